What follows belongs to an exercise in optimizing a design on an open flow for small area and a short achievable clock period; a production flow would make more cautious choices.
RTL that was checked went through simulation tests only; none was proved equivalent to the original.
Runs are listed by start time; runs that overlapped did not see each other's results, and the first one shown may already differ from the original design.
Some runs may be left out. An edit can pass the tests and still lose a function that they never use.
Function not checked in runs 2 to 5, 7, 8, 10 to 12, 17, 19, 20, 22 and 25: the RTL went through the layout flow alone.
Power figures rest on the tool's default switching activity, not on a simulated workload.

--- run.sh ---
#!/bin/bash
# synth_recipe.tcl (not shown) runs the flow's synth.tcl, then flattens the netlist and writes it again
# the make line also repeats each setting of config.mk as NAME=value (left out here)
make -C /OpenROAD-flow-scripts/flow DESIGN_CONFIG=/design/flow/config.mk WORK_HOME=/design/flow/orfs CLKGATE_MAP_FILE= SYNTH_SCRIPT=/design/flow/synth_recipe.tcl finish
--- constraint.sdc ---
create_clock -name core_clock -period 9.0 [get_ports {clk}]
set_input_delay 1.8000 -clock core_clock [delete_from_list [all_inputs] [get_ports {clk}]]
set_output_delay 1.8000 -clock core_clock [all_outputs]
set_load 0.01 [all_outputs]
--- config.mk ---
export PLATFORM = sky130hd
export DESIGN_NAME = pwl
export DESIGN_NICKNAME = pwl
export VERILOG_FILES = /design/flow/design.v
export SDC_FILE = /design/flow/constraint.sdc
export NUM_CORES = 4
export LEC_CHECK = 0
export CAP_MARGIN = 20
export CORE_MARGIN = 2
export CORE_UTILIZATION = 40
export SLEW_MARGIN = 20
--- design.v ---
module pwl(
  input signed [13:0] x,   
  input signed [13:0] x0,  
  input signed [13:0] x1,
  input signed [13:0] x2,
  input signed [13:0] x3,
  input signed [13:0] x4,
  input signed [13:0] x5,
  input signed [13:0] x6,
  input signed [13:0] x7,
  input signed [13:0] x8,
  input signed [13:0] k0,   
  input signed [13:0] k1,
  input signed [13:0] k2,
  input signed [13:0] k3,
  input signed [13:0] k4,
  input signed [13:0] k5,
  input signed [13:0] k6,
  input signed [13:0] k7,
  input signed [13:0] k8,
  input signed [13:0] k9,
  input signed [13:0] b0,   
  input signed [13:0] b1,
  input signed [13:0] b2,
  input signed [13:0] b3,
  input signed [13:0] b4,
  input signed [13:0] b5,
  input signed [13:0] b6,
  input signed [13:0] b7,
  input signed [13:0] b8,
  input signed [13:0] b9,
  input clk,
  output reg signed [27:0] out
);
wire [8:0] z;
assign z[0] = ((x-x0) < 0);
assign z[1] = ((x-x1) < 0);
assign z[2] = ((x-x2) < 0);
assign z[3] = ((x-x3) < 0);
assign z[4] = ((x-x4) < 0);
assign z[5] = ((x-x5) < 0);
assign z[6] = ((x-x6) < 0);
assign z[7] = ((x-x7) < 0);
assign z[8] = ((x-x8) < 0);
reg [13:0] kx, bx;
always @(*) begin
    case(z)
        9'b111111111: begin
            kx = k0; 
            bx = b0;
        end
        9'b011111111: begin
            kx = k1; 
            bx = b1;
        end
        9'b001111111: begin
            kx = k2; 
            bx = b2;
        end
        9'b000111111: begin
            kx = k3; 
            bx = b3;
        end
        9'b000011111: begin
            kx = k4; 
            bx = b4;
        end
        9'b000001111: begin
            kx = k5; 
            bx = b5;
        end
        9'b000000111: begin
            kx = k6; 
            bx = b6;
        end
        9'b000000011: begin
            kx = k7; 
            bx = b7;
        end
        9'b000000001: begin
            kx = k8; 
            bx = b8;
        end
        9'b000000000: begin
            kx = k9; 
            bx = b9;
        end
        default: begin
            kx = 14'd0;
            bx = 14'd0;
        end
    endcase
end
  reg signed [27:0] mul_out;
  reg signed [13:0] P_reg1_high, P_reg2_high;
  reg signed [13:0] P_reg2_low;
  reg [13:0] P_reg1_low;
  always @(posedge clk) begin
    P_reg1_high <= $signed(kx[13:7]) * $signed(x[13:7]);
    P_reg1_low <= kx[6:0] * x[6:0];
    P_reg2_high <= $signed(kx[13:7]) * $signed({1'b0, x[6:0]});
    P_reg2_low <= $signed({1'b0, kx[6:0]}) * $signed(x[13:7]);
  end
  always @(posedge clk) begin
    mul_out <= $signed({14'd0, P_reg1_low}) + (P_reg1_high <<< 14) + (P_reg2_high <<< 7) + (P_reg2_low <<< 7);
  end
reg signed [13:0] bx1,bx2;
always @(posedge clk) begin
    bx1 <= bx;
    bx2 <= bx1;
end
always @(posedge clk) begin
    out <= (mul_out+bx2);
end
endmodule
==> impl_metrics.env, run 1 <==
export IMPL_hold_ws_ps=324.7
export IMPL_cp_endpoint="P_reg1_low[13]"
export IMPL_power_leakage_nw=12.44
export IMPL_antenna_found_initial=1
export IMPL_crit_path_start_kind="primary input"
export IMPL_skew_ps=6.809
export IMPL_core_area_mm2=0.04289
export IMPL_nNetsFinal=3428
export IMPL_grt_usage_pct=27.22
export IMPL_wl_um=60750
export IMPL_async_reset_ff_share_pct=0
export IMPL_clk_pin_slew_ps=60
export IMPL_clockRootBuffer="clkbuf_16"
export IMPL_chipWidth_um=212.0
export IMPL_ios=449
export IMPL_ys_ff_latch=140
export IMPL_place_congestion=0.9786
export IMPL_final_layout_size_suffix_gt1_share_pct=14.32
export IMPL_use_met2_pct=48.72
export IMPL_area_delta_synth_final_pct=44.99
export IMPL_seq_area_mm2=0.002803
export IMPL_synth_edf_count=0
export IMPL_synth_avg_cell_area_um2=8.922
export IMPL_reg2reg_depth=13
export IMPL_hp_start="P_reg1_low[1]"
export IMPL_cap_violations=0
export IMPL_crit_fanout=7
export IMPL_vias=16090
export IMPL_synth_cell_type_count=70
export IMPL_first_iter_violations=930
export IMPL_grt_overflow=0
export IMPL_p_per_area_mw_per_mm2=112.5
export IMPL_hold_buffers=0
export IMPL_grt_pass1_vias=16720
export IMPL_die_h_um=212.0
export IMPL_tightestPinTransition_ps=728.2
export IMPL_hold_violations=0
export IMPL_clkLatencyLatePin_ps=430
export IMPL_h_tree_depth=4
export IMPL_ys_flop_type="dfxtp_1"
export IMPL_grt_busiest_layer="met2"
export IMPL_drcViolationCount=0
export IMPL_globalRouteMet3Util_pct=3.456
export IMPL_vias_per_cell=5.067
export IMPL_n_antenna_cell=0
export IMPL_io_buffer_count=448
export IMPL_outcome="timing/DRC/antenna clean"
export IMPL_crit_required_ps=9310
export IMPL_reg2reg_slack_ps=5600
export IMPL_crit_path_end_kind="flop"
export IMPL_yosysWarnings=1
export IMPL_hpwl_um=53590
export IMPL_preCtsSetupSlack_ps=-504.9
export IMPL_drt_pass1_iterations=6
export IMPL_use_met1_pct=34.06
export IMPL_grt_setup_unrepaired="false"
export IMPL_syn_cell_area_mm2=0.01730
export IMPL_finalSetupViolCount=0
export IMPL_ir_drop_v=0.0001373
export IMPL_fin_crit_ps=8765
export IMPL_rr_startpoint="P_reg2_high[1]"
export IMPL_cts_tree="yes"
export IMPL_fin_ws_ps=234.6
export IMPL_multi_input_area_mm2=0.01333
export IMPL_cts_buffers_inserted=17
export IMPL_maxSlewHeadroom_pct=51.05
export IMPL_crit_type="primary input to flop"
export IMPL_nFillCells=3872
export IMPL_r2r_end="mul_out[26]"
export IMPL_fp_row_count=76
export IMPL_drv_slew=0
export IMPL_grt_max_degree=29
export IMPL_syn_inst=1939
export IMPL_min_path_type="flop to flop"
export IMPL_grt_pass1_wl_um=92850
export IMPL_antenna_left=0
export IMPL_start_util_pct=40.34
export IMPL_fmax_ghz=0.1141
export IMPL_post_route_util_pct=58.49
export IMPL_synth_seq_area_share_pct=16.20
export IMPL_clock_sinks=140
export IMPL_die_area_mm2=0.04493
export IMPL_fin_crit_sh_pct=97.39
export IMPL_avgRoutedWirePerCell_um=19.13
export IMPL_cts_buffer_depth=2
export IMPL_critical_path_arrival_ps=9070
export IMPL_startpoint="x[1]"
[worst max-delay path, cell delays in order]
cell and delay (ps):
clkdlybuf4s50_1 470, buf_4 180, buf_4 210, ha_4 220, a2111oi_4 320, nor4_2 90
o41ai_2 430, nand2_1 160, buf_6 170, buf_4 140, mux2_2 280, a222oi_1 640
nand3_2 260, nand2_2 140, fa_1 440, fa_1 540, inv_1 50, fa_1 520
inv_1 50, fa_1 550, inv_2 50, ha_4 240, a21oi_2 140, nor2b_1 60
o21a_1 170, o31a_1 300, o41ai_2 320, xnor2_1 110
[sequential cells by signal, indices dropped and copies added, names as in the netlist]
| register | count |
|---|---|
| P_reg1_high | 14 |
| P_reg2_low | 14 |
| mul_out | 28 |
| bx1 | 14 |
| P_reg2_high | 14 |
| out | 28 |
| P_reg1_low | 14 |
| bx2 | 14 |
[kinds of logic (layout without fill, tap and decap cells)]
family	count (synthesis)	after routing	share of synthesized area, %
and+or+nand+nor	448	448	13.79
muxes	76	76	4.701
AOI/OAI and AO/OA	375	375	15.22
adders and majority gates	430	430	36.96
buffers and inverters	382	1033	8.672
DFF	140	140	16.20
xor gates and xnor gates	88	88	4.455
[per-layer routing]
metal,up-vias,share of wire (%)
li1,7898,-
met1,7644,43
met2,473,49
met3,72,4.6
met4,2,2.7
met5,-,0.015
[through the flow]
step / TNS (ps) / std cells / instance area, µm² / total power, mW
6_report: 0 / 3175 / 25080 / 2.822
5_1_grt: 0 / 3175 / 25080 / 3.006
4_1_cts: -0.6519 / 3161 / 24630 / 2.817
3_5_place_dp: -5931 / 3129 / 24000 / 2.069
3_3_place_gp: -4353 / 3129 / 24000 / 2.057
2_1_floorplan: 0 / 1939 / 17300 / 1.482
[placed cells by master, fill, tap and decap left out, drive strengths merged, types with 10 or more instances in the layout]
cell type and n:
clkdlybuf4s50 443, o21bai 25, o21a 19, mux2i 34, xor2 13, ha 295
fa 135, a222oi 25, buf 228, dfxtp 140, nand3 43, a211oi 10
nor2b 22, nand4 10, clkbuf 19, inv 332, nor2 58, a22oi 38
nor3 22, a2111oi 12, o21ai 56, mux2 42, and2 135, nand2b 10
a21oi 84, xnor2 75, nand2 111, o2bb2ai 14, a21o 26
[repair_timing]
item / in CTS / in global routing
setup endpoints to repair: 5 / 18
pin swaps: 1 / 54
setup buffers: 0 / 15
gates resized for setup: 2 / 77
[Yosys cell counts (all sizes together) (10+ instances only)]
cell type	number	share of area (%)
fa	135	16
a2111oi	12	0.64
clkbuf	27	0.59
nand2	111	2.4
mux2	42	2.7
xnor2	75	3.8
o21a	19	0.82
a21oi	84	2.4
mux2i	34	2.0
a22oi	38	1.6
nand3	43	1.4
nor2	58	1.3
o21bai	25	1.1
a21o	26	1.1
nor2b	22	0.80
ha	295	21
inv	325	7.1
and2	135	4.9
nand2b	10	0.40
buf	30	1.0
nor3	22	0.67
a211oi	10	0.43
dfxtp	140	16
o21ai	56	1.6
nand4	10	0.36
a222oi	25	1.4
xor2	13	0.66
o2bb2ai	14	0.71
[where the power goes]
part | switching, mW | internal (mW)
clock | 0.280 | 0.450
sequential | 0.0434 | 0.741
combinational | 0.609 | 0.699
[worst min path at each step]
stage	cells past startpoint	to
2_1_floorplan	0	bx2[0]
3_3_place_gp	0	mul_out[3]
3_5_place_dp	0	mul_out[4]
4_1_cts	0	mul_out[1]
5_1_grt	0	mul_out[2]
6_report	0	mul_out[1]
[final cells by class]
class	count	share of cell area [%]
clock buffer	19	1.766
inverter	325	4.864
timing repair buffer	676	25.43
sequential	140	11.17
multi-input combinational	1417	53.14
tap	585	2.918
clock inverter	13	0.7083
==> inputs of run 2 (changes only) <==
==> design.v (replaced) <==
module pwl(
  input signed [13:0] x,
  input signed [13:0] x0,
  input signed [13:0] x1,
  input signed [13:0] x2,
  input signed [13:0] x3,
  input signed [13:0] x4,
  input signed [13:0] x5,
  input signed [13:0] x6,
  input signed [13:0] x7,
  input signed [13:0] x8,
  input signed [13:0] k0,
  input signed [13:0] k1,
  input signed [13:0] k2,
  input signed [13:0] k3,
  input signed [13:0] k4,
  input signed [13:0] k5,
  input signed [13:0] k6,
  input signed [13:0] k7,
  input signed [13:0] k8,
  input signed [13:0] k9,
  input signed [13:0] b0,
  input signed [13:0] b1,
  input signed [13:0] b2,
  input signed [13:0] b3,
  input signed [13:0] b4,
  input signed [13:0] b5,
  input signed [13:0] b6,
  input signed [13:0] b7,
  input signed [13:0] b8,
  input signed [13:0] b9,
  input clk,
  output reg signed [27:0] out
);
wire [8:0] ge;
assign ge[0] = (x >= x0);
assign ge[1] = (x >= x1);
assign ge[2] = (x >= x2);
assign ge[3] = (x >= x3);
assign ge[4] = (x >= x4);
assign ge[5] = (x >= x5);
assign ge[6] = (x >= x6);
assign ge[7] = (x >= x7);
assign ge[8] = (x >= x8);
wire [9:0] sel;
assign sel[0] = ~ge[8];
assign sel[1] = ge[8] & ~ge[7];
assign sel[2] = ge[7] & ~ge[6];
assign sel[3] = ge[6] & ~ge[5];
assign sel[4] = ge[5] & ~ge[4];
assign sel[5] = ge[4] & ~ge[3];
assign sel[6] = ge[3] & ~ge[2];
assign sel[7] = ge[2] & ~ge[1];
assign sel[8] = ge[1] & ~ge[0];
assign sel[9] = ge[0];
wire [13:0] k_sel = ({14{sel[0]}} & k0) | ({14{sel[1]}} & k1) | ({14{sel[2]}} & k2) | ({14{sel[3]}} & k3) | ({14{sel[4]}} & k4) | ({14{sel[5]}} & k5) | ({14{sel[6]}} & k6) | ({14{sel[7]}} & k7) | ({14{sel[8]}} & k8) | ({14{sel[9]}} & k9);
wire [13:0] b_sel = ({14{sel[0]}} & b0) | ({14{sel[1]}} & b1) | ({14{sel[2]}} & b2) | ({14{sel[3]}} & b3) | ({14{sel[4]}} & b4) | ({14{sel[5]}} & b5) | ({14{sel[6]}} & b6) | ({14{sel[7]}} & b7) | ({14{sel[8]}} & b8) | ({14{sel[9]}} & b9);
reg [13:0] k_r, b_r;
reg [13:0] x_r;
always @(posedge clk) begin
  k_r <= k_sel; b_r <= b_sel; x_r <= x;
end
wire [14:0] xe = {x_r, 1'b0};
wire [6:0] one, two, neg;
genvar g;
generate for (g = 0; g < 7; g = g + 1) begin : enc
  assign one[g] = xe[2*g+1] ^ xe[2*g];
  assign two[g] = (xe[2*g+2] & ~xe[2*g+1] & ~xe[2*g]) | (~xe[2*g+2] & xe[2*g+1] & xe[2*g]);
  assign neg[g] = xe[2*g+2];
end endgenerate
wire [14:0] ks1 = {k_r[13], k_r};
wire [14:0] ks2 = {k_r, 1'b0};
wire [14:0] pp0 = (({15{one[0]}} & ks1) | ({15{two[0]}} & ks2)) ^ {15{neg[0]}};
wire [14:0] pp1 = (({15{one[1]}} & ks1) | ({15{two[1]}} & ks2)) ^ {15{neg[1]}};
wire [14:0] pp2 = (({15{one[2]}} & ks1) | ({15{two[2]}} & ks2)) ^ {15{neg[2]}};
wire [14:0] pp3 = (({15{one[3]}} & ks1) | ({15{two[3]}} & ks2)) ^ {15{neg[3]}};
wire [14:0] pp4 = (({15{one[4]}} & ks1) | ({15{two[4]}} & ks2)) ^ {15{neg[4]}};
wire [14:0] pp5 = (({15{one[5]}} & ks1) | ({15{two[5]}} & ks2)) ^ {15{neg[5]}};
wire [14:0] pp6 = (({15{one[6]}} & ks1) | ({15{two[6]}} & ks2)) ^ {15{neg[6]}};
wire s1;
wire c2;
wire s3;
wire c4;
wire s5;
wire c6;
wire s7;
wire c8;
wire s9;
wire c10;
wire s11;
wire c12;
wire s13;
wire c14;
wire s15;
wire c16;
wire s17;
wire c18;
wire s19;
wire c20;
wire s21;
wire c22;
wire s23;
wire c24;
wire s25;
wire c26;
wire s27;
wire c28;
wire s29;
wire c30;
wire s31;
wire c32;
wire s33;
wire c34;
wire s35;
wire c36;
wire s37;
wire c38;
wire s39;
wire c40;
wire s41;
wire c42;
wire s43;
wire c44;
wire s45;
wire c46;
wire s47;
wire c48;
wire s49;
wire c50;
wire s51;
wire c52;
wire s53;
wire c54;
wire s55;
wire c56;
wire s57;
wire c58;
wire s59;
wire c60;
wire s61;
wire c62;
wire s63;
wire c64;
wire s65;
wire c66;
wire s67;
wire c68;
wire s69;
wire c70;
wire s71;
wire c72;
wire s73;
wire c74;
wire s75;
wire c76;
wire s77;
wire c78;
wire s79;
wire c80;
wire s81;
wire c82;
wire s83;
wire c84;
wire s85;
wire c86;
wire s87;
wire c88;
wire s89;
wire c90;
wire s91;
wire c92;
wire s93;
wire c94;
wire s95;
wire c96;
wire s97;
wire c98;
wire s99;
wire c100;
wire s101;
wire c102;
wire s103;
wire c104;
wire s105;
wire c106;
wire s107;
wire c108;
wire s109;
wire c110;
wire s111;
wire c112;
wire s113;
wire c114;
wire s115;
wire c116;
wire s117;
wire c118;
wire s119;
wire c120;
wire s121;
wire c122;
wire s123;
wire c124;
wire s125;
wire c126;
wire s127;
wire c128;
wire s129;
wire c130;
wire s131;
wire c132;
wire s133;
wire c134;
wire s135;
wire c136;
wire s137;
wire c138;
wire s139;
wire c140;
wire s141;
wire c142;
wire s143;
wire c144;
wire s145;
wire c146;
wire s147;
wire c148;
wire s149;
wire c150;
wire s151;
wire c152;
wire s153;
wire c154;
wire s155;
wire c156;
wire s157;
wire c158;
wire s159;
wire c160;
wire s161;
wire c162;
wire s163;
wire c164;
wire s165;
wire c166;
wire s167;
wire c168;
wire s169;
wire c170;
wire s171;
wire c172;
wire s173;
wire c174;
wire s175;
wire c176;
wire s177;
wire c178;
wire s179;
wire c180;
wire s181;
wire c182;
wire s183;
wire c184;
wire s185;
wire c186;
wire s187;
wire c188;
wire s189;
wire c190;
wire s191;
wire c192;
wire s193;
wire c194;
wire s195;
wire c196;
assign s1 = pp0[8] ^ pp1[6];
assign c2 = pp0[8] & pp1[6];
assign s3 = pp0[9] ^ pp1[7];
assign c4 = pp0[9] & pp1[7];
assign s5 = pp0[10] ^ pp1[8] ^ pp2[6];
assign c6 = (pp0[10] & pp1[8]) | (pp0[10] & pp2[6]) | (pp1[8] & pp2[6]);
assign s7 = pp3[4] ^ pp4[2];
assign c8 = pp3[4] & pp4[2];
assign s9 = pp0[11] ^ pp1[9] ^ pp2[7];
assign c10 = (pp0[11] & pp1[9]) | (pp0[11] & pp2[7]) | (pp1[9] & pp2[7]);
assign s11 = pp3[5] ^ pp4[3];
assign c12 = pp3[5] & pp4[3];
assign s13 = pp0[12] ^ pp1[10] ^ pp2[8];
assign c14 = (pp0[12] & pp1[10]) | (pp0[12] & pp2[8]) | (pp1[10] & pp2[8]);
assign s15 = pp3[6] ^ pp4[4] ^ pp5[2];
assign c16 = (pp3[6] & pp4[4]) | (pp3[6] & pp5[2]) | (pp4[4] & pp5[2]);
assign s17 = pp6[0] ^ neg[6];
assign c18 = pp6[0] & neg[6];
assign s19 = pp0[13] ^ pp1[11] ^ pp2[9];
assign c20 = (pp0[13] & pp1[11]) | (pp0[13] & pp2[9]) | (pp1[11] & pp2[9]);
assign s21 = pp3[7] ^ pp4[5] ^ pp5[3];
assign c22 = (pp3[7] & pp4[5]) | (pp3[7] & pp5[3]) | (pp4[5] & pp5[3]);
assign s23 = pp6[1] ^ ~b_r[13] ^ 1'b1;
assign c24 = (pp6[1] & ~b_r[13]) | (pp6[1] & 1'b1) | (~b_r[13] & 1'b1);
assign s25 = ~pp0[14] ^ pp1[12] ^ pp2[10];
assign c26 = (~pp0[14] & pp1[12]) | (~pp0[14] & pp2[10]) | (pp1[12] & pp2[10]);
assign s27 = pp3[8] ^ pp4[6] ^ pp5[4];
assign c28 = (pp3[8] & pp4[6]) | (pp3[8] & pp5[4]) | (pp4[6] & pp5[4]);
assign s29 = pp1[13] ^ pp2[11] ^ pp3[9];
assign c30 = (pp1[13] & pp2[11]) | (pp1[13] & pp3[9]) | (pp2[11] & pp3[9]);
assign s31 = pp4[7] ^ pp5[5];
assign c32 = pp4[7] & pp5[5];
assign s33 = ~pp1[14] ^ pp2[12] ^ pp3[10];
assign c34 = (~pp1[14] & pp2[12]) | (~pp1[14] & pp3[10]) | (pp2[12] & pp3[10]);
assign s35 = pp2[13] ^ pp3[11];
assign c36 = pp2[13] & pp3[11];
assign s37 = pp0[4] ^ pp1[2];
assign c38 = pp0[4] & pp1[2];
assign s39 = pp0[5] ^ pp1[3];
assign c40 = pp0[5] & pp1[3];
assign s41 = pp0[6] ^ pp1[4] ^ pp2[2];
assign c42 = (pp0[6] & pp1[4]) | (pp0[6] & pp2[2]) | (pp1[4] & pp2[2]);
assign s43 = pp3[0] ^ neg[3];
assign c44 = pp3[0] & neg[3];
assign s45 = pp0[7] ^ pp1[5] ^ pp2[3];
assign c46 = (pp0[7] & pp1[5]) | (pp0[7] & pp2[3]) | (pp1[5] & pp2[3]);
assign s47 = pp3[1] ^ b_r[7];
assign c48 = pp3[1] & b_r[7];
assign s49 = s1 ^ pp2[4] ^ pp3[2];
assign c50 = (s1 & pp2[4]) | (s1 & pp3[2]) | (pp2[4] & pp3[2]);
assign s51 = pp4[0] ^ neg[4] ^ b_r[8];
assign c52 = (pp4[0] & neg[4]) | (pp4[0] & b_r[8]) | (neg[4] & b_r[8]);
assign s53 = c2 ^ s3 ^ pp2[5];
assign c54 = (c2 & s3) | (c2 & pp2[5]) | (s3 & pp2[5]);
assign s55 = pp3[3] ^ pp4[1] ^ b_r[9];
assign c56 = (pp3[3] & pp4[1]) | (pp3[3] & b_r[9]) | (pp4[1] & b_r[9]);
assign s57 = c4 ^ s5 ^ s7;
assign c58 = (c4 & s5) | (c4 & s7) | (s5 & s7);
assign s59 = pp5[0] ^ neg[5] ^ b_r[10];
assign c60 = (pp5[0] & neg[5]) | (pp5[0] & b_r[10]) | (neg[5] & b_r[10]);
assign s61 = c6 ^ c8 ^ s9;
assign c62 = (c6 & c8) | (c6 & s9) | (c8 & s9);
assign s63 = s11 ^ pp5[1] ^ b_r[11];
assign c64 = (s11 & pp5[1]) | (s11 & b_r[11]) | (pp5[1] & b_r[11]);
assign s65 = c10 ^ c12 ^ s13;
assign c66 = (c10 & c12) | (c10 & s13) | (c12 & s13);
assign s67 = s15 ^ s17 ^ b_r[12];
assign c68 = (s15 & s17) | (s15 & b_r[12]) | (s17 & b_r[12]);
assign s69 = c14 ^ c16 ^ c18;
assign c70 = (c14 & c16) | (c14 & c18) | (c16 & c18);
assign s71 = s19 ^ s21 ^ s23;
assign c72 = (s19 & s21) | (s19 & s23) | (s21 & s23);
assign s73 = c20 ^ c22 ^ c24;
assign c74 = (c20 & c22) | (c20 & c24) | (c22 & c24);
assign s75 = s25 ^ s27 ^ pp6[2];
assign c76 = (s25 & s27) | (s25 & pp6[2]) | (s27 & pp6[2]);
assign s77 = c26 ^ c28 ^ s29;
assign c78 = (c26 & c28) | (c26 & s29) | (c28 & s29);
assign s79 = s31 ^ pp6[3] ^ 1'b1;
assign c80 = (s31 & pp6[3]) | (s31 & 1'b1) | (pp6[3] & 1'b1);
assign s81 = c30 ^ c32 ^ s33;
assign c82 = (c30 & c32) | (c30 & s33) | (c32 & s33);
assign s83 = pp4[8] ^ pp5[6] ^ pp6[4];
assign c84 = (pp4[8] & pp5[6]) | (pp4[8] & pp6[4]) | (pp5[6] & pp6[4]);
assign s85 = c34 ^ s35 ^ pp4[9];
assign c86 = (c34 & s35) | (c34 & pp4[9]) | (s35 & pp4[9]);
assign s87 = pp5[7] ^ pp6[5] ^ 1'b1;
assign c88 = (pp5[7] & pp6[5]) | (pp5[7] & 1'b1) | (pp6[5] & 1'b1);
assign s89 = c36 ^ ~pp2[14] ^ pp3[12];
assign c90 = (c36 & ~pp2[14]) | (c36 & pp3[12]) | (~pp2[14] & pp3[12]);
assign s91 = pp4[10] ^ pp5[8] ^ pp6[6];
assign c92 = (pp4[10] & pp5[8]) | (pp4[10] & pp6[6]) | (pp5[8] & pp6[6]);
assign s93 = pp3[13] ^ pp4[11] ^ pp5[9];
assign c94 = (pp3[13] & pp4[11]) | (pp3[13] & pp5[9]) | (pp4[11] & pp5[9]);
assign s95 = pp6[7] ^ 1'b1;
assign c96 = pp6[7] & 1'b1;
assign s97 = ~pp3[14] ^ pp4[12] ^ pp5[10];
assign c98 = (~pp3[14] & pp4[12]) | (~pp3[14] & pp5[10]) | (pp4[12] & pp5[10]);
assign s99 = pp4[13] ^ pp5[11];
assign c100 = pp4[13] & pp5[11];
assign s101 = pp0[2] ^ pp1[0];
assign c102 = pp0[2] & pp1[0];
assign s103 = pp0[3] ^ pp1[1];
assign c104 = pp0[3] & pp1[1];
assign s105 = s37 ^ pp2[0] ^ neg[2];
assign c106 = (s37 & pp2[0]) | (s37 & neg[2]) | (pp2[0] & neg[2]);
assign s107 = c38 ^ s39 ^ pp2[1];
assign c108 = (c38 & s39) | (c38 & pp2[1]) | (s39 & pp2[1]);
assign s109 = c40 ^ s41 ^ s43;
assign c110 = (c40 & s41) | (c40 & s43) | (s41 & s43);
assign s111 = c42 ^ c44 ^ s45;
assign c112 = (c42 & c44) | (c42 & s45) | (c44 & s45);
assign s113 = c46 ^ c48 ^ s49;
assign c114 = (c46 & c48) | (c46 & s49) | (c48 & s49);
assign s115 = c50 ^ c52 ^ s53;
assign c116 = (c50 & c52) | (c50 & s53) | (c52 & s53);
assign s117 = c54 ^ c56 ^ s57;
assign c118 = (c54 & c56) | (c54 & s57) | (c56 & s57);
assign s119 = c58 ^ c60 ^ s61;
assign c120 = (c58 & c60) | (c58 & s61) | (c60 & s61);
assign s121 = c62 ^ c64 ^ s65;
assign c122 = (c62 & c64) | (c62 & s65) | (c64 & s65);
assign s123 = c66 ^ c68 ^ s69;
assign c124 = (c66 & c68) | (c66 & s69) | (c68 & s69);
assign s125 = c70 ^ c72 ^ s73;
assign c126 = (c70 & c72) | (c70 & s73) | (c72 & s73);
assign s127 = c74 ^ c76 ^ s77;
assign c128 = (c74 & c76) | (c74 & s77) | (c76 & s77);
assign s129 = c78 ^ c80 ^ s81;
assign c130 = (c78 & c80) | (c78 & s81) | (c80 & s81);
assign s131 = c82 ^ c84 ^ s85;
assign c132 = (c82 & c84) | (c82 & s85) | (c84 & s85);
assign s133 = c86 ^ c88 ^ s89;
assign c134 = (c86 & c88) | (c86 & s89) | (c88 & s89);
assign s135 = c90 ^ c92 ^ s93;
assign c136 = (c90 & c92) | (c90 & s93) | (c92 & s93);
assign s137 = c94 ^ c96 ^ s97;
assign c138 = (c94 & c96) | (c94 & s97) | (c96 & s97);
assign s139 = c98 ^ s99 ^ pp6[9];
assign c140 = (c98 & s99) | (c98 & pp6[9]) | (s99 & pp6[9]);
assign s141 = c100 ^ ~pp4[14] ^ pp5[12];
assign c142 = (c100 & ~pp4[14]) | (c100 & pp5[12]) | (~pp4[14] & pp5[12]);
assign s143 = pp5[13] ^ pp6[11];
assign c144 = pp5[13] & pp6[11];
assign s145 = pp0[0] ^ neg[0];
assign c146 = pp0[0] & neg[0];
assign s147 = pp0[1] ^ b_r[1];
assign c148 = pp0[1] & b_r[1];
assign s149 = s101 ^ neg[1] ^ b_r[2];
assign c150 = (s101 & neg[1]) | (s101 & b_r[2]) | (neg[1] & b_r[2]);
assign s151 = c102 ^ s103 ^ b_r[3];
assign c152 = (c102 & s103) | (c102 & b_r[3]) | (s103 & b_r[3]);
assign s153 = c104 ^ s105 ^ b_r[4];
assign c154 = (c104 & s105) | (c104 & b_r[4]) | (s105 & b_r[4]);
assign s155 = c106 ^ s107 ^ b_r[5];
assign c156 = (c106 & s107) | (c106 & b_r[5]) | (s107 & b_r[5]);
assign s157 = c108 ^ s109 ^ b_r[6];
assign c158 = (c108 & s109) | (c108 & b_r[6]) | (s109 & b_r[6]);
assign s159 = c110 ^ s111 ^ s47;
assign c160 = (c110 & s111) | (c110 & s47) | (s111 & s47);
assign s161 = c112 ^ s113 ^ s51;
assign c162 = (c112 & s113) | (c112 & s51) | (s113 & s51);
assign s163 = c114 ^ s115 ^ s55;
assign c164 = (c114 & s115) | (c114 & s55) | (s115 & s55);
assign s165 = c116 ^ s117 ^ s59;
assign c166 = (c116 & s117) | (c116 & s59) | (s117 & s59);
assign s167 = c118 ^ s119 ^ s63;
assign c168 = (c118 & s119) | (c118 & s63) | (s119 & s63);
assign s169 = c120 ^ s121 ^ s67;
assign c170 = (c120 & s121) | (c120 & s67) | (s121 & s67);
assign s171 = c122 ^ s123 ^ s71;
assign c172 = (c122 & s123) | (c122 & s71) | (s123 & s71);
assign s173 = c124 ^ s125 ^ s75;
assign c174 = (c124 & s125) | (c124 & s75) | (s125 & s75);
assign s175 = c126 ^ s127 ^ s79;
assign c176 = (c126 & s127) | (c126 & s79) | (s127 & s79);
assign s177 = c128 ^ s129 ^ s83;
assign c178 = (c128 & s129) | (c128 & s83) | (s129 & s83);
assign s179 = c130 ^ s131 ^ s87;
assign c180 = (c130 & s131) | (c130 & s87) | (s131 & s87);
assign s181 = c132 ^ s133 ^ s91;
assign c182 = (c132 & s133) | (c132 & s91) | (s133 & s91);
assign s183 = c134 ^ s135 ^ s95;
assign c184 = (c134 & s135) | (c134 & s95) | (s135 & s95);
assign s185 = c136 ^ s137 ^ pp6[8];
assign c186 = (c136 & s137) | (c136 & pp6[8]) | (s137 & pp6[8]);
assign s187 = c138 ^ s139 ^ 1'b1;
assign c188 = (c138 & s139) | (c138 & 1'b1) | (s139 & 1'b1);
assign s189 = c140 ^ s141 ^ pp6[10];
assign c190 = (c140 & s141) | (c140 & pp6[10]) | (s141 & pp6[10]);
assign s191 = c142 ^ s143 ^ 1'b1;
assign c192 = (c142 & s143) | (c142 & 1'b1) | (s143 & 1'b1);
assign s193 = c144 ^ ~pp5[14] ^ pp6[12];
assign c194 = (c144 & ~pp5[14]) | (c144 & pp6[12]) | (~pp5[14] & pp6[12]);
assign s195 = pp6[13] ^ 1'b1;
assign c196 = pp6[13] & 1'b1;
wire [27:0] ra = {1'b1, c196, c194, c192, c190, c188, c186, c184, c182, c180, c178, c176, c174, c172, c170, c168, c166, c164, c162, c160, c158, c156, c154, c152, c150, c148, c146, s145};
wire [27:0] rb = {1'b0, ~pp6[14], s195, s193, s191, s189, s187, s185, s183, s181, s179, s177, s175, s173, s171, s169, s167, s165, s163, s161, s159, s157, s155, s153, s151, s149, s147, b_r[0]};
reg [27:0] sa_r, sb_r;
always @(posedge clk) begin sa_r <= ra; sb_r <= rb; end
always @(posedge clk) out <= sa_r + sb_r;
endmodule
==> run 2 against run 1 <==
Still clean on timing, DRC and antenna; worst setup slack gained 3700 ps; core utilization shrank 3.4 points; fmax grew 74%; final cell count shrank 8.0%; synthesized area shrank 12%; sequential cell count shrank 16; sequential power grew 15%; die area shrank 11%; register-to-register slack lost 1500 ps; routed wire length grew 16%; sequential share of layout area grew 0.80 points; critical path type unchanged; highest routed layer unchanged.
==> impl_metrics.env, run 2 <==
export IMPL_ys_flop_type="dfxtp_1"
export IMPL_crit_type="primary input to flop"
export IMPL_synth_avg_cell_area_um2=7.495
export IMPL_path_cells="clkdlybuf4s50_1 > inv_1 > buf_4 > ha_1 > nand2b_1 > a2111oi_0 > o21ai_1 > a22o_1 > buf_4 > and4bb_2 > a222oi_1 > nand4_1"
export IMPL_preCtsSetupSlack_ps=3641
export IMPL_avgRoutedWirePerCell_um=24.12
export IMPL_cts_setup_buffers=0
export IMPL_final_common_cell="clkdlybuf4s50_1"
export IMPL_critical_path_top_delay_family="simple AND/OR/NAND/NOR gates"
export IMPL_synth_most_common_cell="inv_1"
export IMPL_io_buffer_count=448
export IMPL_finalSetupTns_ps=0
export IMPL_wl_um=70440
export IMPL_outcome="timing/DRC/antenna clean"
export IMPL_drv_slew=0
export IMPL_clockRootBuffer="clkbuf_16"
export IMPL_hpwl_um=56200
export IMPL_final_cell_mix="clkdlybuf4s50_1, inv_1, nand2_1"
export IMPL_min_path_type="flop to flop"
export IMPL_cp_slowest_stage_delay_ps=880
export IMPL_chipWidth_um=199.6
export IMPL_synth_seq_area_share_pct=16.22
export IMPL_grt_overflow=0
export IMPL_ir_drop_v=0.0001394
export IMPL_final_cells=2921
export IMPL_fin_crit_sh_pct=55.94
export IMPL_grt_pass1_vias=16390
export IMPL_cts_tree="yes"
export IMPL_drcViolationCount=0
export IMPL_fmax_ghz=0.1986
export IMPL_first_iter_violations=1619
export IMPL_tightestPinTransition_ps=1088
export IMPL_grt_pass1_wl_um=103100
export IMPL_p_total_mw=4.867
export IMPL_multi_input_area_mm2=0.01117
export IMPL_crit_required_ps=9360
export IMPL_clkLatencyLatePin_ps=440
export IMPL_post_cts_resize_count=0
export IMPL_grt_setup_unrepaired="false"
export IMPL_crit_fanout=29
export IMPL_antenna_found_initial=5
export IMPL_yosysWarnings=1
export IMPL_finalSetupViolCount=0
export IMPL_nFillCells=3604
export IMPL_p_per_area_mw_per_mm2=234.6
export IMPL_crit_path_end_kind="flop"
export IMPL_cts_buffer_depth=2
export IMPL_seq_area_mm2=0.002484
export IMPL_slowest_stage="and4bb_2"
export IMPL_hold_buffers=0
export IMPL_cap_violations=0
export IMPL_fin_crit_ps=5035
export IMPL_place_congestion=1.025
export IMPL_yosysTopAreaCellShare_pct=16.22
export IMPL_grt_usage_pct=35.06
export IMPL_vias=17090
export IMPL_largest_reg_flops=28
export IMPL_reg_top3="out: 28 flops, sa_r: 27 flops, sb_r: 27 flops"
export IMPL_crit_path_start_kind="primary input"
export IMPL_fin_ws_ps=3965
export IMPL_largest_register="out"
export IMPL_nNetsFinal=3062
export IMPL_synthTopCellsByCount="inv_1, nand2_1, ha_1, a21oi_1, nor2_1"
export IMPL_crit_buf_inv=4
export IMPL_synth_cell_type_count=81
export IMPL_async_reset_ff_share_pct=0
export IMPL_syn_cell_area_mm2=0.01530
export IMPL_syn_inst=2042
export IMPL_maxSlewHeadroom_pct=27.19
export IMPL_start_util_pct=40.63
export IMPL_vias_per_cell=5.850
export IMPL_die_h_um=199.6
export IMPL_post_route_util_pct=55.07
export IMPL_final_layout_size_suffix_gt1_share_pct=5.650
export IMPL_antenna_left=0
export IMPL_core_area_mm2=0.03767
export IMPL_ios=449
export IMPL_fp_row_count=71
export IMPL_area_delta_synth_final_pct=35.54
export IMPL_cts_buffers_inserted=17
export IMPL_skew_ps=17.11
export IMPL_synth_edf_count=0
export IMPL_grt_max_degree=83
export IMPL_crit_top_cell="buf_4"
export IMPL_h_tree_depth=4
export IMPL_clock_sinks=124
export IMPL_synth_area_top_cells="dfxtp_1, ha_1, fa_1, inv_1, a21oi_1"
export IMPL_ys_ff_latch=124
export IMPL_critical_path_arrival_ps=5400
export IMPL_reg2reg_slack_ps=4130
export IMPL_yosysTopAreaCell="dfxtp_1"
export IMPL_dpl_cell_count=2886
export IMPL_hold_violations=0
export IMPL_drt_pass1_iterations=6
export IMPL_clk_pin_slew_ps=70
export IMPL_power_leakage_nw=8.939
export IMPL_die_area_mm2=0.03984
==> run 2: cell count changes after synthesis, sizes merged, moves of 75 or more <==
cell    change
ha        -120
and2      -129
nand2      +75
a21oi      +89
nor2      +109
clkbuf     +84
==> run 2: power by group <==
group          leakage, nW  internal, mW  switching, mW
Combinational         7.61          1.41           1.85
Sequential            1.04         0.818         0.0859
Clock                0.290         0.420          0.289
Total                 8.94          2.65           2.22
==> run 2: worst paths after layout <==
path	start	end	cells after the start
setup reg to reg	x_r[4]	sb_r[16]	9
setup / recovery	x[0]	b_r[9]	12
hold reg to reg	b_r[0]	sb_r[0]	0
hold / removal	b_r[0]	sb_r[0]	0
==> run 2: layer usage <==
metal  global-route usage, %  share of wire [%]  wire length (µm)
met1                   47.09                 42             29670
met2                   56.15                 45             31500
met3                   5.924                9.2              6462
met4                   13.28                4.0              2790
met5                       0              0.018                13
==> run 2: worst reg2reg max path: stages (launching register included) <==
cell and delay [ps]:
dfxtp_1 990, inv_2 450, nor2_1 760, a21oi_1 160
o221ai_1 380, fa_1 500, fa_1 430, fa_1 580
inv_1 60, fa_1 440
==> run 2: cells by family (layout without fill, tap and decap cells) <==
logic type / Yosys count / after routing / synth area share (%)
XOR/XNOR: 45 / 45 / 2.575
AO/OA/AOI/OAI: 613 / 613 / 27.18
multiplexers: 38 / 38 / 2.829
adder cells (fa/ha/maj): 260 / 260 / 24.57
other: 0 / 3 / 0
AND/OR/NAND/NOR: 531 / 531 / 15.52
buffers and inverters: 431 / 796 / 11.09
flip-flops: 124 / 124 / 16.22
==> run 2: metrics by stage <==
stage	hold slack, ps	cell area (µm²)
after CTS	436.0	20730
after floorplan	309.6	15300
after global routing	427.9	20740
final	444.7	20740
after global placement	407.3	20140
after detailed placement	409.8	20140
==> run 2: area by class of cell <==
type / instances / share of cell area (%)
inverters: 270 / 4.886
clock inverters: 14 / 0.7600
diodes: 3 / 0.03619
flip-flops and latches: 124 / 11.97
repair buffers: 494 / 23.28
well taps: 511 / 3.082
multi-input cells: 1487 / 53.86
clock buffers: 18 / 2.117
==> inputs of run 3 (changes only) <==
--- a/design.v
+++ b/design.v
@@ -34,13 +34,13 @@
 );
 wire [8:0] ge;
-assign ge[0] = (x >= x0);
-assign ge[1] = (x >= x1);
-assign ge[2] = (x >= x2);
-assign ge[3] = (x >= x3);
-assign ge[4] = (x >= x4);
-assign ge[5] = (x >= x5);
-assign ge[6] = (x >= x6);
-assign ge[7] = (x >= x7);
-assign ge[8] = (x >= x8);
+ge14 u_ge0(.a(x), .b(x0), .y(ge[0]));
+ge14 u_ge1(.a(x), .b(x1), .y(ge[1]));
+ge14 u_ge2(.a(x), .b(x2), .y(ge[2]));
+ge14 u_ge3(.a(x), .b(x3), .y(ge[3]));
+ge14 u_ge4(.a(x), .b(x4), .y(ge[4]));
+ge14 u_ge5(.a(x), .b(x5), .y(ge[5]));
+ge14 u_ge6(.a(x), .b(x6), .y(ge[6]));
+ge14 u_ge7(.a(x), .b(x7), .y(ge[7]));
+ge14 u_ge8(.a(x), .b(x8), .y(ge[8]));
 wire [9:0] sel;
 assign sel[0] = ~ge[8];
@@ -474,4 +474,124 @@
 reg [27:0] sa_r, sb_r;
 always @(posedge clk) begin sa_r <= ra; sb_r <= rb; end
-always @(posedge clk) out <= sa_r + sb_r;
+wire [27:0] bsum;
+wire [3:0] bco;
+wire [7:0] rc0;
+assign rc0[0] = 1'b0;
+assign bsum[0] = sa_r[0] ^ sb_r[0] ^ rc0[0];
+assign rc0[1] = (sa_r[0] & sb_r[0]) | (sa_r[0] & rc0[0]) | (sb_r[0] & rc0[0]);
+assign bsum[1] = sa_r[1] ^ sb_r[1] ^ rc0[1];
+assign rc0[2] = (sa_r[1] & sb_r[1]) | (sa_r[1] & rc0[1]) | (sb_r[1] & rc0[1]);
+assign bsum[2] = sa_r[2] ^ sb_r[2] ^ rc0[2];
+assign rc0[3] = (sa_r[2] & sb_r[2]) | (sa_r[2] & rc0[2]) | (sb_r[2] & rc0[2]);
+assign bsum[3] = sa_r[3] ^ sb_r[3] ^ rc0[3];
+assign rc0[4] = (sa_r[3] & sb_r[3]) | (sa_r[3] & rc0[3]) | (sb_r[3] & rc0[3]);
+assign bsum[4] = sa_r[4] ^ sb_r[4] ^ rc0[4];
+assign rc0[5] = (sa_r[4] & sb_r[4]) | (sa_r[4] & rc0[4]) | (sb_r[4] & rc0[4]);
+assign bsum[5] = sa_r[5] ^ sb_r[5] ^ rc0[5];
+assign rc0[6] = (sa_r[5] & sb_r[5]) | (sa_r[5] & rc0[5]) | (sb_r[5] & rc0[5]);
+assign bsum[6] = sa_r[6] ^ sb_r[6] ^ rc0[6];
+assign rc0[7] = (sa_r[6] & sb_r[6]) | (sa_r[6] & rc0[6]) | (sb_r[6] & rc0[6]);
+assign bco[0] = rc0[7];
+wire [7:0] rc1;
+assign rc1[0] = 1'b0;
+assign bsum[7] = sa_r[7] ^ sb_r[7] ^ rc1[0];
+assign rc1[1] = (sa_r[7] & sb_r[7]) | (sa_r[7] & rc1[0]) | (sb_r[7] & rc1[0]);
+assign bsum[8] = sa_r[8] ^ sb_r[8] ^ rc1[1];
+assign rc1[2] = (sa_r[8] & sb_r[8]) | (sa_r[8] & rc1[1]) | (sb_r[8] & rc1[1]);
+assign bsum[9] = sa_r[9] ^ sb_r[9] ^ rc1[2];
+assign rc1[3] = (sa_r[9] & sb_r[9]) | (sa_r[9] & rc1[2]) | (sb_r[9] & rc1[2]);
+assign bsum[10] = sa_r[10] ^ sb_r[10] ^ rc1[3];
+assign rc1[4] = (sa_r[10] & sb_r[10]) | (sa_r[10] & rc1[3]) | (sb_r[10] & rc1[3]);
+assign bsum[11] = sa_r[11] ^ sb_r[11] ^ rc1[4];
+assign rc1[5] = (sa_r[11] & sb_r[11]) | (sa_r[11] & rc1[4]) | (sb_r[11] & rc1[4]);
+assign bsum[12] = sa_r[12] ^ sb_r[12] ^ rc1[5];
+assign rc1[6] = (sa_r[12] & sb_r[12]) | (sa_r[12] & rc1[5]) | (sb_r[12] & rc1[5]);
+assign bsum[13] = sa_r[13] ^ sb_r[13] ^ rc1[6];
+assign rc1[7] = (sa_r[13] & sb_r[13]) | (sa_r[13] & rc1[6]) | (sb_r[13] & rc1[6]);
+assign bco[1] = rc1[7];
+wire [7:0] rc2;
+assign rc2[0] = 1'b0;
+assign bsum[14] = sa_r[14] ^ sb_r[14] ^ rc2[0];
+assign rc2[1] = (sa_r[14] & sb_r[14]) | (sa_r[14] & rc2[0]) | (sb_r[14] & rc2[0]);
+assign bsum[15] = sa_r[15] ^ sb_r[15] ^ rc2[1];
+assign rc2[2] = (sa_r[15] & sb_r[15]) | (sa_r[15] & rc2[1]) | (sb_r[15] & rc2[1]);
+assign bsum[16] = sa_r[16] ^ sb_r[16] ^ rc2[2];
+assign rc2[3] = (sa_r[16] & sb_r[16]) | (sa_r[16] & rc2[2]) | (sb_r[16] & rc2[2]);
+assign bsum[17] = sa_r[17] ^ sb_r[17] ^ rc2[3];
+assign rc2[4] = (sa_r[17] & sb_r[17]) | (sa_r[17] & rc2[3]) | (sb_r[17] & rc2[3]);
+assign bsum[18] = sa_r[18] ^ sb_r[18] ^ rc2[4];
+assign rc2[5] = (sa_r[18] & sb_r[18]) | (sa_r[18] & rc2[4]) | (sb_r[18] & rc2[4]);
+assign bsum[19] = sa_r[19] ^ sb_r[19] ^ rc2[5];
+assign rc2[6] = (sa_r[19] & sb_r[19]) | (sa_r[19] & rc2[5]) | (sb_r[19] & rc2[5]);
+assign bsum[20] = sa_r[20] ^ sb_r[20] ^ rc2[6];
+assign rc2[7] = (sa_r[20] & sb_r[20]) | (sa_r[20] & rc2[6]) | (sb_r[20] & rc2[6]);
+assign bco[2] = rc2[7];
+wire [7:0] rc3;
+assign rc3[0] = 1'b0;
+assign bsum[21] = sa_r[21] ^ sb_r[21] ^ rc3[0];
+assign rc3[1] = (sa_r[21] & sb_r[21]) | (sa_r[21] & rc3[0]) | (sb_r[21] & rc3[0]);
+assign bsum[22] = sa_r[22] ^ sb_r[22] ^ rc3[1];
+assign rc3[2] = (sa_r[22] & sb_r[22]) | (sa_r[22] & rc3[1]) | (sb_r[22] & rc3[1]);
+assign bsum[23] = sa_r[23] ^ sb_r[23] ^ rc3[2];
+assign rc3[3] = (sa_r[23] & sb_r[23]) | (sa_r[23] & rc3[2]) | (sb_r[23] & rc3[2]);
+assign bsum[24] = sa_r[24] ^ sb_r[24] ^ rc3[3];
+assign rc3[4] = (sa_r[24] & sb_r[24]) | (sa_r[24] & rc3[3]) | (sb_r[24] & rc3[3]);
+assign bsum[25] = sa_r[25] ^ sb_r[25] ^ rc3[4];
+assign rc3[5] = (sa_r[25] & sb_r[25]) | (sa_r[25] & rc3[4]) | (sb_r[25] & rc3[4]);
+assign bsum[26] = sa_r[26] ^ sb_r[26] ^ rc3[5];
+assign rc3[6] = (sa_r[26] & sb_r[26]) | (sa_r[26] & rc3[5]) | (sb_r[26] & rc3[5]);
+assign bsum[27] = sa_r[27] ^ sb_r[27] ^ rc3[6];
+assign rc3[7] = (sa_r[27] & sb_r[27]) | (sa_r[27] & rc3[6]) | (sb_r[27] & rc3[6]);
+assign bco[3] = rc3[7];
+reg [27:0] s_r;
+reg [2:0] co_r;
+always @(posedge clk) begin s_r <= bsum; co_r <= bco[2:0]; end
+wire [3:0] cin;
+assign cin[0] = 1'b0;
+assign cin[1] = co_r[0];
+assign cin[2] = co_r[1] | ((&s_r[13:7]) & cin[1]);
+assign cin[3] = co_r[2] | ((&s_r[20:14]) & cin[2]);
+wire [27:0] res;
+assign res[6:0] = s_r[6:0];
+assign res[7] = s_r[7] ^ cin[1];
+assign res[8] = s_r[8] ^ (cin[1] & (&s_r[7:7]));
+assign res[9] = s_r[9] ^ (cin[1] & (&s_r[8:7]));
+assign res[10] = s_r[10] ^ (cin[1] & (&s_r[9:7]));
+assign res[11] = s_r[11] ^ (cin[1] & (&s_r[10:7]));
+assign res[12] = s_r[12] ^ (cin[1] & (&s_r[11:7]));
+assign res[13] = s_r[13] ^ (cin[1] & (&s_r[12:7]));
+assign res[14] = s_r[14] ^ cin[2];
+assign res[15] = s_r[15] ^ (cin[2] & (&s_r[14:14]));
+assign res[16] = s_r[16] ^ (cin[2] & (&s_r[15:14]));
+assign res[17] = s_r[17] ^ (cin[2] & (&s_r[16:14]));
+assign res[18] = s_r[18] ^ (cin[2] & (&s_r[17:14]));
+assign res[19] = s_r[19] ^ (cin[2] & (&s_r[18:14]));
+assign res[20] = s_r[20] ^ (cin[2] & (&s_r[19:14]));
+assign res[21] = s_r[21] ^ cin[3];
+assign res[22] = s_r[22] ^ (cin[3] & (&s_r[21:21]));
+assign res[23] = s_r[23] ^ (cin[3] & (&s_r[22:21]));
+assign res[24] = s_r[24] ^ (cin[3] & (&s_r[23:21]));
+assign res[25] = s_r[25] ^ (cin[3] & (&s_r[24:21]));
+assign res[26] = s_r[26] ^ (cin[3] & (&s_r[25:21]));
+assign res[27] = s_r[27] ^ (cin[3] & (&s_r[26:21]));
+always @(*) out = res;
+endmodule
+module ge14(input [13:0] a, input [13:0] b, output y);
+  wire [13:0] ua = {~a[13], a[12:0]};
+  wire [13:0] ub = {~b[13], b[12:0]};
+  wire [13:0] g = ua & ~ub;
+  wire [13:0] p = ua | ~ub;
+  wire g10 = g[1] | (p[1] & p[0]);
+  wire g32 = g[3] | (p[3] & g[2]);  wire p32 = p[3] & p[2];
+  wire g54 = g[5] | (p[5] & g[4]);  wire p54 = p[5] & p[4];
+  wire g76 = g[7] | (p[7] & g[6]);  wire p76 = p[7] & p[6];
+  wire g98 = g[9] | (p[9] & g[8]);  wire p98 = p[9] & p[8];
+  wire gba = g[11] | (p[11] & g[10]); wire pba = p[11] & p[10];
+  wire gdc = g[13] | (p[13] & g[12]); wire pdc = p[13] & p[12];
+  wire g3_0 = g32 | (p32 & g10);
+  wire g7_4 = g76 | (p76 & g54); wire p7_4 = p76 & p54;
+  wire gb_8 = gba | (pba & g98); wire pb_8 = pba & p98;
+  wire g7_0 = g7_4 | (p7_4 & g3_0);
+  wire gd_8 = gdc | (pdc & gb_8); wire pd_8 = pdc & pb_8;
+  assign y = gd_8 | (pd_8 & g7_0);
 endmodule
==> flow/run.sh (new file) <==
#!/bin/bash
# Standard ORFS layout, but the port buffers use the smallest buffer cell
# (sky130_fd_sc_hd__buf_1) instead of the resizer's default choice.
set -euo pipefail
echo 'export BUFFER_PORTS_ARGS = -buffer_cell sky130_fd_sc_hd__buf_1' >> config.mk
bash standard.sh > standard_flow.log 2>&1
==> standard.sh (new file) <==
#!/bin/bash
# synth_recipe.tcl (not shown) runs the flow's synth.tcl, then flattens the netlist and writes it again
# the make line also repeats each setting of config.mk as NAME=value (left out here)
make -C /OpenROAD-flow-scripts/flow DESIGN_CONFIG=/design/flow/config.mk WORK_HOME=/design/flow/orfs CLKGATE_MAP_FILE= SYNTH_SCRIPT=/design/flow/synth_recipe.tcl "${@:-finish}"
--- a/config.mk
+++ b/config.mk
@@ -8,4 +8,7 @@
 export CAP_MARGIN = 20
 export CORE_MARGIN = 2
-export CORE_UTILIZATION = 40
+export CORE_UTILIZATION = 50
+export PLACE_DENSITY = 0.65
+export SETUP_SLACK_MARGIN = 5
 export SLEW_MARGIN = 20
+export BUFFER_PORTS_ARGS = -buffer_cell sky130_fd_sc_hd__buf_1
removed: run.sh
==> run 3 against run 2 <==
Fmax rose by 12%; power decreased by 13%; combinational power is 23% lower; sequential share of layout area increased by 2.4 points; register-to-register slack better by 910 ps; critical path type is now flop to output pin; still clean.
==> impl_metrics.env, run 3 <==
export IMPL_ios=449
export IMPL_final_common_cell="buf_1"
export IMPL_final_cells=2496
export IMPL_first_iter_violations=2541
export IMPL_synthTopCellsByCount="inv_1, dfxtp_1, nor2_1, nand2_1, a21oi_1"
export IMPL_ir_drop_v=0.0002745
export IMPL_crit_buf_inv=13
export IMPL_min_path_type="flop to flop"
export IMPL_critical_path_top_delay_family="buffers and inverters"
export IMPL_tightestPinTransition_ps=1171
export IMPL_crit_type="flop to output pin"
export IMPL_core_area_mm2=0.02606
export IMPL_die_h_um=166.9
export IMPL_clkLatencyLatePin_ps=440
export IMPL_startpoint="s_r[7]"
export IMPL_antenna_found_initial=22
export IMPL_fin_crit_ps=4513
export IMPL_maxSlewHeadroom_pct=21.82
export IMPL_synth_area_top_cells="dfxtp_1, fa_1, inv_1, a21oi_1, maj3_1"
export IMPL_hold_violations=0
export IMPL_drcViolationCount=0
export IMPL_grt_pass1_vias=15330
export IMPL_power_leakage_nw=7.069
export IMPL_h_tree_depth=4
export IMPL_yosysTopAreaCellShare_pct=19.17
export IMPL_hold_ws_ps=364.1
export IMPL_finalSetupTns_ps=0
export IMPL_cts_buffer_depth=2
export IMPL_synth_seq_area_share_pct=19.17
export IMPL_clk_pin_slew_ps=80
export IMPL_hold_buffers=0
export IMPL_crit_path_end_kind="output pin"
export IMPL_grt_usage_pct=46.92
export IMPL_rr_startpoint="x_r[3]"
export IMPL_reg_top3="s_r: 28 flops, sa_r: 27 flops, sb_r: 27 flops"
export IMPL_clockRootBuffer="clkbuf_16"
export IMPL_fmax_ghz=0.2216
export IMPL_drt_pass1_iterations=6
export IMPL_slowest_stage="dfxtp_2"
export IMPL_syn_cell_area_mm2=0.01326
export IMPL_chipWidth_um=166.9
export IMPL_syn_inst=1665
export IMPL_hold_end="sb_r[0]"
export IMPL_yosysWarnings=1
export IMPL_crit_path_start_kind="flop"
export IMPL_dpl_cell_count=2321
export IMPL_finalSetupViolCount=0
export IMPL_synth_avg_cell_area_um2=7.966
export IMPL_nNetsFinal=2670
export IMPL_fp_row_count=59
export IMPL_synth_most_common_cell="inv_1"
export IMPL_clock_sinks=127
export IMPL_critical_path_arrival_ps=2710
export IMPL_crit_top_cell="buf_4"
export IMPL_hold_depth=0
export IMPL_crit_fanout=2
export IMPL_ys_flop_type="dfxtp_1"
export IMPL_hp_start="b_r[0]"
export IMPL_largest_register="s_r"
export IMPL_die_area_mm2=0.02785
export IMPL_reg2reg_depth=12
export IMPL_grt_pass1_wl_um=97640
export IMPL_fin_crit_sh_pct=50.15
export IMPL_vias_per_cell=6.675
export IMPL_final_cell_mix="buf_1, inv_1, dfxtp_1"
export IMPL_ys_ff_latch=127
export IMPL_cts_tree="yes"
export IMPL_drv_slew=0
export IMPL_grt_setup_unrepaired="true"
export IMPL_cp_slowest_stage_delay_ps=340
export IMPL_post_route_util_pct=68.27
export IMPL_r2r_end="sb_r[16]"
export IMPL_io_buffer_count=448
export IMPL_final_layout_size_suffix_gt1_share_pct=16.78
export IMPL_outcome="timing/DRC/antenna clean"
export IMPL_skew_ps=13.34
export IMPL_start_util_pct=50.90
export IMPL_reg2reg_slack_ps=5040
export IMPL_async_reset_ff_share_pct=0
export IMPL_synth_cell_type_count=79
export IMPL_largest_reg_flops=28
export IMPL_path_cells="nand4_1 > buf_4 > buf_4 > buf_4 > buf_4 > buf_4 > buf_4 > buf_4 > buf_4 > buf_6 > buf_6 > buf_6 > buf_6 > xnor2_2 > buf_2"
export IMPL_crit_required_ps=7200
export IMPL_place_congestion=1.178
export IMPL_yosysTopAreaCell="dfxtp_1"
export IMPL_grt_max_degree=76
export IMPL_synth_edf_count=0
export IMPL_cts_buffers_inserted=17
export IMPL_avgRoutedWirePerCell_um=28.55
export IMPL_antenna_left=0
export IMPL_hpwl_um=49730
export IMPL_vias=16660
export IMPL_wl_um=71270
export IMPL_p_per_area_mw_per_mm2=237.3
export IMPL_area_delta_synth_final_pct=34.13
export IMPL_grt_overflow=0
export IMPL_cap_violations=0
run 3: cell count changes after synthesis, sizes merged, moves of 29 or more:
| cell | change |
|---|---|
| a21oi | -60 |
| a22o | +32 |
| ha | -146 |
| inv | -107 |
| maj3 | +55 |
| nand2 | -67 |
| nand3 | -33 |
| nor2 | -46 |
| nor2b | +29 |
| o21ai | -29 |
run 3: kinds of logic after synthesis:
kind of cell    count (synthesis)  share of synthesized area, %
flops                         127                         19.17
simple gates                  411                         15.14
xor+xnor                       44                         2.905
fa+ha+maj                     191                         22.17
mux                            11                        0.8678
buf+inv                       324                         9.933
compound gates                557                         29.82
run 3: area by class of cell:
type                       instances  area (µm²)
multi-input combinational       1221       10080
fill                            2048        8268
timing repair buffer             593        3411
sequential                       127        2555
inverter                         166       675.6
clock buffer                      17       425.4
tap                              335       419.2
clock inverter                    15       172.7
antenna                           22       55.05
run 3: how the worst max path moves through the flow:
stage               endpoint  slack, ps  cells past startpoint
CTS                  out[10]       4630                     15
global route         out[27]       4410                     10
finish               out[10]       4490                     15
detailed placement    k_r[7]       3560                     11
floorplan             b_r[1]       4970                     11
global placement      k_r[7]       3630                     11
run 3: timing repair:
item | CTS | global route
cloned | 8 | 10
pin swaps | 40 | 75
resized for setup | 124 | 129
endpoints found under the setup margin | 41 | 53
setup buffers | 73 | 30
hold endpoints to repair | 0 | 0
run 3: power breakdown:
group | switching (mW) | internal (mW) | total, mW
sequential | 0.175 | 0.827 | 1.00
clock | 0.349 | 0.372 | 0.721
combinational | 1.42 | 1.08 | 2.50
run 3: routing by layer:
| metal | up-vias | track usage, % | part of all wire [%] |
|---|---|---|---|
| li1 | 6940 | - | - |
| met1 | 7902 | 57.36 | 35 |
| met2 | 1437 | 74.83 | 45 |
| met3 | 378 | 12.48 | 13 |
| met4 | 4 | 26.76 | 8.1 |
| met5 | - | 0.5217 | 0.091 |
run 3: metrics by stage:
stage                     instance area (µm²)  total power [mW]  setup WS, ps
after detailed placement                14980             2.982          3555
after global placement                  14980             2.879          3629
after global routing                    17780             4.455          4407
final                                   17790             4.222          4487
after floorplan                         13330             2.327          4973
after CTS                               16740             3.870          4632
==> inputs of run 4 (changes only) <==
==> design.v (replaced) <==
module pwl(
  input signed [13:0] x,
  input signed [13:0] x0,
  input signed [13:0] x1,
  input signed [13:0] x2,
  input signed [13:0] x3,
  input signed [13:0] x4,
  input signed [13:0] x5,
  input signed [13:0] x6,
  input signed [13:0] x7,
  input signed [13:0] x8,
  input signed [13:0] k0,
  input signed [13:0] k1,
  input signed [13:0] k2,
  input signed [13:0] k3,
  input signed [13:0] k4,
  input signed [13:0] k5,
  input signed [13:0] k6,
  input signed [13:0] k7,
  input signed [13:0] k8,
  input signed [13:0] k9,
  input signed [13:0] b0,
  input signed [13:0] b1,
  input signed [13:0] b2,
  input signed [13:0] b3,
  input signed [13:0] b4,
  input signed [13:0] b5,
  input signed [13:0] b6,
  input signed [13:0] b7,
  input signed [13:0] b8,
  input signed [13:0] b9,
  input clk,
  output reg signed [27:0] out
);
wire [8:0] ge;
pwl_ge14 u_ge0(.a(x), .b(x0), .y(ge[0]));
pwl_ge14 u_ge1(.a(x), .b(x1), .y(ge[1]));
pwl_ge14 u_ge2(.a(x), .b(x2), .y(ge[2]));
pwl_ge14 u_ge3(.a(x), .b(x3), .y(ge[3]));
pwl_ge14 u_ge4(.a(x), .b(x4), .y(ge[4]));
pwl_ge14 u_ge5(.a(x), .b(x5), .y(ge[5]));
pwl_ge14 u_ge6(.a(x), .b(x6), .y(ge[6]));
pwl_ge14 u_ge7(.a(x), .b(x7), .y(ge[7]));
pwl_ge14 u_ge8(.a(x), .b(x8), .y(ge[8]));
wire [9:0] sel;
assign sel[0] = ~ge[8];
assign sel[1] = ge[8] & ~ge[7];
assign sel[2] = ge[7] & ~ge[6];
assign sel[3] = ge[6] & ~ge[5];
assign sel[4] = ge[5] & ~ge[4];
assign sel[5] = ge[4] & ~ge[3];
assign sel[6] = ge[3] & ~ge[2];
assign sel[7] = ge[2] & ~ge[1];
assign sel[8] = ge[1] & ~ge[0];
assign sel[9] = ge[0];
wire [27:0] kb_sel;
genvar g;
generate for (g = 0; g < 28; g = g + 1) begin : selb
  wire [9:0] d;
  if (g < 14) begin : kk
    assign d = {k9[g], k8[g], k7[g], k6[g], k5[g], k4[g], k3[g], k2[g], k1[g], k0[g]};
  end else begin : bb
    assign d = {b9[g-14], b8[g-14], b7[g-14], b6[g-14], b5[g-14], b4[g-14], b3[g-14], b2[g-14], b1[g-14], b0[g-14]};
  end
  pwl_sel10 u_sel(.s(sel), .d(d), .y(kb_sel[g]));
end endgenerate
wire [14:0] xe = {x, 1'b0};
wire [6:0] one_d, two_d, neg_d;
generate for (g = 0; g < 7; g = g + 1) begin : enc
  assign one_d[g] = xe[2*g+1] ^ xe[2*g];
  assign two_d[g] = (xe[2*g+2] & ~xe[2*g+1] & ~xe[2*g]) | (~xe[2*g+2] & xe[2*g+1] & xe[2*g]);
  assign neg_d[g] = xe[2*g+2];
end endgenerate
reg [13:0] k_r, b_r;
reg [6:0] one_r, two_r, neg_r;
always @(posedge clk) begin
  k_r <= kb_sel[13:0]; b_r <= kb_sel[27:14];
  one_r <= one_d; two_r <= two_d; neg_r <= neg_d;
end
wire pp0_0;
wire pp0_1;
wire pp0_2;
wire pp0_3;
wire pp0_4;
wire pp0_5;
wire pp0_6;
wire pp0_7;
wire pp0_8;
wire pp0_9;
wire pp0_10;
wire pp0_11;
wire pp0_12;
wire pp0_13;
wire pp0_14;
wire pp1_0;
wire pp1_1;
wire pp1_2;
wire pp1_3;
wire pp1_4;
wire pp1_5;
wire pp1_6;
wire pp1_7;
wire pp1_8;
wire pp1_9;
wire pp1_10;
wire pp1_11;
wire pp1_12;
wire pp1_13;
wire pp1_14;
wire pp2_0;
wire pp2_1;
wire pp2_2;
wire pp2_3;
wire pp2_4;
wire pp2_5;
wire pp2_6;
wire pp2_7;
wire pp2_8;
wire pp2_9;
wire pp2_10;
wire pp2_11;
wire pp2_12;
wire pp2_13;
wire pp2_14;
wire pp3_0;
wire pp3_1;
wire pp3_2;
wire pp3_3;
wire pp3_4;
wire pp3_5;
wire pp3_6;
wire pp3_7;
wire pp3_8;
wire pp3_9;
wire pp3_10;
wire pp3_11;
wire pp3_12;
wire pp3_13;
wire pp3_14;
wire pp4_0;
wire pp4_1;
wire pp4_2;
wire pp4_3;
wire pp4_4;
wire pp4_5;
wire pp4_6;
wire pp4_7;
wire pp4_8;
wire pp4_9;
wire pp4_10;
wire pp4_11;
wire pp4_12;
wire pp4_13;
wire pp4_14;
wire pp5_0;
wire pp5_1;
wire pp5_2;
wire pp5_3;
wire pp5_4;
wire pp5_5;
wire pp5_6;
wire pp5_7;
wire pp5_8;
wire pp5_9;
wire pp5_10;
wire pp5_11;
wire pp5_12;
wire pp5_13;
wire pp5_14;
wire pp6_0;
wire pp6_1;
wire pp6_2;
wire pp6_3;
wire pp6_4;
wire pp6_5;
wire pp6_6;
wire pp6_7;
wire pp6_8;
wire pp6_9;
wire pp6_10;
wire pp6_11;
wire pp6_12;
wire pp6_13;
wire pp6_14;
wire b13n;
wire n1;
wire n2;
wire n3;
wire n4;
wire n5;
wire n6;
wire n7;
wire s8, c9;
wire s10, c11;
wire s12, c13;
wire s14, c15;
wire s16, c17;
wire s18, c19;
wire s20, c21;
wire s22, c23;
wire s24, c25;
wire s26, c27;
wire s28, c29;
wire s30, c31;
wire s32, c33;
wire s34, c35;
wire s36, c37;
wire s38, c39;
wire s40, c41;
wire s42, c43;
wire s44, c45;
wire s46, c47;
wire s48, c49;
wire s50, c51;
wire s52, c53;
wire s54, c55;
wire s56, c57;
wire s58, c59;
wire s60, c61;
wire s62, c63;
wire s64, c65;
wire s66, c67;
wire s68, c69;
wire s70, c71;
wire s72, c73;
wire s74, c75;
wire s76, c77;
wire s78, c79;
wire s80, c81;
wire s82, c83;
wire s84, c85;
wire s86, c87;
wire s88, c89;
wire s90, c91;
wire s92, c93;
wire s94, c95;
wire s96, c97;
wire s98, c99;
wire s100, c101;
wire s102, c103;
wire s104, c105;
wire s106, c107;
wire s108, c109;
wire s110, c111;
wire s112, c113;
wire s114, c115;
wire s116, c117;
wire s118, c119;
wire s120, c121;
wire s122, c123;
wire s124, c125;
wire s126, c127;
wire s128, c129;
wire s130, c131;
wire s132, c133;
wire s134, c135;
wire s136, c137;
wire s138, c139;
wire s140, c141;
wire s142, c143;
wire s144, c145;
wire s146, c147;
wire s148, c149;
wire s150, c151;
wire s152, c153;
wire s154, c155;
wire s156, c157;
wire s158, c159;
wire s160, c161;
wire s162, c163;
wire s164, c165;
wire s166, c167;
wire s168, c169;
wire s170, c171;
wire s172, c173;
wire s174, c175;
wire s176, c177;
wire s178, c179;
wire s180, c181;
wire s182, c183;
wire s184, c185;
wire s186, c187;
wire s188, c189;
wire s190, c191;
wire s192, c193;
wire s194, c195;
wire s196, c197;
wire s198, c199;
wire s200, c201;
wire s202, c203;
wire s204, c205;
wire s206, c207;
wire s208, c209;
wire s210, c211;
wire s212, c213;
wire s214, c215;
wire s216, c217;
pwl_bpp0 u_pp0_0(.k1(k_r[0]), .one(one_r[0]), .neg(neg_r[0]), .y(pp0_0));
pwl_bpp u_pp0_1(.k1(k_r[1]), .k0(k_r[0]), .one(one_r[0]), .two(two_r[0]), .neg(neg_r[0]), .y(pp0_1));
pwl_bpp u_pp0_2(.k1(k_r[2]), .k0(k_r[1]), .one(one_r[0]), .two(two_r[0]), .neg(neg_r[0]), .y(pp0_2));
pwl_bpp u_pp0_3(.k1(k_r[3]), .k0(k_r[2]), .one(one_r[0]), .two(two_r[0]), .neg(neg_r[0]), .y(pp0_3));
pwl_bpp u_pp0_4(.k1(k_r[4]), .k0(k_r[3]), .one(one_r[0]), .two(two_r[0]), .neg(neg_r[0]), .y(pp0_4));
pwl_bpp u_pp0_5(.k1(k_r[5]), .k0(k_r[4]), .one(one_r[0]), .two(two_r[0]), .neg(neg_r[0]), .y(pp0_5));
pwl_bpp u_pp0_6(.k1(k_r[6]), .k0(k_r[5]), .one(one_r[0]), .two(two_r[0]), .neg(neg_r[0]), .y(pp0_6));
pwl_bpp u_pp0_7(.k1(k_r[7]), .k0(k_r[6]), .one(one_r[0]), .two(two_r[0]), .neg(neg_r[0]), .y(pp0_7));
pwl_bpp u_pp0_8(.k1(k_r[8]), .k0(k_r[7]), .one(one_r[0]), .two(two_r[0]), .neg(neg_r[0]), .y(pp0_8));
pwl_bpp u_pp0_9(.k1(k_r[9]), .k0(k_r[8]), .one(one_r[0]), .two(two_r[0]), .neg(neg_r[0]), .y(pp0_9));
pwl_bpp u_pp0_10(.k1(k_r[10]), .k0(k_r[9]), .one(one_r[0]), .two(two_r[0]), .neg(neg_r[0]), .y(pp0_10));
pwl_bpp u_pp0_11(.k1(k_r[11]), .k0(k_r[10]), .one(one_r[0]), .two(two_r[0]), .neg(neg_r[0]), .y(pp0_11));
pwl_bpp u_pp0_12(.k1(k_r[12]), .k0(k_r[11]), .one(one_r[0]), .two(two_r[0]), .neg(neg_r[0]), .y(pp0_12));
pwl_bpp u_pp0_13(.k1(k_r[13]), .k0(k_r[12]), .one(one_r[0]), .two(two_r[0]), .neg(neg_r[0]), .y(pp0_13));
pwl_bppn u_pp0_14(.k1(k_r[13]), .k0(k_r[13]), .one(one_r[0]), .two(two_r[0]), .neg(neg_r[0]), .y(pp0_14));
pwl_bpp0 u_pp1_0(.k1(k_r[0]), .one(one_r[1]), .neg(neg_r[1]), .y(pp1_0));
pwl_bpp u_pp1_1(.k1(k_r[1]), .k0(k_r[0]), .one(one_r[1]), .two(two_r[1]), .neg(neg_r[1]), .y(pp1_1));
pwl_bpp u_pp1_2(.k1(k_r[2]), .k0(k_r[1]), .one(one_r[1]), .two(two_r[1]), .neg(neg_r[1]), .y(pp1_2));
pwl_bpp u_pp1_3(.k1(k_r[3]), .k0(k_r[2]), .one(one_r[1]), .two(two_r[1]), .neg(neg_r[1]), .y(pp1_3));
pwl_bpp u_pp1_4(.k1(k_r[4]), .k0(k_r[3]), .one(one_r[1]), .two(two_r[1]), .neg(neg_r[1]), .y(pp1_4));
pwl_bpp u_pp1_5(.k1(k_r[5]), .k0(k_r[4]), .one(one_r[1]), .two(two_r[1]), .neg(neg_r[1]), .y(pp1_5));
pwl_bpp u_pp1_6(.k1(k_r[6]), .k0(k_r[5]), .one(one_r[1]), .two(two_r[1]), .neg(neg_r[1]), .y(pp1_6));
pwl_bpp u_pp1_7(.k1(k_r[7]), .k0(k_r[6]), .one(one_r[1]), .two(two_r[1]), .neg(neg_r[1]), .y(pp1_7));
pwl_bpp u_pp1_8(.k1(k_r[8]), .k0(k_r[7]), .one(one_r[1]), .two(two_r[1]), .neg(neg_r[1]), .y(pp1_8));
pwl_bpp u_pp1_9(.k1(k_r[9]), .k0(k_r[8]), .one(one_r[1]), .two(two_r[1]), .neg(neg_r[1]), .y(pp1_9));
pwl_bpp u_pp1_10(.k1(k_r[10]), .k0(k_r[9]), .one(one_r[1]), .two(two_r[1]), .neg(neg_r[1]), .y(pp1_10));
pwl_bpp u_pp1_11(.k1(k_r[11]), .k0(k_r[10]), .one(one_r[1]), .two(two_r[1]), .neg(neg_r[1]), .y(pp1_11));
pwl_bpp u_pp1_12(.k1(k_r[12]), .k0(k_r[11]), .one(one_r[1]), .two(two_r[1]), .neg(neg_r[1]), .y(pp1_12));
pwl_bpp u_pp1_13(.k1(k_r[13]), .k0(k_r[12]), .one(one_r[1]), .two(two_r[1]), .neg(neg_r[1]), .y(pp1_13));
pwl_bppn u_pp1_14(.k1(k_r[13]), .k0(k_r[13]), .one(one_r[1]), .two(two_r[1]), .neg(neg_r[1]), .y(pp1_14));
pwl_bpp0 u_pp2_0(.k1(k_r[0]), .one(one_r[2]), .neg(neg_r[2]), .y(pp2_0));
pwl_bpp u_pp2_1(.k1(k_r[1]), .k0(k_r[0]), .one(one_r[2]), .two(two_r[2]), .neg(neg_r[2]), .y(pp2_1));
pwl_bpp u_pp2_2(.k1(k_r[2]), .k0(k_r[1]), .one(one_r[2]), .two(two_r[2]), .neg(neg_r[2]), .y(pp2_2));
pwl_bpp u_pp2_3(.k1(k_r[3]), .k0(k_r[2]), .one(one_r[2]), .two(two_r[2]), .neg(neg_r[2]), .y(pp2_3));
pwl_bpp u_pp2_4(.k1(k_r[4]), .k0(k_r[3]), .one(one_r[2]), .two(two_r[2]), .neg(neg_r[2]), .y(pp2_4));
pwl_bpp u_pp2_5(.k1(k_r[5]), .k0(k_r[4]), .one(one_r[2]), .two(two_r[2]), .neg(neg_r[2]), .y(pp2_5));
pwl_bpp u_pp2_6(.k1(k_r[6]), .k0(k_r[5]), .one(one_r[2]), .two(two_r[2]), .neg(neg_r[2]), .y(pp2_6));
pwl_bpp u_pp2_7(.k1(k_r[7]), .k0(k_r[6]), .one(one_r[2]), .two(two_r[2]), .neg(neg_r[2]), .y(pp2_7));
pwl_bpp u_pp2_8(.k1(k_r[8]), .k0(k_r[7]), .one(one_r[2]), .two(two_r[2]), .neg(neg_r[2]), .y(pp2_8));
pwl_bpp u_pp2_9(.k1(k_r[9]), .k0(k_r[8]), .one(one_r[2]), .two(two_r[2]), .neg(neg_r[2]), .y(pp2_9));
pwl_bpp u_pp2_10(.k1(k_r[10]), .k0(k_r[9]), .one(one_r[2]), .two(two_r[2]), .neg(neg_r[2]), .y(pp2_10));
pwl_bpp u_pp2_11(.k1(k_r[11]), .k0(k_r[10]), .one(one_r[2]), .two(two_r[2]), .neg(neg_r[2]), .y(pp2_11));
pwl_bpp u_pp2_12(.k1(k_r[12]), .k0(k_r[11]), .one(one_r[2]), .two(two_r[2]), .neg(neg_r[2]), .y(pp2_12));
pwl_bpp u_pp2_13(.k1(k_r[13]), .k0(k_r[12]), .one(one_r[2]), .two(two_r[2]), .neg(neg_r[2]), .y(pp2_13));
pwl_bppn u_pp2_14(.k1(k_r[13]), .k0(k_r[13]), .one(one_r[2]), .two(two_r[2]), .neg(neg_r[2]), .y(pp2_14));
pwl_bpp0 u_pp3_0(.k1(k_r[0]), .one(one_r[3]), .neg(neg_r[3]), .y(pp3_0));
pwl_bpp u_pp3_1(.k1(k_r[1]), .k0(k_r[0]), .one(one_r[3]), .two(two_r[3]), .neg(neg_r[3]), .y(pp3_1));
pwl_bpp u_pp3_2(.k1(k_r[2]), .k0(k_r[1]), .one(one_r[3]), .two(two_r[3]), .neg(neg_r[3]), .y(pp3_2));
pwl_bpp u_pp3_3(.k1(k_r[3]), .k0(k_r[2]), .one(one_r[3]), .two(two_r[3]), .neg(neg_r[3]), .y(pp3_3));
pwl_bpp u_pp3_4(.k1(k_r[4]), .k0(k_r[3]), .one(one_r[3]), .two(two_r[3]), .neg(neg_r[3]), .y(pp3_4));
pwl_bpp u_pp3_5(.k1(k_r[5]), .k0(k_r[4]), .one(one_r[3]), .two(two_r[3]), .neg(neg_r[3]), .y(pp3_5));
pwl_bpp u_pp3_6(.k1(k_r[6]), .k0(k_r[5]), .one(one_r[3]), .two(two_r[3]), .neg(neg_r[3]), .y(pp3_6));
pwl_bpp u_pp3_7(.k1(k_r[7]), .k0(k_r[6]), .one(one_r[3]), .two(two_r[3]), .neg(neg_r[3]), .y(pp3_7));
pwl_bpp u_pp3_8(.k1(k_r[8]), .k0(k_r[7]), .one(one_r[3]), .two(two_r[3]), .neg(neg_r[3]), .y(pp3_8));
pwl_bpp u_pp3_9(.k1(k_r[9]), .k0(k_r[8]), .one(one_r[3]), .two(two_r[3]), .neg(neg_r[3]), .y(pp3_9));
pwl_bpp u_pp3_10(.k1(k_r[10]), .k0(k_r[9]), .one(one_r[3]), .two(two_r[3]), .neg(neg_r[3]), .y(pp3_10));
pwl_bpp u_pp3_11(.k1(k_r[11]), .k0(k_r[10]), .one(one_r[3]), .two(two_r[3]), .neg(neg_r[3]), .y(pp3_11));
pwl_bpp u_pp3_12(.k1(k_r[12]), .k0(k_r[11]), .one(one_r[3]), .two(two_r[3]), .neg(neg_r[3]), .y(pp3_12));
pwl_bpp u_pp3_13(.k1(k_r[13]), .k0(k_r[12]), .one(one_r[3]), .two(two_r[3]), .neg(neg_r[3]), .y(pp3_13));
pwl_bppn u_pp3_14(.k1(k_r[13]), .k0(k_r[13]), .one(one_r[3]), .two(two_r[3]), .neg(neg_r[3]), .y(pp3_14));
pwl_bpp0 u_pp4_0(.k1(k_r[0]), .one(one_r[4]), .neg(neg_r[4]), .y(pp4_0));
pwl_bpp u_pp4_1(.k1(k_r[1]), .k0(k_r[0]), .one(one_r[4]), .two(two_r[4]), .neg(neg_r[4]), .y(pp4_1));
pwl_bpp u_pp4_2(.k1(k_r[2]), .k0(k_r[1]), .one(one_r[4]), .two(two_r[4]), .neg(neg_r[4]), .y(pp4_2));
pwl_bpp u_pp4_3(.k1(k_r[3]), .k0(k_r[2]), .one(one_r[4]), .two(two_r[4]), .neg(neg_r[4]), .y(pp4_3));
pwl_bpp u_pp4_4(.k1(k_r[4]), .k0(k_r[3]), .one(one_r[4]), .two(two_r[4]), .neg(neg_r[4]), .y(pp4_4));
pwl_bpp u_pp4_5(.k1(k_r[5]), .k0(k_r[4]), .one(one_r[4]), .two(two_r[4]), .neg(neg_r[4]), .y(pp4_5));
pwl_bpp u_pp4_6(.k1(k_r[6]), .k0(k_r[5]), .one(one_r[4]), .two(two_r[4]), .neg(neg_r[4]), .y(pp4_6));
pwl_bpp u_pp4_7(.k1(k_r[7]), .k0(k_r[6]), .one(one_r[4]), .two(two_r[4]), .neg(neg_r[4]), .y(pp4_7));
pwl_bpp u_pp4_8(.k1(k_r[8]), .k0(k_r[7]), .one(one_r[4]), .two(two_r[4]), .neg(neg_r[4]), .y(pp4_8));
pwl_bpp u_pp4_9(.k1(k_r[9]), .k0(k_r[8]), .one(one_r[4]), .two(two_r[4]), .neg(neg_r[4]), .y(pp4_9));
pwl_bpp u_pp4_10(.k1(k_r[10]), .k0(k_r[9]), .one(one_r[4]), .two(two_r[4]), .neg(neg_r[4]), .y(pp4_10));
pwl_bpp u_pp4_11(.k1(k_r[11]), .k0(k_r[10]), .one(one_r[4]), .two(two_r[4]), .neg(neg_r[4]), .y(pp4_11));
pwl_bpp u_pp4_12(.k1(k_r[12]), .k0(k_r[11]), .one(one_r[4]), .two(two_r[4]), .neg(neg_r[4]), .y(pp4_12));
pwl_bpp u_pp4_13(.k1(k_r[13]), .k0(k_r[12]), .one(one_r[4]), .two(two_r[4]), .neg(neg_r[4]), .y(pp4_13));
pwl_bppn u_pp4_14(.k1(k_r[13]), .k0(k_r[13]), .one(one_r[4]), .two(two_r[4]), .neg(neg_r[4]), .y(pp4_14));
pwl_bpp0 u_pp5_0(.k1(k_r[0]), .one(one_r[5]), .neg(neg_r[5]), .y(pp5_0));
pwl_bpp u_pp5_1(.k1(k_r[1]), .k0(k_r[0]), .one(one_r[5]), .two(two_r[5]), .neg(neg_r[5]), .y(pp5_1));
pwl_bpp u_pp5_2(.k1(k_r[2]), .k0(k_r[1]), .one(one_r[5]), .two(two_r[5]), .neg(neg_r[5]), .y(pp5_2));
pwl_bpp u_pp5_3(.k1(k_r[3]), .k0(k_r[2]), .one(one_r[5]), .two(two_r[5]), .neg(neg_r[5]), .y(pp5_3));
pwl_bpp u_pp5_4(.k1(k_r[4]), .k0(k_r[3]), .one(one_r[5]), .two(two_r[5]), .neg(neg_r[5]), .y(pp5_4));
pwl_bpp u_pp5_5(.k1(k_r[5]), .k0(k_r[4]), .one(one_r[5]), .two(two_r[5]), .neg(neg_r[5]), .y(pp5_5));
pwl_bpp u_pp5_6(.k1(k_r[6]), .k0(k_r[5]), .one(one_r[5]), .two(two_r[5]), .neg(neg_r[5]), .y(pp5_6));
pwl_bpp u_pp5_7(.k1(k_r[7]), .k0(k_r[6]), .one(one_r[5]), .two(two_r[5]), .neg(neg_r[5]), .y(pp5_7));
pwl_bpp u_pp5_8(.k1(k_r[8]), .k0(k_r[7]), .one(one_r[5]), .two(two_r[5]), .neg(neg_r[5]), .y(pp5_8));
pwl_bpp u_pp5_9(.k1(k_r[9]), .k0(k_r[8]), .one(one_r[5]), .two(two_r[5]), .neg(neg_r[5]), .y(pp5_9));
pwl_bpp u_pp5_10(.k1(k_r[10]), .k0(k_r[9]), .one(one_r[5]), .two(two_r[5]), .neg(neg_r[5]), .y(pp5_10));
pwl_bpp u_pp5_11(.k1(k_r[11]), .k0(k_r[10]), .one(one_r[5]), .two(two_r[5]), .neg(neg_r[5]), .y(pp5_11));
pwl_bpp u_pp5_12(.k1(k_r[12]), .k0(k_r[11]), .one(one_r[5]), .two(two_r[5]), .neg(neg_r[5]), .y(pp5_12));
pwl_bpp u_pp5_13(.k1(k_r[13]), .k0(k_r[12]), .one(one_r[5]), .two(two_r[5]), .neg(neg_r[5]), .y(pp5_13));
pwl_bppn u_pp5_14(.k1(k_r[13]), .k0(k_r[13]), .one(one_r[5]), .two(two_r[5]), .neg(neg_r[5]), .y(pp5_14));
pwl_bpp0 u_pp6_0(.k1(k_r[0]), .one(one_r[6]), .neg(neg_r[6]), .y(pp6_0));
pwl_bpp u_pp6_1(.k1(k_r[1]), .k0(k_r[0]), .one(one_r[6]), .two(two_r[6]), .neg(neg_r[6]), .y(pp6_1));
pwl_bpp u_pp6_2(.k1(k_r[2]), .k0(k_r[1]), .one(one_r[6]), .two(two_r[6]), .neg(neg_r[6]), .y(pp6_2));
pwl_bpp u_pp6_3(.k1(k_r[3]), .k0(k_r[2]), .one(one_r[6]), .two(two_r[6]), .neg(neg_r[6]), .y(pp6_3));
pwl_bpp u_pp6_4(.k1(k_r[4]), .k0(k_r[3]), .one(one_r[6]), .two(two_r[6]), .neg(neg_r[6]), .y(pp6_4));
pwl_bpp u_pp6_5(.k1(k_r[5]), .k0(k_r[4]), .one(one_r[6]), .two(two_r[6]), .neg(neg_r[6]), .y(pp6_5));
pwl_bpp u_pp6_6(.k1(k_r[6]), .k0(k_r[5]), .one(one_r[6]), .two(two_r[6]), .neg(neg_r[6]), .y(pp6_6));
pwl_bpp u_pp6_7(.k1(k_r[7]), .k0(k_r[6]), .one(one_r[6]), .two(two_r[6]), .neg(neg_r[6]), .y(pp6_7));
pwl_bpp u_pp6_8(.k1(k_r[8]), .k0(k_r[7]), .one(one_r[6]), .two(two_r[6]), .neg(neg_r[6]), .y(pp6_8));
pwl_bpp u_pp6_9(.k1(k_r[9]), .k0(k_r[8]), .one(one_r[6]), .two(two_r[6]), .neg(neg_r[6]), .y(pp6_9));
pwl_bpp u_pp6_10(.k1(k_r[10]), .k0(k_r[9]), .one(one_r[6]), .two(two_r[6]), .neg(neg_r[6]), .y(pp6_10));
pwl_bpp u_pp6_11(.k1(k_r[11]), .k0(k_r[10]), .one(one_r[6]), .two(two_r[6]), .neg(neg_r[6]), .y(pp6_11));
pwl_bpp u_pp6_12(.k1(k_r[12]), .k0(k_r[11]), .one(one_r[6]), .two(two_r[6]), .neg(neg_r[6]), .y(pp6_12));
pwl_bpp u_pp6_13(.k1(k_r[13]), .k0(k_r[12]), .one(one_r[6]), .two(two_r[6]), .neg(neg_r[6]), .y(pp6_13));
pwl_bppn u_pp6_14(.k1(k_r[13]), .k0(k_r[13]), .one(one_r[6]), .two(two_r[6]), .neg(neg_r[6]), .y(pp6_14));
assign b13n = ~b_r[13];
assign n1 = ~b13n;
assign n2 = ~pp6_3;
assign n3 = ~pp6_5;
assign n4 = ~pp6_7;
assign n5 = ~pp6_9;
assign n6 = ~pp6_11;
assign n7 = ~pp6_13;
pwl_ha u_s8(.a(pp0_8), .b(pp1_6), .s(s8), .co(c9));
pwl_ha u_s10(.a(pp0_9), .b(pp1_7), .s(s10), .co(c11));
pwl_fa u_s12(.a(pp0_10), .b(pp1_8), .c(pp2_6), .s(s12), .co(c13));
pwl_ha u_s14(.a(pp3_4), .b(pp4_2), .s(s14), .co(c15));
pwl_fa u_s16(.a(pp0_11), .b(pp1_9), .c(pp2_7), .s(s16), .co(c17));
pwl_ha u_s18(.a(pp3_5), .b(pp4_3), .s(s18), .co(c19));
pwl_fa u_s20(.a(pp0_12), .b(pp1_10), .c(pp2_8), .s(s20), .co(c21));
pwl_fa u_s22(.a(pp3_6), .b(pp4_4), .c(pp5_2), .s(s22), .co(c23));
pwl_ha u_s24(.a(pp6_0), .b(neg_r[6]), .s(s24), .co(c25));
pwl_fa u_s26(.a(pp0_13), .b(pp1_11), .c(pp2_9), .s(s26), .co(c27));
pwl_fa u_s28(.a(pp3_7), .b(pp4_5), .c(pp5_3), .s(s28), .co(c29));
pwl_ha u_s30(.a(pp6_1), .b(n1), .s(s30), .co(c31));
pwl_fa u_s32(.a(pp0_14), .b(pp1_12), .c(pp2_10), .s(s32), .co(c33));
pwl_fa u_s34(.a(pp3_8), .b(pp4_6), .c(pp5_4), .s(s34), .co(c35));
pwl_ha u_s36(.a(pp6_2), .b(b13n), .s(s36), .co(c37));
pwl_fa u_s38(.a(pp1_13), .b(pp2_11), .c(pp3_9), .s(s38), .co(c39));
pwl_ha u_s40(.a(pp4_7), .b(pp5_5), .s(s40), .co(c41));
pwl_fa u_s42(.a(pp1_14), .b(pp2_12), .c(pp3_10), .s(s42), .co(c43));
pwl_ha u_s44(.a(pp4_8), .b(pp5_6), .s(s44), .co(c45));
pwl_ha u_s46(.a(pp2_13), .b(pp3_11), .s(s46), .co(c47));
pwl_ha u_s48(.a(pp2_14), .b(pp3_12), .s(s48), .co(c49));
pwl_ha u_s50(.a(pp0_4), .b(pp1_2), .s(s50), .co(c51));
pwl_ha u_s52(.a(pp0_5), .b(pp1_3), .s(s52), .co(c53));
pwl_fa u_s54(.a(pp0_6), .b(pp1_4), .c(pp2_2), .s(s54), .co(c55));
pwl_ha u_s56(.a(pp3_0), .b(neg_r[3]), .s(s56), .co(c57));
pwl_fa u_s58(.a(pp0_7), .b(pp1_5), .c(pp2_3), .s(s58), .co(c59));
pwl_ha u_s60(.a(pp3_1), .b(b_r[7]), .s(s60), .co(c61));
pwl_fa u_s62(.a(s8), .b(pp2_4), .c(pp3_2), .s(s62), .co(c63));
pwl_fa u_s64(.a(pp4_0), .b(neg_r[4]), .c(b_r[8]), .s(s64), .co(c65));
pwl_fa u_s66(.a(c9), .b(s10), .c(pp2_5), .s(s66), .co(c67));
pwl_fa u_s68(.a(pp3_3), .b(pp4_1), .c(b_r[9]), .s(s68), .co(c69));
pwl_fa u_s70(.a(c11), .b(s12), .c(s14), .s(s70), .co(c71));
pwl_fa u_s72(.a(pp5_0), .b(neg_r[5]), .c(b_r[10]), .s(s72), .co(c73));
pwl_fa u_s74(.a(c13), .b(c15), .c(s16), .s(s74), .co(c75));
pwl_fa u_s76(.a(s18), .b(pp5_1), .c(b_r[11]), .s(s76), .co(c77));
pwl_fa u_s78(.a(c17), .b(c19), .c(s20), .s(s78), .co(c79));
pwl_fa u_s80(.a(s22), .b(s24), .c(b_r[12]), .s(s80), .co(c81));
pwl_fa u_s82(.a(c21), .b(c23), .c(c25), .s(s82), .co(c83));
pwl_fa u_s84(.a(s26), .b(s28), .c(s30), .s(s84), .co(c85));
pwl_fa u_s86(.a(c27), .b(c29), .c(c31), .s(s86), .co(c87));
pwl_fa u_s88(.a(s32), .b(s34), .c(s36), .s(s88), .co(c89));
pwl_fa u_s90(.a(c33), .b(c35), .c(c37), .s(s90), .co(c91));
pwl_fa u_s92(.a(s38), .b(s40), .c(n2), .s(s92), .co(c93));
pwl_fa u_s94(.a(c39), .b(c41), .c(s42), .s(s94), .co(c95));
pwl_fa u_s96(.a(s44), .b(pp6_4), .c(pp6_3), .s(s96), .co(c97));
pwl_fa u_s98(.a(c43), .b(c45), .c(s46), .s(s98), .co(c99));
pwl_fa u_s100(.a(pp4_9), .b(pp5_7), .c(n3), .s(s100), .co(c101));
pwl_fa u_s102(.a(c47), .b(s48), .c(pp4_10), .s(s102), .co(c103));
pwl_fa u_s104(.a(pp5_8), .b(pp6_6), .c(pp6_5), .s(s104), .co(c105));
pwl_fa u_s106(.a(c49), .b(pp3_13), .c(pp4_11), .s(s106), .co(c107));
pwl_ha u_s108(.a(pp5_9), .b(n4), .s(s108), .co(c109));
pwl_fa u_s110(.a(pp3_14), .b(pp4_12), .c(pp5_10), .s(s110), .co(c111));
pwl_ha u_s112(.a(pp6_8), .b(pp6_7), .s(s112), .co(c113));
pwl_ha u_s114(.a(pp4_13), .b(pp5_11), .s(s114), .co(c115));
pwl_ha u_s116(.a(pp4_14), .b(pp5_12), .s(s116), .co(c117));
pwl_ha u_s118(.a(pp0_2), .b(pp1_0), .s(s118), .co(c119));
pwl_ha u_s120(.a(pp0_3), .b(pp1_1), .s(s120), .co(c121));
pwl_fa u_s122(.a(s50), .b(pp2_0), .c(neg_r[2]), .s(s122), .co(c123));
pwl_fa u_s124(.a(c51), .b(s52), .c(pp2_1), .s(s124), .co(c125));
pwl_fa u_s126(.a(c53), .b(s54), .c(s56), .s(s126), .co(c127));
pwl_fa u_s128(.a(c55), .b(c57), .c(s58), .s(s128), .co(c129));
pwl_fa u_s130(.a(c59), .b(c61), .c(s62), .s(s130), .co(c131));
pwl_fa u_s132(.a(c63), .b(c65), .c(s66), .s(s132), .co(c133));
pwl_fa u_s134(.a(c67), .b(c69), .c(s70), .s(s134), .co(c135));
pwl_fa u_s136(.a(c71), .b(c73), .c(s74), .s(s136), .co(c137));
pwl_fa u_s138(.a(c75), .b(c77), .c(s78), .s(s138), .co(c139));
pwl_fa u_s140(.a(c79), .b(c81), .c(s82), .s(s140), .co(c141));
pwl_fa u_s142(.a(c83), .b(c85), .c(s86), .s(s142), .co(c143));
pwl_fa u_s144(.a(c87), .b(c89), .c(s90), .s(s144), .co(c145));
pwl_fa u_s146(.a(c91), .b(c93), .c(s94), .s(s146), .co(c147));
pwl_fa u_s148(.a(c95), .b(c97), .c(s98), .s(s148), .co(c149));
pwl_fa u_s150(.a(c99), .b(c101), .c(s102), .s(s150), .co(c151));
pwl_fa u_s152(.a(c103), .b(c105), .c(s106), .s(s152), .co(c153));
pwl_fa u_s154(.a(c107), .b(c109), .c(s110), .s(s154), .co(c155));
pwl_fa u_s156(.a(c111), .b(c113), .c(s114), .s(s156), .co(c157));
pwl_fa u_s158(.a(c115), .b(s116), .c(pp6_10), .s(s158), .co(c159));
pwl_ha u_s160(.a(c117), .b(pp5_13), .s(s160), .co(c161));
pwl_ha u_s162(.a(pp5_14), .b(pp6_12), .s(s162), .co(c163));
pwl_ha u_s164(.a(pp0_0), .b(neg_r[0]), .s(s164), .co(c165));
pwl_ha u_s166(.a(pp0_1), .b(b_r[1]), .s(s166), .co(c167));
pwl_fa u_s168(.a(s118), .b(neg_r[1]), .c(b_r[2]), .s(s168), .co(c169));
pwl_fa u_s170(.a(c119), .b(s120), .c(b_r[3]), .s(s170), .co(c171));
pwl_fa u_s172(.a(c121), .b(s122), .c(b_r[4]), .s(s172), .co(c173));
pwl_fa u_s174(.a(c123), .b(s124), .c(b_r[5]), .s(s174), .co(c175));
pwl_fa u_s176(.a(c125), .b(s126), .c(b_r[6]), .s(s176), .co(c177));
pwl_fa u_s178(.a(c127), .b(s128), .c(s60), .s(s178), .co(c179));
pwl_fa u_s180(.a(c129), .b(s130), .c(s64), .s(s180), .co(c181));
pwl_fa u_s182(.a(c131), .b(s132), .c(s68), .s(s182), .co(c183));
pwl_fa u_s184(.a(c133), .b(s134), .c(s72), .s(s184), .co(c185));
pwl_fa u_s186(.a(c135), .b(s136), .c(s76), .s(s186), .co(c187));
pwl_fa u_s188(.a(c137), .b(s138), .c(s80), .s(s188), .co(c189));
pwl_fa u_s190(.a(c139), .b(s140), .c(s84), .s(s190), .co(c191));
pwl_fa u_s192(.a(c141), .b(s142), .c(s88), .s(s192), .co(c193));
pwl_fa u_s194(.a(c143), .b(s144), .c(s92), .s(s194), .co(c195));
pwl_fa u_s196(.a(c145), .b(s146), .c(s96), .s(s196), .co(c197));
pwl_fa u_s198(.a(c147), .b(s148), .c(s100), .s(s198), .co(c199));
pwl_fa u_s200(.a(c149), .b(s150), .c(s104), .s(s200), .co(c201));
pwl_fa u_s202(.a(c151), .b(s152), .c(s108), .s(s202), .co(c203));
pwl_fa u_s204(.a(c153), .b(s154), .c(s112), .s(s204), .co(c205));
pwl_fa u_s206(.a(c155), .b(s156), .c(n5), .s(s206), .co(c207));
pwl_fa u_s208(.a(c157), .b(s158), .c(pp6_9), .s(s208), .co(c209));
pwl_fa u_s210(.a(c159), .b(s160), .c(n6), .s(s210), .co(c211));
pwl_fa u_s212(.a(c161), .b(s162), .c(pp6_11), .s(s212), .co(c213));
pwl_ha u_s214(.a(c163), .b(n7), .s(s214), .co(c215));
pwl_ha u_s216(.a(pp6_14), .b(pp6_13), .s(s216), .co(c217));
reg [54:0] r2;
always @(posedge clk) r2 <= {c217, s216, c215, s214, c213, s212, c211, s210, c209, s208, c207, s206, c205, s204, c203, s202, c201, s200, c199, s198, c197, s196, c195, s194, c193, s192, c191, s190, c189, s188, c187, s186, c185, s184, c183, s182, c181, s180, c179, s178, c177, s176, c175, s174, c173, s172, c171, s170, c169, s168, c167, s166, c165, b_r[0], s164};
wire cs218, cc219;
pwl_ha u_cs218(.a(r2[0]), .b(r2[1]), .s(cs218), .co(cc219));
wire cs220, cc221;
pwl_fa u_cs220(.a(r2[2]), .b(r2[3]), .c(cc219), .s(cs220), .co(cc221));
wire cs222, cc223;
pwl_fa u_cs222(.a(r2[4]), .b(r2[5]), .c(cc221), .s(cs222), .co(cc223));
wire cs224, cc225;
pwl_fa u_cs224(.a(r2[6]), .b(r2[7]), .c(cc223), .s(cs224), .co(cc225));
wire cs226, cc227;
pwl_fa u_cs226(.a(r2[8]), .b(r2[9]), .c(cc225), .s(cs226), .co(cc227));
wire cs228, cc229;
pwl_fa u_cs228(.a(r2[10]), .b(r2[11]), .c(cc227), .s(cs228), .co(cc229));
wire cs230, cc231;
pwl_fa u_cs230(.a(r2[12]), .b(r2[13]), .c(cc229), .s(cs230), .co(cc231));
wire cs232, cc233;
pwl_ha u_cs232(.a(r2[14]), .b(r2[15]), .s(cs232), .co(cc233));
wire cs234, cc235;
pwl_fa u_cs234(.a(r2[16]), .b(r2[17]), .c(cc233), .s(cs234), .co(cc235));
wire cs236, cc237;
pwl_fa u_cs236(.a(r2[18]), .b(r2[19]), .c(cc235), .s(cs236), .co(cc237));
wire cs238, cc239;
pwl_fa u_cs238(.a(r2[20]), .b(r2[21]), .c(cc237), .s(cs238), .co(cc239));
wire cs240, cc241;
pwl_fa u_cs240(.a(r2[22]), .b(r2[23]), .c(cc239), .s(cs240), .co(cc241));
wire cs242, cc243;
pwl_fa u_cs242(.a(r2[24]), .b(r2[25]), .c(cc241), .s(cs242), .co(cc243));
wire cs244, cc245;
pwl_fa u_cs244(.a(r2[26]), .b(r2[27]), .c(cc243), .s(cs244), .co(cc245));
wire cin246 = cc231;
wire cin247 = cc245 | ((cs232 & cs234 & cs236 & cs238 & cs240 & cs242 & cs244) & cin246);
wire cs248, cc249;
pwl_ha u_cs248(.a(r2[28]), .b(r2[29]), .s(cs248), .co(cc249));
wire cs250, cc251;
pwl_fa u_cs250(.a(r2[30]), .b(r2[31]), .c(cc249), .s(cs250), .co(cc251));
wire cs252, cc253;
pwl_fa u_cs252(.a(r2[32]), .b(r2[33]), .c(cc251), .s(cs252), .co(cc253));
wire cs254, cc255;
pwl_fa u_cs254(.a(r2[34]), .b(r2[35]), .c(cc253), .s(cs254), .co(cc255));
wire cs256, cc257;
pwl_fa u_cs256(.a(r2[36]), .b(r2[37]), .c(cc255), .s(cs256), .co(cc257));
wire cs258, cc259;
pwl_fa u_cs258(.a(r2[38]), .b(r2[39]), .c(cc257), .s(cs258), .co(cc259));
wire cs260, cc261;
pwl_fa u_cs260(.a(r2[40]), .b(r2[41]), .c(cc259), .s(cs260), .co(cc261));
wire cin262 = cin247;
wire cin263 = cc261 | ((cs248 & cs250 & cs252 & cs254 & cs256 & cs258 & cs260) & cin262);
wire cs264, cc265;
pwl_ha u_cs264(.a(r2[42]), .b(r2[43]), .s(cs264), .co(cc265));
wire cs266, cc267;
pwl_fa u_cs266(.a(r2[44]), .b(r2[45]), .c(cc265), .s(cs266), .co(cc267));
wire cs268, cc269;
pwl_fa u_cs268(.a(r2[46]), .b(r2[47]), .c(cc267), .s(cs268), .co(cc269));
wire cs270, cc271;
pwl_fa u_cs270(.a(r2[48]), .b(r2[49]), .c(cc269), .s(cs270), .co(cc271));
wire cs272, cc273;
pwl_fa u_cs272(.a(r2[50]), .b(r2[51]), .c(cc271), .s(cs272), .co(cc273));
wire cs274, cc275;
pwl_fa u_cs274(.a(r2[52]), .b(r2[53]), .c(cc273), .s(cs274), .co(cc275));
wire cs276;
assign cs276 = ~(r2[54] ^ cc275);
wire cin278 = cin263;
wire cin279 = 1'b0 | ((cs264 & cs266 & cs268 & cs270 & cs272 & cs274 & cs276) & cin278);
wire [27:0] res = {(cs276 ^ (cin278 & cs264 & cs266 & cs268 & cs270 & cs272 & cs274)), (cs274 ^ (cin278 & cs264 & cs266 & cs268 & cs270 & cs272)), (cs272 ^ (cin278 & cs264 & cs266 & cs268 & cs270)), (cs270 ^ (cin278 & cs264 & cs266 & cs268)), (cs268 ^ (cin278 & cs264 & cs266)), (cs266 ^ (cin278 & cs264)), (cs264 ^ (cin278)), (cs260 ^ (cin262 & cs248 & cs250 & cs252 & cs254 & cs256 & cs258)), (cs258 ^ (cin262 & cs248 & cs250 & cs252 & cs254 & cs256)), (cs256 ^ (cin262 & cs248 & cs250 & cs252 & cs254)), (cs254 ^ (cin262 & cs248 & cs250 & cs252)), (cs252 ^ (cin262 & cs248 & cs250)), (cs250 ^ (cin262 & cs248)), (cs248 ^ (cin262)), (cs244 ^ (cin246 & cs232 & cs234 & cs236 & cs238 & cs240 & cs242)), (cs242 ^ (cin246 & cs232 & cs234 & cs236 & cs238 & cs240)), (cs240 ^ (cin246 & cs232 & cs234 & cs236 & cs238)), (cs238 ^ (cin246 & cs232 & cs234 & cs236)), (cs236 ^ (cin246 & cs232 & cs234)), (cs234 ^ (cin246 & cs232)), (cs232 ^ (cin246)), cs230, cs228, cs226, cs224, cs222, cs220, cs218};
always @(posedge clk) out <= res;
endmodule
module pwl_ge14(input [13:0] a, input [13:0] b, output y);
  wire [13:0] ua = {~a[13], a[12:0]};
  wire [13:0] ub = {~b[13], b[12:0]};
  wire [13:0] g = ua & ~ub;
  wire [13:0] p = ua | ~ub;
  wire g10 = g[1] | (p[1] & p[0]);
  wire g32 = g[3] | (p[3] & g[2]);  wire p32 = p[3] & p[2];
  wire g54 = g[5] | (p[5] & g[4]);  wire p54 = p[5] & p[4];
  wire g76 = g[7] | (p[7] & g[6]);  wire p76 = p[7] & p[6];
  wire g98 = g[9] | (p[9] & g[8]);  wire p98 = p[9] & p[8];
  wire gba = g[11] | (p[11] & g[10]); wire pba = p[11] & p[10];
  wire gdc = g[13] | (p[13] & g[12]); wire pdc = p[13] & p[12];
  wire g3_0 = g32 | (p32 & g10);
  wire g7_4 = g76 | (p76 & g54); wire p7_4 = p76 & p54;
  wire gb_8 = gba | (pba & g98); wire pb_8 = pba & p98;
  wire g7_0 = g7_4 | (p7_4 & g3_0);
  wire gd_8 = gdc | (pdc & gb_8); wire pd_8 = pdc & pb_8;
  assign y = gd_8 | (pd_8 & g7_0);
endmodule
module pwl_sel10(input [9:0] s, input [9:0] d, output y);
  assign y = |(s & d);
endmodule
module pwl_bpp(input k1, input k0, input one, input two, input neg, output y);
  assign y = ((one & k1) | (two & k0)) ^ neg;
endmodule
module pwl_bpp0(input k1, input one, input neg, output y);
  assign y = (one & k1) ^ neg;
endmodule
module pwl_bppn(input k1, input k0, input one, input two, input neg, output y);
  assign y = ~(((one & k1) | (two & k0)) ^ neg);
endmodule
module pwl_fa(input a, input b, input c, output s, output co);
  assign s = a ^ b ^ c;
  assign co = (a & b) | (a & c) | (b & c);
endmodule
module pwl_ha(input a, input b, output s, output co);
  assign s = a ^ b;
  assign co = a & b;
endmodule
module pwl_ha1(input a, input b, output s, output co);
  assign s = ~(a ^ b);
  assign co = a | b;
endmodule
module pwl_ha_nn(input a, input b, output s, output co);
  assign s = a ^ b;
  assign co = ~(a | b);
endmodule
module pwl_ha_pn(input a, input b, output s, output co);
  assign s = a ^ b;
  assign co = a & ~b;
endmodule
--- a/config.mk
+++ b/config.mk
@@ -8,7 +8,7 @@
 export CAP_MARGIN = 20
 export CORE_MARGIN = 2
-export CORE_UTILIZATION = 50
-export PLACE_DENSITY = 0.65
-export SETUP_SLACK_MARGIN = 5
+export CORE_UTILIZATION = 40
+export CTS_BUF_LIST = sky130_fd_sc_hd__clkbuf_4 sky130_fd_sc_hd__clkbuf_8
 export SLEW_MARGIN = 20
+export SYNTH_HIERARCHICAL = 1
 export BUFFER_PORTS_ARGS = -buffer_cell sky130_fd_sc_hd__buf_1
==> run 4 against run 3 <==
Routed wire length shrank 33%; worst setup slack got worse by 460 ps; non-clock buffer count shrank 124; die area rose by 9.5%.
==> impl_metrics.env, run 4 <==
export IMPL_outcome="timing/DRC/antenna clean"
export IMPL_clockRootBuffer="clkbuf_8"
export IMPL_clock_sinks=132
export IMPL_core_area_mm2=0.02870
export IMPL_cts_buffers_inserted=17
export IMPL_synth_avg_cell_area_um2=11.11
export IMPL_h_tree_depth=4
export IMPL_reg2reg_depth=18
export IMPL_fin_crit_sh_pct=55.23
export IMPL_synth_seq_area_share_pct=22.70
export IMPL_power_leakage_nw=5.312
export IMPL_largest_register="r2"
export IMPL_hp_start="b_r[0]"
export IMPL_final_common_cell="buf_1"
export IMPL_synth_edf_count=0
export IMPL_fp_row_count=62
export IMPL_cts_tree="yes"
export IMPL_avgRoutedWirePerCell_um=24.70
export IMPL_final_cell_mix="buf_1, dfxtp_1, a22oi_1"
export IMPL_cts_setup_buffers=0
export IMPL_hold_depth=0
export IMPL_grt_usage_pct=30.93
export IMPL_synth_most_common_cell="dfxtp_1"
export IMPL_nFillCells=2799
export IMPL_grt_overflow=0
export IMPL_p_total_mw=3.824
export IMPL_min_path_type="flop to flop"
export IMPL_io_buffer_count=448
export IMPL_antenna_left=0
export IMPL_largest_reg_flops=55
export IMPL_fin_crit_ps=4971
export IMPL_crit_required_ps=9370
export IMPL_crit_path_end_kind="flop"
export IMPL_clkLatencyLatePin_ps=470
export IMPL_reg_top3="r2: 55 flops, out: 28 flops"
export IMPL_post_cts_resize_count=0
export IMPL_crit_fanout=2
export IMPL_r2r_end="out[27]"
export IMPL_vias=11140
export IMPL_critical_path_arrival_ps=5340
export IMPL_crit_type="flop to flop"
export IMPL_final_layout_size_suffix_gt1_share_pct=15.82
export IMPL_ios=449
export IMPL_skew_ps=18.70
export IMPL_area_delta_synth_final_pct=24.08
export IMPL_rr_startpoint="r2[0]"
export IMPL_tightestPinTransition_ps=1063
export IMPL_place_congestion=1.009
export IMPL_synth_cell_type_count=33
export IMPL_hpwl_um=38860
export IMPL_antenna_found_initial=10
export IMPL_finalSetupTns_ps=0
export IMPL_start_util_pct=40.56
export IMPL_finalSetupViolCount=0
export IMPL_hold_violations=0
export IMPL_ys_flop_type="dfxtp_1"
export IMPL_drv_slew=0
export IMPL_synthTopCellsByCount="dfxtp_1, a22oi_1, fa_1, xnor2_1"
export IMPL_yosysTopAreaCellShare_pct=22.70
export IMPL_grt_max_degree=30
export IMPL_cap_violations=0
export IMPL_yosysWarnings=7
export IMPL_drt_pass1_iterations=5
export IMPL_vias_per_cell=5.728
export IMPL_die_area_mm2=0.03049
export IMPL_hold_buffers=0
export IMPL_grt_pass1_vias=11210
export IMPL_nNetsFinal=2107
export IMPL_wl_um=48010
export IMPL_first_iter_violations=841
export IMPL_p_per_area_mw_per_mm2=264.7
export IMPL_ir_drop_v=0.0001302
export IMPL_hold_end="r2[1]"
export IMPL_reg2reg_slack_ps=4030
export IMPL_grt_pass1_wl_um=70370
export IMPL_grt_setup_unrepaired="false"
export IMPL_crit_path_start_kind="flop"
export IMPL_async_reset_ff_share_pct=0
export IMPL_maxSlewHeadroom_pct=29.16
export IMPL_syn_cell_area_mm2=0.01164
export IMPL_syn_inst=1048
export IMPL_die_h_um=174.6
export IMPL_synth_area_top_cells="dfxtp_1, fa_1, a22oi_2, xnor2_1, a22oi_1"
export IMPL_drcViolationCount=0
export IMPL_clk_pin_slew_ps=110
export IMPL_cts_buffer_depth=2
export IMPL_ys_ff_latch=132
export IMPL_fmax_ghz=0.2012
export IMPL_chipWidth_um=174.6
export IMPL_yosysTopAreaCell="dfxtp_1"
==> run 4: report_power, final <==
group	switching, mW	internal [mW]	leakage, nW
Sequential	0.231	0.872	1.11
Clock	0.307	0.238	0.210
Combinational	1.15	1.03	3.99
==> run 4: worst max-delay path by stage <==
stage / start / end / slack [ps] / depth (start not counted)
final: r2[0] / out[27] / 4030 / 18
after global routing: r2[0] / out[27] / 3820 / 18
after CTS: r2[0] / out[27] / 4000 / 18
after detailed placement: x[13] / b_r[12] / 4020 / 11
after global placement: r2[0] / out[27] / 4030 / 18
after floorplan: x8[8] / b_r[0] / 3980 / 9
==> run 4: kinds of logic (layout without fill, tap and decap cells) <==
logic type | count (synthesis) | after routing | share of synthesized area [%]
AOI/OAI and AO/OA | 363 | 363 | 31.08
xor gates and xnor gates | 115 | 115 | 8.651
adders and majority gates | 177 | 177 | 25.05
buffers and inverters | 98 | 599 | 3.160
DFF | 132 | 132 | 22.70
other | 0 | 11 | 0
and+or+nand+nor | 163 | 163 | 9.361
==> run 4: routing by layer <==
metal,part of all wire [%],track usage (%)
met1,43,41.69
met2,48,50.99
met3,5.7,3.721
met4,2.9,11.70
met5,0,0
==> run 4: critical path, stage by stage, from the launching register on <==
cell and delay, ps:
dfxtp_1 330, ha_1 200, fa_1 390, fa_1 410, fa_1 400, fa_1 430
fa_1 400, fa_1 480, nand4_1 160, o21bai_2 110, a21o_1 180, ha_1 180
ha_1 180, ha_1 190, ha_1 190, ha_1 180, ha_1 190, xor2_1 150
xnor2_1 130
==> run 4: area by class of cell <==
class	count	area [µm²]	area share, %
tap	384	480.5	3.326
sequential	132	2643	18.29
clock buffer	17	234.0	1.620
antenna	11	27.53	0.1905
timing repair buffer	469	1846	12.77
clock inverter	15	183.9	1.273
multi-input combinational	818	8665	59.98
inverter	98	367.9	2.546
==> run 4: per-module statistics from Yosys (local to each module, per instance), a selection <==
| module | copies in the design | cells | flip-flops and latches |
|---|---|---|---|
| pwl_sel10 | 28 | 6 | 0 |
| pwl_fa | 101 | 1 | 0 |
| pwl_bpp | 91 | 2 | 0 |
| pwl_bpp0 | 7 | 2 | 0 |
| pwl | 1 | 205 | 132 |
| pwl_ha | 31 | 1 | 0 |
==> run 4: per-stage QoR <==
stage | cell area, µm² | setup WS [ps] | utilization, % | hold WS (ps) | std cells
floorplan | 11640 | 3977 | - | 309.6 | 1048
finish | 14450 | 4029 | 50.33 | 353.3 | 1944
global placement | 13990 | 4033 | 48.74 | 332.7 | 1900
global route | 14440 | 3815 | 50.32 | 360.3 | 1943
detailed placement | 14000 | 4017 | 48.78 | 333.1 | 1901
CTS | 14420 | 3999 | 50.23 | 355.9 | 1933
==> inputs of run 5 (changes only) <==
--- a/config.mk
+++ b/config.mk
@@ -10,4 +10,5 @@
 export CORE_UTILIZATION = 40
 export CTS_BUF_LIST = sky130_fd_sc_hd__clkbuf_4 sky130_fd_sc_hd__clkbuf_8
+export SETUP_SLACK_MARGIN = 5
 export SLEW_MARGIN = 20
 export SYNTH_HIERARCHICAL = 1
==> run 5 against run 4 <==
Worst setup slack improved by 540 ps; routed wire length down 7.2%; via count down 0.98%; final area is 1.9% higher; hold slack worse by 11 ps; largest cell class unchanged; largest power group unchanged; highest routed layer is now met5.
==> impl_metrics.env, run 5 <==
export IMPL_outcome="timing/DRC/antenna clean"
export IMPL_h_tree_depth=4
export IMPL_area_delta_synth_final_pct=26.42
export IMPL_reg_top3="r2: 55 flops, out: 28 flops"
export IMPL_core_area_mm2=0.02870
export IMPL_clock_sinks=132
export IMPL_grt_max_degree=30
export IMPL_fin_area_mm2=0.01472
export IMPL_synth_cell_type_count=33
export IMPL_antenna_found_initial=13
export IMPL_final_layout_size_suffix_gt1_share_pct=18.92
export IMPL_drt_pass1_iterations=6
export IMPL_start_util_pct=40.56
export IMPL_syn_cell_area_mm2=0.01164
export IMPL_critical_path_arrival_ps=4780
export IMPL_die_h_um=174.6
export IMPL_grt_pass1_wl_um=66450
export IMPL_cts_tree="yes"
export IMPL_maxSlewHeadroom_pct=29.92
export IMPL_largest_register="r2"
export IMPL_path_cells="ha_2 > fa_2 > fa_2 > fa_2 > fa_2 > fa_2 > fa_2 > nand4_1 > o21bai_2 > a21o_1 > ha_2 > ha_4 > ha_4 > ha_4 > ha_4 > ha_4 > xor2_2 > xnor2_1"
export IMPL_crit_fanout=2
export IMPL_grt_usage_pct=28.81
export IMPL_die_area_mm2=0.03049
export IMPL_dpl_cell_area_mm2=0.01408
export IMPL_skew_ps=14.45
export IMPL_clockRootBuffer="clkbuf_8"
export IMPL_crit_path_end_kind="flop"
export IMPL_hold_buffers=0
export IMPL_synth_most_common_cell="dfxtp_1"
export IMPL_yosysTopAreaCellShare_pct=22.70
export IMPL_finalSetupTns_ps=0
export IMPL_drv_slew=0
export IMPL_first_iter_violations=755
export IMPL_dpl_cell_count=1897
export IMPL_synth_edf_count=0
export IMPL_crit_type="flop to flop"
export IMPL_fin_crit_ps=4428
export IMPL_tightestPinTransition_ps=1050
export IMPL_yosysWarnings=7
export IMPL_async_reset_ff_share_pct=0
export IMPL_ir_drop_v=0.0001369
export IMPL_ys_ff_latch=132
export IMPL_nNetsFinal=2107
export IMPL_crit_buf_inv=0
export IMPL_syn_inst=1048
export IMPL_fin_crit_sh_pct=49.20
export IMPL_largest_reg_flops=55
export IMPL_final_cell_mix="buf_1, dfxtp_1, a22oi_1"
export IMPL_avgRoutedWirePerCell_um=22.89
export IMPL_drcViolationCount=0
export IMPL_p_total_mw=4.097
export IMPL_yosysTopAreaCell="dfxtp_1"
export IMPL_post_route_util_pct=51.28
export IMPL_nFillCells=2763
export IMPL_grt_overflow=0
export IMPL_fmax_ghz=0.2259
export IMPL_chipWidth_um=174.6
export IMPL_cts_buffers_inserted=17
export IMPL_ios=449
export IMPL_critical_path_top_delay_family="adder cells"
export IMPL_final_common_cell="buf_1"
export IMPL_final_cells=1947
export IMPL_crit_required_ps=9350
export IMPL_synthTopCellsByCount="dfxtp_1, a22oi_1, fa_1, xnor2_1"
export IMPL_wl_um=44570
export IMPL_reg2reg_slack_ps=4570
export IMPL_antenna_left=0
export IMPL_synth_avg_cell_area_um2=11.11
export IMPL_min_path_type="flop to flop"
export IMPL_io_buffer_count=448
export IMPL_p_per_area_mw_per_mm2=278.3
export IMPL_finalSetupViolCount=0
export IMPL_hold_violations=0
export IMPL_clkLatencyLatePin_ps=460
export IMPL_cp_slowest_stage_delay_ps=390
export IMPL_vias_per_cell=5.663
export IMPL_crit_top_cell="fa_2"
export IMPL_slowest_stage="fa_2"
export IMPL_vias=11030
export IMPL_cap_violations=0
export IMPL_ys_flop_type="dfxtp_1"
export IMPL_grt_pass1_vias=11170
export IMPL_clk_pin_slew_ps=90
export IMPL_power_leakage_nw=5.283
export IMPL_grt_setup_unrepaired="true"
export IMPL_synth_area_top_cells="dfxtp_1, fa_1, a22oi_2, xnor2_1, a22oi_1"
export IMPL_crit_path_start_kind="flop"
export IMPL_fp_row_count=62
export IMPL_hpwl_um=36060
export IMPL_synth_seq_area_share_pct=22.70
export IMPL_cts_buffer_depth=2
export IMPL_place_congestion=1.013
run 5: stage by stage:
step | setup slack, ps | hold WS [ps]
after floorplan | 4755 | 309.6
after global placement | 3960 | 337.5
after detailed placement | 4280 | 330.6
after CTS | 4559 | 351.9
after global routing | 4454 | 357.3
final | 4572 | 341.8
run 5: layer usage:
metal / wire, µm / vias to the layer above / global-route usage (%)
met5: 13 / - / 0
met4: 1735 / 2 / 12.92
met3: 3607 / 99 / 7.746
met2: 20110 / 511 / 43.98
met1: 19100 / 5438 / 38.27
li1: - / 4976 / -
run 5: layout make-up:
class / count / area [µm²] / area share (%)
antenna: 14 / 35.03 / 0.2380
clock buffer: 20 / 256.5 / 1.743
clock inverter: 12 / 122.6 / 0.8331
inverter: 98 / 367.9 / 2.499
multi-input combinational: 818 / 8920 / 60.61
sequential: 132 / 2649 / 18.00
tap: 384 / 480.5 / 3.264
timing repair buffer: 469 / 1887 / 12.82
run 5: worst paths after layout:
| path | end | startpoint | cells past startpoint |
|---|---|---|---|
| setup / recovery | out[27] | r2[0] | 18 |
| hold / removal | r2[1] | b_r[0] | 0 |
| setup reg to reg | out[27] | r2[0] | 18 |
| hold reg to reg | r2[1] | b_r[0] | 0 |
run 5: repair_timing:
item / 4_1_cts / 5_1_grt
setup buffers: 3 / 1
pin swaps: 3 / 6
gates cloned: 0 / 0
resized for setup: 29 / 18
setup endpoints to repair: 37 / 37
run 5: worst reg2reg max path, delay by kind of cell, from the launching register on:
kind / cells / cell delay, ps
DFF: 1 / 320
and+or+nand+nor: 1 / 130
adders and majority gates: 13 / 3320
xor gates and xnor gates: 2 / 270
AOI/OAI and AO/OA: 2 / 280
run 5: modules after synthesis, one instance, submodules excluded:
module     cells inside  copies in the design
pwl_ha                1                    31
pwl_fa                1                   101
pwl_sel10             6                    28
pwl                 205                     1
pwl_bpp0              2                     7
pwl_ge14             37                     9
pwl_bppn              2                     7
pwl_bpp               2                    91
run 5: cells by family (layout without fill, tap and decap cells):
group | Yosys count | in the layout | share of synthesized area, %
compound gates | 363 | 363 | 31.08
xor+xnor | 115 | 115 | 8.651
fa+ha+maj | 177 | 177 | 25.05
buf+inv | 98 | 599 | 3.160
flops | 132 | 132 | 22.70
other cells | 0 | 14 | 0
simple gates | 163 | 163 | 9.361
run 5: report_power, final:
group          total [mW]  internal [mW]  switching (mW)
clock network       0.492          0.233           0.260
logic                2.48           1.23            1.26
registers            1.12          0.875           0.248
total                4.10           2.33            1.76
==> inputs of run 6 (changes only) <==
--- a/design.v
+++ b/design.v
@@ -34,13 +34,14 @@
 );
 wire [8:0] ge;
-pwl_ge14 u_ge0(.a(x), .b(x0), .y(ge[0]));
-pwl_ge14 u_ge1(.a(x), .b(x1), .y(ge[1]));
-pwl_ge14 u_ge2(.a(x), .b(x2), .y(ge[2]));
-pwl_ge14 u_ge3(.a(x), .b(x3), .y(ge[3]));
-pwl_ge14 u_ge4(.a(x), .b(x4), .y(ge[4]));
-pwl_ge14 u_ge5(.a(x), .b(x5), .y(ge[5]));
-pwl_ge14 u_ge6(.a(x), .b(x6), .y(ge[6]));
-pwl_ge14 u_ge7(.a(x), .b(x7), .y(ge[7]));
-pwl_ge14 u_ge8(.a(x), .b(x8), .y(ge[8]));
+wire [13:0] nx = ~x;
+pwl_ge14 u_ge0(.nx(nx), .b(x0), .y(ge[0]));
+pwl_ge14 u_ge1(.nx(nx), .b(x1), .y(ge[1]));
+pwl_ge14 u_ge2(.nx(nx), .b(x2), .y(ge[2]));
+pwl_ge14 u_ge3(.nx(nx), .b(x3), .y(ge[3]));
+pwl_ge14 u_ge4(.nx(nx), .b(x4), .y(ge[4]));
+pwl_ge14 u_ge5(.nx(nx), .b(x5), .y(ge[5]));
+pwl_ge14 u_ge6(.nx(nx), .b(x6), .y(ge[6]));
+pwl_ge14 u_ge7(.nx(nx), .b(x7), .y(ge[7]));
+pwl_ge14 u_ge8(.nx(nx), .b(x8), .y(ge[8]));
 wire [9:0] sel;
 assign sel[0] = ~ge[8];
@@ -527,9 +528,9 @@
 pwl_fa u_cs226(.a(r2[8]), .b(r2[9]), .c(cc225), .s(cs226), .co(cc227));
 wire cs228, cc229;
-pwl_fa u_cs228(.a(r2[10]), .b(r2[11]), .c(cc227), .s(cs228), .co(cc229));
+pwl_ha u_cs228(.a(r2[10]), .b(r2[11]), .s(cs228), .co(cc229));
 wire cs230, cc231;
 pwl_fa u_cs230(.a(r2[12]), .b(r2[13]), .c(cc229), .s(cs230), .co(cc231));
 wire cs232, cc233;
-pwl_ha u_cs232(.a(r2[14]), .b(r2[15]), .s(cs232), .co(cc233));
+pwl_fa u_cs232(.a(r2[14]), .b(r2[15]), .c(cc231), .s(cs232), .co(cc233));
 wire cs234, cc235;
 pwl_fa u_cs234(.a(r2[16]), .b(r2[17]), .c(cc233), .s(cs234), .co(cc235));
@@ -538,52 +539,55 @@
 wire cs238, cc239;
 pwl_fa u_cs238(.a(r2[20]), .b(r2[21]), .c(cc237), .s(cs238), .co(cc239));
-wire cs240, cc241;
-pwl_fa u_cs240(.a(r2[22]), .b(r2[23]), .c(cc239), .s(cs240), .co(cc241));
+wire cin240 = cc227;
+wire cin241 = cc239 | ((cs228 & cs230 & cs232 & cs234 & cs236 & cs238) & cin240);
 wire cs242, cc243;
-pwl_fa u_cs242(.a(r2[24]), .b(r2[25]), .c(cc241), .s(cs242), .co(cc243));
+pwl_ha u_cs242(.a(r2[22]), .b(r2[23]), .s(cs242), .co(cc243));
 wire cs244, cc245;
-pwl_fa u_cs244(.a(r2[26]), .b(r2[27]), .c(cc243), .s(cs244), .co(cc245));
-wire cin246 = cc231;
-wire cin247 = cc245 | ((cs232 & cs234 & cs236 & cs238 & cs240 & cs242 & cs244) & cin246);
+pwl_fa u_cs244(.a(r2[24]), .b(r2[25]), .c(cc243), .s(cs244), .co(cc245));
+wire cs246, cc247;
+pwl_fa u_cs246(.a(r2[26]), .b(r2[27]), .c(cc245), .s(cs246), .co(cc247));
 wire cs248, cc249;
-pwl_ha u_cs248(.a(r2[28]), .b(r2[29]), .s(cs248), .co(cc249));
+pwl_fa u_cs248(.a(r2[28]), .b(r2[29]), .c(cc247), .s(cs248), .co(cc249));
 wire cs250, cc251;
 pwl_fa u_cs250(.a(r2[30]), .b(r2[31]), .c(cc249), .s(cs250), .co(cc251));
 wire cs252, cc253;
 pwl_fa u_cs252(.a(r2[32]), .b(r2[33]), .c(cc251), .s(cs252), .co(cc253));
-wire cs254, cc255;
-pwl_fa u_cs254(.a(r2[34]), .b(r2[35]), .c(cc253), .s(cs254), .co(cc255));
+wire cin254 = cin241;
+wire cin255 = cc253 | ((cs242 & cs244 & cs246 & cs248 & cs250 & cs252) & cin254);
 wire cs256, cc257;
-pwl_fa u_cs256(.a(r2[36]), .b(r2[37]), .c(cc255), .s(cs256), .co(cc257));
+pwl_ha u_cs256(.a(r2[34]), .b(r2[35]), .s(cs256), .co(cc257));
 wire cs258, cc259;
-pwl_fa u_cs258(.a(r2[38]), .b(r2[39]), .c(cc257), .s(cs258), .co(cc259));
+pwl_fa u_cs258(.a(r2[36]), .b(r2[37]), .c(cc257), .s(cs258), .co(cc259));
 wire cs260, cc261;
-pwl_fa u_cs260(.a(r2[40]), .b(r2[41]), .c(cc259), .s(cs260), .co(cc261));
-wire cin262 = cin247;
-wire cin263 = cc261 | ((cs248 & cs250 & cs252 & cs254 & cs256 & cs258 & cs260) & cin262);
+pwl_fa u_cs260(.a(r2[38]), .b(r2[39]), .c(cc259), .s(cs260), .co(cc261));
+wire cs262, cc263;
+pwl_fa u_cs262(.a(r2[40]), .b(r2[41]), .c(cc261), .s(cs262), .co(cc263));
 wire cs264, cc265;
-pwl_ha u_cs264(.a(r2[42]), .b(r2[43]), .s(cs264), .co(cc265));
+pwl_fa u_cs264(.a(r2[42]), .b(r2[43]), .c(cc263), .s(cs264), .co(cc265));
 wire cs266, cc267;
 pwl_fa u_cs266(.a(r2[44]), .b(r2[45]), .c(cc265), .s(cs266), .co(cc267));
-wire cs268, cc269;
-pwl_fa u_cs268(.a(r2[46]), .b(r2[47]), .c(cc267), .s(cs268), .co(cc269));
+wire cin268 = cin255;
+wire cin269 = cc267 | ((cs256 & cs258 & cs260 & cs262 & cs264 & cs266) & cin268);
 wire cs270, cc271;
-pwl_fa u_cs270(.a(r2[48]), .b(r2[49]), .c(cc269), .s(cs270), .co(cc271));
+pwl_ha u_cs270(.a(r2[46]), .b(r2[47]), .s(cs270), .co(cc271));
 wire cs272, cc273;
-pwl_fa u_cs272(.a(r2[50]), .b(r2[51]), .c(cc271), .s(cs272), .co(cc273));
+pwl_fa u_cs272(.a(r2[48]), .b(r2[49]), .c(cc271), .s(cs272), .co(cc273));
 wire cs274, cc275;
-pwl_fa u_cs274(.a(r2[52]), .b(r2[53]), .c(cc273), .s(cs274), .co(cc275));
-wire cs276;
-assign cs276 = ~(r2[54] ^ cc275);
-wire cin278 = cin263;
-wire cin279 = 1'b0 | ((cs264 & cs266 & cs268 & cs270 & cs272 & cs274 & cs276) & cin278);
-wire [27:0] res = {(cs276 ^ (cin278 & cs264 & cs266 & cs268 & cs270 & cs272 & cs274)), (cs274 ^ (cin278 & cs264 & cs266 & cs268 & cs270 & cs272)), (cs272 ^ (cin278 & cs264 & cs266 & cs268 & cs270)), (cs270 ^ (cin278 & cs264 & cs266 & cs268)), (cs268 ^ (cin278 & cs264 & cs266)), (cs266 ^ (cin278 & cs264)), (cs264 ^ (cin278)), (cs260 ^ (cin262 & cs248 & cs250 & cs252 & cs254 & cs256 & cs258)), (cs258 ^ (cin262 & cs248 & cs250 & cs252 & cs254 & cs256)), (cs256 ^ (cin262 & cs248 & cs250 & cs252 & cs254)), (cs254 ^ (cin262 & cs248 & cs250 & cs252)), (cs252 ^ (cin262 & cs248 & cs250)), (cs250 ^ (cin262 & cs248)), (cs248 ^ (cin262)), (cs244 ^ (cin246 & cs232 & cs234 & cs236 & cs238 & cs240 & cs242)), (cs242 ^ (cin246 & cs232 & cs234 & cs236 & cs238 & cs240)), (cs240 ^ (cin246 & cs232 & cs234 & cs236 & cs238)), (cs238 ^ (cin246 & cs232 & cs234 & cs236)), (cs236 ^ (cin246 & cs232 & cs234)), (cs234 ^ (cin246 & cs232)), (cs232 ^ (cin246)), cs230, cs228, cs226, cs224, cs222, cs220, cs218};
+pwl_fa u_cs274(.a(r2[50]), .b(r2[51]), .c(cc273), .s(cs274), .co(cc275));
+wire cs276, cc277;
+pwl_fa u_cs276(.a(r2[52]), .b(r2[53]), .c(cc275), .s(cs276), .co(cc277));
+wire cs278;
+assign cs278 = ~(r2[54] ^ cc277);
+wire cin280 = cin269;
+wire cin281 = 1'b0 | ((cs270 & cs272 & cs274 & cs276 & cs278) & cin280);
+wire [27:0] res = {(cs278 ^ (cin280 & cs270 & cs272 & cs274 & cs276)), (cs276 ^ (cin280 & cs270 & cs272 & cs274)), (cs274 ^ (cin280 & cs270 & cs272)), (cs272 ^ (cin280 & cs270)), (cs270 ^ (cin280)), (cs266 ^ (cin268 & cs256 & cs258 & cs260 & cs262 & cs264)), (cs264 ^ (cin268 & cs256 & cs258 & cs260 & cs262)), (cs262 ^ (cin268 & cs256 & cs258 & cs260)), (cs260 ^ (cin268 & cs256 & cs258)), (cs258 ^ (cin268 & cs256)), (cs256 ^ (cin268)), (cs252 ^ (cin254 & cs242 & cs244 & cs246 & cs248 & cs250)), (cs250 ^ (cin254 & cs242 & cs244 & cs246 & cs248)), (cs248 ^ (cin254 & cs242 & cs244 & cs246)), (cs246 ^ (cin254 & cs242 & cs244)), (cs244 ^ (cin254 & cs242)), (cs242 ^ (cin254)), (cs238 ^ (cin240 & cs228 & cs230 & cs232 & cs234 & cs236)), (cs236 ^ (cin240 & cs228 & cs230 & cs232 & cs234)), (cs234 ^ (cin240 & cs228 & cs230 & cs232)), (cs232 ^ (cin240 & cs228 & cs230)), (cs230 ^ (cin240 & cs228)), (cs228 ^ (cin240)), cs226, cs224, cs222, cs220, cs218};
 always @(posedge clk) out <= res;
 endmodule
-module pwl_ge14(input [13:0] a, input [13:0] b, output y);
-  wire [13:0] ua = {~a[13], a[12:0]};
-  wire [13:0] ub = {~b[13], b[12:0]};
-  wire [13:0] g = ua & ~ub;
-  wire [13:0] p = ua | ~ub;
+module pwl_ge14(input [13:0] nx, input [13:0] b, output y);
+  wire [13:0] g, p;
+  assign g[12:0] = ~(nx[12:0] | b[12:0]);
+  assign p[12:0] = ~(nx[12:0] & b[12:0]);
+  assign g[13] = nx[13] & b[13];
+  assign p[13] = nx[13] | b[13];
   wire g10 = g[1] | (p[1] & p[0]);
   wire g32 = g[3] | (p[3] & g[2]);  wire p32 = p[3] & p[2];
==> flow/run.sh (replaced) <==
#!/bin/bash
# Standard ORFS layout (standard.sh) with three changes:
#  - port buffers use sky130_fd_sc_hd__buf_1 instead of the resizer's default choice;
#  - buffers left by synthesis are removed at floorplan (repair_design re-buffers as needed);
#  - before floorplan every combinational cell is swapped for the smallest-area cell of the
#    same function (flow/downsize.tcl); later timing/design repair upsizes where needed.
set -euo pipefail
here=$(pwd)
cat >> config.mk <<EOC
export BUFFER_PORTS_ARGS = -buffer_cell sky130_fd_sc_hd__buf_1
export REMOVE_ABC_BUFFERS = 1
export PRE_FLOORPLAN_TCL = $here/flow/downsize.tcl
EOC
bash standard.sh > standard_flow.log 2>&1
==> flow/downsize.tcl (new file) <==
# Replace each combinational cell with the smallest-area cell of the same function
# (same name stem, other drive strength). Registers, adders and tie cells are kept.
set n 0
set saved 0.0
foreach inst [get_cells *] {
  set cell [get_lib_cells -of_objects $inst]
  set ref [get_name $cell]
  if {![regexp {^(sky130_fd_sc_hd__[a-z0-9]+)_([0-9]+)$} $ref -> stem drive]} { continue }
  if {[regexp {__(df|dl|sdf|edf|fa|ha|conb|tap|clk|fill|decap|diode)} $stem]} { continue }
  set best $ref
  set best_area [get_property $cell area]
  foreach cand [get_lib_cells ${stem}_*] {
    set cname [get_name $cand]
    if {![regexp "^${stem}_\[0-9\]+\$" $cname]} { continue }
    set a [get_property $cand area]
    if {$a < $best_area - 1e-6} { set best $cname; set best_area $a }
  }
  if {$best ne $ref} {
    set saved [expr {$saved + [get_property $cell area] - $best_area}]
    replace_cell $inst $best
    incr n
  }
}
puts "downsize: replaced $n cells, saved [format %.1f $saved] um2"
--- a/config.mk
+++ b/config.mk
@@ -14,2 +14,4 @@
 export SYNTH_HIERARCHICAL = 1
 export BUFFER_PORTS_ARGS = -buffer_cell sky130_fd_sc_hd__buf_1
+export REMOVE_ABC_BUFFERS = 1
+export PRE_FLOORPLAN_TCL = /design/flow/flow/downsize.tcl
==> run 6 against run 5 <==
Worst setup slack better by 460 ps; sequential power is 4% lower; fmax is 12% higher; combinational power is 2% higher; power is 0.80% higher; largest power group unchanged; core utilization is 2.6 points higher; count of clock-buffer cells in the layout is 3 lower; global-route usage is 6.7 points higher; routed wire length is 12% higher; critical path depth is 6 lower; first-iteration DRC count is 130% higher; synthesized cell count is 3.2% lower.
==> impl_metrics.env, run 6 <==
export IMPL_fmax_ghz=0.2521
export IMPL_die_h_um=164.8
export IMPL_power_net_switching_mw=1.827
export IMPL_p_int_mw=2.303
export IMPL_multi_input_area_mm2=0.007796
export IMPL_crit_path_end_kind="flop"
export IMPL_fp_row_count=58
export IMPL_avgRoutedWirePerCell_um=26.27
export IMPL_cts_tree="yes"
export IMPL_largest_register="r2"
export IMPL_grt_pass1_vias=10930
export IMPL_antenna_found_initial=4
export IMPL_finalSetupTns_ps=0
export IMPL_maxSlewHeadroom_pct=26.48
export IMPL_core_area_mm2=0.02525
export IMPL_skew_ps=19.89
export IMPL_drcViolationCount=0
export IMPL_first_iter_violations=1699
export IMPL_final_common_cell="buf_1"
export IMPL_die_area_mm2=0.02715
export IMPL_cts_buffer_depth=2
export IMPL_h_tree_depth=4
export IMPL_reg_top3="r2: 55 flops, out: 28 flops"
export IMPL_yosysWarnings=7
export IMPL_p_clk_share_pct=12.5
export IMPL_outcome="timing/DRC/antenna clean"
export IMPL_final_cell_mix="buf_1, a22oi_1, dfxtp_1"
export IMPL_place_congestion=1.097
export IMPL_ios=449
export IMPL_io_buffer_count=448
export IMPL_crit_type="primary input to flop"
export IMPL_critical_path_arrival_ps=4300
export IMPL_chipWidth_um=164.8
export IMPL_hpwl_um=39260
export IMPL_crit_top_cell="buf_4"
export IMPL_vias_per_cell=6.275
export IMPL_drt_pass1_iterations=7
export IMPL_power_leakage_nw=4.818
export IMPL_final_layout_size_suffix_gt1_share_pct=9.942
export IMPL_nFillCells=2401
export IMPL_fin_crit_sh_pct=44.08
export IMPL_crit_path_start_kind="primary input"
export IMPL_slowest_stage="a22oi_1"
export IMPL_cap_violations=0
export IMPL_clk_pin_slew_ps=90
export IMPL_path_cells="buf_1 > clkinvlp_4 > buf_4 > buf_4 > a22oi_1 > a211oi_1 > nor2_1 > o21a_1 > nor2b_4 > buf_4 > a22oi_1 > nand4_1"
export IMPL_cp_slowest_stage_delay_ps=420
export IMPL_grt_usage_pct=35.46
export IMPL_hold_violations=0
export IMPL_p_per_area_mw_per_mm2=303.7
export IMPL_clkLatencyLatePin_ps=470
export IMPL_pwr_share_comb_pct=61.3
export IMPL_fin_crit_ps=3967
export IMPL_seq_area_mm2=0.002644
export IMPL_crit_required_ps=9340
export IMPL_grt_overflow=0
export IMPL_p_sw_share_pct=44.24
export IMPL_hold_buffers=0
export IMPL_clock_sinks=132
export IMPL_drv_slew=0
export IMPL_crit_fanout=20
export IMPL_p_seq_share_pct=26.1
export IMPL_grt_setup_unrepaired="true"
export IMPL_cts_buffers_inserted=17
export IMPL_finalSetupViolCount=0
export IMPL_ir_drop_v=0.0002281
export IMPL_wl_um=49730
export IMPL_clockRootBuffer="clkbuf_8"
export IMPL_vias=11880
export IMPL_largest_reg_flops=55
export IMPL_hold_ws_ps=336.8
export IMPL_grt_max_degree=30
export IMPL_syn_inst=1014
export IMPL_antenna_left=0
export IMPL_start_util_pct=40.94
export IMPL_min_path_type="flop to flop"
export IMPL_nNetsFinal=2118
export IMPL_tightestPinTransition_ps=1101
export IMPL_grt_pass1_wl_um=69930
[run 6: layout make-up]
class                   instances  area share, %
flip-flops and latches        132          19.45
inverters                      24          1.022
multi-input cells             858          57.35
diodes                          4        0.07363
clock buffers                  17          1.721
well taps                     330          3.037
clock inverters                15          1.215
repair inverters                8         0.4050
repair buffers                505          15.73
[run 6: critical path: cells and delay by family]
family                 cells  cell delay (ps)
AO/OA/AOI/OAI              4              990
AND/OR/NAND/NOR            3              460
buffers and inverters      5             1020
[run 6: worst paths after layout]
check                             from      end  slack [ps]  cells after the start
worst max-delay path              x[2]   b_r[1]        5030                     12
worst min register to register  b_r[0]    r2[1]         340                      0
worst max register to register  r2[10]  out[27]        5090                     15
worst min-delay path            b_r[0]    r2[1]         340                      0
[run 6: power by group through the flow]
stage	Sequential [mW]	Clock (mW)	Combinational, mW
2_1_floorplan	1.06	0	1.43
3_3_place_gp	1.08	0	2.25
3_5_place_dp	1.09	0	2.31
4_1_cts	1.08	0.531	2.39
5_1_grt	1.11	0.559	2.84
6_report	1.08	0.518	2.53
[run 6: metrics by stage]
step	worst slack [ps]	area (µm²)	total power, mW	instances	utilization, %
final	5033	13590	4.129	1893	53.83
after global routing	4936	13590	4.506	1892	53.82
after CTS	4943	13290	3.999	1869	52.61
after detailed placement	4121	12550	3.397	1805	49.70
after global placement	4207	12550	3.338	1805	49.70
after floorplan	4427	10340	2.492	1014	-
[run 6: routing by layer]
metal,wire length [µm],track usage [%]
met1,20950,50.32
met2,21640,52.30
met3,5533,10.22
met4,1538,10.12
met5,72,1.705
[run 6: what timing repair did]
action                                 in CTS  in global routing
setup buffers                              27                 17
cloned                                      5                  3
pin swaps                                   8                 14
setup endpoints to repair                  33                 32
resized for setup                          35                 38
endpoints found under the hold margin       0                  0
==> inputs of run 7 (changes only) <==
--- a/design.v
+++ b/design.v
@@ -66,17 +66,15 @@
   pwl_sel10 u_sel(.s(sel), .d(d), .y(kb_sel[g]));
 end endgenerate
-wire [14:0] xe = {x, 1'b0};
-wire [6:0] one_d, two_d, neg_d;
-generate for (g = 0; g < 7; g = g + 1) begin : enc
-  assign one_d[g] = xe[2*g+1] ^ xe[2*g];
-  assign two_d[g] = (xe[2*g+2] & ~xe[2*g+1] & ~xe[2*g]) | (~xe[2*g+2] & xe[2*g+1] & xe[2*g]);
-  assign neg_d[g] = xe[2*g+2];
-end endgenerate
-reg [13:0] k_r, b_r;
-reg [6:0] one_r, two_r, neg_r;
+reg [13:0] k_r, b_r, x_r;
 always @(posedge clk) begin
-  k_r <= kb_sel[13:0]; b_r <= kb_sel[27:14];
-  one_r <= one_d; two_r <= two_d; neg_r <= neg_d;
+  k_r <= kb_sel[13:0]; b_r <= kb_sel[27:14]; x_r <= x;
 end
+wire [14:0] xe = {x_r, 1'b0};
+wire [6:0] one_r, two_r, neg_r;
+generate for (g = 0; g < 7; g = g + 1) begin : enc
+  assign one_r[g] = xe[2*g+1] ^ xe[2*g];
+  assign two_r[g] = (xe[2*g+2] & ~xe[2*g+1] & ~xe[2*g]) | (~xe[2*g+2] & xe[2*g+1] & xe[2*g]);
+  assign neg_r[g] = xe[2*g+2];
+end endgenerate
 wire pp0_0;
 wire pp0_1;
@@ -605,5 +603,13 @@
 endmodule
 module pwl_sel10(input [9:0] s, input [9:0] d, output y);
-  assign y = |(s & d);
+  wire n0, n1, n2, n3;
+  pwl_aoi222 u0(.s(s[2:0]), .d(d[2:0]), .yn(n0));
+  pwl_aoi222 u1(.s(s[5:3]), .d(d[5:3]), .yn(n1));
+  pwl_aoi222 u2(.s(s[8:6]), .d(d[8:6]), .yn(n2));
+  assign n3 = ~(s[9] & d[9]);
+  assign y = ~(n0 & n1 & n2 & n3);
+endmodule
+module pwl_aoi222(input [2:0] s, input [2:0] d, output yn);
+  assign yn = ~((s[0] & d[0]) | (s[1] & d[1]) | (s[2] & d[2]));
 endmodule
 module pwl_bpp(input k1, input k0, input one, input two, input neg, output y);
==> flow/run.sh (replaced) <==
#!/bin/bash
# Standard ORFS layout (standard.sh) with these changes:
#  - port buffers use sky130_fd_sc_hd__buf_1 instead of the resizer's default choice;
#  - buffers left by synthesis are removed at floorplan (repair_design re-buffers as needed);
#  - before floorplan every combinational cell is swapped for the smallest-area cell of the
#    same function (flow/downsize.tcl); later timing/design repair upsizes where needed;
#  - clock tree synthesis adds no dummy loads.
set -euo pipefail
here=$(pwd)
cat >> config.mk <<EOC
export BUFFER_PORTS_ARGS = -buffer_cell sky130_fd_sc_hd__buf_1
export REMOVE_ABC_BUFFERS = 1
export CTS_ARGS = -sink_clustering_enable -repair_clock_nets -dont_use_dummy_load -buf_list "sky130_fd_sc_hd__clkbuf_4 sky130_fd_sc_hd__clkbuf_8"
export PRE_FLOORPLAN_TCL = $here/flow/downsize.tcl
EOC
bash standard.sh > standard_flow.log 2>&1
--- a/config.mk
+++ b/config.mk
@@ -15,3 +15,4 @@
 export BUFFER_PORTS_ARGS = -buffer_cell sky130_fd_sc_hd__buf_1
 export REMOVE_ABC_BUFFERS = 1
+export CTS_ARGS = -sink_clustering_enable -repair_clock_nets -dont_use_dummy_load -buf_list "sky130_fd_sc_hd__clkbuf_4 sky130_fd_sc_hd__clkbuf_8"
 export PRE_FLOORPLAN_TCL = /design/flow/flow/downsize.tcl
==> run 7 against run 6 <==
Die area is 2.7% lower; sequential cell count is 7 lower; first-iteration DRC count is 26% higher; largest cell class unchanged; still clean; via count is 2.5% higher; final cell count is 0.21% higher; hold slack worse by 19 ps; synthesized cell count is 3.4% lower; fmax is 5.7% lower; final area is 2.0% higher; global-route usage is 2.8 points higher; sequential share of layout area is 1.4 points lower; core utilization is 1.7 points higher.
==> impl_metrics.env, run 7 <==
export IMPL_fmax_ghz=0.2377
export IMPL_nNetsFinal=2130
export IMPL_crit_type="primary input to flop"
export IMPL_min_path_type="flop to flop"
export IMPL_core_area_mm2=0.02496
export IMPL_crit_top_cell="a222oi_1"
export IMPL_antenna_left=0
export IMPL_grt_setup_unrepaired="true"
export IMPL_finalSetupTns_ps=0
export IMPL_finalSetupViolCount=0
export IMPL_nFillCells=2376
export IMPL_grt_max_degree=29
export IMPL_critical_path_arrival_ps=4470
export IMPL_vias_per_cell=6.419
export IMPL_grt_pass1_wl_um=73950
export IMPL_hpwl_um=38670
export IMPL_place_congestion=1.019
export IMPL_crit_buf_inv=3
export IMPL_yosysWarnings=7
export IMPL_largest_register="r2"
export IMPL_grt_overflow=0
export IMPL_cts_tree="yes"
export IMPL_skew_ps=31.66
export IMPL_tightestPinTransition_ps=947.0
export IMPL_crit_required_ps=9270
export IMPL_cp_slowest_stage_delay_ps=730
export IMPL_cts_buffer_depth=2
export IMPL_clockRootBuffer="clkbuf_8"
export IMPL_cts_buffers_inserted=17
export IMPL_largest_reg_flops=55
export IMPL_crit_path_start_kind="primary input"
export IMPL_syn_inst=980
export IMPL_final_common_cell="buf_1"
export IMPL_critical_path_top_delay_family="compound AO/OA/AOI/OAI gates"
export IMPL_drv_slew=0
export IMPL_drt_pass1_iterations=10
export IMPL_h_tree_depth=4
export IMPL_chipWidth_um=162.5
export IMPL_clock_sinks=125
export IMPL_reg_top3="r2: 55 flops, out: 28 flops"
export IMPL_path_cells="buf_8 > clkinvlp_4 > a222oi_1 > o21ai_1 > nor2_2 > o21a_2 > nor2_4 > buf_12 > a222oi_1 > nand4_1"
export IMPL_ir_drop_v=0.0001532
export IMPL_io_buffer_count=448
export IMPL_clkLatencyLatePin_ps=460
export IMPL_crit_fanout=5
export IMPL_first_iter_violations=2141
export IMPL_p_per_area_mw_per_mm2=293.5
export IMPL_final_cell_mix="buf_1, a22oi_1, dfxtp_1"
export IMPL_final_layout_size_suffix_gt1_share_pct=13.50
export IMPL_grt_usage_pct=38.29
export IMPL_maxSlewHeadroom_pct=36.87
export IMPL_fp_row_count=58
export IMPL_die_area_mm2=0.02642
export IMPL_die_h_um=162.5
export IMPL_outcome="timing/DRC/antenna clean"
export IMPL_drcViolationCount=0
export IMPL_start_util_pct=40.28
export IMPL_hold_violations=0
export IMPL_antenna_found_initial=15
export IMPL_avgRoutedWirePerCell_um=28.09
export IMPL_fin_crit_sh_pct=46.75
export IMPL_hold_buffers=0
export IMPL_clk_pin_slew_ps=80
export IMPL_grt_pass1_vias=11560
export IMPL_wl_um=53290
export IMPL_crit_path_end_kind="flop"
export IMPL_cap_violations=0
export IMPL_vias=12180
export IMPL_slowest_stage="a222oi_1"
export IMPL_power_leakage_nw=4.948
export IMPL_p_total_mw=4.070
export IMPL_fin_crit_ps=4207
export IMPL_ios=449
-- run 7: path summary, 6_finish.rpt --
path / startpoint / cells after the start / end / slack (ps)
max: x[5] / 10 / k_r[8] / 4790
max reg2reg: r2[34] / 15 / out[27] / 5120
min reg2reg: b_r[0] / 0 / r2[1] / 320
min: b_r[0] / 0 / r2[1] / 320
-- run 7: power breakdown --
group          total (mW)  internal, mW  leakage [nW]  switching (mW)
clock network       0.376         0.166         0.122           0.210
logic                2.67          1.25          3.78            1.42
registers            1.02         0.843          1.05           0.181
-- run 7: timing repair --
item | CTS | global route
setup buffers | 34 | 31
gates cloned | 12 | 6
endpoints found under the setup margin | 43 | 39
resized for setup | 67 | 74
pin swaps | 22 | 39
-- run 7: final cells by class --
| type | count | area (µm²) | share of cell area [%] |
|---|---|---|---|
| multi-input cells | 833 | 7792 | 56.19 |
| well taps | 330 | 412.9 | 2.977 |
| flip-flops and latches | 125 | 2505 | 18.06 |
| clock buffers | 17 | 234.0 | 1.687 |
| repair buffers | 547 | 2685 | 19.36 |
| diodes | 11 | 27.53 | 0.1985 |
| repair inverters | 10 | 70.07 | 0.5052 |
| inverters | 24 | 141.4 | 1.019 |
-- run 7: stage by stage --
stage	hold slack (ps)	setup WS, ps	area [µm²]	util (%)	cells
4_1_cts	340.6	4883	13200	52.86	1849
5_1_grt	333.7	4861	13850	55.48	1890
2_1_floorplan	309.6	4366	10050	-	980
6_report	318.1	4793	13870	55.55	1897
3_3_place_gp	328.4	3846	12390	49.63	1786
3_5_place_dp	338.1	3747	12390	49.63	1786
-- run 7: metal layers --
| layer | global-route usage (%) | vias up | wire, µm |
|---|---|---|---|
| met1 | 51.95 | 5838 | 21200 |
| li1 | - | 5138 | - |
| met3 | 14.13 | 171 | 7462 |
| met4 | 13.76 | 16 | 2577 |
| met5 | 0 | - | 102 |
| met2 | 55.98 | 1013 | 21950 |
==> inputs of run 8 (changes only) <==
--- a/design.v
+++ b/design.v
@@ -515,69 +515,137 @@
 reg [54:0] r2;
 always @(posedge clk) r2 <= {c217, s216, c215, s214, c213, s212, c211, s210, c209, s208, c207, s206, c205, s204, c203, s202, c201, s200, c199, s198, c197, s196, c195, s194, c193, s192, c191, s190, c189, s188, c187, s186, c185, s184, c183, s182, c181, s180, c179, s178, c177, s176, c175, s174, c173, s172, c171, s170, c169, s168, c167, s166, c165, b_r[0], s164};
-wire cs218, cc219;
-pwl_ha u_cs218(.a(r2[0]), .b(r2[1]), .s(cs218), .co(cc219));
-wire cs220, cc221;
-pwl_fa u_cs220(.a(r2[2]), .b(r2[3]), .c(cc219), .s(cs220), .co(cc221));
-wire cs222, cc223;
-pwl_fa u_cs222(.a(r2[4]), .b(r2[5]), .c(cc221), .s(cs222), .co(cc223));
-wire cs224, cc225;
-pwl_fa u_cs224(.a(r2[6]), .b(r2[7]), .c(cc223), .s(cs224), .co(cc225));
-wire cs226, cc227;
-pwl_fa u_cs226(.a(r2[8]), .b(r2[9]), .c(cc225), .s(cs226), .co(cc227));
-wire cs228, cc229;
-pwl_ha u_cs228(.a(r2[10]), .b(r2[11]), .s(cs228), .co(cc229));
-wire cs230, cc231;
-pwl_fa u_cs230(.a(r2[12]), .b(r2[13]), .c(cc229), .s(cs230), .co(cc231));
-wire cs232, cc233;
-pwl_fa u_cs232(.a(r2[14]), .b(r2[15]), .c(cc231), .s(cs232), .co(cc233));
-wire cs234, cc235;
-pwl_fa u_cs234(.a(r2[16]), .b(r2[17]), .c(cc233), .s(cs234), .co(cc235));
-wire cs236, cc237;
-pwl_fa u_cs236(.a(r2[18]), .b(r2[19]), .c(cc235), .s(cs236), .co(cc237));
-wire cs238, cc239;
-pwl_fa u_cs238(.a(r2[20]), .b(r2[21]), .c(cc237), .s(cs238), .co(cc239));
-wire cin240 = cc227;
-wire cin241 = cc239 | ((cs228 & cs230 & cs232 & cs234 & cs236 & cs238) & cin240);
-wire cs242, cc243;
-pwl_ha u_cs242(.a(r2[22]), .b(r2[23]), .s(cs242), .co(cc243));
-wire cs244, cc245;
-pwl_fa u_cs244(.a(r2[24]), .b(r2[25]), .c(cc243), .s(cs244), .co(cc245));
-wire cs246, cc247;
-pwl_fa u_cs246(.a(r2[26]), .b(r2[27]), .c(cc245), .s(cs246), .co(cc247));
-wire cs248, cc249;
-pwl_fa u_cs248(.a(r2[28]), .b(r2[29]), .c(cc247), .s(cs248), .co(cc249));
-wire cs250, cc251;
-pwl_fa u_cs250(.a(r2[30]), .b(r2[31]), .c(cc249), .s(cs250), .co(cc251));
-wire cs252, cc253;
-pwl_fa u_cs252(.a(r2[32]), .b(r2[33]), .c(cc251), .s(cs252), .co(cc253));
-wire cin254 = cin241;
-wire cin255 = cc253 | ((cs242 & cs244 & cs246 & cs248 & cs250 & cs252) & cin254);
-wire cs256, cc257;
-pwl_ha u_cs256(.a(r2[34]), .b(r2[35]), .s(cs256), .co(cc257));
-wire cs258, cc259;
-pwl_fa u_cs258(.a(r2[36]), .b(r2[37]), .c(cc257), .s(cs258), .co(cc259));
-wire cs260, cc261;
-pwl_fa u_cs260(.a(r2[38]), .b(r2[39]), .c(cc259), .s(cs260), .co(cc261));
-wire cs262, cc263;
-pwl_fa u_cs262(.a(r2[40]), .b(r2[41]), .c(cc261), .s(cs262), .co(cc263));
-wire cs264, cc265;
-pwl_fa u_cs264(.a(r2[42]), .b(r2[43]), .c(cc263), .s(cs264), .co(cc265));
-wire cs266, cc267;
-pwl_fa u_cs266(.a(r2[44]), .b(r2[45]), .c(cc265), .s(cs266), .co(cc267));
-wire cin268 = cin255;
-wire cin269 = cc267 | ((cs256 & cs258 & cs260 & cs262 & cs264 & cs266) & cin268);
-wire cs270, cc271;
-pwl_ha u_cs270(.a(r2[46]), .b(r2[47]), .s(cs270), .co(cc271));
-wire cs272, cc273;
-pwl_fa u_cs272(.a(r2[48]), .b(r2[49]), .c(cc271), .s(cs272), .co(cc273));
-wire cs274, cc275;
-pwl_fa u_cs274(.a(r2[50]), .b(r2[51]), .c(cc273), .s(cs274), .co(cc275));
-wire cs276, cc277;
-pwl_fa u_cs276(.a(r2[52]), .b(r2[53]), .c(cc275), .s(cs276), .co(cc277));
-wire cs278;
-assign cs278 = ~(r2[54] ^ cc277);
-wire cin280 = cin269;
-wire cin281 = 1'b0 | ((cs270 & cs272 & cs274 & cs276 & cs278) & cin280);
-wire [27:0] res = {(cs278 ^ (cin280 & cs270 & cs272 & cs274 & cs276)), (cs276 ^ (cin280 & cs270 & cs272 & cs274)), (cs274 ^ (cin280 & cs270 & cs272)), (cs272 ^ (cin280 & cs270)), (cs270 ^ (cin280)), (cs266 ^ (cin268 & cs256 & cs258 & cs260 & cs262 & cs264)), (cs264 ^ (cin268 & cs256 & cs258 & cs260 & cs262)), (cs262 ^ (cin268 & cs256 & cs258 & cs260)), (cs260 ^ (cin268 & cs256 & cs258)), (cs258 ^ (cin268 & cs256)), (cs256 ^ (cin268)), (cs252 ^ (cin254 & cs242 & cs244 & cs246 & cs248 & cs250)), (cs250 ^ (cin254 & cs242 & cs244 & cs246 & cs248)), (cs248 ^ (cin254 & cs242 & cs244 & cs246)), (cs246 ^ (cin254 & cs242 & cs244)), (cs244 ^ (cin254 & cs242)), (cs242 ^ (cin254)), (cs238 ^ (cin240 & cs228 & cs230 & cs232 & cs234 & cs236)), (cs236 ^ (cin240 & cs228 & cs230 & cs232 & cs234)), (cs234 ^ (cin240 & cs228 & cs230 & cs232)), (cs232 ^ (cin240 & cs228 & cs230)), (cs230 ^ (cin240 & cs228)), (cs228 ^ (cin240)), cs226, cs224, cs222, cs220, cs218};
+wire [27:0] ca = {r2[54], r2[52], r2[50], r2[48], r2[46], r2[44], r2[42], r2[40], r2[38], r2[36], r2[34], r2[32], r2[30], r2[28], r2[26], r2[24], r2[22], r2[20], r2[18], r2[16], r2[14], r2[12], r2[10], r2[8], r2[6], r2[4], r2[2], r2[0]};
+wire [27:0] cb = {1'b1, r2[53], r2[51], r2[49], r2[47], r2[45], r2[43], r2[41], r2[39], r2[37], r2[35], r2[33], r2[31], r2[29], r2[27], r2[25], r2[23], r2[21], r2[19], r2[17], r2[15], r2[13], r2[11], r2[9], r2[7], r2[5], r2[3], r2[1]};
+wire [27:0] pg_g = ca & cb;
+wire [27:0] pg_p = ca ^ cb;
+wire G218 = pg_g[1] | (pg_p[1] & pg_g[0]);
+wire P219 = pg_p[1] & pg_p[0];
+wire G220 = pg_g[3] | (pg_p[3] & pg_g[2]);
+wire P221 = pg_p[3] & pg_p[2];
+wire G222 = pg_g[5] | (pg_p[5] & pg_g[4]);
+wire P223 = pg_p[5] & pg_p[4];
+wire G224 = pg_g[7] | (pg_p[7] & pg_g[6]);
+wire P225 = pg_p[7] & pg_p[6];
+wire G226 = pg_g[9] | (pg_p[9] & pg_g[8]);
+wire P227 = pg_p[9] & pg_p[8];
+wire G228 = pg_g[11] | (pg_p[11] & pg_g[10]);
+wire P229 = pg_p[11] & pg_p[10];
+wire G230 = pg_g[13] | (pg_p[13] & pg_g[12]);
+wire P231 = pg_p[13] & pg_p[12];
+wire G232 = pg_g[15] | (pg_p[15] & pg_g[14]);
+wire P233 = pg_p[15] & pg_p[14];
+wire G234 = pg_g[17] | (pg_p[17] & pg_g[16]);
+wire P235 = pg_p[17] & pg_p[16];
+wire G236 = pg_g[19] | (pg_p[19] & pg_g[18]);
+wire P237 = pg_p[19] & pg_p[18];
+wire G238 = pg_g[21] | (pg_p[21] & pg_g[20]);
+wire P239 = pg_p[21] & pg_p[20];
+wire G240 = pg_g[23] | (pg_p[23] & pg_g[22]);
+wire P241 = pg_p[23] & pg_p[22];
+wire G242 = pg_g[25] | (pg_p[25] & pg_g[24]);
+wire P243 = pg_p[25] & pg_p[24];
+wire G244 = pg_g[27] | (pg_p[27] & pg_g[26]);
+wire P245 = pg_p[27] & pg_p[26];
+wire G246 = pg_g[2] | (pg_p[2] & G218);
+wire P247 = pg_p[2] & P219;
+wire G248 = G220 | (P221 & G218);
+wire P249 = P221 & P219;
+wire G250 = pg_g[6] | (pg_p[6] & G222);
+wire P251 = pg_p[6] & P223;
+wire G252 = G224 | (P225 & G222);
+wire P253 = P225 & P223;
+wire G254 = pg_g[10] | (pg_p[10] & G226);
+wire P255 = pg_p[10] & P227;
+wire G256 = G228 | (P229 & G226);
+wire P257 = P229 & P227;
+wire G258 = pg_g[14] | (pg_p[14] & G230);
+wire P259 = pg_p[14] & P231;
+wire G260 = G232 | (P233 & G230);
+wire P261 = P233 & P231;
+wire G262 = pg_g[18] | (pg_p[18] & G234);
+wire P263 = pg_p[18] & P235;
+wire G264 = G236 | (P237 & G234);
+wire P265 = P237 & P235;
+wire G266 = pg_g[22] | (pg_p[22] & G238);
+wire P267 = pg_p[22] & P239;
+wire G268 = G240 | (P241 & G238);
+wire P269 = P241 & P239;
+wire G270 = pg_g[26] | (pg_p[26] & G242);
+wire P271 = pg_p[26] & P243;
+wire G272 = G244 | (P245 & G242);
+wire P273 = P245 & P243;
+wire G274 = pg_g[4] | (pg_p[4] & G248);
+wire P275 = pg_p[4] & P249;
+wire G276 = G222 | (P223 & G248);
+wire P277 = P223 & P249;
+wire G278 = G250 | (P251 & G248);
+wire P279 = P251 & P249;
+wire G280 = G252 | (P253 & G248);
+wire P281 = P253 & P249;
+wire G282 = pg_g[12] | (pg_p[12] & G256);
+wire P283 = pg_p[12] & P257;
+wire G284 = G230 | (P231 & G256);
+wire P285 = P231 & P257;
+wire G286 = G258 | (P259 & G256);
+wire P287 = P259 & P257;
+wire G288 = G260 | (P261 & G256);
+wire P289 = P261 & P257;
+wire G290 = pg_g[20] | (pg_p[20] & G264);
+wire P291 = pg_p[20] & P265;
+wire G292 = G238 | (P239 & G264);
+wire P293 = P239 & P265;
+wire G294 = G266 | (P267 & G264);
+wire P295 = P267 & P265;
+wire G296 = G268 | (P269 & G264);
+wire P297 = P269 & P265;
+wire G298 = pg_g[8] | (pg_p[8] & G280);
+wire P299 = pg_p[8] & P281;
+wire G300 = G226 | (P227 & G280);
+wire P301 = P227 & P281;
+wire G302 = G254 | (P255 & G280);
+wire P303 = P255 & P281;
+wire G304 = G256 | (P257 & G280);
+wire P305 = P257 & P281;
+wire G306 = G282 | (P283 & G280);
+wire P307 = P283 & P281;
+wire G308 = G284 | (P285 & G280);
+wire P309 = P285 & P281;
+wire G310 = G286 | (P287 & G280);
+wire P311 = P287 & P281;
+wire G312 = G288 | (P289 & G280);
+wire P313 = P289 & P281;
+wire G314 = pg_g[24] | (pg_p[24] & G296);
+wire P315 = pg_p[24] & P297;
+wire G316 = G242 | (P243 & G296);
+wire P317 = P243 & P297;
+wire G318 = G270 | (P271 & G296);
+wire P319 = P271 & P297;
+wire G320 = G272 | (P273 & G296);
+wire P321 = P273 & P297;
+wire G322 = pg_g[16] | (pg_p[16] & G312);
+wire P323 = pg_p[16] & P313;
+wire G324 = G234 | (P235 & G312);
+wire P325 = P235 & P313;
+wire G326 = G262 | (P263 & G312);
+wire P327 = P263 & P313;
+wire G328 = G264 | (P265 & G312);
+wire P329 = P265 & P313;
+wire G330 = G290 | (P291 & G312);
+wire P331 = P291 & P313;
+wire G332 = G292 | (P293 & G312);
+wire P333 = P293 & P313;
+wire G334 = G294 | (P295 & G312);
+wire P335 = P295 & P313;
+wire G336 = G296 | (P297 & G312);
+wire P337 = P297 & P313;
+wire G338 = G314 | (P315 & G312);
+wire P339 = P315 & P313;
+wire G340 = G316 | (P317 & G312);
+wire P341 = P317 & P313;
+wire G342 = G318 | (P319 & G312);
+wire P343 = P319 & P313;
+wire G344 = G320 | (P321 & G312);
+wire P345 = P321 & P313;
+wire [27:0] res = {(pg_p[27] ^ G342), (pg_p[26] ^ G340), (pg_p[25] ^ G338), (pg_p[24] ^ G336), (pg_p[23] ^ G334), (pg_p[22] ^ G332), (pg_p[21] ^ G330), (pg_p[20] ^ G328), (pg_p[19] ^ G326), (pg_p[18] ^ G324), (pg_p[17] ^ G322), (pg_p[16] ^ G312), (pg_p[15] ^ G310), (pg_p[14] ^ G308), (pg_p[13] ^ G306), (pg_p[12] ^ G304), (pg_p[11] ^ G302), (pg_p[10] ^ G300), (pg_p[9] ^ G298), (pg_p[8] ^ G280), (pg_p[7] ^ G278), (pg_p[6] ^ G276), (pg_p[5] ^ G274), (pg_p[4] ^ G248), (pg_p[3] ^ G246), (pg_p[2] ^ G218), (pg_p[1] ^ pg_g[0]), pg_p[0]};
 always @(posedge clk) out <= res;
 endmodule
--- a/flow/run.sh
+++ b/flow/run.sh
@@ -5,5 +5,6 @@
 #  - before floorplan every combinational cell is swapped for the smallest-area cell of the
 #    same function (flow/downsize.tcl); later timing/design repair upsizes where needed;
-#  - clock tree synthesis adds no dummy loads.
+#  - clock tree synthesis adds no dummy loads;
+#  - timing repair aims at a setup slack of 5.5 ns against the 9 ns clock.
 set -euo pipefail
 here=$(pwd)
@@ -12,4 +13,5 @@
 export REMOVE_ABC_BUFFERS = 1
 export CTS_ARGS = -sink_clustering_enable -repair_clock_nets -dont_use_dummy_load -buf_list "sky130_fd_sc_hd__clkbuf_4 sky130_fd_sc_hd__clkbuf_8"
+export SETUP_SLACK_MARGIN = 5.5
 export PRE_FLOORPLAN_TCL = $here/flow/downsize.tcl
 EOC
--- a/config.mk
+++ b/config.mk
@@ -10,5 +10,4 @@
 export CORE_UTILIZATION = 40
 export CTS_BUF_LIST = sky130_fd_sc_hd__clkbuf_4 sky130_fd_sc_hd__clkbuf_8
-export SETUP_SLACK_MARGIN = 5
 export SLEW_MARGIN = 20
 export SYNTH_HIERARCHICAL = 1
@@ -16,3 +15,4 @@
 export REMOVE_ABC_BUFFERS = 1
 export CTS_ARGS = -sink_clustering_enable -repair_clock_nets -dont_use_dummy_load -buf_list "sky130_fd_sc_hd__clkbuf_4 sky130_fd_sc_hd__clkbuf_8"
+export SETUP_SLACK_MARGIN = 5.5
 export PRE_FLOORPLAN_TCL = /design/flow/flow/downsize.tcl
==> run 8 against run 7 <==
Via count grew 4.4%; combinational power grew 4%; largest cell class unchanged; final cell count grew 6.6%; sequential power is essentially flat; highest routed layer unchanged; still clean on timing, DRC and antenna.
==> impl_metrics.env, run 8 <==
export IMPL_critical_path_arrival_ps=3970
export IMPL_crit_required_ps=9280
export IMPL_finalSetupViolCount=0
export IMPL_grt_pass1_vias=11750
export IMPL_fmax_ghz=0.2715
export IMPL_hold_buffers=0
export IMPL_tightestPinTransition_ps=756.8
export IMPL_core_area_mm2=0.02584
export IMPL_final_cell_mix="buf_1, a22oi_1, dfxtp_1"
export IMPL_crit_path_start_kind="primary input"
export IMPL_ios=449
export IMPL_path_cells="buf_8 > clkinvlp_4 > a222oi_1 > o21ai_1 > nor2_4 > o21a_4 > nor2b_4 > clkbuf_16 > a222oi_1 > nand4_1"
export IMPL_cts_buffer_depth=2
export IMPL_avgRoutedWirePerCell_um=25.14
export IMPL_clkLatencyLatePin_ps=460
export IMPL_drt_pass1_iterations=12
export IMPL_cp_slowest_stage_delay_ps=450
export IMPL_hold_end="r2[1]"
export IMPL_place_congestion=0.9903
export IMPL_r2r_end="r2[23]"
export IMPL_grt_busiest_layer="met2"
export IMPL_h_tree_depth=4
export IMPL_slowest_stage="a222oi_1"
export IMPL_start_util_pct=40.33
export IMPL_rr_startpoint="x_r[1]"
export IMPL_io_buffer_count=448
export IMPL_die_area_mm2=0.02736
export IMPL_hpwl_um=36160
export IMPL_reg_top3="r2: 55 flops, out: 28 flops"
export IMPL_grt_usage_pct=34.55
export IMPL_nFillCells=2370
export IMPL_reg2reg_slack_ps=5560
export IMPL_cap_violations=0
export IMPL_clock_sinks=125
export IMPL_grt_setup_unrepaired="true"
export IMPL_vias_per_cell=6.285
export IMPL_fp_row_count=59
export IMPL_use_met2_pct=50.64
export IMPL_p_per_area_mw_per_mm2=281.9
export IMPL_vias=12720
export IMPL_clk_pin_slew_ps=60
export IMPL_crit_fanout=7
export IMPL_hold_depth=0
export IMPL_largest_register="r2"
export IMPL_syn_inst=1083
export IMPL_preCtsSetupSlack_ps=4105
export IMPL_reg2reg_depth=9
export IMPL_cts_tree="yes"
export IMPL_antenna_found_initial=10
export IMPL_final_common_cell="buf_1"
export IMPL_nNetsFinal=2238
export IMPL_die_h_um=165.4
export IMPL_cts_buffers_inserted=17
export IMPL_maxSlewHeadroom_pct=49.48
export IMPL_crit_path_end_kind="flop"
export IMPL_drv_slew=0
export IMPL_largest_reg_flops=55
export IMPL_yosysWarnings=7
export IMPL_globalRouteMet3Util_pct=9.391
export IMPL_crit_top_cell="a222oi_1"
export IMPL_ir_drop_v=0.0002173
export IMPL_power_leakage_nw=5.369
export IMPL_hp_start="b_r[0]"
export IMPL_final_layout_size_suffix_gt1_share_pct=14.35
export IMPL_grt_max_degree=37
export IMPL_clockRootBuffer="clkbuf_8"
export IMPL_skew_ps=42.18
export IMPL_drcViolationCount=0
export IMPL_chipWidth_um=165.4
export IMPL_fin_crit_sh_pct=40.93
export IMPL_use_met1_pct=48.48
export IMPL_antenna_left=0
export IMPL_hold_violations=0
export IMPL_min_path_type="flop to flop"
export IMPL_hold_ws_ps=328.9
export IMPL_fin_ws_ps=5316
export IMPL_grt_overflow=0
export IMPL_fin_crit_ps=3684
export IMPL_crit_type="primary input to flop"
export IMPL_first_iter_violations=2057
export IMPL_wl_um=50870
export IMPL_outcome="timing/DRC/antenna clean"
export IMPL_grt_pass1_wl_um=69770
export IMPL_finalSetupTns_ps=0
-- run 8: report_power, final --
part           switching (mW)  internal, mW  leakage [nW]
Combinational            1.51          1.28          4.20
Clock                   0.215         0.166         0.122
Sequential              0.155         0.837          1.05
-- run 8: metrics by stage --
step           std cells  utilization (%)  instance area [µm²]  total power [mW]
5_1_grt             2020            57.09                14750             4.517
3_3_place_gp        1891            49.27                12730             3.509
4_1_cts             1969            54.06                13970             4.057
2_1_floorplan       1083                -                10420             2.691
6_report            2023            57.12                14760             4.160
3_5_place_dp        1891            49.30                12740             3.569
-- run 8: final cells by class --
class,count,area [µm²],share of cell area (%)
Inverter,45,214.0,1.450
Multi-Input combinational cell,913,8155,55.26
Clock buffer,17,234.0,1.585
Timing Repair inverter,11,77.57,0.5256
Timing Repair Buffer,568,3114,21.10
Tap cell,335,419.2,2.840
Sequential cell,125,2522,17.09
Antenna cell,9,22.52,0.1526
-- run 8: layer usage --
metal / share of wire (%) / up-vias
met3: 12 / 186
met1: 40 / 6067
met5: 0.098 / -
li1: - / 5551
met4: 4.2 / 8
met2: 44 / 903
-- run 8: repair_timing --
item / CTS / global route
setup buffers: 50 / 32
resized for setup: 113 / 82
pin swaps: 83 / 89
hold endpoints to repair: 0 / 0
setup endpoints to repair: 65 / 45
gates cloned: 11 / 13
-- run 8: how the worst max path moves through the flow --
stage,startpoint,endpoint,slack [ps]
finish,x[6],k_r[4],5320
global route,x[7],b_r[12],5280
CTS,x[13],k_r[12],5420
global placement,x[13],b_r[3],4220
detailed placement,x[12],k_r[7],4110
floorplan,x[10],b_r[0],4370
-- run 8: critical path, delay by kind of cell --
kind            cells  cell delay [ps]
simple gates        3              460
compound gates      4             1230
buf+inv             3              460
==> inputs of run 9 (changes only) <==
--- a/design.v
+++ b/design.v
@@ -66,15 +66,17 @@
   pwl_sel10 u_sel(.s(sel), .d(d), .y(kb_sel[g]));
 end endgenerate
-reg [13:0] k_r, b_r, x_r;
-always @(posedge clk) begin
-  k_r <= kb_sel[13:0]; b_r <= kb_sel[27:14]; x_r <= x;
-end
-wire [14:0] xe = {x_r, 1'b0};
-wire [6:0] one_r, two_r, neg_r;
+wire [14:0] xe = {x, 1'b0};
+wire [6:0] one_d, two_d, neg_d;
 generate for (g = 0; g < 7; g = g + 1) begin : enc
-  assign one_r[g] = xe[2*g+1] ^ xe[2*g];
-  assign two_r[g] = (xe[2*g+2] & ~xe[2*g+1] & ~xe[2*g]) | (~xe[2*g+2] & xe[2*g+1] & xe[2*g]);
-  assign neg_r[g] = xe[2*g+2];
+  assign one_d[g] = xe[2*g+1] ^ xe[2*g];
+  assign two_d[g] = (xe[2*g+2] & ~xe[2*g+1] & ~xe[2*g]) | (~xe[2*g+2] & xe[2*g+1] & xe[2*g]);
+  assign neg_d[g] = xe[2*g+2];
 end endgenerate
+reg [13:0] k_r, b_r;
+reg [6:0] one_r, two_r, neg_r;
+always @(posedge clk) begin
+  k_r <= kb_sel[13:0]; b_r <= kb_sel[27:14];
+  one_r <= one_d; two_r <= two_d; neg_r <= neg_d;
+end
 wire pp0_0;
 wire pp0_1;
@@ -515,137 +517,69 @@
 reg [54:0] r2;
 always @(posedge clk) r2 <= {c217, s216, c215, s214, c213, s212, c211, s210, c209, s208, c207, s206, c205, s204, c203, s202, c201, s200, c199, s198, c197, s196, c195, s194, c193, s192, c191, s190, c189, s188, c187, s186, c185, s184, c183, s182, c181, s180, c179, s178, c177, s176, c175, s174, c173, s172, c171, s170, c169, s168, c167, s166, c165, b_r[0], s164};
-wire [27:0] ca = {r2[54], r2[52], r2[50], r2[48], r2[46], r2[44], r2[42], r2[40], r2[38], r2[36], r2[34], r2[32], r2[30], r2[28], r2[26], r2[24], r2[22], r2[20], r2[18], r2[16], r2[14], r2[12], r2[10], r2[8], r2[6], r2[4], r2[2], r2[0]};
-wire [27:0] cb = {1'b1, r2[53], r2[51], r2[49], r2[47], r2[45], r2[43], r2[41], r2[39], r2[37], r2[35], r2[33], r2[31], r2[29], r2[27], r2[25], r2[23], r2[21], r2[19], r2[17], r2[15], r2[13], r2[11], r2[9], r2[7], r2[5], r2[3], r2[1]};
-wire [27:0] pg_g = ca & cb;
-wire [27:0] pg_p = ca ^ cb;
-wire G218 = pg_g[1] | (pg_p[1] & pg_g[0]);
-wire P219 = pg_p[1] & pg_p[0];
-wire G220 = pg_g[3] | (pg_p[3] & pg_g[2]);
-wire P221 = pg_p[3] & pg_p[2];
-wire G222 = pg_g[5] | (pg_p[5] & pg_g[4]);
-wire P223 = pg_p[5] & pg_p[4];
-wire G224 = pg_g[7] | (pg_p[7] & pg_g[6]);
-wire P225 = pg_p[7] & pg_p[6];
-wire G226 = pg_g[9] | (pg_p[9] & pg_g[8]);
-wire P227 = pg_p[9] & pg_p[8];
-wire G228 = pg_g[11] | (pg_p[11] & pg_g[10]);
-wire P229 = pg_p[11] & pg_p[10];
-wire G230 = pg_g[13] | (pg_p[13] & pg_g[12]);
-wire P231 = pg_p[13] & pg_p[12];
-wire G232 = pg_g[15] | (pg_p[15] & pg_g[14]);
-wire P233 = pg_p[15] & pg_p[14];
-wire G234 = pg_g[17] | (pg_p[17] & pg_g[16]);
-wire P235 = pg_p[17] & pg_p[16];
-wire G236 = pg_g[19] | (pg_p[19] & pg_g[18]);
-wire P237 = pg_p[19] & pg_p[18];
-wire G238 = pg_g[21] | (pg_p[21] & pg_g[20]);
-wire P239 = pg_p[21] & pg_p[20];
-wire G240 = pg_g[23] | (pg_p[23] & pg_g[22]);
-wire P241 = pg_p[23] & pg_p[22];
-wire G242 = pg_g[25] | (pg_p[25] & pg_g[24]);
-wire P243 = pg_p[25] & pg_p[24];
-wire G244 = pg_g[27] | (pg_p[27] & pg_g[26]);
-wire P245 = pg_p[27] & pg_p[26];
-wire G246 = pg_g[2] | (pg_p[2] & G218);
-wire P247 = pg_p[2] & P219;
-wire G248 = G220 | (P221 & G218);
-wire P249 = P221 & P219;
-wire G250 = pg_g[6] | (pg_p[6] & G222);
-wire P251 = pg_p[6] & P223;
-wire G252 = G224 | (P225 & G222);
-wire P253 = P225 & P223;
-wire G254 = pg_g[10] | (pg_p[10] & G226);
-wire P255 = pg_p[10] & P227;
-wire G256 = G228 | (P229 & G226);
-wire P257 = P229 & P227;
-wire G258 = pg_g[14] | (pg_p[14] & G230);
-wire P259 = pg_p[14] & P231;
-wire G260 = G232 | (P233 & G230);
-wire P261 = P233 & P231;
-wire G262 = pg_g[18] | (pg_p[18] & G234);
-wire P263 = pg_p[18] & P235;
-wire G264 = G236 | (P237 & G234);
-wire P265 = P237 & P235;
-wire G266 = pg_g[22] | (pg_p[22] & G238);
-wire P267 = pg_p[22] & P239;
-wire G268 = G240 | (P241 & G238);
-wire P269 = P241 & P239;
-wire G270 = pg_g[26] | (pg_p[26] & G242);
-wire P271 = pg_p[26] & P243;
-wire G272 = G244 | (P245 & G242);
-wire P273 = P245 & P243;
-wire G274 = pg_g[4] | (pg_p[4] & G248);
-wire P275 = pg_p[4] & P249;
-wire G276 = G222 | (P223 & G248);
-wire P277 = P223 & P249;
-wire G278 = G250 | (P251 & G248);
-wire P279 = P251 & P249;
-wire G280 = G252 | (P253 & G248);
-wire P281 = P253 & P249;
-wire G282 = pg_g[12] | (pg_p[12] & G256);
-wire P283 = pg_p[12] & P257;
-wire G284 = G230 | (P231 & G256);
-wire P285 = P231 & P257;
-wire G286 = G258 | (P259 & G256);
-wire P287 = P259 & P257;
-wire G288 = G260 | (P261 & G256);
-wire P289 = P261 & P257;
-wire G290 = pg_g[20] | (pg_p[20] & G264);
-wire P291 = pg_p[20] & P265;
-wire G292 = G238 | (P239 & G264);
-wire P293 = P239 & P265;
-wire G294 = G266 | (P267 & G264);
-wire P295 = P267 & P265;
-wire G296 = G268 | (P269 & G264);
-wire P297 = P269 & P265;
-wire G298 = pg_g[8] | (pg_p[8] & G280);
-wire P299 = pg_p[8] & P281;
-wire G300 = G226 | (P227 & G280);
-wire P301 = P227 & P281;
-wire G302 = G254 | (P255 & G280);
-wire P303 = P255 & P281;
-wire G304 = G256 | (P257 & G280);
-wire P305 = P257 & P281;
-wire G306 = G282 | (P283 & G280);
-wire P307 = P283 & P281;
-wire G308 = G284 | (P285 & G280);
-wire P309 = P285 & P281;
-wire G310 = G286 | (P287 & G280);
-wire P311 = P287 & P281;
-wire G312 = G288 | (P289 & G280);
-wire P313 = P289 & P281;
-wire G314 = pg_g[24] | (pg_p[24] & G296);
-wire P315 = pg_p[24] & P297;
-wire G316 = G242 | (P243 & G296);
-wire P317 = P243 & P297;
-wire G318 = G270 | (P271 & G296);
-wire P319 = P271 & P297;
-wire G320 = G272 | (P273 & G296);
-wire P321 = P273 & P297;
-wire G322 = pg_g[16] | (pg_p[16] & G312);
-wire P323 = pg_p[16] & P313;
-wire G324 = G234 | (P235 & G312);
-wire P325 = P235 & P313;
-wire G326 = G262 | (P263 & G312);
-wire P327 = P263 & P313;
-wire G328 = G264 | (P265 & G312);
-wire P329 = P265 & P313;
-wire G330 = G290 | (P291 & G312);
-wire P331 = P291 & P313;
-wire G332 = G292 | (P293 & G312);
-wire P333 = P293 & P313;
-wire G334 = G294 | (P295 & G312);
-wire P335 = P295 & P313;
-wire G336 = G296 | (P297 & G312);
-wire P337 = P297 & P313;
-wire G338 = G314 | (P315 & G312);
-wire P339 = P315 & P313;
-wire G340 = G316 | (P317 & G312);
-wire P341 = P317 & P313;
-wire G342 = G318 | (P319 & G312);
-wire P343 = P319 & P313;
-wire G344 = G320 | (P321 & G312);
-wire P345 = P321 & P313;
-wire [27:0] res = {(pg_p[27] ^ G342), (pg_p[26] ^ G340), (pg_p[25] ^ G338), (pg_p[24] ^ G336), (pg_p[23] ^ G334), (pg_p[22] ^ G332), (pg_p[21] ^ G330), (pg_p[20] ^ G328), (pg_p[19] ^ G326), (pg_p[18] ^ G324), (pg_p[17] ^ G322), (pg_p[16] ^ G312), (pg_p[15] ^ G310), (pg_p[14] ^ G308), (pg_p[13] ^ G306), (pg_p[12] ^ G304), (pg_p[11] ^ G302), (pg_p[10] ^ G300), (pg_p[9] ^ G298), (pg_p[8] ^ G280), (pg_p[7] ^ G278), (pg_p[6] ^ G276), (pg_p[5] ^ G274), (pg_p[4] ^ G248), (pg_p[3] ^ G246), (pg_p[2] ^ G218), (pg_p[1] ^ pg_g[0]), pg_p[0]};
+wire cs218, cc219;
+pwl_ha u_cs218(.a(r2[0]), .b(r2[1]), .s(cs218), .co(cc219));
+wire cs220, cc221;
+pwl_fa u_cs220(.a(r2[2]), .b(r2[3]), .c(cc219), .s(cs220), .co(cc221));
+wire cs222, cc223;
+pwl_fa u_cs222(.a(r2[4]), .b(r2[5]), .c(cc221), .s(cs222), .co(cc223));
+wire cs224, cc225;
+pwl_fa u_cs224(.a(r2[6]), .b(r2[7]), .c(cc223), .s(cs224), .co(cc225));
+wire cs226, cc227;
+pwl_fa u_cs226(.a(r2[8]), .b(r2[9]), .c(cc225), .s(cs226), .co(cc227));
+wire cs228, cc229;
+pwl_ha u_cs228(.a(r2[10]), .b(r2[11]), .s(cs228), .co(cc229));
+wire cs230, cc231;
+pwl_fa u_cs230(.a(r2[12]), .b(r2[13]), .c(cc229), .s(cs230), .co(cc231));
+wire cs232, cc233;
+pwl_fa u_cs232(.a(r2[14]), .b(r2[15]), .c(cc231), .s(cs232), .co(cc233));
+wire cs234, cc235;
+pwl_fa u_cs234(.a(r2[16]), .b(r2[17]), .c(cc233), .s(cs234), .co(cc235));
+wire cs236, cc237;
+pwl_fa u_cs236(.a(r2[18]), .b(r2[19]), .c(cc235), .s(cs236), .co(cc237));
+wire cs238, cc239;
+pwl_fa u_cs238(.a(r2[20]), .b(r2[21]), .c(cc237), .s(cs238), .co(cc239));
+wire cin240 = cc227;
+wire cin241 = cc239 | ((cs228 & cs230 & cs232 & cs234 & cs236 & cs238) & cin240);
+wire cs242, cc243;
+pwl_ha u_cs242(.a(r2[22]), .b(r2[23]), .s(cs242), .co(cc243));
+wire cs244, cc245;
+pwl_fa u_cs244(.a(r2[24]), .b(r2[25]), .c(cc243), .s(cs244), .co(cc245));
+wire cs246, cc247;
+pwl_fa u_cs246(.a(r2[26]), .b(r2[27]), .c(cc245), .s(cs246), .co(cc247));
+wire cs248, cc249;
+pwl_fa u_cs248(.a(r2[28]), .b(r2[29]), .c(cc247), .s(cs248), .co(cc249));
+wire cs250, cc251;
+pwl_fa u_cs250(.a(r2[30]), .b(r2[31]), .c(cc249), .s(cs250), .co(cc251));
+wire cs252, cc253;
+pwl_fa u_cs252(.a(r2[32]), .b(r2[33]), .c(cc251), .s(cs252), .co(cc253));
+wire cin254 = cin241;
+wire cin255 = cc253 | ((cs242 & cs244 & cs246 & cs248 & cs250 & cs252) & cin254);
+wire cs256, cc257;
+pwl_ha u_cs256(.a(r2[34]), .b(r2[35]), .s(cs256), .co(cc257));
+wire cs258, cc259;
+pwl_fa u_cs258(.a(r2[36]), .b(r2[37]), .c(cc257), .s(cs258), .co(cc259));
+wire cs260, cc261;
+pwl_fa u_cs260(.a(r2[38]), .b(r2[39]), .c(cc259), .s(cs260), .co(cc261));
+wire cs262, cc263;
+pwl_fa u_cs262(.a(r2[40]), .b(r2[41]), .c(cc261), .s(cs262), .co(cc263));
+wire cs264, cc265;
+pwl_fa u_cs264(.a(r2[42]), .b(r2[43]), .c(cc263), .s(cs264), .co(cc265));
+wire cs266, cc267;
+pwl_fa u_cs266(.a(r2[44]), .b(r2[45]), .c(cc265), .s(cs266), .co(cc267));
+wire cin268 = cin255;
+wire cin269 = cc267 | ((cs256 & cs258 & cs260 & cs262 & cs264 & cs266) & cin268);
+wire cs270, cc271;
+pwl_ha u_cs270(.a(r2[46]), .b(r2[47]), .s(cs270), .co(cc271));
+wire cs272, cc273;
+pwl_fa u_cs272(.a(r2[48]), .b(r2[49]), .c(cc271), .s(cs272), .co(cc273));
+wire cs274, cc275;
+pwl_fa u_cs274(.a(r2[50]), .b(r2[51]), .c(cc273), .s(cs274), .co(cc275));
+wire cs276, cc277;
+pwl_fa u_cs276(.a(r2[52]), .b(r2[53]), .c(cc275), .s(cs276), .co(cc277));
+wire cs278;
+assign cs278 = ~(r2[54] ^ cc277);
+wire cin280 = cin269;
+wire cin281 = 1'b0 | ((cs270 & cs272 & cs274 & cs276 & cs278) & cin280);
+wire [27:0] res = {(cs278 ^ (cin280 & cs270 & cs272 & cs274 & cs276)), (cs276 ^ (cin280 & cs270 & cs272 & cs274)), (cs274 ^ (cin280 & cs270 & cs272)), (cs272 ^ (cin280 & cs270)), (cs270 ^ (cin280)), (cs266 ^ (cin268 & cs256 & cs258 & cs260 & cs262 & cs264)), (cs264 ^ (cin268 & cs256 & cs258 & cs260 & cs262)), (cs262 ^ (cin268 & cs256 & cs258 & cs260)), (cs260 ^ (cin268 & cs256 & cs258)), (cs258 ^ (cin268 & cs256)), (cs256 ^ (cin268)), (cs252 ^ (cin254 & cs242 & cs244 & cs246 & cs248 & cs250)), (cs250 ^ (cin254 & cs242 & cs244 & cs246 & cs248)), (cs248 ^ (cin254 & cs242 & cs244 & cs246)), (cs246 ^ (cin254 & cs242 & cs244)), (cs244 ^ (cin254 & cs242)), (cs242 ^ (cin254)), (cs238 ^ (cin240 & cs228 & cs230 & cs232 & cs234 & cs236)), (cs236 ^ (cin240 & cs228 & cs230 & cs232 & cs234)), (cs234 ^ (cin240 & cs228 & cs230 & cs232)), (cs232 ^ (cin240 & cs228 & cs230)), (cs230 ^ (cin240 & cs228)), (cs228 ^ (cin240)), cs226, cs224, cs222, cs220, cs218};
 always @(posedge clk) out <= res;
 endmodule
==> flow/run.sh (replaced) <==
#!/bin/bash
# Standard ORFS layout (standard.sh) with three changes:
#  - port buffers use sky130_fd_sc_hd__buf_1 instead of the resizer's default choice;
#  - buffers left by synthesis are removed at floorplan (repair_design re-buffers as needed);
#  - before floorplan every combinational cell is swapped for the smallest-area cell of the
#    same function (flow/downsize.tcl); later timing/design repair upsizes where needed.
set -euo pipefail
here=$(pwd)
cat >> config.mk <<EOC
export BUFFER_PORTS_ARGS = -buffer_cell sky130_fd_sc_hd__buf_1
export REMOVE_ABC_BUFFERS = 1
export PRE_FLOORPLAN_TCL = $here/flow/downsize.tcl
EOC
bash standard.sh > standard_flow.log 2>&1
--- a/config.mk
+++ b/config.mk
@@ -10,9 +10,8 @@
 export CORE_UTILIZATION = 40
 export CTS_BUF_LIST = sky130_fd_sc_hd__clkbuf_4 sky130_fd_sc_hd__clkbuf_8
+export SETUP_SLACK_MARGIN = 5
 export SLEW_MARGIN = 20
 export SYNTH_HIERARCHICAL = 1
 export BUFFER_PORTS_ARGS = -buffer_cell sky130_fd_sc_hd__buf_1
 export REMOVE_ABC_BUFFERS = 1
-export CTS_ARGS = -sink_clustering_enable -repair_clock_nets -dont_use_dummy_load -buf_list "sky130_fd_sc_hd__clkbuf_4 sky130_fd_sc_hd__clkbuf_8"
-export SETUP_SLACK_MARGIN = 5.5
 export PRE_FLOORPLAN_TCL = /design/flow/flow/downsize.tcl
==> run 9 against run 8 <==
Clock power increased by 26%; sequential cell count up 7; critical path depth rose by 6; critical endpoint is now out[27].
==> impl_metrics.env, run 9 <==
export IMPL_hp_start="b_r[0]"
export IMPL_die_area_mm2=0.02670
export IMPL_crit_fanout=2
export IMPL_clockRootBuffer="clkbuf_8"
export IMPL_clk_pin_slew_ps=90
export IMPL_reg2reg_depth=16
export IMPL_largest_reg_flops=55
export IMPL_crit_path_start_kind="flop"
export IMPL_antenna_left=0
export IMPL_grt_busiest_layer="met2"
export IMPL_use_met2_pct=50.96
export IMPL_cts_buffers_inserted=17
export IMPL_power_leakage_nw=4.737
export IMPL_grt_pass1_wl_um=66950
export IMPL_critical_path_arrival_ps=4390
export IMPL_die_h_um=163.4
export IMPL_drcViolationCount=0
export IMPL_clkLatencyLatePin_ps=450
export IMPL_globalRouteMet3Util_pct=8.888
export IMPL_use_met1_pct=47.09
export IMPL_syn_inst=986
export IMPL_r2r_end="out[27]"
export IMPL_rr_startpoint="r2[34]"
export IMPL_tightestPinTransition_ps=1051
export IMPL_vias_per_cell=6.203
export IMPL_cts_buffer_depth=2
export IMPL_io_buffer_count=448
export IMPL_ir_drop_v=0.0001983
export IMPL_final_layout_size_suffix_gt1_share_pct=10.33
export IMPL_avgRoutedWirePerCell_um=25.16
export IMPL_skew_ps=16.57
export IMPL_largest_register="r2"
export IMPL_finalSetupTns_ps=0
export IMPL_grt_max_degree=38
export IMPL_core_area_mm2=0.02504
export IMPL_final_common_cell="buf_1"
export IMPL_fin_crit_sh_pct=44.93
export IMPL_yosysWarnings=7
export IMPL_crit_required_ps=9340
export IMPL_fin_ws_ps=4957
export IMPL_reg_top3="r2: 55 flops, out: 28 flops"
export IMPL_cts_tree="yes"
export IMPL_drt_pass1_iterations=10
export IMPL_hold_violations=0
export IMPL_reg2reg_slack_ps=4960
export IMPL_fp_row_count=58
export IMPL_min_path_type="flop to flop"
export IMPL_crit_path_end_kind="flop"
export IMPL_vias=11580
export IMPL_grt_usage_pct=34.06
export IMPL_place_congestion=1.011
export IMPL_hpwl_um=36580
export IMPL_h_tree_depth=4
export IMPL_wl_um=46980
export IMPL_cap_violations=0
export IMPL_clock_sinks=132
export IMPL_grt_pass1_vias=10850
export IMPL_nNetsFinal=2088
export IMPL_first_iter_violations=1823
export IMPL_outcome="timing/DRC/antenna clean"
export IMPL_startpoint="r2[34]"
export IMPL_fin_crit_ps=4044
export IMPL_p_per_area_mw_per_mm2=297.5
export IMPL_antenna_found_initial=5
export IMPL_preCtsSetupSlack_ps=4251
export IMPL_maxSlewHeadroom_pct=29.84
export IMPL_chipWidth_um=163.4
export IMPL_fmax_ghz=0.2473
export IMPL_hold_depth=0
export IMPL_grt_overflow=0
export IMPL_start_util_pct=40.60
export IMPL_ios=449
export IMPL_grt_setup_unrepaired="true"
export IMPL_hold_end="r2[1]"
export IMPL_crit_type="flop to flop"
export IMPL_drv_slew=0
export IMPL_finalSetupViolCount=0
export IMPL_final_cell_mix="buf_1, dfxtp_1, a22oi_1"
export IMPL_post_route_util_pct=53.48
## run 9: through the flow
stage	power, mW	std cells	hold WS (ps)	cell area, µm²
final	3.983	1867	337.9	13390
after global routing	4.356	1863	359.2	13380
after global placement	3.299	1778	320.2	12380
after detailed placement	3.339	1778	319.2	12380
after CTS	3.897	1830	340.8	12980
after floorplan	2.481	986	309.6	10160
## run 9: worst max-delay path by stage
stage | end | slack, ps | cells after the start
after floorplan | b_r[0] | 4350 | 8
after global placement | k_r[9] | 4220 | 12
after detailed placement | k_r[9] | 4250 | 12
after CTS | out[27] | 4960 | 15
after global routing | out[27] | 4830 | 16
final | out[27] | 4960 | 16
## run 9: power by group
group          internal, mW  switching (mW)
clock                 0.223           0.259
sequential            0.877           0.208
combinational          1.13            1.28
total                  2.23            1.75
## run 9: layout make-up
class / count / area, µm²
fill: 2431 / 11650
multi-input combinational: 830 / 7601
sequential: 132 / 2646
timing repair buffer: 504 / 2162
tap: 330 / 412.9
clock buffer: 18 / 241.5
inverter: 24 / 133.9
clock inverter: 14 / 130.1
timing repair inverter: 7 / 42.54
antenna: 8 / 20.02
## run 9: what timing repair did
item / in CTS / in global routing
pin swaps: 9 / 19
resized for setup: 30 / 45
buffers inserted: 16 / 25
endpoints found under the setup margin: 33 / 31
gates cloned: 4 / 4
hold buffers: 0 / 0
## run 9: worst max-delay path, stage by stage, from the launching register on
cell and delay, ps:
dfxtp_2 340, ha_4 160, fa_2 360, fa_2 370
fa_2 380, fa_2 370, fa_1 490, nand4_1 150
buf_4 120, nor2_2 20, a31o_1 240, ha_2 210
ha_4 160, ha_4 150, ha_4 160, xor2_2 140
xnor2_1 120
## run 9: metal layers
layer  wire length (µm)  vias to the layer above
li1                   -                     5060
met3               5125                      152
met1              19330                     5602
met5                  0                        -
met2              20610                      767
met4               1917                        0
==> inputs of run 10 (changes only) <==
--- a/design.v
+++ b/design.v
@@ -44,15 +44,7 @@
 pwl_ge14 u_ge7(.nx(nx), .b(x7), .y(ge[7]));
 pwl_ge14 u_ge8(.nx(nx), .b(x8), .y(ge[8]));
-wire [9:0] sel;
-assign sel[0] = ~ge[8];
-assign sel[1] = ge[8] & ~ge[7];
-assign sel[2] = ge[7] & ~ge[6];
-assign sel[3] = ge[6] & ~ge[5];
-assign sel[4] = ge[5] & ~ge[4];
-assign sel[5] = ge[4] & ~ge[3];
-assign sel[6] = ge[3] & ~ge[2];
-assign sel[7] = ge[2] & ~ge[1];
-assign sel[8] = ge[1] & ~ge[0];
-assign sel[9] = ge[0];
+wire [9:0] sel_k, sel_b;
+pwl_dec u_dec_k(.ge(ge), .sel(sel_k));
+pwl_dec u_dec_b(.ge(ge), .sel(sel_b));
 wire [27:0] kb_sel;
 genvar g;
@@ -64,5 +56,5 @@
     assign d = {b9[g-14], b8[g-14], b7[g-14], b6[g-14], b5[g-14], b4[g-14], b3[g-14], b2[g-14], b1[g-14], b0[g-14]};
   end
-  pwl_sel10 u_sel(.s(sel), .d(d), .y(kb_sel[g]));
+  pwl_sel10 u_sel(.s(g < 14 ? sel_k : sel_b), .d(d), .y(kb_sel[g]));
 end endgenerate
 wire [14:0] xe = {x, 1'b0};
@@ -517,69 +509,137 @@
 reg [54:0] r2;
 always @(posedge clk) r2 <= {c217, s216, c215, s214, c213, s212, c211, s210, c209, s208, c207, s206, c205, s204, c203, s202, c201, s200, c199, s198, c197, s196, c195, s194, c193, s192, c191, s190, c189, s188, c187, s186, c185, s184, c183, s182, c181, s180, c179, s178, c177, s176, c175, s174, c173, s172, c171, s170, c169, s168, c167, s166, c165, b_r[0], s164};
-wire cs218, cc219;
-pwl_ha u_cs218(.a(r2[0]), .b(r2[1]), .s(cs218), .co(cc219));
-wire cs220, cc221;
-pwl_fa u_cs220(.a(r2[2]), .b(r2[3]), .c(cc219), .s(cs220), .co(cc221));
-wire cs222, cc223;
-pwl_fa u_cs222(.a(r2[4]), .b(r2[5]), .c(cc221), .s(cs222), .co(cc223));
-wire cs224, cc225;
-pwl_fa u_cs224(.a(r2[6]), .b(r2[7]), .c(cc223), .s(cs224), .co(cc225));
-wire cs226, cc227;
-pwl_fa u_cs226(.a(r2[8]), .b(r2[9]), .c(cc225), .s(cs226), .co(cc227));
-wire cs228, cc229;
-pwl_ha u_cs228(.a(r2[10]), .b(r2[11]), .s(cs228), .co(cc229));
-wire cs230, cc231;
-pwl_fa u_cs230(.a(r2[12]), .b(r2[13]), .c(cc229), .s(cs230), .co(cc231));
-wire cs232, cc233;
-pwl_fa u_cs232(.a(r2[14]), .b(r2[15]), .c(cc231), .s(cs232), .co(cc233));
-wire cs234, cc235;
-pwl_fa u_cs234(.a(r2[16]), .b(r2[17]), .c(cc233), .s(cs234), .co(cc235));
-wire cs236, cc237;
-pwl_fa u_cs236(.a(r2[18]), .b(r2[19]), .c(cc235), .s(cs236), .co(cc237));
-wire cs238, cc239;
-pwl_fa u_cs238(.a(r2[20]), .b(r2[21]), .c(cc237), .s(cs238), .co(cc239));
-wire cin240 = cc227;
-wire cin241 = cc239 | ((cs228 & cs230 & cs232 & cs234 & cs236 & cs238) & cin240);
-wire cs242, cc243;
-pwl_ha u_cs242(.a(r2[22]), .b(r2[23]), .s(cs242), .co(cc243));
-wire cs244, cc245;
-pwl_fa u_cs244(.a(r2[24]), .b(r2[25]), .c(cc243), .s(cs244), .co(cc245));
-wire cs246, cc247;
-pwl_fa u_cs246(.a(r2[26]), .b(r2[27]), .c(cc245), .s(cs246), .co(cc247));
-wire cs248, cc249;
-pwl_fa u_cs248(.a(r2[28]), .b(r2[29]), .c(cc247), .s(cs248), .co(cc249));
-wire cs250, cc251;
-pwl_fa u_cs250(.a(r2[30]), .b(r2[31]), .c(cc249), .s(cs250), .co(cc251));
-wire cs252, cc253;
-pwl_fa u_cs252(.a(r2[32]), .b(r2[33]), .c(cc251), .s(cs252), .co(cc253));
-wire cin254 = cin241;
-wire cin255 = cc253 | ((cs242 & cs244 & cs246 & cs248 & cs250 & cs252) & cin254);
-wire cs256, cc257;
-pwl_ha u_cs256(.a(r2[34]), .b(r2[35]), .s(cs256), .co(cc257));
-wire cs258, cc259;
-pwl_fa u_cs258(.a(r2[36]), .b(r2[37]), .c(cc257), .s(cs258), .co(cc259));
-wire cs260, cc261;
-pwl_fa u_cs260(.a(r2[38]), .b(r2[39]), .c(cc259), .s(cs260), .co(cc261));
-wire cs262, cc263;
-pwl_fa u_cs262(.a(r2[40]), .b(r2[41]), .c(cc261), .s(cs262), .co(cc263));
-wire cs264, cc265;
-pwl_fa u_cs264(.a(r2[42]), .b(r2[43]), .c(cc263), .s(cs264), .co(cc265));
-wire cs266, cc267;
-pwl_fa u_cs266(.a(r2[44]), .b(r2[45]), .c(cc265), .s(cs266), .co(cc267));
-wire cin268 = cin255;
-wire cin269 = cc267 | ((cs256 & cs258 & cs260 & cs262 & cs264 & cs266) & cin268);
-wire cs270, cc271;
-pwl_ha u_cs270(.a(r2[46]), .b(r2[47]), .s(cs270), .co(cc271));
-wire cs272, cc273;
-pwl_fa u_cs272(.a(r2[48]), .b(r2[49]), .c(cc271), .s(cs272), .co(cc273));
-wire cs274, cc275;
-pwl_fa u_cs274(.a(r2[50]), .b(r2[51]), .c(cc273), .s(cs274), .co(cc275));
-wire cs276, cc277;
-pwl_fa u_cs276(.a(r2[52]), .b(r2[53]), .c(cc275), .s(cs276), .co(cc277));
-wire cs278;
-assign cs278 = ~(r2[54] ^ cc277);
-wire cin280 = cin269;
-wire cin281 = 1'b0 | ((cs270 & cs272 & cs274 & cs276 & cs278) & cin280);
-wire [27:0] res = {(cs278 ^ (cin280 & cs270 & cs272 & cs274 & cs276)), (cs276 ^ (cin280 & cs270 & cs272 & cs274)), (cs274 ^ (cin280 & cs270 & cs272)), (cs272 ^ (cin280 & cs270)), (cs270 ^ (cin280)), (cs266 ^ (cin268 & cs256 & cs258 & cs260 & cs262 & cs264)), (cs264 ^ (cin268 & cs256 & cs258 & cs260 & cs262)), (cs262 ^ (cin268 & cs256 & cs258 & cs260)), (cs260 ^ (cin268 & cs256 & cs258)), (cs258 ^ (cin268 & cs256)), (cs256 ^ (cin268)), (cs252 ^ (cin254 & cs242 & cs244 & cs246 & cs248 & cs250)), (cs250 ^ (cin254 & cs242 & cs244 & cs246 & cs248)), (cs248 ^ (cin254 & cs242 & cs244 & cs246)), (cs246 ^ (cin254 & cs242 & cs244)), (cs244 ^ (cin254 & cs242)), (cs242 ^ (cin254)), (cs238 ^ (cin240 & cs228 & cs230 & cs232 & cs234 & cs236)), (cs236 ^ (cin240 & cs228 & cs230 & cs232 & cs234)), (cs234 ^ (cin240 & cs228 & cs230 & cs232)), (cs232 ^ (cin240 & cs228 & cs230)), (cs230 ^ (cin240 & cs228)), (cs228 ^ (cin240)), cs226, cs224, cs222, cs220, cs218};
+wire [27:0] ca = {r2[54], r2[52], r2[50], r2[48], r2[46], r2[44], r2[42], r2[40], r2[38], r2[36], r2[34], r2[32], r2[30], r2[28], r2[26], r2[24], r2[22], r2[20], r2[18], r2[16], r2[14], r2[12], r2[10], r2[8], r2[6], r2[4], r2[2], r2[0]};
+wire [27:0] cb = {1'b1, r2[53], r2[51], r2[49], r2[47], r2[45], r2[43], r2[41], r2[39], r2[37], r2[35], r2[33], r2[31], r2[29], r2[27], r2[25], r2[23], r2[21], r2[19], r2[17], r2[15], r2[13], r2[11], r2[9], r2[7], r2[5], r2[3], r2[1]};
+wire [27:0] pg_g = ca & cb;
+wire [27:0] pg_p = ca ^ cb;
+wire G218 = pg_g[1] | (pg_p[1] & pg_g[0]);
+wire P219 = pg_p[1] & pg_p[0];
+wire G220 = pg_g[3] | (pg_p[3] & pg_g[2]);
+wire P221 = pg_p[3] & pg_p[2];
+wire G222 = pg_g[5] | (pg_p[5] & pg_g[4]);
+wire P223 = pg_p[5] & pg_p[4];
+wire G224 = pg_g[7] | (pg_p[7] & pg_g[6]);
+wire P225 = pg_p[7] & pg_p[6];
+wire G226 = pg_g[9] | (pg_p[9] & pg_g[8]);
+wire P227 = pg_p[9] & pg_p[8];
+wire G228 = pg_g[11] | (pg_p[11] & pg_g[10]);
+wire P229 = pg_p[11] & pg_p[10];
+wire G230 = pg_g[13] | (pg_p[13] & pg_g[12]);
+wire P231 = pg_p[13] & pg_p[12];
+wire G232 = pg_g[15] | (pg_p[15] & pg_g[14]);
+wire P233 = pg_p[15] & pg_p[14];
+wire G234 = pg_g[17] | (pg_p[17] & pg_g[16]);
+wire P235 = pg_p[17] & pg_p[16];
+wire G236 = pg_g[19] | (pg_p[19] & pg_g[18]);
+wire P237 = pg_p[19] & pg_p[18];
+wire G238 = pg_g[21] | (pg_p[21] & pg_g[20]);
+wire P239 = pg_p[21] & pg_p[20];
+wire G240 = pg_g[23] | (pg_p[23] & pg_g[22]);
+wire P241 = pg_p[23] & pg_p[22];
+wire G242 = pg_g[25] | (pg_p[25] & pg_g[24]);
+wire P243 = pg_p[25] & pg_p[24];
+wire G244 = pg_g[27] | (pg_p[27] & pg_g[26]);
+wire P245 = pg_p[27] & pg_p[26];
+wire G246 = pg_g[2] | (pg_p[2] & G218);
+wire P247 = pg_p[2] & P219;
+wire G248 = G220 | (P221 & G218);
+wire P249 = P221 & P219;
+wire G250 = pg_g[6] | (pg_p[6] & G222);
+wire P251 = pg_p[6] & P223;
+wire G252 = G224 | (P225 & G222);
+wire P253 = P225 & P223;
+wire G254 = pg_g[10] | (pg_p[10] & G226);
+wire P255 = pg_p[10] & P227;
+wire G256 = G228 | (P229 & G226);
+wire P257 = P229 & P227;
+wire G258 = pg_g[14] | (pg_p[14] & G230);
+wire P259 = pg_p[14] & P231;
+wire G260 = G232 | (P233 & G230);
+wire P261 = P233 & P231;
+wire G262 = pg_g[18] | (pg_p[18] & G234);
+wire P263 = pg_p[18] & P235;
+wire G264 = G236 | (P237 & G234);
+wire P265 = P237 & P235;
+wire G266 = pg_g[22] | (pg_p[22] & G238);
+wire P267 = pg_p[22] & P239;
+wire G268 = G240 | (P241 & G238);
+wire P269 = P241 & P239;
+wire G270 = pg_g[26] | (pg_p[26] & G242);
+wire P271 = pg_p[26] & P243;
+wire G272 = G244 | (P245 & G242);
+wire P273 = P245 & P243;
+wire G274 = pg_g[4] | (pg_p[4] & G248);
+wire P275 = pg_p[4] & P249;
+wire G276 = G222 | (P223 & G248);
+wire P277 = P223 & P249;
+wire G278 = G250 | (P251 & G248);
+wire P279 = P251 & P249;
+wire G280 = G252 | (P253 & G248);
+wire P281 = P253 & P249;
+wire G282 = pg_g[12] | (pg_p[12] & G256);
+wire P283 = pg_p[12] & P257;
+wire G284 = G230 | (P231 & G256);
+wire P285 = P231 & P257;
+wire G286 = G258 | (P259 & G256);
+wire P287 = P259 & P257;
+wire G288 = G260 | (P261 & G256);
+wire P289 = P261 & P257;
+wire G290 = pg_g[20] | (pg_p[20] & G264);
+wire P291 = pg_p[20] & P265;
+wire G292 = G238 | (P239 & G264);
+wire P293 = P239 & P265;
+wire G294 = G266 | (P267 & G264);
+wire P295 = P267 & P265;
+wire G296 = G268 | (P269 & G264);
+wire P297 = P269 & P265;
+wire G298 = pg_g[8] | (pg_p[8] & G280);
+wire P299 = pg_p[8] & P281;
+wire G300 = G226 | (P227 & G280);
+wire P301 = P227 & P281;
+wire G302 = G254 | (P255 & G280);
+wire P303 = P255 & P281;
+wire G304 = G256 | (P257 & G280);
+wire P305 = P257 & P281;
+wire G306 = G282 | (P283 & G280);
+wire P307 = P283 & P281;
+wire G308 = G284 | (P285 & G280);
+wire P309 = P285 & P281;
+wire G310 = G286 | (P287 & G280);
+wire P311 = P287 & P281;
+wire G312 = G288 | (P289 & G280);
+wire P313 = P289 & P281;
+wire G314 = pg_g[24] | (pg_p[24] & G296);
+wire P315 = pg_p[24] & P297;
+wire G316 = G242 | (P243 & G296);
+wire P317 = P243 & P297;
+wire G318 = G270 | (P271 & G296);
+wire P319 = P271 & P297;
+wire G320 = G272 | (P273 & G296);
+wire P321 = P273 & P297;
+wire G322 = pg_g[16] | (pg_p[16] & G312);
+wire P323 = pg_p[16] & P313;
+wire G324 = G234 | (P235 & G312);
+wire P325 = P235 & P313;
+wire G326 = G262 | (P263 & G312);
+wire P327 = P263 & P313;
+wire G328 = G264 | (P265 & G312);
+wire P329 = P265 & P313;
+wire G330 = G290 | (P291 & G312);
+wire P331 = P291 & P313;
+wire G332 = G292 | (P293 & G312);
+wire P333 = P293 & P313;
+wire G334 = G294 | (P295 & G312);
+wire P335 = P295 & P313;
+wire G336 = G296 | (P297 & G312);
+wire P337 = P297 & P313;
+wire G338 = G314 | (P315 & G312);
+wire P339 = P315 & P313;
+wire G340 = G316 | (P317 & G312);
+wire P341 = P317 & P313;
+wire G342 = G318 | (P319 & G312);
+wire P343 = P319 & P313;
+wire G344 = G320 | (P321 & G312);
+wire P345 = P321 & P313;
+wire [27:0] res = {(pg_p[27] ^ G342), (pg_p[26] ^ G340), (pg_p[25] ^ G338), (pg_p[24] ^ G336), (pg_p[23] ^ G334), (pg_p[22] ^ G332), (pg_p[21] ^ G330), (pg_p[20] ^ G328), (pg_p[19] ^ G326), (pg_p[18] ^ G324), (pg_p[17] ^ G322), (pg_p[16] ^ G312), (pg_p[15] ^ G310), (pg_p[14] ^ G308), (pg_p[13] ^ G306), (pg_p[12] ^ G304), (pg_p[11] ^ G302), (pg_p[10] ^ G300), (pg_p[9] ^ G298), (pg_p[8] ^ G280), (pg_p[7] ^ G278), (pg_p[6] ^ G276), (pg_p[5] ^ G274), (pg_p[4] ^ G248), (pg_p[3] ^ G246), (pg_p[2] ^ G218), (pg_p[1] ^ pg_g[0]), pg_p[0]};
 always @(posedge clk) out <= res;
 endmodule
@@ -604,4 +664,12 @@
   assign y = gd_8 | (pd_8 & g7_0);
 endmodule
+module pwl_dec(input [8:0] ge, output [9:0] sel);
+  assign sel[0] = ~ge[8];
+  genvar j;
+  generate for (j = 1; j < 9; j = j + 1) begin : d
+    assign sel[j] = ge[9-j] & ~ge[8-j];
+  end endgenerate
+  assign sel[9] = ge[0];
+endmodule
 module pwl_sel10(input [9:0] s, input [9:0] d, output y);
   wire n0, n1, n2, n3;
==> flow/run.sh (replaced) <==
#!/bin/bash
# Standard ORFS layout (standard.sh) with these changes:
#  - port buffers use sky130_fd_sc_hd__buf_1 instead of the resizer's default choice;
#  - buffers left by synthesis are removed at floorplan (repair_design re-buffers as needed);
#  - before floorplan every combinational cell is swapped for the smallest-area cell of the
#    same function (flow/downsize.tcl); later timing/design repair upsizes where needed;
#  - clock tree synthesis adds no dummy loads;
#  - timing repair aims at a setup slack of 5.3 ns against the 9 ns clock.
set -euo pipefail
here=$(pwd)
cat >> config.mk <<EOC
export BUFFER_PORTS_ARGS = -buffer_cell sky130_fd_sc_hd__buf_1
export REMOVE_ABC_BUFFERS = 1
export CTS_ARGS = -sink_clustering_enable -repair_clock_nets -dont_use_dummy_load -buf_list "sky130_fd_sc_hd__clkbuf_4 sky130_fd_sc_hd__clkbuf_8"
export SETUP_SLACK_MARGIN = 5.3
export PRE_FLOORPLAN_TCL = $here/flow/downsize.tcl
EOC
bash standard.sh > standard_flow.log 2>&1
--- a/config.mk
+++ b/config.mk
@@ -10,8 +10,9 @@
 export CORE_UTILIZATION = 40
 export CTS_BUF_LIST = sky130_fd_sc_hd__clkbuf_4 sky130_fd_sc_hd__clkbuf_8
-export SETUP_SLACK_MARGIN = 5
 export SLEW_MARGIN = 20
 export SYNTH_HIERARCHICAL = 1
 export BUFFER_PORTS_ARGS = -buffer_cell sky130_fd_sc_hd__buf_1
 export REMOVE_ABC_BUFFERS = 1
+export CTS_ARGS = -sink_clustering_enable -repair_clock_nets -dont_use_dummy_load -buf_list "sky130_fd_sc_hd__clkbuf_4 sky130_fd_sc_hd__clkbuf_8"
+export SETUP_SLACK_MARGIN = 5.3
 export PRE_FLOORPLAN_TCL = /design/flow/flow/downsize.tcl
==> run 10 against run 9 <==
Combinational power up 8.7%; non-clock buffer count up 45; synthesized cell count up 12%; global-route usage down 0.60 points; critical path type is now primary input to flop; die area up 4.2%; first-iteration DRC count up 1.9%; critical endpoint is now k_r[2]; clock power down 22%; sequential share of layout area down 1.5 points; sequential cell count unchanged; largest power group unchanged; critical path depth down 5; power up 2.2%; largest cell class unchanged; routed wire length up 6.5%.
==> impl_metrics.env, run 10 <==
export IMPL_core_area_mm2=0.02606
export IMPL_largest_register="r2"
export IMPL_skew_ps=33.60
export IMPL_place_congestion=0.9425
export IMPL_crit_fanout=9
export IMPL_fin_crit_sh_pct=42.33
export IMPL_hpwl_um=35800
export IMPL_cts_buffer_depth=2
export IMPL_wl_um=50020
export IMPL_nFillCells=2480
export IMPL_grt_setup_unrepaired="true"
export IMPL_final_cells=2016
export IMPL_min_path_type="flop to flop"
export IMPL_p_per_area_mw_per_mm2=281.7
export IMPL_power_leakage_nw=5.285
export IMPL_crit_required_ps=9280
export IMPL_hold_end="r2[1]"
export IMPL_fin_crit_ps=3809
export IMPL_yosysWarnings=7
export IMPL_final_layout_size_suffix_gt1_share_pct=12.17
export IMPL_final_common_cell="buf_1"
export IMPL_reg2reg_slack_ps=5530
export IMPL_syn_inst=1102
export IMPL_hold_depth=0
export IMPL_clock_sinks=132
export IMPL_drt_pass1_iterations=12
export IMPL_grt_max_degree=31
export IMPL_route_met2_wl_um=22400
export IMPL_clkLatencyLatePin_ps=450
export IMPL_p_int_mw=2.254
export IMPL_pwr_share_comb_pct=64.6
export IMPL_maxSlewHeadroom_pct=28.62
export IMPL_largest_reg_flops=55
export IMPL_vias_per_cell=6.254
export IMPL_antenna_left=0
export IMPL_wirelength_met1_um=20060
export IMPL_crit_type="primary input to flop"
export IMPL_grt_pass1_wl_um=71590
export IMPL_drcViolationCount=0
export IMPL_wl_met3_um=5293
export IMPL_drv_slew=0
export IMPL_start_util_pct=40.67
export IMPL_outcome="timing/DRC/antenna clean"
export IMPL_fp_row_count=59
export IMPL_antenna_found_initial=5
export IMPL_crit_path_end_kind="flop"
export IMPL_chipWidth_um=166.8
export IMPL_cap_violations=0
export IMPL_finalSetupTns_ps=0
export IMPL_hp_start="b_r[0]"
export IMPL_cts_buffers_inserted=17
export IMPL_top_layer="met4"
export IMPL_p_clk_share_pct=9.3
export IMPL_vias=12610
export IMPL_h_tree_depth=4
export IMPL_grt_overflow=0
export IMPL_clockRootBuffer="clkbuf_8"
export IMPL_p_sw_share_pct=44.61
export IMPL_final_cell_mix="buf_1, dfxtp_1, a22oi_1"
export IMPL_io_buffer_count=448
export IMPL_grt_usage_pct=33.45
export IMPL_r2r_end="r2[29]"
export IMPL_critical_path_arrival_ps=4090
export IMPL_rr_startpoint="neg_r[3]"
export IMPL_p_seq_share_pct=26.1
export IMPL_ios=449
export IMPL_tightestPinTransition_ps=1069
export IMPL_hold_violations=0
export IMPL_grt_pass1_vias=11980
export IMPL_dpl_cell_count=1894
export IMPL_avgRoutedWirePerCell_um=24.81
export IMPL_die_h_um=166.8
export IMPL_power_net_switching_mw=1.815
export IMPL_clk_pin_slew_ps=70
export IMPL_p_total_mw=4.069
export IMPL_crit_path_start_kind="primary input"
export IMPL_cts_tree="yes"
export IMPL_nNetsFinal=2235
export IMPL_die_area_mm2=0.02781
export IMPL_first_iter_violations=1858
export IMPL_hold_buffers=0
export IMPL_finalSetupViolCount=0
export IMPL_reg2reg_depth=5
export IMPL_reg_top3="r2: 55 flops, out: 28 flops"
export IMPL_fmax_ghz=0.2625
export IMPL_ir_drop_v=0.0001944
[run 10: cell type report]
type | instances | area [µm²] | share of cell area (%)
multi-input cells | 926 | 8077 | 55.92
repair buffers | 549 | 2783 | 19.27
flip-flops and latches | 132 | 2643 | 18.30
well taps | 335 | 419.2 | 2.902
clock buffers | 17 | 234.0 | 1.620
inverters | 45 | 222.7 | 1.542
repair inverters | 7 | 52.55 | 0.3639
diodes | 5 | 12.51 | 0.08663
[run 10: per-stage QoR]
stage / worst slack, ps / cell area, µm² / hold slack [ps] / util, %
after floorplan: 4687 / 10590 / 309.6 / -
after global placement: 4035 / 12770 / 318.6 / 49.02
after detailed placement: 3887 / 12780 / 319.9 / 49.05
after CTS: 5299 / 13990 / 332.0 / 53.68
after global routing: 5124 / 14440 / 337.8 / 55.42
final: 5191 / 14440 / 334.1 / 55.42
[run 10: worst max-delay path, stage by stage]
cell and delay (ps):
buf_4 150, clkinvlp_4 70, buf_4 160, buf_4 140, nor2_1 40, a211oi_2 290
nand3_1 110, o21a_2 250, and2b_4 210, a222oi_1 720, nand4_1 140
[run 10: worst max path at each step]
| stage | from | cells past startpoint | to |
|---|---|---|---|
| 6_report | x[12] | 11 | k_r[2] |
| 5_1_grt | x[5] | 11 | k_r[2] |
| 4_1_cts | x[7] | 10 | k_r[2] |
| 3_5_place_dp | x[7] | 9 | k_r[2] |
| 3_3_place_gp | x[11] | 10 | k_r[7] |
| 2_1_floorplan | x[10] | 8 | b_r[0] |
[run 10: power groups by stage]
stage | clock network [mW] | logic [mW] | registers, mW
floorplan | 0 | 1.70 | 1.03
global placement | 0 | 2.43 | 1.07
detailed placement | 0 | 2.49 | 1.07
CTS | 0.386 | 2.57 | 1.06
global route | 0.409 | 2.96 | 1.09
finish | 0.377 | 2.63 | 1.06
[run 10: timing repair]
item                                    in CTS  in global routing
setup buffers                               59                 26
pin swaps                                   26                 57
resized for setup                          122                 56
endpoints found under the setup margin      28                 28
cloned                                      11                  4
[run 10: per-layer routing]
layer	vias up	global-route usage, %
met4	0	14.09
met2	853	52.53
met1	6049	45.15
met3	142	6.488
li1	5565	-
met5	-	0
==> inputs of run 11 (changes only) <==
--- a/design.v
+++ b/design.v
@@ -646,22 +646,38 @@
 module pwl_ge14(input [13:0] nx, input [13:0] b, output y);
   wire [13:0] g, p;
-  assign g[12:0] = ~(nx[12:0] | b[12:0]);
-  assign p[12:0] = ~(nx[12:0] & b[12:0]);
-  assign g[13] = nx[13] & b[13];
-  assign p[13] = nx[13] | b[13];
-  wire g10 = g[1] | (p[1] & p[0]);
-  wire g32 = g[3] | (p[3] & g[2]);  wire p32 = p[3] & p[2];
-  wire g54 = g[5] | (p[5] & g[4]);  wire p54 = p[5] & p[4];
-  wire g76 = g[7] | (p[7] & g[6]);  wire p76 = p[7] & p[6];
-  wire g98 = g[9] | (p[9] & g[8]);  wire p98 = p[9] & p[8];
-  wire gba = g[11] | (p[11] & g[10]); wire pba = p[11] & p[10];
-  wire gdc = g[13] | (p[13] & g[12]); wire pdc = p[13] & p[12];
-  wire g3_0 = g32 | (p32 & g10);
-  wire g7_4 = g76 | (p76 & g54); wire p7_4 = p76 & p54;
-  wire gb_8 = gba | (pba & g98); wire pb_8 = pba & p98;
-  wire g7_0 = g7_4 | (p7_4 & g3_0);
-  wire gd_8 = gdc | (pdc & gb_8); wire pd_8 = pdc & pb_8;
-  assign y = gd_8 | (pd_8 & g7_0);
+  genvar i;
+  generate for (i = 0; i < 13; i = i + 1) begin : bl
+    pwl_nor2 ug(.a(nx[i]), .b(b[i]), .y(g[i]));
+    pwl_nand2 up(.a(nx[i]), .b(b[i]), .y(p[i]));
+  end endgenerate
+  pwl_and2 ug13(.a(nx[13]), .b(b[13]), .y(g[13]));
+  pwl_or2 up13(.a(nx[13]), .b(b[13]), .y(p[13]));
+  wire [6:0] gn1, pn1;
+  pwl_a21oi l1g0(.a1(p[1]), .a2(p[0]), .b1(g[1]), .y(gn1[0]));
+  generate for (i = 1; i < 7; i = i + 1) begin : l1
+    pwl_a21oi ug(.a1(p[2*i+1]), .a2(g[2*i]), .b1(g[2*i+1]), .y(gn1[i]));
+    pwl_nand2 up(.a(p[2*i+1]), .b(p[2*i]), .y(pn1[i]));
+  end endgenerate
+  wire [3:0] g2, p2;
+  pwl_o21ai l2g0(.a1(pn1[1]), .a2(gn1[0]), .b1(gn1[1]), .y(g2[0]));
+  pwl_o21ai l2g1(.a1(pn1[3]), .a2(gn1[2]), .b1(gn1[3]), .y(g2[1]));
+  pwl_nor2  l2p1(.a(pn1[3]), .b(pn1[2]), .y(p2[1]));
+  pwl_o21ai l2g2(.a1(pn1[5]), .a2(gn1[4]), .b1(gn1[5]), .y(g2[2]));
+  pwl_nor2  l2p2(.a(pn1[5]), .b(pn1[4]), .y(p2[2]));
+  pwl_inv   l2g3(.a(gn1[6]), .y(g2[3]));
+  pwl_inv   l2p3(.a(pn1[6]), .y(p2[3]));
+  wire gn3_0, gn3_1, pn3_1;
+  pwl_a21oi l3g0(.a1(p2[1]), .a2(g2[0]), .b1(g2[1]), .y(gn3_0));
+  pwl_a21oi l3g1(.a1(p2[3]), .a2(g2[2]), .b1(g2[3]), .y(gn3_1));
+  pwl_nand2 l3p1(.a(p2[3]), .b(p2[2]), .y(pn3_1));
+  pwl_o21ai l4(.a1(pn3_1), .a2(gn3_0), .b1(gn3_1), .y(y));
 endmodule
+module pwl_nor2(input a, input b, output y); assign y = ~(a | b); endmodule
+module pwl_nand2(input a, input b, output y); assign y = ~(a & b); endmodule
+module pwl_and2(input a, input b, output y); assign y = a & b; endmodule
+module pwl_or2(input a, input b, output y); assign y = a | b; endmodule
+module pwl_inv(input a, output y); assign y = ~a; endmodule
+module pwl_a21oi(input a1, input a2, input b1, output y); assign y = ~((a1 & a2) | b1); endmodule
+module pwl_o21ai(input a1, input a2, input b1, output y); assign y = ~((a1 | a2) & b1); endmodule
 module pwl_dec(input [8:0] ge, output [9:0] sel);
   assign sel[0] = ~ge[8];
--- a/flow/run.sh
+++ b/flow/run.sh
@@ -6,5 +6,5 @@
 #    same function (flow/downsize.tcl); later timing/design repair upsizes where needed;
 #  - clock tree synthesis adds no dummy loads;
-#  - timing repair aims at a setup slack of 5.3 ns against the 9 ns clock.
+#  - timing repair aims at a setup slack of 5.0 ns against the 9 ns clock.
 set -euo pipefail
 here=$(pwd)
@@ -13,5 +13,5 @@
 export REMOVE_ABC_BUFFERS = 1
 export CTS_ARGS = -sink_clustering_enable -repair_clock_nets -dont_use_dummy_load -buf_list "sky130_fd_sc_hd__clkbuf_4 sky130_fd_sc_hd__clkbuf_8"
-export SETUP_SLACK_MARGIN = 5.3
+export SETUP_SLACK_MARGIN = 5.0
 export PRE_FLOORPLAN_TCL = $here/flow/downsize.tcl
 EOC
--- a/config.mk
+++ b/config.mk
@@ -15,4 +15,4 @@
 export REMOVE_ABC_BUFFERS = 1
 export CTS_ARGS = -sink_clustering_enable -repair_clock_nets -dont_use_dummy_load -buf_list "sky130_fd_sc_hd__clkbuf_4 sky130_fd_sc_hd__clkbuf_8"
-export SETUP_SLACK_MARGIN = 5.3
+export SETUP_SLACK_MARGIN = 5.0
 export PRE_FLOORPLAN_TCL = /design/flow/flow/downsize.tcl
==> run 11 against run 10 <==
Hold slack better by 16 ps; count of clock-buffer cells in the layout unchanged; die area up 2.1%; sequential cell count unchanged; core utilization down 4.3 points; via count down 1.3%; synthesized cell count up 16%; final area down 5.3%; sequential power about the same; power down 5.1%; register-to-register slack about the same; critical path type unchanged.
==> impl_metrics.env, run 11 <==
export IMPL_cp_slowest_stage_delay_ps=430
export IMPL_grt_setup_unrepaired="true"
export IMPL_hold_buffers=0
export IMPL_finalSetupTns_ps=0
export IMPL_crit_path_end_kind="flop"
export IMPL_power_leakage_nw=5.426
export IMPL_clockRootBuffer="clkbuf_8"
export IMPL_final_common_cell="buf_1"
export IMPL_post_route_util_pct=51.15
export IMPL_fmax_ghz=0.2503
export IMPL_grt_pass1_wl_um=65430
export IMPL_final_cells=2140
export IMPL_grt_max_degree=31
export IMPL_avgRoutedWirePerCell_um=21.11
export IMPL_reg_top3="r2: 55 flops, out: 28 flops"
export IMPL_yosysWarnings=7
export IMPL_die_area_mm2=0.02839
export IMPL_crit_required_ps=9230
export IMPL_drt_pass1_iterations=8
export IMPL_crit_path_start_kind="primary input"
export IMPL_wl_um=45180
export IMPL_top_layer="met5"
export IMPL_maxSlewHeadroom_pct=26.85
export IMPL_largest_reg_flops=55
export IMPL_fin_crit_sh_pct=44.39
export IMPL_antenna_left=0
export IMPL_clkLatencyLatePin_ps=450
export IMPL_clock_sinks=132
export IMPL_grt_pass1_vias=11390
export IMPL_crit_type="primary input to flop"
export IMPL_io_buffer_count=448
export IMPL_path_cells="buf_2 > clkinvlp_4 > buf_4 > nand2_1 > nand2_1 > o21ai_1 > a21oi_1 > o21ai_1 > nor2b_1 > buf_4 > a222oi_1 > nand4_1"
export IMPL_slowest_stage="a222oi_1"
export IMPL_clk_pin_slew_ps=70
export IMPL_largest_register="r2"
export IMPL_route_met2_wl_um=19980
export IMPL_wirelength_met1_um=19020
export IMPL_drcViolationCount=0
export IMPL_fin_crit_ps=3995
export IMPL_grt_usage_pct=30.19
export IMPL_nNetsFinal=2353
export IMPL_outcome="timing/DRC/antenna clean"
export IMPL_final_cell_mix="buf_1, nand2_1, nor2_1"
export IMPL_hold_violations=0
export IMPL_core_area_mm2=0.02673
export IMPL_syn_inst=1282
export IMPL_crit_fanout=14
export IMPL_cts_tree="yes"
export IMPL_cts_buffers_inserted=17
export IMPL_skew_ps=52.39
export IMPL_p_per_area_mw_per_mm2=282.4
export IMPL_fin_ws_ps=5005
export IMPL_wl_met3_um=5013
export IMPL_vias=12450
export IMPL_vias_per_cell=5.817
export IMPL_h_tree_depth=4
export IMPL_p_total_mw=3.861
export IMPL_preCtsSetupSlack_ps=4269
export IMPL_chipWidth_um=168.5
export IMPL_tightestPinTransition_ps=1096
export IMPL_die_h_um=168.5
export IMPL_critical_path_arrival_ps=4230
export IMPL_cts_buffer_depth=2
export IMPL_ios=449
export IMPL_hpwl_um=34940
export IMPL_grt_overflow=0
export IMPL_ir_drop_v=0.0001013
export IMPL_place_congestion=0.9828
export IMPL_cap_violations=0
export IMPL_fp_row_count=60
export IMPL_drv_slew=0
export IMPL_finalSetupViolCount=0
export IMPL_dpl_cell_count=2078
export IMPL_start_util_pct=40.50
export IMPL_final_layout_size_suffix_gt1_share_pct=5.518
export IMPL_min_path_type="flop to flop"
export IMPL_first_iter_violations=1898
export IMPL_antenna_found_initial=6
[run 11: repair_timing]
item                                    CTS  global route
buffers inserted                         16            18
gates resized for setup                  18            25
pin swaps                                 0             5
endpoints found under the setup margin   25            28
gates cloned                              3             3
[run 11: stage by stage]
| stage | hold WS, ps | instance area, µm² |
|---|---|---|
| 2_1_floorplan | 309.6 | 10820 |
| 3_3_place_gp | 319.5 | 13000 |
| 3_5_place_dp | 317.8 | 13000 |
| 4_1_cts | 334.3 | 13430 |
| 5_1_grt | 354.3 | 13660 |
| 6_report | 350.0 | 13670 |
[run 11: final timing paths]
kind                              start      to  slack (ps)  cells past startpoint
worst min register to register   b_r[0]   r2[1]         350                      0
worst min-delay path             b_r[0]   r2[1]         350                      0
worst max-delay path               x[3]  b_r[2]        5000                     12
worst max register to register  k_r[13]  r2[37]        5530                      6
[run 11: critical path, delay by kind of cell]
kind | cells | cell delay [ps]
AOI/OAI and AO/OA | 4 | 1040
buffers and inverters | 4 | 840
and+or+nand+nor | 4 | 520
[run 11: final cells by class]
type,instances,area (µm²)
Antenna cell,5,12.51
Clock buffer,17,234.0
Fill cell,2683,13060
Inverter,63,277.8
Multi-Input combinational cell,1085,7983
Sequential cell,132,2643
Tap cell,341,426.7
Timing Repair Buffer,491,2049
Timing Repair inverter,6,45.04
[run 11: per-layer routing]
metal	vias up	GRT usage, %
met1	5877	41.83
met2	789	45.54
met3	78	8.768
met4	4	9.070
met5	-	1.043
li1	5700	-
[run 11: power by group]
part / leakage [nW] / total, mW / internal [mW] / switching, mW
sequential: 1.11 / 1.05 / 0.868 / 0.180
clock: 0.122 / 0.369 / 0.166 / 0.203
combinational: 4.19 / 2.44 / 1.11 / 1.33
total: 5.43 / 3.86 / 2.14 / 1.72
==> inputs of run 12 (changes only) <==
--- a/design.v
+++ b/design.v
@@ -509,137 +509,69 @@
 reg [54:0] r2;
 always @(posedge clk) r2 <= {c217, s216, c215, s214, c213, s212, c211, s210, c209, s208, c207, s206, c205, s204, c203, s202, c201, s200, c199, s198, c197, s196, c195, s194, c193, s192, c191, s190, c189, s188, c187, s186, c185, s184, c183, s182, c181, s180, c179, s178, c177, s176, c175, s174, c173, s172, c171, s170, c169, s168, c167, s166, c165, b_r[0], s164};
-wire [27:0] ca = {r2[54], r2[52], r2[50], r2[48], r2[46], r2[44], r2[42], r2[40], r2[38], r2[36], r2[34], r2[32], r2[30], r2[28], r2[26], r2[24], r2[22], r2[20], r2[18], r2[16], r2[14], r2[12], r2[10], r2[8], r2[6], r2[4], r2[2], r2[0]};
-wire [27:0] cb = {1'b1, r2[53], r2[51], r2[49], r2[47], r2[45], r2[43], r2[41], r2[39], r2[37], r2[35], r2[33], r2[31], r2[29], r2[27], r2[25], r2[23], r2[21], r2[19], r2[17], r2[15], r2[13], r2[11], r2[9], r2[7], r2[5], r2[3], r2[1]};
-wire [27:0] pg_g = ca & cb;
-wire [27:0] pg_p = ca ^ cb;
-wire G218 = pg_g[1] | (pg_p[1] & pg_g[0]);
-wire P219 = pg_p[1] & pg_p[0];
-wire G220 = pg_g[3] | (pg_p[3] & pg_g[2]);
-wire P221 = pg_p[3] & pg_p[2];
-wire G222 = pg_g[5] | (pg_p[5] & pg_g[4]);
-wire P223 = pg_p[5] & pg_p[4];
-wire G224 = pg_g[7] | (pg_p[7] & pg_g[6]);
-wire P225 = pg_p[7] & pg_p[6];
-wire G226 = pg_g[9] | (pg_p[9] & pg_g[8]);
-wire P227 = pg_p[9] & pg_p[8];
-wire G228 = pg_g[11] | (pg_p[11] & pg_g[10]);
-wire P229 = pg_p[11] & pg_p[10];
-wire G230 = pg_g[13] | (pg_p[13] & pg_g[12]);
-wire P231 = pg_p[13] & pg_p[12];
-wire G232 = pg_g[15] | (pg_p[15] & pg_g[14]);
-wire P233 = pg_p[15] & pg_p[14];
-wire G234 = pg_g[17] | (pg_p[17] & pg_g[16]);
-wire P235 = pg_p[17] & pg_p[16];
-wire G236 = pg_g[19] | (pg_p[19] & pg_g[18]);
-wire P237 = pg_p[19] & pg_p[18];
-wire G238 = pg_g[21] | (pg_p[21] & pg_g[20]);
-wire P239 = pg_p[21] & pg_p[20];
-wire G240 = pg_g[23] | (pg_p[23] & pg_g[22]);
-wire P241 = pg_p[23] & pg_p[22];
-wire G242 = pg_g[25] | (pg_p[25] & pg_g[24]);
-wire P243 = pg_p[25] & pg_p[24];
-wire G244 = pg_g[27] | (pg_p[27] & pg_g[26]);
-wire P245 = pg_p[27] & pg_p[26];
-wire G246 = pg_g[2] | (pg_p[2] & G218);
-wire P247 = pg_p[2] & P219;
-wire G248 = G220 | (P221 & G218);
-wire P249 = P221 & P219;
-wire G250 = pg_g[6] | (pg_p[6] & G222);
-wire P251 = pg_p[6] & P223;
-wire G252 = G224 | (P225 & G222);
-wire P253 = P225 & P223;
-wire G254 = pg_g[10] | (pg_p[10] & G226);
-wire P255 = pg_p[10] & P227;
-wire G256 = G228 | (P229 & G226);
-wire P257 = P229 & P227;
-wire G258 = pg_g[14] | (pg_p[14] & G230);
-wire P259 = pg_p[14] & P231;
-wire G260 = G232 | (P233 & G230);
-wire P261 = P233 & P231;
-wire G262 = pg_g[18] | (pg_p[18] & G234);
-wire P263 = pg_p[18] & P235;
-wire G264 = G236 | (P237 & G234);
-wire P265 = P237 & P235;
-wire G266 = pg_g[22] | (pg_p[22] & G238);
-wire P267 = pg_p[22] & P239;
-wire G268 = G240 | (P241 & G238);
-wire P269 = P241 & P239;
-wire G270 = pg_g[26] | (pg_p[26] & G242);
-wire P271 = pg_p[26] & P243;
-wire G272 = G244 | (P245 & G242);
-wire P273 = P245 & P243;
-wire G274 = pg_g[4] | (pg_p[4] & G248);
-wire P275 = pg_p[4] & P249;
-wire G276 = G222 | (P223 & G248);
-wire P277 = P223 & P249;
-wire G278 = G250 | (P251 & G248);
-wire P279 = P251 & P249;
-wire G280 = G252 | (P253 & G248);
-wire P281 = P253 & P249;
-wire G282 = pg_g[12] | (pg_p[12] & G256);
-wire P283 = pg_p[12] & P257;
-wire G284 = G230 | (P231 & G256);
-wire P285 = P231 & P257;
-wire G286 = G258 | (P259 & G256);
-wire P287 = P259 & P257;
-wire G288 = G260 | (P261 & G256);
-wire P289 = P261 & P257;
-wire G290 = pg_g[20] | (pg_p[20] & G264);
-wire P291 = pg_p[20] & P265;
-wire G292 = G238 | (P239 & G264);
-wire P293 = P239 & P265;
-wire G294 = G266 | (P267 & G264);
-wire P295 = P267 & P265;
-wire G296 = G268 | (P269 & G264);
-wire P297 = P269 & P265;
-wire G298 = pg_g[8] | (pg_p[8] & G280);
-wire P299 = pg_p[8] & P281;
-wire G300 = G226 | (P227 & G280);
-wire P301 = P227 & P281;
-wire G302 = G254 | (P255 & G280);
-wire P303 = P255 & P281;
-wire G304 = G256 | (P257 & G280);
-wire P305 = P257 & P281;
-wire G306 = G282 | (P283 & G280);
-wire P307 = P283 & P281;
-wire G308 = G284 | (P285 & G280);
-wire P309 = P285 & P281;
-wire G310 = G286 | (P287 & G280);
-wire P311 = P287 & P281;
-wire G312 = G288 | (P289 & G280);
-wire P313 = P289 & P281;
-wire G314 = pg_g[24] | (pg_p[24] & G296);
-wire P315 = pg_p[24] & P297;
-wire G316 = G242 | (P243 & G296);
-wire P317 = P243 & P297;
-wire G318 = G270 | (P271 & G296);
-wire P319 = P271 & P297;
-wire G320 = G272 | (P273 & G296);
-wire P321 = P273 & P297;
-wire G322 = pg_g[16] | (pg_p[16] & G312);
-wire P323 = pg_p[16] & P313;
-wire G324 = G234 | (P235 & G312);
-wire P325 = P235 & P313;
-wire G326 = G262 | (P263 & G312);
-wire P327 = P263 & P313;
-wire G328 = G264 | (P265 & G312);
-wire P329 = P265 & P313;
-wire G330 = G290 | (P291 & G312);
-wire P331 = P291 & P313;
-wire G332 = G292 | (P293 & G312);
-wire P333 = P293 & P313;
-wire G334 = G294 | (P295 & G312);
-wire P335 = P295 & P313;
-wire G336 = G296 | (P297 & G312);
-wire P337 = P297 & P313;
-wire G338 = G314 | (P315 & G312);
-wire P339 = P315 & P313;
-wire G340 = G316 | (P317 & G312);
-wire P341 = P317 & P313;
-wire G342 = G318 | (P319 & G312);
-wire P343 = P319 & P313;
-wire G344 = G320 | (P321 & G312);
-wire P345 = P321 & P313;
-wire [27:0] res = {(pg_p[27] ^ G342), (pg_p[26] ^ G340), (pg_p[25] ^ G338), (pg_p[24] ^ G336), (pg_p[23] ^ G334), (pg_p[22] ^ G332), (pg_p[21] ^ G330), (pg_p[20] ^ G328), (pg_p[19] ^ G326), (pg_p[18] ^ G324), (pg_p[17] ^ G322), (pg_p[16] ^ G312), (pg_p[15] ^ G310), (pg_p[14] ^ G308), (pg_p[13] ^ G306), (pg_p[12] ^ G304), (pg_p[11] ^ G302), (pg_p[10] ^ G300), (pg_p[9] ^ G298), (pg_p[8] ^ G280), (pg_p[7] ^ G278), (pg_p[6] ^ G276), (pg_p[5] ^ G274), (pg_p[4] ^ G248), (pg_p[3] ^ G246), (pg_p[2] ^ G218), (pg_p[1] ^ pg_g[0]), pg_p[0]};
+wire cs218, cc219;
+pwl_ha u_cs218(.a(r2[0]), .b(r2[1]), .s(cs218), .co(cc219));
+wire cs220, cc221;
+pwl_fa u_cs220(.a(r2[2]), .b(r2[3]), .c(cc219), .s(cs220), .co(cc221));
+wire cs222, cc223;
+pwl_fa u_cs222(.a(r2[4]), .b(r2[5]), .c(cc221), .s(cs222), .co(cc223));
+wire cs224, cc225;
+pwl_fa u_cs224(.a(r2[6]), .b(r2[7]), .c(cc223), .s(cs224), .co(cc225));
+wire cs226, cc227;
+pwl_fa u_cs226(.a(r2[8]), .b(r2[9]), .c(cc225), .s(cs226), .co(cc227));
+wire cs228, cc229;
+pwl_ha u_cs228(.a(r2[10]), .b(r2[11]), .s(cs228), .co(cc229));
+wire cs230, cc231;
+pwl_fa u_cs230(.a(r2[12]), .b(r2[13]), .c(cc229), .s(cs230), .co(cc231));
+wire cs232, cc233;
+pwl_fa u_cs232(.a(r2[14]), .b(r2[15]), .c(cc231), .s(cs232), .co(cc233));
+wire cs234, cc235;
+pwl_fa u_cs234(.a(r2[16]), .b(r2[17]), .c(cc233), .s(cs234), .co(cc235));
+wire cs236, cc237;
+pwl_fa u_cs236(.a(r2[18]), .b(r2[19]), .c(cc235), .s(cs236), .co(cc237));
+wire cs238, cc239;
+pwl_fa u_cs238(.a(r2[20]), .b(r2[21]), .c(cc237), .s(cs238), .co(cc239));
+wire cin240 = cc227;
+wire cin241 = cc239 | ((cs228 & cs230 & cs232 & cs234 & cs236 & cs238) & cin240);
+wire cs242, cc243;
+pwl_ha u_cs242(.a(r2[22]), .b(r2[23]), .s(cs242), .co(cc243));
+wire cs244, cc245;
+pwl_fa u_cs244(.a(r2[24]), .b(r2[25]), .c(cc243), .s(cs244), .co(cc245));
+wire cs246, cc247;
+pwl_fa u_cs246(.a(r2[26]), .b(r2[27]), .c(cc245), .s(cs246), .co(cc247));
+wire cs248, cc249;
+pwl_fa u_cs248(.a(r2[28]), .b(r2[29]), .c(cc247), .s(cs248), .co(cc249));
+wire cs250, cc251;
+pwl_fa u_cs250(.a(r2[30]), .b(r2[31]), .c(cc249), .s(cs250), .co(cc251));
+wire cs252, cc253;
+pwl_fa u_cs252(.a(r2[32]), .b(r2[33]), .c(cc251), .s(cs252), .co(cc253));
+wire cin254 = cin241;
+wire cin255 = cc253 | ((cs242 & cs244 & cs246 & cs248 & cs250 & cs252) & cin254);
+wire cs256, cc257;
+pwl_ha u_cs256(.a(r2[34]), .b(r2[35]), .s(cs256), .co(cc257));
+wire cs258, cc259;
+pwl_fa u_cs258(.a(r2[36]), .b(r2[37]), .c(cc257), .s(cs258), .co(cc259));
+wire cs260, cc261;
+pwl_fa u_cs260(.a(r2[38]), .b(r2[39]), .c(cc259), .s(cs260), .co(cc261));
+wire cs262, cc263;
+pwl_fa u_cs262(.a(r2[40]), .b(r2[41]), .c(cc261), .s(cs262), .co(cc263));
+wire cs264, cc265;
+pwl_fa u_cs264(.a(r2[42]), .b(r2[43]), .c(cc263), .s(cs264), .co(cc265));
+wire cs266, cc267;
+pwl_fa u_cs266(.a(r2[44]), .b(r2[45]), .c(cc265), .s(cs266), .co(cc267));
+wire cin268 = cin255;
+wire cin269 = cc267 | ((cs256 & cs258 & cs260 & cs262 & cs264 & cs266) & cin268);
+wire cs270, cc271;
+pwl_ha u_cs270(.a(r2[46]), .b(r2[47]), .s(cs270), .co(cc271));
+wire cs272, cc273;
+pwl_fa u_cs272(.a(r2[48]), .b(r2[49]), .c(cc271), .s(cs272), .co(cc273));
+wire cs274, cc275;
+pwl_fa u_cs274(.a(r2[50]), .b(r2[51]), .c(cc273), .s(cs274), .co(cc275));
+wire cs276, cc277;
+pwl_fa u_cs276(.a(r2[52]), .b(r2[53]), .c(cc275), .s(cs276), .co(cc277));
+wire cs278;
+assign cs278 = ~(r2[54] ^ cc277);
+wire cin280 = cin269;
+wire cin281 = 1'b0 | ((cs270 & cs272 & cs274 & cs276 & cs278) & cin280);
+wire [27:0] res = {(cs278 ^ (cin280 & cs270 & cs272 & cs274 & cs276)), (cs276 ^ (cin280 & cs270 & cs272 & cs274)), (cs274 ^ (cin280 & cs270 & cs272)), (cs272 ^ (cin280 & cs270)), (cs270 ^ (cin280)), (cs266 ^ (cin268 & cs256 & cs258 & cs260 & cs262 & cs264)), (cs264 ^ (cin268 & cs256 & cs258 & cs260 & cs262)), (cs262 ^ (cin268 & cs256 & cs258 & cs260)), (cs260 ^ (cin268 & cs256 & cs258)), (cs258 ^ (cin268 & cs256)), (cs256 ^ (cin268)), (cs252 ^ (cin254 & cs242 & cs244 & cs246 & cs248 & cs250)), (cs250 ^ (cin254 & cs242 & cs244 & cs246 & cs248)), (cs248 ^ (cin254 & cs242 & cs244 & cs246)), (cs246 ^ (cin254 & cs242 & cs244)), (cs244 ^ (cin254 & cs242)), (cs242 ^ (cin254)), (cs238 ^ (cin240 & cs228 & cs230 & cs232 & cs234 & cs236)), (cs236 ^ (cin240 & cs228 & cs230 & cs232 & cs234)), (cs234 ^ (cin240 & cs228 & cs230 & cs232)), (cs232 ^ (cin240 & cs228 & cs230)), (cs230 ^ (cin240 & cs228)), (cs228 ^ (cin240)), cs226, cs224, cs222, cs220, cs218};
 always @(posedge clk) out <= res;
 endmodule
==> run 12 against run 11 <==
Global-route usage rose by 5.3 points; final area is 2.1% higher; die area fell by 3.3%; critical path type unchanged; still clean; clock skew is 20 ps lower; sequential power rose by 4%.
==> impl_metrics.env, run 12 <==
export IMPL_outcome="timing/DRC/antenna clean"
export IMPL_core_area_mm2=0.02584
export IMPL_pwr_share_comb_pct=62.2
export IMPL_crit_required_ps=9280
export IMPL_grt_max_degree=22
export IMPL_p_int_mw=2.184
export IMPL_cap_violations=0
export IMPL_p_seq_share_pct=28.0
export IMPL_drt_pass1_iterations=10
export IMPL_antenna_found_initial=10
export IMPL_hpwl_um=39050
export IMPL_wl_um=50790
export IMPL_finalSetupTns_ps=0
export IMPL_start_util_pct=40.48
export IMPL_multi_input_area_mm2=0.007996
export IMPL_hold_violations=0
export IMPL_nNetsFinal=2290
export IMPL_grt_pass1_wl_um=72620
export IMPL_final_layout_size_suffix_gt1_share_pct=11.42
export IMPL_vias_per_cell=5.894
export IMPL_place_congestion=1.016
export IMPL_skew_ps=32.64
export IMPL_clock_sinks=132
export IMPL_grt_overflow=0
export IMPL_ios=449
export IMPL_fin_crit_ps=4061
export IMPL_crit_path_end_kind="flop"
export IMPL_seq_area_mm2=0.002646
export IMPL_largest_reg_flops=55
export IMPL_drv_slew=0
export IMPL_h_tree_depth=4
export IMPL_grt_usage_pct=35.48
export IMPL_p_sw_share_pct=43.76
export IMPL_crit_type="primary input to flop"
export IMPL_critical_path_arrival_ps=4350
export IMPL_p_clk_share_pct=9.9
export IMPL_p_per_area_mw_per_mm2=278.3
export IMPL_syn_inst=1177
export IMPL_min_path_type="flop to flop"
export IMPL_final_cell_mix="buf_1, nand2_1, dfxtp_1"
export IMPL_clk_pin_slew_ps=80
export IMPL_cts_buffer_depth=2
export IMPL_first_iter_violations=1803
export IMPL_cts_tree="yes"
export IMPL_chipWidth_um=165.7
export IMPL_largest_register="r2"
export IMPL_preCtsSetupSlack_ps=3595
export IMPL_crit_fanout=6
export IMPL_die_h_um=165.7
export IMPL_finalSetupViolCount=0
export IMPL_antenna_left=0
export IMPL_grt_pass1_vias=11600
export IMPL_io_buffer_count=448
export IMPL_power_net_switching_mw=1.700
export IMPL_die_area_mm2=0.02746
export IMPL_avgRoutedWirePerCell_um=24.68
export IMPL_yosysWarnings=7
export IMPL_clkLatencyLatePin_ps=470
export IMPL_tightestPinTransition_ps=1099
export IMPL_drcViolationCount=0
export IMPL_fmax_ghz=0.2462
export IMPL_power_leakage_nw=5.482
export IMPL_vias=12130
export IMPL_maxSlewHeadroom_pct=26.76
export IMPL_clockRootBuffer="clkbuf_8"
export IMPL_grt_setup_unrepaired="true"
export IMPL_crit_path_start_kind="primary input"
export IMPL_fp_row_count=59
export IMPL_reg_top3="r2: 55 flops, out: 28 flops"
export IMPL_fin_crit_sh_pct=45.13
export IMPL_ir_drop_v=0.0001959
export IMPL_fin_ws_ps=4939
export IMPL_cts_buffers_inserted=17
export IMPL_final_common_cell="buf_1"
export IMPL_nFillCells=2513
[run 12: power by group through the flow]
stage	registers (mW)	clock network (mW)	logic (mW)
floorplan	1.05	0	1.40
global placement	1.08	0	2.10
detailed placement	1.09	0	2.15
CTS	1.08	0.390	2.32
global route	1.11	0.411	2.72
finish	1.09	0.383	2.41
[run 12: critical path, cell delays in order]
cell        delay, ps
buf_4             160
clkinvlp_4        160
buf_4             130
nand2_1            40
a21oi_1           170
o21ai_1           110
a21oi_2           270
o21ai_2           130
and2b_4           220
a222oi_1          950
nand4_1           190
[run 12: per-stage QoR]
stage | power, mW | area (µm²) | utilization [%] | instances | hold WS [ps]
2_1_floorplan | 2.454 | 10450 | - | 1175 | 309.6
3_3_place_gp | 3.183 | 12690 | 49.12 | 1973 | 310.1
3_5_place_dp | 3.233 | 12690 | 49.12 | 1973 | 313.2
4_1_cts | 3.786 | 13480 | 52.19 | 2028 | 331.6
5_1_grt | 4.243 | 13940 | 53.97 | 2052 | 338.1
6_report | 3.884 | 13960 | 54.02 | 2058 | 330.9
[run 12: area by class of cell]
type	count	area share [%]
repair buffers	523	17.36
clock buffers	17	1.676
inverters	43	1.533
multi-input cells	1000	57.29
repair inverters	1	0.05378
flip-flops and latches	132	18.96
diodes	7	0.1255
well taps	335	3.003
[run 12: per-layer routing]
metal | vias up | global-route usage [%] | wire (µm)
met3 | 82 | 11.09 | 6360
met5 | - | 0 | 31
li1 | 5368 | - | -
met2 | 875 | 54.81 | 22260
met4 | 4 | 8.582 | 1105
met1 | 5801 | 48.64 | 21040
[run 12: worst paths after layout]
check / startpoint / endpoint / slack (ps) / depth (start not counted)
worst min-delay path: b_r[0] / r2[1] / 330 / 0
worst max register to register: r2[35] / out[27] / 5100 / 15
worst min register to register: b_r[0] / r2[1] / 330 / 0
worst max-delay path: x[1] / k_r[4] / 4940 / 11
[run 12: what timing repair did]
item                                   in CTS  in global routing
gates resized for setup                    57                 76
pin swaps                                  19                 31
setup endpoints to repair                  37                 32
buffers inserted                           37                 22
endpoints found under the hold margin       0                  0
cloned                                      1                  1
hold buffers                                0                  0
==> inputs of run 13 (changes only) <==
==> design.v: back to that of run 9 <==
--- a/flow/run.sh
+++ b/flow/run.sh
@@ -5,6 +5,5 @@
 #  - before floorplan every combinational cell is swapped for the smallest-area cell of the
 #    same function (flow/downsize.tcl); later timing/design repair upsizes where needed;
-#  - clock tree synthesis adds no dummy loads;
-#  - timing repair aims at a setup slack of 5.0 ns against the 9 ns clock.
+#  - clock tree synthesis adds no dummy loads.
 set -euo pipefail
 here=$(pwd)
@@ -13,5 +12,4 @@
 export REMOVE_ABC_BUFFERS = 1
 export CTS_ARGS = -sink_clustering_enable -repair_clock_nets -dont_use_dummy_load -buf_list "sky130_fd_sc_hd__clkbuf_4 sky130_fd_sc_hd__clkbuf_8"
-export SETUP_SLACK_MARGIN = 5.0
 export PRE_FLOORPLAN_TCL = $here/flow/downsize.tcl
 EOC
--- a/config.mk
+++ b/config.mk
@@ -10,4 +10,5 @@
 export CORE_UTILIZATION = 40
 export CTS_BUF_LIST = sky130_fd_sc_hd__clkbuf_4 sky130_fd_sc_hd__clkbuf_8
+export SETUP_SLACK_MARGIN = 5
 export SLEW_MARGIN = 20
 export SYNTH_HIERARCHICAL = 1
@@ -15,4 +16,3 @@
 export REMOVE_ABC_BUFFERS = 1
 export CTS_ARGS = -sink_clustering_enable -repair_clock_nets -dont_use_dummy_load -buf_list "sky130_fd_sc_hd__clkbuf_4 sky130_fd_sc_hd__clkbuf_8"
-export SETUP_SLACK_MARGIN = 5.0
 export PRE_FLOORPLAN_TCL = /design/flow/flow/downsize.tcl
==> run 13 against run 12 <==
Worst setup slack better by 21 ps; fmax rose by 0.53%; first-iteration DRC count decreased by 1.8%; routed wire length down 8.1%; final area shrank 5.2%; critical endpoint is now k_r[9]; largest cell class unchanged.
==> impl_metrics.env, run 13 <==
export IMPL_yosysWarnings=7
export IMPL_reg2reg_slack_ps=4970
export IMPL_core_area_mm2=0.02504
export IMPL_cap_violations=0
export IMPL_syn_inst=986
export IMPL_chipWidth_um=163.4
export IMPL_power_leakage_nw=4.634
export IMPL_drt_pass1_iterations=8
export IMPL_first_iter_violations=1770
export IMPL_rr_startpoint="r2[34]"
export IMPL_preCtsSetupSlack_ps=4251
export IMPL_hold_violations=0
export IMPL_post_route_util_pct=52.83
export IMPL_drcViolationCount=0
export IMPL_grt_usage_pct=33.99
export IMPL_skew_ps=25.01
export IMPL_slowest_stage="a222oi_1"
export IMPL_crit_type="primary input to flop"
export IMPL_reg_top3="r2: 55 flops, out: 28 flops"
export IMPL_io_buffer_count=448
export IMPL_p_per_area_mw_per_mm2=295.9
export IMPL_fin_crit_sh_pct=44.89
export IMPL_start_util_pct=40.60
export IMPL_clock_sinks=132
export IMPL_antenna_found_initial=4
export IMPL_crit_required_ps=9290
export IMPL_final_cell_mix="buf_1, dfxtp_1, a22oi_1"
export IMPL_finalSetupTns_ps=0
export IMPL_min_path_type="flop to flop"
export IMPL_hold_buffers=0
export IMPL_hpwl_um=36580
export IMPL_clockRootBuffer="clkbuf_8"
export IMPL_final_layout_size_suffix_gt1_share_pct=9.344
export IMPL_crit_path_start_kind="primary input"
export IMPL_ir_drop_v=0.0002063
export IMPL_crit_path_end_kind="flop"
export IMPL_final_cells=1847
export IMPL_wl_um=46650
export IMPL_clkLatencyLatePin_ps=450
export IMPL_tightestPinTransition_ps=1055
export IMPL_fmax_ghz=0.2475
export IMPL_dpl_cell_area_mm2=0.01238
export IMPL_final_common_cell="buf_1"
export IMPL_cp_slowest_stage_delay_ps=580
export IMPL_nNetsFinal=2083
export IMPL_fin_ws_ps=4960
export IMPL_h_tree_depth=4
export IMPL_grt_overflow=0
export IMPL_fin_area_mm2=0.01323
export IMPL_die_h_um=163.4
export IMPL_grt_setup_unrepaired="true"
export IMPL_critical_path_arrival_ps=4330
export IMPL_reg2reg_depth=16
export IMPL_hp_start="b_r[0]"
export IMPL_place_congestion=1.011
export IMPL_drv_slew=0
export IMPL_ios=449
export IMPL_cts_tree="yes"
export IMPL_cts_buffer_depth=2
export IMPL_startpoint="x[2]"
export IMPL_largest_reg_flops=55
export IMPL_grt_pass1_vias=10800
export IMPL_cts_buffers_inserted=17
export IMPL_maxSlewHeadroom_pct=29.59
export IMPL_die_area_mm2=0.02670
export IMPL_clk_pin_slew_ps=90
export IMPL_crit_fanout=28
export IMPL_dpl_cell_count=1778
export IMPL_fp_row_count=58
export IMPL_finalSetupViolCount=0
export IMPL_grt_pass1_wl_um=66740
export IMPL_path_cells="buf_1 > clkinvlp_4 > a22oi_1 > a211oi_1 > nor2_1 > o21a_1 > nor2b_2 > buf_4 > a222oi_1 > nand4_1"
export IMPL_antenna_left=0
export IMPL_cp_endpoint="k_r[9]"
export IMPL_largest_register="r2"
export IMPL_outcome="timing/DRC/antenna clean"
export IMPL_vias=11510
export IMPL_fin_crit_ps=4040
export IMPL_vias_per_cell=6.230
export IMPL_avgRoutedWirePerCell_um=25.26
export IMPL_grt_max_degree=38
export IMPL_r2r_end="out[27]"
run 13: metrics by stage:
stage	hold slack (ps)	power [mW]
after global routing	359.2	4.287
final	337.7	3.914
after floorplan	309.6	2.481
after global placement	320.2	3.299
after detailed placement	319.2	3.339
after CTS	340.8	3.782
run 13: timing repair:
action                                  4_1_cts  5_1_grt
endpoints found under the setup margin       33       31
cloned                                        5        4
gates resized for setup                      29       54
buffers inserted                             17       18
pin swaps                                     8       34
run 13: cell type report:
cell class                      count  area (µm²)
Antenna cell                        8       20.02
Clock buffer                       17       234.0
Fill cell                        2434       11810
Inverter                           24       131.4
Multi-Input combinational cell    830        7631
Sequential cell                   132        2646
Tap cell                          330       412.9
Timing Repair Buffer              497        2090
Timing Repair inverter              9       62.56
run 13: worst min-delay path by stage:
| stage | to | cells after the start |
|---|---|---|
| final | r2[1] | 0 |
| after floorplan | r2[1] | 0 |
| after detailed placement | r2[1] | 0 |
| after global routing | r2[1] | 0 |
| after global placement | r2[1] | 0 |
| after CTS | r2[1] | 0 |
run 13: power breakdown:
part	switching, mW	internal [mW]
Clock	0.206	0.166
Combinational	1.30	1.16
Sequential	0.207	0.878
run 13: worst max-delay path: cells and delay by family:
kind | cells | cell delay (ps)
AOI/OAI and AO/OA | 4 | 1190
buffers and inverters | 3 | 910
and+or+nand+nor | 3 | 420
run 13: per-layer routing:
metal	vias to the layer above	routed length, µm	track usage, %
met5	-	0	0
met4	0	1737	12.31
met3	124	5121	8.964
met2	764	20660	51.07
met1	5583	19130	47.03
li1	5035	-	-
==> inputs of run 14 (changes only) <==
--- a/design.v
+++ b/design.v
@@ -410,176 +410,166 @@
 assign n6 = ~pp6_11;
 assign n7 = ~pp6_13;
-pwl_ha u_s8(.a(pp0_8), .b(pp1_6), .s(s8), .co(c9));
-pwl_ha u_s10(.a(pp0_9), .b(pp1_7), .s(s10), .co(c11));
-pwl_fa u_s12(.a(pp0_10), .b(pp1_8), .c(pp2_6), .s(s12), .co(c13));
-pwl_ha u_s14(.a(pp3_4), .b(pp4_2), .s(s14), .co(c15));
-pwl_fa u_s16(.a(pp0_11), .b(pp1_9), .c(pp2_7), .s(s16), .co(c17));
-pwl_ha u_s18(.a(pp3_5), .b(pp4_3), .s(s18), .co(c19));
-pwl_fa u_s20(.a(pp0_12), .b(pp1_10), .c(pp2_8), .s(s20), .co(c21));
-pwl_fa u_s22(.a(pp3_6), .b(pp4_4), .c(pp5_2), .s(s22), .co(c23));
-pwl_ha u_s24(.a(pp6_0), .b(neg_r[6]), .s(s24), .co(c25));
-pwl_fa u_s26(.a(pp0_13), .b(pp1_11), .c(pp2_9), .s(s26), .co(c27));
-pwl_fa u_s28(.a(pp3_7), .b(pp4_5), .c(pp5_3), .s(s28), .co(c29));
-pwl_ha u_s30(.a(pp6_1), .b(n1), .s(s30), .co(c31));
-pwl_fa u_s32(.a(pp0_14), .b(pp1_12), .c(pp2_10), .s(s32), .co(c33));
-pwl_fa u_s34(.a(pp3_8), .b(pp4_6), .c(pp5_4), .s(s34), .co(c35));
-pwl_ha u_s36(.a(pp6_2), .b(b13n), .s(s36), .co(c37));
-pwl_fa u_s38(.a(pp1_13), .b(pp2_11), .c(pp3_9), .s(s38), .co(c39));
-pwl_ha u_s40(.a(pp4_7), .b(pp5_5), .s(s40), .co(c41));
-pwl_fa u_s42(.a(pp1_14), .b(pp2_12), .c(pp3_10), .s(s42), .co(c43));
-pwl_ha u_s44(.a(pp4_8), .b(pp5_6), .s(s44), .co(c45));
-pwl_ha u_s46(.a(pp2_13), .b(pp3_11), .s(s46), .co(c47));
-pwl_ha u_s48(.a(pp2_14), .b(pp3_12), .s(s48), .co(c49));
-pwl_ha u_s50(.a(pp0_4), .b(pp1_2), .s(s50), .co(c51));
-pwl_ha u_s52(.a(pp0_5), .b(pp1_3), .s(s52), .co(c53));
-pwl_fa u_s54(.a(pp0_6), .b(pp1_4), .c(pp2_2), .s(s54), .co(c55));
-pwl_ha u_s56(.a(pp3_0), .b(neg_r[3]), .s(s56), .co(c57));
-pwl_fa u_s58(.a(pp0_7), .b(pp1_5), .c(pp2_3), .s(s58), .co(c59));
-pwl_ha u_s60(.a(pp3_1), .b(b_r[7]), .s(s60), .co(c61));
-pwl_fa u_s62(.a(s8), .b(pp2_4), .c(pp3_2), .s(s62), .co(c63));
-pwl_fa u_s64(.a(pp4_0), .b(neg_r[4]), .c(b_r[8]), .s(s64), .co(c65));
-pwl_fa u_s66(.a(c9), .b(s10), .c(pp2_5), .s(s66), .co(c67));
-pwl_fa u_s68(.a(pp3_3), .b(pp4_1), .c(b_r[9]), .s(s68), .co(c69));
-pwl_fa u_s70(.a(c11), .b(s12), .c(s14), .s(s70), .co(c71));
-pwl_fa u_s72(.a(pp5_0), .b(neg_r[5]), .c(b_r[10]), .s(s72), .co(c73));
-pwl_fa u_s74(.a(c13), .b(c15), .c(s16), .s(s74), .co(c75));
-pwl_fa u_s76(.a(s18), .b(pp5_1), .c(b_r[11]), .s(s76), .co(c77));
-pwl_fa u_s78(.a(c17), .b(c19), .c(s20), .s(s78), .co(c79));
-pwl_fa u_s80(.a(s22), .b(s24), .c(b_r[12]), .s(s80), .co(c81));
-pwl_fa u_s82(.a(c21), .b(c23), .c(c25), .s(s82), .co(c83));
-pwl_fa u_s84(.a(s26), .b(s28), .c(s30), .s(s84), .co(c85));
-pwl_fa u_s86(.a(c27), .b(c29), .c(c31), .s(s86), .co(c87));
-pwl_fa u_s88(.a(s32), .b(s34), .c(s36), .s(s88), .co(c89));
-pwl_fa u_s90(.a(c33), .b(c35), .c(c37), .s(s90), .co(c91));
-pwl_fa u_s92(.a(s38), .b(s40), .c(n2), .s(s92), .co(c93));
-pwl_fa u_s94(.a(c39), .b(c41), .c(s42), .s(s94), .co(c95));
-pwl_fa u_s96(.a(s44), .b(pp6_4), .c(pp6_3), .s(s96), .co(c97));
-pwl_fa u_s98(.a(c43), .b(c45), .c(s46), .s(s98), .co(c99));
-pwl_fa u_s100(.a(pp4_9), .b(pp5_7), .c(n3), .s(s100), .co(c101));
-pwl_fa u_s102(.a(c47), .b(s48), .c(pp4_10), .s(s102), .co(c103));
-pwl_fa u_s104(.a(pp5_8), .b(pp6_6), .c(pp6_5), .s(s104), .co(c105));
-pwl_fa u_s106(.a(c49), .b(pp3_13), .c(pp4_11), .s(s106), .co(c107));
-pwl_ha u_s108(.a(pp5_9), .b(n4), .s(s108), .co(c109));
-pwl_fa u_s110(.a(pp3_14), .b(pp4_12), .c(pp5_10), .s(s110), .co(c111));
-pwl_ha u_s112(.a(pp6_8), .b(pp6_7), .s(s112), .co(c113));
-pwl_ha u_s114(.a(pp4_13), .b(pp5_11), .s(s114), .co(c115));
-pwl_ha u_s116(.a(pp4_14), .b(pp5_12), .s(s116), .co(c117));
-pwl_ha u_s118(.a(pp0_2), .b(pp1_0), .s(s118), .co(c119));
-pwl_ha u_s120(.a(pp0_3), .b(pp1_1), .s(s120), .co(c121));
-pwl_fa u_s122(.a(s50), .b(pp2_0), .c(neg_r[2]), .s(s122), .co(c123));
-pwl_fa u_s124(.a(c51), .b(s52), .c(pp2_1), .s(s124), .co(c125));
-pwl_fa u_s126(.a(c53), .b(s54), .c(s56), .s(s126), .co(c127));
-pwl_fa u_s128(.a(c55), .b(c57), .c(s58), .s(s128), .co(c129));
-pwl_fa u_s130(.a(c59), .b(c61), .c(s62), .s(s130), .co(c131));
-pwl_fa u_s132(.a(c63), .b(c65), .c(s66), .s(s132), .co(c133));
-pwl_fa u_s134(.a(c67), .b(c69), .c(s70), .s(s134), .co(c135));
-pwl_fa u_s136(.a(c71), .b(c73), .c(s74), .s(s136), .co(c137));
-pwl_fa u_s138(.a(c75), .b(c77), .c(s78), .s(s138), .co(c139));
-pwl_fa u_s140(.a(c79), .b(c81), .c(s82), .s(s140), .co(c141));
-pwl_fa u_s142(.a(c83), .b(c85), .c(s86), .s(s142), .co(c143));
-pwl_fa u_s144(.a(c87), .b(c89), .c(s90), .s(s144), .co(c145));
-pwl_fa u_s146(.a(c91), .b(c93), .c(s94), .s(s146), .co(c147));
-pwl_fa u_s148(.a(c95), .b(c97), .c(s98), .s(s148), .co(c149));
-pwl_fa u_s150(.a(c99), .b(c101), .c(s102), .s(s150), .co(c151));
-pwl_fa u_s152(.a(c103), .b(c105), .c(s106), .s(s152), .co(c153));
-pwl_fa u_s154(.a(c107), .b(c109), .c(s110), .s(s154), .co(c155));
-pwl_fa u_s156(.a(c111), .b(c113), .c(s114), .s(s156), .co(c157));
-pwl_fa u_s158(.a(c115), .b(s116), .c(pp6_10), .s(s158), .co(c159));
-pwl_ha u_s160(.a(c117), .b(pp5_13), .s(s160), .co(c161));
-pwl_ha u_s162(.a(pp5_14), .b(pp6_12), .s(s162), .co(c163));
-pwl_ha u_s164(.a(pp0_0), .b(neg_r[0]), .s(s164), .co(c165));
-pwl_ha u_s166(.a(pp0_1), .b(b_r[1]), .s(s166), .co(c167));
-pwl_fa u_s168(.a(s118), .b(neg_r[1]), .c(b_r[2]), .s(s168), .co(c169));
-pwl_fa u_s170(.a(c119), .b(s120), .c(b_r[3]), .s(s170), .co(c171));
-pwl_fa u_s172(.a(c121), .b(s122), .c(b_r[4]), .s(s172), .co(c173));
-pwl_fa u_s174(.a(c123), .b(s124), .c(b_r[5]), .s(s174), .co(c175));
-pwl_fa u_s176(.a(c125), .b(s126), .c(b_r[6]), .s(s176), .co(c177));
-pwl_fa u_s178(.a(c127), .b(s128), .c(s60), .s(s178), .co(c179));
-pwl_fa u_s180(.a(c129), .b(s130), .c(s64), .s(s180), .co(c181));
-pwl_fa u_s182(.a(c131), .b(s132), .c(s68), .s(s182), .co(c183));
-pwl_fa u_s184(.a(c133), .b(s134), .c(s72), .s(s184), .co(c185));
-pwl_fa u_s186(.a(c135), .b(s136), .c(s76), .s(s186), .co(c187));
-pwl_fa u_s188(.a(c137), .b(s138), .c(s80), .s(s188), .co(c189));
-pwl_fa u_s190(.a(c139), .b(s140), .c(s84), .s(s190), .co(c191));
-pwl_fa u_s192(.a(c141), .b(s142), .c(s88), .s(s192), .co(c193));
-pwl_fa u_s194(.a(c143), .b(s144), .c(s92), .s(s194), .co(c195));
-pwl_fa u_s196(.a(c145), .b(s146), .c(s96), .s(s196), .co(c197));
-pwl_fa u_s198(.a(c147), .b(s148), .c(s100), .s(s198), .co(c199));
-pwl_fa u_s200(.a(c149), .b(s150), .c(s104), .s(s200), .co(c201));
-pwl_fa u_s202(.a(c151), .b(s152), .c(s108), .s(s202), .co(c203));
-pwl_fa u_s204(.a(c153), .b(s154), .c(s112), .s(s204), .co(c205));
-pwl_fa u_s206(.a(c155), .b(s156), .c(n5), .s(s206), .co(c207));
-pwl_fa u_s208(.a(c157), .b(s158), .c(pp6_9), .s(s208), .co(c209));
-pwl_fa u_s210(.a(c159), .b(s160), .c(n6), .s(s210), .co(c211));
-pwl_fa u_s212(.a(c161), .b(s162), .c(pp6_11), .s(s212), .co(c213));
-pwl_ha u_s214(.a(c163), .b(n7), .s(s214), .co(c215));
-pwl_ha u_s216(.a(pp6_14), .b(pp6_13), .s(s216), .co(c217));
-reg [54:0] r2;
-always @(posedge clk) r2 <= {c217, s216, c215, s214, c213, s212, c211, s210, c209, s208, c207, s206, c205, s204, c203, s202, c201, s200, c199, s198, c197, s196, c195, s194, c193, s192, c191, s190, c189, s188, c187, s186, c185, s184, c183, s182, c181, s180, c179, s178, c177, s176, c175, s174, c173, s172, c171, s170, c169, s168, c167, s166, c165, b_r[0], s164};
-wire cs218, cc219;
-pwl_ha u_cs218(.a(r2[0]), .b(r2[1]), .s(cs218), .co(cc219));
-wire cs220, cc221;
-pwl_fa u_cs220(.a(r2[2]), .b(r2[3]), .c(cc219), .s(cs220), .co(cc221));
-wire cs222, cc223;
-pwl_fa u_cs222(.a(r2[4]), .b(r2[5]), .c(cc221), .s(cs222), .co(cc223));
-wire cs224, cc225;
-pwl_fa u_cs224(.a(r2[6]), .b(r2[7]), .c(cc223), .s(cs224), .co(cc225));
+pwl_fa u_s8(.a(neg_r[0]), .b(b_r[0]), .c(pp0_0), .s(s8), .co(c9));
+pwl_fa u_s10(.a(b_r[1]), .b(pp0_1), .c(c9), .s(s10), .co(c11));
+pwl_fa u_s12(.a(neg_r[1]), .b(b_r[2]), .c(pp0_2), .s(s12), .co(c13));
+pwl_fa u_s14(.a(pp1_0), .b(s12), .c(c11), .s(s14), .co(c15));
+pwl_fa u_s16(.a(b_r[3]), .b(pp0_3), .c(pp1_1), .s(s16), .co(c17));
+pwl_fa u_s18(.a(c13), .b(s16), .c(c15), .s(s18), .co(c19));
+pwl_fa u_s20(.a(neg_r[2]), .b(b_r[4]), .c(pp0_4), .s(s20), .co(c21));
+pwl_fa u_s22(.a(pp1_2), .b(pp2_0), .c(c17), .s(s22), .co(c23));
+pwl_ha u_s24(.a(s20), .b(s22), .s(s24), .co(c25));
+pwl_fa u_s26(.a(b_r[5]), .b(pp0_5), .c(pp1_3), .s(s26), .co(c27));
+pwl_fa u_s28(.a(pp2_1), .b(c21), .c(s26), .s(s28), .co(c29));
+pwl_fa u_s30(.a(c23), .b(s28), .c(c25), .s(s30), .co(c31));
+pwl_fa u_s32(.a(neg_r[3]), .b(b_r[6]), .c(pp0_6), .s(s32), .co(c33));
+pwl_fa u_s34(.a(pp1_4), .b(pp2_2), .c(pp3_0), .s(s34), .co(c35));
+pwl_fa u_s36(.a(c27), .b(s32), .c(s34), .s(s36), .co(c37));
+pwl_ha u_s38(.a(c29), .b(s36), .s(s38), .co(c39));
+pwl_fa u_s40(.a(b_r[7]), .b(pp0_7), .c(pp1_5), .s(s40), .co(c41));
+pwl_fa u_s42(.a(pp2_3), .b(pp3_1), .c(c33), .s(s42), .co(c43));
+pwl_fa u_s44(.a(c35), .b(s40), .c(c37), .s(s44), .co(c45));
+pwl_fa u_s46(.a(s42), .b(c39), .c(s44), .s(s46), .co(c47));
+pwl_fa u_s48(.a(neg_r[4]), .b(b_r[8]), .c(pp0_8), .s(s48), .co(c49));
+pwl_fa u_s50(.a(pp1_6), .b(pp2_4), .c(pp3_2), .s(s50), .co(c51));
+pwl_fa u_s52(.a(pp4_0), .b(c41), .c(s48), .s(s52), .co(c53));
+pwl_fa u_s54(.a(s50), .b(c43), .c(s52), .s(s54), .co(c55));
+pwl_ha u_s56(.a(c45), .b(s54), .s(s56), .co(c57));
+pwl_fa u_s58(.a(b_r[9]), .b(pp0_9), .c(pp1_7), .s(s58), .co(c59));
+pwl_fa u_s60(.a(pp2_5), .b(pp3_3), .c(pp4_1), .s(s60), .co(c61));
+pwl_fa u_s62(.a(c49), .b(c51), .c(s58), .s(s62), .co(c63));
+pwl_fa u_s64(.a(s60), .b(c53), .c(s62), .s(s64), .co(c65));
+pwl_ha u_s66(.a(c55), .b(s64), .s(s66), .co(c67));
+pwl_fa u_s68(.a(neg_r[5]), .b(b_r[10]), .c(pp0_10), .s(s68), .co(c69));
+pwl_fa u_s70(.a(pp1_8), .b(pp2_6), .c(pp3_4), .s(s70), .co(c71));
+pwl_fa u_s72(.a(pp4_2), .b(pp5_0), .c(c59), .s(s72), .co(c73));
+pwl_fa u_s74(.a(c61), .b(s68), .c(s70), .s(s74), .co(c75));
+pwl_fa u_s76(.a(c63), .b(s72), .c(s74), .s(s76), .co(c77));
+pwl_ha u_s78(.a(c65), .b(s76), .s(s78), .co(c79));
+pwl_fa u_s80(.a(b_r[11]), .b(pp0_11), .c(pp1_9), .s(s80), .co(c81));
+pwl_fa u_s82(.a(pp2_7), .b(pp3_5), .c(pp4_3), .s(s82), .co(c83));
+pwl_fa u_s84(.a(pp5_1), .b(c69), .c(c71), .s(s84), .co(c85));
+pwl_fa u_s86(.a(s80), .b(s82), .c(c73), .s(s86), .co(c87));
+pwl_fa u_s88(.a(c75), .b(s84), .c(s86), .s(s88), .co(c89));
+pwl_ha u_s90(.a(c77), .b(c79), .s(s90), .co(c91));
+pwl_fa u_s92(.a(neg_r[6]), .b(b_r[12]), .c(pp0_12), .s(s92), .co(c93));
+pwl_fa u_s94(.a(pp1_10), .b(pp2_8), .c(pp3_6), .s(s94), .co(c95));
+pwl_fa u_s96(.a(pp4_4), .b(pp5_2), .c(pp6_0), .s(s96), .co(c97));
+pwl_fa u_s98(.a(c81), .b(c83), .c(s92), .s(s98), .co(c99));
+pwl_fa u_s100(.a(s94), .b(s96), .c(c85), .s(s100), .co(c101));
+pwl_fa u_s102(.a(s98), .b(c87), .c(s100), .s(s102), .co(c103));
+pwl_ha u_s104(.a(c89), .b(s102), .s(s104), .co(c105));
+pwl_fa u_s106(.a(n1), .b(pp0_13), .c(pp1_11), .s(s106), .co(c107));
+pwl_fa u_s108(.a(pp2_9), .b(pp3_7), .c(pp4_5), .s(s108), .co(c109));
+pwl_fa u_s110(.a(pp5_3), .b(pp6_1), .c(c93), .s(s110), .co(c111));
+pwl_fa u_s112(.a(c95), .b(c97), .c(s106), .s(s112), .co(c113));
+pwl_fa u_s114(.a(s108), .b(c99), .c(s110), .s(s114), .co(c115));
+pwl_fa u_s116(.a(s112), .b(c101), .c(s114), .s(s116), .co(c117));
+pwl_ha u_s118(.a(c103), .b(s116), .s(s118), .co(c119));
+pwl_fa u_s120(.a(b13n), .b(pp0_14), .c(pp1_12), .s(s120), .co(c121));
+pwl_fa u_s122(.a(pp2_10), .b(pp3_8), .c(pp4_6), .s(s122), .co(c123));
+pwl_fa u_s124(.a(pp5_4), .b(pp6_2), .c(c107), .s(s124), .co(c125));
+pwl_fa u_s126(.a(c109), .b(s120), .c(s122), .s(s126), .co(c127));
+pwl_fa u_s128(.a(c111), .b(c113), .c(s124), .s(s128), .co(c129));
+pwl_fa u_s130(.a(s126), .b(c115), .c(s128), .s(s130), .co(c131));
+pwl_ha u_s132(.a(c117), .b(s130), .s(s132), .co(c133));
+pwl_fa u_s134(.a(pp1_13), .b(pp2_11), .c(pp3_9), .s(s134), .co(c135));
+pwl_fa u_s136(.a(pp4_7), .b(pp5_5), .c(n2), .s(s136), .co(c137));
+pwl_fa u_s138(.a(c121), .b(c123), .c(s134), .s(s138), .co(c139));
+pwl_fa u_s140(.a(s136), .b(c125), .c(c127), .s(s140), .co(c141));
+pwl_fa u_s142(.a(s138), .b(c129), .c(s140), .s(s142), .co(c143));
+pwl_ha u_s144(.a(c131), .b(s142), .s(s144), .co(c145));
+pwl_fa u_s146(.a(pp1_14), .b(pp2_12), .c(pp3_10), .s(s146), .co(c147));
+pwl_fa u_s148(.a(pp4_8), .b(pp5_6), .c(pp6_4), .s(s148), .co(c149));
+pwl_fa u_s150(.a(pp6_3), .b(c135), .c(s146), .s(s150), .co(c151));
+pwl_fa u_s152(.a(s148), .b(c137), .c(c139), .s(s152), .co(c153));
+pwl_fa u_s154(.a(s150), .b(c141), .c(s152), .s(s154), .co(c155));
+pwl_ha u_s156(.a(c143), .b(s154), .s(s156), .co(c157));
+pwl_fa u_s158(.a(pp2_13), .b(pp3_11), .c(pp4_9), .s(s158), .co(c159));
+pwl_fa u_s160(.a(pp5_7), .b(n3), .c(c147), .s(s160), .co(c161));
+pwl_fa u_s162(.a(c149), .b(s158), .c(c151), .s(s162), .co(c163));
+pwl_fa u_s164(.a(s160), .b(c153), .c(s162), .s(s164), .co(c165));
+pwl_ha u_s166(.a(c155), .b(s164), .s(s166), .co(c167));
+pwl_fa u_s168(.a(pp2_14), .b(pp3_12), .c(pp4_10), .s(s168), .co(c169));
+pwl_fa u_s170(.a(pp5_8), .b(pp6_6), .c(pp6_5), .s(s170), .co(c171));
+pwl_fa u_s172(.a(c159), .b(s168), .c(s170), .s(s172), .co(c173));
+pwl_fa u_s174(.a(c161), .b(s172), .c(c163), .s(s174), .co(c175));
+pwl_ha u_s176(.a(c165), .b(s174), .s(s176), .co(c177));
+pwl_fa u_s178(.a(pp3_13), .b(pp4_11), .c(pp5_9), .s(s178), .co(c179));
+pwl_fa u_s180(.a(n4), .b(c169), .c(c171), .s(s180), .co(c181));
+pwl_fa u_s182(.a(s178), .b(c173), .c(s180), .s(s182), .co(c183));
+pwl_ha u_s184(.a(s182), .b(c175), .s(s184), .co(c185));
+pwl_fa u_s186(.a(pp3_14), .b(pp4_12), .c(pp5_10), .s(s186), .co(c187));
+pwl_fa u_s188(.a(pp6_8), .b(pp6_7), .c(c179), .s(s188), .co(c189));
+pwl_fa u_s190(.a(s186), .b(c181), .c(s188), .s(s190), .co(c191));
+pwl_ha u_s192(.a(c183), .b(s190), .s(s192), .co(c193));
+pwl_fa u_s194(.a(pp4_13), .b(pp5_11), .c(n5), .s(s194), .co(c195));
+pwl_fa u_s196(.a(c187), .b(s194), .c(c189), .s(s196), .co(c197));
+pwl_ha u_s198(.a(c191), .b(s196), .s(s198), .co(c199));
+pwl_fa u_s200(.a(pp4_14), .b(pp5_12), .c(pp6_10), .s(s200), .co(c201));
+pwl_fa u_s202(.a(pp6_9), .b(s200), .c(c195), .s(s202), .co(c203));
+pwl_ha u_s204(.a(s202), .b(c197), .s(s204), .co(c205));
+pwl_fa u_s206(.a(pp5_13), .b(n6), .c(c201), .s(s206), .co(c207));
+pwl_ha u_s208(.a(s206), .b(c203), .s(s208), .co(c209));
+pwl_fa u_s210(.a(pp5_14), .b(pp6_12), .c(pp6_11), .s(s210), .co(c211));
+pwl_fa u_s212(.a(s210), .b(c207), .c(c209), .s(s212), .co(c213));
+pwl_ha u_s214(.a(n7), .b(c211), .s(s214), .co(c215));
+pwl_fa u_s216(.a(pp6_14), .b(pp6_13), .c(c215), .s(s216), .co(c217));
+reg [46:0] r2;
+always @(posedge clk) r2 <= {c217, s216, s214, c213, s212, s208, c205, s204, c199, s198, c193, s192, c185, s184, c177, s176, c167, s166, c157, s156, c145, s144, c133, s132, c119, s118, c105, s104, c91, s90, s88, s78, c67, s66, c57, s56, c47, s46, s38, c31, s30, s24, c19, s18, s14, s10, s8};
 wire cs226, cc227;
-pwl_fa u_cs226(.a(r2[8]), .b(r2[9]), .c(cc225), .s(cs226), .co(cc227));
-wire cs228, cc229;
-pwl_ha u_cs228(.a(r2[10]), .b(r2[11]), .s(cs228), .co(cc229));
+pwl_ha u_cs226(.a(r2[4]), .b(r2[5]), .s(cs226), .co(cc227));
 wire cs230, cc231;
-pwl_fa u_cs230(.a(r2[12]), .b(r2[13]), .c(cc229), .s(cs230), .co(cc231));
+pwl_ha u_cs230(.a(r2[7]), .b(r2[8]), .s(cs230), .co(cc231));
 wire cs232, cc233;
-pwl_fa u_cs232(.a(r2[14]), .b(r2[15]), .c(cc231), .s(cs232), .co(cc233));
+pwl_ha u_cs232(.a(r2[9]), .b(cc231), .s(cs232), .co(cc233));
 wire cs234, cc235;
-pwl_fa u_cs234(.a(r2[16]), .b(r2[17]), .c(cc233), .s(cs234), .co(cc235));
+pwl_fa u_cs234(.a(r2[10]), .b(r2[11]), .c(cc233), .s(cs234), .co(cc235));
 wire cs236, cc237;
-pwl_fa u_cs236(.a(r2[18]), .b(r2[19]), .c(cc235), .s(cs236), .co(cc237));
+pwl_fa u_cs236(.a(r2[12]), .b(r2[13]), .c(cc235), .s(cs236), .co(cc237));
 wire cs238, cc239;
-pwl_fa u_cs238(.a(r2[20]), .b(r2[21]), .c(cc237), .s(cs238), .co(cc239));
+pwl_fa u_cs238(.a(r2[14]), .b(r2[15]), .c(cc237), .s(cs238), .co(cc239));
 wire cin240 = cc227;
-wire cin241 = cc239 | ((cs228 & cs230 & cs232 & cs234 & cs236 & cs238) & cin240);
+wire cin241 = cc239 | ((r2[6] & cs230 & cs232 & cs234 & cs236 & cs238) & cin240);
 wire cs242, cc243;
-pwl_ha u_cs242(.a(r2[22]), .b(r2[23]), .s(cs242), .co(cc243));
+pwl_ha u_cs242(.a(r2[16]), .b(r2[17]), .s(cs242), .co(cc243));
 wire cs244, cc245;
-pwl_fa u_cs244(.a(r2[24]), .b(r2[25]), .c(cc243), .s(cs244), .co(cc245));
+pwl_fa u_cs244(.a(r2[18]), .b(r2[19]), .c(cc243), .s(cs244), .co(cc245));
 wire cs246, cc247;
-pwl_fa u_cs246(.a(r2[26]), .b(r2[27]), .c(cc245), .s(cs246), .co(cc247));
+pwl_fa u_cs246(.a(r2[20]), .b(r2[21]), .c(cc245), .s(cs246), .co(cc247));
 wire cs248, cc249;
-pwl_fa u_cs248(.a(r2[28]), .b(r2[29]), .c(cc247), .s(cs248), .co(cc249));
+pwl_fa u_cs248(.a(r2[22]), .b(r2[23]), .c(cc247), .s(cs248), .co(cc249));
 wire cs250, cc251;
-pwl_fa u_cs250(.a(r2[30]), .b(r2[31]), .c(cc249), .s(cs250), .co(cc251));
+pwl_fa u_cs250(.a(r2[24]), .b(r2[25]), .c(cc249), .s(cs250), .co(cc251));
 wire cs252, cc253;
-pwl_fa u_cs252(.a(r2[32]), .b(r2[33]), .c(cc251), .s(cs252), .co(cc253));
+pwl_fa u_cs252(.a(r2[26]), .b(r2[27]), .c(cc251), .s(cs252), .co(cc253));
 wire cin254 = cin241;
 wire cin255 = cc253 | ((cs242 & cs244 & cs246 & cs248 & cs250 & cs252) & cin254);
 wire cs256, cc257;
-pwl_ha u_cs256(.a(r2[34]), .b(r2[35]), .s(cs256), .co(cc257));
+pwl_ha u_cs256(.a(r2[28]), .b(r2[29]), .s(cs256), .co(cc257));
 wire cs258, cc259;
-pwl_fa u_cs258(.a(r2[36]), .b(r2[37]), .c(cc257), .s(cs258), .co(cc259));
+pwl_fa u_cs258(.a(r2[30]), .b(r2[31]), .c(cc257), .s(cs258), .co(cc259));
 wire cs260, cc261;
-pwl_fa u_cs260(.a(r2[38]), .b(r2[39]), .c(cc259), .s(cs260), .co(cc261));
+pwl_fa u_cs260(.a(r2[32]), .b(r2[33]), .c(cc259), .s(cs260), .co(cc261));
 wire cs262, cc263;
-pwl_fa u_cs262(.a(r2[40]), .b(r2[41]), .c(cc261), .s(cs262), .co(cc263));
+pwl_fa u_cs262(.a(r2[34]), .b(r2[35]), .c(cc261), .s(cs262), .co(cc263));
 wire cs264, cc265;
-pwl_fa u_cs264(.a(r2[42]), .b(r2[43]), .c(cc263), .s(cs264), .co(cc265));
+pwl_fa u_cs264(.a(r2[36]), .b(r2[37]), .c(cc263), .s(cs264), .co(cc265));
 wire cs266, cc267;
-pwl_fa u_cs266(.a(r2[44]), .b(r2[45]), .c(cc265), .s(cs266), .co(cc267));
+pwl_fa u_cs266(.a(r2[38]), .b(r2[39]), .c(cc265), .s(cs266), .co(cc267));
 wire cin268 = cin255;
 wire cin269 = cc267 | ((cs256 & cs258 & cs260 & cs262 & cs264 & cs266) & cin268);
 wire cs270, cc271;
-pwl_ha u_cs270(.a(r2[46]), .b(r2[47]), .s(cs270), .co(cc271));
+pwl_ha u_cs270(.a(r2[40]), .b(r2[41]), .s(cs270), .co(cc271));
 wire cs272, cc273;
-pwl_fa u_cs272(.a(r2[48]), .b(r2[49]), .c(cc271), .s(cs272), .co(cc273));
+pwl_ha u_cs272(.a(r2[42]), .b(cc271), .s(cs272), .co(cc273));
 wire cs274, cc275;
-pwl_fa u_cs274(.a(r2[50]), .b(r2[51]), .c(cc273), .s(cs274), .co(cc275));
+pwl_fa u_cs274(.a(r2[43]), .b(r2[44]), .c(cc273), .s(cs274), .co(cc275));
 wire cs276, cc277;
-pwl_fa u_cs276(.a(r2[52]), .b(r2[53]), .c(cc275), .s(cs276), .co(cc277));
+pwl_ha u_cs276(.a(r2[45]), .b(cc275), .s(cs276), .co(cc277));
 wire cs278;
-assign cs278 = ~(r2[54] ^ cc277);
+assign cs278 = ~(r2[46] ^ cc277);
 wire cin280 = cin269;
 wire cin281 = 1'b0 | ((cs270 & cs272 & cs274 & cs276 & cs278) & cin280);
-wire [27:0] res = {(cs278 ^ (cin280 & cs270 & cs272 & cs274 & cs276)), (cs276 ^ (cin280 & cs270 & cs272 & cs274)), (cs274 ^ (cin280 & cs270 & cs272)), (cs272 ^ (cin280 & cs270)), (cs270 ^ (cin280)), (cs266 ^ (cin268 & cs256 & cs258 & cs260 & cs262 & cs264)), (cs264 ^ (cin268 & cs256 & cs258 & cs260 & cs262)), (cs262 ^ (cin268 & cs256 & cs258 & cs260)), (cs260 ^ (cin268 & cs256 & cs258)), (cs258 ^ (cin268 & cs256)), (cs256 ^ (cin268)), (cs252 ^ (cin254 & cs242 & cs244 & cs246 & cs248 & cs250)), (cs250 ^ (cin254 & cs242 & cs244 & cs246 & cs248)), (cs248 ^ (cin254 & cs242 & cs244 & cs246)), (cs246 ^ (cin254 & cs242 & cs244)), (cs244 ^ (cin254 & cs242)), (cs242 ^ (cin254)), (cs238 ^ (cin240 & cs228 & cs230 & cs232 & cs234 & cs236)), (cs236 ^ (cin240 & cs228 & cs230 & cs232 & cs234)), (cs234 ^ (cin240 & cs228 & cs230 & cs232)), (cs232 ^ (cin240 & cs228 & cs230)), (cs230 ^ (cin240 & cs228)), (cs228 ^ (cin240)), cs226, cs224, cs222, cs220, cs218};
+wire [27:0] res = {(cs278 ^ (cin280 & cs270 & cs272 & cs274 & cs276)), (cs276 ^ (cin280 & cs270 & cs272 & cs274)), (cs274 ^ (cin280 & cs270 & cs272)), (cs272 ^ (cin280 & cs270)), (cs270 ^ (cin280)), (cs266 ^ (cin268 & cs256 & cs258 & cs260 & cs262 & cs264)), (cs264 ^ (cin268 & cs256 & cs258 & cs260 & cs262)), (cs262 ^ (cin268 & cs256 & cs258 & cs260)), (cs260 ^ (cin268 & cs256 & cs258)), (cs258 ^ (cin268 & cs256)), (cs256 ^ (cin268)), (cs252 ^ (cin254 & cs242 & cs244 & cs246 & cs248 & cs250)), (cs250 ^ (cin254 & cs242 & cs244 & cs246 & cs248)), (cs248 ^ (cin254 & cs242 & cs244 & cs246)), (cs246 ^ (cin254 & cs242 & cs244)), (cs244 ^ (cin254 & cs242)), (cs242 ^ (cin254)), (cs238 ^ (cin240 & r2[6] & cs230 & cs232 & cs234 & cs236)), (cs236 ^ (cin240 & r2[6] & cs230 & cs232 & cs234)), (cs234 ^ (cin240 & r2[6] & cs230 & cs232)), (cs232 ^ (cin240 & r2[6] & cs230)), (cs230 ^ (cin240 & r2[6])), (r2[6] ^ (cin240)), cs226, r2[3], r2[2], r2[1], r2[0]};
 always @(posedge clk) out <= res;
 endmodule
--- a/config.mk
+++ b/config.mk
@@ -8,6 +8,7 @@
 export CAP_MARGIN = 20
 export CORE_MARGIN = 2
-export CORE_UTILIZATION = 40
+export CORE_UTILIZATION = 55
 export CTS_BUF_LIST = sky130_fd_sc_hd__clkbuf_4 sky130_fd_sc_hd__clkbuf_8
+export PLACE_DENSITY = 0.7
 export SETUP_SLACK_MARGIN = 5
 export SLEW_MARGIN = 20
==> run 14 against run 13 <==
Still clean; sequential share of layout area down 1.8 points; register-to-register slack worse by 130 ps; global-route usage up 22 points; clock skew up 17 ps; via count up 17%.
==> impl_metrics.env, run 14 <==
export IMPL_outcome="timing/DRC/antenna clean"
export IMPL_fmax_ghz=0.2333
export IMPL_use_met2_pct=77.54
export IMPL_largest_register="r2"
export IMPL_final_common_cell="buf_1"
export IMPL_hold_end="out[0]"
export IMPL_path_cells="buf_12 > clkinvlp_4 > buf_6 > a222oi_1 > o21ai_1 > nor2_2 > o21a_1 > nor2b_4 > a222oi_1 > nand4_1"
export IMPL_skew_ps=41.71
export IMPL_clk_pin_slew_ps=80
export IMPL_clockRootBuffer="clkbuf_8"
export IMPL_grt_pass1_vias=12660
export IMPL_grt_max_degree=27
export IMPL_antenna_left=0
export IMPL_start_util_pct=55.73
export IMPL_power_leakage_nw=4.882
export IMPL_finalSetupViolCount=0
export IMPL_grt_overflow=0
export IMPL_cts_buffer_depth=2
export IMPL_use_met1_pct=69.31
export IMPL_r2r_end="out[27]"
export IMPL_grt_setup_unrepaired="true"
export IMPL_fin_area_mm2=0.01366
export IMPL_tightestPinTransition_ps=1188
export IMPL_crit_top_cell="a222oi_1"
export IMPL_finalSetupTns_ps=0
export IMPL_critical_path_arrival_ps=4570
export IMPL_die_h_um=138.5
export IMPL_fin_crit_sh_pct=47.64
export IMPL_rr_startpoint="r2[28]"
export IMPL_grt_pass1_wl_um=79680
export IMPL_io_buffer_count=448
export IMPL_syn_inst=973
export IMPL_hold_violations=0
export IMPL_grt_busiest_layer="met2"
export IMPL_crit_path_end_kind="flop"
export IMPL_crit_fanout=7
export IMPL_chipWidth_um=138.5
export IMPL_die_area_mm2=0.01917
export IMPL_maxSlewHeadroom_pct=20.68
export IMPL_hpwl_um=41050
export IMPL_wl_um=58200
export IMPL_reg2reg_slack_ps=4840
export IMPL_h_tree_depth=4
export IMPL_grt_usage_pct=56.31
export IMPL_drcViolationCount=0
export IMPL_cts_buffers_inserted=17
export IMPL_place_congestion=1.111
export IMPL_crit_buf_inv=3
export IMPL_dpl_cell_area_mm2=0.01205
export IMPL_yosysWarnings=7
export IMPL_vias=13420
export IMPL_fin_ws_ps=4713
export IMPL_globalRouteMet3Util_pct=34.67
export IMPL_ios=449
export IMPL_nNetsFinal=2116
export IMPL_crit_type="primary input to flop"
export IMPL_vias_per_cell=7.513
export IMPL_crit_path_start_kind="primary input"
export IMPL_preCtsSetupSlack_ps=3768
export IMPL_largest_reg_flops=47
export IMPL_ir_drop_v=0.0003168
export IMPL_clkLatencyLatePin_ps=460
export IMPL_cp_slowest_stage_delay_ps=850
export IMPL_final_cell_mix="buf_1, a22oi_1, dfxtp_1"
export IMPL_core_area_mm2=0.01784
export IMPL_final_layout_size_suffix_gt1_share_pct=13.70
export IMPL_cts_tree="yes"
export IMPL_antenna_found_initial=11
export IMPL_drv_slew=0
export IMPL_drt_pass1_iterations=12
export IMPL_fin_crit_ps=4287
export IMPL_reg_top3="r2: 47 flops, out: 28 flops"
export IMPL_min_path_type="flop to flop"
export IMPL_first_iter_violations=3412
export IMPL_crit_required_ps=9290
export IMPL_hp_start="r2[0]"
export IMPL_hold_depth=0
export IMPL_slowest_stage="a222oi_1"
export IMPL_hold_buffers=0
export IMPL_p_per_area_mw_per_mm2=322.8
export IMPL_cap_violations=0
export IMPL_critical_path_top_delay_family="compound AO/OA/AOI/OAI gates"
export IMPL_reg2reg_depth=15
export IMPL_fp_row_count=49
export IMPL_clock_sinks=124
export IMPL_avgRoutedWirePerCell_um=32.59
## run 14: area by class of cell
cell class              instances  area, µm²
multi-input cells             827       7701
clock buffers                  17      234.0
fillers                      1246       4182
diodes                         10      25.02
repair inverters               12      85.08
well taps                     229      286.5
repair buffers                543       2700
flip-flops and latches        124       2485
inverters                      24      142.6
## run 14: layer usage
layer  up-vias  routed length (µm)  share of wire, %
met5         -                 182              0.31
met4        10                4263               7.3
met3       457               11890                20
met2      1628               22950                39
met1      6217               18910                32
li1       5107                   -                 -
## run 14: report_power, final
part	internal [mW]	switching [mW]	leakage, nW	total (mW)
logic	1.33	1.67	3.72	3.00
clock network	0.166	0.206	0.122	0.371
registers	0.829	0.213	1.04	1.04
## run 14: timing repair
action / CTS / global route
setup endpoints to repair: 33 / 31
pin swaps: 19 / 34
cloned: 15 / 2
gates resized for setup: 81 / 75
buffers inserted: 46 / 32
## run 14: metrics by stage
stage	hold slack, ps	util, %	total power [mW]	instances
floorplan	309.6	-	2.402	973
global placement	315.0	67.46	3.241	1664
global route	340.0	76.48	4.520	1780
detailed placement	313.2	67.52	3.486	1664
finish	334.7	76.56	4.409	1786
CTS	317.6	73.13	4.006	1742
## run 14: worst max-delay path by stage
stage | from | to | slack (ps) | cells past startpoint
global placement | x[7] | b_r[7] | 3510 | 10
detailed placement | x[10] | k_r[4] | 3770 | 10
global route | r2[29] | out[27] | 4810 | 15
CTS | x[10] | k_r[2] | 5000 | 10
floorplan | x[10] | b_r[0] | 4350 | 8
finish | x[7] | k_r[11] | 4710 | 10
==> inputs of run 15 (changes only) <==
--- a/config.mk
+++ b/config.mk
@@ -8,7 +8,6 @@
 export CAP_MARGIN = 20
 export CORE_MARGIN = 2
-export CORE_UTILIZATION = 55
+export CORE_UTILIZATION = 40
 export CTS_BUF_LIST = sky130_fd_sc_hd__clkbuf_4 sky130_fd_sc_hd__clkbuf_8
-export PLACE_DENSITY = 0.7
 export SETUP_SLACK_MARGIN = 5
 export SLEW_MARGIN = 20
==> run 15 against run 14 <==
Non-clock buffer count decreased by 46; critical path type unchanged; first-iteration DRC count decreased by 41%; synthesized cell count unchanged; routed wire length decreased by 14%; worst setup slack improved by 230 ps; final cell count increased by 2.5%; critical path depth increased by 2; sequential power about the same; fmax increased by 5.6%.
==> impl_metrics.env, run 15 <==
export IMPL_outcome="timing/DRC/antenna clean"
export IMPL_p_seq_share_pct=25.8
export IMPL_grt_pass1_vias=11170
export IMPL_vias_per_cell=6.406
export IMPL_power_leakage_nw=4.542
export IMPL_p_int_mw=2.154
export IMPL_grt_max_degree=30
export IMPL_fmax_ghz=0.2464
export IMPL_crit_type="primary input to flop"
export IMPL_p_sw_share_pct=45.16
export IMPL_finalSetupViolCount=0
export IMPL_cts_buffer_depth=2
export IMPL_min_path_type="flop to flop"
export IMPL_fin_crit_ps=4059
export IMPL_p_clk_share_pct=9.3
export IMPL_vias=11720
export IMPL_largest_reg_flops=47
export IMPL_hpwl_um=38860
export IMPL_clk_pin_slew_ps=80
export IMPL_final_common_cell="buf_1"
export IMPL_antenna_left=0
export IMPL_p_per_area_mw_per_mm2=302.0
export IMPL_nNetsFinal=2065
export IMPL_crit_required_ps=9270
export IMPL_first_iter_violations=2015
export IMPL_antenna_found_initial=10
export IMPL_grt_overflow=0
export IMPL_power_net_switching_mw=1.774
export IMPL_core_area_mm2=0.02439
export IMPL_wl_um=50000
export IMPL_place_congestion=1.024
export IMPL_pwr_share_comb_pct=64.9
export IMPL_maxSlewHeadroom_pct=25.16
export IMPL_final_layout_size_suffix_gt1_share_pct=8.957
export IMPL_drt_pass1_iterations=10
export IMPL_hold_violations=0
export IMPL_crit_fanout=28
export IMPL_drcViolationCount=0
export IMPL_final_cell_mix="buf_1, a22oi_1, dfxtp_1"
export IMPL_seq_area_mm2=0.002484
export IMPL_finalSetupTns_ps=0
export IMPL_crit_path_start_kind="primary input"
export IMPL_drv_slew=0
export IMPL_syn_inst=973
export IMPL_die_area_mm2=0.02613
export IMPL_avgRoutedWirePerCell_um=27.32
export IMPL_yosysWarnings=7
export IMPL_cap_violations=0
export IMPL_chipWidth_um=161.7
export IMPL_start_util_pct=40.76
export IMPL_cts_buffers_inserted=17
export IMPL_cts_tree="yes"
export IMPL_multi_input_area_mm2=0.007530
export IMPL_grt_usage_pct=36.80
export IMPL_reg_top3="r2: 47 flops, out: 28 flops"
export IMPL_grt_pass1_wl_um=70790
export IMPL_fp_row_count=57
export IMPL_io_buffer_count=448
export IMPL_clockRootBuffer="clkbuf_8"
export IMPL_grt_setup_unrepaired="true"
export IMPL_largest_register="r2"
export IMPL_h_tree_depth=4
export IMPL_die_h_um=161.7
export IMPL_skew_ps=43.88
export IMPL_crit_path_end_kind="flop"
export IMPL_clkLatencyLatePin_ps=460
export IMPL_critical_path_arrival_ps=4330
export IMPL_nFillCells=2364
export IMPL_fin_crit_sh_pct=45.10
export IMPL_ios=449
export IMPL_tightestPinTransition_ps=1121
export IMPL_p_total_mw=3.928
export IMPL_ir_drop_v=0.0001741
export IMPL_clock_sinks=124
[run 15: power groups by stage]
stage	logic, mW	registers, mW	clock network [mW]
floorplan	1.40	0.999	0
global placement	2.37	1.02	0
detailed placement	2.40	1.02	0
CTS	2.46	1.01	0.376
global route	2.83	1.04	0.397
finish	2.55	1.01	0.364
[run 15: final cells by class]
cell class	count	area share, %
Inverter	24	1.068
Timing Repair Buffer	497	16.32
Timing Repair inverter	9	0.5003
Antenna cell	10	0.1924
Tap cell	324	3.117
Clock buffer	17	1.799
Sequential cell	124	19.10
Multi-Input combinational cell	825	57.90
[run 15: worst max-delay path, cell delays in order]
cell and delay (ps):
buf_1 270, clkinvlp_4 140, buf_4 200, buf_4 160
a21oi_1 120, a21oi_1 120, a32oi_1 210, o21a_1 240
nor2b_2 70, buf_6 190, a222oi_1 610, nand4_1 170
[run 15: stage by stage]
step | hold slack (ps) | setup slack [ps] | area (µm²) | util, % | instances
after global placement | 313.0 | 4178 | 12150 | 49.80 | 1758
after floorplan | 309.6 | 4350 | 9942 | - | 973
after CTS | 328.5 | 4993 | 12670 | 51.94 | 1801
after detailed placement | 314.6 | 4055 | 12150 | 49.80 | 1758
final | 332.1 | 4941 | 13000 | 53.31 | 1830
after global routing | 334.6 | 4851 | 13000 | 53.28 | 1827
[run 15: path summary, 6_finish.rpt]
path                            slack [ps]  endpoint  depth (start not counted)   start
worst max-delay path                  4940    k_r[0]                         12    x[9]
worst min register to register         330    out[1]                          0   r2[1]
worst min-delay path                   330    out[1]                          0   r2[1]
worst max register to register        4970   out[27]                         16  r2[28]
[run 15: repair_timing]
item | CTS | global route
buffers inserted | 19 | 17
hold buffers | 0 | 0
endpoints found under the setup margin | 31 | 30
resized for setup | 30 | 52
gates cloned | 7 | 2
pin swaps | 3 | 14
[run 15: metal layers]
layer,share of wire (%),GRT usage (%),vias to the layer above
li1,-,-,5005
met1,41,50.80,5661
met2,43,54.84,901
met3,12,10.93,154
met4,3.6,13.35,2
met5,0.022,0,-
==> inputs of run 16 (changes only) <==
--- a/flow/run.sh
+++ b/flow/run.sh
@@ -5,5 +5,5 @@
 #  - before floorplan every combinational cell is swapped for the smallest-area cell of the
 #    same function (flow/downsize.tcl); later timing/design repair upsizes where needed;
-#  - clock tree synthesis adds no dummy loads.
+#  - clock tree synthesis adds no dummy loads and clusters up to 30 sinks per buffer.
 set -euo pipefail
 here=$(pwd)
@@ -11,5 +11,5 @@
 export BUFFER_PORTS_ARGS = -buffer_cell sky130_fd_sc_hd__buf_1
 export REMOVE_ABC_BUFFERS = 1
-export CTS_ARGS = -sink_clustering_enable -repair_clock_nets -dont_use_dummy_load -buf_list "sky130_fd_sc_hd__clkbuf_4 sky130_fd_sc_hd__clkbuf_8"
+export CTS_ARGS = -sink_clustering_enable -repair_clock_nets -dont_use_dummy_load -sink_clustering_size 30 -buf_list "sky130_fd_sc_hd__clkbuf_4 sky130_fd_sc_hd__clkbuf_8"
 export PRE_FLOORPLAN_TCL = $here/flow/downsize.tcl
 EOC
--- a/config.mk
+++ b/config.mk
@@ -15,4 +15,4 @@
 export BUFFER_PORTS_ARGS = -buffer_cell sky130_fd_sc_hd__buf_1
 export REMOVE_ABC_BUFFERS = 1
-export CTS_ARGS = -sink_clustering_enable -repair_clock_nets -dont_use_dummy_load -buf_list "sky130_fd_sc_hd__clkbuf_4 sky130_fd_sc_hd__clkbuf_8"
+export CTS_ARGS = -sink_clustering_enable -repair_clock_nets -dont_use_dummy_load -sink_clustering_size 30 -buf_list "sky130_fd_sc_hd__clkbuf_4 sky130_fd_sc_hd__clkbuf_8"
 export PRE_FLOORPLAN_TCL = /design/flow/flow/downsize.tcl
==> run 16 against run 15 <==
Still clean; sequential cell count unchanged; hold slack stayed put; sequential power is essentially flat; core utilization did not move; power is the same; sequential share of layout area stayed put; first-iteration DRC count unchanged; fmax did not move; count of clock-buffer cells in the layout unchanged; critical path depth unchanged.
==> impl_metrics.env, run 16 <==
export IMPL_final_cell_mix="buf_1, a22oi_1, dfxtp_1"
export IMPL_crit_buf_inv=5
export IMPL_core_area_mm2=0.02439
export IMPL_power_leakage_nw=4.542
export IMPL_tightestPinTransition_ps=1121
export IMPL_cts_buffer_depth=2
export IMPL_die_area_mm2=0.02613
export IMPL_clockRootBuffer="clkbuf_8"
export IMPL_final_layout_size_suffix_gt1_share_pct=8.957
export IMPL_skew_ps=43.88
export IMPL_start_util_pct=40.76
export IMPL_clkLatencyLatePin_ps=460
export IMPL_syn_inst=973
export IMPL_maxSlewHeadroom_pct=25.16
export IMPL_largest_reg_flops=47
export IMPL_ir_drop_v=0.0001741
export IMPL_outcome="timing/DRC/antenna clean"
export IMPL_reg_top3="r2: 47 flops, out: 28 flops"
export IMPL_grt_busiest_layer="met2"
export IMPL_crit_fanout=28
export IMPL_finalSetupViolCount=0
export IMPL_globalRouteMet3Util_pct=10.93
export IMPL_hold_violations=0
export IMPL_crit_path_end_kind="flop"
export IMPL_grt_pass1_vias=11170
export IMPL_slowest_stage="a222oi_1"
export IMPL_fmax_ghz=0.2464
export IMPL_yosysWarnings=7
export IMPL_finalSetupTns_ps=0
export IMPL_vias=11720
export IMPL_place_congestion=1.024
export IMPL_drv_slew=0
export IMPL_fin_area_mm2=0.01300
export IMPL_ios=449
export IMPL_first_iter_violations=2015
export IMPL_avgRoutedWirePerCell_um=27.32
export IMPL_drt_pass1_iterations=10
export IMPL_post_route_util_pct=53.31
export IMPL_critical_path_arrival_ps=4330
export IMPL_use_met2_pct=54.84
export IMPL_fin_crit_ps=4059
export IMPL_wl_um=50000
export IMPL_cts_buffers_inserted=17
export IMPL_grt_setup_unrepaired="true"
export IMPL_chipWidth_um=161.7
export IMPL_h_tree_depth=4
export IMPL_antenna_left=0
export IMPL_cap_violations=0
export IMPL_hpwl_um=38860
export IMPL_fin_crit_sh_pct=45.10
export IMPL_cts_tree="yes"
export IMPL_clk_pin_slew_ps=80
export IMPL_final_common_cell="buf_1"
export IMPL_critical_path_top_delay_family="compound AO/OA/AOI/OAI gates"
export IMPL_p_per_area_mw_per_mm2=302.0
export IMPL_dpl_cell_area_mm2=0.01215
export IMPL_grt_usage_pct=36.80
export IMPL_cp_slowest_stage_delay_ps=610
export IMPL_die_h_um=161.7
export IMPL_min_path_type="flop to flop"
export IMPL_crit_type="primary input to flop"
export IMPL_path_cells="buf_1 > clkinvlp_4 > buf_4 > buf_4 > a21oi_1 > a21oi_1 > a32oi_1 > o21a_1 > nor2b_2 > buf_6 > a222oi_1 > nand4_1"
export IMPL_clock_sinks=124
export IMPL_grt_max_degree=30
export IMPL_grt_pass1_wl_um=70790
export IMPL_grt_overflow=0
export IMPL_drcViolationCount=0
export IMPL_fp_row_count=57
export IMPL_antenna_found_initial=10
export IMPL_use_met1_pct=50.80
export IMPL_largest_register="r2"
export IMPL_crit_required_ps=9270
export IMPL_crit_path_start_kind="primary input"
export IMPL_hold_ws_ps=332.1
export IMPL_vias_per_cell=6.406
export IMPL_io_buffer_count=448
export IMPL_nNetsFinal=2065
[run 16: stage by stage]
| step | total power, mW | setup WS [ps] | instances |
|---|---|---|---|
| after global routing | 4.262 | 4851 | 1827 |
| after floorplan | 2.402 | 4350 | 973 |
| after global placement | 3.383 | 4178 | 1758 |
| after detailed placement | 3.418 | 4055 | 1758 |
| after CTS | 3.849 | 4993 | 1801 |
| final | 3.928 | 4941 | 1830 |
[run 16: worst reg2reg max path, stage by stage (launching register included)]
cell	delay, ps
dfxtp_1	310
ha_2	190
fa_2	340
fa_2	350
fa_2	340
fa_2	350
fa_1	480
nand4_1	170
buf_4	130
nor2_1	30
a31o_1	230
ha_2	170
ha_1	180
ha_2	190
ha_4	160
xor2_2	170
xnor2_1	120
[run 16: routing by layer]
layer	routed length, µm	part of all wire (%)	vias up
li1	-	-	5005
met1	20450	41	5661
met2	21670	43	901
met3	6073	12	154
met4	1799	3.6	2
met5	11	0.022	-
[run 16: what timing repair did]
item | in CTS | in global routing
pin swaps | 3 | 14
gates resized for setup | 30 | 52
buffers inserted | 19 | 17
endpoints found under the setup margin | 31 | 30
hold buffers | 0 | 0
gates cloned | 7 | 2
[run 16: area by class of cell]
class / instances / area, µm²
fill: 2364 / 11390
inverter: 24 / 138.9
timing repair buffer: 497 / 2122
timing repair inverter: 9 / 65.06
tap: 324 / 405.4
antenna: 10 / 25.02
sequential: 124 / 2484
multi-input combinational: 825 / 7530
clock buffer: 17 / 234.0
[run 16: where the power goes]
| group | internal, mW | switching [mW] | leakage [nW] |
|---|---|---|---|
| registers | 0.828 | 0.187 | 1.04 |
| clock network | 0.166 | 0.198 | 0.122 |
| logic | 1.16 | 1.39 | 3.38 |
| total | 2.15 | 1.77 | 4.54 |
[run 16: path summary, 6_finish.rpt]
kind / start / to / slack, ps / depth (start not counted)
max: x[9] / k_r[0] / 4940 / 12
min: r2[1] / out[1] / 330 / 0
max reg2reg: r2[28] / out[27] / 4970 / 16
min reg2reg: r2[1] / out[1] / 330 / 0
==> inputs of run 17 (changes only) <==
--- a/design.v
+++ b/design.v
@@ -418,16 +418,16 @@
 pwl_fa u_s20(.a(neg_r[2]), .b(b_r[4]), .c(pp0_4), .s(s20), .co(c21));
 pwl_fa u_s22(.a(pp1_2), .b(pp2_0), .c(c17), .s(s22), .co(c23));
-pwl_ha u_s24(.a(s20), .b(s22), .s(s24), .co(c25));
+pwl_fa u_s24(.a(s20), .b(s22), .c(c19), .s(s24), .co(c25));
 pwl_fa u_s26(.a(b_r[5]), .b(pp0_5), .c(pp1_3), .s(s26), .co(c27));
 pwl_fa u_s28(.a(pp2_1), .b(c21), .c(s26), .s(s28), .co(c29));
-pwl_fa u_s30(.a(c23), .b(s28), .c(c25), .s(s30), .co(c31));
+pwl_ha u_s30(.a(c23), .b(s28), .s(s30), .co(c31));
 pwl_fa u_s32(.a(neg_r[3]), .b(b_r[6]), .c(pp0_6), .s(s32), .co(c33));
 pwl_fa u_s34(.a(pp1_4), .b(pp2_2), .c(pp3_0), .s(s34), .co(c35));
 pwl_fa u_s36(.a(c27), .b(s32), .c(s34), .s(s36), .co(c37));
-pwl_ha u_s38(.a(c29), .b(s36), .s(s38), .co(c39));
+pwl_fa u_s38(.a(c29), .b(s36), .c(c31), .s(s38), .co(c39));
 pwl_fa u_s40(.a(b_r[7]), .b(pp0_7), .c(pp1_5), .s(s40), .co(c41));
 pwl_fa u_s42(.a(pp2_3), .b(pp3_1), .c(c33), .s(s42), .co(c43));
 pwl_fa u_s44(.a(c35), .b(s40), .c(c37), .s(s44), .co(c45));
-pwl_fa u_s46(.a(s42), .b(c39), .c(s44), .s(s46), .co(c47));
+pwl_fa u_s46(.a(s42), .b(s44), .c(c39), .s(s46), .co(c47));
 pwl_fa u_s48(.a(neg_r[4]), .b(b_r[8]), .c(pp0_8), .s(s48), .co(c49));
 pwl_fa u_s50(.a(pp1_6), .b(pp2_4), .c(pp3_2), .s(s50), .co(c51));
@@ -439,5 +439,5 @@
 pwl_fa u_s62(.a(c49), .b(c51), .c(s58), .s(s62), .co(c63));
 pwl_fa u_s64(.a(s60), .b(c53), .c(s62), .s(s64), .co(c65));
-pwl_ha u_s66(.a(c55), .b(s64), .s(s66), .co(c67));
+pwl_fa u_s66(.a(c55), .b(s64), .c(c57), .s(s66), .co(c67));
 pwl_fa u_s68(.a(neg_r[5]), .b(b_r[10]), .c(pp0_10), .s(s68), .co(c69));
 pwl_fa u_s70(.a(pp1_8), .b(pp2_6), .c(pp3_4), .s(s70), .co(c71));
@@ -505,72 +505,71 @@
 pwl_fa u_s194(.a(pp4_13), .b(pp5_11), .c(n5), .s(s194), .co(c195));
 pwl_fa u_s196(.a(c187), .b(s194), .c(c189), .s(s196), .co(c197));
-pwl_ha u_s198(.a(c191), .b(s196), .s(s198), .co(c199));
+pwl_fa u_s198(.a(c191), .b(s196), .c(c193), .s(s198), .co(c199));
 pwl_fa u_s200(.a(pp4_14), .b(pp5_12), .c(pp6_10), .s(s200), .co(c201));
 pwl_fa u_s202(.a(pp6_9), .b(s200), .c(c195), .s(s202), .co(c203));
 pwl_ha u_s204(.a(s202), .b(c197), .s(s204), .co(c205));
 pwl_fa u_s206(.a(pp5_13), .b(n6), .c(c201), .s(s206), .co(c207));
-pwl_ha u_s208(.a(s206), .b(c203), .s(s208), .co(c209));
+pwl_fa u_s208(.a(s206), .b(c203), .c(c205), .s(s208), .co(c209));
 pwl_fa u_s210(.a(pp5_14), .b(pp6_12), .c(pp6_11), .s(s210), .co(c211));
-pwl_fa u_s212(.a(s210), .b(c207), .c(c209), .s(s212), .co(c213));
-pwl_ha u_s214(.a(n7), .b(c211), .s(s214), .co(c215));
+pwl_ha u_s212(.a(s210), .b(c207), .s(s212), .co(c213));
+pwl_fa u_s214(.a(n7), .b(c211), .c(c213), .s(s214), .co(c215));
 pwl_fa u_s216(.a(pp6_14), .b(pp6_13), .c(c215), .s(s216), .co(c217));
-reg [46:0] r2;
-always @(posedge clk) r2 <= {c217, s216, s214, c213, s212, s208, c205, s204, c199, s198, c193, s192, c185, s184, c177, s176, c167, s166, c157, s156, c145, s144, c133, s132, c119, s118, c105, s104, c91, s90, s88, s78, c67, s66, c57, s56, c47, s46, s38, c31, s30, s24, c19, s18, s14, s10, s8};
-wire cs226, cc227;
-pwl_ha u_cs226(.a(r2[4]), .b(r2[5]), .s(cs226), .co(cc227));
-wire cs230, cc231;
-pwl_ha u_cs230(.a(r2[7]), .b(r2[8]), .s(cs230), .co(cc231));
-wire cs232, cc233;
-pwl_ha u_cs232(.a(r2[9]), .b(cc231), .s(cs232), .co(cc233));
+reg [42:0] r2;
+always @(posedge clk) r2 <= {c217, s216, s214, s212, c209, s208, s204, c199, s198, s192, c185, s184, c177, s176, c167, s166, c157, s156, c145, s144, c133, s132, c119, s118, c105, s104, c91, s90, s88, s78, c67, s66, s56, c47, s46, s38, s30, c25, s24, s18, s14, s10, s8};
+wire cs228, cc229;
+pwl_ha u_cs228(.a(r2[5]), .b(r2[6]), .s(cs228), .co(cc229));
 wire cs234, cc235;
-pwl_fa u_cs234(.a(r2[10]), .b(r2[11]), .c(cc233), .s(cs234), .co(cc235));
+pwl_ha u_cs234(.a(r2[9]), .b(r2[10]), .s(cs234), .co(cc235));
 wire cs236, cc237;
-pwl_fa u_cs236(.a(r2[12]), .b(r2[13]), .c(cc235), .s(cs236), .co(cc237));
+pwl_ha u_cs236(.a(r2[11]), .b(cc235), .s(cs236), .co(cc237));
 wire cs238, cc239;
-pwl_fa u_cs238(.a(r2[14]), .b(r2[15]), .c(cc237), .s(cs238), .co(cc239));
-wire cin240 = cc227;
-wire cin241 = cc239 | ((r2[6] & cs230 & cs232 & cs234 & cs236 & cs238) & cin240);
-wire cs242, cc243;
-pwl_ha u_cs242(.a(r2[16]), .b(r2[17]), .s(cs242), .co(cc243));
+pwl_fa u_cs238(.a(r2[12]), .b(r2[13]), .c(cc237), .s(cs238), .co(cc239));
+wire cs240, cc241;
+pwl_fa u_cs240(.a(r2[14]), .b(r2[15]), .c(cc239), .s(cs240), .co(cc241));
+wire cin242 = cc229;
+wire cin243 = cc241 | ((r2[7] & r2[8] & cs234 & cs236 & cs238 & cs240) & cin242);
 wire cs244, cc245;
-pwl_fa u_cs244(.a(r2[18]), .b(r2[19]), .c(cc243), .s(cs244), .co(cc245));
+pwl_ha u_cs244(.a(r2[16]), .b(r2[17]), .s(cs244), .co(cc245));
 wire cs246, cc247;
-pwl_fa u_cs246(.a(r2[20]), .b(r2[21]), .c(cc245), .s(cs246), .co(cc247));
+pwl_fa u_cs246(.a(r2[18]), .b(r2[19]), .c(cc245), .s(cs246), .co(cc247));
 wire cs248, cc249;
-pwl_fa u_cs248(.a(r2[22]), .b(r2[23]), .c(cc247), .s(cs248), .co(cc249));
+pwl_fa u_cs248(.a(r2[20]), .b(r2[21]), .c(cc247), .s(cs248), .co(cc249));
 wire cs250, cc251;
-pwl_fa u_cs250(.a(r2[24]), .b(r2[25]), .c(cc249), .s(cs250), .co(cc251));
+pwl_fa u_cs250(.a(r2[22]), .b(r2[23]), .c(cc249), .s(cs250), .co(cc251));
 wire cs252, cc253;
-pwl_fa u_cs252(.a(r2[26]), .b(r2[27]), .c(cc251), .s(cs252), .co(cc253));
-wire cin254 = cin241;
-wire cin255 = cc253 | ((cs242 & cs244 & cs246 & cs248 & cs250 & cs252) & cin254);
-wire cs256, cc257;
-pwl_ha u_cs256(.a(r2[28]), .b(r2[29]), .s(cs256), .co(cc257));
+pwl_fa u_cs252(.a(r2[24]), .b(r2[25]), .c(cc251), .s(cs252), .co(cc253));
+wire cs254, cc255;
+pwl_fa u_cs254(.a(r2[26]), .b(r2[27]), .c(cc253), .s(cs254), .co(cc255));
+wire cin256 = cin243;
+wire cin257 = cc255 | ((cs244 & cs246 & cs248 & cs250 & cs252 & cs254) & cin256);
 wire cs258, cc259;
-pwl_fa u_cs258(.a(r2[30]), .b(r2[31]), .c(cc257), .s(cs258), .co(cc259));
+pwl_ha u_cs258(.a(r2[28]), .b(r2[29]), .s(cs258), .co(cc259));
 wire cs260, cc261;
-pwl_fa u_cs260(.a(r2[32]), .b(r2[33]), .c(cc259), .s(cs260), .co(cc261));
+pwl_fa u_cs260(.a(r2[30]), .b(r2[31]), .c(cc259), .s(cs260), .co(cc261));
 wire cs262, cc263;
-pwl_fa u_cs262(.a(r2[34]), .b(r2[35]), .c(cc261), .s(cs262), .co(cc263));
+pwl_fa u_cs262(.a(r2[32]), .b(r2[33]), .c(cc261), .s(cs262), .co(cc263));
 wire cs264, cc265;
-pwl_fa u_cs264(.a(r2[36]), .b(r2[37]), .c(cc263), .s(cs264), .co(cc265));
+pwl_ha u_cs264(.a(r2[34]), .b(cc263), .s(cs264), .co(cc265));
 wire cs266, cc267;
-pwl_fa u_cs266(.a(r2[38]), .b(r2[39]), .c(cc265), .s(cs266), .co(cc267));
-wire cin268 = cin255;
-wire cin269 = cc267 | ((cs256 & cs258 & cs260 & cs262 & cs264 & cs266) & cin268);
-wire cs270, cc271;
-pwl_ha u_cs270(.a(r2[40]), .b(r2[41]), .s(cs270), .co(cc271));
+pwl_fa u_cs266(.a(r2[35]), .b(r2[36]), .c(cc265), .s(cs266), .co(cc267));
+wire cin268 = cin257;
+wire cin269 = cc267 | ((cs258 & cs260 & cs262 & cs264 & cs266) & cin268);
 wire cs272, cc273;
-pwl_ha u_cs272(.a(r2[42]), .b(cc271), .s(cs272), .co(cc273));
+pwl_ha u_cs272(.a(r2[38]), .b(r2[39]), .s(cs272), .co(cc273));
 wire cs274, cc275;
-pwl_fa u_cs274(.a(r2[43]), .b(r2[44]), .c(cc273), .s(cs274), .co(cc275));
+pwl_ha u_cs274(.a(r2[40]), .b(cc273), .s(cs274), .co(cc275));
 wire cs276, cc277;
-pwl_ha u_cs276(.a(r2[45]), .b(cc275), .s(cs276), .co(cc277));
+pwl_ha u_cs276(.a(r2[41]), .b(cc275), .s(cs276), .co(cc277));
 wire cs278;
-assign cs278 = ~(r2[46] ^ cc277);
+assign cs278 = ~(r2[42] ^ cc277);
 wire cin280 = cin269;
-wire cin281 = 1'b0 | ((cs270 & cs272 & cs274 & cs276 & cs278) & cin280);
-wire [27:0] res = {(cs278 ^ (cin280 & cs270 & cs272 & cs274 & cs276)), (cs276 ^ (cin280 & cs270 & cs272 & cs274)), (cs274 ^ (cin280 & cs270 & cs272)), (cs272 ^ (cin280 & cs270)), (cs270 ^ (cin280)), (cs266 ^ (cin268 & cs256 & cs258 & cs260 & cs262 & cs264)), (cs264 ^ (cin268 & cs256 & cs258 & cs260 & cs262)), (cs262 ^ (cin268 & cs256 & cs258 & cs260)), (cs260 ^ (cin268 & cs256 & cs258)), (cs258 ^ (cin268 & cs256)), (cs256 ^ (cin268)), (cs252 ^ (cin254 & cs242 & cs244 & cs246 & cs248 & cs250)), (cs250 ^ (cin254 & cs242 & cs244 & cs246 & cs248)), (cs248 ^ (cin254 & cs242 & cs244 & cs246)), (cs246 ^ (cin254 & cs242 & cs244)), (cs244 ^ (cin254 & cs242)), (cs242 ^ (cin254)), (cs238 ^ (cin240 & r2[6] & cs230 & cs232 & cs234 & cs236)), (cs236 ^ (cin240 & r2[6] & cs230 & cs232 & cs234)), (cs234 ^ (cin240 & r2[6] & cs230 & cs232)), (cs232 ^ (cin240 & r2[6] & cs230)), (cs230 ^ (cin240 & r2[6])), (r2[6] ^ (cin240)), cs226, r2[3], r2[2], r2[1], r2[0]};
-always @(posedge clk) out <= res;
+wire cin281 = 1'b0 | ((r2[37] & cs272 & cs274 & cs276 & cs278) & cin280);
+reg [27:0] s_r;
+reg [3:0] ci_r;
+always @(posedge clk) begin
+  s_r <= {cs278, cs276, cs274, cs272, r2[37], cs266, cs264, cs262, cs260, cs258, cs254, cs252, cs250, cs248, cs246, cs244, cs240, cs238, cs236, cs234, r2[8], r2[7], cs228, r2[4], r2[3], r2[2], r2[1], r2[0]};
+  ci_r <= {cin280, cin268, cin256, cin242};
+end
+always @(*) out = {(s_r[27] ^ (ci_r[3] & s_r[23] & s_r[24] & s_r[25] & s_r[26])), (s_r[26] ^ (ci_r[3] & s_r[23] & s_r[24] & s_r[25])), (s_r[25] ^ (ci_r[3] & s_r[23] & s_r[24])), (s_r[24] ^ (ci_r[3] & s_r[23])), (s_r[23] ^ (ci_r[3])), (s_r[22] ^ (ci_r[2] & s_r[18] & s_r[19] & s_r[20] & s_r[21])), (s_r[21] ^ (ci_r[2] & s_r[18] & s_r[19] & s_r[20])), (s_r[20] ^ (ci_r[2] & s_r[18] & s_r[19])), (s_r[19] ^ (ci_r[2] & s_r[18])), (s_r[18] ^ (ci_r[2])), (s_r[17] ^ (ci_r[1] & s_r[12] & s_r[13] & s_r[14] & s_r[15] & s_r[16])), (s_r[16] ^ (ci_r[1] & s_r[12] & s_r[13] & s_r[14] & s_r[15])), (s_r[15] ^ (ci_r[1] & s_r[12] & s_r[13] & s_r[14])), (s_r[14] ^ (ci_r[1] & s_r[12] & s_r[13])), (s_r[13] ^ (ci_r[1] & s_r[12])), (s_r[12] ^ (ci_r[1])), (s_r[11] ^ (ci_r[0] & s_r[6] & s_r[7] & s_r[8] & s_r[9] & s_r[10])), (s_r[10] ^ (ci_r[0] & s_r[6] & s_r[7] & s_r[8] & s_r[9])), (s_r[9] ^ (ci_r[0] & s_r[6] & s_r[7] & s_r[8])), (s_r[8] ^ (ci_r[0] & s_r[6] & s_r[7])), (s_r[7] ^ (ci_r[0] & s_r[6])), (s_r[6] ^ (ci_r[0])), s_r[5], s_r[4], s_r[3], s_r[2], s_r[1], s_r[0]};
 endmodule
 module pwl_ge14(input [13:0] nx, input [13:0] b, output y);
==> flow/run.sh (replaced) <==
#!/bin/bash
# Standard ORFS layout (standard.sh) with these changes:
#  - port buffers use sky130_fd_sc_hd__buf_1 instead of the resizer's default choice;
#  - buffers left by synthesis are removed at floorplan (repair_design re-buffers as needed);
#  - before floorplan every combinational cell is swapped for the smallest-area cell of the
#    same function (flow/downsize.tcl); later timing/design repair upsizes where needed;
#  - clock tree synthesis adds no dummy loads.
set -euo pipefail
here=$(pwd)
cat >> config.mk <<EOC
export BUFFER_PORTS_ARGS = -buffer_cell sky130_fd_sc_hd__buf_1
export REMOVE_ABC_BUFFERS = 1
export CTS_ARGS = -sink_clustering_enable -repair_clock_nets -dont_use_dummy_load -buf_list "sky130_fd_sc_hd__clkbuf_4 sky130_fd_sc_hd__clkbuf_8"
export PRE_FLOORPLAN_TCL = $here/flow/downsize.tcl
EOC
bash standard.sh > standard_flow.log 2>&1
--- a/config.mk
+++ b/config.mk
@@ -15,4 +15,4 @@
 export BUFFER_PORTS_ARGS = -buffer_cell sky130_fd_sc_hd__buf_1
 export REMOVE_ABC_BUFFERS = 1
-export CTS_ARGS = -sink_clustering_enable -repair_clock_nets -dont_use_dummy_load -sink_clustering_size 30 -buf_list "sky130_fd_sc_hd__clkbuf_4 sky130_fd_sc_hd__clkbuf_8"
+export CTS_ARGS = -sink_clustering_enable -repair_clock_nets -dont_use_dummy_load -buf_list "sky130_fd_sc_hd__clkbuf_4 sky130_fd_sc_hd__clkbuf_8"
 export PRE_FLOORPLAN_TCL = /design/flow/flow/downsize.tcl
==> run 17 against run 16 <==
Worst setup slack gained 18 ps; routed wire length decreased by 3.0%; critical path type unchanged; register-to-register slack improved by 440 ps; non-clock buffer count increased by 6; sequential power about the same; sequential share of layout area increased by 0.077 points; sequential cell count stayed put; still clean; clock power shrank 3%; combinational power down 7.8%; global-route usage down 0.99 points; synthesized cell count increased by 0.21%.
==> impl_metrics.env, run 17 <==
export IMPL_clk_pin_slew_ps=80
export IMPL_largest_reg_flops=43
export IMPL_hold_depth=0
export IMPL_hold_ws_ps=297.1
export IMPL_start_util_pct=40.77
export IMPL_hpwl_um=37720
export IMPL_fmax_ghz=0.2475
export IMPL_die_h_um=161.4
export IMPL_fp_row_count=57
export IMPL_antenna_left=0
export IMPL_die_area_mm2=0.02606
export IMPL_min_path_type="flop to flop"
export IMPL_ir_drop_v=0.0001657
export IMPL_clock_sinks=124
export IMPL_crit_required_ps=9290
export IMPL_clkLatencyLatePin_ps=450
export IMPL_avgRoutedWirePerCell_um=26.50
export IMPL_skew_ps=30.84
export IMPL_cts_tree="yes"
export IMPL_maxSlewHeadroom_pct=27.65
export IMPL_vias_per_cell=6.390
export IMPL_cts_buffers_inserted=17
export IMPL_drcViolationCount=0
export IMPL_final_cells=1830
export IMPL_outcome="timing/DRC/antenna clean"
export IMPL_h_tree_depth=4
export IMPL_cap_violations=0
export IMPL_crit_type="primary input to flop"
export IMPL_hold_violations=0
export IMPL_drv_slew=0
export IMPL_syn_inst=975
export IMPL_grt_pass1_wl_um=68960
export IMPL_cp_slowest_stage_delay_ps=610
export IMPL_first_iter_violations=1870
export IMPL_grt_usage_pct=35.82
export IMPL_ios=449
export IMPL_hold_buffers=0
export IMPL_crit_fanout=28
export IMPL_p_per_area_mw_per_mm2=286.4
export IMPL_crit_path_end_kind="flop"
export IMPL_crit_top_cell="buf_4"
export IMPL_fin_crit_ps=4041
export IMPL_nFillCells=2364
export IMPL_reg2reg_depth=6
export IMPL_slowest_stage="a222oi_1"
export IMPL_largest_register="r2"
export IMPL_reg_top3="r2: 43 flops, s_r: 28 flops"
export IMPL_reg2reg_slack_ps=5410
export IMPL_core_area_mm2=0.02432
export IMPL_tightestPinTransition_ps=1084
export IMPL_wl_um=48500
export IMPL_vias=11690
export IMPL_crit_path_start_kind="primary input"
export IMPL_finalSetupTns_ps=0
export IMPL_chipWidth_um=161.4
export IMPL_seq_area_mm2=0.002482
export IMPL_io_buffer_count=448
export IMPL_grt_overflow=0
export IMPL_path_cells="clkbuf_4 > clkinvlp_4 > buf_4 > a2111oi_0 > a21oi_1 > a32oi_1 > o21a_1 > nor2b_2 > buf_4 > a222oi_1 > nand4_1"
export IMPL_final_common_cell="buf_1"
export IMPL_finalSetupViolCount=0
export IMPL_grt_setup_unrepaired="true"
export IMPL_critical_path_arrival_ps=4330
export IMPL_cts_buffer_depth=2
export IMPL_clockRootBuffer="clkbuf_8"
export IMPL_multi_input_area_mm2=0.007435
export IMPL_yosysWarnings=7
export IMPL_final_cell_mix="buf_1, a22oi_1, dfxtp_1"
export IMPL_dpl_cell_count=1754
export IMPL_nNetsFinal=2061
export IMPL_drt_pass1_iterations=10
export IMPL_grt_pass1_vias=10950
export IMPL_antenna_found_initial=8
export IMPL_final_layout_size_suffix_gt1_share_pct=8.690
export IMPL_power_leakage_nw=4.559
export IMPL_grt_max_degree=30
export IMPL_place_congestion=1.033
export IMPL_fin_crit_sh_pct=44.90
==> run 17: layout make-up <==
class	instances	share of cell area, %
Multi-Input combinational cell	820	57.43
Sequential cell	124	19.18
Timing Repair Buffer	503	16.75
Tap cell	324	3.132
Clock buffer	17	1.807
Inverter	25	1.102
Timing Repair inverter	7	0.4060
Antenna cell	10	0.1933
==> run 17: routing by layer <==
layer / track usage, % / routed length, µm / vias to the layer above / part of all wire [%]
li1: - / - / 4988 / -
met1: 51.40 / 20320 / 5714 / 42
met2: 52.23 / 20900 / 873 / 43
met3: 10.30 / 6002 / 117 / 12
met4: 10.59 / 1259 / 2 / 2.6
met5: 0 / 13 / - / 0.027
==> run 17: metrics by stage <==
step | utilization, % | instance area, µm² | power, mW | setup WS, ps
6_report | 53.23 | 12940 | 3.707 | 4959
5_1_grt | 53.20 | 12940 | 4.026 | 4963
4_1_cts | 52.47 | 12760 | 3.685 | 4986
3_5_place_dp | 49.74 | 12100 | 3.291 | 4040
3_3_place_gp | 49.74 | 12100 | 3.248 | 4063
2_1_floorplan | - | 9892 | 2.392 | 4350
==> run 17: power by group <==
| group | internal, mW | switching (mW) | total (mW) |
|---|---|---|---|
| Clock | 0.165 | 0.188 | 0.353 |
| Combinational | 1.06 | 1.29 | 2.35 |
| Sequential | 0.825 | 0.180 | 1.01 |
==> run 17: path summary, 6_finish.rpt <==
kind	start	to
max	x[10]	k_r[13]
min	r2[37]	s_r[23]
max reg2reg	neg_r[2]	r2[21]
min reg2reg	r2[37]	s_r[23]
==> run 17: critical path: cells and delay by family <==
kind,cells,cell delay (ps)
AOI/OAI and AO/OA,5,1530
buffers and inverters,4,780
and+or+nand+nor,2,210
==> run 17: repair_timing <==
| item | 4_1_cts | 5_1_grt |
|---|---|---|
| pin swaps | 3 | 22 |
| cloned | 7 | 0 |
| buffers inserted | 39 | 3 |
| resized for setup | 36 | 44 |
| setup endpoints to repair | 28 | 28 |
==> inputs of run 18 (changes only) <==
--- a/design.v
+++ b/design.v
@@ -418,16 +418,16 @@
 pwl_fa u_s20(.a(neg_r[2]), .b(b_r[4]), .c(pp0_4), .s(s20), .co(c21));
 pwl_fa u_s22(.a(pp1_2), .b(pp2_0), .c(c17), .s(s22), .co(c23));
-pwl_fa u_s24(.a(s20), .b(s22), .c(c19), .s(s24), .co(c25));
+pwl_ha u_s24(.a(s20), .b(s22), .s(s24), .co(c25));
 pwl_fa u_s26(.a(b_r[5]), .b(pp0_5), .c(pp1_3), .s(s26), .co(c27));
 pwl_fa u_s28(.a(pp2_1), .b(c21), .c(s26), .s(s28), .co(c29));
-pwl_ha u_s30(.a(c23), .b(s28), .s(s30), .co(c31));
+pwl_fa u_s30(.a(c23), .b(s28), .c(c25), .s(s30), .co(c31));
 pwl_fa u_s32(.a(neg_r[3]), .b(b_r[6]), .c(pp0_6), .s(s32), .co(c33));
 pwl_fa u_s34(.a(pp1_4), .b(pp2_2), .c(pp3_0), .s(s34), .co(c35));
 pwl_fa u_s36(.a(c27), .b(s32), .c(s34), .s(s36), .co(c37));
-pwl_fa u_s38(.a(c29), .b(s36), .c(c31), .s(s38), .co(c39));
+pwl_ha u_s38(.a(c29), .b(s36), .s(s38), .co(c39));
 pwl_fa u_s40(.a(b_r[7]), .b(pp0_7), .c(pp1_5), .s(s40), .co(c41));
 pwl_fa u_s42(.a(pp2_3), .b(pp3_1), .c(c33), .s(s42), .co(c43));
 pwl_fa u_s44(.a(c35), .b(s40), .c(c37), .s(s44), .co(c45));
-pwl_fa u_s46(.a(s42), .b(s44), .c(c39), .s(s46), .co(c47));
+pwl_fa u_s46(.a(s42), .b(c39), .c(s44), .s(s46), .co(c47));
 pwl_fa u_s48(.a(neg_r[4]), .b(b_r[8]), .c(pp0_8), .s(s48), .co(c49));
 pwl_fa u_s50(.a(pp1_6), .b(pp2_4), .c(pp3_2), .s(s50), .co(c51));
@@ -439,5 +439,5 @@
 pwl_fa u_s62(.a(c49), .b(c51), .c(s58), .s(s62), .co(c63));
 pwl_fa u_s64(.a(s60), .b(c53), .c(s62), .s(s64), .co(c65));
-pwl_fa u_s66(.a(c55), .b(s64), .c(c57), .s(s66), .co(c67));
+pwl_ha u_s66(.a(c55), .b(s64), .s(s66), .co(c67));
 pwl_fa u_s68(.a(neg_r[5]), .b(b_r[10]), .c(pp0_10), .s(s68), .co(c69));
 pwl_fa u_s70(.a(pp1_8), .b(pp2_6), .c(pp3_4), .s(s70), .co(c71));
@@ -505,68 +505,76 @@
 pwl_fa u_s194(.a(pp4_13), .b(pp5_11), .c(n5), .s(s194), .co(c195));
 pwl_fa u_s196(.a(c187), .b(s194), .c(c189), .s(s196), .co(c197));
-pwl_fa u_s198(.a(c191), .b(s196), .c(c193), .s(s198), .co(c199));
+pwl_ha u_s198(.a(c191), .b(s196), .s(s198), .co(c199));
 pwl_fa u_s200(.a(pp4_14), .b(pp5_12), .c(pp6_10), .s(s200), .co(c201));
 pwl_fa u_s202(.a(pp6_9), .b(s200), .c(c195), .s(s202), .co(c203));
 pwl_ha u_s204(.a(s202), .b(c197), .s(s204), .co(c205));
 pwl_fa u_s206(.a(pp5_13), .b(n6), .c(c201), .s(s206), .co(c207));
-pwl_fa u_s208(.a(s206), .b(c203), .c(c205), .s(s208), .co(c209));
+pwl_ha u_s208(.a(s206), .b(c203), .s(s208), .co(c209));
 pwl_fa u_s210(.a(pp5_14), .b(pp6_12), .c(pp6_11), .s(s210), .co(c211));
-pwl_ha u_s212(.a(s210), .b(c207), .s(s212), .co(c213));
-pwl_fa u_s214(.a(n7), .b(c211), .c(c213), .s(s214), .co(c215));
+pwl_fa u_s212(.a(s210), .b(c207), .c(c209), .s(s212), .co(c213));
+pwl_ha u_s214(.a(n7), .b(c211), .s(s214), .co(c215));
 pwl_fa u_s216(.a(pp6_14), .b(pp6_13), .c(c215), .s(s216), .co(c217));
-reg [42:0] r2;
-always @(posedge clk) r2 <= {c217, s216, s214, s212, c209, s208, s204, c199, s198, s192, c185, s184, c177, s176, c167, s166, c157, s156, c145, s144, c133, s132, c119, s118, c105, s104, c91, s90, s88, s78, c67, s66, s56, c47, s46, s38, s30, c25, s24, s18, s14, s10, s8};
+reg [46:0] r2;
+always @(posedge clk) r2 <= {c217, s216, s214, c213, s212, s208, c205, s204, c199, s198, c193, s192, c185, s184, c177, s176, c167, s166, c157, s156, c145, s144, c133, s132, c119, s118, c105, s104, c91, s90, s88, s78, c67, s66, c57, s56, c47, s46, s38, c31, s30, s24, c19, s18, s14, s10, s8};
+wire cs226, cc227;
+pwl_ha u_cs226(.a(r2[4]), .b(r2[5]), .s(cs226), .co(cc227));
 wire cs228, cc229;
-pwl_ha u_cs228(.a(r2[5]), .b(r2[6]), .s(cs228), .co(cc229));
+pwl_ha u_cs228(.a(r2[6]), .b(cc227), .s(cs228), .co(cc229));
+wire cs230, cc231;
+pwl_ha u_cs230(.a(r2[7]), .b(r2[8]), .s(cs230), .co(cc231));
+wire cs232, cc233;
+pwl_ha u_cs232(.a(r2[9]), .b(cc231), .s(cs232), .co(cc233));
 wire cs234, cc235;
-pwl_ha u_cs234(.a(r2[9]), .b(r2[10]), .s(cs234), .co(cc235));
+pwl_fa u_cs234(.a(r2[10]), .b(r2[11]), .c(cc233), .s(cs234), .co(cc235));
 wire cs236, cc237;
-pwl_ha u_cs236(.a(r2[11]), .b(cc235), .s(cs236), .co(cc237));
+pwl_fa u_cs236(.a(r2[12]), .b(r2[13]), .c(cc235), .s(cs236), .co(cc237));
 wire cs238, cc239;
-pwl_fa u_cs238(.a(r2[12]), .b(r2[13]), .c(cc237), .s(cs238), .co(cc239));
+pwl_fa u_cs238(.a(r2[14]), .b(r2[15]), .c(cc237), .s(cs238), .co(cc239));
 wire cs240, cc241;
-pwl_fa u_cs240(.a(r2[14]), .b(r2[15]), .c(cc239), .s(cs240), .co(cc241));
+pwl_fa u_cs240(.a(r2[16]), .b(r2[17]), .c(cc239), .s(cs240), .co(cc241));
 wire cin242 = cc229;
-wire cin243 = cc241 | ((r2[7] & r2[8] & cs234 & cs236 & cs238 & cs240) & cin242);
+wire cin243 = cc241 | ((cs230 & cs232 & cs234 & cs236 & cs238 & cs240) & cin242);
 wire cs244, cc245;
-pwl_ha u_cs244(.a(r2[16]), .b(r2[17]), .s(cs244), .co(cc245));
+pwl_ha u_cs244(.a(r2[18]), .b(r2[19]), .s(cs244), .co(cc245));
 wire cs246, cc247;
-pwl_fa u_cs246(.a(r2[18]), .b(r2[19]), .c(cc245), .s(cs246), .co(cc247));
+pwl_fa u_cs246(.a(r2[20]), .b(r2[21]), .c(cc245), .s(cs246), .co(cc247));
 wire cs248, cc249;
-pwl_fa u_cs248(.a(r2[20]), .b(r2[21]), .c(cc247), .s(cs248), .co(cc249));
+pwl_fa u_cs248(.a(r2[22]), .b(r2[23]), .c(cc247), .s(cs248), .co(cc249));
 wire cs250, cc251;
-pwl_fa u_cs250(.a(r2[22]), .b(r2[23]), .c(cc249), .s(cs250), .co(cc251));
+pwl_fa u_cs250(.a(r2[24]), .b(r2[25]), .c(cc249), .s(cs250), .co(cc251));
 wire cs252, cc253;
-pwl_fa u_cs252(.a(r2[24]), .b(r2[25]), .c(cc251), .s(cs252), .co(cc253));
+pwl_fa u_cs252(.a(r2[26]), .b(r2[27]), .c(cc251), .s(cs252), .co(cc253));
 wire cs254, cc255;
-pwl_fa u_cs254(.a(r2[26]), .b(r2[27]), .c(cc253), .s(cs254), .co(cc255));
+pwl_fa u_cs254(.a(r2[28]), .b(r2[29]), .c(cc253), .s(cs254), .co(cc255));
 wire cin256 = cin243;
 wire cin257 = cc255 | ((cs244 & cs246 & cs248 & cs250 & cs252 & cs254) & cin256);
 wire cs258, cc259;
-pwl_ha u_cs258(.a(r2[28]), .b(r2[29]), .s(cs258), .co(cc259));
+pwl_ha u_cs258(.a(r2[30]), .b(r2[31]), .s(cs258), .co(cc259));
 wire cs260, cc261;
-pwl_fa u_cs260(.a(r2[30]), .b(r2[31]), .c(cc259), .s(cs260), .co(cc261));
+pwl_fa u_cs260(.a(r2[32]), .b(r2[33]), .c(cc259), .s(cs260), .co(cc261));
 wire cs262, cc263;
-pwl_fa u_cs262(.a(r2[32]), .b(r2[33]), .c(cc261), .s(cs262), .co(cc263));
+pwl_fa u_cs262(.a(r2[34]), .b(r2[35]), .c(cc261), .s(cs262), .co(cc263));
 wire cs264, cc265;
-pwl_ha u_cs264(.a(r2[34]), .b(cc263), .s(cs264), .co(cc265));
+pwl_fa u_cs264(.a(r2[36]), .b(r2[37]), .c(cc263), .s(cs264), .co(cc265));
 wire cs266, cc267;
-pwl_fa u_cs266(.a(r2[35]), .b(r2[36]), .c(cc265), .s(cs266), .co(cc267));
+pwl_fa u_cs266(.a(r2[38]), .b(r2[39]), .c(cc265), .s(cs266), .co(cc267));
 wire cin268 = cin257;
 wire cin269 = cc267 | ((cs258 & cs260 & cs262 & cs264 & cs266) & cin268);
+wire cs270, cc271;
+pwl_ha u_cs270(.a(r2[40]), .b(r2[41]), .s(cs270), .co(cc271));
 wire cs272, cc273;
-pwl_ha u_cs272(.a(r2[38]), .b(r2[39]), .s(cs272), .co(cc273));
+pwl_ha u_cs272(.a(r2[42]), .b(cc271), .s(cs272), .co(cc273));
 wire cs274, cc275;
-pwl_ha u_cs274(.a(r2[40]), .b(cc273), .s(cs274), .co(cc275));
+pwl_fa u_cs274(.a(r2[43]), .b(r2[44]), .c(cc273), .s(cs274), .co(cc275));
 wire cs276, cc277;
-pwl_ha u_cs276(.a(r2[41]), .b(cc275), .s(cs276), .co(cc277));
+pwl_ha u_cs276(.a(r2[45]), .b(cc275), .s(cs276), .co(cc277));
 wire cs278;
-assign cs278 = ~(r2[42] ^ cc277);
+assign cs278 = ~(r2[46] ^ cc277);
 wire cin280 = cin269;
-wire cin281 = 1'b0 | ((r2[37] & cs272 & cs274 & cs276 & cs278) & cin280);
+wire cin281 = 1'b0 | ((cs270 & cs272 & cs274 & cs276 & cs278) & cin280);
 reg [27:0] s_r;
 reg [3:0] ci_r;
 always @(posedge clk) begin
-  s_r <= {cs278, cs276, cs274, cs272, r2[37], cs266, cs264, cs262, cs260, cs258, cs254, cs252, cs250, cs248, cs246, cs244, cs240, cs238, cs236, cs234, r2[8], r2[7], cs228, r2[4], r2[3], r2[2], r2[1], r2[0]};
+  s_r <= {cs278, cs276, cs274, cs272, cs270, cs266, cs264, cs262, cs260, cs258, cs254, cs252, cs250, cs248, cs246, cs244, cs240, cs238, cs236, cs234, cs232, cs230, cs228, cs226, r2[3], r2[2], r2[1], r2[0]};
   ci_r <= {cin280, cin268, cin256, cin242};
 end
==> run 18 against run 17 <==
Via count is essentially flat; core utilization fell by 0.25 points; worst setup slack gained 44 ps; routed wire length increased by 5.7%; clock power is 5% higher; combinational power about the same; global-route usage rose by 2.1 points; fmax rose by 1.1%; synthesized cell count rose by 0.82%; final cell count barely moved.
==> impl_metrics.env, run 18 <==
export IMPL_p_int_mw=2.072
export IMPL_largest_register="r2"
export IMPL_grt_pass1_wl_um=73170
export IMPL_grt_pass1_vias=11350
export IMPL_cts_buffers_inserted=17
export IMPL_startpoint="x[7]"
export IMPL_die_h_um=162.5
export IMPL_h_tree_depth=4
export IMPL_final_layout_size_suffix_gt1_share_pct=7.759
export IMPL_place_congestion=1.142
export IMPL_maxSlewHeadroom_pct=23.72
export IMPL_crit_path_end_kind="flop"
export IMPL_min_path_type="flop to flop"
export IMPL_grt_overflow=0
export IMPL_ir_drop_v=0.0001571
export IMPL_fin_crit_ps=3996
export IMPL_fmax_ghz=0.2502
export IMPL_hp_start="r2[2]"
export IMPL_drt_pass1_iterations=10
export IMPL_cap_violations=0
export IMPL_drcViolationCount=0
export IMPL_tightestPinTransition_ps=1143
export IMPL_reg_top3="r2: 47 flops, s_r: 28 flops"
export IMPL_final_cell_mix="buf_1, dfxtp_1, a22oi_1"
export IMPL_power_net_switching_mw=1.701
export IMPL_skew_ps=32.69
export IMPL_clkLatencyLatePin_ps=440
export IMPL_dpl_cell_count=1762
export IMPL_hold_buffers=0
export IMPL_critical_path_arrival_ps=4280
export IMPL_fp_row_count=57
export IMPL_nNetsFinal=2064
export IMPL_start_util_pct=41.06
export IMPL_p_seq_share_pct=27.5
export IMPL_chipWidth_um=162.5
export IMPL_antenna_found_initial=6
export IMPL_outcome="timing/DRC/antenna clean"
export IMPL_vias=11700
export IMPL_grt_setup_unrepaired="false"
export IMPL_yosysWarnings=7
export IMPL_grt_max_degree=30
export IMPL_clk_pin_slew_ps=60
export IMPL_p_clk_share_pct=9.8
export IMPL_cts_tree="yes"
export IMPL_final_cells=1829
export IMPL_ios=449
export IMPL_first_iter_violations=1971
export IMPL_grt_usage_pct=37.95
export IMPL_p_sw_share_pct=45.09
export IMPL_avgRoutedWirePerCell_um=28.03
export IMPL_p_total_mw=3.773
export IMPL_crit_required_ps=9290
export IMPL_clock_sinks=128
export IMPL_fin_crit_sh_pct=44.40
export IMPL_drv_slew=0
export IMPL_final_common_cell="buf_1"
export IMPL_syn_inst=983
export IMPL_finalSetupViolCount=0
export IMPL_rr_startpoint="neg_r[3]"
export IMPL_post_route_util_pct=52.97
export IMPL_crit_fanout=28
export IMPL_crit_path_start_kind="primary input"
export IMPL_clockRootBuffer="clkbuf_8"
export IMPL_hold_violations=0
export IMPL_cts_buffer_depth=2
export IMPL_power_leakage_nw=4.569
export IMPL_antenna_left=0
export IMPL_hpwl_um=40170
export IMPL_core_area_mm2=0.02446
export IMPL_crit_type="primary input to flop"
export IMPL_pwr_share_comb_pct=62.7
export IMPL_finalSetupTns_ps=0
export IMPL_io_buffer_count=448
export IMPL_wl_um=51270
export IMPL_die_area_mm2=0.02639
export IMPL_p_per_area_mw_per_mm2=291.2
export IMPL_vias_per_cell=6.399
export IMPL_largest_reg_flops=47
run 18: power groups by stage:
stage,combinational [mW],sequential (mW),clock [mW]
5_1_grt,2.64,1.06,0.399
4_1_cts,2.33,1.04,0.382
6_report,2.37,1.04,0.370
3_3_place_gp,2.26,1.04,0
3_5_place_dp,2.30,1.05,0
2_1_floorplan,1.41,0.994,0
run 18: worst paths after layout:
path,end,slack (ps),cells after the start
setup / recovery,b_r[7],5000,11
hold / removal,s_r[2],320,0
setup reg to reg,r2[21],5330,6
hold reg to reg,s_r[2],320,0
run 18: critical path: stages:
cell and delay (ps):
clkbuf_4 180, clkinvlp_4 160, buf_4 200, a222oi_1 310, o21ai_0 150, nor2_2 250, o21a_1 240, nor2b_2 60
buf_6 190, a222oi_1 550, nand4_1 150
run 18: through the flow:
step,setup WS (ps),area (µm²),hold slack [ps]
6_report,5004,12960,321.1
5_1_grt,4973,12940,336.2
4_1_cts,5004,12820,327.7
3_5_place_dp,4047,12230,315.0
3_3_place_gp,4030,12230,311.3
2_1_floorplan,4350,10020,309.6
run 18: layout make-up:
| cell class | count | area, µm² |
|---|---|---|
| diodes | 10 | 25.02 |
| fillers | 2396 | 11500 |
| well taps | 324 | 405.4 |
| multi-input cells | 824 | 7448 |
| repair inverters | 7 | 50.05 |
| repair buffers | 494 | 2091 |
| clock buffers | 17 | 234.0 |
| inverters | 25 | 142.6 |
| flip-flops and latches | 128 | 2562 |
run 18: layer usage:
layer / vias up / global-route usage (%) / routed length [µm]
met2: 839 / 54.55 / 21700
met3: 122 / 10.54 / 6526
met1: 5740 / 54.74 / 21160
li1: 5001 / - / -
met4: 2 / 12.87 / 1878
met5: - / 0 / 11
run 18: repair_timing:
action	CTS	global route
pin swaps	3	13
endpoints found under the setup margin	28	28
setup buffers	32	1
cloned	7	0
resized for setup	31	35
==> inputs of run 19 (changes only) <==
--- a/design.v
+++ b/design.v
@@ -583,22 +583,38 @@
 module pwl_ge14(input [13:0] nx, input [13:0] b, output y);
   wire [13:0] g, p;
-  assign g[12:0] = ~(nx[12:0] | b[12:0]);
-  assign p[12:0] = ~(nx[12:0] & b[12:0]);
-  assign g[13] = nx[13] & b[13];
-  assign p[13] = nx[13] | b[13];
-  wire g10 = g[1] | (p[1] & p[0]);
-  wire g32 = g[3] | (p[3] & g[2]);  wire p32 = p[3] & p[2];
-  wire g54 = g[5] | (p[5] & g[4]);  wire p54 = p[5] & p[4];
-  wire g76 = g[7] | (p[7] & g[6]);  wire p76 = p[7] & p[6];
-  wire g98 = g[9] | (p[9] & g[8]);  wire p98 = p[9] & p[8];
-  wire gba = g[11] | (p[11] & g[10]); wire pba = p[11] & p[10];
-  wire gdc = g[13] | (p[13] & g[12]); wire pdc = p[13] & p[12];
-  wire g3_0 = g32 | (p32 & g10);
-  wire g7_4 = g76 | (p76 & g54); wire p7_4 = p76 & p54;
-  wire gb_8 = gba | (pba & g98); wire pb_8 = pba & p98;
-  wire g7_0 = g7_4 | (p7_4 & g3_0);
-  wire gd_8 = gdc | (pdc & gb_8); wire pd_8 = pdc & pb_8;
-  assign y = gd_8 | (pd_8 & g7_0);
+  genvar i;
+  generate for (i = 0; i < 13; i = i + 1) begin : bl
+    pwl_nor2 ug(.a(nx[i]), .b(b[i]), .y(g[i]));
+    pwl_nand2 up(.a(nx[i]), .b(b[i]), .y(p[i]));
+  end endgenerate
+  pwl_and2 ug13(.a(nx[13]), .b(b[13]), .y(g[13]));
+  pwl_or2 up13(.a(nx[13]), .b(b[13]), .y(p[13]));
+  wire [6:0] gn1, pn1;
+  pwl_a21oi l1g0(.a1(p[1]), .a2(p[0]), .b1(g[1]), .y(gn1[0]));
+  generate for (i = 1; i < 7; i = i + 1) begin : l1
+    pwl_a21oi ug(.a1(p[2*i+1]), .a2(g[2*i]), .b1(g[2*i+1]), .y(gn1[i]));
+    pwl_nand2 up(.a(p[2*i+1]), .b(p[2*i]), .y(pn1[i]));
+  end endgenerate
+  wire [3:0] g2, p2;
+  pwl_o21ai l2g0(.a1(pn1[1]), .a2(gn1[0]), .b1(gn1[1]), .y(g2[0]));
+  pwl_o21ai l2g1(.a1(pn1[3]), .a2(gn1[2]), .b1(gn1[3]), .y(g2[1]));
+  pwl_nor2  l2p1(.a(pn1[3]), .b(pn1[2]), .y(p2[1]));
+  pwl_o21ai l2g2(.a1(pn1[5]), .a2(gn1[4]), .b1(gn1[5]), .y(g2[2]));
+  pwl_nor2  l2p2(.a(pn1[5]), .b(pn1[4]), .y(p2[2]));
+  pwl_inv   l2g3(.a(gn1[6]), .y(g2[3]));
+  pwl_inv   l2p3(.a(pn1[6]), .y(p2[3]));
+  wire gn3_0, gn3_1, pn3_1;
+  pwl_a21oi l3g0(.a1(p2[1]), .a2(g2[0]), .b1(g2[1]), .y(gn3_0));
+  pwl_a21oi l3g1(.a1(p2[3]), .a2(g2[2]), .b1(g2[3]), .y(gn3_1));
+  pwl_nand2 l3p1(.a(p2[3]), .b(p2[2]), .y(pn3_1));
+  pwl_o21ai l4(.a1(pn3_1), .a2(gn3_0), .b1(gn3_1), .y(y));
 endmodule
+module pwl_nor2(input a, input b, output y); assign y = ~(a | b); endmodule
+module pwl_nand2(input a, input b, output y); assign y = ~(a & b); endmodule
+module pwl_and2(input a, input b, output y); assign y = a & b; endmodule
+module pwl_or2(input a, input b, output y); assign y = a | b; endmodule
+module pwl_inv(input a, output y); assign y = ~a; endmodule
+module pwl_a21oi(input a1, input a2, input b1, output y); assign y = ~((a1 & a2) | b1); endmodule
+module pwl_o21ai(input a1, input a2, input b1, output y); assign y = ~((a1 | a2) & b1); endmodule
 module pwl_sel10(input [9:0] s, input [9:0] d, output y);
   wire n0, n1, n2, n3;
--- a/flow/run.sh
+++ b/flow/run.sh
@@ -5,5 +5,6 @@
 #  - before floorplan every combinational cell is swapped for the smallest-area cell of the
 #    same function (flow/downsize.tcl); later timing/design repair upsizes where needed;
-#  - clock tree synthesis adds no dummy loads.
+#  - clock tree synthesis adds no dummy loads;
+#  - timing repair aims at a setup slack of 5.3 ns against the 9 ns clock.
 set -euo pipefail
 here=$(pwd)
@@ -12,4 +13,5 @@
 export REMOVE_ABC_BUFFERS = 1
 export CTS_ARGS = -sink_clustering_enable -repair_clock_nets -dont_use_dummy_load -buf_list "sky130_fd_sc_hd__clkbuf_4 sky130_fd_sc_hd__clkbuf_8"
+export SETUP_SLACK_MARGIN = 5.3
 export PRE_FLOORPLAN_TCL = $here/flow/downsize.tcl
 EOC
--- a/config.mk
+++ b/config.mk
@@ -10,5 +10,4 @@
 export CORE_UTILIZATION = 40
 export CTS_BUF_LIST = sky130_fd_sc_hd__clkbuf_4 sky130_fd_sc_hd__clkbuf_8
-export SETUP_SLACK_MARGIN = 5
 export SLEW_MARGIN = 20
 export SYNTH_HIERARCHICAL = 1
@@ -16,3 +15,4 @@
 export REMOVE_ABC_BUFFERS = 1
 export CTS_ARGS = -sink_clustering_enable -repair_clock_nets -dont_use_dummy_load -buf_list "sky130_fd_sc_hd__clkbuf_4 sky130_fd_sc_hd__clkbuf_8"
+export SETUP_SLACK_MARGIN = 5.3
 export PRE_FLOORPLAN_TCL = /design/flow/flow/downsize.tcl
==> run 19 against run 18 <==
Still clean; count of clock-buffer cells in the layout unchanged; sequential cell count unchanged; sequential power about the same; register-to-register slack improved by 40 ps; final area is 10% higher; worst setup slack better by 240 ps; critical endpoint is now b_r[11]; largest power group unchanged.
==> impl_metrics.env, run 19 <==
export IMPL_h_tree_depth=4
export IMPL_antenna_found_initial=17
export IMPL_chipWidth_um=164.2
export IMPL_fmax_ghz=0.2665
export IMPL_reg_top3="r2: 47 flops, s_r: 28 flops"
export IMPL_crit_top_cell="o21ai_2"
export IMPL_hold_buffers=0
export IMPL_first_iter_violations=1758
export IMPL_crit_fanout=8
export IMPL_min_path_type="flop to flop"
export IMPL_cp_slowest_stage_delay_ps=670
export IMPL_final_cells=2064
export IMPL_clock_sinks=128
export IMPL_use_met1_pct=47.35
export IMPL_finalSetupTns_ps=0
export IMPL_cap_violations=0
export IMPL_grt_setup_unrepaired="true"
export IMPL_ios=449
export IMPL_final_cell_mix="buf_1, nand2_1, nor2_1"
export IMPL_grt_pass1_wl_um=71820
export IMPL_skew_ps=32.52
export IMPL_clkLatencyLatePin_ps=470
export IMPL_path_cells="buf_8 > clkinvlp_4 > buf_6 > nor2_1 > a21oi_1 > o21ai_2 > a21oi_4 > o21ai_2 > nor2b_4 > buf_12 > a222oi_1 > nand4_1"
export IMPL_ir_drop_v=0.0001594
export IMPL_fin_crit_ps=3752
export IMPL_p_total_mw=3.799
export IMPL_crit_path_end_kind="flop"
export IMPL_globalRouteMet3Util_pct=19.17
export IMPL_largest_reg_flops=47
export IMPL_reg2reg_depth=7
export IMPL_grt_max_degree=29
export IMPL_core_area_mm2=0.02518
export IMPL_hold_ws_ps=335.2
export IMPL_slowest_stage="a222oi_1"
export IMPL_power_leakage_nw=5.597
export IMPL_preCtsSetupSlack_ps=3950
export IMPL_syn_inst=1163
export IMPL_grt_usage_pct=37.00
export IMPL_p_per_area_mw_per_mm2=265.8
export IMPL_hold_violations=0
export IMPL_crit_path_start_kind="primary input"
export IMPL_final_common_cell="buf_1"
export IMPL_io_buffer_count=448
export IMPL_largest_register="r2"
export IMPL_dpl_cell_count=1950
export IMPL_grt_busiest_layer="met2"
export IMPL_final_layout_size_suffix_gt1_share_pct=14.00
export IMPL_crit_required_ps=9290
export IMPL_tightestPinTransition_ps=1090
export IMPL_cts_buffer_depth=2
export IMPL_drv_slew=0
export IMPL_grt_overflow=0
export IMPL_yosysWarnings=7
export IMPL_crit_type="primary input to flop"
export IMPL_hold_depth=0
export IMPL_drcViolationCount=0
export IMPL_hpwl_um=38020
export IMPL_vias_per_cell=5.859
export IMPL_wl_um=51500
export IMPL_fin_area_mm2=0.01429
export IMPL_nNetsFinal=2290
export IMPL_fin_ws_ps=5248
export IMPL_fp_row_count=58
export IMPL_outcome="timing/DRC/antenna clean"
export IMPL_clockRootBuffer="clkbuf_8"
export IMPL_vias=12090
export IMPL_place_congestion=1.011
export IMPL_clk_pin_slew_ps=90
export IMPL_drt_pass1_iterations=10
export IMPL_grt_pass1_vias=11570
export IMPL_use_met2_pct=52.76
export IMPL_cts_buffers_inserted=17
export IMPL_maxSlewHeadroom_pct=27.27
export IMPL_start_util_pct=40.78
export IMPL_cts_tree="yes"
export IMPL_avgRoutedWirePerCell_um=24.95
export IMPL_finalSetupViolCount=0
export IMPL_die_area_mm2=0.02697
export IMPL_post_route_util_pct=56.76
export IMPL_dpl_cell_area_mm2=0.01249
export IMPL_die_h_um=164.2
export IMPL_critical_path_arrival_ps=4040
export IMPL_antenna_left=0
export IMPL_fin_crit_sh_pct=41.69
==> run 19: final timing paths <==
check | start | endpoint | slack (ps)
worst max-delay path | x[3] | b_r[11] | 5250
worst max register to register | one_r[2] | r2[23] | 5370
worst min-delay path | r2[1] | s_r[1] | 340
worst min register to register | r2[1] | s_r[1] | 340
==> run 19: timing repair <==
item / CTS / global route
buffers inserted: 44 / 30
setup endpoints to repair: 32 / 39
pin swaps: 18 / 45
cloned: 9 / 1
resized for setup: 96 / 107
==> run 19: cell type report <==
cell class | instances | area (µm²)
fill | 2447 | 10890
multi-input combinational | 986 | 8025
timing repair buffer | 542 | 2774
sequential | 128 | 2575
tap | 330 | 412.9
clock buffer | 17 | 234.0
inverter | 43 | 202.7
timing repair inverter | 5 | 37.54
antenna | 13 | 32.53
==> run 19: power breakdown <==
group          internal, mW  leakage (nW)  total [mW]  switching (mW)
combinational          1.09          4.40        2.35            1.26
clock                 0.166         0.122       0.376           0.209
sequential            0.849          1.07        1.07           0.221
==> run 19: per-layer routing <==
layer  share of wire [%]  up-vias
li1                    -     5368
met3                  15      119
met4                 3.1        8
met1                  40     5752
met5               0.099        -
met2                  42      846
==> run 19: critical path: cells and delay by family <==
family                 cells  cell delay [ps]
and+or+nand+nor            3              360
buffers and inverters      4              550
AOI/OAI and AO/OA          5             1330
==> inputs of run 20 (changes only) <==
--- a/design.v
+++ b/design.v
@@ -418,5 +418,5 @@
 pwl_fa u_s20(.a(neg_r[2]), .b(b_r[4]), .c(pp0_4), .s(s20), .co(c21));
 pwl_fa u_s22(.a(pp1_2), .b(pp2_0), .c(c17), .s(s22), .co(c23));
-pwl_ha u_s24(.a(s20), .b(s22), .s(s24), .co(c25));
+pwl_fa u_s24(.a(s20), .b(s22), .c(c19), .s(s24), .co(c25));
 pwl_fa u_s26(.a(b_r[5]), .b(pp0_5), .c(pp1_3), .s(s26), .co(c27));
 pwl_fa u_s28(.a(pp2_1), .b(c21), .c(s26), .s(s28), .co(c29));
@@ -434,5 +434,5 @@
 pwl_fa u_s52(.a(pp4_0), .b(c41), .c(s48), .s(s52), .co(c53));
 pwl_fa u_s54(.a(s50), .b(c43), .c(s52), .s(s54), .co(c55));
-pwl_ha u_s56(.a(c45), .b(s54), .s(s56), .co(c57));
+pwl_fa u_s56(.a(c45), .b(s54), .c(c47), .s(s56), .co(c57));
 pwl_fa u_s58(.a(b_r[9]), .b(pp0_9), .c(pp1_7), .s(s58), .co(c59));
 pwl_fa u_s60(.a(pp2_5), .b(pp3_3), .c(pp4_1), .s(s60), .co(c61));
@@ -445,5 +445,5 @@
 pwl_fa u_s74(.a(c61), .b(s68), .c(s70), .s(s74), .co(c75));
 pwl_fa u_s76(.a(c63), .b(s72), .c(s74), .s(s76), .co(c77));
-pwl_ha u_s78(.a(c65), .b(s76), .s(s78), .co(c79));
+pwl_fa u_s78(.a(c65), .b(s76), .c(c67), .s(s78), .co(c79));
 pwl_fa u_s80(.a(b_r[11]), .b(pp0_11), .c(pp1_9), .s(s80), .co(c81));
 pwl_fa u_s82(.a(pp2_7), .b(pp3_5), .c(pp4_3), .s(s82), .co(c83));
@@ -451,5 +451,5 @@
 pwl_fa u_s86(.a(s80), .b(s82), .c(c73), .s(s86), .co(c87));
 pwl_fa u_s88(.a(c75), .b(s84), .c(s86), .s(s88), .co(c89));
-pwl_ha u_s90(.a(c77), .b(c79), .s(s90), .co(c91));
+pwl_fa u_s90(.a(c77), .b(s88), .c(c79), .s(s90), .co(c91));
 pwl_fa u_s92(.a(neg_r[6]), .b(b_r[12]), .c(pp0_12), .s(s92), .co(c93));
 pwl_fa u_s94(.a(pp1_10), .b(pp2_8), .c(pp3_6), .s(s94), .co(c95));
@@ -465,5 +465,5 @@
 pwl_fa u_s114(.a(s108), .b(c99), .c(s110), .s(s114), .co(c115));
 pwl_fa u_s116(.a(s112), .b(c101), .c(s114), .s(s116), .co(c117));
-pwl_ha u_s118(.a(c103), .b(s116), .s(s118), .co(c119));
+pwl_fa u_s118(.a(c103), .b(s116), .c(c105), .s(s118), .co(c119));
 pwl_fa u_s120(.a(b13n), .b(pp0_14), .c(pp1_12), .s(s120), .co(c121));
 pwl_fa u_s122(.a(pp2_10), .b(pp3_8), .c(pp4_6), .s(s122), .co(c123));
@@ -478,5 +478,5 @@
 pwl_fa u_s140(.a(s136), .b(c125), .c(c127), .s(s140), .co(c141));
 pwl_fa u_s142(.a(s138), .b(c129), .c(s140), .s(s142), .co(c143));
-pwl_ha u_s144(.a(c131), .b(s142), .s(s144), .co(c145));
+pwl_fa u_s144(.a(c131), .b(s142), .c(c133), .s(s144), .co(c145));
 pwl_fa u_s146(.a(pp1_14), .b(pp2_12), .c(pp3_10), .s(s146), .co(c147));
 pwl_fa u_s148(.a(pp4_8), .b(pp5_6), .c(pp6_4), .s(s148), .co(c149));
@@ -489,5 +489,5 @@
 pwl_fa u_s162(.a(c149), .b(s158), .c(c151), .s(s162), .co(c163));
 pwl_fa u_s164(.a(s160), .b(c153), .c(s162), .s(s164), .co(c165));
-pwl_ha u_s166(.a(c155), .b(s164), .s(s166), .co(c167));
+pwl_fa u_s166(.a(c155), .b(s164), .c(c157), .s(s166), .co(c167));
 pwl_fa u_s168(.a(pp2_14), .b(pp3_12), .c(pp4_10), .s(s168), .co(c169));
 pwl_fa u_s170(.a(pp5_8), .b(pp6_6), .c(pp6_5), .s(s170), .co(c171));
@@ -498,5 +498,5 @@
 pwl_fa u_s180(.a(n4), .b(c169), .c(c171), .s(s180), .co(c181));
 pwl_fa u_s182(.a(s178), .b(c173), .c(s180), .s(s182), .co(c183));
-pwl_ha u_s184(.a(s182), .b(c175), .s(s184), .co(c185));
+pwl_fa u_s184(.a(s182), .b(c175), .c(c177), .s(s184), .co(c185));
 pwl_fa u_s186(.a(pp3_14), .b(pp4_12), .c(pp5_10), .s(s186), .co(c187));
 pwl_fa u_s188(.a(pp6_8), .b(pp6_7), .c(c179), .s(s188), .co(c189));
@@ -505,70 +505,66 @@
 pwl_fa u_s194(.a(pp4_13), .b(pp5_11), .c(n5), .s(s194), .co(c195));
 pwl_fa u_s196(.a(c187), .b(s194), .c(c189), .s(s196), .co(c197));
-pwl_ha u_s198(.a(c191), .b(s196), .s(s198), .co(c199));
+pwl_fa u_s198(.a(c191), .b(s196), .c(c193), .s(s198), .co(c199));
 pwl_fa u_s200(.a(pp4_14), .b(pp5_12), .c(pp6_10), .s(s200), .co(c201));
 pwl_fa u_s202(.a(pp6_9), .b(s200), .c(c195), .s(s202), .co(c203));
-pwl_ha u_s204(.a(s202), .b(c197), .s(s204), .co(c205));
+pwl_fa u_s204(.a(s202), .b(c197), .c(c199), .s(s204), .co(c205));
 pwl_fa u_s206(.a(pp5_13), .b(n6), .c(c201), .s(s206), .co(c207));
 pwl_ha u_s208(.a(s206), .b(c203), .s(s208), .co(c209));
 pwl_fa u_s210(.a(pp5_14), .b(pp6_12), .c(pp6_11), .s(s210), .co(c211));
 pwl_fa u_s212(.a(s210), .b(c207), .c(c209), .s(s212), .co(c213));
-pwl_ha u_s214(.a(n7), .b(c211), .s(s214), .co(c215));
+pwl_fa u_s214(.a(n7), .b(c211), .c(c213), .s(s214), .co(c215));
 pwl_fa u_s216(.a(pp6_14), .b(pp6_13), .c(c215), .s(s216), .co(c217));
-reg [46:0] r2;
-always @(posedge clk) r2 <= {c217, s216, s214, c213, s212, s208, c205, s204, c199, s198, c193, s192, c185, s184, c177, s176, c167, s166, c157, s156, c145, s144, c133, s132, c119, s118, c105, s104, c91, s90, s88, s78, c67, s66, c57, s56, c47, s46, s38, c31, s30, s24, c19, s18, s14, s10, s8};
-wire cs226, cc227;
-pwl_ha u_cs226(.a(r2[4]), .b(r2[5]), .s(cs226), .co(cc227));
-wire cs228, cc229;
-pwl_ha u_cs228(.a(r2[6]), .b(cc227), .s(cs228), .co(cc229));
+reg [35:0] r2;
+always @(posedge clk) r2 <= {c217, s216, s214, s212, s208, c205, s204, s198, s192, c185, s184, s176, c167, s166, s156, c145, s144, s132, c119, s118, s104, c91, s90, s78, s66, c57, s56, s46, s38, c31, s30, s24, s18, s14, s10, s8};
 wire cs230, cc231;
-pwl_ha u_cs230(.a(r2[7]), .b(r2[8]), .s(cs230), .co(cc231));
+pwl_ha u_cs230(.a(r2[6]), .b(r2[7]), .s(cs230), .co(cc231));
 wire cs232, cc233;
-pwl_ha u_cs232(.a(r2[9]), .b(cc231), .s(cs232), .co(cc233));
+pwl_ha u_cs232(.a(r2[8]), .b(cc231), .s(cs232), .co(cc233));
 wire cs234, cc235;
-pwl_fa u_cs234(.a(r2[10]), .b(r2[11]), .c(cc233), .s(cs234), .co(cc235));
+pwl_ha u_cs234(.a(r2[9]), .b(cc233), .s(cs234), .co(cc235));
 wire cs236, cc237;
-pwl_fa u_cs236(.a(r2[12]), .b(r2[13]), .c(cc235), .s(cs236), .co(cc237));
+pwl_fa u_cs236(.a(r2[10]), .b(r2[11]), .c(cc235), .s(cs236), .co(cc237));
 wire cs238, cc239;
-pwl_fa u_cs238(.a(r2[14]), .b(r2[15]), .c(cc237), .s(cs238), .co(cc239));
+pwl_ha u_cs238(.a(r2[12]), .b(cc237), .s(cs238), .co(cc239));
 wire cs240, cc241;
-pwl_fa u_cs240(.a(r2[16]), .b(r2[17]), .c(cc239), .s(cs240), .co(cc241));
-wire cin242 = cc229;
+pwl_ha u_cs240(.a(r2[13]), .b(cc239), .s(cs240), .co(cc241));
+wire cin242 = 1'b0;
 wire cin243 = cc241 | ((cs230 & cs232 & cs234 & cs236 & cs238 & cs240) & cin242);
 wire cs244, cc245;
-pwl_ha u_cs244(.a(r2[18]), .b(r2[19]), .s(cs244), .co(cc245));
+pwl_ha u_cs244(.a(r2[14]), .b(r2[15]), .s(cs244), .co(cc245));
 wire cs246, cc247;
-pwl_fa u_cs246(.a(r2[20]), .b(r2[21]), .c(cc245), .s(cs246), .co(cc247));
+pwl_ha u_cs246(.a(r2[16]), .b(cc245), .s(cs246), .co(cc247));
 wire cs248, cc249;
-pwl_fa u_cs248(.a(r2[22]), .b(r2[23]), .c(cc247), .s(cs248), .co(cc249));
+pwl_fa u_cs248(.a(r2[17]), .b(r2[18]), .c(cc247), .s(cs248), .co(cc249));
 wire cs250, cc251;
-pwl_fa u_cs250(.a(r2[24]), .b(r2[25]), .c(cc249), .s(cs250), .co(cc251));
+pwl_ha u_cs250(.a(r2[19]), .b(cc249), .s(cs250), .co(cc251));
 wire cs252, cc253;
-pwl_fa u_cs252(.a(r2[26]), .b(r2[27]), .c(cc251), .s(cs252), .co(cc253));
+pwl_fa u_cs252(.a(r2[20]), .b(r2[21]), .c(cc251), .s(cs252), .co(cc253));
 wire cs254, cc255;
-pwl_fa u_cs254(.a(r2[28]), .b(r2[29]), .c(cc253), .s(cs254), .co(cc255));
+pwl_ha u_cs254(.a(r2[22]), .b(cc253), .s(cs254), .co(cc255));
 wire cin256 = cin243;
 wire cin257 = cc255 | ((cs244 & cs246 & cs248 & cs250 & cs252 & cs254) & cin256);
 wire cs258, cc259;
-pwl_ha u_cs258(.a(r2[30]), .b(r2[31]), .s(cs258), .co(cc259));
+pwl_ha u_cs258(.a(r2[23]), .b(r2[24]), .s(cs258), .co(cc259));
 wire cs260, cc261;
-pwl_fa u_cs260(.a(r2[32]), .b(r2[33]), .c(cc259), .s(cs260), .co(cc261));
+pwl_ha u_cs260(.a(r2[25]), .b(cc259), .s(cs260), .co(cc261));
 wire cs262, cc263;
-pwl_fa u_cs262(.a(r2[34]), .b(r2[35]), .c(cc261), .s(cs262), .co(cc263));
+pwl_fa u_cs262(.a(r2[26]), .b(r2[27]), .c(cc261), .s(cs262), .co(cc263));
 wire cs264, cc265;
-pwl_fa u_cs264(.a(r2[36]), .b(r2[37]), .c(cc263), .s(cs264), .co(cc265));
+pwl_ha u_cs264(.a(r2[28]), .b(cc263), .s(cs264), .co(cc265));
 wire cs266, cc267;
-pwl_fa u_cs266(.a(r2[38]), .b(r2[39]), .c(cc265), .s(cs266), .co(cc267));
+pwl_ha u_cs266(.a(r2[29]), .b(cc265), .s(cs266), .co(cc267));
 wire cin268 = cin257;
 wire cin269 = cc267 | ((cs258 & cs260 & cs262 & cs264 & cs266) & cin268);
 wire cs270, cc271;
-pwl_ha u_cs270(.a(r2[40]), .b(r2[41]), .s(cs270), .co(cc271));
+pwl_ha u_cs270(.a(r2[30]), .b(r2[31]), .s(cs270), .co(cc271));
 wire cs272, cc273;
-pwl_ha u_cs272(.a(r2[42]), .b(cc271), .s(cs272), .co(cc273));
+pwl_ha u_cs272(.a(r2[32]), .b(cc271), .s(cs272), .co(cc273));
 wire cs274, cc275;
-pwl_fa u_cs274(.a(r2[43]), .b(r2[44]), .c(cc273), .s(cs274), .co(cc275));
+pwl_ha u_cs274(.a(r2[33]), .b(cc273), .s(cs274), .co(cc275));
 wire cs276, cc277;
-pwl_ha u_cs276(.a(r2[45]), .b(cc275), .s(cs276), .co(cc277));
+pwl_ha u_cs276(.a(r2[34]), .b(cc275), .s(cs276), .co(cc277));
 wire cs278;
-assign cs278 = ~(r2[46] ^ cc277);
+assign cs278 = ~(r2[35] ^ cc277);
 wire cin280 = cin269;
 wire cin281 = 1'b0 | ((cs270 & cs272 & cs274 & cs276 & cs278) & cin280);
@@ -576,5 +572,5 @@
 reg [3:0] ci_r;
 always @(posedge clk) begin
-  s_r <= {cs278, cs276, cs274, cs272, cs270, cs266, cs264, cs262, cs260, cs258, cs254, cs252, cs250, cs248, cs246, cs244, cs240, cs238, cs236, cs234, cs232, cs230, cs228, cs226, r2[3], r2[2], r2[1], r2[0]};
+  s_r <= {cs278, cs276, cs274, cs272, cs270, cs266, cs264, cs262, cs260, cs258, cs254, cs252, cs250, cs248, cs246, cs244, cs240, cs238, cs236, cs234, cs232, cs230, r2[5], r2[4], r2[3], r2[2], r2[1], r2[0]};
   ci_r <= {cin280, cin268, cin256, cin242};
 end
@@ -583,38 +579,22 @@
 module pwl_ge14(input [13:0] nx, input [13:0] b, output y);
   wire [13:0] g, p;
-  genvar i;
-  generate for (i = 0; i < 13; i = i + 1) begin : bl
-    pwl_nor2 ug(.a(nx[i]), .b(b[i]), .y(g[i]));
-    pwl_nand2 up(.a(nx[i]), .b(b[i]), .y(p[i]));
-  end endgenerate
-  pwl_and2 ug13(.a(nx[13]), .b(b[13]), .y(g[13]));
-  pwl_or2 up13(.a(nx[13]), .b(b[13]), .y(p[13]));
-  wire [6:0] gn1, pn1;
-  pwl_a21oi l1g0(.a1(p[1]), .a2(p[0]), .b1(g[1]), .y(gn1[0]));
-  generate for (i = 1; i < 7; i = i + 1) begin : l1
-    pwl_a21oi ug(.a1(p[2*i+1]), .a2(g[2*i]), .b1(g[2*i+1]), .y(gn1[i]));
-    pwl_nand2 up(.a(p[2*i+1]), .b(p[2*i]), .y(pn1[i]));
-  end endgenerate
-  wire [3:0] g2, p2;
-  pwl_o21ai l2g0(.a1(pn1[1]), .a2(gn1[0]), .b1(gn1[1]), .y(g2[0]));
-  pwl_o21ai l2g1(.a1(pn1[3]), .a2(gn1[2]), .b1(gn1[3]), .y(g2[1]));
-  pwl_nor2  l2p1(.a(pn1[3]), .b(pn1[2]), .y(p2[1]));
-  pwl_o21ai l2g2(.a1(pn1[5]), .a2(gn1[4]), .b1(gn1[5]), .y(g2[2]));
-  pwl_nor2  l2p2(.a(pn1[5]), .b(pn1[4]), .y(p2[2]));
-  pwl_inv   l2g3(.a(gn1[6]), .y(g2[3]));
-  pwl_inv   l2p3(.a(pn1[6]), .y(p2[3]));
-  wire gn3_0, gn3_1, pn3_1;
-  pwl_a21oi l3g0(.a1(p2[1]), .a2(g2[0]), .b1(g2[1]), .y(gn3_0));
-  pwl_a21oi l3g1(.a1(p2[3]), .a2(g2[2]), .b1(g2[3]), .y(gn3_1));
-  pwl_nand2 l3p1(.a(p2[3]), .b(p2[2]), .y(pn3_1));
-  pwl_o21ai l4(.a1(pn3_1), .a2(gn3_0), .b1(gn3_1), .y(y));
+  assign g[12:0] = ~(nx[12:0] | b[12:0]);
+  assign p[12:0] = ~(nx[12:0] & b[12:0]);
+  assign g[13] = nx[13] & b[13];
+  assign p[13] = nx[13] | b[13];
+  wire g10 = g[1] | (p[1] & p[0]);
+  wire g32 = g[3] | (p[3] & g[2]);  wire p32 = p[3] & p[2];
+  wire g54 = g[5] | (p[5] & g[4]);  wire p54 = p[5] & p[4];
+  wire g76 = g[7] | (p[7] & g[6]);  wire p76 = p[7] & p[6];
+  wire g98 = g[9] | (p[9] & g[8]);  wire p98 = p[9] & p[8];
+  wire gba = g[11] | (p[11] & g[10]); wire pba = p[11] & p[10];
+  wire gdc = g[13] | (p[13] & g[12]); wire pdc = p[13] & p[12];
+  wire g3_0 = g32 | (p32 & g10);
+  wire g7_4 = g76 | (p76 & g54); wire p7_4 = p76 & p54;
+  wire gb_8 = gba | (pba & g98); wire pb_8 = pba & p98;
+  wire g7_0 = g7_4 | (p7_4 & g3_0);
+  wire gd_8 = gdc | (pdc & gb_8); wire pd_8 = pdc & pb_8;
+  assign y = gd_8 | (pd_8 & g7_0);
 endmodule
-module pwl_nor2(input a, input b, output y); assign y = ~(a | b); endmodule
-module pwl_nand2(input a, input b, output y); assign y = ~(a & b); endmodule
-module pwl_and2(input a, input b, output y); assign y = a & b; endmodule
-module pwl_or2(input a, input b, output y); assign y = a | b; endmodule
-module pwl_inv(input a, output y); assign y = ~a; endmodule
-module pwl_a21oi(input a1, input a2, input b1, output y); assign y = ~((a1 & a2) | b1); endmodule
-module pwl_o21ai(input a1, input a2, input b1, output y); assign y = ~((a1 | a2) & b1); endmodule
 module pwl_sel10(input [9:0] s, input [9:0] d, output y);
   wire n0, n1, n2, n3;
--- a/flow/run.sh
+++ b/flow/run.sh
@@ -5,6 +5,5 @@
 #  - before floorplan every combinational cell is swapped for the smallest-area cell of the
 #    same function (flow/downsize.tcl); later timing/design repair upsizes where needed;
-#  - clock tree synthesis adds no dummy loads;
-#  - timing repair aims at a setup slack of 5.3 ns against the 9 ns clock.
+#  - clock tree synthesis adds no dummy loads.
 set -euo pipefail
 here=$(pwd)
@@ -13,5 +12,4 @@
 export REMOVE_ABC_BUFFERS = 1
 export CTS_ARGS = -sink_clustering_enable -repair_clock_nets -dont_use_dummy_load -buf_list "sky130_fd_sc_hd__clkbuf_4 sky130_fd_sc_hd__clkbuf_8"
-export SETUP_SLACK_MARGIN = 5.3
 export PRE_FLOORPLAN_TCL = $here/flow/downsize.tcl
 EOC
--- a/config.mk
+++ b/config.mk
@@ -10,4 +10,5 @@
 export CORE_UTILIZATION = 40
 export CTS_BUF_LIST = sky130_fd_sc_hd__clkbuf_4 sky130_fd_sc_hd__clkbuf_8
+export SETUP_SLACK_MARGIN = 5
 export SLEW_MARGIN = 20
 export SYNTH_HIERARCHICAL = 1
@@ -15,4 +16,3 @@
 export REMOVE_ABC_BUFFERS = 1
 export CTS_ARGS = -sink_clustering_enable -repair_clock_nets -dont_use_dummy_load -buf_list "sky130_fd_sc_hd__clkbuf_4 sky130_fd_sc_hd__clkbuf_8"
-export SETUP_SLACK_MARGIN = 5.3
 export PRE_FLOORPLAN_TCL = /design/flow/flow/downsize.tcl
==> run 20 against run 19 <==
Still clean on timing, DRC and antenna; register-to-register slack got worse by 250 ps; critical path depth fell by 1; synthesized cell count down 17%; via count is 4.0% lower; global-route usage is 0.40 points higher; count of clock-buffer cells in the layout did not move; hold slack worse by 14 ps; largest cell class unchanged.
==> impl_metrics.env, run 20 <==
export IMPL_nNetsFinal=2043
export IMPL_crit_path_end_kind="flop"
export IMPL_reg2reg_depth=8
export IMPL_avgRoutedWirePerCell_um=27.19
export IMPL_reg_top3="r2: 36 flops, s_r: 28 flops"
export IMPL_cts_buffers_inserted=17
export IMPL_hold_violations=0
export IMPL_wl_um=49290
export IMPL_hpwl_um=38920
export IMPL_clkLatencyLatePin_ps=440
export IMPL_crit_type="primary input to flop"
export IMPL_place_congestion=1.118
export IMPL_yosysWarnings=7
export IMPL_clock_sinks=116
export IMPL_final_cell_mix="buf_1, a22oi_1, dfxtp_1"
export IMPL_critical_path_arrival_ps=4340
export IMPL_grt_pass1_vias=10960
export IMPL_vias=11610
export IMPL_cp_depth=11
export IMPL_vias_per_cell=6.403
export IMPL_fp_row_count=56
export IMPL_final_layout_size_suffix_gt1_share_pct=8.710
export IMPL_cts_tree="yes"
export IMPL_largest_register="r2"
export IMPL_first_iter_violations=1774
export IMPL_antenna_found_initial=10
export IMPL_cp_slowest_stage_delay_ps=420
export IMPL_drcViolationCount=0
export IMPL_dpl_cell_area_mm2=0.01184
export IMPL_final_common_cell="buf_1"
export IMPL_p_per_area_mw_per_mm2=304.2
export IMPL_ir_drop_v=0.0002303
export IMPL_crit_buf_inv=4
export IMPL_ios=449
export IMPL_crit_top_cell="buf_4"
export IMPL_cts_buffer_depth=2
export IMPL_die_area_mm2=0.02550
export IMPL_grt_pass1_wl_um=70790
export IMPL_hold_ws_ps=321.1
export IMPL_crit_required_ps=9280
export IMPL_tightestPinTransition_ps=866.1
export IMPL_fin_crit_sh_pct=45.15
export IMPL_critical_path_top_delay_family="compound AO/OA/AOI/OAI gates"
export IMPL_maxSlewHeadroom_pct=42.18
export IMPL_syn_inst=960
export IMPL_finalSetupViolCount=0
export IMPL_grt_setup_unrepaired="true"
export IMPL_grt_max_degree=30
export IMPL_slowest_stage="a2111oi_0"
export IMPL_preCtsSetupSlack_ps=4010
export IMPL_p_total_mw=3.862
export IMPL_fmax_ghz=0.2461
export IMPL_h_tree_depth=4
export IMPL_path_cells="buf_2 > clkinvlp_4 > buf_4 > a2111oi_0 > a21oi_1 > a32oi_1 > o21a_1 > nor2b_4 > buf_4 > a222oi_1 > nand4_1"
export IMPL_crit_fanout=24
export IMPL_largest_reg_flops=36
export IMPL_hold_depth=0
export IMPL_clk_pin_slew_ps=60
export IMPL_clockRootBuffer="clkbuf_8"
export IMPL_chipWidth_um=159.7
export IMPL_fin_crit_ps=4063
export IMPL_drv_slew=0
export IMPL_start_util_pct=41.06
export IMPL_skew_ps=32.62
export IMPL_fin_area_mm2=0.01269
export IMPL_crit_path_start_kind="primary input"
export IMPL_cap_violations=0
export IMPL_outcome="timing/DRC/antenna clean"
export IMPL_antenna_left=0
export IMPL_power_leakage_nw=4.458
export IMPL_die_h_um=159.7
export IMPL_finalSetupTns_ps=0
export IMPL_io_buffer_count=448
export IMPL_min_path_type="flop to flop"
export IMPL_drt_pass1_iterations=7
export IMPL_grt_usage_pct=37.40
export IMPL_core_area_mm2=0.02361
export IMPL_fin_ws_ps=4937
export IMPL_grt_overflow=0
## run 20: power breakdown
part / total [mW] / switching (mW) / internal [mW]
sequential: 0.956 / 0.174 / 0.782
combinational: 2.56 / 1.40 / 1.16
clock: 0.346 / 0.181 / 0.165
total: 3.86 / 1.76 / 2.10
## run 20: worst paths after layout
check	from	end	slack (ps)
max	x[10]	b_r[5]	4940
min	r2[5]	s_r[5]	320
max reg2reg	k_r[9]	r2[13]	5120
min reg2reg	r2[5]	s_r[5]	320
## run 20: final cells by class
| class | count | area (µm²) |
|---|---|---|
| diodes | 13 | 32.53 |
| repair buffers | 507 | 2197 |
| flip-flops and latches | 116 | 2327 |
| inverters | 22 | 131.4 |
| fillers | 2303 | 10920 |
| well taps | 319 | 399.1 |
| multi-input cells | 810 | 7311 |
| clock buffers | 17 | 234.0 |
| repair inverters | 9 | 62.56 |
## run 20: what timing repair did
| action | CTS | global route |
|---|---|---|
| setup endpoints to repair | 28 | 36 |
| gates resized for setup | 27 | 32 |
| pin swaps | 1 | 19 |
| setup buffers | 26 | 21 |
| gates cloned | 7 | 2 |
| hold endpoints to repair | 0 | 0 |
| hold buffers | 0 | 0 |
## run 20: layer usage
layer / vias up / share of wire, % / GRT usage [%]
li1: 4935 / - / -
met1: 5666 / 41 / 52.44
met2: 882 / 42 / 54.31
met3: 125 / 13 / 12.31
met4: 0 / 3.3 / 12.02
met5: - / 0 / 0
## run 20: metrics by stage
step	util (%)	std cells
5_1_grt	53.71	1808
2_1_floorplan	-	948
3_5_place_dp	50.15	1727
4_1_cts	52.56	1777
3_3_place_gp	50.15	1727
6_report	53.76	1813
==> inputs of run 21 (changes only) <==
--- a/design.v
+++ b/design.v
@@ -421,23 +421,23 @@
 pwl_fa u_s26(.a(b_r[5]), .b(pp0_5), .c(pp1_3), .s(s26), .co(c27));
 pwl_fa u_s28(.a(pp2_1), .b(c21), .c(s26), .s(s28), .co(c29));
-pwl_fa u_s30(.a(c23), .b(s28), .c(c25), .s(s30), .co(c31));
+pwl_ha u_s30(.a(c23), .b(s28), .s(s30), .co(c31));
 pwl_fa u_s32(.a(neg_r[3]), .b(b_r[6]), .c(pp0_6), .s(s32), .co(c33));
 pwl_fa u_s34(.a(pp1_4), .b(pp2_2), .c(pp3_0), .s(s34), .co(c35));
 pwl_fa u_s36(.a(c27), .b(s32), .c(s34), .s(s36), .co(c37));
-pwl_ha u_s38(.a(c29), .b(s36), .s(s38), .co(c39));
+pwl_fa u_s38(.a(c29), .b(s36), .c(c31), .s(s38), .co(c39));
 pwl_fa u_s40(.a(b_r[7]), .b(pp0_7), .c(pp1_5), .s(s40), .co(c41));
 pwl_fa u_s42(.a(pp2_3), .b(pp3_1), .c(c33), .s(s42), .co(c43));
 pwl_fa u_s44(.a(c35), .b(s40), .c(c37), .s(s44), .co(c45));
-pwl_fa u_s46(.a(s42), .b(c39), .c(s44), .s(s46), .co(c47));
+pwl_fa u_s46(.a(s42), .b(s44), .c(c39), .s(s46), .co(c47));
 pwl_fa u_s48(.a(neg_r[4]), .b(b_r[8]), .c(pp0_8), .s(s48), .co(c49));
 pwl_fa u_s50(.a(pp1_6), .b(pp2_4), .c(pp3_2), .s(s50), .co(c51));
 pwl_fa u_s52(.a(pp4_0), .b(c41), .c(s48), .s(s52), .co(c53));
 pwl_fa u_s54(.a(s50), .b(c43), .c(s52), .s(s54), .co(c55));
-pwl_fa u_s56(.a(c45), .b(s54), .c(c47), .s(s56), .co(c57));
+pwl_ha u_s56(.a(c45), .b(s54), .s(s56), .co(c57));
 pwl_fa u_s58(.a(b_r[9]), .b(pp0_9), .c(pp1_7), .s(s58), .co(c59));
 pwl_fa u_s60(.a(pp2_5), .b(pp3_3), .c(pp4_1), .s(s60), .co(c61));
 pwl_fa u_s62(.a(c49), .b(c51), .c(s58), .s(s62), .co(c63));
 pwl_fa u_s64(.a(s60), .b(c53), .c(s62), .s(s64), .co(c65));
-pwl_ha u_s66(.a(c55), .b(s64), .s(s66), .co(c67));
+pwl_fa u_s66(.a(c55), .b(s64), .c(c57), .s(s66), .co(c67));
 pwl_fa u_s68(.a(neg_r[5]), .b(b_r[10]), .c(pp0_10), .s(s68), .co(c69));
 pwl_fa u_s70(.a(pp1_8), .b(pp2_6), .c(pp3_4), .s(s70), .co(c71));
@@ -445,5 +445,5 @@
 pwl_fa u_s74(.a(c61), .b(s68), .c(s70), .s(s74), .co(c75));
 pwl_fa u_s76(.a(c63), .b(s72), .c(s74), .s(s76), .co(c77));
-pwl_fa u_s78(.a(c65), .b(s76), .c(c67), .s(s78), .co(c79));
+pwl_ha u_s78(.a(c65), .b(s76), .s(s78), .co(c79));
 pwl_fa u_s80(.a(b_r[11]), .b(pp0_11), .c(pp1_9), .s(s80), .co(c81));
 pwl_fa u_s82(.a(pp2_7), .b(pp3_5), .c(pp4_3), .s(s82), .co(c83));
@@ -451,5 +451,5 @@
 pwl_fa u_s86(.a(s80), .b(s82), .c(c73), .s(s86), .co(c87));
 pwl_fa u_s88(.a(c75), .b(s84), .c(s86), .s(s88), .co(c89));
-pwl_fa u_s90(.a(c77), .b(s88), .c(c79), .s(s90), .co(c91));
+pwl_fa u_s90(.a(c77), .b(c79), .c(s88), .s(s90), .co(c91));
 pwl_fa u_s92(.a(neg_r[6]), .b(b_r[12]), .c(pp0_12), .s(s92), .co(c93));
 pwl_fa u_s94(.a(pp1_10), .b(pp2_8), .c(pp3_6), .s(s94), .co(c95));
@@ -465,5 +465,5 @@
 pwl_fa u_s114(.a(s108), .b(c99), .c(s110), .s(s114), .co(c115));
 pwl_fa u_s116(.a(s112), .b(c101), .c(s114), .s(s116), .co(c117));
-pwl_fa u_s118(.a(c103), .b(s116), .c(c105), .s(s118), .co(c119));
+pwl_ha u_s118(.a(c103), .b(s116), .s(s118), .co(c119));
 pwl_fa u_s120(.a(b13n), .b(pp0_14), .c(pp1_12), .s(s120), .co(c121));
 pwl_fa u_s122(.a(pp2_10), .b(pp3_8), .c(pp4_6), .s(s122), .co(c123));
@@ -478,5 +478,5 @@
 pwl_fa u_s140(.a(s136), .b(c125), .c(c127), .s(s140), .co(c141));
 pwl_fa u_s142(.a(s138), .b(c129), .c(s140), .s(s142), .co(c143));
-pwl_fa u_s144(.a(c131), .b(s142), .c(c133), .s(s144), .co(c145));
+pwl_ha u_s144(.a(c131), .b(s142), .s(s144), .co(c145));
 pwl_fa u_s146(.a(pp1_14), .b(pp2_12), .c(pp3_10), .s(s146), .co(c147));
 pwl_fa u_s148(.a(pp4_8), .b(pp5_6), .c(pp6_4), .s(s148), .co(c149));
@@ -489,5 +489,5 @@
 pwl_fa u_s162(.a(c149), .b(s158), .c(c151), .s(s162), .co(c163));
 pwl_fa u_s164(.a(s160), .b(c153), .c(s162), .s(s164), .co(c165));
-pwl_fa u_s166(.a(c155), .b(s164), .c(c157), .s(s166), .co(c167));
+pwl_ha u_s166(.a(c155), .b(s164), .s(s166), .co(c167));
 pwl_fa u_s168(.a(pp2_14), .b(pp3_12), .c(pp4_10), .s(s168), .co(c169));
 pwl_fa u_s170(.a(pp5_8), .b(pp6_6), .c(pp6_5), .s(s170), .co(c171));
@@ -498,5 +498,5 @@
 pwl_fa u_s180(.a(n4), .b(c169), .c(c171), .s(s180), .co(c181));
 pwl_fa u_s182(.a(s178), .b(c173), .c(s180), .s(s182), .co(c183));
-pwl_fa u_s184(.a(s182), .b(c175), .c(c177), .s(s184), .co(c185));
+pwl_ha u_s184(.a(s182), .b(c175), .s(s184), .co(c185));
 pwl_fa u_s186(.a(pp3_14), .b(pp4_12), .c(pp5_10), .s(s186), .co(c187));
 pwl_fa u_s188(.a(pp6_8), .b(pp6_7), .c(c179), .s(s188), .co(c189));
@@ -508,69 +508,63 @@
 pwl_fa u_s200(.a(pp4_14), .b(pp5_12), .c(pp6_10), .s(s200), .co(c201));
 pwl_fa u_s202(.a(pp6_9), .b(s200), .c(c195), .s(s202), .co(c203));
-pwl_fa u_s204(.a(s202), .b(c197), .c(c199), .s(s204), .co(c205));
+pwl_ha u_s204(.a(s202), .b(c197), .s(s204), .co(c205));
 pwl_fa u_s206(.a(pp5_13), .b(n6), .c(c201), .s(s206), .co(c207));
-pwl_ha u_s208(.a(s206), .b(c203), .s(s208), .co(c209));
+pwl_fa u_s208(.a(s206), .b(c203), .c(c205), .s(s208), .co(c209));
 pwl_fa u_s210(.a(pp5_14), .b(pp6_12), .c(pp6_11), .s(s210), .co(c211));
 pwl_fa u_s212(.a(s210), .b(c207), .c(c209), .s(s212), .co(c213));
-pwl_fa u_s214(.a(n7), .b(c211), .c(c213), .s(s214), .co(c215));
+pwl_ha u_s214(.a(n7), .b(c211), .s(s214), .co(c215));
 pwl_fa u_s216(.a(pp6_14), .b(pp6_13), .c(c215), .s(s216), .co(c217));
-reg [35:0] r2;
-always @(posedge clk) r2 <= {c217, s216, s214, s212, s208, c205, s204, s198, s192, c185, s184, s176, c167, s166, s156, c145, s144, s132, c119, s118, s104, c91, s90, s78, s66, c57, s56, s46, s38, c31, s30, s24, s18, s14, s10, s8};
-wire cs230, cc231;
-pwl_ha u_cs230(.a(r2[6]), .b(r2[7]), .s(cs230), .co(cc231));
-wire cs232, cc233;
-pwl_ha u_cs232(.a(r2[8]), .b(cc231), .s(cs232), .co(cc233));
+reg [41:0] r2;
+always @(posedge clk) r2 <= {c217, s216, s214, c213, s212, s208, s204, c199, s198, s192, c185, s184, c177, s176, c167, s166, c157, s156, c145, s144, c133, s132, c119, s118, c105, s104, c91, s90, s78, c67, s66, s56, c47, s46, s38, s30, c25, s24, s18, s14, s10, s8};
+wire cs228, cc229;
+pwl_ha u_cs228(.a(r2[5]), .b(r2[6]), .s(cs228), .co(cc229));
 wire cs234, cc235;
-pwl_ha u_cs234(.a(r2[9]), .b(cc233), .s(cs234), .co(cc235));
+pwl_ha u_cs234(.a(r2[9]), .b(r2[10]), .s(cs234), .co(cc235));
 wire cs236, cc237;
-pwl_fa u_cs236(.a(r2[10]), .b(r2[11]), .c(cc235), .s(cs236), .co(cc237));
+pwl_ha u_cs236(.a(r2[11]), .b(cc235), .s(cs236), .co(cc237));
 wire cs238, cc239;
-pwl_ha u_cs238(.a(r2[12]), .b(cc237), .s(cs238), .co(cc239));
+pwl_fa u_cs238(.a(r2[12]), .b(r2[13]), .c(cc237), .s(cs238), .co(cc239));
 wire cs240, cc241;
-pwl_ha u_cs240(.a(r2[13]), .b(cc239), .s(cs240), .co(cc241));
-wire cin242 = 1'b0;
-wire cin243 = cc241 | ((cs230 & cs232 & cs234 & cs236 & cs238 & cs240) & cin242);
+pwl_ha u_cs240(.a(r2[14]), .b(cc239), .s(cs240), .co(cc241));
+wire cin242 = cc229;
+wire cin243 = cc241 | ((r2[7] & r2[8] & cs234 & cs236 & cs238 & cs240) & cin242);
 wire cs244, cc245;
-pwl_ha u_cs244(.a(r2[14]), .b(r2[15]), .s(cs244), .co(cc245));
+pwl_ha u_cs244(.a(r2[15]), .b(r2[16]), .s(cs244), .co(cc245));
 wire cs246, cc247;
-pwl_ha u_cs246(.a(r2[16]), .b(cc245), .s(cs246), .co(cc247));
+pwl_fa u_cs246(.a(r2[17]), .b(r2[18]), .c(cc245), .s(cs246), .co(cc247));
 wire cs248, cc249;
-pwl_fa u_cs248(.a(r2[17]), .b(r2[18]), .c(cc247), .s(cs248), .co(cc249));
+pwl_fa u_cs248(.a(r2[19]), .b(r2[20]), .c(cc247), .s(cs248), .co(cc249));
 wire cs250, cc251;
-pwl_ha u_cs250(.a(r2[19]), .b(cc249), .s(cs250), .co(cc251));
+pwl_fa u_cs250(.a(r2[21]), .b(r2[22]), .c(cc249), .s(cs250), .co(cc251));
 wire cs252, cc253;
-pwl_fa u_cs252(.a(r2[20]), .b(r2[21]), .c(cc251), .s(cs252), .co(cc253));
+pwl_fa u_cs252(.a(r2[23]), .b(r2[24]), .c(cc251), .s(cs252), .co(cc253));
 wire cs254, cc255;
-pwl_ha u_cs254(.a(r2[22]), .b(cc253), .s(cs254), .co(cc255));
+pwl_fa u_cs254(.a(r2[25]), .b(r2[26]), .c(cc253), .s(cs254), .co(cc255));
 wire cin256 = cin243;
 wire cin257 = cc255 | ((cs244 & cs246 & cs248 & cs250 & cs252 & cs254) & cin256);
 wire cs258, cc259;
-pwl_ha u_cs258(.a(r2[23]), .b(r2[24]), .s(cs258), .co(cc259));
+pwl_ha u_cs258(.a(r2[27]), .b(r2[28]), .s(cs258), .co(cc259));
 wire cs260, cc261;
-pwl_ha u_cs260(.a(r2[25]), .b(cc259), .s(cs260), .co(cc261));
+pwl_fa u_cs260(.a(r2[29]), .b(r2[30]), .c(cc259), .s(cs260), .co(cc261));
 wire cs262, cc263;
-pwl_fa u_cs262(.a(r2[26]), .b(r2[27]), .c(cc261), .s(cs262), .co(cc263));
+pwl_fa u_cs262(.a(r2[31]), .b(r2[32]), .c(cc261), .s(cs262), .co(cc263));
 wire cs264, cc265;
-pwl_ha u_cs264(.a(r2[28]), .b(cc263), .s(cs264), .co(cc265));
+pwl_ha u_cs264(.a(r2[33]), .b(cc263), .s(cs264), .co(cc265));
 wire cs266, cc267;
-pwl_ha u_cs266(.a(r2[29]), .b(cc265), .s(cs266), .co(cc267));
+pwl_fa u_cs266(.a(r2[34]), .b(r2[35]), .c(cc265), .s(cs266), .co(cc267));
 wire cin268 = cin257;
 wire cin269 = cc267 | ((cs258 & cs260 & cs262 & cs264 & cs266) & cin268);
-wire cs270, cc271;
-pwl_ha u_cs270(.a(r2[30]), .b(r2[31]), .s(cs270), .co(cc271));
-wire cs272, cc273;
-pwl_ha u_cs272(.a(r2[32]), .b(cc271), .s(cs272), .co(cc273));
 wire cs274, cc275;
-pwl_ha u_cs274(.a(r2[33]), .b(cc273), .s(cs274), .co(cc275));
+pwl_ha u_cs274(.a(r2[38]), .b(r2[39]), .s(cs274), .co(cc275));
 wire cs276, cc277;
-pwl_ha u_cs276(.a(r2[34]), .b(cc275), .s(cs276), .co(cc277));
+pwl_ha u_cs276(.a(r2[40]), .b(cc275), .s(cs276), .co(cc277));
 wire cs278;
-assign cs278 = ~(r2[35] ^ cc277);
+assign cs278 = ~(r2[41] ^ cc277);
 wire cin280 = cin269;
-wire cin281 = 1'b0 | ((cs270 & cs272 & cs274 & cs276 & cs278) & cin280);
+wire cin281 = 1'b0 | ((r2[36] & r2[37] & cs274 & cs276 & cs278) & cin280);
 reg [27:0] s_r;
 reg [3:0] ci_r;
 always @(posedge clk) begin
-  s_r <= {cs278, cs276, cs274, cs272, cs270, cs266, cs264, cs262, cs260, cs258, cs254, cs252, cs250, cs248, cs246, cs244, cs240, cs238, cs236, cs234, cs232, cs230, r2[5], r2[4], r2[3], r2[2], r2[1], r2[0]};
+  s_r <= {cs278, cs276, cs274, r2[37], r2[36], cs266, cs264, cs262, cs260, cs258, cs254, cs252, cs250, cs248, cs246, cs244, cs240, cs238, cs236, cs234, r2[8], r2[7], cs228, r2[4], r2[3], r2[2], r2[1], r2[0]};
   ci_r <= {cin280, cin268, cin256, cin242};
 end
==> run 21 against run 20 <==
Still clean on timing, DRC and antenna; final area grew 0.59%; final cell count is 0.17% lower; routed wire length down 1.5%; clock power is 7.2% higher; count of clock-buffer cells in the layout stayed put; non-clock buffer count decreased by 20; via count decreased by 0.84%.
==> impl_metrics.env, run 21 <==
export IMPL_outcome="timing/DRC/antenna clean"
export IMPL_p_per_area_mw_per_mm2=292.6
export IMPL_crit_type="primary input to flop"
export IMPL_fin_crit_ps=3997
export IMPL_final_common_cell="buf_1"
export IMPL_finalSetupViolCount=0
export IMPL_vias=11510
export IMPL_avgRoutedWirePerCell_um=26.82
export IMPL_largest_register="r2"
export IMPL_place_congestion=1.097
export IMPL_dpl_cell_count=1751
export IMPL_tightestPinTransition_ps=1180
export IMPL_power_net_switching_mw=1.682
export IMPL_yosysWarnings=7
export IMPL_grt_max_degree=30
export IMPL_hp_start="r2[2]"
export IMPL_crit_fanout=28
export IMPL_fin_area_mm2=0.01277
export IMPL_antenna_found_initial=7
export IMPL_dpl_cell_area_mm2=0.01206
export IMPL_critical_path_arrival_ps=4260
export IMPL_clk_pin_slew_ps=100
export IMPL_grt_usage_pct=35.91
export IMPL_maxSlewHeadroom_pct=21.20
export IMPL_critical_path_top_delay_family="compound AO/OA/AOI/OAI gates"
export IMPL_core_area_mm2=0.02432
export IMPL_finalSetupTns_ps=0
export IMPL_reg_top3="r2: 42 flops, s_r: 28 flops"
export IMPL_fin_crit_sh_pct=44.41
export IMPL_skew_ps=39.41
export IMPL_path_cells="clkbuf_4 > clkinvlp_4 > buf_4 > or2_0 > a211oi_2 > nand3_1 > o21a_1 > nor2b_2 > buf_6 > a222oi_1 > nand4_1"
export IMPL_final_cells=1810
export IMPL_p_clk_share_pct=9.9
export IMPL_start_util_pct=40.63
export IMPL_vias_per_cell=6.359
export IMPL_cts_buffer_depth=2
export IMPL_slowest_stage="a222oi_1"
export IMPL_syn_inst=973
export IMPL_ios=449
export IMPL_pwr_share_comb_pct=63.3
export IMPL_die_h_um=161.2
export IMPL_crit_path_start_kind="primary input"
export IMPL_post_route_util_pct=52.51
export IMPL_drcViolationCount=0
export IMPL_p_int_mw=2.054
export IMPL_largest_reg_flops=42
export IMPL_antenna_left=0
export IMPL_drv_slew=0
export IMPL_h_tree_depth=4
export IMPL_clockRootBuffer="clkbuf_8"
export IMPL_clkLatencyLatePin_ps=460
export IMPL_rr_startpoint="neg_r[1]"
export IMPL_hold_buffers=0
export IMPL_p_seq_share_pct=26.8
export IMPL_drt_pass1_iterations=7
export IMPL_fp_row_count=57
export IMPL_chipWidth_um=161.2
export IMPL_first_iter_violations=2000
export IMPL_crit_path_end_kind="flop"
export IMPL_fmax_ghz=0.2502
export IMPL_hpwl_um=38170
export IMPL_cts_buffers_inserted=17
export IMPL_clock_sinks=123
export IMPL_p_sw_share_pct=45.02
export IMPL_min_path_type="flop to flop"
export IMPL_power_leakage_nw=4.463
export IMPL_grt_overflow=0
export IMPL_final_cell_mix="buf_1, a22oi_1, dfxtp_1"
export IMPL_cp_slowest_stage_delay_ps=550
export IMPL_startpoint="x[13]"
export IMPL_hold_violations=0
export IMPL_grt_pass1_vias=11060
export IMPL_nNetsFinal=2042
export IMPL_grt_pass1_wl_um=69200
export IMPL_wl_um=48540
export IMPL_die_area_mm2=0.02598
export IMPL_io_buffer_count=448
export IMPL_cap_violations=0
export IMPL_grt_setup_unrepaired="true"
export IMPL_ir_drop_v=0.0001537
export IMPL_crit_required_ps=9260
export IMPL_crit_buf_inv=4
export IMPL_cts_tree="yes"
export IMPL_final_layout_size_suffix_gt1_share_pct=7.037
-- run 21: repair_timing --
item,4_1_cts,5_1_grt
gates resized for setup,25,36
setup buffers,19,8
pin swaps,3,7
cloned,7,0
setup endpoints to repair,28,28
-- run 21: area by class of cell --
type / count / area (µm²)
timing repair inverter: 7 / 47.55
timing repair buffer: 487 / 2079
inverter: 25 / 142.6
multi-input combinational: 819 / 7378
clock buffer: 17 / 234.0
sequential: 123 / 2462
antenna: 8 / 20.02
fill: 2383 / 11550
tap: 324 / 405.4
-- run 21: metal layers --
layer / global-route usage (%) / share of wire [%] / wire length [µm] / vias to the layer above
li1: - / - / - / 4947
met2: 53.34 / 44 / 21130 / 817
met4: 11.73 / 3.1 / 1516 / 0
met1: 49.63 / 41 / 19820 / 5633
met3: 11.53 / 13 / 6068 / 113
met5: 0 / 0 / 0 / -
-- run 21: power groups by stage --
stage	clock, mW	combinational, mW	sequential, mW
after floorplan	0	1.45	0.957
after global placement	0	2.28	1.01
after detailed placement	0	2.30	1.01
after CTS	0.379	2.34	0.999
after global routing	0.401	2.66	1.02
final	0.371	2.37	1.00
-- run 21: worst paths after layout --
kind / cells past startpoint / end / slack, ps
max: 11 / b_r[12] / 5000
min: 0 / s_r[2] / 330
max reg2reg: 6 / r2[14] / 5240
min reg2reg: 0 / s_r[2] / 330
-- run 21: per-stage QoR --
| step | setup slack [ps] | hold WS, ps | power (mW) |
|---|---|---|---|
| 2_1_floorplan | 4350 | 309.6 | 2.409 |
| 3_3_place_gp | 4133 | 311.0 | 3.290 |
| 3_5_place_dp | 4050 | 314.3 | 3.315 |
| 4_1_cts | 5000 | 327.9 | 3.722 |
| 5_1_grt | 4957 | 339.0 | 4.089 |
| 6_report | 5003 | 329.9 | 3.737 |
==> inputs of run 22 (changes only) <==
--- a/design.v
+++ b/design.v
@@ -451,5 +451,5 @@
 pwl_fa u_s86(.a(s80), .b(s82), .c(c73), .s(s86), .co(c87));
 pwl_fa u_s88(.a(c75), .b(s84), .c(s86), .s(s88), .co(c89));
-pwl_fa u_s90(.a(c77), .b(c79), .c(s88), .s(s90), .co(c91));
+pwl_ha u_s90(.a(c77), .b(c79), .s(s90), .co(c91));
 pwl_fa u_s92(.a(neg_r[6]), .b(b_r[12]), .c(pp0_12), .s(s92), .co(c93));
 pwl_fa u_s94(.a(pp1_10), .b(pp2_8), .c(pp3_6), .s(s94), .co(c95));
@@ -512,9 +512,9 @@
 pwl_fa u_s208(.a(s206), .b(c203), .c(c205), .s(s208), .co(c209));
 pwl_fa u_s210(.a(pp5_14), .b(pp6_12), .c(pp6_11), .s(s210), .co(c211));
-pwl_fa u_s212(.a(s210), .b(c207), .c(c209), .s(s212), .co(c213));
-pwl_ha u_s214(.a(n7), .b(c211), .s(s214), .co(c215));
+pwl_ha u_s212(.a(s210), .b(c207), .s(s212), .co(c213));
+pwl_fa u_s214(.a(n7), .b(c211), .c(c213), .s(s214), .co(c215));
 pwl_fa u_s216(.a(pp6_14), .b(pp6_13), .c(c215), .s(s216), .co(c217));
-reg [41:0] r2;
-always @(posedge clk) r2 <= {c217, s216, s214, c213, s212, s208, s204, c199, s198, s192, c185, s184, c177, s176, c167, s166, c157, s156, c145, s144, c133, s132, c119, s118, c105, s104, c91, s90, s78, c67, s66, s56, c47, s46, s38, s30, c25, s24, s18, s14, s10, s8};
+reg [42:0] r2;
+always @(posedge clk) r2 <= {c217, s216, s214, s212, c209, s208, s204, c199, s198, s192, c185, s184, c177, s176, c167, s166, c157, s156, c145, s144, c133, s132, c119, s118, c105, s104, c91, s90, s88, s78, c67, s66, s56, c47, s46, s38, s30, c25, s24, s18, s14, s10, s8};
 wire cs228, cc229;
 pwl_ha u_cs228(.a(r2[5]), .b(r2[6]), .s(cs228), .co(cc229));
@@ -526,45 +526,47 @@
 pwl_fa u_cs238(.a(r2[12]), .b(r2[13]), .c(cc237), .s(cs238), .co(cc239));
 wire cs240, cc241;
-pwl_ha u_cs240(.a(r2[14]), .b(cc239), .s(cs240), .co(cc241));
+pwl_fa u_cs240(.a(r2[14]), .b(r2[15]), .c(cc239), .s(cs240), .co(cc241));
 wire cin242 = cc229;
 wire cin243 = cc241 | ((r2[7] & r2[8] & cs234 & cs236 & cs238 & cs240) & cin242);
 wire cs244, cc245;
-pwl_ha u_cs244(.a(r2[15]), .b(r2[16]), .s(cs244), .co(cc245));
+pwl_ha u_cs244(.a(r2[16]), .b(r2[17]), .s(cs244), .co(cc245));
 wire cs246, cc247;
-pwl_fa u_cs246(.a(r2[17]), .b(r2[18]), .c(cc245), .s(cs246), .co(cc247));
+pwl_fa u_cs246(.a(r2[18]), .b(r2[19]), .c(cc245), .s(cs246), .co(cc247));
 wire cs248, cc249;
-pwl_fa u_cs248(.a(r2[19]), .b(r2[20]), .c(cc247), .s(cs248), .co(cc249));
+pwl_fa u_cs248(.a(r2[20]), .b(r2[21]), .c(cc247), .s(cs248), .co(cc249));
 wire cs250, cc251;
-pwl_fa u_cs250(.a(r2[21]), .b(r2[22]), .c(cc249), .s(cs250), .co(cc251));
+pwl_fa u_cs250(.a(r2[22]), .b(r2[23]), .c(cc249), .s(cs250), .co(cc251));
 wire cs252, cc253;
-pwl_fa u_cs252(.a(r2[23]), .b(r2[24]), .c(cc251), .s(cs252), .co(cc253));
+pwl_fa u_cs252(.a(r2[24]), .b(r2[25]), .c(cc251), .s(cs252), .co(cc253));
 wire cs254, cc255;
-pwl_fa u_cs254(.a(r2[25]), .b(r2[26]), .c(cc253), .s(cs254), .co(cc255));
+pwl_fa u_cs254(.a(r2[26]), .b(r2[27]), .c(cc253), .s(cs254), .co(cc255));
 wire cin256 = cin243;
 wire cin257 = cc255 | ((cs244 & cs246 & cs248 & cs250 & cs252 & cs254) & cin256);
 wire cs258, cc259;
-pwl_ha u_cs258(.a(r2[27]), .b(r2[28]), .s(cs258), .co(cc259));
+pwl_ha u_cs258(.a(r2[28]), .b(r2[29]), .s(cs258), .co(cc259));
 wire cs260, cc261;
-pwl_fa u_cs260(.a(r2[29]), .b(r2[30]), .c(cc259), .s(cs260), .co(cc261));
+pwl_fa u_cs260(.a(r2[30]), .b(r2[31]), .c(cc259), .s(cs260), .co(cc261));
 wire cs262, cc263;
-pwl_fa u_cs262(.a(r2[31]), .b(r2[32]), .c(cc261), .s(cs262), .co(cc263));
+pwl_fa u_cs262(.a(r2[32]), .b(r2[33]), .c(cc261), .s(cs262), .co(cc263));
 wire cs264, cc265;
-pwl_ha u_cs264(.a(r2[33]), .b(cc263), .s(cs264), .co(cc265));
+pwl_ha u_cs264(.a(r2[34]), .b(cc263), .s(cs264), .co(cc265));
 wire cs266, cc267;
-pwl_fa u_cs266(.a(r2[34]), .b(r2[35]), .c(cc265), .s(cs266), .co(cc267));
+pwl_fa u_cs266(.a(r2[35]), .b(r2[36]), .c(cc265), .s(cs266), .co(cc267));
 wire cin268 = cin257;
 wire cin269 = cc267 | ((cs258 & cs260 & cs262 & cs264 & cs266) & cin268);
+wire cs272, cc273;
+pwl_ha u_cs272(.a(r2[38]), .b(r2[39]), .s(cs272), .co(cc273));
 wire cs274, cc275;
-pwl_ha u_cs274(.a(r2[38]), .b(r2[39]), .s(cs274), .co(cc275));
+pwl_ha u_cs274(.a(r2[40]), .b(cc273), .s(cs274), .co(cc275));
 wire cs276, cc277;
-pwl_ha u_cs276(.a(r2[40]), .b(cc275), .s(cs276), .co(cc277));
+pwl_ha u_cs276(.a(r2[41]), .b(cc275), .s(cs276), .co(cc277));
 wire cs278;
-assign cs278 = ~(r2[41] ^ cc277);
+assign cs278 = ~(r2[42] ^ cc277);
 wire cin280 = cin269;
-wire cin281 = 1'b0 | ((r2[36] & r2[37] & cs274 & cs276 & cs278) & cin280);
+wire cin281 = 1'b0 | ((r2[37] & cs272 & cs274 & cs276 & cs278) & cin280);
 reg [27:0] s_r;
 reg [3:0] ci_r;
 always @(posedge clk) begin
-  s_r <= {cs278, cs276, cs274, r2[37], r2[36], cs266, cs264, cs262, cs260, cs258, cs254, cs252, cs250, cs248, cs246, cs244, cs240, cs238, cs236, cs234, r2[8], r2[7], cs228, r2[4], r2[3], r2[2], r2[1], r2[0]};
+  s_r <= {cs278, cs276, cs274, cs272, r2[37], cs266, cs264, cs262, cs260, cs258, cs254, cs252, cs250, cs248, cs246, cs244, cs240, cs238, cs236, cs234, r2[8], r2[7], cs228, r2[4], r2[3], r2[2], r2[1], r2[0]};
   ci_r <= {cin280, cin268, cin256, cin242};
 end
@@ -592,13 +594,18 @@
 endmodule
 module pwl_sel10(input [9:0] s, input [9:0] d, output y);
-  wire n0, n1, n2, n3;
-  pwl_aoi222 u0(.s(s[2:0]), .d(d[2:0]), .yn(n0));
-  pwl_aoi222 u1(.s(s[5:3]), .d(d[5:3]), .yn(n1));
-  pwl_aoi222 u2(.s(s[8:6]), .d(d[8:6]), .yn(n2));
-  assign n3 = ~(s[9] & d[9]);
-  assign y = ~(n0 & n1 & n2 & n3);
+  wire [4:0] n;
+  genvar i;
+  generate for (i = 0; i < 5; i = i + 1) begin : g
+    pwl_aoi22 u(.a1(s[2*i]), .a2(d[2*i]), .b1(s[2*i+1]), .b2(d[2*i+1]), .y(n[i]));
+  end endgenerate
+  wire a;
+  pwl_and4 ua(.a(n[0]), .b(n[1]), .c(n[2]), .d(n[3]), .y(a));
+  assign y = ~(a & n[4]);
 endmodule
-module pwl_aoi222(input [2:0] s, input [2:0] d, output yn);
-  assign yn = ~((s[0] & d[0]) | (s[1] & d[1]) | (s[2] & d[2]));
+module pwl_aoi22(input a1, input a2, input b1, input b2, output y);
+  assign y = ~((a1 & a2) | (b1 & b2));
+endmodule
+module pwl_and4(input a, input b, input c, input d, output y);
+  assign y = a & b & c & d;
 endmodule
 module pwl_bpp(input k1, input k0, input one, input two, input neg, output y);
--- a/flow/run.sh
+++ b/flow/run.sh
@@ -5,5 +5,6 @@
 #  - before floorplan every combinational cell is swapped for the smallest-area cell of the
 #    same function (flow/downsize.tcl); later timing/design repair upsizes where needed;
-#  - clock tree synthesis adds no dummy loads.
+#  - clock tree synthesis adds no dummy loads;
+#  - timing repair aims at a setup slack of 5.1 ns against the 9 ns clock.
 set -euo pipefail
 here=$(pwd)
@@ -12,4 +13,5 @@
 export REMOVE_ABC_BUFFERS = 1
 export CTS_ARGS = -sink_clustering_enable -repair_clock_nets -dont_use_dummy_load -buf_list "sky130_fd_sc_hd__clkbuf_4 sky130_fd_sc_hd__clkbuf_8"
+export SETUP_SLACK_MARGIN = 5.1
 export PRE_FLOORPLAN_TCL = $here/flow/downsize.tcl
 EOC
--- a/config.mk
+++ b/config.mk
@@ -10,5 +10,4 @@
 export CORE_UTILIZATION = 40
 export CTS_BUF_LIST = sky130_fd_sc_hd__clkbuf_4 sky130_fd_sc_hd__clkbuf_8
-export SETUP_SLACK_MARGIN = 5
 export SLEW_MARGIN = 20
 export SYNTH_HIERARCHICAL = 1
@@ -16,3 +15,4 @@
 export REMOVE_ABC_BUFFERS = 1
 export CTS_ARGS = -sink_clustering_enable -repair_clock_nets -dont_use_dummy_load -buf_list "sky130_fd_sc_hd__clkbuf_4 sky130_fd_sc_hd__clkbuf_8"
+export SETUP_SLACK_MARGIN = 5.1
 export PRE_FLOORPLAN_TCL = /design/flow/flow/downsize.tcl
==> run 22 against run 21 <==
Fmax rose by 0.56%; worst setup slack better by 22 ps; sequential power about the same; routed wire length shrank 1.6%; power down 2.6%; largest cell class unchanged; largest power group unchanged.
==> impl_metrics.env, run 22 <==
export IMPL_outcome="timing/DRC/antenna clean"
export IMPL_fin_crit_ps=3975
export IMPL_final_cell_mix="buf_1, a22oi_1, dfxtp_1"
export IMPL_fin_crit_sh_pct=44.16
export IMPL_preCtsSetupSlack_ps=3897
export IMPL_chipWidth_um=163.6
export IMPL_final_cells=1901
export IMPL_crit_buf_inv=4
export IMPL_slowest_stage="clkinvlp_4"
export IMPL_clockRootBuffer="clkbuf_8"
export IMPL_crit_type="primary input to flop"
export IMPL_dpl_cell_area_mm2=0.01236
export IMPL_vias=11640
export IMPL_globalRouteMet3Util_pct=9.573
export IMPL_grt_max_degree=38
export IMPL_fp_row_count=58
export IMPL_largest_register="r2"
export IMPL_first_iter_violations=1459
export IMPL_grt_busiest_layer="met2"
export IMPL_hold_violations=0
export IMPL_cts_buffers_inserted=17
export IMPL_drcViolationCount=0
export IMPL_die_area_mm2=0.02678
export IMPL_cp_slowest_stage_delay_ps=420
export IMPL_clk_pin_slew_ps=60
export IMPL_grt_pass1_wl_um=67390
export IMPL_grt_pass1_vias=10810
export IMPL_dpl_cell_count=1811
export IMPL_cts_buffer_depth=2
export IMPL_grt_overflow=0
export IMPL_die_h_um=163.6
export IMPL_finalSetupTns_ps=0
export IMPL_post_route_util_pct=53.36
export IMPL_fmax_ghz=0.2516
export IMPL_critical_path_top_delay_family="buffers and inverters"
export IMPL_use_met1_pct=46.79
export IMPL_wl_um=47750
export IMPL_path_cells="buf_1 > clkinvlp_4 > o211ai_1 > a211oi_1 > nor2_2 > o21a_4 > nor2b_4 > buf_12 > buf_4 > a22oi_1 > and4_1 > nand2_1"
export IMPL_start_util_pct=40.60
export IMPL_ir_drop_v=0.0001590
export IMPL_syn_inst=1031
export IMPL_crit_path_end_kind="flop"
export IMPL_final_common_cell="buf_1"
export IMPL_core_area_mm2=0.02511
export IMPL_fin_ws_ps=5025
export IMPL_largest_reg_flops=43
export IMPL_nNetsFinal=2124
export IMPL_yosysWarnings=7
export IMPL_hpwl_um=37100
export IMPL_clkLatencyLatePin_ps=460
export IMPL_fin_area_mm2=0.01340
export IMPL_reg_top3="r2: 43 flops, s_r: 28 flops"
export IMPL_critical_path_arrival_ps=4290
export IMPL_crit_required_ps=9320
export IMPL_place_congestion=1.094
export IMPL_io_buffer_count=448
export IMPL_p_per_area_mw_per_mm2=271.6
export IMPL_finalSetupViolCount=0
export IMPL_cap_violations=0
export IMPL_h_tree_depth=4
export IMPL_drv_slew=0
export IMPL_avgRoutedWirePerCell_um=25.12
export IMPL_final_layout_size_suffix_gt1_share_pct=8.980
export IMPL_antenna_found_initial=12
export IMPL_use_met2_pct=50.82
export IMPL_ios=449
export IMPL_vias_per_cell=6.122
export IMPL_cts_tree="yes"
export IMPL_power_leakage_nw=4.738
export IMPL_tightestPinTransition_ps=1147
export IMPL_antenna_left=0
export IMPL_crit_fanout=9
export IMPL_grt_usage_pct=34.32
export IMPL_grt_setup_unrepaired="true"
export IMPL_maxSlewHeadroom_pct=23.43
export IMPL_clock_sinks=124
export IMPL_skew_ps=38.68
export IMPL_min_path_type="flop to flop"
export IMPL_drt_pass1_iterations=7
export IMPL_crit_path_start_kind="primary input"
run 22: cell types whose count changed in the layout (fill, tap and decap cells not counted), sizes merged, moves of 2 or more:
cell    previous run  this run
nand4             31         3
nor2b              7         9
and4               0        28
buf              480       501
a222oi            93         9
a22oi            125       265
diode              8        12
run 22: worst register-to-register path, delay by kind of cell (launching register included):
family | cells | cell delay (ps)
flops | 1 | 1070
fa+ha+maj | 5 | 2250
xor+xnor | 1 | 240
run 22: through the flow:
step,hold WS (ps),total power [mW]
final,325.0,3.639
after global routing,332.4,4.023
after CTS,326.3,3.625
after detailed placement,313.2,3.201
after global placement,311.6,3.148
after floorplan,309.6,2.404
run 22: cell type report:
class,instances,area (µm²)
tap,330,412.9
sequential,124,2482
fill,2436,11710
multi-input combinational,879,7782
antenna,12,30.03
timing repair buffer,507,2262
clock buffer,17,234.0
timing repair inverter,7,52.55
inverter,25,142.6
run 22: worst paths after layout:
path	startpoint	to	slack (ps)	cells past startpoint
setup / recovery	x[0]	b_r[9]	5030	12
hold / removal	r2[1]	s_r[1]	320	0
setup reg to reg	neg_r[1]	r2[21]	5330	6
hold reg to reg	r2[1]	s_r[1]	320	0
run 22: per-layer routing:
metal | part of all wire [%] | vias to the layer above
li1 | - | 5120
met3 | 11 | 118
met5 | 0.24 | -
met4 | 4.5 | 4
met2 | 44 | 726
met1 | 41 | 5670
run 22: what timing repair did:
item / in CTS / in global routing
gates cloned: 9 / 1
gates resized for setup: 41 / 37
buffers inserted: 32 / 19
hold buffers: 0 / 0
setup endpoints to repair: 28 / 30
pin swaps: 1 / 10
run 22: report_power, final:
part	total (mW)	internal [mW]	switching, mW
clock	0.358	0.165	0.192
combinational	2.28	1.05	1.22
sequential	1.01	0.825	0.181
total	3.64	2.04	1.60
==> inputs of run 23 (changes only) <==
==> design.v: back to that of run 21 <==
==> run 23 against run 22 <==
Critical endpoint is now b_r[3]; routed wire length up 3.5%; sequential cell count decreased by 1; highest routed layer is now met4; via count shrank 0.44%; hold slack improved by 3.6 ps; critical path depth is 3 higher; core utilization down 0.13 points; critical path type unchanged; combinational power grew 5%; register-to-register slack lost 70 ps; global-route usage up 1.8 points; final cell count is 4.5% lower; sequential power barely moved; clock power rose by 4%.
==> impl_metrics.env, run 23 <==
export IMPL_p_int_mw=2.071
export IMPL_final_cell_mix="buf_1, a22oi_1, dfxtp_1"
export IMPL_clkLatencyLatePin_ps=460
export IMPL_maxSlewHeadroom_pct=23.01
export IMPL_die_area_mm2=0.02598
export IMPL_syn_inst=973
export IMPL_grt_max_degree=30
export IMPL_drcViolationCount=0
export IMPL_post_route_util_pct=53.23
export IMPL_crit_path_start_kind="primary input"
export IMPL_final_common_cell="buf_1"
export IMPL_start_util_pct=40.63
export IMPL_tightestPinTransition_ps=1153
export IMPL_fin_area_mm2=0.01295
export IMPL_antenna_found_initial=7
export IMPL_final_cells=1816
export IMPL_fp_row_count=57
export IMPL_hold_ws_ps=328.6
export IMPL_grt_pass1_wl_um=69540
export IMPL_first_iter_violations=2039
export IMPL_power_leakage_nw=4.533
export IMPL_cts_tree="yes"
export IMPL_skew_ps=39.64
export IMPL_p_seq_share_pct=26.6
export IMPL_vias_per_cell=6.381
export IMPL_nFillCells=2364
export IMPL_yosysWarnings=7
export IMPL_cap_violations=0
export IMPL_cts_buffer_depth=2
export IMPL_finalSetupViolCount=0
export IMPL_ios=449
export IMPL_vias=11590
export IMPL_grt_pass1_vias=11110
export IMPL_p_clk_share_pct=9.9
export IMPL_avgRoutedWirePerCell_um=27.20
export IMPL_grt_usage_pct=36.13
export IMPL_crit_path_end_kind="flop"
export IMPL_min_path_type="flop to flop"
export IMPL_h_tree_depth=4
export IMPL_clk_pin_slew_ps=100
export IMPL_power_net_switching_mw=1.695
export IMPL_reg_top3="r2: 42 flops, s_r: 28 flops"
export IMPL_ir_drop_v=0.0001537
export IMPL_nNetsFinal=2048
export IMPL_hold_buffers=0
export IMPL_hold_violations=0
export IMPL_die_h_um=161.2
export IMPL_wl_um=49400
export IMPL_clock_sinks=123
export IMPL_drt_pass1_iterations=9
export IMPL_grt_overflow=0
export IMPL_core_area_mm2=0.02432
export IMPL_antenna_left=0
export IMPL_crit_required_ps=9300
export IMPL_crit_fanout=28
export IMPL_chipWidth_um=161.2
export IMPL_fmax_ghz=0.2603
export IMPL_io_buffer_count=448
export IMPL_drv_slew=0
export IMPL_clockRootBuffer="clkbuf_8"
export IMPL_final_layout_size_suffix_gt1_share_pct=8.086
export IMPL_dpl_cell_count=1751
export IMPL_p_per_area_mw_per_mm2=290.9
export IMPL_finalSetupTns_ps=0
export IMPL_hpwl_um=38170
export IMPL_p_sw_share_pct=45.01
export IMPL_cts_buffers_inserted=17
export IMPL_outcome="timing/DRC/antenna clean"
export IMPL_largest_register="r2"
export IMPL_fin_crit_ps=3842
export IMPL_largest_reg_flops=42
export IMPL_dpl_cell_area_mm2=0.01206
export IMPL_fin_crit_sh_pct=42.69
export IMPL_grt_setup_unrepaired="true"
export IMPL_pwr_share_comb_pct=63.5
export IMPL_place_congestion=1.097
export IMPL_critical_path_arrival_ps=4140
export IMPL_crit_type="primary input to flop"
## run 23: layout make-up
class | count | area (µm²) | area share, %
repair buffers | 493 | 2206 | 17.04
well taps | 324 | 405.4 | 3.131
repair inverters | 7 | 50.05 | 0.3866
inverters | 25 | 145.1 | 1.121
diodes | 8 | 20.02 | 0.1546
flip-flops and latches | 123 | 2464 | 19.03
multi-input cells | 819 | 7422 | 57.33
clock buffers | 17 | 234.0 | 1.807
## run 23: worst max-delay path: stages
cell and delay, ps:
buf_4 140, clkinvlp_4 110, buf_12 150, buf_12 120, buf_4 110, o2bb2ai_1 60, a211oi_2 240, nand3_1 110
o21a_1 210, inv_4 70, buf_12 140, nor2_2 60, buf_8 170, a222oi_1 450, nand4_1 160
## run 23: worst paths after layout
path | end | start | slack, ps | depth (start not counted)
hold / removal | s_r[2] | r2[2] | 330 | 0
setup reg to reg | r2[14] | neg_r[1] | 5260 | 6
setup / recovery | b_r[3] | x[10] | 5160 | 15
hold reg to reg | s_r[2] | r2[2] | 330 | 0
## run 23: stage by stage
stage	power (mW)	worst slack, ps
global placement	3.290	4133
global route	4.119	5079
finish	3.766	5158
CTS	3.730	5106
detailed placement	3.315	4050
floorplan	2.409	4350
## run 23: power groups by stage
| stage | combinational, mW | sequential, mW | clock [mW] |
|---|---|---|---|
| after detailed placement | 2.30 | 1.01 | 0 |
| after CTS | 2.35 | 0.999 | 0.379 |
| after global routing | 2.69 | 1.02 | 0.402 |
| after global placement | 2.28 | 1.01 | 0 |
| final | 2.39 | 1.00 | 0.372 |
| after floorplan | 1.45 | 0.957 | 0 |
## run 23: what timing repair did
item,CTS,global route
gates cloned,7,2
resized for setup,38,53
buffers inserted,25,6
pin swaps,5,24
setup endpoints to repair,28,29
## run 23: routing by layer
| metal | part of all wire (%) | track usage (%) | up-vias |
|---|---|---|---|
| met2 | 44 | 54.04 | 822 |
| li1 | - | - | 4958 |
| met5 | 0 | 0 | - |
| met4 | 3.3 | 11.00 | 0 |
| met3 | 12 | 11.25 | 118 |
| met1 | 41 | 50.16 | 5689 |
==> inputs of run 24 (changes only) <==
--- a/flow/run.sh
+++ b/flow/run.sh
@@ -6,5 +6,5 @@
 #    same function (flow/downsize.tcl); later timing/design repair upsizes where needed;
 #  - clock tree synthesis adds no dummy loads;
-#  - timing repair aims at a setup slack of 5.1 ns against the 9 ns clock.
+#  - timing repair aims at a setup slack of 5.2 ns against the 9 ns clock.
 set -euo pipefail
 here=$(pwd)
@@ -13,5 +13,5 @@
 export REMOVE_ABC_BUFFERS = 1
 export CTS_ARGS = -sink_clustering_enable -repair_clock_nets -dont_use_dummy_load -buf_list "sky130_fd_sc_hd__clkbuf_4 sky130_fd_sc_hd__clkbuf_8"
-export SETUP_SLACK_MARGIN = 5.1
+export SETUP_SLACK_MARGIN = 5.2
 export PRE_FLOORPLAN_TCL = $here/flow/downsize.tcl
 EOC
--- a/config.mk
+++ b/config.mk
@@ -15,4 +15,4 @@
 export REMOVE_ABC_BUFFERS = 1
 export CTS_ARGS = -sink_clustering_enable -repair_clock_nets -dont_use_dummy_load -buf_list "sky130_fd_sc_hd__clkbuf_4 sky130_fd_sc_hd__clkbuf_8"
-export SETUP_SLACK_MARGIN = 5.1
+export SETUP_SLACK_MARGIN = 5.2
 export PRE_FLOORPLAN_TCL = /design/flow/flow/downsize.tcl
==> run 24 against run 23 <==
Via count increased by 1.4%; critical path depth did not move; final cell count increased by 0.77%; sequential power is essentially flat; critical endpoint unchanged; sequential share of layout area fell by 0.53 points; largest power group unchanged; synthesized cell count stayed put; fmax shrank 0.36%; global-route usage is 0.26 points higher; worst setup slack lost 14 ps; die area is the same; power grew 1.4%.
==> impl_metrics.env, run 24 <==
export IMPL_fmax_ghz=0.2593
export IMPL_fin_crit_ps=3856
export IMPL_yosysWarnings=7
export IMPL_grt_pass1_vias=11170
export IMPL_power_leakage_nw=4.670
export IMPL_largest_reg_flops=42
export IMPL_final_cells=1830
export IMPL_cts_buffer_depth=2
export IMPL_avgRoutedWirePerCell_um=27.65
export IMPL_die_area_mm2=0.02598
export IMPL_finalSetupTns_ps=0
export IMPL_critical_path_arrival_ps=4140
export IMPL_ios=449
export IMPL_ir_drop_v=0.0001530
export IMPL_hpwl_um=38170
export IMPL_largest_register="r2"
export IMPL_drv_slew=0
export IMPL_crit_path_start_kind="primary input"
export IMPL_multi_input_area_mm2=0.007522
export IMPL_min_path_type="flop to flop"
export IMPL_clock_sinks=123
export IMPL_skew_ps=38.92
export IMPL_antenna_found_initial=8
export IMPL_h_tree_depth=4
export IMPL_maxSlewHeadroom_pct=22.03
export IMPL_hold_buffers=0
export IMPL_syn_inst=973
export IMPL_clockRootBuffer="clkbuf_8"
export IMPL_crit_required_ps=9280
export IMPL_hold_violations=0
export IMPL_final_layout_size_suffix_gt1_share_pct=10.09
export IMPL_drcViolationCount=0
export IMPL_crit_fanout=9
export IMPL_grt_overflow=0
export IMPL_fin_crit_sh_pct=42.85
export IMPL_outcome="timing/DRC/antenna clean"
export IMPL_seq_area_mm2=0.002465
export IMPL_grt_usage_pct=36.40
export IMPL_reg_top3="r2: 42 flops, s_r: 28 flops"
export IMPL_grt_setup_unrepaired="true"
export IMPL_clk_pin_slew_ps=80
export IMPL_tightestPinTransition_ps=1168
export IMPL_dpl_cell_count=1751
export IMPL_cts_buffers_inserted=17
export IMPL_first_iter_violations=1991
export IMPL_drt_pass1_iterations=12
export IMPL_finalSetupViolCount=0
export IMPL_antenna_left=0
export IMPL_vias=11750
export IMPL_clkLatencyLatePin_ps=450
export IMPL_cap_violations=0
export IMPL_grt_pass1_wl_um=69900
export IMPL_final_cell_mix="buf_1, a22oi_1, dfxtp_1"
export IMPL_wl_um=50600
export IMPL_vias_per_cell=6.420
export IMPL_core_area_mm2=0.02432
export IMPL_crit_path_end_kind="flop"
export IMPL_place_congestion=1.097
export IMPL_io_buffer_count=448
export IMPL_grt_max_degree=30
export IMPL_final_common_cell="buf_1"
export IMPL_cts_tree="yes"
export IMPL_crit_type="primary input to flop"
export IMPL_die_h_um=161.2
export IMPL_nFillCells=2315
export IMPL_start_util_pct=40.63
export IMPL_nNetsFinal=2061
export IMPL_p_per_area_mw_per_mm2=286.7
export IMPL_chipWidth_um=161.2
export IMPL_fp_row_count=57
-- run 24: area by class of cell --
| type | instances | share of cell area [%] |
|---|---|---|
| multi-input cells | 819 | 56.46 |
| repair buffers | 506 | 18.59 |
| flip-flops and latches | 123 | 18.50 |
| well taps | 324 | 3.043 |
| clock buffers | 17 | 1.756 |
| inverters | 25 | 1.089 |
| repair inverters | 7 | 0.3944 |
| diodes | 9 | 0.1690 |
-- run 24: worst max-delay path: stages --
cell and delay, ps:
buf_12 110, clkinvlp_4 110, buf_12 140, buf_12 110
buf_6 100, o2bb2ai_4 50, a211oi_2 240, nand3_1 110
o21a_1 220, inv_4 110, buf_12 160, nor2_4 70
buf_12 160, a222oi_1 460, nand4_1 180
-- run 24: per-stage QoR --
| step | utilization (%) | hold WS (ps) | total power, mW | setup slack [ps] | area, µm² |
|---|---|---|---|---|---|
| floorplan | - | 309.6 | 2.409 | 4350 | 9859 |
| global placement | 49.58 | 311.0 | 3.290 | 4133 | 12060 |
| detailed placement | 49.58 | 314.3 | 3.315 | 4050 | 12060 |
| CTS | 52.47 | 327.9 | 3.745 | 5190 | 12760 |
| global route | 54.76 | 339.0 | 4.169 | 5149 | 13320 |
| finish | 54.79 | 332.5 | 3.819 | 5144 | 13320 |
-- run 24: worst paths after layout --
kind	endpoint	slack, ps	depth (start not counted)	from
hold / removal	s_r[1]	330	0	r2[1]
hold reg to reg	s_r[1]	330	0	r2[1]
setup reg to reg	r2[14]	5250	6	neg_r[1]
setup / recovery	b_r[3]	5140	15	x[10]
-- run 24: power breakdown --
group | internal [mW] | switching [mW]
clock network | 0.166 | 0.206
registers | 0.821 | 0.183
logic | 1.11 | 1.33
total | 2.10 | 1.72
-- run 24: timing repair --
action	4_1_cts	5_1_grt
setup endpoints to repair	30	32
gates cloned	8	6
buffers inserted	26	13
resized for setup	59	72
pin swaps	11	34
-- run 24: layer usage --
layer | GRT usage [%] | share of wire, %
met1 | 50.55 | 41
met4 | 11.57 | 4.0
met3 | 11.15 | 13
met2 | 54.31 | 43
met5 | 0 | 0.024
==> inputs of run 25 (changes only) <==
==> design.v: back to that of run 17 <==
==> run 25 against run 24 <==
Via count increased by 3.3%; critical path type unchanged; highest routed layer unchanged; combinational power grew 2%; fmax is 3.7% lower; routed wire length rose by 3.7%; largest cell class unchanged.
==> impl_metrics.env, run 25 <==
export IMPL_outcome="timing/DRC/antenna clean"
export IMPL_crit_buf_inv=4
export IMPL_hp_start="r2[37]"
export IMPL_finalSetupTns_ps=0
export IMPL_clk_pin_slew_ps=80
export IMPL_hold_end="s_r[23]"
export IMPL_critical_path_arrival_ps=4280
export IMPL_final_common_cell="buf_1"
export IMPL_nNetsFinal=2109
export IMPL_maxSlewHeadroom_pct=27.18
export IMPL_h_tree_depth=4
export IMPL_hold_violations=0
export IMPL_clkLatencyLatePin_ps=450
export IMPL_grt_max_degree=30
export IMPL_reg_top3="r2: 43 flops, s_r: 28 flops"
export IMPL_ir_drop_v=0.0001656
export IMPL_p_per_area_mw_per_mm2=278.0
export IMPL_fin_crit_sh_pct=44.51
export IMPL_core_area_mm2=0.02432
export IMPL_r2r_end="r2[21]"
export IMPL_die_area_mm2=0.02606
export IMPL_cp_depth=11
export IMPL_min_path_type="flop to flop"
export IMPL_grt_pass1_wl_um=69300
export IMPL_antenna_found_initial=9
export IMPL_avgRoutedWirePerCell_um=27.94
export IMPL_ios=449
export IMPL_clock_sinks=124
export IMPL_finalSetupViolCount=0
export IMPL_drt_pass1_iterations=10
export IMPL_final_layout_size_suffix_gt1_share_pct=13.02
export IMPL_hold_depth=0
export IMPL_fin_area_mm2=0.01386
export IMPL_cp_slowest_stage_delay_ps=630
export IMPL_fin_crit_ps=4006
export IMPL_cts_buffer_depth=2
export IMPL_hold_buffers=0
export IMPL_chipWidth_um=161.4
export IMPL_largest_reg_flops=43
export IMPL_yosysWarnings=7
export IMPL_crit_fanout=6
export IMPL_reg2reg_depth=6
export IMPL_vias_per_cell=6.464
export IMPL_fmax_ghz=0.2496
export IMPL_crit_required_ps=9270
export IMPL_antenna_left=0
export IMPL_clockRootBuffer="clkbuf_8"
export IMPL_hpwl_um=37720
export IMPL_path_cells="clkbuf_2 > clkinvlp_4 > buf_4 > o22ai_1 > a211oi_1 > nor2_1 > o21a_1 > nor2b_4 > buf_12 > a222oi_1 > nand4_1"
export IMPL_startpoint="x[4]"
export IMPL_dpl_cell_area_mm2=0.01210
export IMPL_slowest_stage="a222oi_1"
export IMPL_rr_startpoint="neg_r[2]"
export IMPL_grt_pass1_vias=11050
export IMPL_final_cell_mix="buf_1, a22oi_1, dfxtp_1"
export IMPL_cap_violations=0
export IMPL_place_congestion=1.033
export IMPL_crit_type="primary input to flop"
export IMPL_crit_path_end_kind="flop"
export IMPL_io_buffer_count=448
export IMPL_power_leakage_nw=4.972
export IMPL_critical_path_top_delay_family="compound AO/OA/AOI/OAI gates"
export IMPL_grt_usage_pct=35.93
export IMPL_reg2reg_slack_ps=5390
export IMPL_drv_slew=0
export IMPL_wl_um=52470
export IMPL_skew_ps=33.53
export IMPL_die_h_um=161.4
export IMPL_grt_setup_unrepaired="true"
export IMPL_grt_overflow=0
export IMPL_cts_buffers_inserted=17
export IMPL_tightestPinTransition_ps=1091
export IMPL_start_util_pct=40.77
export IMPL_crit_path_start_kind="primary input"
export IMPL_largest_register="r2"
export IMPL_cts_tree="yes"
export IMPL_first_iter_violations=1974
export IMPL_fp_row_count=57
export IMPL_vias=12140
export IMPL_drcViolationCount=0
export IMPL_syn_inst=975
==> run 25: layout make-up <==
class | instances | area, µm²
clock buffers | 17 | 234.0
repair buffers | 551 | 2934
well taps | 324 | 405.4
flip-flops and latches | 124 | 2482
multi-input cells | 820 | 7580
inverters | 25 | 142.6
fillers | 2274 | 10460
repair inverters | 7 | 52.55
diodes | 10 | 25.02
==> run 25: worst max-delay path by stage <==
stage                     endpoint  slack [ps]
after floorplan             b_r[0]        4350
after global routing       k_r[13]        5050
after detailed placement   k_r[12]        4040
final                      k_r[13]        4990
after global placement      b_r[2]        4060
after CTS                  k_r[12]        5180
==> run 25: power by group <==
group	total, mW	leakage (nW)	internal, mW	switching [mW]
combinational	2.49	3.81	1.14	1.35
sequential	1.01	1.04	0.825	0.182
clock	0.353	0.122	0.166	0.187
==> run 25: per-layer routing <==
metal	share of wire, %	track usage (%)	vias up
met3	14	9.836	163
li1	-	-	5082
met1	40	51.59	5928
met5	0.025	0	-
met2	42	52.72	964
met4	4.0	10.67	2
==> run 25: repair_timing <==
item / CTS / global route
endpoints found under the setup margin: 30 / 32
pin swaps: 17 / 52
gates resized for setup: 75 / 87
cloned: 7 / 11
buffers inserted: 40 / 39
==> run 25: metrics by stage <==
step	setup slack (ps)	util (%)	std cells	hold slack [ps]	power (mW)
2_1_floorplan	4350	-	969	309.6	2.392
3_3_place_gp	4063	49.74	1754	310.6	3.248
3_5_place_dp	4040	49.74	1754	312.1	3.291
4_1_cts	5179	52.97	1818	300.1	3.699
5_1_grt	5047	56.94	1875	302.5	4.160
6_report	4994	56.97	1878	292.4	3.852

==> port drivers added, routing unchanged <==
No port has a modelled driver above. Below, the same layouts with a new extraction and two added sets of constraints.
Step 1 assumes that a clkbuf_16 drives the clock port and a buf_2 every other input.
Step 2, shift: input delay + t, output delay - t, t = (earliest + latest rising clock arrival at the registers) / 2. This alone moves slack from input paths to output paths.
Slacks: ideal ports / drivers / drivers and shift; pairs: ideal ports / drivers.
run	t, ns	setup slack, ns	latest minus earliest clock arrival (ns)
run 1	0.470	0.235 / 0.254 / -0.216	0.008 / 0.008
run 2	0.482	3.965 / 3.986 / 3.504	0.018 / 0.018
run 3	0.489	4.487 / 4.434 / 4.303	0.015 / 0.016
run 4	0.508	4.029 / 4.029 / 4.029	0.022 / 0.021
run 5	0.499	4.572 / 4.572 / 4.572	0.017 / 0.016
run 6	0.508	5.033 / 5.009 / 4.501	0.020 / 0.020
run 7	0.484	4.793 / 4.778 / 4.294	0.032 / 0.031
run 8	0.484	5.316 / 5.304 / 4.820	0.042 / 0.042
run 9	0.490	4.957 / 4.957 / 4.517	0.017 / 0.017
run 10	0.475	5.191 / 5.120 / 4.645	0.033 / 0.034
run 11	0.464	5.005 / 4.977 / 4.514	0.052 / 0.053
run 12	0.498	4.939 / 4.955 / 4.457	0.033 / 0.033
run 13	0.484	4.960 / 4.968 / 4.494	0.027 / 0.028
run 14	0.489	4.713 / 4.689 / 4.200	0.043 / 0.043
run 15	0.477	4.941 / 4.957 / 4.480	0.044 / 0.044
run 16	0.477	4.941 / 4.957 / 4.480	0.044 / 0.044
run 17	0.481	4.959 / 4.955 / 4.474	0.032 / 0.032
run 18	0.469	5.004 / 5.010 / 4.541	0.033 / 0.033
run 19	0.502	5.248 / 5.255 / 4.756	0.034 / 0.035
run 20	0.468	4.937 / 4.954 / 4.486	0.033 / 0.032
run 21	0.487	5.003 / 4.998 / 4.512	0.041 / 0.041
run 22	0.483	5.025 / 5.032 / 4.549	0.039 / 0.040
run 23	0.481	5.158 / 5.149 / 4.669	0.042 / 0.041
run 24	0.476	5.144 / 5.122 / 4.647	0.041 / 0.041
run 25	0.476	4.994 / 4.956 / 4.480	0.034 / 0.034
Met with ideal ports but missed after step 2: setup timing in run 1. For run 10, which loses most, drivers alone change the setup slack by -0.071 ns; drivers and shift together by -0.546 ns.
